What follows belongs to an exercise in optimizing a design on an open flow for small area; a production flow would make more cautious choices. Where RTL was checked, it was by simulation tests only, not by an equivalence proof against the original. Order is by start time. A run may have started before the one above it ended, and the first run may already hold edits. Not every run is shown, and edits may drop behaviour that the tests do not exercise. No functional check of the RTL was part of run 11. Power figures rest on the tool's default switching activity, not on a simulated workload.

### design/flow/run.sh
#!/bin/bash
# synth_recipe.tcl (not shown) runs the flow's synth.tcl, then flattens the netlist and writes it again
# the make line also repeats each setting of config.mk as NAME=value (left out here)
make -C /OpenROAD-flow-scripts/flow DESIGN_CONFIG=/design/flow/config.mk WORK_HOME=/design/flow/orfs CLKGATE_MAP_FILE= SYNTH_SCRIPT=/design/flow/synth_recipe.tcl finish
### design/flow/config.mk
export PLATFORM = sky130hd
export DESIGN_NAME = transposed_filter
export DESIGN_NICKNAME = transposed_filter
export VERILOG_FILES = /design/flow/design.v
export SDC_FILE = /design/flow/constraint.sdc
export NUM_CORES = 4
export LEC_CHECK = 0
export CAP_MARGIN = 20
export CORE_MARGIN = 2
export CORE_UTILIZATION = 40
export SLEW_MARGIN = 20
### design/flow/constraint.sdc
create_clock -name core_clock -period 10.0 [get_ports {clk}]
set_input_delay 2.0000 -clock core_clock [delete_from_list [all_inputs] [get_ports {clk}]]
set_output_delay 2.0000 -clock core_clock [all_outputs]
set_load 0.01 [all_outputs]
### design/flow/design.v
module  transposed_filter(
  input signed [15:0] noisy_signal,
  input clk, rst,
  output reg signed [31:0] filtered_signal  
  );
 wire signed [15:0] coe0 = 16'b0000000000000000,
             coe1 = 16'b1111111111100101,
             coe2 = 16'b1111111110110111,
             coe3 = 16'b0000000010110100,
             coe4 = 16'b0000001000111010,
             coe5 = 16'b0000000000000000,
             coe6 = 16'b1111100110101011,
             coe7=  16'b1111100110101100,
             coe8 = 16'b0000101011010000,
             coe9 = 16'b0010010110111110,
             coe10 =16'b0011001100011111,
             coe11 =16'b0010010110111110,
             coe12= 16'b0000101011010000,
             coe13 =16'b1111100110101100,
             coe14 =16'b1111100110101011,
             coe15 =16'b0000000000000000,
             coe16 =16'b0000001000111010,
             coe17 =16'b0000000010110100,
             coe18 =16'b1111111110110111,
             coe19 =16'b1111111111100101,
             coe20 =16'b0000000000000000;
 wire signed [31:0] mul [1:21];
  assign mul[1] = coe20 * noisy_signal;
  assign mul[2] = coe19 * noisy_signal;
  assign mul[3] = coe18 * noisy_signal;
  assign mul[4] = coe17 * noisy_signal;
  assign mul[5] = coe16 * noisy_signal;
  assign mul[6] = coe15 * noisy_signal;
  assign mul[7] = coe14 * noisy_signal;
  assign mul[8] = coe13 * noisy_signal;
  assign mul[9] = coe12 * noisy_signal;
  assign mul[10] = coe11 * noisy_signal;
  assign mul[11] = coe10 * noisy_signal;
  assign mul[12] = coe9 * noisy_signal;
  assign mul[13] = coe8 * noisy_signal;
  assign mul[14] = coe7 * noisy_signal;
  assign mul[15] = coe6 * noisy_signal;
  assign mul[16] = coe5 * noisy_signal;
  assign mul[17] = coe4 * noisy_signal;
  assign mul[18] = coe3 * noisy_signal;
  assign mul[19] = coe2 * noisy_signal;
  assign mul[20] = coe1 * noisy_signal;
  assign mul[21] = coe0 * noisy_signal;
     reg signed [31:0] delayed [1:20];
     always@(posedge clk)
      begin 
      if(rst)
      begin
        delayed[1] <=0;
        delayed[2] <=0;
        delayed[3] <=0;
        delayed[4] <=0;
        delayed[5] <=0;
        delayed[6] <=0;
        delayed[7] <=0;
        delayed[8] <=0;
        delayed[9] <=0;
        delayed[10]<=0;
        delayed[11]<=0;
        delayed[12]<=0;
        delayed[13]<=0;
        delayed[14]<=0;
        delayed[15]<=0;
        delayed[16]<=0;
        delayed[17]<=0;
        delayed[18]<=0;
        delayed[19]<=0;
        delayed[20]<=0;
      end  
      else
      begin 
       delayed[1]  <= mul[1] ;  
       delayed[2]  <= delayed[1] + mul[2]; 
       delayed[3]  <= delayed[2] + mul[3]; 
       delayed[4]  <= delayed[3] + mul[4]; 
       delayed[5]  <= delayed[4] + mul[5]; 
       delayed[6]  <= delayed[5] + mul[6]; 
       delayed[7]  <= delayed[6] + mul[7]; 
       delayed[8]  <= delayed[7] + mul[8] ; 
       delayed[9]  <= delayed[8] + mul[9];
       delayed[10] <= delayed[9] + mul[10] ;
       delayed[11] <= delayed[10]+ mul[11];
       delayed[12] <= delayed[11]+ mul[12];
       delayed[13] <= delayed[12]+ mul[13];
       delayed[14] <= delayed[13]+ mul[14];
       delayed[15] <= delayed[14]+ mul[15];
       delayed[16] <= delayed[15]+ mul[16];
       delayed[17] <= delayed[16]+ mul[17];
       delayed[18] <= delayed[17]+ mul[18];
       delayed[19] <= delayed[18]+ mul[19];    
       delayed[20] <= delayed[19]+ mul[20];
       end
      end
always@(*)
 begin
 if(rst)
    filtered_signal = 16'd0; 
 else
   filtered_signal = delayed[20] + mul[21];  
 end
endmodule
==> results of run 1 <==
-- through the flow --
step | util [%] | instance area [um2] | TNS, ps | hold slack, ps | setup WS, ps
after floorplan | - | 61700 | 0 | 414 | 895
after global placement | 43.9 | 67500 | -57.1 | 418 | -57.1
after detailed placement | 43.9 | 67500 | -159 | 420 | -85.6
after CTS | 45.7 | 70200 | 0 | 426 | 638
after global routing | 45.7 | 70200 | 0 | 441 | 118
final | 45.7 | 70200 | 0 | 426 | 577
-- synthesized netlist by cell type (13+ instances only) --
cell type / instances / share of area [%]
or3_1: 48 / 0.49
o21bai_1: 77 / 0.94
or2_2: 22 / 0.22
and4_1: 14 / 0.20
buf_1: 13 / 0.079
a21boi_0: 16 / 0.19
nand2_1: 249 / 1.5
nor3_1: 151 / 1.2
nand4_1: 38 / 0.39
a41oi_1: 19 / 0.27
xnor2_1: 339 / 4.8
nor2_1: 637 / 3.9
o211ai_1: 40 / 0.49
a2111oi_0: 13 / 0.18
fa_1: 474 / 15
nor2b_1: 217 / 2.2
a31oi_1: 59 / 0.60
clkbuf_1: 75 / 0.46
nor4_1: 14 / 0.14
a211oi_1: 77 / 0.94
ha_1: 955 / 19
xor2_1: 230 / 3.3
and2_1: 46 / 0.47
a21oi_1: 465 / 3.8
a211o_1: 18 / 0.26
nand2b_1: 84 / 0.85
o21ai_0: 268 / 2.2
o31ai_1: 21 / 0.26
and3_1: 75 / 0.76
dfxtp_1: 598 / 19
o21ai_1: 20 / 0.16
o21a_1: 96 / 1.2
nand3_1: 104 / 0.84
inv_1: 950 / 5.8
a21o_1: 278 / 3.4
-- cell type report --
cell class	count	area, um2
clock inverter	35	518
sequential	598	12000
clock buffer	103	2200
fill	15028	83500
antenna	2	5.00
multi-input combinational	5384	45800
inverter	951	3570
timing repair buffer	440	3530
tap	2044	2560
-- worst max path at each step --
stage,depth (start not counted),to,startpoint
2_1_floorplan,28,delayed[11][31],noisy_signal[1]
3_3_place_gp,28,delayed[12][30],noisy_signal[9]
3_5_place_dp,31,delayed[11][31],noisy_signal[7]
4_1_cts,31,delayed[11][31],noisy_signal[7]
5_1_grt,29,delayed[10][31],noisy_signal[9]
6_report,28,delayed[12][30],noisy_signal[9]
-- cells by family after synthesis --
family	Yosys count	synth area share, %
AO/OA/AOI/OAI	1624	17.3
XOR/XNOR	574	8.26
adder cells (fa/ha/maj)	1429	34.7
buffers and inverters	1040	6.33
flip-flops	598	19.4
multiplexers	21	0.367
AND/OR/NAND/NOR	1736	13.6
-- per-layer routing --
layer  part of all wire (%)  up-vias
met4                    4.1        2
met1                     47    24604
met2                     44     1181
li1                       -    24815
met5                 0.0099        -
met3                    4.6      299
==> impl_metrics.ini, run 1 <==
[drt]
drc = 0
ant_nets = 0
vias = 50901
drt_iter0_drc = 3537
routed_via_density = 5.33
drt-total-wl_um = 203000
post_drt_wl_per_cell_um = 21.2
first_pass_iters = 6

[setup_path]
rr_endpoint = delayed[12][30]
cp_slowest_cell = clkdlybuf4s50_1
cp_max_fo = 17
rr_startpoint = delayed[11][4]
cp_common_cell = fa_1
r2r_cells = 12
arrival_ps = 10000
critPathMaxStageDelay_ps = 620
r2r_setup_slack_ps = 5800
crit_family = adder cells
crit_type = input port to flop
endpoint_kind = flop
crit_buf_inv = 8
worstPathRequired_ps = 10580
start_kind = input port

[floorplanning]
core-area_um2 = 154000
die_y_um = 397
initial_core_util_pct = 40.2
num_rows = 144
fp.dieW_um = 397
io_pins = 50
design.die.area_um2 = 157000

[placement]
io_buffers = 49
post-dp-hpwl_um = 169000
gp_congestion = 1.01
placed_cells = 9417

[cts]
post_cts_buffers = 0
clock_latency_ps = 720
clk_pin_slew_ps = 60
root_buffer = clkbuf_16
clock_path_buffers = 3
cts_htree_levels = 3
postCtsResizedCells = 0
cts_tree = yes
cts_buffers = 75
cts_sinks = 598
postCtsHoldBufs = 0

[finish]
largest-register = delayed
drive_above_1_share_pct = 7.95
largest_reg_flops = 598
fin_cells = 9557
nets = 8897
final_cell_mix = ha_1, inv_1, nor2_1
final_common_cell = ha_1
top_regs = delayed (598)
syn_to_final_growth_pct = 13.7

[min_path]
hold_path.class = flop to flop
holdPathEnd = delayed[16][16]
min_from = delayed[15][16]
min_path_cells = 1

[grt]
grt_pass1_wl_um = 310000
gr-max-usage-layer = met2
grt_overflow_total = 0
grtUsageTotal_pct = 25.8
grtUsageMet2_pct = 41.4
grt_pass1_vias = 52106
grt_use_met1_pct = 35.5
grt_max_degree = 81
grtUsageMet3_pct = 2.99
antenna_found_initial = 6

[synth]
ys.flop_type = dfxtp_1
synth_cells = 7022
synthesis.area_um2 = 61700
ys_seq_elements = 598
synth_edf_count = 0
syn_area_per_cell_um2 = 8.79
synth-seq-area-share_pct = 19.4
async_flop_share_pct = 0
yosys_warnings = 2
synth.distinct_cells = 93

[sta]
finClkSkew_ps = 34.1
grt_setup_unrepaired = no
finalMaxSlewViolations = 0
finalHoldViolCount = 0
fin_crit_ps = 9420
fin_crit_sh_pct = 94.2
max-slew-margin-rel_pct = 27.6
fmax_ghz = 0.106
tightest_slew_ps = 1080
setup_viol = 0

[outcome]
status = complete, no violations

[run]
maxCapViolCount = 0
Power of run 1 is left out: the tool's default activity adds up to more than one toggle a clock period on the data nets, which glitch-free logic cannot reach.
==> run 2, diff against run 1 <==
==> design/flow/design.v (replaced) <==
module transposed_filter(
  input signed [15:0] noisy_signal,
  input clk, rst,
  output signed [31:0] filtered_signal
  );
  reg [15:0] d1;
  reg [15:0] d2;
  reg [15:0] d3;
  reg [15:0] d4;
  reg [15:0] d5;
  reg [15:0] d6;
  reg [15:0] d7;
  reg [15:0] d8;
  reg [15:0] d9;
  reg [15:0] d10;
  reg [15:0] d11;
  reg [15:0] d12;
  reg [15:0] d13;
  reg [15:0] d14;
  reg [15:0] d15;
  reg [15:0] d16;
  reg [15:0] d17;
  reg [15:0] d18;
  reg [15:0] y;
  reg [31:16] ya, yb;
  reg r1;
  wire [15:0] sum;
  wire [31:16] suma, sumb, yo;
  always @(posedge clk) begin
    d1 <= rst ? 16'hffff : ~noisy_signal;
    d2 <= rst ? 16'h0000 : ~d1;
    d3 <= rst ? 16'hffff : ~d2;
    d4 <= rst ? 16'h0000 : ~d3;
    d5 <= rst ? 16'hffff : ~d4;
    d6 <= rst ? 16'h0000 : ~d5;
    d7 <= rst ? 16'hffff : ~d6;
    d8 <= rst ? 16'h0000 : ~d7;
    d9 <= rst ? 16'hffff : ~d8;
    d10 <= rst ? 16'h0000 : ~d9;
    d11 <= rst ? 16'hffff : ~d10;
    d12 <= rst ? 16'h0000 : ~d11;
    d13 <= rst ? 16'hffff : ~d12;
    d14 <= rst ? 16'h0000 : ~d13;
    d15 <= rst ? 16'hffff : ~d14;
    d16 <= rst ? 16'h0000 : ~d15;
    d17 <= rst ? 16'hffff : ~d16;
    d18 <= rst ? 16'h0000 : ~d17;
    r1 <= rst;
    y <= sum;
    ya <= suma;
    yb <= sumb;
  end
  assign filtered_signal = (rst | r1) ? 32'd0 : {yo, y};
  wire [32:16] oc;
  assign oc[16] = 1'b0;
  genvar gi;
  generate for (gi = 16; gi < 32; gi = gi + 1) begin : oadd
    fa u (.a(ya[gi]), .b(yb[gi]), .c(oc[gi]), .s(yo[gi]), .co(oc[gi+1]));
  end endgenerate
  wire s1, c2;
  ha us1 (.a(d18[0]), .b(noisy_signal[0]), .s(s1), .co(c2));
  wire s3, c4;
  fa us3 (.a(d18[1]), .b(noisy_signal[1]), .c(c2), .s(s3), .co(c4));
  wire s5, c6;
  fa us5 (.a(d18[2]), .b(noisy_signal[2]), .c(c4), .s(s5), .co(c6));
  wire s7, c8;
  fa us7 (.a(d18[3]), .b(noisy_signal[3]), .c(c6), .s(s7), .co(c8));
  wire s9, c10;
  fa us9 (.a(d18[4]), .b(noisy_signal[4]), .c(c8), .s(s9), .co(c10));
  wire s11, c12;
  fa us11 (.a(d18[5]), .b(noisy_signal[5]), .c(c10), .s(s11), .co(c12));
  wire s13, c14;
  fa us13 (.a(d18[6]), .b(noisy_signal[6]), .c(c12), .s(s13), .co(c14));
  wire s15, c16;
  fa us15 (.a(d18[7]), .b(noisy_signal[7]), .c(c14), .s(s15), .co(c16));
  wire s17, c18;
  ha us17 (.a(d18[8]), .b(noisy_signal[8]), .s(s17), .co(c18));
  wire s19, c20;
  fa us19 (.a(d18[9]), .b(noisy_signal[9]), .c(c18), .s(s19), .co(c20));
  wire s21, c22;
  fa us21 (.a(d18[10]), .b(noisy_signal[10]), .c(c20), .s(s21), .co(c22));
  wire s23, c24;
  fa us23 (.a(d18[11]), .b(noisy_signal[11]), .c(c22), .s(s23), .co(c24));
  wire s25, c26;
  fa us25 (.a(d18[12]), .b(noisy_signal[12]), .c(c24), .s(s25), .co(c26));
  wire s27, c28;
  fa us27 (.a(d18[13]), .b(noisy_signal[13]), .c(c26), .s(s27), .co(c28));
  wire s29, c30;
  fa us29 (.a(d18[14]), .b(noisy_signal[14]), .c(c28), .s(s29), .co(c30));
  wire s31, c32;
  fa us31 (.a(d18[15]), .b(noisy_signal[15]), .c(~c30), .s(s31), .co(c32));
  wire s33, c34;
  ha us33 (.a(~d1[0]), .b(~d17[0]), .s(s33), .co(c34));
  wire s35, c36;
  fa us35 (.a(d1[1]), .b(d17[1]), .c(~c34), .s(s35), .co(c36));
  wire s37, c38;
  fa us37 (.a(d1[2]), .b(d17[2]), .c(c36), .s(s37), .co(c38));
  wire s39, c40;
  fa us39 (.a(d1[3]), .b(d17[3]), .c(c38), .s(s39), .co(c40));
  wire s41, c42;
  fa us41 (.a(d1[4]), .b(d17[4]), .c(c40), .s(s41), .co(c42));
  wire s43, c44;
  fa us43 (.a(d1[5]), .b(d17[5]), .c(c42), .s(s43), .co(c44));
  wire s45, c46;
  fa us45 (.a(d1[6]), .b(d17[6]), .c(c44), .s(s45), .co(c46));
  wire s47, c48;
  fa us47 (.a(d1[7]), .b(d17[7]), .c(c46), .s(s47), .co(c48));
  wire s49, c50;
  ha us49 (.a(~d1[8]), .b(~d17[8]), .s(s49), .co(c50));
  wire s51, c52;
  fa us51 (.a(d1[9]), .b(d17[9]), .c(~c50), .s(s51), .co(c52));
  wire s53, c54;
  fa us53 (.a(d1[10]), .b(d17[10]), .c(c52), .s(s53), .co(c54));
  wire s55, c56;
  fa us55 (.a(d1[11]), .b(d17[11]), .c(c54), .s(s55), .co(c56));
  wire s57, c58;
  fa us57 (.a(d1[12]), .b(d17[12]), .c(c56), .s(s57), .co(c58));
  wire s59, c60;
  fa us59 (.a(d1[13]), .b(d17[13]), .c(c58), .s(s59), .co(c60));
  wire s61, c62;
  fa us61 (.a(d1[14]), .b(d17[14]), .c(c60), .s(s61), .co(c62));
  wire s63, c64;
  fa us63 (.a(d1[15]), .b(d17[15]), .c(~c62), .s(s63), .co(c64));
  wire s65, c66;
  ha us65 (.a(d2[0]), .b(d16[0]), .s(s65), .co(c66));
  wire s67, c68;
  fa us67 (.a(d2[1]), .b(d16[1]), .c(c66), .s(s67), .co(c68));
  wire s69, c70;
  fa us69 (.a(d2[2]), .b(d16[2]), .c(c68), .s(s69), .co(c70));
  wire s71, c72;
  fa us71 (.a(d2[3]), .b(d16[3]), .c(c70), .s(s71), .co(c72));
  wire s73, c74;
  fa us73 (.a(d2[4]), .b(d16[4]), .c(c72), .s(s73), .co(c74));
  wire s75, c76;
  fa us75 (.a(d2[5]), .b(d16[5]), .c(c74), .s(s75), .co(c76));
  wire s77, c78;
  fa us77 (.a(d2[6]), .b(d16[6]), .c(c76), .s(s77), .co(c78));
  wire s79, c80;
  fa us79 (.a(d2[7]), .b(d16[7]), .c(c78), .s(s79), .co(c80));
  wire s81, c82;
  ha us81 (.a(d2[8]), .b(d16[8]), .s(s81), .co(c82));
  wire s83, c84;
  fa us83 (.a(d2[9]), .b(d16[9]), .c(c82), .s(s83), .co(c84));
  wire s85, c86;
  fa us85 (.a(d2[10]), .b(d16[10]), .c(c84), .s(s85), .co(c86));
  wire s87, c88;
  fa us87 (.a(d2[11]), .b(d16[11]), .c(c86), .s(s87), .co(c88));
  wire s89, c90;
  fa us89 (.a(d2[12]), .b(d16[12]), .c(c88), .s(s89), .co(c90));
  wire s91, c92;
  fa us91 (.a(d2[13]), .b(d16[13]), .c(c90), .s(s91), .co(c92));
  wire s93, c94;
  fa us93 (.a(d2[14]), .b(d16[14]), .c(c92), .s(s93), .co(c94));
  wire s95, c96;
  fa us95 (.a(d2[15]), .b(d16[15]), .c(~c94), .s(s95), .co(c96));
  wire s97, c98;
  ha us97 (.a(~d3[0]), .b(~d15[0]), .s(s97), .co(c98));
  wire s99, c100;
  fa us99 (.a(d3[1]), .b(d15[1]), .c(~c98), .s(s99), .co(c100));
  wire s101, c102;
  fa us101 (.a(d3[2]), .b(d15[2]), .c(c100), .s(s101), .co(c102));
  wire s103, c104;
  fa us103 (.a(d3[3]), .b(d15[3]), .c(c102), .s(s103), .co(c104));
  wire s105, c106;
  fa us105 (.a(d3[4]), .b(d15[4]), .c(c104), .s(s105), .co(c106));
  wire s107, c108;
  fa us107 (.a(d3[5]), .b(d15[5]), .c(c106), .s(s107), .co(c108));
  wire s109, c110;
  fa us109 (.a(d3[6]), .b(d15[6]), .c(c108), .s(s109), .co(c110));
  wire s111, c112;
  fa us111 (.a(d3[7]), .b(d15[7]), .c(c110), .s(s111), .co(c112));
  wire s113, c114;
  ha us113 (.a(~d3[8]), .b(~d15[8]), .s(s113), .co(c114));
  wire s115, c116;
  fa us115 (.a(d3[9]), .b(d15[9]), .c(~c114), .s(s115), .co(c116));
  wire s117, c118;
  fa us117 (.a(d3[10]), .b(d15[10]), .c(c116), .s(s117), .co(c118));
  wire s119, c120;
  fa us119 (.a(d3[11]), .b(d15[11]), .c(c118), .s(s119), .co(c120));
  wire s121, c122;
  fa us121 (.a(d3[12]), .b(d15[12]), .c(c120), .s(s121), .co(c122));
  wire s123, c124;
  fa us123 (.a(d3[13]), .b(d15[13]), .c(c122), .s(s123), .co(c124));
  wire s125, c126;
  fa us125 (.a(d3[14]), .b(d15[14]), .c(c124), .s(s125), .co(c126));
  wire s127, c128;
  fa us127 (.a(d3[15]), .b(d15[15]), .c(~c126), .s(s127), .co(c128));
  wire s129, c130;
  ha us129 (.a(~d5[0]), .b(~d13[0]), .s(s129), .co(c130));
  wire s131, c132;
  fa us131 (.a(d5[1]), .b(d13[1]), .c(~c130), .s(s131), .co(c132));
  wire s133, c134;
  fa us133 (.a(d5[2]), .b(d13[2]), .c(c132), .s(s133), .co(c134));
  wire s135, c136;
  fa us135 (.a(d5[3]), .b(d13[3]), .c(c134), .s(s135), .co(c136));
  wire s137, c138;
  fa us137 (.a(d5[4]), .b(d13[4]), .c(c136), .s(s137), .co(c138));
  wire s139, c140;
  fa us139 (.a(d5[5]), .b(d13[5]), .c(c138), .s(s139), .co(c140));
  wire s141, c142;
  fa us141 (.a(d5[6]), .b(d13[6]), .c(c140), .s(s141), .co(c142));
  wire s143, c144;
  fa us143 (.a(d5[7]), .b(d13[7]), .c(c142), .s(s143), .co(c144));
  wire s145, c146;
  ha us145 (.a(~d5[8]), .b(~d13[8]), .s(s145), .co(c146));
  wire s147, c148;
  fa us147 (.a(d5[9]), .b(d13[9]), .c(~c146), .s(s147), .co(c148));
  wire s149, c150;
  fa us149 (.a(d5[10]), .b(d13[10]), .c(c148), .s(s149), .co(c150));
  wire s151, c152;
  fa us151 (.a(d5[11]), .b(d13[11]), .c(c150), .s(s151), .co(c152));
  wire s153, c154;
  fa us153 (.a(d5[12]), .b(d13[12]), .c(c152), .s(s153), .co(c154));
  wire s155, c156;
  fa us155 (.a(d5[13]), .b(d13[13]), .c(c154), .s(s155), .co(c156));
  wire s157, c158;
  fa us157 (.a(d5[14]), .b(d13[14]), .c(c156), .s(s157), .co(c158));
  wire s159, c160;
  fa us159 (.a(d5[15]), .b(d13[15]), .c(~c158), .s(s159), .co(c160));
  wire s161, c162;
  ha us161 (.a(d6[0]), .b(d12[0]), .s(s161), .co(c162));
  wire s163, c164;
  fa us163 (.a(d6[1]), .b(d12[1]), .c(c162), .s(s163), .co(c164));
  wire s165, c166;
  fa us165 (.a(d6[2]), .b(d12[2]), .c(c164), .s(s165), .co(c166));
  wire s167, c168;
  fa us167 (.a(d6[3]), .b(d12[3]), .c(c166), .s(s167), .co(c168));
  wire s169, c170;
  fa us169 (.a(d6[4]), .b(d12[4]), .c(c168), .s(s169), .co(c170));
  wire s171, c172;
  fa us171 (.a(d6[5]), .b(d12[5]), .c(c170), .s(s171), .co(c172));
  wire s173, c174;
  fa us173 (.a(d6[6]), .b(d12[6]), .c(c172), .s(s173), .co(c174));
  wire s175, c176;
  fa us175 (.a(d6[7]), .b(d12[7]), .c(c174), .s(s175), .co(c176));
  wire s177, c178;
  ha us177 (.a(d6[8]), .b(d12[8]), .s(s177), .co(c178));
  wire s179, c180;
  fa us179 (.a(d6[9]), .b(d12[9]), .c(c178), .s(s179), .co(c180));
  wire s181, c182;
  fa us181 (.a(d6[10]), .b(d12[10]), .c(c180), .s(s181), .co(c182));
  wire s183, c184;
  fa us183 (.a(d6[11]), .b(d12[11]), .c(c182), .s(s183), .co(c184));
  wire s185, c186;
  fa us185 (.a(d6[12]), .b(d12[12]), .c(c184), .s(s185), .co(c186));
  wire s187, c188;
  fa us187 (.a(d6[13]), .b(d12[13]), .c(c186), .s(s187), .co(c188));
  wire s189, c190;
  fa us189 (.a(d6[14]), .b(d12[14]), .c(c188), .s(s189), .co(c190));
  wire s191, c192;
  fa us191 (.a(d6[15]), .b(d12[15]), .c(~c190), .s(s191), .co(c192));
  wire s193, c194;
  ha us193 (.a(~d7[0]), .b(~d11[0]), .s(s193), .co(c194));
  wire s195, c196;
  fa us195 (.a(d7[1]), .b(d11[1]), .c(~c194), .s(s195), .co(c196));
  wire s197, c198;
  fa us197 (.a(d7[2]), .b(d11[2]), .c(c196), .s(s197), .co(c198));
  wire s199, c200;
  fa us199 (.a(d7[3]), .b(d11[3]), .c(c198), .s(s199), .co(c200));
  wire s201, c202;
  fa us201 (.a(d7[4]), .b(d11[4]), .c(c200), .s(s201), .co(c202));
  wire s203, c204;
  fa us203 (.a(d7[5]), .b(d11[5]), .c(c202), .s(s203), .co(c204));
  wire s205, c206;
  fa us205 (.a(d7[6]), .b(d11[6]), .c(c204), .s(s205), .co(c206));
  wire s207, c208;
  fa us207 (.a(d7[7]), .b(d11[7]), .c(c206), .s(s207), .co(c208));
  wire s209, c210;
  ha us209 (.a(~d7[8]), .b(~d11[8]), .s(s209), .co(c210));
  wire s211, c212;
  fa us211 (.a(d7[9]), .b(d11[9]), .c(~c210), .s(s211), .co(c212));
  wire s213, c214;
  fa us213 (.a(d7[10]), .b(d11[10]), .c(c212), .s(s213), .co(c214));
  wire s215, c216;
  fa us215 (.a(d7[11]), .b(d11[11]), .c(c214), .s(s215), .co(c216));
  wire s217, c218;
  fa us217 (.a(d7[12]), .b(d11[12]), .c(c216), .s(s217), .co(c218));
  wire s219, c220;
  fa us219 (.a(d7[13]), .b(d11[13]), .c(c218), .s(s219), .co(c220));
  wire s221, c222;
  fa us221 (.a(d7[14]), .b(d11[14]), .c(c220), .s(s221), .co(c222));
  wire s223, c224;
  fa us223 (.a(d7[15]), .b(d11[15]), .c(~c222), .s(s223), .co(c224));
  wire s225, c226;
  ha us225 (.a(d8[0]), .b(d10[0]), .s(s225), .co(c226));
  wire s227, c228;
  fa us227 (.a(d8[1]), .b(d10[1]), .c(c226), .s(s227), .co(c228));
  wire s229, c230;
  fa us229 (.a(d8[2]), .b(d10[2]), .c(c228), .s(s229), .co(c230));
  wire s231, c232;
  fa us231 (.a(d8[3]), .b(d10[3]), .c(c230), .s(s231), .co(c232));
  wire s233, c234;
  fa us233 (.a(d8[4]), .b(d10[4]), .c(c232), .s(s233), .co(c234));
  wire s235, c236;
  fa us235 (.a(d8[5]), .b(d10[5]), .c(c234), .s(s235), .co(c236));
  wire s237, c238;
  fa us237 (.a(d8[6]), .b(d10[6]), .c(c236), .s(s237), .co(c238));
  wire s239, c240;
  fa us239 (.a(d8[7]), .b(d10[7]), .c(c238), .s(s239), .co(c240));
  wire s241, c242;
  ha us241 (.a(d8[8]), .b(d10[8]), .s(s241), .co(c242));
  wire s243, c244;
  fa us243 (.a(d8[9]), .b(d10[9]), .c(c242), .s(s243), .co(c244));
  wire s245, c246;
  fa us245 (.a(d8[10]), .b(d10[10]), .c(c244), .s(s245), .co(c246));
  wire s247, c248;
  fa us247 (.a(d8[11]), .b(d10[11]), .c(c246), .s(s247), .co(c248));
  wire s249, c250;
  fa us249 (.a(d8[12]), .b(d10[12]), .c(c248), .s(s249), .co(c250));
  wire s251, c252;
  fa us251 (.a(d8[13]), .b(d10[13]), .c(c250), .s(s251), .co(c252));
  wire s253, c254;
  fa us253 (.a(d8[14]), .b(d10[14]), .c(c252), .s(s253), .co(c254));
  wire s255, c256;
  fa us255 (.a(d8[15]), .b(d10[15]), .c(~c254), .s(s255), .co(c256));
  wire s257, c258;
  ha us257 (.a(s129), .b(s161), .s(s257), .co(c258));
  wire s259, c260;
  fa us259 (.a(c258), .b(~s131), .c(s163), .s(s259), .co(c260));
  wire s261, c262;
  fa us261 (.a(~s133), .b(s165), .c(c260), .s(s261), .co(c262));
  wire s263, c264;
  fa us263 (.a(~s135), .b(s167), .c(c262), .s(s263), .co(c264));
  wire s265, c266;
  fa us265 (.a(~s137), .b(s169), .c(c264), .s(s265), .co(c266));
  wire s267, c268;
  fa us267 (.a(~s139), .b(s171), .c(c266), .s(s267), .co(c268));
  wire s269, c270;
  fa us269 (.a(~s141), .b(s173), .c(c268), .s(s269), .co(c270));
  wire s271, c272;
  fa us271 (.a(~s143), .b(s175), .c(c270), .s(s271), .co(c272));
  wire s273, c274;
  fa us273 (.a(s145), .b(s177), .c(c176), .s(s273), .co(c274));
  wire s275, c276;
  ha us275 (.a(~c144), .b(c272), .s(s275), .co(c276));
  wire s277, c278;
  fa us277 (.a(~s147), .b(s179), .c(c274), .s(s277), .co(c278));
  wire s279, c280;
  ha us279 (.a(c276), .b(s277), .s(s279), .co(c280));
  wire s281, c282;
  fa us281 (.a(~s149), .b(s181), .c(c278), .s(s281), .co(c282));
  wire s283, c284;
  ha us283 (.a(c280), .b(s281), .s(s283), .co(c284));
  wire s285, c286;
  fa us285 (.a(~s151), .b(s183), .c(c282), .s(s285), .co(c286));
  wire s287, c288;
  ha us287 (.a(c284), .b(s285), .s(s287), .co(c288));
  wire s289, c290;
  fa us289 (.a(~s153), .b(s185), .c(c286), .s(s289), .co(c290));
  wire s291, c292;
  ha us291 (.a(c288), .b(s289), .s(s291), .co(c292));
  wire s293, c294;
  fa us293 (.a(~s155), .b(s187), .c(c290), .s(s293), .co(c294));
  wire s295, c296;
  ha us295 (.a(c292), .b(s293), .s(s295), .co(c296));
  wire s297, c298;
  fa us297 (.a(~s157), .b(s189), .c(c294), .s(s297), .co(c298));
  wire s299, c300;
  ha us299 (.a(c296), .b(s297), .s(s299), .co(c300));
  wire s301, c302;
  fa us301 (.a(s159), .b(~s191), .c(c298), .s(s301), .co(c302));
  wire s303, c304;
  ha us303 (.a(c300), .b(s301), .s(s303), .co(c304));
  wire s305, c306;
  fa us305 (.a(c160), .b(~c192), .c(c302), .s(s305), .co(c306));
  wire s307, c308;
  fa us307 (.a(1'b1), .b(d9[0]), .c(~s129), .s(s307), .co(c308));
  wire s309, c310;
  fa us309 (.a(~s33), .b(s307), .c(s1), .s(s309), .co(c310));
  wire s311, c312;
  fa us311 (.a(d9[1]), .b(s97), .c(~s225), .s(s311), .co(c312));
  wire s313, c314;
  fa us313 (.a(c308), .b(s131), .c(s35), .s(s313), .co(c314));
  wire s315, c316;
  fa us315 (.a(s311), .b(s313), .c(c310), .s(s315), .co(c316));
  wire s317, c318;
  ha us317 (.a(s3), .b(s315), .s(s317), .co(c318));
  wire s319, c320;
  fa us319 (.a(d9[2]), .b(s65), .c(c312), .s(s319), .co(c320));
  wire s321, c322;
  fa us321 (.a(s257), .b(s99), .c(s227), .s(s321), .co(c322));
  wire s323, c324;
  fa us323 (.a(s133), .b(s37), .c(c314), .s(s323), .co(c324));
  wire s325, c326;
  fa us325 (.a(s319), .b(~s321), .c(s323), .s(s325), .co(c326));
  wire s327, c328;
  fa us327 (.a(s325), .b(s1), .c(c316), .s(s327), .co(c328));
  wire s329, c330;
  fa us329 (.a(s5), .b(c318), .c(s327), .s(s329), .co(c330));
  wire s331, c332;
  fa us331 (.a(1'b1), .b(d9[3]), .c(~s33), .s(s331), .co(c332));
  wire s333, c334;
  fa us333 (.a(~s97), .b(s67), .c(s331), .s(s333), .co(c334));
  wire s335, c336;
  fa us335 (.a(~c320), .b(s101), .c(s229), .s(s335), .co(c336));
  wire s337, c338;
  fa us337 (.a(c322), .b(s259), .c(~s333), .s(s337), .co(c338));
  wire s339, c340;
  fa us339 (.a(s135), .b(s39), .c(c324), .s(s339), .co(c340));
  wire s341, c342;
  fa us341 (.a(s335), .b(s337), .c(~c326), .s(s341), .co(c342));
  wire s343, c344;
  fa us343 (.a(s339), .b(~s341), .c(s3), .s(s343), .co(c344));
  wire s345, c346;
  fa us345 (.a(s343), .b(c328), .c(s7), .s(s345), .co(c346));
  wire s347, c348;
  ha us347 (.a(c330), .b(s345), .s(s347), .co(c348));
  wire s349, c350;
  fa us349 (.a(1'b1), .b(d9[4]), .c(s193), .s(s349), .co(c350));
  wire s351, c352;
  fa us351 (.a(s65), .b(s257), .c(~c332), .s(s351), .co(c352));
  wire s353, c354;
  fa us353 (.a(s35), .b(s99), .c(s349), .s(s353), .co(c354));
  wire s355, c356;
  fa us355 (.a(s69), .b(c334), .c(s353), .s(s355), .co(c356));
  wire s357, c358;
  fa us357 (.a(s351), .b(s103), .c(s231), .s(s357), .co(c358));
  wire s359, c360;
  fa us359 (.a(c336), .b(s261), .c(c338), .s(s359), .co(c360));
  wire s361, c362;
  fa us361 (.a(s355), .b(s137), .c(s41), .s(s361), .co(c362));
  wire s363, c364;
  fa us363 (.a(~c340), .b(s357), .c(s359), .s(s363), .co(c364));
  wire s365, c366;
  fa us365 (.a(c342), .b(~s361), .c(s363), .s(s365), .co(c366));
  wire s367, c368;
  fa us367 (.a(s5), .b(c344), .c(~s365), .s(s367), .co(c368));
  wire s369, c370;
  fa us369 (.a(s367), .b(s9), .c(c346), .s(s369), .co(c370));
  wire s371, c372;
  ha us371 (.a(c348), .b(s369), .s(s371), .co(c372));
  wire s373, c374;
  fa us373 (.a(d9[5]), .b(~d9[0]), .c(c350), .s(s373), .co(c374));
  wire s375, c376;
  fa us375 (.a(s67), .b(s195), .c(c352), .s(s375), .co(c376));
  wire s377, c378;
  fa us377 (.a(s37), .b(s101), .c(c354), .s(s377), .co(c378));
  wire s379, c380;
  fa us379 (.a(s373), .b(s71), .c(c356), .s(s379), .co(c380));
  wire s381, c382;
  fa us381 (.a(s259), .b(s375), .c(~s377), .s(s381), .co(c382));
  wire s383, c384;
  fa us383 (.a(s105), .b(s233), .c(c358), .s(s383), .co(c384));
  wire s385, c386;
  fa us385 (.a(s263), .b(c360), .c(s1), .s(s385), .co(c386));
  wire s387, c388;
  fa us387 (.a(s379), .b(s139), .c(s43), .s(s387), .co(c388));
  wire s389, c390;
  fa us389 (.a(s381), .b(s383), .c(c364), .s(s389), .co(c390));
  wire s391, c392;
  fa us391 (.a(c362), .b(~s385), .c(s387), .s(s391), .co(c392));
  wire s393, c394;
  fa us393 (.a(c366), .b(s389), .c(~s391), .s(s393), .co(c394));
  wire s395, c396;
  fa us395 (.a(s7), .b(c368), .c(~s393), .s(s395), .co(c396));
  wire s397, c398;
  fa us397 (.a(s11), .b(c370), .c(s395), .s(s397), .co(c398));
  wire s399, c400;
  ha us399 (.a(c372), .b(s397), .s(s399), .co(c400));
  wire s401, c402;
  fa us401 (.a(~d9[6]), .b(d9[1]), .c(s33), .s(s401), .co(c402));
  wire s403, c404;
  fa us403 (.a(s65), .b(s193), .c(s225), .s(s403), .co(c404));
  wire s405, c406;
  fa us405 (.a(~s97), .b(s257), .c(s401), .s(s405), .co(c406));
  wire s407, c408;
  fa us407 (.a(s403), .b(s69), .c(s197), .s(s407), .co(c408));
  wire s409, c410;
  fa us409 (.a(c374), .b(s39), .c(s103), .s(s409), .co(c410));
  wire s411, c412;
  fa us411 (.a(s405), .b(c376), .c(s261), .s(s411), .co(c412));
  wire s413, c414;
  fa us413 (.a(c378), .b(s73), .c(s409), .s(s413), .co(c414));
  wire s415, c416;
  fa us415 (.a(s407), .b(c382), .c(s411), .s(s415), .co(c416));
  wire s417, c418;
  fa us417 (.a(~c380), .b(s107), .c(s235), .s(s417), .co(c418));
  wire s419, c420;
  fa us419 (.a(c384), .b(s265), .c(c386), .s(s419), .co(c420));
  wire s421, c422;
  fa us421 (.a(s413), .b(s141), .c(s45), .s(s421), .co(c422));
  wire s423, c424;
  fa us423 (.a(s3), .b(s415), .c(s417), .s(s423), .co(c424));
  wire s425, c426;
  fa us425 (.a(c388), .b(c392), .c(s421), .s(s425), .co(c426));
  wire s427, c428;
  fa us427 (.a(c390), .b(s419), .c(s423), .s(s427), .co(c428));
  wire s429, c430;
  fa us429 (.a(~c394), .b(s425), .c(s9), .s(s429), .co(c430));
  wire s431, c432;
  fa us431 (.a(~s427), .b(c396), .c(s429), .s(s431), .co(c432));
  wire s433, c434;
  fa us433 (.a(s13), .b(c398), .c(s431), .s(s433), .co(c434));
  wire s435, c436;
  ha us435 (.a(c400), .b(s433), .s(s435), .co(c436));
  wire s437, c438;
  fa us437 (.a(1'b1), .b(d9[7]), .c(~d9[2]), .s(s437), .co(c438));
  wire s439, c440;
  fa us439 (.a(s437), .b(s35), .c(s195), .s(s439), .co(c440));
  wire s441, c442;
  fa us441 (.a(c402), .b(c404), .c(s67), .s(s441), .co(c442));
  wire s443, c444;
  fa us443 (.a(s99), .b(s227), .c(c406), .s(s443), .co(c444));
  wire s445, c446;
  fa us445 (.a(s259), .b(~s439), .c(s441), .s(s445), .co(c446));
  wire s447, c448;
  fa us447 (.a(s71), .b(s199), .c(c408), .s(s447), .co(c448));
  wire s449, c450;
  fa us449 (.a(s443), .b(s445), .c(s263), .s(s449), .co(c450));
  wire s451, c452;
  fa us451 (.a(s41), .b(s105), .c(c410), .s(s451), .co(c452));
  wire s453, c454;
  fa us453 (.a(c412), .b(s447), .c(c416), .s(s453), .co(c454));
  wire s455, c456;
  fa us455 (.a(s75), .b(c414), .c(s451), .s(s455), .co(c456));
  wire s457, c458;
  fa us457 (.a(s449), .b(s109), .c(s237), .s(s457), .co(c458));
  wire s459, c460;
  fa us459 (.a(c418), .b(s267), .c(c420), .s(s459), .co(c460));
  wire s461, c462;
  fa us461 (.a(s455), .b(s143), .c(s47), .s(s461), .co(c462));
  wire s463, c464;
  fa us463 (.a(s5), .b(s453), .c(c424), .s(s463), .co(c464));
  wire s465, c466;
  fa us465 (.a(c422), .b(c426), .c(s461), .s(s465), .co(c466));
  wire s467, c468;
  fa us467 (.a(s457), .b(s459), .c(c428), .s(s467), .co(c468));
  wire s469, c470;
  fa us469 (.a(~s463), .b(s465), .c(c430), .s(s469), .co(c470));
  wire s471, c472;
  fa us471 (.a(s11), .b(c432), .c(s469), .s(s471), .co(c472));
  wire s473, c474;
  fa us473 (.a(~s467), .b(s15), .c(c434), .s(s473), .co(c474));
  wire s475, c476;
  fa us475 (.a(s471), .b(c436), .c(s473), .s(s475), .co(c476));
  wire s477, c478;
  fa us477 (.a(1'b1), .b(d9[8]), .c(d9[0]), .s(s477), .co(c478));
  wire s479, c480;
  fa us479 (.a(d9[3]), .b(s145), .c(s49), .s(s479), .co(c480));
  wire s481, c482;
  fa us481 (.a(s65), .b(c438), .c(s477), .s(s481), .co(c482));
  wire s483, c484;
  fa us483 (.a(s193), .b(s479), .c(s69), .s(s483), .co(c484));
  wire s485, c486;
  fa us485 (.a(s481), .b(s37), .c(s197), .s(s485), .co(c486));
  wire s487, c488;
  fa us487 (.a(s101), .b(s229), .c(c442), .s(s487), .co(c488));
  wire s489, c490;
  fa us489 (.a(~c440), .b(s261), .c(c444), .s(s489), .co(c490));
  wire s491, c492;
  fa us491 (.a(c446), .b(s483), .c(s487), .s(s491), .co(c492));
  wire s493, c494;
  fa us493 (.a(~s485), .b(s73), .c(s201), .s(s493), .co(c494));
  wire s495, c496;
  fa us495 (.a(c448), .b(s489), .c(s491), .s(s495), .co(c496));
  wire s497, c498;
  fa us497 (.a(s17), .b(s43), .c(s107), .s(s497), .co(c498));
  wire s499, c500;
  fa us499 (.a(~c452), .b(s265), .c(c450), .s(s499), .co(c500));
  wire s501, c502;
  fa us501 (.a(s493), .b(s495), .c(c454), .s(s501), .co(c502));
  wire s503, c504;
  fa us503 (.a(s77), .b(c456), .c(s497), .s(s503), .co(c504));
  wire s505, c506;
  fa us505 (.a(s499), .b(s111), .c(s239), .s(s505), .co(c506));
  wire s507, c508;
  fa us507 (.a(c144), .b(c48), .c(s503), .s(s507), .co(c508));
  wire s509, c510;
  fa us509 (.a(c458), .b(s269), .c(c460), .s(s509), .co(c510));
  wire s511, c512;
  fa us511 (.a(s7), .b(s501), .c(c464), .s(s511), .co(c512));
  wire s513, c514;
  fa us513 (.a(c462), .b(~s505), .c(s507), .s(s513), .co(c514));
  wire s515, c516;
  fa us515 (.a(s509), .b(c468), .c(s511), .s(s515), .co(c516));
  wire s517, c518;
  fa us517 (.a(c466), .b(s513), .c(c470), .s(s517), .co(c518));
  wire s519, c520;
  fa us519 (.a(s13), .b(c16), .c(c472), .s(s519), .co(c520));
  wire s521, c522;
  fa us521 (.a(~s515), .b(s517), .c(c474), .s(s521), .co(c522));
  wire s523, c524;
  fa us523 (.a(s519), .b(c476), .c(s521), .s(s523), .co(c524));
  wire s525, c526;
  fa us525 (.a(d9[9]), .b(~d9[4]), .c(d9[1]), .s(s525), .co(c526));
  wire s527, c528;
  fa us527 (.a(s113), .b(s97), .c(c478), .s(s527), .co(c528));
  wire s529, c530;
  fa us529 (.a(s241), .b(s225), .c(c480), .s(s529), .co(c530));
  wire s531, c532;
  fa us531 (.a(s525), .b(s257), .c(s147), .s(s531), .co(c532));
  wire s533, c534;
  fa us533 (.a(s51), .b(s67), .c(s195), .s(s533), .co(c534));
  wire s535, c536;
  fa us535 (.a(c482), .b(s527), .c(s531), .s(s535), .co(c536));
  wire s537, c538;
  fa us537 (.a(s529), .b(s71), .c(s103), .s(s537), .co(c538));
  wire s539, c540;
  fa us539 (.a(s533), .b(s39), .c(s199), .s(s539), .co(c540));
  wire s541, c542;
  fa us541 (.a(s231), .b(c484), .c(c488), .s(s541), .co(c542));
  wire s543, c544;
  fa us543 (.a(c486), .b(s535), .c(s539), .s(s543), .co(c544));
  wire s545, c546;
  fa us545 (.a(s263), .b(c490), .c(c492), .s(s545), .co(c546));
  wire s547, c548;
  fa us547 (.a(s537), .b(s541), .c(s75), .s(s547), .co(c548));
  wire s549, c550;
  fa us549 (.a(s203), .b(c494), .c(c496), .s(s549), .co(c550));
  wire s551, c552;
  fa us551 (.a(s543), .b(s19), .c(s45), .s(s551), .co(c552));
  wire s553, c554;
  fa us553 (.a(s545), .b(s267), .c(c500), .s(s553), .co(c554));
  wire s555, c556;
  fa us555 (.a(s109), .b(c498), .c(~s547), .s(s555), .co(c556));
  wire s557, c558;
  fa us557 (.a(s549), .b(c112), .c(c240), .s(s557), .co(c558));
  wire s559, c560;
  fa us559 (.a(s79), .b(c504), .c(s551), .s(s559), .co(c560));
  wire s561, c562;
  fa us561 (.a(c502), .b(s553), .c(~s555), .s(s561), .co(c562));
  wire s563, c564;
  fa us563 (.a(c506), .b(s557), .c(s271), .s(s563), .co(c564));
  wire s565, c566;
  fa us565 (.a(c508), .b(s559), .c(~s9), .s(s565), .co(c566));
  wire s567, c568;
  fa us567 (.a(c510), .b(s561), .c(c512), .s(s567), .co(c568));
  wire s569, c570;
  fa us569 (.a(~s563), .b(c514), .c(s565), .s(s569), .co(c570));
  wire s571, c572;
  fa us571 (.a(c516), .b(s567), .c(~s569), .s(s571), .co(c572));
  wire s573, c574;
  fa us573 (.a(c518), .b(s15), .c(~s571), .s(s573), .co(c574));
  wire s575, c576;
  fa us575 (.a(c520), .b(s573), .c(c522), .s(s575), .co(c576));
  wire s577, c578;
  ha us577 (.a(c524), .b(s575), .s(s577), .co(c578));
  wire s579, c580;
  fa us579 (.a(d9[10]), .b(~d9[5]), .c(d9[2]), .s(s579), .co(c580));
  wire s581, c582;
  fa us581 (.a(d9[0]), .b(~s81), .c(s193), .s(s581), .co(c582));
  wire s583, c584;
  fa us583 (.a(c526), .b(s579), .c(c528), .s(s583), .co(c584));
  wire s585, c586;
  fa us585 (.a(s115), .b(s99), .c(s243), .s(s585), .co(c586));
  wire s587, c588;
  fa us587 (.a(s227), .b(s581), .c(c530), .s(s587), .co(c588));
  wire s589, c590;
  fa us589 (.a(s149), .b(s53), .c(s69), .s(s589), .co(c590));
  wire s591, c592;
  fa us591 (.a(s197), .b(c532), .c(c534), .s(s591), .co(c592));
  wire s593, c594;
  fa us593 (.a(s259), .b(~s585), .c(s583), .s(s593), .co(c594));
  wire s595, c596;
  fa us595 (.a(c536), .b(s589), .c(s591), .s(s595), .co(c596));
  wire s597, c598;
  fa us597 (.a(s587), .b(s73), .c(s105), .s(s597), .co(c598));
  wire s599, c600;
  fa us599 (.a(s593), .b(s41), .c(s201), .s(s599), .co(c600));
  wire s601, c602;
  fa us601 (.a(s233), .b(c538), .c(c542), .s(s601), .co(c602));
  wire s603, c604;
  fa us603 (.a(c540), .b(s595), .c(s17), .s(s603), .co(c604));
  wire s605, c606;
  fa us605 (.a(s265), .b(c546), .c(s597), .s(s605), .co(c606));
  wire s607, c608;
  fa us607 (.a(c544), .b(s599), .c(s603), .s(s607), .co(c608));
  wire s609, c610;
  fa us609 (.a(s601), .b(s77), .c(s205), .s(s609), .co(c610));
  wire s611, c612;
  fa us611 (.a(c548), .b(c550), .c(s605), .s(s611), .co(c612));
  wire s613, c614;
  fa us613 (.a(s21), .b(c80), .c(s607), .s(s613), .co(c614));
  wire s615, c616;
  fa us615 (.a(s47), .b(s111), .c(c552), .s(s615), .co(c616));
  wire s617, c618;
  fa us617 (.a(s269), .b(c554), .c(s609), .s(s617), .co(c618));
  wire s619, c620;
  fa us619 (.a(c556), .b(s613), .c(c560), .s(s619), .co(c620));
  wire s621, c622;
  fa us621 (.a(s611), .b(c558), .c(s273), .s(s621), .co(c622));
  wire s623, c624;
  fa us623 (.a(~s615), .b(c562), .c(s617), .s(s623), .co(c624));
  wire s625, c626;
  fa us625 (.a(s275), .b(c564), .c(s621), .s(s625), .co(c626));
  wire s627, c628;
  fa us627 (.a(s619), .b(c566), .c(~s11), .s(s627), .co(c628));
  wire s629, c630;
  fa us629 (.a(s623), .b(c568), .c(s625), .s(s629), .co(c630));
  wire s631, c632;
  fa us631 (.a(c570), .b(s627), .c(c16), .s(s631), .co(c632));
  wire s633, c634;
  fa us633 (.a(s629), .b(c572), .c(~s631), .s(s633), .co(c634));
  wire s635, c636;
  fa us635 (.a(c574), .b(~s633), .c(c576), .s(s635), .co(c636));
  wire s637, c638;
  ha us637 (.a(c578), .b(s635), .s(s637), .co(c638));
  wire s639, c640;
  fa us639 (.a(1'b1), .b(d9[11]), .c(d9[3]), .s(s639), .co(c640));
  wire s641, c642;
  fa us641 (.a(d9[6]), .b(d9[1]), .c(s49), .s(s641), .co(c642));
  wire s643, c644;
  fa us643 (.a(~s113), .b(s225), .c(c580), .s(s643), .co(c644));
  wire s645, c646;
  fa us645 (.a(s639), .b(s83), .c(s195), .s(s645), .co(c646));
  wire s647, c648;
  fa us647 (.a(s257), .b(c582), .c(s641), .s(s647), .co(c648));
  wire s649, c650;
  fa us649 (.a(s643), .b(s645), .c(c584), .s(s649), .co(c650));
  wire s651, c652;
  fa us651 (.a(s117), .b(s101), .c(s245), .s(s651), .co(c652));
  wire s653, c654;
  fa us653 (.a(s229), .b(c586), .c(s647), .s(s653), .co(c654));
  wire s655, c656;
  fa us655 (.a(c588), .b(s651), .c(s653), .s(s655), .co(c656));
  wire s657, c658;
  fa us657 (.a(s151), .b(s55), .c(s71), .s(s657), .co(c658));
  wire s659, c660;
  fa us659 (.a(s199), .b(c590), .c(c592), .s(s659), .co(c660));
  wire s661, c662;
  fa us661 (.a(s261), .b(c594), .c(s649), .s(s661), .co(c662));
  wire s663, c664;
  fa us663 (.a(c596), .b(s657), .c(s659), .s(s663), .co(c664));
  wire s665, c666;
  fa us665 (.a(s661), .b(s43), .c(s203), .s(s665), .co(c666));
  wire s667, c668;
  fa us667 (.a(s655), .b(s75), .c(s107), .s(s667), .co(c668));
  wire s669, c670;
  fa us669 (.a(s235), .b(c598), .c(c602), .s(s669), .co(c670));
  wire s671, c672;
  fa us671 (.a(c600), .b(s663), .c(c604), .s(s671), .co(c672));
  wire s673, c674;
  fa us673 (.a(s19), .b(s665), .c(c608), .s(s673), .co(c674));
  wire s675, c676;
  fa us675 (.a(s267), .b(c606), .c(s667), .s(s675), .co(c676));
  wire s677, c678;
  fa us677 (.a(s669), .b(s79), .c(s207), .s(s677), .co(c678));
  wire s679, c680;
  fa us679 (.a(s671), .b(c48), .c(c112), .s(s679), .co(c680));
  wire s681, c682;
  fa us681 (.a(c610), .b(c612), .c(s675), .s(s681), .co(c682));
  wire s683, c684;
  fa us683 (.a(s23), .b(c614), .c(s673), .s(s683), .co(c684));
  wire s685, c686;
  fa us685 (.a(c616), .b(s679), .c(~s271), .s(s685), .co(c686));
  wire s687, c688;
  fa us687 (.a(c618), .b(s677), .c(s681), .s(s687), .co(c688));
  wire s689, c690;
  fa us689 (.a(c622), .b(c624), .c(s279), .s(s689), .co(c690));
  wire s691, c692;
  fa us691 (.a(s683), .b(c620), .c(s685), .s(s691), .co(c692));
  wire s693, c694;
  fa us693 (.a(s687), .b(c626), .c(s13), .s(s693), .co(c694));
  wire s695, c696;
  fa us695 (.a(c628), .b(s691), .c(~s689), .s(s695), .co(c696));
  wire s697, c698;
  fa us697 (.a(c630), .b(s693), .c(~s695), .s(s697), .co(c698));
  wire s699, c700;
  fa us699 (.a(~c632), .b(s697), .c(c634), .s(s699), .co(c700));
  wire s701, c702;
  fa us701 (.a(~s699), .b(c636), .c(c638), .s(s701), .co(c702));
  wire s703, c704;
  fa us703 (.a(d9[12]), .b(d9[4]), .c(d9[0]), .s(s703), .co(c704));
  wire s705, c706;
  fa us705 (.a(d9[7]), .b(d9[2]), .c(s81), .s(s705), .co(c706));
  wire s707, c708;
  fa us707 (.a(s209), .b(s193), .c(c640), .s(s707), .co(c708));
  wire s709, c710;
  fa us709 (.a(s703), .b(s51), .c(s115), .s(s709), .co(c710));
  wire s711, c712;
  fa us711 (.a(c642), .b(~s227), .c(s705), .s(s711), .co(c712));
  wire s713, c714;
  fa us713 (.a(c644), .b(s707), .c(s85), .s(s713), .co(c714));
  wire s715, c716;
  fa us715 (.a(s197), .b(c646), .c(s709), .s(s715), .co(c716));
  wire s717, c718;
  fa us717 (.a(c648), .b(s259), .c(s711), .s(s717), .co(c718));
  wire s719, c720;
  fa us719 (.a(s119), .b(s103), .c(s247), .s(s719), .co(c720));
  wire s721, c722;
  fa us721 (.a(s231), .b(c652), .c(c654), .s(s721), .co(c722));
  wire s723, c724;
  fa us723 (.a(s713), .b(c650), .c(s715), .s(s723), .co(c724));
  wire s725, c726;
  fa us725 (.a(s717), .b(s719), .c(c656), .s(s725), .co(c726));
  wire s727, c728;
  fa us727 (.a(s153), .b(s57), .c(s73), .s(s727), .co(c728));
  wire s729, c730;
  fa us729 (.a(s201), .b(c658), .c(c660), .s(s729), .co(c730));
  wire s731, c732;
  fa us731 (.a(s263), .b(c662), .c(s723), .s(s731), .co(c732));
  wire s733, c734;
  fa us733 (.a(~s721), .b(c664), .c(s727), .s(s733), .co(c734));
  wire s735, c736;
  fa us735 (.a(s729), .b(s731), .c(s45), .s(s735), .co(c736));
  wire s737, c738;
  fa us737 (.a(s725), .b(s77), .c(s109), .s(s737), .co(c738));
  wire s739, c740;
  fa us739 (.a(s205), .b(c666), .c(s733), .s(s739), .co(c740));
  wire s741, c742;
  fa us741 (.a(s237), .b(c668), .c(c670), .s(s741), .co(c742));
  wire s743, c744;
  fa us743 (.a(c672), .b(s21), .c(s735), .s(s743), .co(c744));
  wire s745, c746;
  fa us745 (.a(c80), .b(c208), .c(s269), .s(s745), .co(c746));
  wire s747, c748;
  fa us747 (.a(c676), .b(s737), .c(s741), .s(s747), .co(c748));
  wire s749, c750;
  fa us749 (.a(s739), .b(c674), .c(c680), .s(s749), .co(c750));
  wire s751, c752;
  fa us751 (.a(s273), .b(c678), .c(c682), .s(s751), .co(c752));
  wire s753, c754;
  fa us753 (.a(s743), .b(s25), .c(c684), .s(s753), .co(c754));
  wire s755, c756;
  fa us755 (.a(s745), .b(s747), .c(s275), .s(s755), .co(c756));
  wire s757, c758;
  fa us757 (.a(s749), .b(c686), .c(s753), .s(s757), .co(c758));
  wire s759, c760;
  fa us759 (.a(c688), .b(s751), .c(s755), .s(s759), .co(c760));
  wire s761, c762;
  fa us761 (.a(~c692), .b(s283), .c(c690), .s(s761), .co(c762));
  wire s763, c764;
  fa us763 (.a(s759), .b(s15), .c(c694), .s(s763), .co(c764));
  wire s765, c766;
  fa us765 (.a(s757), .b(c696), .c(~s761), .s(s765), .co(c766));
  wire s767, c768;
  fa us767 (.a(s763), .b(c698), .c(~s765), .s(s767), .co(c768));
  wire s769, c770;
  fa us769 (.a(s767), .b(c700), .c(~c702), .s(s769), .co(c770));
  wire s771, c772;
  fa us771 (.a(d9[13]), .b(d9[5]), .c(d9[1]), .s(s771), .co(c772));
  wire s773, c774;
  fa us773 (.a(d9[8]), .b(d9[3]), .c(~s225), .s(s773), .co(c774));
  wire s775, c776;
  fa us775 (.a(c704), .b(s771), .c(c708), .s(s775), .co(c776));
  wire s777, c778;
  fa us777 (.a(c706), .b(s83), .c(s211), .s(s777), .co(c778));
  wire s779, c780;
  fa us779 (.a(s195), .b(s773), .c(c712), .s(s779), .co(c780));
  wire s781, c782;
  fa us781 (.a(s53), .b(s117), .c(s229), .s(s781), .co(c782));
  wire s783, c784;
  fa us783 (.a(c710), .b(s775), .c(s87), .s(s783), .co(c784));
  wire s785, c786;
  fa us785 (.a(s777), .b(s261), .c(c718), .s(s785), .co(c786));
  wire s787, c788;
  fa us787 (.a(s199), .b(c714), .c(c716), .s(s787), .co(c788));
  wire s789, c790;
  fa us789 (.a(s781), .b(s783), .c(c724), .s(s789), .co(c790));
  wire s791, c792;
  fa us791 (.a(s779), .b(s121), .c(s105), .s(s791), .co(c792));
  wire s793, c794;
  fa us793 (.a(s249), .b(s233), .c(c720), .s(s793), .co(c794));
  wire s795, c796;
  fa us795 (.a(c722), .b(s17), .c(s785), .s(s795), .co(c796));
  wire s797, c798;
  fa us797 (.a(s787), .b(s155), .c(s59), .s(s797), .co(c798));
  wire s799, c800;
  fa us799 (.a(s75), .b(s203), .c(c728), .s(s799), .co(c800));
  wire s801, c802;
  fa us801 (.a(c730), .b(s265), .c(c732), .s(s801), .co(c802));
  wire s803, c804;
  fa us803 (.a(s791), .b(s793), .c(c726), .s(s803), .co(c804));
  wire s805, c806;
  fa us805 (.a(s789), .b(c734), .c(s797), .s(s805), .co(c806));
  wire s807, c808;
  fa us807 (.a(s795), .b(s803), .c(s79), .s(s807), .co(c808));
  wire s809, c810;
  fa us809 (.a(s799), .b(s801), .c(s47), .s(s809), .co(c810));
  wire s811, c812;
  fa us811 (.a(s111), .b(s239), .c(c738), .s(s811), .co(c812));
  wire s813, c814;
  fa us813 (.a(s207), .b(c736), .c(c740), .s(s813), .co(c814));
  wire s815, c816;
  fa us815 (.a(~c742), .b(s805), .c(s23), .s(s815), .co(c816));
  wire s817, c818;
  fa us817 (.a(s271), .b(c746), .c(c748), .s(s817), .co(c818));
  wire s819, c820;
  fa us819 (.a(c744), .b(s809), .c(s813), .s(s819), .co(c820));
  wire s821, c822;
  fa us821 (.a(s807), .b(s811), .c(~s815), .s(s821), .co(c822));
  wire s823, c824;
  fa us823 (.a(c750), .b(s27), .c(s819), .s(s823), .co(c824));
  wire s825, c826;
  fa us825 (.a(c752), .b(s817), .c(s279), .s(s825), .co(c826));
  wire s827, c828;
  fa us827 (.a(c756), .b(~c754), .c(s821), .s(s827), .co(c828));
  wire s829, c830;
  fa us829 (.a(c760), .b(s825), .c(s827), .s(s829), .co(c830));
  wire s831, c832;
  fa us831 (.a(s823), .b(c758), .c(~c16), .s(s831), .co(c832));
  wire s833, c834;
  fa us833 (.a(s287), .b(c762), .c(s829), .s(s833), .co(c834));
  wire s835, c836;
  fa us835 (.a(~c764), .b(s831), .c(c766), .s(s835), .co(c836));
  wire s837, c838;
  fa us837 (.a(s833), .b(c768), .c(~s835), .s(s837), .co(c838));
  wire s839, c840;
  ha us839 (.a(~s837), .b(~c770), .s(s839), .co(c840));
  wire s841, c842;
  fa us841 (.a(d9[14]), .b(d9[6]), .c(d9[2]), .s(s841), .co(c842));
  wire s843, c844;
  fa us843 (.a(d9[9]), .b(d9[4]), .c(d9[0]), .s(s843), .co(c844));
  wire s845, c846;
  fa us845 (.a(s49), .b(s81), .c(s209), .s(s845), .co(c846));
  wire s847, c848;
  fa us847 (.a(s113), .b(c772), .c(s841), .s(s847), .co(c848));
  wire s849, c850;
  fa us849 (.a(s241), .b(s843), .c(c774), .s(s849), .co(c850));
  wire s851, c852;
  fa us851 (.a(s227), .b(~s845), .c(s847), .s(s851), .co(c852));
  wire s853, c854;
  fa us853 (.a(s85), .b(s213), .c(s197), .s(s853), .co(c854));
  wire s855, c856;
  fa us855 (.a(c778), .b(s849), .c(~c776), .s(s855), .co(c856));
  wire s857, c858;
  fa us857 (.a(s851), .b(s55), .c(s119), .s(s857), .co(c858));
  wire s859, c860;
  fa us859 (.a(s231), .b(c782), .c(~c780), .s(s859), .co(c860));
  wire s861, c862;
  fa us861 (.a(s853), .b(s855), .c(s263), .s(s861), .co(c862));
  wire s863, c864;
  fa us863 (.a(s89), .b(s201), .c(c784), .s(s863), .co(c864));
  wire s865, c866;
  fa us865 (.a(c788), .b(s857), .c(s859), .s(s865), .co(c866));
  wire s867, c868;
  fa us867 (.a(c786), .b(s123), .c(s107), .s(s867), .co(c868));
  wire s869, c870;
  fa us869 (.a(s251), .b(s235), .c(c792), .s(s869), .co(c870));
  wire s871, c872;
  fa us871 (.a(c794), .b(s861), .c(s19), .s(s871), .co(c872));
  wire s873, c874;
  fa us873 (.a(s863), .b(c790), .c(s865), .s(s873), .co(c874));
  wire s875, c876;
  fa us875 (.a(c796), .b(s867), .c(s869), .s(s875), .co(c876));
  wire s877, c878;
  fa us877 (.a(s157), .b(s61), .c(s77), .s(s877), .co(c878));
  wire s879, c880;
  fa us879 (.a(s205), .b(c798), .c(c800), .s(s879), .co(c880));
  wire s881, c882;
  fa us881 (.a(s267), .b(c802), .c(s873), .s(s881), .co(c882));
  wire s883, c884;
  fa us883 (.a(c804), .b(s871), .c(c80), .s(s883), .co(c884));
  wire s885, c886;
  fa us885 (.a(c48), .b(c208), .c(c806), .s(s885), .co(c886));
  wire s887, c888;
  fa us887 (.a(c112), .b(c240), .c(s875), .s(s887), .co(c888));
  wire s889, c890;
  fa us889 (.a(s877), .b(s879), .c(s881), .s(s889), .co(c890));
  wire s891, c892;
  fa us891 (.a(s273), .b(c808), .c(c812), .s(s891), .co(c892));
  wire s893, c894;
  fa us893 (.a(c810), .b(c814), .c(s885), .s(s893), .co(c894));
  wire s895, c896;
  fa us895 (.a(s883), .b(s887), .c(s275), .s(s895), .co(c896));
  wire s897, c898;
  fa us897 (.a(s25), .b(c816), .c(s889), .s(s897), .co(c898));
  wire s899, c900;
  fa us899 (.a(c818), .b(s891), .c(c822), .s(s899), .co(c900));
  wire s901, c902;
  fa us901 (.a(c820), .b(s893), .c(s897), .s(s901), .co(c902));
  wire s903, c904;
  fa us903 (.a(s895), .b(s283), .c(c826), .s(s903), .co(c904));
  wire s905, c906;
  fa us905 (.a(s29), .b(c824), .c(~c828), .s(s905), .co(c906));
  wire s907, c908;
  fa us907 (.a(s899), .b(s903), .c(c830), .s(s907), .co(c908));
  wire s909, c910;
  fa us909 (.a(s901), .b(s905), .c(c832), .s(s909), .co(c910));
  wire s911, c912;
  fa us911 (.a(s291), .b(c834), .c(s907), .s(s911), .co(c912));
  wire s913, c914;
  fa us913 (.a(s909), .b(c836), .c(~s911), .s(s913), .co(c914));
  wire s915, c916;
  fa us915 (.a(~c838), .b(s913), .c(c840), .s(s915), .co(c916));
  wire s917, c918;
  fa us917 (.a(d9[15]), .b(d9[10]), .c(d9[5]), .s(s917), .co(c918));
  wire s919, c920;
  fa us919 (.a(d9[7]), .b(d9[3]), .c(~d9[1]), .s(s919), .co(c920));
  wire s921, c922;
  fa us921 (.a(c842), .b(s919), .c(s51), .s(s921), .co(c922));
  wire s923, c924;
  fa us923 (.a(c844), .b(s917), .c(c846), .s(s923), .co(c924));
  wire s925, c926;
  fa us925 (.a(s83), .b(s115), .c(s243), .s(s925), .co(c926));
  wire s927, c928;
  fa us927 (.a(s211), .b(c848), .c(s229), .s(s927), .co(c928));
  wire s929, c930;
  fa us929 (.a(c850), .b(s923), .c(s925), .s(s929), .co(c930));
  wire s931, c932;
  fa us931 (.a(s921), .b(c852), .c(s927), .s(s931), .co(c932));
  wire s933, c934;
  fa us933 (.a(s87), .b(s215), .c(s199), .s(s933), .co(c934));
  wire s935, c936;
  fa us935 (.a(c854), .b(c856), .c(s929), .s(s935), .co(c936));
  wire s937, c938;
  fa us937 (.a(s57), .b(s121), .c(s233), .s(s937), .co(c938));
  wire s939, c940;
  fa us939 (.a(c858), .b(c860), .c(s931), .s(s939), .co(c940));
  wire s941, c942;
  fa us941 (.a(s933), .b(s935), .c(s265), .s(s941), .co(c942));
  wire s943, c944;
  fa us943 (.a(s91), .b(s203), .c(c864), .s(s943), .co(c944));
  wire s945, c946;
  fa us945 (.a(~c862), .b(s937), .c(c866), .s(s945), .co(c946));
  wire s947, c948;
  fa us947 (.a(s939), .b(s943), .c(c874), .s(s947), .co(c948));
  wire s949, c950;
  fa us949 (.a(s125), .b(s109), .c(s253), .s(s949), .co(c950));
  wire s951, c952;
  fa us951 (.a(s237), .b(c868), .c(c870), .s(s951), .co(c952));
  wire s953, c954;
  fa us953 (.a(s941), .b(s21), .c(c872), .s(s953), .co(c954));
  wire s955, c956;
  fa us955 (.a(s945), .b(s79), .c(s207), .s(s955), .co(c956));
  wire s957, c958;
  fa us957 (.a(s159), .b(s63), .c(c876), .s(s957), .co(c958));
  wire s959, c960;
  fa us959 (.a(c878), .b(c880), .c(s269), .s(s959), .co(c960));
  wire s961, c962;
  fa us961 (.a(s949), .b(s951), .c(s953), .s(s961), .co(c962));
  wire s963, c964;
  fa us963 (.a(c882), .b(s947), .c(c886), .s(s963), .co(c964));
  wire s965, c966;
  fa us965 (.a(c884), .b(c888), .c(s957), .s(s965), .co(c966));
  wire s967, c968;
  fa us967 (.a(s955), .b(s959), .c(c890), .s(s967), .co(c968));
  wire s969, c970;
  fa us969 (.a(s961), .b(c892), .c(s965), .s(s969), .co(c970));
  wire s971, c972;
  fa us971 (.a(c894), .b(s963), .c(s27), .s(s971), .co(c972));
  wire s973, c974;
  fa us973 (.a(s279), .b(c896), .c(c900), .s(s973), .co(c974));
  wire s975, c976;
  fa us975 (.a(c898), .b(s967), .c(s971), .s(s975), .co(c976));
  wire s977, c978;
  fa us977 (.a(s969), .b(s31), .c(s287), .s(s977), .co(c978));
  wire s979, c980;
  fa us979 (.a(c902), .b(c906), .c(s975), .s(s979), .co(c980));
  wire s981, c982;
  fa us981 (.a(c904), .b(s973), .c(s977), .s(s981), .co(c982));
  wire s983, c984;
  fa us983 (.a(~c908), .b(s979), .c(c910), .s(s983), .co(c984));
  wire s985, c986;
  fa us985 (.a(s295), .b(s981), .c(c912), .s(s985), .co(c986));
  wire s987, c988;
  fa us987 (.a(s983), .b(c914), .c(~s985), .s(s987), .co(c988));
  wire s989, c990;
  ha us989 (.a(s987), .b(c916), .s(s989), .co(c990));
  wire s991, c992;
  fa us991 (.a(d9[11]), .b(d9[6]), .c(d9[2]), .s(s991), .co(c992));
  wire s993, c994;
  fa us993 (.a(d9[8]), .b(d9[4]), .c(s81), .s(s993), .co(c994));
  wire s995, c996;
  fa us995 (.a(s209), .b(c918), .c(s991), .s(s995), .co(c996));
  wire s997, c998;
  fa us997 (.a(c920), .b(s993), .c(s53), .s(s997), .co(c998));
  wire s999, c1000;
  fa us999 (.a(s995), .b(c924), .c(s85), .s(s999), .co(c1000));
  wire s1001, c1002;
  fa us1001 (.a(s117), .b(s245), .c(c926), .s(s1001), .co(c1002));
  wire s1003, c1004;
  fa us1003 (.a(s213), .b(c922), .c(s231), .s(s1003), .co(c1004));
  wire s1005, c1006;
  fa us1005 (.a(c928), .b(~c930), .c(s997), .s(s1005), .co(c1006));
  wire s1007, c1008;
  fa us1007 (.a(s999), .b(s1001), .c(s89), .s(s1007), .co(c1008));
  wire s1009, c1010;
  fa us1009 (.a(s217), .b(s201), .c(c934), .s(s1009), .co(c1010));
  wire s1011, c1012;
  fa us1011 (.a(c932), .b(s1003), .c(s1005), .s(s1011), .co(c1012));
  wire s1013, c1014;
  fa us1013 (.a(c936), .b(s1007), .c(s1009), .s(s1013), .co(c1014));
  wire s1015, c1016;
  fa us1015 (.a(s59), .b(s123), .c(s235), .s(s1015), .co(c1016));
  wire s1017, c1018;
  fa us1017 (.a(c938), .b(c940), .c(s1011), .s(s1017), .co(c1018));
  wire s1019, c1020;
  fa us1019 (.a(s93), .b(s205), .c(c944), .s(s1019), .co(c1020));
  wire s1021, c1022;
  fa us1021 (.a(s267), .b(c942), .c(s1013), .s(s1021), .co(c1022));
  wire s1023, c1024;
  fa us1023 (.a(s1015), .b(c946), .c(s1017), .s(s1023), .co(c1024));
  wire s1025, c1026;
  fa us1025 (.a(c160), .b(c64), .c(s111), .s(s1025), .co(c1026));
  wire s1027, c1028;
  fa us1027 (.a(c80), .b(c208), .c(s127), .s(s1027), .co(c1028));
  wire s1029, c1030;
  fa us1029 (.a(s255), .b(s1019), .c(c948), .s(s1029), .co(c1030));
  wire s1031, c1032;
  fa us1031 (.a(s239), .b(c950), .c(c952), .s(s1031), .co(c1032));
  wire s1033, c1034;
  fa us1033 (.a(s23), .b(c954), .c(s1021), .s(s1033), .co(c1034));
  wire s1035, c1036;
  fa us1035 (.a(s1023), .b(c956), .c(s271), .s(s1035), .co(c1036));
  wire s1037, c1038;
  fa us1037 (.a(c958), .b(s1025), .c(s1031), .s(s1037), .co(c1038));
  wire s1039, c1040;
  fa us1039 (.a(c960), .b(s1027), .c(s1029), .s(s1039), .co(c1040));
  wire s1041, c1042;
  fa us1041 (.a(c962), .b(s1033), .c(c966), .s(s1041), .co(c1042));
  wire s1043, c1044;
  fa us1043 (.a(c964), .b(s1035), .c(c968), .s(s1043), .co(c1044));
  wire s1045, c1046;
  fa us1045 (.a(s1037), .b(c970), .c(s1041), .s(s1045), .co(c1046));
  wire s1047, c1048;
  fa us1047 (.a(s1039), .b(s29), .c(c972), .s(s1047), .co(c1048));
  wire s1049, c1050;
  fa us1049 (.a(s283), .b(c32), .c(c974), .s(s1049), .co(c1050));
  wire s1051, c1052;
  fa us1051 (.a(s1043), .b(c976), .c(s1047), .s(s1051), .co(c1052));
  wire s1053, c1054;
  fa us1053 (.a(s1045), .b(s291), .c(c978), .s(s1053), .co(c1054));
  wire s1055, c1056;
  fa us1055 (.a(~s1049), .b(c980), .c(s1051), .s(s1055), .co(c1056));
  wire s1057, c1058;
  fa us1057 (.a(c982), .b(s1053), .c(~s1055), .s(s1057), .co(c1058));
  wire s1059, c1060;
  fa us1059 (.a(~c984), .b(s299), .c(c986), .s(s1059), .co(c1060));
  wire s1061, c1062;
  fa us1061 (.a(s1057), .b(~c988), .c(s1059), .s(s1061), .co(c1062));
  wire s1063, c1064;
  fa us1063 (.a(d9[12]), .b(d9[7]), .c(d9[3]), .s(s1063), .co(c1064));
  wire s1065, c1066;
  fa us1065 (.a(d9[9]), .b(d9[5]), .c(s113), .s(s1065), .co(c1066));
  wire s1067, c1068;
  fa us1067 (.a(s241), .b(c992), .c(s1063), .s(s1067), .co(c1068));
  wire s1069, c1070;
  fa us1069 (.a(c994), .b(s83), .c(s211), .s(s1069), .co(c1070));
  wire s1071, c1072;
  fa us1071 (.a(~s1065), .b(c996), .c(s1067), .s(s1071), .co(c1072));
  wire s1073, c1074;
  fa us1073 (.a(s1069), .b(s55), .c(s215), .s(s1073), .co(c1074));
  wire s1075, c1076;
  fa us1075 (.a(s1071), .b(s87), .c(s119), .s(s1075), .co(c1076));
  wire s1077, c1078;
  fa us1077 (.a(s247), .b(c1000), .c(c1002), .s(s1077), .co(c1078));
  wire s1079, c1080;
  fa us1079 (.a(c998), .b(s233), .c(c1004), .s(s1079), .co(c1080));
  wire s1081, c1082;
  fa us1081 (.a(c1006), .b(s1073), .c(~s1075), .s(s1081), .co(c1082));
  wire s1083, c1084;
  fa us1083 (.a(s1077), .b(s91), .c(s219), .s(s1083), .co(c1084));
  wire s1085, c1086;
  fa us1085 (.a(s203), .b(c1008), .c(c1010), .s(s1085), .co(c1086));
  wire s1087, c1088;
  fa us1087 (.a(s1079), .b(c1012), .c(s1081), .s(s1087), .co(c1088));
  wire s1089, c1090;
  fa us1089 (.a(s61), .b(s125), .c(s237), .s(s1089), .co(c1090));
  wire s1091, c1092;
  fa us1091 (.a(c1016), .b(c1018), .c(s1087), .s(s1091), .co(c1092));
  wire s1093, c1094;
  fa us1093 (.a(c1014), .b(s1083), .c(s1085), .s(s1093), .co(c1094));
  wire s1095, c1096;
  fa us1095 (.a(c128), .b(c256), .c(s207), .s(s1095), .co(c1096));
  wire s1097, c1098;
  fa us1097 (.a(c112), .b(c240), .c(s95), .s(s1097), .co(c1098));
  wire s1099, c1100;
  fa us1099 (.a(c1020), .b(s1089), .c(c1024), .s(s1099), .co(c1100));
  wire s1101, c1102;
  fa us1101 (.a(s269), .b(c1022), .c(s1093), .s(s1101), .co(c1102));
  wire s1103, c1104;
  fa us1103 (.a(s1091), .b(s273), .c(c1028), .s(s1103), .co(c1104));
  wire s1105, c1106;
  fa us1105 (.a(c1026), .b(c1032), .c(s1097), .s(s1105), .co(c1106));
  wire s1107, c1108;
  fa us1107 (.a(s1095), .b(c1030), .c(s275), .s(s1107), .co(c1108));
  wire s1109, c1110;
  fa us1109 (.a(s25), .b(c1034), .c(s1101), .s(s1109), .co(c1110));
  wire s1111, c1112;
  fa us1111 (.a(s1099), .b(c1036), .c(s1103), .s(s1111), .co(c1112));
  wire s1113, c1114;
  fa us1113 (.a(c1038), .b(s1105), .c(s1109), .s(s1113), .co(c1114));
  wire s1115, c1116;
  fa us1115 (.a(c1040), .b(s1107), .c(s1111), .s(s1115), .co(c1116));
  wire s1117, c1118;
  fa us1117 (.a(c1042), .b(s1113), .c(s31), .s(s1117), .co(c1118));
  wire s1119, c1120;
  fa us1119 (.a(c1044), .b(c1048), .c(s1115), .s(s1119), .co(c1120));
  wire s1121, c1122;
  fa us1121 (.a(c1046), .b(s287), .c(c1050), .s(s1121), .co(c1122));
  wire s1123, c1124;
  fa us1123 (.a(c1052), .b(~s1117), .c(s1119), .s(s1123), .co(c1124));
  wire s1125, c1126;
  fa us1125 (.a(s295), .b(c1054), .c(s1121), .s(s1125), .co(c1126));
  wire s1127, c1128;
  fa us1127 (.a(c1056), .b(s1123), .c(~s1125), .s(s1127), .co(c1128));
  wire s1129, c1130;
  fa us1129 (.a(c1058), .b(s303), .c(c1060), .s(s1129), .co(c1130));
  wire s1131, c1132;
  ha us1131 (.a(s1127), .b(~c1062), .s(s1131), .co(c1132));
  wire s1133, c1134;
  fa us1133 (.a(1'b1), .b(d9[10]), .c(d9[6]), .s(s1133), .co(c1134));
  wire s1135, c1136;
  fa us1135 (.a(d9[13]), .b(d9[8]), .c(d9[4]), .s(s1135), .co(c1136));
  wire s1137, c1138;
  fa us1137 (.a(s209), .b(c1064), .c(s1135), .s(s1137), .co(c1138));
  wire s1139, c1140;
  fa us1139 (.a(s1133), .b(c1066), .c(~s115), .s(s1139), .co(c1140));
  wire s1141, c1142;
  fa us1141 (.a(s243), .b(c1068), .c(s1137), .s(s1141), .co(c1142));
  wire s1143, c1144;
  fa us1143 (.a(s85), .b(s213), .c(c1070), .s(s1143), .co(c1144));
  wire s1145, c1146;
  fa us1145 (.a(~s1139), .b(c1072), .c(s1141), .s(s1145), .co(c1146));
  wire s1147, c1148;
  fa us1147 (.a(s1143), .b(s57), .c(s217), .s(s1147), .co(c1148));
  wire s1149, c1150;
  fa us1149 (.a(s89), .b(s121), .c(s249), .s(s1149), .co(c1150));
  wire s1151, c1152;
  fa us1151 (.a(~c1074), .b(c1076), .c(c1078), .s(s1151), .co(c1152));
  wire s1153, c1154;
  fa us1153 (.a(s1145), .b(s1149), .c(s1151), .s(s1153), .co(c1154));
  wire s1155, c1156;
  fa us1155 (.a(s235), .b(c1080), .c(c1082), .s(s1155), .co(c1156));
  wire s1157, c1158;
  fa us1157 (.a(s1147), .b(c1088), .c(s1155), .s(s1157), .co(c1158));
  wire s1159, c1160;
  fa us1159 (.a(s93), .b(s221), .c(s205), .s(s1159), .co(c1160));
  wire s1161, c1162;
  fa us1161 (.a(c1084), .b(c1086), .c(s1153), .s(s1161), .co(c1162));
  wire s1163, c1164;
  fa us1163 (.a(c96), .b(s63), .c(s127), .s(s1163), .co(c1164));
  wire s1165, c1166;
  fa us1165 (.a(c208), .b(s239), .c(c1090), .s(s1165), .co(c1166));
  wire s1167, c1168;
  fa us1167 (.a(c1094), .b(s1159), .c(s1161), .s(s1167), .co(c1168));
  wire s1169, c1170;
  fa us1169 (.a(c1092), .b(s1157), .c(c1096), .s(s1169), .co(c1170));
  wire s1171, c1172;
  fa us1171 (.a(c1098), .b(s271), .c(s1163), .s(s1171), .co(c1172));
  wire s1173, c1174;
  fa us1173 (.a(s1165), .b(c1100), .c(c1104), .s(s1173), .co(c1174));
  wire s1175, c1176;
  fa us1175 (.a(c1102), .b(s1167), .c(c1106), .s(s1175), .co(c1176));
  wire s1177, c1178;
  fa us1177 (.a(s1169), .b(s279), .c(c1108), .s(s1177), .co(c1178));
  wire s1179, c1180;
  fa us1179 (.a(s1171), .b(s27), .c(c1110), .s(s1179), .co(c1180));
  wire s1181, c1182;
  fa us1181 (.a(c1112), .b(s1173), .c(s1177), .s(s1181), .co(c1182));
  wire s1183, c1184;
  fa us1183 (.a(s1175), .b(c1114), .c(s1179), .s(s1183), .co(c1184));
  wire s1185, c1186;
  fa us1185 (.a(c32), .b(s1183), .c(c1118), .s(s1185), .co(c1186));
  wire s1187, c1188;
  fa us1187 (.a(c1116), .b(s1181), .c(c1120), .s(s1187), .co(c1188));
  wire s1189, c1190;
  fa us1189 (.a(s291), .b(c1122), .c(s1185), .s(s1189), .co(c1190));
  wire s1191, c1192;
  fa us1191 (.a(c1124), .b(s1187), .c(~s299), .s(s1191), .co(c1192));
  wire s1193, c1194;
  fa us1193 (.a(c1126), .b(s1189), .c(c304), .s(s1193), .co(c1194));
  wire s1195, c1196;
  fa us1195 (.a(s1191), .b(~s305), .c(c1128), .s(s1195), .co(c1196));
  wire s1197, c1198;
  fa us1197 (.a(s1193), .b(c1130), .c(~s1195), .s(s1197), .co(c1198));
  wire s1199, c1200;
  fa us1199 (.a(d9[14]), .b(d9[9]), .c(d9[5]), .s(s1199), .co(c1200));
  wire s1201, c1202;
  fa us1201 (.a(d9[11]), .b(d9[7]), .c(s241), .s(s1201), .co(c1202));
  wire s1203, c1204;
  fa us1203 (.a(~c1134), .b(c1136), .c(s1199), .s(s1203), .co(c1204));
  wire s1205, c1206;
  fa us1205 (.a(s211), .b(s1201), .c(c1140), .s(s1205), .co(c1206));
  wire s1207, c1208;
  fa us1207 (.a(c1138), .b(s1203), .c(s117), .s(s1207), .co(c1208));
  wire s1209, c1210;
  fa us1209 (.a(s245), .b(c1142), .c(s1207), .s(s1209), .co(c1210));
  wire s1211, c1212;
  fa us1211 (.a(s87), .b(s215), .c(c1144), .s(s1211), .co(c1212));
  wire s1213, c1214;
  fa us1213 (.a(s1205), .b(~c1146), .c(s1211), .s(s1213), .co(c1214));
  wire s1215, c1216;
  fa us1215 (.a(s1209), .b(s91), .c(s123), .s(s1215), .co(c1216));
  wire s1217, c1218;
  fa us1217 (.a(s59), .b(s219), .c(c1148), .s(s1217), .co(c1218));
  wire s1219, c1220;
  fa us1219 (.a(s251), .b(c1150), .c(c1152), .s(s1219), .co(c1220));
  wire s1221, c1222;
  fa us1221 (.a(s1213), .b(s237), .c(c1156), .s(s1221), .co(c1222));
  wire s1223, c1224;
  fa us1223 (.a(c1154), .b(s1215), .c(s1219), .s(s1223), .co(c1224));
  wire s1225, c1226;
  fa us1225 (.a(s1217), .b(c240), .c(s95), .s(s1225), .co(c1226));
  wire s1227, c1228;
  fa us1227 (.a(c64), .b(c128), .c(s207), .s(s1227), .co(c1228));
  wire s1229, c1230;
  fa us1229 (.a(s223), .b(c1158), .c(s1221), .s(s1229), .co(c1230));
  wire s1231, c1232;
  fa us1231 (.a(c1160), .b(c1162), .c(s1223), .s(s1231), .co(c1232));
  wire s1233, c1234;
  fa us1233 (.a(s273), .b(c1164), .c(s1227), .s(s1233), .co(c1234));
  wire s1235, c1236;
  fa us1235 (.a(c1166), .b(s1225), .c(s1229), .s(s1235), .co(c1236));
  wire s1237, c1238;
  fa us1237 (.a(c1168), .b(s1231), .c(s275), .s(s1237), .co(c1238));
  wire s1239, c1240;
  fa us1239 (.a(~c1170), .b(c1172), .c(s1233), .s(s1239), .co(c1240));
  wire s1241, c1242;
  fa us1241 (.a(s1235), .b(~s1237), .c(c1174), .s(s1241), .co(c1242));
  wire s1243, c1244;
  fa us1243 (.a(c1176), .b(s29), .c(c1180), .s(s1243), .co(c1244));
  wire s1245, c1246;
  fa us1245 (.a(~s1239), .b(s283), .c(c1178), .s(s1245), .co(c1246));
  wire s1247, c1248;
  fa us1247 (.a(s1241), .b(c1182), .c(s1245), .s(s1247), .co(c1248));
  wire s1249, c1250;
  fa us1249 (.a(c1184), .b(s1243), .c(c1186), .s(s1249), .co(c1250));
  wire s1251, c1252;
  fa us1251 (.a(s1247), .b(c1188), .c(~s295), .s(s1251), .co(c1252));
  wire s1253, c1254;
  fa us1253 (.a(c1190), .b(s1249), .c(~s1251), .s(s1253), .co(c1254));
  wire s1255, c1256;
  fa us1255 (.a(s303), .b(c306), .c(s1253), .s(s1255), .co(c1256));
  wire s1257, c1258;
  fa us1257 (.a(c1192), .b(~c1194), .c(c1196), .s(s1257), .co(c1258));
  wire s1259, c1260;
  ha us1259 (.a(~s1255), .b(~c1198), .s(s1259), .co(c1260));
  wire s1261, c1262;
  fa us1261 (.a(d9[15]), .b(d9[12]), .c(d9[8]), .s(s1261), .co(c1262));
  wire s1263, c1264;
  fa us1263 (.a(d9[10]), .b(d9[6]), .c(c1200), .s(s1263), .co(c1264));
  wire s1265, c1266;
  fa us1265 (.a(s209), .b(s1261), .c(c1202), .s(s1265), .co(c1266));
  wire s1267, c1268;
  fa us1267 (.a(~s243), .b(c1204), .c(s1263), .s(s1267), .co(c1268));
  wire s1269, c1270;
  fa us1269 (.a(s213), .b(s1265), .c(c1206), .s(s1269), .co(c1270));
  wire s1271, c1272;
  fa us1271 (.a(s1267), .b(s119), .c(s247), .s(s1271), .co(c1272));
  wire s1273, c1274;
  fa us1273 (.a(c1208), .b(c1210), .c(s1271), .s(s1273), .co(c1274));
  wire s1275, c1276;
  fa us1275 (.a(s89), .b(s217), .c(c1212), .s(s1275), .co(c1276));
  wire s1277, c1278;
  fa us1277 (.a(s1269), .b(c1214), .c(s1275), .s(s1277), .co(c1278));
  wire s1279, c1280;
  fa us1279 (.a(s1273), .b(s93), .c(s125), .s(s1279), .co(c1280));
  wire s1281, c1282;
  fa us1281 (.a(s61), .b(s221), .c(c1218), .s(s1281), .co(c1282));
  wire s1283, c1284;
  fa us1283 (.a(s253), .b(c1216), .c(c1220), .s(s1283), .co(c1284));
  wire s1285, c1286;
  fa us1285 (.a(s1277), .b(c96), .c(c224), .s(s1285), .co(c1286));
  wire s1287, c1288;
  fa us1287 (.a(c208), .b(c1224), .c(s1279), .s(s1287), .co(c1288));
  wire s1289, c1290;
  fa us1289 (.a(s239), .b(c1222), .c(s1281), .s(s1289), .co(c1290));
  wire s1291, c1292;
  fa us1291 (.a(s1283), .b(c1228), .c(c1232), .s(s1291), .co(c1292));
  wire s1293, c1294;
  fa us1293 (.a(c1226), .b(s1285), .c(c1230), .s(s1293), .co(c1294));
  wire s1295, c1296;
  fa us1295 (.a(s1287), .b(c1234), .c(s1291), .s(s1295), .co(c1296));
  wire s1297, c1298;
  fa us1297 (.a(s1289), .b(c1236), .c(s1293), .s(s1297), .co(c1298));
  wire s1299, c1300;
  fa us1299 (.a(s279), .b(c1238), .c(c1240), .s(s1299), .co(c1300));
  wire s1301, c1302;
  fa us1301 (.a(s1295), .b(c1244), .c(s1299), .s(s1301), .co(c1302));
  wire s1303, c1304;
  fa us1303 (.a(s1297), .b(c1242), .c(s31), .s(s1303), .co(c1304));
  wire s1305, c1306;
  fa us1305 (.a(s287), .b(c1246), .c(s1303), .s(s1305), .co(c1306));
  wire s1307, c1308;
  fa us1307 (.a(~s1301), .b(c1248), .c(s1305), .s(s1307), .co(c1308));
  wire s1309, c1310;
  fa us1309 (.a(c1250), .b(s299), .c(~c1252), .s(s1309), .co(c1310));
  wire s1311, c1312;
  fa us1311 (.a(~s1307), .b(c304), .c(c1254), .s(s1311), .co(c1312));
  wire s1313, c1314;
  fa us1313 (.a(s1309), .b(s305), .c(c1256), .s(s1313), .co(c1314));
  wire s1315, c1316;
  fa us1315 (.a(s1311), .b(~c1258), .c(s1313), .s(s1315), .co(c1316));
  wire s1317, c1318;
  fa us1317 (.a(d9[13]), .b(~d9[11]), .c(d9[9]), .s(s1317), .co(c1318));
  wire s1319, c1320;
  fa us1319 (.a(~d9[7]), .b(s241), .c(c1262), .s(s1319), .co(c1320));
  wire s1321, c1322;
  fa us1321 (.a(~s1317), .b(s211), .c(c1264), .s(s1321), .co(c1322));
  wire s1323, c1324;
  fa us1323 (.a(s1319), .b(c1266), .c(s245), .s(s1323), .co(c1324));
  wire s1325, c1326;
  fa us1325 (.a(c1268), .b(s1321), .c(~s215), .s(s1325), .co(c1326));
  wire s1327, c1328;
  fa us1327 (.a(~s1323), .b(s121), .c(s249), .s(s1327), .co(c1328));
  wire s1329, c1330;
  fa us1329 (.a(~c1270), .b(c1272), .c(s1325), .s(s1329), .co(c1330));
  wire s1331, c1332;
  fa us1331 (.a(s91), .b(s219), .c(c1276), .s(s1331), .co(c1332));
  wire s1333, c1334;
  fa us1333 (.a(c1274), .b(s1327), .c(s1329), .s(s1333), .co(c1334));
  wire s1335, c1336;
  fa us1335 (.a(c1278), .b(s1331), .c(c240), .s(s1335), .co(c1336));
  wire s1337, c1338;
  fa us1337 (.a(s1333), .b(s63), .c(s223), .s(s1337), .co(c1338));
  wire s1339, c1340;
  fa us1339 (.a(s95), .b(s127), .c(s255), .s(s1339), .co(c1340));
  wire s1341, c1342;
  fa us1341 (.a(c1280), .b(~c1282), .c(c1284), .s(s1341), .co(c1342));
  wire s1343, c1344;
  fa us1343 (.a(c1286), .b(s1335), .c(c1290), .s(s1343), .co(c1344));
  wire s1345, c1346;
  fa us1345 (.a(c1288), .b(s1337), .c(s1341), .s(s1345), .co(c1346));
  wire s1347, c1348;
  fa us1347 (.a(s1339), .b(c1294), .c(s1343), .s(s1347), .co(c1348));
  wire s1349, c1350;
  fa us1349 (.a(c1292), .b(s1345), .c(c1296), .s(s1349), .co(c1350));
  wire s1351, c1352;
  fa us1351 (.a(c1298), .b(s1347), .c(~s283), .s(s1351), .co(c1352));
  wire s1353, c1354;
  fa us1353 (.a(~c32), .b(c1300), .c(s1349), .s(s1353), .co(c1354));
  wire s1355, c1356;
  fa us1355 (.a(s1351), .b(c1304), .c(s291), .s(s1355), .co(c1356));
  wire s1357, c1358;
  fa us1357 (.a(c1302), .b(s1353), .c(~c1306), .s(s1357), .co(c1358));
  wire s1359, c1360;
  fa us1359 (.a(s1355), .b(c1308), .c(~s1357), .s(s1359), .co(c1360));
  wire s1361, c1362;
  fa us1361 (.a(s303), .b(c1310), .c(c306), .s(s1361), .co(c1362));
  wire s1363, c1364;
  fa us1363 (.a(~s1359), .b(c1312), .c(s1361), .s(s1363), .co(c1364));
  wire s1365, c1366;
  ha us1365 (.a(~c1314), .b(~s1363), .s(s1365), .co(c1366));
  wire s1367, c1368;
  fa us1367 (.a(1'b1), .b(d9[14]), .c(d9[10]), .s(s1367), .co(c1368));
  wire s1369, c1370;
  fa us1369 (.a(d9[12]), .b(d9[8]), .c(~c1318), .s(s1369), .co(c1370));
  wire s1371, c1372;
  fa us1371 (.a(s1367), .b(s243), .c(c1320), .s(s1371), .co(c1372));
  wire s1373, c1374;
  fa us1373 (.a(s1369), .b(s213), .c(c1322), .s(s1373), .co(c1374));
  wire s1375, c1376;
  fa us1375 (.a(s1371), .b(s247), .c(c1324), .s(s1375), .co(c1376));
  wire s1377, c1378;
  fa us1377 (.a(s1373), .b(~s217), .c(c1326), .s(s1377), .co(c1378));
  wire s1379, c1380;
  fa us1379 (.a(~s1375), .b(s123), .c(s251), .s(s1379), .co(c1380));
  wire s1381, c1382;
  fa us1381 (.a(c1328), .b(c1330), .c(s1377), .s(s1381), .co(c1382));
  wire s1383, c1384;
  fa us1383 (.a(s93), .b(s221), .c(c1332), .s(s1383), .co(c1384));
  wire s1385, c1386;
  fa us1385 (.a(s1379), .b(c1334), .c(s1381), .s(s1385), .co(c1386));
  wire s1387, c1388;
  fa us1387 (.a(~c64), .b(c96), .c(c128), .s(s1387), .co(c1388));
  wire s1389, c1390;
  fa us1389 (.a(~c224), .b(c256), .c(s1383), .s(s1389), .co(c1390));
  wire s1391, c1392;
  fa us1391 (.a(s1385), .b(c1338), .c(c1342), .s(s1391), .co(c1392));
  wire s1393, c1394;
  fa us1393 (.a(c1336), .b(c1340), .c(s1387), .s(s1393), .co(c1394));
  wire s1395, c1396;
  fa us1395 (.a(s1389), .b(c1344), .c(s1393), .s(s1395), .co(c1396));
  wire s1397, c1398;
  fa us1397 (.a(c1346), .b(s1391), .c(~c1348), .s(s1397), .co(c1398));
  wire s1399, c1400;
  fa us1399 (.a(~s1395), .b(c1350), .c(s1397), .s(s1399), .co(c1400));
  wire s1401, c1402;
  fa us1401 (.a(s287), .b(c1354), .c(s1399), .s(s1401), .co(c1402));
  wire s1403, c1404;
  fa us1403 (.a(c1352), .b(s295), .c(c1356), .s(s1403), .co(c1404));
  wire s1405, c1406;
  fa us1405 (.a(s1401), .b(c1358), .c(~s1403), .s(s1405), .co(c1406));
  wire s1407, c1408;
  fa us1407 (.a(c304), .b(s305), .c(s1405), .s(s1407), .co(c1408));
  wire s1409, c1410;
  fa us1409 (.a(~c1360), .b(c1362), .c(s1407), .s(s1409), .co(c1410));
  wire s1411, c1412;
  ha us1411 (.a(~c1364), .b(~s1409), .s(s1411), .co(c1412));
  wire s1413, c1414;
  fa us1413 (.a(1'b0), .b(d9[15]), .c(d9[13]), .s(s1413), .co(c1414));
  wire s1415, c1416;
  fa us1415 (.a(d9[11]), .b(~d9[9]), .c(c1368), .s(s1415), .co(c1416));
  wire s1417, c1418;
  fa us1417 (.a(s1413), .b(c1370), .c(~s1415), .s(s1417), .co(c1418));
  wire s1419, c1420;
  fa us1419 (.a(s245), .b(c1372), .c(~s1417), .s(s1419), .co(c1420));
  wire s1421, c1422;
  fa us1421 (.a(s215), .b(c1374), .c(~s1419), .s(s1421), .co(c1422));
  wire s1423, c1424;
  fa us1423 (.a(s249), .b(c1376), .c(s219), .s(s1423), .co(c1424));
  wire s1425, c1426;
  fa us1425 (.a(c1378), .b(s1421), .c(s125), .s(s1425), .co(c1426));
  wire s1427, c1428;
  fa us1427 (.a(s253), .b(c1380), .c(c1382), .s(s1427), .co(c1428));
  wire s1429, c1430;
  fa us1429 (.a(~s1423), .b(s95), .c(s223), .s(s1429), .co(c1430));
  wire s1431, c1432;
  fa us1431 (.a(~c1384), .b(s1425), .c(c1386), .s(s1431), .co(c1432));
  wire s1433, c1434;
  fa us1433 (.a(s1427), .b(s1429), .c(s1431), .s(s1433), .co(c1434));
  wire s1435, c1436;
  fa us1435 (.a(c1388), .b(c1390), .c(c1394), .s(s1435), .co(c1436));
  wire s1437, c1438;
  fa us1437 (.a(c1392), .b(s1433), .c(~c1396), .s(s1437), .co(c1438));
  wire s1439, c1440;
  fa us1439 (.a(~s1435), .b(c1398), .c(s1437), .s(s1439), .co(c1440));
  wire s1441, c1442;
  fa us1441 (.a(c1400), .b(s1439), .c(s291), .s(s1441), .co(c1442));
  wire s1443, c1444;
  fa us1443 (.a(c1402), .b(s1441), .c(~s299), .s(s1443), .co(c1444));
  wire s1445, c1446;
  fa us1445 (.a(~c1404), .b(c306), .c(c1406), .s(s1445), .co(c1446));
  wire s1447, c1448;
  fa us1447 (.a(s1443), .b(c1408), .c(s1445), .s(s1447), .co(c1448));
  wire s1449, c1450;
  ha us1449 (.a(~c1410), .b(~s1447), .s(s1449), .co(c1450));
  wire s1451, c1452;
  fa us1451 (.a(d9[14]), .b(~d9[12]), .c(d9[10]), .s(s1451), .co(c1452));
  wire s1453, c1454;
  fa us1453 (.a(c1414), .b(s1451), .c(~c1416), .s(s1453), .co(c1454));
  wire s1455, c1456;
  fa us1455 (.a(c1418), .b(s1453), .c(~s247), .s(s1455), .co(c1456));
  wire s1457, c1458;
  fa us1457 (.a(~c1420), .b(s217), .c(s1455), .s(s1457), .co(c1458));
  wire s1459, c1460;
  fa us1459 (.a(c1422), .b(~s251), .c(s1457), .s(s1459), .co(c1460));
  wire s1461, c1462;
  fa us1461 (.a(s221), .b(c1424), .c(s127), .s(s1461), .co(c1462));
  wire s1463, c1464;
  fa us1463 (.a(s1459), .b(c96), .c(c224), .s(s1463), .co(c1464));
  wire s1465, c1466;
  fa us1465 (.a(~s255), .b(c1426), .c(c1428), .s(s1465), .co(c1466));
  wire s1467, c1468;
  fa us1467 (.a(c1430), .b(s1463), .c(c1432), .s(s1467), .co(c1468));
  wire s1469, c1470;
  fa us1469 (.a(~s1461), .b(s1465), .c(c1434), .s(s1469), .co(c1470));
  wire s1471, c1472;
  fa us1471 (.a(s1467), .b(s1469), .c(c1438), .s(s1471), .co(c1472));
  wire s1473, c1474;
  fa us1473 (.a(~c1436), .b(c1440), .c(s1471), .s(s1473), .co(c1474));
  wire s1475, c1476;
  fa us1475 (.a(s1473), .b(s295), .c(c1442), .s(s1475), .co(c1476));
  wire s1477, c1478;
  fa us1477 (.a(s1475), .b(~s303), .c(c1444), .s(s1477), .co(c1478));
  wire s1479, c1480;
  fa us1479 (.a(c1446), .b(s1477), .c(c1448), .s(s1479), .co(c1480));
  wire s1481, c1482;
  fa us1481 (.a(d9[15]), .b(d9[13]), .c(~d9[11]), .s(s1481), .co(c1482));
  wire s1483, c1484;
  fa us1483 (.a(c1452), .b(~s1481), .c(c1454), .s(s1483), .co(c1484));
  wire s1485, c1486;
  fa us1485 (.a(s1483), .b(~s249), .c(c1456), .s(s1485), .co(c1486));
  wire s1487, c1488;
  fa us1487 (.a(s219), .b(c1458), .c(s1485), .s(s1487), .co(c1488));
  wire s1489, c1490;
  fa us1489 (.a(s253), .b(c128), .c(c256), .s(s1489), .co(c1490));
  wire s1491, c1492;
  fa us1491 (.a(c1460), .b(s1487), .c(s223), .s(s1491), .co(c1492));
  wire s1493, c1494;
  fa us1493 (.a(c1464), .b(c1466), .c(s1491), .s(s1493), .co(c1494));
  wire s1495, c1496;
  fa us1495 (.a(c1462), .b(s1489), .c(~c1468), .s(s1495), .co(c1496));
  wire s1497, c1498;
  fa us1497 (.a(s1493), .b(c1470), .c(~s1495), .s(s1497), .co(c1498));
  wire s1499, c1500;
  fa us1499 (.a(s1497), .b(c1472), .c(c1474), .s(s1499), .co(c1500));
  wire s1501, c1502;
  fa us1501 (.a(s1499), .b(s299), .c(c1476), .s(s1501), .co(c1502));
  wire s1503, c1504;
  fa us1503 (.a(c304), .b(~s1501), .c(s305), .s(s1503), .co(c1504));
  wire s1505, c1506;
  ha us1505 (.a(~c1478), .b(s1503), .s(s1505), .co(c1506));
  wire s1507, c1508;
  fa us1507 (.a(1'b1), .b(d9[14]), .c(~d9[12]), .s(s1507), .co(c1508));
  wire s1509, c1510;
  fa us1509 (.a(c1482), .b(s1507), .c(~c1484), .s(s1509), .co(c1510));
  wire s1511, c1512;
  fa us1511 (.a(s1509), .b(s251), .c(~c1486), .s(s1511), .co(c1512));
  wire s1513, c1514;
  fa us1513 (.a(s221), .b(c1488), .c(~s1511), .s(s1513), .co(c1514));
  wire s1515, c1516;
  fa us1515 (.a(c224), .b(s255), .c(s1513), .s(s1515), .co(c1516));
  wire s1517, c1518;
  fa us1517 (.a(~c1490), .b(c1492), .c(s1515), .s(s1517), .co(c1518));
  wire s1519, c1520;
  fa us1519 (.a(c1494), .b(s1517), .c(~c1496), .s(s1519), .co(c1520));
  wire s1521, c1522;
  fa us1521 (.a(c1498), .b(s1519), .c(c1500), .s(s1521), .co(c1522));
  wire s1523, c1524;
  fa us1523 (.a(s1521), .b(s303), .c(c1502), .s(s1523), .co(c1524));
  wire s1525, c1526;
  fa us1525 (.a(c306), .b(~s1523), .c(c1504), .s(s1525), .co(c1526));
  wire s1527, c1528;
  fa us1527 (.a(d9[15]), .b(d9[13]), .c(~c1508), .s(s1527), .co(c1528));
  wire s1529, c1530;
  fa us1529 (.a(~s1527), .b(c1510), .c(s253), .s(s1529), .co(c1530));
  wire s1531, c1532;
  fa us1531 (.a(c1512), .b(s223), .c(s1529), .s(s1531), .co(c1532));
  wire s1533, c1534;
  fa us1533 (.a(c256), .b(c1514), .c(c1516), .s(s1533), .co(c1534));
  wire s1535, c1536;
  fa us1535 (.a(~s1531), .b(c1518), .c(s1533), .s(s1535), .co(c1536));
  wire s1537, c1538;
  fa us1537 (.a(s1535), .b(c1520), .c(c1522), .s(s1537), .co(c1538));
  wire s1539, c1540;
  fa us1539 (.a(c304), .b(s305), .c(s1537), .s(s1539), .co(c1540));
  wire s1541, c1542;
  ha us1541 (.a(~c1524), .b(~s1539), .s(s1541), .co(c1542));
  wire s1543, c1544;
  fa us1543 (.a(1'b0), .b(d9[14]), .c(c1528), .s(s1543), .co(c1544));
  wire s1545, c1546;
  fa us1545 (.a(s1543), .b(~c224), .c(s255), .s(s1545), .co(c1546));
  wire s1547, c1548;
  fa us1547 (.a(c1530), .b(c1532), .c(~s1545), .s(s1547), .co(c1548));
  wire s1549, c1550;
  fa us1549 (.a(c1534), .b(~s1547), .c(c1536), .s(s1549), .co(c1550));
  wire s1551, c1552;
  fa us1551 (.a(s1549), .b(c306), .c(c1538), .s(s1551), .co(c1552));
  wire s1553, c1554;
  ha us1553 (.a(~s1551), .b(~c1540), .s(s1553), .co(c1554));
  wire s1555, c1556;
  fa us1555 (.a(1'b1), .b(d9[15]), .c(~c1544), .s(s1555), .co(c1556));
  wire s1557, c1558;
  fa us1557 (.a(~s1555), .b(c256), .c(c1546), .s(s1557), .co(c1558));
  wire s1559, c1560;
  fa us1559 (.a(~c1548), .b(s1557), .c(c1550), .s(s1559), .co(c1560));
  wire s1561, c1562;
  ha us1561 (.a(~s1559), .b(~c1552), .s(s1561), .co(c1562));
  wire s1563, c1564;
  fa us1563 (.a(1'b1), .b(c1556), .c(~c1558), .s(s1563), .co(c1564));
  wire s1565, c1566;
  ha us1565 (.a(s1563), .b(~c1560), .s(s1565), .co(c1566));
  assign sum = {s989, s915, s839, ~s769, s701, s637, s577, s523, s475, s435, s399, s371, s347, s329, s317, s309};
  assign suma = {c1564, c1562, c1554, c1542, c1526, c1506, ~c1480, c1450, c1412, c1366, ~c1316, c1260, s1257, c1132, ~s1129, c990};
  assign sumb = {c1566, s1565, s1561, s1553, s1541, s1525, s1505, ~s1479, s1449, s1411, s1365, ~s1315, s1259, ~s1197, s1131, ~s1061};
endmodule
module fa(input a, b, c, output s, co);
  assign s = a ^ b ^ c;
  assign co = (a & b) | (a & c) | (b & c);
endmodule
module ha(input a, b, output s, co);
  assign s = a ^ b;
  assign co = a & b;
endmodule
--- a/design/flow/config.mk
+++ b/design/flow/config.mk
@@ -9,3 +9,4 @@
 export CORE_MARGIN = 2
 export CORE_UTILIZATION = 40
 export SLEW_MARGIN = 20
+export SYNTH_HIERARCHICAL = 1
==> impl_metrics.ini, run 2 <==
[drt]
drt_iter0_drc = 648
post_drt_wl_per_cell_um = 20.6
first_pass_iters = 4
drc = 0
ant_nets = 0
vias = 12347
routed_via_density = 4.59
drt-total-wl_um = 55300

[floorplanning]
initial_core_util_pct = 40.2
die_y_um = 255
design.die.area_um2 = 65100
num_rows = 92
fp.dieW_um = 255
io_pins = 50
core-area_um2 = 62700

[setup_path]
arrival_ps = 7620
cp_max_fo = 1
endpoint_kind = output port
crit_type = flop to output port
start_kind = flop
worstPathRequired_ps = 8000
r2r_setup_slack_ps = 710

[finish]
fin_util_pct = 44.8
n_antenna_cell = 0
final_common_cell = fa_1
final_cell_mix = fa_1, dfxtp_1, inv_1
nets = 2628
syn_to_final_growth_pct = 11.4
drive_above_1_share_pct = 4.56

[cts]
post_cts_buffers = 0
cts_buffers = 40
cts_htree_levels = 2
clock_path_buffers = 3
cts_sinks = 337
clock_latency_ps = 570
postCtsHoldBufs = 0
root_buffer = clkbuf_16
clk_pin_slew_ps = 60
cts_tree = yes

[placement]
gp_congestion = 0.902
post-dp-hpwl_um = 48200
io_buffers = 49
pre_cts_ws_ps = 480

[synth]
ys_seq_elements = 337
synth-seq-area-share_pct = 26.7
synthTopCellsByCount = fa_1, dfxtp_1, inv_1
yosysMostFrequentCell = fa_1
synth_top_area_share_pct = 59.9
yosys_warnings = 7
synth_area_leader_cell = fa_1
synth.distinct_cells = 11
async_flop_share_pct = 0
synthesis.area_um2 = 25200
ys.flop_type = dfxtp_1
ys_top_cells_by_area = fa_1, dfxtp_1, nand2b_1, inv_1, ha_1
synth_edf_count = 0
synth_cells = 1731
syn_area_per_cell_um2 = 14.6

[sta]
fmax_ghz = 0.104
finalMaxSlewViolations = 0
max-slew-margin-rel_pct = 49.2
tightest_slew_ps = 762
setup_viol = 0
grt_setup_unrepaired = no
final.setup.tns_ps = 0
fin_crit_ps = 9620
finalHoldViolCount = 0
fin_ws_ps = 379
fin_crit_sh_pct = 96.2
finClkSkew_ps = 31.9

[run]
maxCapViolCount = 0

[grt]
grt_max_degree = 93
grtUsageTotal_pct = 18.4
antenna_found_initial = 0
grt_overflow_total = 0
grt_pass1_vias = 15087
grt_pass1_wl_um = 86800

[outcome]
status = complete, no violations

[min_path]
hold_path.class = flop to flop
-- run 2: final timing paths --
kind | start | to | cells after the start
worst max-delay path | ya[16] | filtered_signal[30] | 17
worst min-delay path | d14[13] | d15[13] | 1
worst max register to register | d5[0] | y[15] | 29
worst min register to register | d14[13] | d15[13] | 1
-- run 2: metrics by stage --
| step | hold slack (ps) | instance area, um2 | std cells |
|---|---|---|---|
| 2_1_floorplan | 355 | 25300 | 1743 |
| 3_3_place_gp | 356 | 26700 | 2615 |
| 3_5_place_dp | 361 | 26700 | 2615 |
| 4_1_cts | 375 | 28100 | 2689 |
| 5_1_grt | 384 | 28100 | 2689 |
| 6_report | 373 | 28100 | 2689 |
-- run 2: modules after synthesis, one instance, submodules excluded --
module	cells	times used
transposed_filter	932	1
fa	1	755
ha	1	44
-- run 2: worst max-delay path, cell delays in order, from the launching register on --
cell	delay (ps)
dfxtp_1	310
fa_1	430
fa_1	380
fa_1	390
fa_1	390
fa_1	390
fa_1	400
fa_1	390
fa_1	390
fa_1	410
fa_1	390
fa_1	390
fa_1	380
fa_1	380
fa_1	390
fa_1	480
nor3b_1	180
clkdlybuf4s50_1	570
-- run 2: kinds of logic (layout without fill, tap and decap cells) --
group,Yosys count,count (layout),share of synthesized area (%)
buf+inv,273,373,4.49
fa+ha+maj,799,799,62.1
other cells,2,14,0.0298
flops,337,337,26.7
simple gates,320,320,6.66
-- run 2: routing by layer --
layer / wire, um / vias up / global-route usage, %
met5: 0 / - / 0
met4: 1110 / 0 / 4.56
met3: 2390 / 67 / 3.21
met2: 28900 / 219 / 32.2
met1: 23000 / 6873 / 23.8
li1: - / 5188 / -
-- run 2: area by class of cell --
cell class,instances,area [um2]
Clock buffer,58,1190
Tap cell,846,1060
Multi-Input combinational cell,1133,17400
Fill cell,5604,34600
Inverter,235,882
Sequential cell,337,6750
Clock inverter,16,226
Timing Repair Buffer,64,603
-- run 2: timing repair --
action / 4_1_cts / 5_1_grt
endpoints found under the hold margin: 0 / 0
pin swaps: 0 / 0
setup endpoints to repair: 1 / 1
gates resized for setup: 1 / 2
Power of run 2 is not shown: the default activity estimate is doubtful for this run.
==> run 3: too many edits to list; what changed since run 2 <==
design/flow/design.v: 1637 -> 1793 lines; modules unchanged: 2
  transposed_filter: edited, 1629 -> 1752 lines, shown in part
  hn: new, 4 lines
  fa1: new, 4 lines
  fa1n: new, 4 lines
  mx: new, 3 lines
  gxor: new, 3 lines
  gxnor: new, 3 lines
  gnor: new, 3 lines
  gorb: new, 3 lines
  gnand: new, 3 lines
  gor: new, 3 lines
==> module transposed_filter, changes in run 3, first 53 of 2371 lines <==
@@ -21,42 +21,109 @@
   reg [15:0] d16;
   reg [15:0] d17;
   reg [15:0] d18;
-  reg [15:0] y;
-  reg [31:16] ya, yb;
+  reg [11:0] y;
+  reg [31:12] ya, yb;
   reg r1;
-  wire [15:0] sum;
-  wire [31:16] suma, sumb, yo;
+  wire rstn = ~rst;
+  wire [15:0] d1n;
+  genvar gi;
+  generate for (gi = 0; gi < 15; gi = gi + 1) begin : g1
+    gnand u (.a(rstn), .b(noisy_signal[gi]), .y(d1n[gi]));
+  end endgenerate
+  assign d1n[15] = rstn & noisy_signal[15];
+  wire [15:0] d2n;
+  assign d2n[14:0] = ~({15{rst}} | d1[14:0]);
+  gnand un2 (.a(rstn), .b(d1[15]), .y(d2n[15]));
+  wire [15:0] d3n;
+  generate for (gi = 0; gi < 15; gi = gi + 1) begin : g3
+    gnand u (.a(rstn), .b(d2[gi]), .y(d3n[gi]));
+  end endgenerate
+  assign d3n[15] = ~(rst | d2[15]);
+  wire [15:0] d4n;
+  assign d4n[14:0] = ~({15{rst}} | d3[14:0]);
+  gnand un4 (.a(rstn), .b(d3[15]), .y(d4n[15]));
+  wire [15:0] d5n;
+  generate for (gi = 0; gi < 15; gi = gi + 1) begin : g5
+    gnand u (.a(rstn), .b(d4[gi]), .y(d5n[gi]));
+  end endgenerate
+  assign d5n[15] = ~(rst | d4[15]);
+  wire [15:0] d6n;
+  assign d6n[14:0] = ~({15{rst}} | d5[14:0]);
+  gnand un6 (.a(rstn), .b(d5[15]), .y(d6n[15]));
+  wire [15:0] d7n;
+  generate for (gi = 0; gi < 15; gi = gi + 1) begin : g7
+    gnand u (.a(rstn), .b(d6[gi]), .y(d7n[gi]));
+  end endgenerate
+  assign d7n[15] = ~(rst | d6[15]);
+  wire [15:0] d8n;
+  assign d8n[14:0] = ~({15{rst}} | d7[14:0]);
+  gnand un8 (.a(rstn), .b(d7[15]), .y(d8n[15]));
+  wire [15:0] d9n;
+  generate for (gi = 0; gi < 15; gi = gi + 1) begin : g9
+    gnand u (.a(rstn), .b(d8[gi]), .y(d9n[gi]));
+  end endgenerate
+  assign d9n[15] = ~(rst | d8[15]);
+  wire [15:0] d10n;
+  assign d10n[14:0] = ~({15{rst}} | d9[14:0]);
+  gnand un10 (.a(rstn), .b(d9[15]), .y(d10n[15]));
==> module hn as of run 3 <==
module hn(input a, b, output s, con);
  assign s = a ^ b;
  assign con = ~(a | b);
endmodule
==> module fa1 as of run 3 <==
module fa1(input a, b, output s, co);
  assign s = ~(a ^ b);
  assign co = a | b;
endmodule
==> module fa1n as of run 3 <==
module fa1n(input a, b, output s, co);
  assign s = ~(a ^ b);
  assign co = ~(a & b);
endmodule
==> module mx as of run 3 <==
module mx(input a, b, s, output y);
  assign y = s ? b : a;
endmodule
==> module gxor as of run 3 <==
module gxor(input a, b, output y);
  assign y = a ^ b;
endmodule
==> module gxnor as of run 3 <==
module gxnor(input a, b, output y);
  assign y = ~(a ^ b);
endmodule
==> module gnor as of run 3 <==
module gnor(input a, b, output y);
  assign y = ~(a | b);
endmodule
==> module gorb as of run 3 <==
module gorb(input an, b, output y);
  assign y = ~an | b;
endmodule
==> module gnand as of run 3 <==
module gnand(input a, b, output y);
  assign y = ~(a & b);
endmodule
==> module gor as of run 3 <==
module gor(input a, b, output y);
  assign y = a | b;
endmodule
==> impl_metrics.ini, run 3 <==
[power]
switching_share_pct = 39.0
power_switching_w = 0.00299
ir_worst_vdd_v = 0.000348
sequentialPowerShare_pct = 21.6
power_leakage_nw = 10.4
p_per_area_nw_per_um2 = 288
combPwrFrac_pct = 59.2
clockPowerShare_pct = 19.2
p_int_w = 0.00467

[setup_path]
start_kind = flop
arrival_ps = 9740
r2r_setup_slack_ps = 710
worstPathRequired_ps = 10450
endpoint_kind = flop
crit_type = flop to flop
cp_max_fo = 4

[drt]
vias = 11729
ant_nets = 0
first_pass_iters = 5
drt_iter0_drc = 627
drc = 0
routed_via_density = 4.72
post_drt_wl_per_cell_um = 23.1
drt-total-wl_um = 57500

[cts]
root_buffer = clkbuf_16
postCtsHoldBufs = 0
post_cts_buffers = 0
clk_pin_slew_ps = 60
cts_htree_levels = 2
postCtsResizedCells = 0
cts_tree = yes
clock_path_buffers = 3
cts_sinks = 339
clock_latency_ps = 570
cts_buffers = 38

[grt]
grt_overflow_total = 0
grtUsageTotal_pct = 20.3
antenna_found_initial = 0
grt_pass1_wl_um = 88500
grt_max_degree = 77
grt_pass1_vias = 14187

[synth]
synth_cells = 1601
synthesis.area_um2 = 23800
syn_area_per_cell_um2 = 14.9
yosys_warnings = 7
ys.flop_type = dfxtp_1
async_flop_share_pct = 0
ys_top_cells_by_area = fa_1, dfxtp_1, nor2_1, nand2_1, ha_1
synth_top_area_share_pct = 59.6
ys_seq_elements = 339
synth-seq-area-share_pct = 28.5
synthTopCellsByCount = fa_1, dfxtp_1, nor2_1
synth_edf_count = 0
yosysMostFrequentCell = fa_1
synth.distinct_cells = 14
synth_area_leader_cell = fa_1

[finish]
top_regs = ya (19), yb (19)
drive_above_1_share_pct = 5.20
fin_util_pct = 45.1
n_antenna_cell = 0
final_cell_mix = fa_1, dfxtp_1, nor2_1
final_common_cell = fa_1
syn_to_final_growth_pct = 11.5
nets = 2450

[floorplanning]
design.die.area_um2 = 61600
num_rows = 89
initial_core_util_pct = 40.4
fp.dieW_um = 248
io_pins = 50
die_y_um = 248
core-area_um2 = 59000

[sta]
tightest_slew_ps = 962
fin_ws_ps = 710
finalHoldViolCount = 0
fin_crit_sh_pct = 92.9
fin_crit_ps = 9290
fmax_ghz = 0.108
setup_viol = 0
finalMaxSlewViolations = 0
grt_setup_unrepaired = no
final.setup.tns_ps = 0
max-slew-margin-rel_pct = 35.6
finClkSkew_ps = 21.6

[min_path]
hold_path.class = flop to flop

[placement]
pre_cts_ws_ps = 623
post-dp-hpwl_um = 49700
io_buffers = 49
gp_congestion = 0.904

[run]
maxCapViolCount = 0

[outcome]
status = complete, no violations
-- run 3: cell count changes in the layout (fill, tap and decap cells not counted), moves of 8 or more --
cell / previous run / this run
or2_1: 0 / 9
inv_1: 235 / 94
nand2b_1: 144 / 5
xnor2_1: 0 / 13
nand2_1: 0 / 149
nor2_1: 144 / 164
conb_1: 14 / 0
mux2_4: 0 / 8
nor3b_1: 32 / 0
nor2b_1: 0 / 29
xor2_1: 0 / 22
fa_1: 755 / 710
-- run 3: critical path, stage by stage (launching register included) --
cell	delay (ps)
dfxtp_1	330
nor2_1	110
inv_1	60
fa_1	390
fa_1	400
fa_1	390
fa_1	400
fa_1	450
fa_1	560
inv_1	90
fa_1	450
fa_1	450
fa_1	420
fa_1	600
fa_1	460
ha_1	220
fa_1	430
fa_1	480
fa_1	520
fa_1	410
fa_1	510
inv_1	50
fa_1	390
fa_1	430
xor2_1	170
-- run 3: power by group through the flow --
stage	sequential [W]	combinational (W)	clock, W
floorplan	0.00168	0.00340	0
global placement	0.00169	0.00465	0
detailed placement	0.00169	0.00474	0
CTS	0.00166	0.00477	0.00150
global route	0.00167	0.00542	0.00156
finish	0.00166	0.00453	0.00147
-- run 3: kinds of logic after synthesis --
group	synth area share [%]
xor gates and xnor gates	1.29
buffers and inverters	2.05
muxes	0.504
adders and majority gates	61.6
DFF	28.5
and+or+nand+nor	6.05
-- run 3: area by class of cell --
cell class,count,area (um2)
Clock buffer,48,1070
Clock inverter,22,258
Fill cell,5312,32400
Inverter,95,359
Multi-Input combinational cell,1148,16600
Sequential cell,339,6790
Tap cell,773,967
Timing Repair Buffer,61,578
-- run 3: stage by stage --
step                      std cells  area (um2)  hold slack, ps  power (W)
final                          2486       26600             359    0.00766
after global routing           2486       26600             377    0.00865
after CTS                      2486       26600             364    0.00793
after global placement         2416       25300             345    0.00633
after floorplan                1601       23800             343    0.00508
after detailed placement       2416       25300             348    0.00643
-- run 3: final timing paths --
kind	startpoint	to	depth (start not counted)
min reg2reg	d14[12]	d15[12]	1
min	d14[12]	d15[12]	1
max	d13[0]	yb[7]	24
max reg2reg	d13[0]	yb[7]	24
-- run 3: per-module statistics from Yosys (local to each module, per instance) --
| module | flops+latches | area, um2 | cells inside | copies in the design |
|---|---|---|---|---|
| gnor | 0 | 3.75 | 1 | 17 |
| gnand | 0 | 3.75 | 1 | 149 |
| gxnor | 0 | 8.76 | 1 | 13 |
| gor | 0 | 6.26 | 1 | 9 |
| mx | 0 | 15.0 | 1 | 8 |
| gorb | 0 | 6.26 | 1 | 5 |
| fa | 0 | 20.0 | 1 | 710 |
| ha | 0 | 12.5 | 1 | 39 |
| gxor | 0 | 8.76 | 1 | 22 |
| transposed_filter | 339 | 8010 | 629 | 1 |
-- run 3: routing by layer --
metal  vias up  global-route usage [%]  share of wire (%)
met2       253                    33.1                 49
li1       4961                       -                  -
met5         -                       0                  0
met3        68                    4.32                5.5
met4         0                    5.30                2.2
met1      6447                    27.7                 43
==> run 4, diff against run 3 <==
==> design/flow/flow/run.sh (new file) <==
#!/bin/bash
# Own flow: the standard layout (standard.sh, unchanged synthesis, floorplan,
# power grid, placement and routing), with two settings passed to ORFS:
#  - port buffers use the smallest buffer cell instead of the one buffer_ports picks;
#  - clock tree synthesis without dummy loads, clkbuf_8 buffers and clusters of up to 20 sinks.
set -euo pipefail
export BUFFER_PORTS_ARGS="-buffer_cell sky130_fd_sc_hd__buf_1"
export CTS_ARGS="-sink_clustering_enable -repair_clock_nets -dont_use_dummy_load -buf_list sky130_fd_sc_hd__clkbuf_8 -sink_clustering_size 20 -sink_clustering_max_diameter 60"
bash standard.sh > standard.log 2>&1
==> design/flow/standard.sh (new file) <==
#!/bin/bash
# synth_recipe.tcl (not shown) runs the flow's synth.tcl, then flattens the netlist and writes it again
# the make line also repeats each setting of config.mk as NAME=value (left out here)
make -C /OpenROAD-flow-scripts/flow DESIGN_CONFIG=/design/flow/config.mk WORK_HOME=/design/flow/orfs CLKGATE_MAP_FILE= SYNTH_SCRIPT=/design/flow/synth_recipe.tcl "${@:-finish}"
removed: design/flow/run.sh
==> impl_metrics.ini, run 4 <==
[synth]
synth-seq-area-share_pct = 28.5
synthTopCellsByCount = fa_1, dfxtp_1, nor2_1
async_flop_share_pct = 0
yosys_warnings = 7
synth_cells = 1601
synth_area_leader_cell = fa_1
ys_top_cells_by_area = fa_1, dfxtp_1, nor2_1, nand2_1, ha_1
synth_edf_count = 0
ys_seq_elements = 339
yosysMostFrequentCell = fa_1
synth.distinct_cells = 14
syn_area_per_cell_um2 = 14.9
synthesis.area_um2 = 23800
ys.flop_type = dfxtp_1
synth_top_area_share_pct = 59.6

[sta]
final.setup.tns_ps = 0
fin_crit_ps = 9210
finalMaxSlewViolations = 0
grt_setup_unrepaired = no
fin_crit_sh_pct = 92.1
setup_viol = 0
fmax_ghz = 0.109
tightest_slew_ps = 951
finClkSkew_ps = 61.2
max-slew-margin-rel_pct = 36.6
fin_ws_ps = 791
finalHoldViolCount = 0

[drt]
post_drt_wl_per_cell_um = 23.2
vias = 11851
routed_via_density = 4.84
ant_nets = 0
first_pass_iters = 5
drt-total-wl_um = 56700
drc = 0
drt_iter0_drc = 709

[finish]
multi_input_area_um2 = 16600
top_regs = ya (19), yb (19)
final_common_cell = fa_1
drive_above_1_share_pct = 3.11
fillerInstances = 5414
fin_cells = 2447
regArea_um2 = 6790
final_cell_mix = fa_1, dfxtp_1, nor2_1
syn_to_final_growth_pct = 6.44
nets = 2442
design_area_um2 = 25400

[grt]
grt_overflow_total = 0
grt_pass1_vias = 14018
grt_use_met1_pct = 26.8
grtUsageMet3_pct = 4.49
grt_max_degree = 83
gr-max-usage-layer = met2
grt_pass1_wl_um = 86700
grtUsageMet2_pct = 31.9
antenna_found_initial = 1
grtUsageTotal_pct = 19.7

[cts]
cts_tree = yes
post_cts_buffers = 0
cts_htree_levels = 1
cts_sinks = 339
cts_buffers = 31
clk_pin_slew_ps = 110
postCtsHoldBufs = 0
clock_path_buffers = 3
postCtsResizedCells = 0
root_buffer = clkbuf_8
clock_latency_ps = 680

[power]
p_per_area_nw_per_um2 = 269
power_leakage_nw = 9.86
ir_worst_vdd_v = 0.000339
finalPower_w = 0.00683

[floorplanning]
num_rows = 89
design.die.area_um2 = 61600
initial_core_util_pct = 40.4
io_pins = 50
fp.dieW_um = 248
die_y_um = 248
core-area_um2 = 59000

[setup_path]
arrival_ps = 9730
worstPathRequired_ps = 10520
r2r_cells = 22
start_kind = flop
crit_path_start = d6[0]
crit_end = yb[7]
crit_type = flop to flop
endpoint_kind = flop
cp_max_fo = 3
r2r_setup_slack_ps = 790
rr_startpoint = d6[0]
rr_endpoint = yb[7]

[placement]
placed_cells = 2415
gp_congestion = 0.936
pre_cts_ws_ps = 766
post_dp_cell_area_um2 = 25000
io_buffers = 49
post-dp-hpwl_um = 49500

[outcome]
status = complete, no violations

[min_path]
hold_path.class = flop to flop

[run]
maxCapViolCount = 0
==> run 4: per-module statistics from Yosys, one instance, submodules excluded <==
module / area (um2) / cells / flip-flops and latches
gor: 6.26 / 1 / 0
gorb: 6.26 / 1 / 0
ha: 12.5 / 1 / 0
transposed_filter: 8010 / 629 / 339
gxor: 8.76 / 1 / 0
gxnor: 8.76 / 1 / 0
mx: 15.0 / 1 / 0
gnor: 3.75 / 1 / 0
gnand: 3.75 / 1 / 0
fa: 20.0 / 1 / 0
==> run 4: cell families after synthesis <==
group | after synthesis | share of synthesized area, %
xor gates and xnor gates | 35 | 1.29
adders and majority gates | 749 | 61.6
buffers and inverters | 114 | 2.05
DFF | 339 | 28.5
muxes | 8 | 0.504
and+or+nand+nor | 356 | 6.05
==> run 4: area by class of cell <==
class / count / area share, %
Antenna cell: 1 / 0.00986
Clock buffer: 31 / 1.68
Inverter: 95 / 1.41
Multi-Input combinational cell: 1148 / 65.3
Sequential cell: 339 / 26.7
Tap cell: 773 / 3.81
Timing Repair Buffer: 60 / 1.06
==> run 4: critical path: stages, from the launching register on <==
cell,delay (ps)
dfxtp_1,330
ha_1,210
fa_1,400
fa_1,400
fa_1,400
fa_1,400
fa_1,410
fa_1,400
fa_1,430
fa_1,430
fa_1,400
fa_1,450
fa_1,630
fa_1,470
fa_1,400
fa_1,570
fa_1,430
fa_1,420
fa_1,510
inv_1,50
fa_1,380
fa_1,430
xor2_1,170
==> run 4: how the worst min path moves through the flow <==
stage          cells past startpoint    start  endpoint
5_1_grt                            1  d14[12]   d15[12]
3_5_place_dp                       1   d14[5]    d15[5]
4_1_cts                            1  d14[12]   d15[12]
2_1_floorplan                      1   d14[0]    d15[0]
6_report                           1  d14[12]   d15[12]
3_3_place_gp                       1  d14[10]   d15[10]
==> run 4: per-layer routing <==
layer  part of all wire, %  routed length, um
met5                     0                  0
met4                   2.9               1660
met3                   7.2               4060
met2                    49              27600
met1                    41              23300
==> run 4: power breakdown <==
| part | total (W) | internal [W] | switching (W) |
|---|---|---|---|
| logic | 0.00447 | 0.00214 | 0.00233 |
| registers | 0.00166 | 0.00160 | 0.0000522 |
| clock network | 0.000709 | 0.000273 | 0.000436 |
| total | 0.00683 | 0.00402 | 0.00281 |
==> run 4: metrics by stage <==
stage / hold WS (ps) / util [%]
6_report: 329 / 43.0
5_1_grt: 347 / 43.0
4_1_cts: 337 / 43.0
3_5_place_dp: 347 / 42.3
3_3_place_gp: 344 / 42.3
2_1_floorplan: 343 / -
==> run 5, diff against run 4 <==
==> design/flow/flow/run.sh (replaced) <==
#!/bin/bash
# Own flow: the standard layout (standard.sh, unchanged synthesis, floorplan,
# power grid, placement and routing), with two settings passed to ORFS:
#  - port buffers use the smallest buffer cell instead of the one buffer_ports picks;
#  - clock tree synthesis without dummy loads.
set -euo pipefail
export BUFFER_PORTS_ARGS="-buffer_cell sky130_fd_sc_hd__buf_1"
export CTS_ARGS="-sink_clustering_enable -repair_clock_nets -dont_use_dummy_load "
bash standard.sh > standard.log 2>&1
==> impl_metrics.ini, run 5 <==
[grt]
grtUsageTotal_pct = 20.0
antenna_found_initial = 0
grt_overflow_total = 0
grt_max_degree = 83
grt_pass1_wl_um = 87600
grt_pass1_vias = 14166

[synth]
syn_area_per_cell_um2 = 14.9
synth_edf_count = 0
ys_seq_elements = 339
yosysMostFrequentCell = fa_1
synth_cells = 1601
synthesis.area_um2 = 23800
async_flop_share_pct = 0
yosys_warnings = 7
synth.distinct_cells = 14
synth_top_area_share_pct = 59.6
synth_area_leader_cell = fa_1
ys.flop_type = dfxtp_1
synthTopCellsByCount = fa_1, dfxtp_1, nor2_1
ys_top_cells_by_area = fa_1, dfxtp_1, nor2_1, nand2_1, ha_1
synth-seq-area-share_pct = 28.5

[outcome]
status = complete, no violations

[finish]
top_regs = ya (19), yb (19)
n_antenna_cell = 0
design_area_um2 = 26000
final_cell_mix = fa_1, dfxtp_1, nor2_1
final_common_cell = fa_1
fin_util_pct = 44.0
syn_to_final_growth_pct = 8.84
fin_cells = 2455
nets = 2451
drive_above_1_share_pct = 3.63

[cts]
postCtsResizedCells = 0
clock_latency_ps = 560
clk_pin_slew_ps = 50
cts_buffers = 40
postCtsHoldBufs = 0
cts_sinks = 339
root_buffer = clkbuf_16
cts_htree_levels = 2
clock_path_buffers = 3
post_cts_buffers = 0
cts_tree = yes

[sta]
fin_crit_sh_pct = 92.2
tightest_slew_ps = 954
max-slew-margin-rel_pct = 36.4
grt_setup_unrepaired = no
setup_viol = 0
finalHoldViolCount = 0
final.setup.tns_ps = 0
fin_crit_ps = 9220
fmax_ghz = 0.108
fin_hold_ws_ps = 353
finalMaxSlewViolations = 0
finClkSkew_ps = 44.1

[setup_path]
cp_common_cell = fa_1
r2r_cells = 22
worstPathRequired_ps = 10430
cp_max_fo = 3
rr_startpoint = d6[0]
crit_end = yb[7]
arrival_ps = 9650
r2r_setup_slack_ps = 780
cp_slowest_cell = fa_1
crit_type = flop to flop
crit_path_start = d6[0]
endpoint_kind = flop
cp_cell_sequence = ha_1, fa_1, fa_1, fa_1, fa_1, fa_1, fa_1, fa_1, fa_1, fa_1, fa_1, fa_1, fa_1, fa_1, fa_1, fa_1, fa_1, fa_1, inv_1, fa_1, fa_1, xor2_1
rr_endpoint = yb[7]
start_kind = flop
critPathMaxStageDelay_ps = 620

[power]
ir_worst_vdd_v = 0.000319
power_leakage_nw = 10.1
p_per_area_nw_per_um2 = 283

[floorplanning]
io_pins = 50
initial_core_util_pct = 40.4
design.die.area_um2 = 61600
die_y_um = 248
fp.dieW_um = 248
core-area_um2 = 59000
num_rows = 89

[placement]
io_buffers = 49
placed_cells = 2415
post_dp_cell_area_um2 = 25000
post-dp-hpwl_um = 49500
gp_congestion = 0.936

[drt]
routed_via_density = 4.87
post_drt_wl_per_cell_um = 23.3
first_pass_iters = 5
drt-total-wl_um = 57200
ant_nets = 0
drc = 0
drt_iter0_drc = 775
vias = 11957

[run]
maxCapViolCount = 0

[min_path]
hold_path.class = flop to flop
run 5: cell counts after synthesis:
Identical to the previous run, type by type.
run 5: cell families after synthesis:
logic type,Yosys count,synth area share [%]
simple gates,356,6.05
buf+inv,114,2.05
flops,339,28.5
fa+ha+maj,749,61.6
mux,8,0.504
xor+xnor,35,1.29
run 5: power breakdown:
part | internal, W | switching [W] | total (W) | leakage [nW]
Combinational | 0.00214 | 0.00233 | 0.00447 | 6.88
Clock | 0.000699 | 0.000518 | 0.00122 | 0.493
Sequential | 0.00161 | 0.0000523 | 0.00166 | 2.76
Total | 0.00445 | 0.00290 | 0.00735 | 10.1
run 5: Yosys stat by module (local to each module, per instance):
module | area [um2] | times used | flops+latches | cells
gnor | 3.75 | 17 | 0 | 1
mx | 15.0 | 8 | 0 | 1
gxnor | 8.76 | 13 | 0 | 1
gnand | 3.75 | 149 | 0 | 1
gorb | 6.26 | 5 | 0 | 1
fa | 20.0 | 710 | 0 | 1
transposed_filter | 8010 | 1 | 339 | 629
gxor | 8.76 | 22 | 0 | 1
ha | 12.5 | 39 | 0 | 1
gor | 6.26 | 9 | 0 | 1
run 5: final cells by class:
class	instances	area [um2]
inverter	95	359
timing repair buffer	60	270
multi-input combinational	1148	16600
clock buffer	40	1000
fill	5352	33100
tap	773	967
sequential	339	6790
run 5: routing by layer:
metal,track usage [%],share of wire [%],vias to the layer above
met5,0,0,-
met4,6.06,2.9,0
met3,4.84,7.2,92
met2,32.3,49,363
met1,27.0,41,6566
li1,-,-,4936
run 5: stage by stage:
| step | total power [W] | setup slack, ps |
|---|---|---|
| 2_1_floorplan | 0.00508 | 1270 |
| 3_3_place_gp | 0.00629 | 863 |
| 3_5_place_dp | 0.00635 | 766 |
| 4_1_cts | 0.00762 | 740 |
| 5_1_grt | 0.00839 | 448 |
| 6_report | 0.00735 | 778 |
run 5: critical path, delay by kind of cell, from the launching register on:
family	cells	cell delay [ps]
buf+inv	1	50
fa+ha+maj	20	8570
xor+xnor	1	170
flops	1	320
run 5: worst min-delay path by stage:
stage             from      end  slack, ps  cells after the start
2_1_floorplan   d14[0]   d15[0]        340                      1
5_1_grt         d14[6]   d15[6]        360                      1
4_1_cts         d14[6]   d15[6]        360                      1
6_report        d10[0]   d11[0]        350                      1
3_5_place_dp    d14[5]   d15[5]        350                      1
3_3_place_gp   d14[10]  d15[10]        340                      1
==> run 6, diff against run 5 <==
==> design/flow/flow/run.sh (replaced) <==
#!/bin/bash
# Own flow: the standard layout (standard.sh, unchanged synthesis, floorplan,
# power grid, placement and routing), with two settings passed to ORFS:
#  - port buffers use the smallest buffer cell instead of the one buffer_ports picks;
#  - clock tree synthesis without dummy loads, clkbuf_8 buffers and clusters of up to 14 sinks.
set -euo pipefail
export BUFFER_PORTS_ARGS="-buffer_cell sky130_fd_sc_hd__buf_1"
export CTS_ARGS="-sink_clustering_enable -repair_clock_nets -dont_use_dummy_load -buf_list sky130_fd_sc_hd__clkbuf_8 -sink_clustering_size 14 -sink_clustering_max_diameter 50"
bash standard.sh > standard.log 2>&1
==> impl_metrics.ini, run 6 <==
[synth]
synth_cells = 1601
ys_seq_elements = 339
synthesis.area_um2 = 23800
synthXorXnorAreaFrac_pct = 1.29
synth_top_family_by_area = adder cells
synth-seq-area-share_pct = 28.5
syn_area_per_cell_um2 = 14.9
yosys_warnings = 7
ys_top_cells_by_area = fa_1, dfxtp_1, nor2_1, nand2_1, ha_1
async_flop_share_pct = 0
yosysMostFrequentCell = fa_1
synth_compound_area_share_pct = 0
synth_fa_ha_area_share_pct = 61.6
synth.distinct_cells = 14
synth_area_leader_cell = fa_1
synth_edf_count = 0
synthMuxAreaShare_pct = 0.504
synthTopCellsByCount = fa_1, dfxtp_1, nor2_1
ys.flop_type = dfxtp_1
synthSimpleGateAreaFrac_pct = 6.05
synth_top_area_share_pct = 59.6

[power]
ir_worst_vdd_v = 0.000340
p_per_area_nw_per_um2 = 272
power_leakage_nw = 9.93

[floorplanning]
core-area_um2 = 59000
die_y_um = 248
fp.dieW_um = 248
design.die.area_um2 = 61600
io_pins = 50
initial_core_util_pct = 40.4
num_rows = 89

[cts]
clock_latency_ps = 660
cts_sinks = 339
clock_path_buffers = 3
postCtsHoldBufs = 0
postCtsResizedCells = 0
post_cts_buffers = 0
root_buffer = clkbuf_8
cts_buffers = 41
cts_tree = yes
cts_htree_levels = 2
clk_pin_slew_ps = 80

[sta]
finalHoldViolCount = 0
max-slew-margin-rel_pct = 35.8
tightest_slew_ps = 960
finClkSkew_ps = 100
grt_setup_unrepaired = no
fin_crit_sh_pct = 93.2
fin_crit_ps = 9320
final.setup.tns_ps = 0
fmax_ghz = 0.107
setup_viol = 0
finalMaxSlewViolations = 0
fin_ws_ps = 678

[placement]
pre_cts_ws_ps = 766
gp_congestion = 0.936
placed_cells = 2415
post-dp-hpwl_um = 49500
io_buffers = 49

[setup_path]
crit_type = flop to flop
r2r_cells = 22
worstPathRequired_ps = 10450
cp_cell_sequence = ha_1, fa_1, fa_1, fa_1, fa_1, fa_1, fa_1, fa_1, fa_1, fa_1, fa_1, fa_1, fa_1, fa_1, fa_1, fa_1, fa_1, fa_1, inv_1, fa_1, fa_1, xor2_1
critPathMaxStageDelay_ps = 620
cp_slowest_cell = fa_1
arrival_ps = 9770
endpoint_kind = flop
cp_common_cell = fa_1
cp_max_fo = 3
start_kind = flop

[finish]
final_cell_mix = fa_1, dfxtp_1, nor2_1
fillerInstances = 5392
drive_above_1_share_pct = 3.68
top_regs = ya (19), yb (19)
nets = 2452
final_common_cell = fa_1
fin_cells = 2457
syn_to_final_growth_pct = 7.02

[drt]
drc = 0
post_drt_wl_per_cell_um = 23.2
first_pass_iters = 4
drt_iter0_drc = 751
routed_via_density = 4.86
ant_nets = 0
vias = 11943
drt-total-wl_um = 57100

[outcome]
status = complete, no violations

[min_path]
min_path_cells = 1
hold_path.class = flop to flop

[grt]
grtUsageTotal_pct = 20.0
grt_overflow_total = 0
grt_max_degree = 83
antenna_found_initial = 1
grt_pass1_vias = 14149
grt_pass1_wl_um = 87100

[run]
maxCapViolCount = 0
## run 6: final timing paths
check                           slack, ps  endpoint  startpoint
worst max-delay path                  680     yb[7]       d6[0]
worst min register to register        290    d11[0]      d10[0]
worst min-delay path                  290    d11[0]      d10[0]
worst max register to register        680     yb[7]       d6[0]
## run 6: logic make-up after synthesis
kind of cell / after synthesis
xor gates and xnor gates: 35
adders and majority gates: 749
DFF: 339
buffers and inverters: 114
and+or+nand+nor: 356
muxes: 8
## run 6: power breakdown
part,internal [W],switching [W]
Sequential,0.00160,0.0000523
Combinational,0.00214,0.00232
Clock,0.000362,0.000468
## run 6: cell type report
cell class,instances,area (um2),area share (%)
Multi-Input combinational cell,1148,16600,64.9
Sequential cell,339,6790,26.6
Tap cell,773,967,3.79
Clock buffer,41,564,2.21
Inverter,95,359,1.41
Timing Repair Buffer,60,270,1.06
Antenna cell,1,2.50,0.00980
## run 6: modules after synthesis (local to each module, per instance)
module | flops+latches | cells
ha | 0 | 1
gxor | 0 | 1
gor | 0 | 1
gnor | 0 | 1
gnand | 0 | 1
gorb | 0 | 1
gxnor | 0 | 1
transposed_filter | 339 | 629
mx | 0 | 1
fa | 0 | 1
## run 6: worst max-delay path: cells and delay by family (launching register included)
| family | cells | cell delay (ps) |
|---|---|---|
| xor+xnor | 1 | 170 |
| fa+ha+maj | 20 | 8580 |
| buf+inv | 1 | 50 |
| flops | 1 | 330 |
## run 6: stage by stage
stage / utilization [%] / cell area [um2] / hold slack, ps / power [W]
finish: 43.2 / 25500 / 294 / 0.00695
global route: 43.2 / 25500 / 322 / 0.00800
CTS: 43.2 / 25500 / 319 / 0.00722
detailed placement: 42.3 / 25000 / 347 / 0.00635
global placement: 42.3 / 25000 / 344 / 0.00629
floorplan: - / 23800 / 343 / 0.00508
## run 6: routing by layer
metal / share of wire [%] / global-route usage, % / wire [um]
met1: 42 / 27.0 / 23800
met2: 49 / 32.0 / 27700
met3: 6.8 / 5.07 / 3900
met4: 2.9 / 5.95 / 1650
met5: 0 / 0 / 0
==> run 7, diff against run 6 <==
--- a/design/flow/design.v
+++ b/design/flow/design.v
@@ -1698,12 +1698,11 @@
   wire s1539, c1540;
   fa us1539 (.a(ya[23]), .b(yb[23]), .c(c1538), .s(s1539), .co(c1540));
   wire s1541, c1542;
-  gxor uxs1541 (.a(ya[24]), .b(yb[24]), .y(s1541));
-  gnor uns1541 (.a(ya[24]), .b(yb[24]), .y(c1542));
+  fa us1541 (.a(ya[24]), .b(yb[24]), .c(c1540), .s(s1541), .co(c1542));
   wire s1543, c1544;
-  fa us1543 (.a(~ya[25]), .b(yb[25]), .c(c1542), .s(s1543), .co(c1544));
+  fa us1543 (.a(ya[25]), .b(~yb[25]), .c(c1542), .s(s1543), .co(c1544));
   wire s1545, c1546;
-  fa us1545 (.a(ya[26]), .b(~yb[26]), .c(c1544), .s(s1545), .co(c1546));
+  ha us1545 (.a(ya[26]), .b(~yb[26]), .s(s1545), .co(c1546));
   wire s1547, c1548;
   fa us1547 (.a(~ya[27]), .b(yb[27]), .c(c1546), .s(s1547), .co(c1548));
   wire s1549, c1550;
@@ -1713,42 +1712,34 @@
   wire s1553, c1554;
   fa us1553 (.a(ya[30]), .b(yb[30]), .c(c1552), .s(s1553), .co(c1554));
   wire s1555, c1556;
-  gxnor uxs1555 (.a(ya[24]), .b(yb[24]), .y(s1555));
-  gnand uns1555 (.a(ya[24]), .b(yb[24]), .y(c1556));
+  gxor uxs1555 (.a(yb[26]), .b(ya[26]), .y(s1555));
+  gorb uns1555 (.an(yb[26]), .b(ya[26]), .y(c1556));
   wire s1557, c1558;
-  fa us1557 (.a(~ya[25]), .b(yb[25]), .c(c1556), .s(s1557), .co(c1558));
+  fa us1557 (.a(~ya[27]), .b(yb[27]), .c(c1556), .s(s1557), .co(c1558));
   wire s1559, c1560;
-  fa us1559 (.a(ya[26]), .b(~yb[26]), .c(c1558), .s(s1559), .co(c1560));
+  fa us1559 (.a(ya[28]), .b(~yb[28]), .c(c1558), .s(s1559), .co(c1560));
   wire s1561, c1562;
-  fa us1561 (.a(~ya[27]), .b(yb[27]), .c(c1560), .s(s1561), .co(c1562));
+  fa us1561 (.a(~ya[29]), .b(yb[29]), .c(c1560), .s(s1561), .co(c1562));
   wire s1563, c1564;
-  fa us1563 (.a(ya[28]), .b(~yb[28]), .c(c1562), .s(s1563), .co(c1564));
-  wire s1565, c1566;
-  fa us1565 (.a(~ya[29]), .b(yb[29]), .c(c1564), .s(s1565), .co(c1566));
-  wire s1567, c1568;
-  fa us1567 (.a(ya[30]), .b(yb[30]), .c(c1566), .s(s1567), .co(c1568));
+  fa us1563 (.a(ya[30]), .b(yb[30]), .c(c1562), .s(s1563), .co(c1564));
+  wire m1565;
+  mxi um1565 (.a(s1555), .b(s1545), .s(c1544), .y(m1565));
+  wire m1566;
+  mxi um1566 (.a(s1557), .b(s1547), .s(c1544), .y(m1566));
+  wire m1567;
+  mxi um1567 (.a(s1559), .b(s1549), .s(c1544), .y(m1567));
+  wire m1568;
+  mxi um1568 (.a(s1561), .b(s1551), .s(c1544), .y(m1568));
   wire m1569;
-  mx um1569 (.a(s1555), .b(s1541), .s(c1540), .y(m1569));
+  mxi um1569 (.a(s1563), .b(s1553), .s(c1544), .y(m1569));
   wire m1570;
-  mx um1570 (.a(s1557), .b(s1543), .s(c1540), .y(m1570));
-  wire m1571;
-  mx um1571 (.a(s1559), .b(s1545), .s(c1540), .y(m1571));
-  wire m1572;
-  mx um1572 (.a(s1561), .b(s1547), .s(c1540), .y(m1572));
-  wire m1573;
-  mx um1573 (.a(s1563), .b(s1549), .s(c1540), .y(m1573));
-  wire m1574;
-  mx um1574 (.a(s1565), .b(s1551), .s(c1540), .y(m1574));
-  wire m1575;
-  mx um1575 (.a(s1567), .b(s1553), .s(c1540), .y(m1575));
-  wire m1576;
-  mx um1576 (.a(c1568), .b(c1554), .s(c1540), .y(m1576));
+  mxi um1570 (.a(c1564), .b(c1554), .s(c1544), .y(m1570));
   assign sum = {s779, s725, s677, s633, s593, s557, s523, s497, s477, s459, s447, s439};
   assign suma = {1'b1, c1514, c1512, c1504, c1492, c1476, c1452, c1424, c1394, c1356, c1312, c1260, s1257, c1148, s1145, c1022, c956, c896, s893, c780};
   assign sumb = {1'b0, c1516, s1515, s1511, s1503, s1491, s1475, s1451, s1423, s1393, s1355, s1311, s1259, s1205, s1147, s1083, s1021, s959, s895, s837};
   wire clr;
   gor ucl (.a(rst), .b(r1), .y(clr));
-  assign filtered_signal = {~clr & ~m1576, ~clr & m1575, ~clr & m1574, ~clr & m1573, ~clr & m1572, ~clr & m1571, ~clr & m1570, ~clr & m1569, ~clr & ~s1539, ~clr & ~s1537, ~clr & s1535, ~clr & s1533, ~clr & s1531, ~clr & s1529, ~clr & s1527, ~clr & s1525, ~clr & s1523, ~clr & s1521, ~clr & s1519, ~clr & s1517, ~clr & ~y[11], ~clr & y[10], ~clr & y[9], ~clr & y[8], ~clr & y[7], ~clr & y[6], ~clr & y[5], ~clr & y[4], ~clr & y[3], ~clr & y[2], ~clr & y[1], ~clr & y[0]};
+  assign filtered_signal = {~clr & m1570, ~clr & ~m1569, ~clr & ~m1568, ~clr & ~m1567, ~clr & ~m1566, ~clr & ~m1565, ~clr & ~s1543, ~clr & ~s1541, ~clr & ~s1539, ~clr & ~s1537, ~clr & s1535, ~clr & s1533, ~clr & s1531, ~clr & s1529, ~clr & s1527, ~clr & s1525, ~clr & s1523, ~clr & s1521, ~clr & s1519, ~clr & s1517, ~clr & ~y[11], ~clr & y[10], ~clr & y[9], ~clr & y[8], ~clr & y[7], ~clr & y[6], ~clr & y[5], ~clr & y[4], ~clr & y[3], ~clr & y[2], ~clr & y[1], ~clr & y[0]};
 endmodule
 module fa(input a, b, c, output s, co);
   assign s = a ^ b ^ c;
@@ -1770,8 +1761,8 @@
   assign s = ~(a ^ b);
   assign co = ~(a & b);
 endmodule
-module mx(input a, b, s, output y);
-  assign y = s ? b : a;
+module mxi(input a, b, s, output y);
+  assign y = ~(s ? b : a);
 endmodule
 module gxor(input a, b, output y);
   assign y = a ^ b;
==> design/flow/flow/run.sh (replaced) <==
#!/bin/bash
# Own flow: the standard layout (standard.sh, unchanged synthesis, floorplan,
# power grid, placement and routing), with two settings passed to ORFS:
#  - port buffers use the smallest buffer cell instead of the one buffer_ports picks;
#  - clock tree synthesis without dummy loads, clkbuf_4 or clkbuf_8 buffers and clusters of up to 12 sinks.
set -euo pipefail
export BUFFER_PORTS_ARGS="-buffer_cell sky130_fd_sc_hd__buf_1"
export CTS_ARGS="-sink_clustering_enable -repair_clock_nets -dont_use_dummy_load -buf_list {sky130_fd_sc_hd__clkbuf_4 sky130_fd_sc_hd__clkbuf_8} -sink_clustering_size 12 -sink_clustering_max_diameter 40"
bash standard.sh > standard.log 2>&1
==> impl_metrics.ini, run 7 <==
[outcome]
status = complete, no violations

[drt]
drt_iter0_drc = 720
drt-total-wl_um = 56800
vias = 11885
drc = 0
ant_nets = 0
routed_via_density = 4.82
first_pass_iters = 5
post_drt_wl_per_cell_um = 23.1

[synth]
synthesis.area_um2 = 23700
syn_area_per_cell_um2 = 14.9
synth-seq-area-share_pct = 28.6
synth_area_leader_cell = fa_1
synth.distinct_cells = 14
synth_edf_count = 0
yosysMostFrequentCell = fa_1
ys_seq_elements = 339
yosys_warnings = 7
synth_cells = 1596
ys.flop_type = dfxtp_1
ys_top_cells_by_area = fa_1, dfxtp_1, nor2_1, nand2_1, ha_1
async_flop_share_pct = 0
synth_top_area_share_pct = 59.7
synthTopCellsByCount = fa_1, dfxtp_1, nor2_1

[setup_path]
crit_end = yb[7]
crit_buf_inv = 1
crit_family = adder cells
crit_type = flop to flop
worst-path-stages = 22
critPathMaxStageDelay_ps = 580
cp_max_fo = 3
arrival_ps = 9810
start_kind = flop
endpoint_kind = flop
cp_common_cell = fa_1
worstPathRequired_ps = 10490
crit_path_start = d6[0]
rr_endpoint = yb[7]
r2r_cells = 22
cp_cell_sequence = ha_1, fa_1, fa_1, fa_1, fa_1, fa_1, fa_1, fa_1, fa_1, fa_1, fa_1, fa_1, fa_1, fa_1, fa_1, fa_1, fa_1, fa_1, inv_1, fa_1, fa_1, xor2_1
cp_slowest_cell = fa_1
rr_startpoint = d6[0]
r2r_setup_slack_ps = 670

[grt]
grt_overflow_total = 0
antenna_found_initial = 1
grt_max_degree = 82
grtUsageTotal_pct = 20.0
grt_pass1_wl_um = 87300
grt_pass1_vias = 14334

[cts]
post_cts_buffers = 0
cts_htree_levels = 2
clk_pin_slew_ps = 80
cts_sinks = 339
clock_latency_ps = 640
postCtsResizedCells = 0
clock_path_buffers = 3
postCtsHoldBufs = 0
root_buffer = clkbuf_8
cts_buffers = 53
cts_tree = yes

[power]
p_per_area_nw_per_um2 = 275
power_leakage_nw = 9.98
sequentialPowerShare_pct = 23.6
combPwrFrac_pct = 62.9
p_int_w = 0.00415
finalPower_w = 0.00704
switching_share_pct = 41.0
ir_worst_vdd_v = 0.000319
clockPowerShare_pct = 13.5
power_switching_w = 0.00288

[sta]
finClkSkew_ps = 68.0
finalMaxSlewViolations = 0
fmax_ghz = 0.107
fin_crit_sh_pct = 93.3
fin_hold_ws_ps = 333
max-slew-margin-rel_pct = 36.0
fin_crit_ps = 9330
finalHoldViolCount = 0
fin_ws_ps = 671
setup_viol = 0
tightest_slew_ps = 960
final.setup.tns_ps = 0
grt_setup_unrepaired = no

[finish]
fin_util_pct = 43.5
top_regs = ya (19), yb (19)
drive_above_1_share_pct = 3.96
final_cell_mix = fa_1, dfxtp_1, nor2_1
final_common_cell = fa_1
nets = 2459
syn_to_final_growth_pct = 7.78

[floorplanning]
die_y_um = 248
fp.dieW_um = 248
initial_core_util_pct = 40.4
io_pins = 50
design.die.area_um2 = 61300
core-area_um2 = 58800
num_rows = 89

[placement]
gp_congestion = 0.901
post-dp-hpwl_um = 49600
io_buffers = 49
pre_cts_ws_ps = 723

[min_path]
hold_path.class = flop to flop

[run]
maxCapViolCount = 0
[run 7: cell count changes after synthesis]
cell	previous run	this run
nor2b_1	29	23
mux2i_1	0	6
mux2_4	8	0
xnor2_1	13	12
fa_1	710	708
ha_1	39	40
nand2_1	149	148
nand2b_1	5	6
nor2_1	164	169
[run 7: through the flow]
step           std cells  area [um2]
2_1_floorplan       1596       23700
3_3_place_gp        2411       24900
3_5_place_dp        2411       24900
4_1_cts             2464       25600
5_1_grt             2465       25600
6_report            2465       25600
[run 7: worst min-delay path by stage]
| stage | from | cells past startpoint | endpoint | slack (ps) |
|---|---|---|---|---|
| after global routing | d14[7] | 1 | d15[7] | 340 |
| after detailed placement | d14[9] | 1 | d15[9] | 350 |
| after floorplan | d14[0] | 1 | d15[0] | 340 |
| final | d14[7] | 1 | d15[7] | 330 |
| after global placement | d14[8] | 1 | d15[8] | 350 |
| after CTS | d14[8] | 1 | d15[8] | 330 |
[run 7: logic make-up (layout without fill, tap and decap cells)]
| group | after synthesis | in the layout | share of synthesized area [%] |
|---|---|---|---|
| fa+ha+maj | 748 | 748 | 61.8 |
| simple gates | 355 | 355 | 6.01 |
| other cells | 0 | 1 | 0 |
| flops | 339 | 339 | 28.6 |
| mux | 6 | 6 | 0.253 |
| xor+xnor | 34 | 34 | 1.25 |
| buf+inv | 114 | 209 | 2.06 |
[run 7: worst register-to-register path, cell delays in order (launching register included)]
cell,delay (ps)
dfxtp_1,320
ha_1,200
fa_1,380
fa_1,400
fa_1,390
fa_1,400
fa_1,400
fa_1,420
fa_1,440
fa_1,420
fa_1,410
fa_1,510
fa_1,460
fa_1,580
fa_1,460
fa_1,580
fa_1,430
fa_1,420
fa_1,510
inv_1,50
fa_1,380
fa_1,430
xor2_1,170
[run 7: modules after synthesis, one instance, submodules excluded]
module             flip-flops and latches  cells  copies in the design
fa                                      0      1                   708
gnand                                   0      1                   148
gnor                                    0      1                    16
gor                                     0      1                     9
gorb                                    0      1                     6
gxnor                                   0      1                    12
gxor                                    0      1                    22
ha                                      0      1                    40
mxi                                     0      1                     6
transposed_filter                     339    629                     1
[run 7: area by class of cell]
| cell class | count | area [um2] |
|---|---|---|
| fillers | 5394 | 33200 |
| multi-input cells | 1143 | 16500 |
| flip-flops and latches | 339 | 6790 |
| well taps | 773 | 967 |
| clock buffers | 53 | 729 |
| inverters | 95 | 359 |
| repair buffers | 61 | 278 |
| diodes | 1 | 2.50 |
[run 7: power by group through the flow]
stage / combinational [W] / sequential (W) / clock (W)
detailed placement: 0.00466 / 0.00169 / 0
global placement: 0.00460 / 0.00169 / 0
finish: 0.00443 / 0.00166 / 0.000952
global route: 0.00528 / 0.00167 / 0.00104
floorplan: 0.00330 / 0.00168 / 0
CTS: 0.00471 / 0.00166 / 0.000989
[run 7: per-layer routing]
metal / track usage (%) / part of all wire (%)
met1: 26.7 / 42
met2: 32.7 / 50
met3: 4.89 / 6.0
met4: 5.65 / 2.8
met5: 0 / 0
==> run 8, diff against run 7 <==
==> design/flow/flow/run.sh (replaced) <==
#!/bin/bash
# Own flow: the standard layout (standard.sh, unchanged synthesis, floorplan,
# power grid, placement and routing), with two settings passed to ORFS:
#  - port buffers use the smallest buffer cell instead of the one buffer_ports picks;
#  - clock tree synthesis without dummy loads, clkbuf_4 buffers and clusters of up to 10 sinks.
set -euo pipefail
export BUFFER_PORTS_ARGS="-buffer_cell sky130_fd_sc_hd__buf_1"
export CTS_ARGS="-sink_clustering_enable -repair_clock_nets -dont_use_dummy_load -buf_list sky130_fd_sc_hd__clkbuf_4 -sink_clustering_size 10 -sink_clustering_max_diameter 40"
bash standard.sh > standard.log 2>&1
==> impl_metrics.ini, run 8 <==
[outcome]
status = complete, no violations

[synth]
synthesis.area_um2 = 23700
ys.flop_type = dfxtp_1
ys_top_cells_by_area = fa_1, dfxtp_1, nor2_1, nand2_1, ha_1
synth_cells = 1596
synth_edf_count = 0
synthTopCellsByCount = fa_1, dfxtp_1, nor2_1
synth.distinct_cells = 14
synth_top_area_share_pct = 59.7
yosysMostFrequentCell = fa_1
synth-seq-area-share_pct = 28.6
yosys_warnings = 7
async_flop_share_pct = 0
synth_area_leader_cell = fa_1
syn_area_per_cell_um2 = 14.9
ys_seq_elements = 339

[sta]
finalMaxSlewViolations = 0
grt_setup_unrepaired = no
max-slew-margin-rel_pct = 34.6
fmax_ghz = 0.107
fin_ws_ps = 686
finClkSkew_ps = 155
setup_viol = 0
finalHoldViolCount = 0
final.setup.tns_ps = 0
tightest_slew_ps = 981
fin_crit_sh_pct = 93.1
fin_crit_ps = 9310

[finish]
nets = 2460
drive_above_1_share_pct = 4.02
fillerInstances = 5421
final_common_cell = fa_1
top_regs = ya (19), yb (19)
fin_util_pct = 43.0
regArea_um2 = 6790
multi_input_area_um2 = 16500
syn_to_final_growth_pct = 6.42
final_cell_mix = fa_1, dfxtp_1, nor2_1

[cts]
root_buffer = clkbuf_4
cts_htree_levels = 2
postCtsHoldBufs = 0
cts_sinks = 339
clock_latency_ps = 840
clk_pin_slew_ps = 110
cts_tree = yes
postCtsResizedCells = 0
post_cts_buffers = 0
cts_buffers = 54
clock_path_buffers = 3

[setup_path]
cp_max_fo = 3
crit_type = flop to flop
worstPathRequired_ps = 10660
crit_path_start = d6[0]
rr_endpoint = yb[7]
crit_end = yb[7]
cp_slowest_cell = fa_1
r2r_setup_slack_ps = 690
endpoint_kind = flop
arrival_ps = 9980
cp_cell_sequence = ha_1, fa_1, fa_1, fa_1, fa_1, fa_1, fa_1, fa_1, fa_1, fa_1, fa_1, fa_1, fa_1, fa_1, fa_1, fa_1, fa_1, fa_1, inv_1, fa_1, fa_1, xor2_1
r2r_cells = 22
rr_startpoint = d6[0]
critPathMaxStageDelay_ps = 590
start_kind = flop
cp_common_cell = fa_1

[drt]
drc = 0
vias = 11936
ant_nets = 0
post_drt_wl_per_cell_um = 23.0
routed_via_density = 4.84
first_pass_iters = 5
drt_iter0_drc = 719
drt-total-wl_um = 56800

[placement]
io_buffers = 49
pre_cts_ws_ps = 723
gp_congestion = 0.901
post-dp-hpwl_um = 49600

[floorplanning]
design.die.area_um2 = 61300
initial_core_util_pct = 40.4
core-area_um2 = 58800
io_pins = 50
num_rows = 89
die_y_um = 248
fp.dieW_um = 248

[grt]
grt_use_met1_pct = 26.7
grtUsageMet3_pct = 4.56
grt_pass1_wl_um = 87300
antenna_found_initial = 1
grt_overflow_total = 0
grt_max_degree = 82
gr-max-usage-layer = met2
grtUsageTotal_pct = 20.0
grt_pass1_vias = 14371
grtUsageMet2_pct = 32.7

[power]
p_per_area_nw_per_um2 = 269
ir_worst_vdd_v = 0.000319
finalPower_w = 0.00679
power_leakage_nw = 9.85

[min_path]
hold_path.class = flop to flop
min_from = d14[7]
min_path_cells = 1

[run]
maxCapViolCount = 0
==> run 8: modules after synthesis, one instance, submodules excluded, excerpt <==
module	cells	area (um2)	flip-flops and latches
gnand	1	3.75	0
gor	1	6.26	0
transposed_filter	629	7990	339
gxor	1	8.76	0
gnor	1	3.75	0
gorb	1	6.26	0
mxi	1	10.0	0
gxnor	1	8.76	0
ha	1	12.5	0
==> run 8: power breakdown <==
group	switching (W)	internal [W]	leakage (nW)	total [W]
registers	0.0000505	0.00160	2.76	0.00166
clock network	0.000457	0.000245	0.248	0.000702
logic	0.00235	0.00209	6.84	0.00443
==> run 8: worst max-delay path: cells and delay by family (launching register included) <==
kind	cells	cell delay (ps)
xor+xnor	1	170
fa+ha+maj	20	8620
flops	1	330
buf+inv	1	50
==> run 8: how the worst min path moves through the flow <==
| stage | to | slack [ps] |
|---|---|---|
| CTS | d15[8] | 310 |
| global route | d15[7] | 310 |
| floorplan | d15[0] | 340 |
| detailed placement | d15[9] | 350 |
| finish | d15[7] | 310 |
| global placement | d15[8] | 350 |
==> run 8: metrics by stage <==
step / area [um2] / hold slack (ps) / std cells
after floorplan: 23700 / 343 / 1596
after global placement: 24900 / 345 / 2411
after detailed placement: 24900 / 347 / 2411
after CTS: 25300 / 313 / 2465
after global routing: 25300 / 312 / 2466
final: 25300 / 306 / 2466
==> run 8: cell families (layout without fill, tap and decap cells) <==
logic type	count (synthesis)	after routing	synth area share, %
DFF	339	339	28.6
xor gates and xnor gates	34	34	1.25
buffers and inverters	114	210	2.06
and+or+nand+nor	355	355	6.01
other	0	1	0
adders and majority gates	748	748	61.8
muxes	6	6	0.253
==> run 8: layout make-up <==
cell class / instances / area share [%]
Antenna cell: 1 / 0.00991
Clock buffer: 54 / 1.60
Inverter: 95 / 1.42
Multi-Input combinational cell: 1143 / 65.2
Sequential cell: 339 / 26.9
Tap cell: 773 / 3.83
Timing Repair Buffer: 61 / 1.10
==> run 8: routing by layer <==
metal  vias up  wire length (um)
li1       4960                 -
met1      6589             23700
met2       305             28300
met3        82              3270
met4         0              1540
met5         -                 0
==> run 9, diff against run 8 <==
==> design/flow/flow/run.sh (replaced) <==
#!/bin/bash
# Own flow: the standard layout (standard.sh, unchanged synthesis, floorplan,
# power grid, placement and routing), with two settings passed to ORFS:
#  - port buffers use the smallest buffer cell instead of the one buffer_ports picks;
#  - clock tree synthesis without dummy loads, clkbuf_4 buffers and clusters of up to 12 sinks.
set -euo pipefail
export BUFFER_PORTS_ARGS="-buffer_cell sky130_fd_sc_hd__buf_1"
export CTS_ARGS="-sink_clustering_enable -repair_clock_nets -dont_use_dummy_load -buf_list sky130_fd_sc_hd__clkbuf_4 -sink_clustering_size 12 -sink_clustering_max_diameter 30"
bash standard.sh > standard.log 2>&1
==> impl_metrics.ini, run 9 <==
[outcome]
status = complete, no violations

[run]
maxCapViolCount = 0

[drt]
routed_via_density = 4.83
drt-total-wl_um = 56900
vias = 12026
drt_iter0_drc = 764
ant_nets = 0
drc = 0
first_pass_iters = 4
post_drt_wl_per_cell_um = 22.8

[synth]
ys_seq_elements = 339
yosys_warnings = 7
synth.distinct_cells = 14
yosysMostFrequentCell = fa_1
synth_cells = 1596
ys.flop_type = dfxtp_1
synth_area_leader_cell = fa_1
synth-seq-area-share_pct = 28.6
async_flop_share_pct = 0
synth_top_area_share_pct = 59.7
synth_edf_count = 0
ys_top_cells_by_area = fa_1, dfxtp_1, nor2_1, nand2_1, ha_1
syn_area_per_cell_um2 = 14.9
synthesis.area_um2 = 23700
synthTopCellsByCount = fa_1, dfxtp_1, nor2_1

[floorplanning]
io_pins = 50
core-area_um2 = 58800
fp.dieW_um = 248
design.die.area_um2 = 61300
initial_core_util_pct = 40.4
die_y_um = 248
num_rows = 89

[power]
clockPowerShare_pct = 12.0
combPwrFrac_pct = 64.0
switching_share_pct = 41.6
power_switching_w = 0.00287
sequentialPowerShare_pct = 24.0
p_per_area_nw_per_um2 = 271
power_leakage_nw = 9.96
finalPower_w = 0.00690
p_int_w = 0.00403
ir_worst_vdd_v = 0.000306

[sta]
finalMaxSlewViolations = 0
fmax_ghz = 0.107
max-slew-margin-rel_pct = 34.5
finalHoldViolCount = 0
fin_crit_ps = 9320
final.setup.tns_ps = 0
fin_crit_sh_pct = 93.2
grt_setup_unrepaired = no
finClkSkew_ps = 137
tightest_slew_ps = 982
setup_viol = 0

[setup_path]
rr_startpoint = d6[0]
endpoint_kind = flop
cp_common_cell = fa_1
cp_cell_sequence = ha_1, fa_1, fa_1, fa_1, fa_1, fa_1, fa_1, fa_1, fa_1, fa_1, fa_1, fa_1, fa_1, fa_1, fa_1, fa_1, fa_1, fa_1, inv_1, fa_1, fa_1, xor2_1
arrival_ps = 9950
r2r_cells = 22
start_kind = flop
critPathMaxStageDelay_ps = 590
worstPathRequired_ps = 10630
rr_endpoint = yb[7]
cp_max_fo = 3
crit_type = flop to flop
r2r_setup_slack_ps = 680
cp_slowest_cell = fa_1

[min_path]
min_path_cells = 1
min_from = d14[9]
hold_path.class = flop to flop
holdPathEnd = d15[9]

[grt]
antenna_found_initial = 1
grtUsageTotal_pct = 20.2
grtUsageMet3_pct = 4.97
grtUsageMet2_pct = 32.7
grt_pass1_vias = 14475
grt_use_met1_pct = 26.8
grt_max_degree = 82
gr-max-usage-layer = met2
grt_overflow_total = 0
grt_pass1_wl_um = 87700

[finish]
top_regs = ya (19), yb (19)
fillerInstances = 5412
nets = 2483
design_area_um2 = 25400
final_common_cell = fa_1
syn_to_final_growth_pct = 7.15
final_cell_mix = fa_1, dfxtp_1, nor2_1
drive_above_1_share_pct = 5.31

[cts]
post_cts_buffers = 0
cts_tree = yes
cts_htree_levels = 3
root_buffer = clkbuf_4
clk_pin_slew_ps = 80
clock_latency_ps = 830
postCtsResizedCells = 0
cts_buffers = 77
clock_path_buffers = 3
postCtsHoldBufs = 0
cts_sinks = 339

[placement]
post_dp_cell_area_um2 = 24900
post-dp-hpwl_um = 49600
io_buffers = 49
gp_congestion = 0.901
## run 9: changes by cell type in the layout (fill, tap and decap cells not counted), sizes merged
cell	before	now
diode	1	2
clkbuf	55	78
## run 9: cell families (layout without fill, tap and decap cells)
family	after synthesis	in the layout	synth area share, %
xor+xnor	34	34	1.25
mux	6	6	0.253
flops	339	339	28.6
fa+ha+maj	748	748	61.8
simple gates	355	355	6.01
other cells	0	2	0
buf+inv	114	233	2.06
## run 9: how the worst max path moves through the flow
stage | slack, ps | cells past startpoint | end | from
after global placement | 790 | 22 | yb[7] | d6[0]
after floorplan | 1270 | 24 | yb[7] | d13[0]
final | 680 | 22 | yb[7] | d6[0]
after CTS | 620 | 22 | yb[7] | d6[0]
after global routing | 310 | 24 | yb[7] | d13[0]
after detailed placement | 720 | 22 | yb[7] | d6[0]
## run 9: cell type report
type | instances | area, um2 | area share [%]
Sequential cell | 339 | 6790 | 26.7
Multi-Input combinational cell | 1143 | 16500 | 64.7
Tap cell | 773 | 967 | 3.80
Inverter | 95 | 359 | 1.41
Timing Repair Buffer | 61 | 278 | 1.09
Antenna cell | 2 | 5.00 | 0.0197
Clock buffer | 77 | 578 | 2.27
## run 9: routing by layer
metal / share of wire, % / wire, um
met5: 0 / 0
met3: 5.5 / 3150
met2: 50 / 28300
met1: 42 / 23900
met4: 2.7 / 1510
## run 9: Yosys stat by module, one instance, submodules excluded
module | flip-flops and latches | cells
transposed_filter | 339 | 629
fa | 0 | 1
ha | 0 | 1
mxi | 0 | 1
gxnor | 0 | 1
gxor | 0 | 1
gor | 0 | 1
gorb | 0 | 1
gnand | 0 | 1
gnor | 0 | 1
## run 9: through the flow
stage | hold slack, ps | worst slack (ps) | instances | utilization (%)
after floorplan | 343 | 1270 | 1596 | -
after global placement | 345 | 793 | 2411 | 42.3
after detailed placement | 347 | 723 | 2411 | 42.3
after CTS | 315 | 624 | 2488 | 43.2
after global routing | 322 | 312 | 2490 | 43.3
final | 308 | 677 | 2490 | 43.3
## run 9: power by group through the flow
stage	sequential, W	combinational [W]	clock (W)
global route	0.00167	0.00527	0.000933
floorplan	0.00168	0.00330	0
global placement	0.00169	0.00460	0
finish	0.00166	0.00442	0.000831
detailed placement	0.00169	0.00466	0
CTS	0.00166	0.00470	0.000877
## run 9: critical path: cells and delay by family, from the launching register on
kind	cells	cell delay, ps
buffers and inverters	1	50
flip-flops	1	320
XOR/XNOR	1	170
adder cells (fa/ha/maj)	20	8610
==> run 10: too many edits to list; what changed since run 9 <==
design/flow/design.v: 1784 -> 1672 lines; modules unchanged: 12
  transposed_filter: edited, 1743 -> 1631 lines, shown in part
==> module transposed_filter, changes in run 10, first 40 of 2129 lines <==
@@ -133,15 +133,15 @@
   wire s7, c8;
   fa us7 (.a(d18[3]), .b(noisy_signal[3]), .c(c6), .s(s7), .co(c8));
   wire s9, c10;
-  fa us9 (.a(d18[4]), .b(noisy_signal[4]), .c(c8), .s(s9), .co(c10));
+  ha us9 (.a(d18[4]), .b(noisy_signal[4]), .s(s9), .co(c10));
   wire s11, c12;
   fa us11 (.a(d18[5]), .b(noisy_signal[5]), .c(c10), .s(s11), .co(c12));
   wire s13, c14;
-  ha us13 (.a(d18[6]), .b(noisy_signal[6]), .s(s13), .co(c14));
+  fa us13 (.a(d18[6]), .b(noisy_signal[6]), .c(c12), .s(s13), .co(c14));
   wire s15, c16;
   fa us15 (.a(d18[7]), .b(noisy_signal[7]), .c(c14), .s(s15), .co(c16));
   wire s17, c18;
-  fa us17 (.a(d18[8]), .b(noisy_signal[8]), .c(c16), .s(s17), .co(c18));
+  ha us17 (.a(d18[8]), .b(noisy_signal[8]), .s(s17), .co(c18));
   wire s19, c20;
   fa us19 (.a(d18[9]), .b(noisy_signal[9]), .c(c18), .s(s19), .co(c20));
   wire s21, c22;
@@ -174,16 +174,16 @@
   wire s47, c48;
   fa us47 (.a(d1[7]), .b(d17[7]), .c(c46), .s(s47), .co(c48));
   wire s49, c50;
-  fa us49 (.a(d1[8]), .b(d17[8]), .c(c48), .s(s49), .co(c50));
+  gxor uxs49 (.a(d1[8]), .b(d17[8]), .y(s49));
+  gnor uns49 (.a(d1[8]), .b(d17[8]), .y(c50));
   wire s51, c52;
-  fa us51 (.a(d1[9]), .b(d17[9]), .c(c50), .s(s51), .co(c52));
+  fa us51 (.a(d1[9]), .b(d17[9]), .c(~c50), .s(s51), .co(c52));
   wire s53, c54;
   fa us53 (.a(d1[10]), .b(d17[10]), .c(c52), .s(s53), .co(c54));
   wire s55, c56;
-  gxor uxs55 (.a(d1[11]), .b(d17[11]), .y(s55));
-  gnor uns55 (.a(d1[11]), .b(d17[11]), .y(c56));
+  fa us55 (.a(d1[11]), .b(d17[11]), .c(c54), .s(s55), .co(c56));
   wire s57, c58;
-  fa us57 (.a(d1[12]), .b(d17[12]), .c(~c56), .s(s57), .co(c58));
+  fa us57 (.a(d1[12]), .b(d17[12]), .c(c56), .s(s57), .co(c58));
   wire s59, c60;
   fa us59 (.a(d1[13]), .b(d17[13]), .c(c58), .s(s59), .co(c60));
==> design/flow/flow/run.sh (replaced) <==
#!/bin/bash
# Own flow: the standard layout (standard.sh, unchanged synthesis, floorplan,
# power grid, placement and routing), with two settings passed to ORFS:
#  - port buffers use the smallest buffer cell instead of the one buffer_ports picks;
#  - clock tree synthesis without dummy loads, clkbuf_4 buffers and clusters of up to 10 sinks.
set -euo pipefail
export BUFFER_PORTS_ARGS="-buffer_cell sky130_fd_sc_hd__buf_1"
export CTS_ARGS="-sink_clustering_enable -repair_clock_nets -dont_use_dummy_load -buf_list sky130_fd_sc_hd__clkbuf_4 -sink_clustering_size 10 -sink_clustering_max_diameter 40"
bash standard.sh > standard.log 2>&1
==> impl_metrics.ini, run 10 <==
[sta]
max-slew-margin-rel_pct = 32.8
fmax_ghz = 0.108
fin_crit_sh_pct = 92.5
fin_crit_ps = 9250
fin_ws_ps = 751
finClkSkew_ps = 66.9
grt_setup_unrepaired = no
finalHoldViolCount = 0
setup_viol = 0
final.setup.tns_ps = 0
tightest_slew_ps = 1010
finalMaxSlewViolations = 0

[drt]
drc = 0
drt-total-wl_um = 50800
vias = 11392
ant_nets = 0
first_pass_iters = 4
drt_iter0_drc = 526
routed_via_density = 4.63
post_drt_wl_per_cell_um = 20.7

[synth]
ys_top_cells_by_area = fa_1, dfxtp_1, inv_1, nor2_1, nand2_1
synthTopCellsByCount = fa_1, dfxtp_1, inv_1
synth_cells = 1612
synth_top_area_share_pct = 57.3
synth.distinct_cells = 14
ys_seq_elements = 339
async_flop_share_pct = 0
syn_area_per_cell_um2 = 14.2
synth_area_leader_cell = fa_1
yosys_warnings = 7
synth_edf_count = 0
synth-seq-area-share_pct = 29.6
synthesis.area_um2 = 22900
ys.flop_type = dfxtp_1
yosysMostFrequentCell = fa_1

[setup_path]
endpoint_kind = flop
start_kind = flop
r2r_setup_slack_ps = 750
rr_endpoint = yb[9]
worstPathRequired_ps = 10660
r2r_cells = 27
rr_startpoint = d5[0]
cp_max_fo = 3
arrival_ps = 9910
crit_type = flop to flop
crit_path_start = d5[0]

[cts]
postCtsHoldBufs = 0
cts_htree_levels = 2
root_buffer = clkbuf_4
postCtsResizedCells = 0
clk_pin_slew_ps = 90
clock_path_buffers = 3
cts_buffers = 53
clock_latency_ps = 800
cts_tree = yes
cts_sinks = 339
post_cts_buffers = 0

[floorplanning]
core-area_um2 = 56600
num_rows = 87
initial_core_util_pct = 40.5
die_y_um = 244
io_pins = 50
design.die.area_um2 = 59300
fp.dieW_um = 244

[placement]
gp_congestion = 0.886
post-dp-hpwl_um = 44600
pre_cts_ws_ps = 712
io_buffers = 49
placed_cells = 2406

[grt]
grt_overflow_total = 0
gr-max-usage-layer = met2
grt_use_met1_pct = 24.1
antenna_found_initial = 1
grtUsageMet3_pct = 3.77
grtUsageMet2_pct = 30.5
grtUsageTotal_pct = 18.5
grt_max_degree = 86
grt_pass1_vias = 13619
grt_pass1_wl_um = 80100

[min_path]
min_path_cells = 1
min_from = d14[2]
holdPathEnd = d15[2]
hold_path.class = flop to flop

[finish]
drive_above_1_share_pct = 3.70
final_common_cell = fa_1
nets = 2418
final_cell_mix = fa_1, dfxtp_1, inv_1
fin_cells = 2460
multi_input_area_um2 = 15400
regArea_um2 = 6790
fillerInstances = 5248
syn_to_final_growth_pct = 6.38
top_regs = ya (19), yb (19)

[outcome]
status = complete, no violations

[run]
maxCapViolCount = 0

[power]
ir_worst_vdd_v = 0.000344
power_leakage_nw = 9.63
p_per_area_nw_per_um2 = 255
==> run 10: cell types whose count changed in the layout (fill, tap and decap cells not counted) <==
| cell | previous run | this run |
|---|---|---|
| diode_2 | 2 | 1 |
| buf_4 | 12 | 8 |
| nand2_1 | 148 | 147 |
| inv_1 | 94 | 167 |
| clkbuf_4 | 78 | 54 |
| nand2b_1 | 6 | 10 |
| or2_1 | 9 | 4 |
| ha_1 | 40 | 38 |
| xor2_1 | 22 | 26 |
| nor2b_1 | 23 | 28 |
| xnor2_1 | 12 | 6 |
| nor2_1 | 169 | 164 |
| fa_1 | 708 | 657 |
==> run 10: layout make-up <==
| cell class | instances | share of cell area, % |
|---|---|---|
| multi-input combinational | 1086 | 63.1 |
| sequential | 339 | 27.8 |
| tap | 756 | 3.87 |
| inverter | 168 | 2.59 |
| clock buffer | 53 | 1.63 |
| timing repair buffer | 57 | 1.01 |
| antenna | 1 | 0.0103 |
==> run 10: worst max-delay path by stage <==
stage / end / slack, ps
after CTS: yb[9] / 670
after detailed placement: yb[9] / 710
after floorplan: yb[9] / 1140
final: yb[9] / 750
after global placement: yb[9] / 750
after global routing: yb[9] / 400
==> run 10: modules after synthesis (local to each module, per instance) <==
module / cells inside / copies in the design / cell area [um2] / flops+latches
fa: 1 / 657 / 20.0 / 0
gnand: 1 / 147 / 3.75 / 0
gnor: 1 / 16 / 3.75 / 0
gor: 1 / 4 / 6.26 / 0
gorb: 1 / 10 / 6.26 / 0
gxnor: 1 / 6 / 8.76 / 0
gxor: 1 / 26 / 8.76 / 0
ha: 1 / 38 / 12.5 / 0
mxi: 1 / 6 / 10.0 / 0
transposed_filter: 702 / 1 / 8280 / 339
==> run 10: critical path, stage by stage (launching register included) <==
cell and delay (ps):
dfxtp_1 340, nor2_1 90, inv_1 60, fa_1 370
fa_1 550, inv_1 80, fa_1 430, fa_1 630
inv_1 90, fa_1 510, inv_1 60, fa_1 460
fa_1 440, fa_1 500, inv_1 70, fa_1 450
fa_1 390, inv_1 70, fa_1 410, inv_1 80
fa_1 500, fa_1 420, fa_1 390, fa_1 380
fa_1 480, inv_1 50, fa_1 370, fa_1 440
==> run 10: cell families (layout without fill, tap and decap cells) <==
logic type	count (synthesis)	in the layout	synth area share, %
XOR/XNOR	32	32	1.22
AND/OR/NAND/NOR	353	353	6.23
flip-flops	339	339	29.6
adder cells (fa/ha/maj)	695	695	59.4
multiplexers	6	6	0.262
other	0	1	0
buffers and inverters	187	278	3.33
==> run 10: stage by stage <==
| step | utilization (%) | instance area (um2) | power (W) | hold slack (ps) |
|---|---|---|---|---|
| 3_5_place_dp | 42.4 | 24000 | 0.00577 | 347 |
| 2_1_floorplan | - | 22900 | 0.00464 | 343 |
| 5_1_grt | 43.1 | 24400 | 0.00712 | 336 |
| 6_report | 43.1 | 24400 | 0.00622 | 333 |
| 3_3_place_gp | 42.4 | 24000 | 0.00563 | 346 |
| 4_1_cts | 43.1 | 24400 | 0.00651 | 338 |
==> run 10: layer usage <==
layer,vias up,wire length [um],share of wire [%]
li1,4914,-,-
met1,6137,20100,40
met2,250,25700,50
met3,91,2990,5.9
met4,0,2030,4.0
met5,-,0,0
==> run 10: power by group <==
group / switching (W) / internal, W
Sequential: 0.0000477 / 0.00161
Clock: 0.000453 / 0.000240
Combinational: 0.00205 / 0.00182
Total: 0.00255 / 0.00367
--- run 11: outline of the changes from run 10 ---
design/flow/design.v: 1672 -> 1650 lines; modules unchanged: 12
  transposed_filter: edited, 1631 -> 1609 lines, shown in part
==> module transposed_filter, changes in run 11, first 40 of 1890 lines <==
@@ -133,15 +133,15 @@
   wire s7, c8;
   fa us7 (.a(d18[3]), .b(noisy_signal[3]), .c(c6), .s(s7), .co(c8));
   wire s9, c10;
-  ha us9 (.a(d18[4]), .b(noisy_signal[4]), .s(s9), .co(c10));
+  fa us9 (.a(d18[4]), .b(noisy_signal[4]), .c(c8), .s(s9), .co(c10));
   wire s11, c12;
   fa us11 (.a(d18[5]), .b(noisy_signal[5]), .c(c10), .s(s11), .co(c12));
   wire s13, c14;
-  fa us13 (.a(d18[6]), .b(noisy_signal[6]), .c(c12), .s(s13), .co(c14));
+  ha us13 (.a(d18[6]), .b(noisy_signal[6]), .s(s13), .co(c14));
   wire s15, c16;
   fa us15 (.a(d18[7]), .b(noisy_signal[7]), .c(c14), .s(s15), .co(c16));
   wire s17, c18;
-  ha us17 (.a(d18[8]), .b(noisy_signal[8]), .s(s17), .co(c18));
+  fa us17 (.a(d18[8]), .b(noisy_signal[8]), .c(c16), .s(s17), .co(c18));
   wire s19, c20;
   fa us19 (.a(d18[9]), .b(noisy_signal[9]), .c(c18), .s(s19), .co(c20));
   wire s21, c22;
@@ -174,16 +174,16 @@
   wire s47, c48;
   fa us47 (.a(d1[7]), .b(d17[7]), .c(c46), .s(s47), .co(c48));
   wire s49, c50;
-  gxor uxs49 (.a(d1[8]), .b(d17[8]), .y(s49));
-  gnor uns49 (.a(d1[8]), .b(d17[8]), .y(c50));
+  fa us49 (.a(d1[8]), .b(d17[8]), .c(c48), .s(s49), .co(c50));
   wire s51, c52;
-  fa us51 (.a(d1[9]), .b(d17[9]), .c(~c50), .s(s51), .co(c52));
+  fa us51 (.a(d1[9]), .b(d17[9]), .c(c50), .s(s51), .co(c52));
   wire s53, c54;
   fa us53 (.a(d1[10]), .b(d17[10]), .c(c52), .s(s53), .co(c54));
   wire s55, c56;
-  fa us55 (.a(d1[11]), .b(d17[11]), .c(c54), .s(s55), .co(c56));
+  gxor uxs55 (.a(d1[11]), .b(d17[11]), .y(s55));
+  gnor uns55 (.a(d1[11]), .b(d17[11]), .y(c56));
   wire s57, c58;
-  fa us57 (.a(d1[12]), .b(d17[12]), .c(c56), .s(s57), .co(c58));
+  fa us57 (.a(d1[12]), .b(d17[12]), .c(~c56), .s(s57), .co(c58));
   wire s59, c60;
   fa us59 (.a(d1[13]), .b(d17[13]), .c(c58), .s(s59), .co(c60));
==> impl_metrics.ini, run 11 <==
[grt]
grt_overflow_total = 0
grt_pass1_vias = 13770
grt_max_degree = 90
grtUsageTotal_pct = 18.0
grt_pass1_wl_um = 79000
antenna_found_initial = 1

[finish]
final_common_cell = fa_1
nets = 2448
largest_reg_flops = 20
top_regs = yb (20), ya (19)
design_area_um2 = 24400
largest-register = yb
drive_above_1_share_pct = 4.19
fin_util_pct = 43.2
syn_to_final_growth_pct = 6.66
final_cell_mix = fa_1, dfxtp_1, inv_1

[setup_path]
r2r_setup_slack_ps = 300
cp_slowest_cell = fa_2
start_kind = flop
endpoint_kind = flop
cp_common_cell = fa_1
rr_endpoint = yb[23]
rr_startpoint = d13[0]
worstPathRequired_ps = 10650
critPathMaxStageDelay_ps = 590
r2r_cells = 26
arrival_ps = 10350
cp_max_fo = 3
crit_type = flop to flop

[synth]
ys.flop_type = dfxtp_1
ys_top_cells_by_area = fa_1, dfxtp_1, inv_1, nor2_1, nand2_1
yosysMostFrequentCell = fa_1
syn_area_per_cell_um2 = 13.9
synth_edf_count = 0
synthTopCellsByCount = fa_1, dfxtp_1, inv_1
synth_area_leader_cell = fa_1
yosys_warnings = 7
ys_seq_elements = 340
synth.distinct_cells = 14
async_flop_share_pct = 0
synth_top_area_share_pct = 56.2
synth_cells = 1646
synth-seq-area-share_pct = 29.8
synthesis.area_um2 = 22900

[sta]
finClkSkew_ps = 123
fin_hold_ws_ps = 297
finalMaxSlewViolations = 0
fin_crit_sh_pct = 97.0
finalHoldViolCount = 0
fmax_ghz = 0.103
setup_viol = 0
fin_crit_ps = 9700
tightest_slew_ps = 1020
max-slew-margin-rel_pct = 32.0
final.setup.tns_ps = 0
grt_setup_unrepaired = no

[power]
ir_worst_vdd_v = 0.000363
power_leakage_nw = 9.79
p_per_area_nw_per_um2 = 287

[cts]
cts_buffers = 54
clock_path_buffers = 3
cts_htree_levels = 2
root_buffer = clkbuf_4
cts_tree = yes
clk_pin_slew_ps = 100
postCtsHoldBufs = 0
clock_latency_ps = 840
cts_sinks = 340

[outcome]
status = complete, no violations

[placement]
post_dp_cell_area_um2 = 24000
gp_congestion = 0.869
io_buffers = 49
post-dp-hpwl_um = 43200

[drt]
drt-total-wl_um = 49600
routed_via_density = 4.63
post_drt_wl_per_cell_um = 19.8
ant_nets = 0
first_pass_iters = 5
vias = 11568
drt_iter0_drc = 558
drc = 0

[floorplanning]
design.die.area_um2 = 59100
num_rows = 87
core-area_um2 = 56500
initial_core_util_pct = 40.5
die_y_um = 243
fp.dieW_um = 243
io_pins = 50

[min_path]
hold_path.class = flop to flop
holdPathEnd = d15[12]
min_path_cells = 1
min_from = d14[12]

[run]
maxCapViolCount = 0
-- run 11: worst max path at each step --
stage                     startpoint      to  cells after the start
after floorplan               d13[0]  yb[23]                     26
after global placement        d13[0]  yb[21]                     27
after detailed placement      d13[0]  yb[23]                     26
after CTS                     d13[0]  yb[23]                     26
after global routing          d13[0]  yb[23]                     26
final                         d13[0]  yb[23]                     26
-- run 11: what timing repair did --
item                       in CTS  in global routing
gates resized for setup         0                  3
setup buffers                   0                  3
setup endpoints to repair       0                  6
-- run 11: routing by layer --
metal	global-route usage, %	routed length [um]
met2	30.2	25200
met1	24.5	21400
met5	0	0
met3	2.92	2020
met4	4.38	931
-- run 11: logic make-up after synthesis --
group / Yosys count / synth area share, %
adders and majority gates: 684 / 58.5
and+or+nand+nor: 351 / 6.19
DFF: 340 / 29.8
buffers and inverters: 233 / 4.09
xor gates and xnor gates: 32 / 1.23
muxes: 6 / 0.263
-- run 11: per-module statistics from Yosys, one instance, submodules excluded, excerpt --
module / cells inside / times used
gorb: 1 / 10
gnand: 1 / 146
gxor: 1 / 25
gor: 1 / 4
fa: 1 / 642
transposed_filter: 749 / 1
-- run 11: final cells by class --
cell class	instances	area [um2]
fillers	5288	32100
multi-input cells	1073	15100
flip-flops and latches	340	6810
well taps	756	946
inverters	214	806
clock buffers	54	405
repair buffers	63	293
diodes	1	2.50
-- run 11: metrics by stage --
stage	worst slack [ps]	std cells	power (W)
after CTS	188	2497	0.00725
after floorplan	814	1646	0.00488
after global routing	1.81	2501	0.00786
final	297	2501	0.00699
after detailed placement	265	2443	0.00653
after global placement	383	2443	0.00632
-- run 11: where the power goes --
part           leakage [nW]  total, W  switching [W]  internal, W
sequential             2.77   0.00169      0.0000560      0.00163
combinational          6.77   0.00461        0.00250      0.00211
clock                 0.248  0.000695       0.000450     0.000245
-- run 11: critical path: cells and delay by family (launching register included) --
kind | cells | cell delay, ps
adders and majority gates | 19 | 8660
buffers and inverters | 6 | 430
DFF | 1 | 330
and+or+nand+nor | 1 | 100
--- run 12: outline of the changes from run 11 ---
design/flow/design.v: 1650 -> 1667 lines; modules unchanged: 12
  transposed_filter: edited, 1609 -> 1626 lines, shown in part
==> module transposed_filter, changes in run 12, first 40 of 1996 lines <==
@@ -133,15 +133,15 @@
   wire s7, c8;
   fa us7 (.a(d18[3]), .b(noisy_signal[3]), .c(c6), .s(s7), .co(c8));
   wire s9, c10;
-  fa us9 (.a(d18[4]), .b(noisy_signal[4]), .c(c8), .s(s9), .co(c10));
+  ha us9 (.a(d18[4]), .b(noisy_signal[4]), .s(s9), .co(c10));
   wire s11, c12;
   fa us11 (.a(d18[5]), .b(noisy_signal[5]), .c(c10), .s(s11), .co(c12));
   wire s13, c14;
-  ha us13 (.a(d18[6]), .b(noisy_signal[6]), .s(s13), .co(c14));
+  fa us13 (.a(d18[6]), .b(noisy_signal[6]), .c(c12), .s(s13), .co(c14));
   wire s15, c16;
   fa us15 (.a(d18[7]), .b(noisy_signal[7]), .c(c14), .s(s15), .co(c16));
   wire s17, c18;
-  fa us17 (.a(d18[8]), .b(noisy_signal[8]), .c(c16), .s(s17), .co(c18));
+  ha us17 (.a(d18[8]), .b(noisy_signal[8]), .s(s17), .co(c18));
   wire s19, c20;
   fa us19 (.a(d18[9]), .b(noisy_signal[9]), .c(c18), .s(s19), .co(c20));
   wire s21, c22;
@@ -174,16 +174,16 @@
   wire s47, c48;
   fa us47 (.a(d1[7]), .b(d17[7]), .c(c46), .s(s47), .co(c48));
   wire s49, c50;
-  fa us49 (.a(d1[8]), .b(d17[8]), .c(c48), .s(s49), .co(c50));
+  gxor uxs49 (.a(d1[8]), .b(d17[8]), .y(s49));
+  gnor uns49 (.a(d1[8]), .b(d17[8]), .y(c50));
   wire s51, c52;
-  fa us51 (.a(d1[9]), .b(d17[9]), .c(c50), .s(s51), .co(c52));
+  fa us51 (.a(d1[9]), .b(d17[9]), .c(~c50), .s(s51), .co(c52));
   wire s53, c54;
   fa us53 (.a(d1[10]), .b(d17[10]), .c(c52), .s(s53), .co(c54));
   wire s55, c56;
-  gxor uxs55 (.a(d1[11]), .b(d17[11]), .y(s55));
-  gnor uns55 (.a(d1[11]), .b(d17[11]), .y(c56));
+  fa us55 (.a(d1[11]), .b(d17[11]), .c(c54), .s(s55), .co(c56));
   wire s57, c58;
-  fa us57 (.a(d1[12]), .b(d17[12]), .c(~c56), .s(s57), .co(c58));
+  fa us57 (.a(d1[12]), .b(d17[12]), .c(c56), .s(s57), .co(c58));
   wire s59, c60;
   fa us59 (.a(d1[13]), .b(d17[13]), .c(c58), .s(s59), .co(c60));
==> impl_metrics.ini, run 12 <==
[min_path]
min_from = d14[7]
min_path_cells = 1
hold_path.class = flop to flop
holdPathEnd = d15[7]

[setup_path]
cp_slowest_cell = fa_1
cp_max_fo = 6
crit_family = adder cells
r2r_cells = 25
r2r_setup_slack_ps = 1090
rr_endpoint = yb[9]
crit_type = flop to output port
rr_startpoint = d13[0]
start_kind = flop
arrival_ps = 6960
endpoint_kind = output port
crit_buf_inv = 2
critPathMaxStageDelay_ps = 540
worstPathRequired_ps = 8000
cp_common_cell = fa_1
cp_cell_sequence = inv_1, ha_1, fa_1, fa_1, fa_1, fa_1, fa_1, fa_1, fa_1, fa_1, fa_1, fa_1, fa_1, fa_1, fa_1, mux2i_1, nor2b_1, buf_1

[synth]
synth-seq-area-share_pct = 29.7
yosysMostFrequentCell = fa_1
synth_area_leader_cell = fa_1
synth.distinct_cells = 14
async_flop_share_pct = 0
synthesis.area_um2 = 22900
synth_top_area_share_pct = 57.5
synthTopCellsByCount = fa_1, dfxtp_1, nor2_1
synth_cells = 1599
ys.flop_type = dfxtp_1
synth_edf_count = 0
yosys_warnings = 7
ys_top_cells_by_area = fa_1, dfxtp_1, nor2_1, inv_1, nand2_1
ys_seq_elements = 339
syn_area_per_cell_um2 = 14.3

[cts]
root_buffer = clkbuf_4
post_cts_buffers = 0
postCtsResizedCells = 0
cts_sinks = 339
clock_path_buffers = 3
postCtsHoldBufs = 0
cts_htree_levels = 2
clock_latency_ps = 780
cts_buffers = 47
clk_pin_slew_ps = 100
cts_tree = yes

[floorplanning]
num_rows = 87
fp.dieW_um = 243
die_y_um = 243
initial_core_util_pct = 40.5
core-area_um2 = 56500
io_pins = 50
design.die.area_um2 = 59100

[drt]
first_pass_iters = 4
drc = 0
ant_nets = 0
vias = 11482
routed_via_density = 4.71
drt-total-wl_um = 52100
post_drt_wl_per_cell_um = 21.4
drt_iter0_drc = 625

[sta]
finalMaxSlewViolations = 0
final.setup.tns_ps = 0
finClkSkew_ps = 101
fin_crit_ps = 8960
finalHoldViolCount = 0
grt_setup_unrepaired = no
setup_viol = 0
fin_crit_sh_pct = 89.6
tightest_slew_ps = 956
max-slew-margin-rel_pct = 36.3
fmax_ghz = 0.112

[power]
clockPowerShare_pct = 11.4
p_per_area_nw_per_um2 = 237
ir_worst_vdd_v = 0.000308
power_switching_w = 0.00235
switching_share_pct = 40.7
power_leakage_nw = 9.61
sequentialPowerShare_pct = 28.3
p_int_w = 0.00341
combPwrFrac_pct = 60.3

[grt]
antenna_found_initial = 1
grt_max_degree = 79
grtUsageTotal_pct = 18.9
grt_overflow_total = 0
grt_pass1_vias = 13798
grt_pass1_wl_um = 82000

[finish]
fin_util_pct = 43.0
drive_above_1_share_pct = 3.27
syn_to_final_growth_pct = 6.14
final_cell_mix = fa_1, dfxtp_1, nor2_1
final_common_cell = fa_1
top_regs = ya (19), yb (19)
nets = 2396

[placement]
gp_congestion = 0.922
io_buffers = 49
post-dp-hpwl_um = 45800

[outcome]
status = complete, no violations

[run]
maxCapViolCount = 0
## run 12: cell count changes after synthesis
cell | before | now
fa_1 | 642 | 657
or2_1 | 4 | 3
ha_1 | 42 | 37
nor2_1 | 166 | 165
nand2b_1 | 10 | 9
nor2b_1 | 25 | 28
xnor2_1 | 7 | 5
dfxtp_1 | 340 | 339
xor2_1 | 25 | 26
inv_1 | 214 | 158
nand2_1 | 146 | 147
## run 12: logic make-up after synthesis
kind of cell | count (synthesis) | synth area share (%)
XOR/XNOR | 31 | 1.19
adder cells (fa/ha/maj) | 694 | 59.5
buffers and inverters | 177 | 3.17
flip-flops | 339 | 29.7
multiplexers | 6 | 0.262
AND/OR/NAND/NOR | 352 | 6.21
## run 12: worst max path at each step
stage	to	start	cells after the start	slack, ps
final	filtered_signal[31]	yb[0]	18	1040
after detailed placement	yb[9]	d13[0]	25	1090
after CTS	filtered_signal[31]	yb[0]	18	830
after floorplan	yb[9]	d13[0]	25	1550
after global placement	yb[9]	d13[0]	25	1160
after global routing	filtered_signal[31]	yb[0]	18	670
## run 12: final cells by class
type	count	area (um2)
inverter	158	596
fill	5181	32200
antenna	1	2.50
sequential	339	6790
multi-input combinational	1083	15400
clock buffer	47	353
tap	756	946
timing repair buffer	55	233
## run 12: power groups by stage
| stage | combinational, W | sequential [W] | clock, W |
|---|---|---|---|
| floorplan | 0.00262 | 0.00165 | 0 |
| global placement | 0.00350 | 0.00166 | 0 |
| detailed placement | 0.00362 | 0.00166 | 0 |
| CTS | 0.00365 | 0.00163 | 0.000689 |
| global route | 0.00414 | 0.00164 | 0.000741 |
| finish | 0.00348 | 0.00163 | 0.000656 |
## run 12: stage by stage
| stage | cells | power (W) | area (um2) | hold WS [ps] | worst slack (ps) |
|---|---|---|---|---|---|
| global placement | 2391 | 0.00516 | 23900 | 345 | 1160 |
| detailed placement | 2391 | 0.00528 | 23900 | 348 | 1090 |
| global route | 2439 | 0.00653 | 24300 | 345 | 673 |
| finish | 2439 | 0.00576 | 24300 | 339 | 1040 |
| CTS | 2438 | 0.00597 | 24300 | 335 | 829 |
| floorplan | 1599 | 0.00427 | 22900 | 343 | 1550 |
## run 12: metal layers
| layer | share of wire [%] | global-route usage (%) |
|---|---|---|
| met1 | 41 | 24.9 |
| met2 | 52 | 32.4 |
| met3 | 4.1 | 2.85 |
| met4 | 2.8 | 5.79 |
| met5 | 0 | 0 |
## run 12: worst register-to-register path, delay by kind of cell, from the launching register on
kind | cells | cell delay, ps
adders and majority gates | 17 | 7790
buffers and inverters | 6 | 410
DFF | 1 | 340
and+or+nand+nor | 2 | 250
## run 12: Yosys stat by module, one instance, submodules excluded
module / cells inside / area (um2) / flops+latches / copies in the design
transposed_filter: 692 / 8240 / 339 / 1
fa: 1 / 20.0 / 0 / 657
ha: 1 / 12.5 / 0 / 37
mxi: 1 / 10.0 / 0 / 6
gxnor: 1 / 8.76 / 0 / 5
gxor: 1 / 8.76 / 0 / 26
gor: 1 / 6.26 / 0 / 3
gorb: 1 / 6.26 / 0 / 9
gnand: 1 / 3.75 / 0 / 147
gnor: 1 / 3.75 / 0 / 17
## Run 13: large edit since run 12, in outline
design/flow/design.v: 1667 -> 1643 lines; modules unchanged: 12
  transposed_filter: edited, 1626 -> 1602 lines, shown in part
==> module transposed_filter, changes in run 13, first 49 of 2124 lines <==
@@ -25,6 +25,7 @@
   reg [31:12] ya, yb;
   reg r1;
   wire rstn = ~rst;
+  wire clr, clrn;
   wire [15:0] d1n;
   genvar gi;
   generate for (gi = 0; gi < 15; gi = gi + 1) begin : g1
@@ -40,53 +41,49 @@
   end endgenerate
   assign d3n[15] = ~(rst | d2[15]);
   wire [15:0] d4n;
-  assign d4n[14:0] = ~({15{rst}} | d3[14:0]);
-  gnand un4 (.a(rstn), .b(d3[15]), .y(d4n[15]));
+  assign d4n = d3;    
   wire [15:0] d5n;
-  generate for (gi = 0; gi < 15; gi = gi + 1) begin : g5
-    gnand u (.a(rstn), .b(d4[gi]), .y(d5n[gi]));
-  end endgenerate
-  assign d5n[15] = ~(rst | d4[15]);
+  assign d5n[14:0] = ~({15{clr}} | d4[14:0]);
+  gnand un5 (.a(clrn), .b(d4[15]), .y(d5n[15]));
   wire [15:0] d6n;
-  assign d6n[14:0] = ~({15{rst}} | d5[14:0]);
-  gnand un6 (.a(rstn), .b(d5[15]), .y(d6n[15]));
-  wire [15:0] d7n;
-  generate for (gi = 0; gi < 15; gi = gi + 1) begin : g7
-    gnand u (.a(rstn), .b(d6[gi]), .y(d7n[gi]));
+  generate for (gi = 0; gi < 15; gi = gi + 1) begin : g6
+    gnand u (.a(rstn), .b(d5[gi]), .y(d6n[gi]));
   end endgenerate
-  assign d7n[15] = ~(rst | d6[15]);
+  assign d6n[15] = ~(rst | d5[15]);
+  wire [15:0] d7n;
+  assign d7n[14:0] = ~({15{rst}} | d6[14:0]);
+  gnand un7 (.a(rstn), .b(d6[15]), .y(d7n[15]));
   wire [15:0] d8n;
-  assign d8n[14:0] = ~({15{rst}} | d7[14:0]);
-  gnand un8 (.a(rstn), .b(d7[15]), .y(d8n[15]));
-  wire [15:0] d9n;
-  generate for (gi = 0; gi < 15; gi = gi + 1) begin : g9
-    gnand u (.a(rstn), .b(d8[gi]), .y(d9n[gi]));
+  generate for (gi = 0; gi < 15; gi = gi + 1) begin : g8
+    gnand u (.a(rstn), .b(d7[gi]), .y(d8n[gi]));
   end endgenerate
-  assign d9n[15] = ~(rst | d8[15]);
+  assign d8n[15] = ~(rst | d7[15]);
+  wire [15:0] d9n;
+  assign d9n[14:0] = ~({15{rst}} | d8[14:0]);
==> impl_metrics.ini, run 13 <==
[outcome]
status = complete, no violations

[finish]
syn_to_final_growth_pct = 6.27
largest-register = yb
final_common_cell = fa_1
drive_above_1_share_pct = 3.55
largest_reg_flops = 20
final_cell_mix = fa_1, dfxtp_1, inv_1
top_regs = yb (20), ya (19)
nets = 2338
fillerInstances = 5166
fin_util_pct = 42.7

[cts]
postCtsResizedCells = 0
clk_pin_slew_ps = 110
clock_latency_ps = 850
root_buffer = clkbuf_4
cts_buffers = 49
post_cts_buffers = 0
cts_htree_levels = 2
cts_tree = yes
clock_path_buffers = 3
postCtsHoldBufs = 0
cts_sinks = 340

[floorplanning]
design.die.area_um2 = 58300
num_rows = 87
die_y_um = 241
fp.dieW_um = 241
initial_core_util_pct = 40.2
core-area_um2 = 56100
io_pins = 50

[synth]
synth_fa_ha_area_share_pct = 59.3
yosys_warnings = 7
syn_area_per_cell_um2 = 14.5
synthSimpleGateAreaFrac_pct = 5.86
synth_top_family_by_area = adder cells
yosysMostFrequentCell = fa_1
synth_area_leader_cell = fa_1
synthTopCellsByCount = fa_1, dfxtp_1, inv_1
ys_seq_elements = 340
async_flop_share_pct = 0
synth-seq-area-share_pct = 30.2
ys.flop_type = dfxtp_1
synth_edf_count = 0
synth_cells = 1551
synth_top_area_share_pct = 57.1
synthXorXnorAreaFrac_pct = 1.24
synthMuxAreaShare_pct = 0.266
synth.distinct_cells = 17
synth_compound_area_share_pct = 0
ys_top_cells_by_area = fa_1, dfxtp_1, inv_1, nor2_1, ha_1
synthesis.area_um2 = 22500

[grt]
grt_pass1_wl_um = 77500
antenna_found_initial = 2
grt_max_degree = 83
grtUsageTotal_pct = 18.5
grt_overflow_total = 0
grt_pass1_vias = 13227

[min_path]
hold_path.class = flop to flop

[placement]
io_buffers = 49
gp_congestion = 0.913
post-dp-hpwl_um = 42500

[sta]
finClkSkew_ps = 125
fmax_ghz = 0.108
tightest_slew_ps = 1040
fin_crit_sh_pct = 92.2
max-slew-margin-rel_pct = 30.5
grt_setup_unrepaired = no
final.setup.tns_ps = 0
finalHoldViolCount = 0
finalMaxSlewViolations = 0
setup_viol = 0
fin_crit_ps = 9220

[setup_path]
cp_common_cell = fa_1
worst-path-stages = 23
crit_end = ya[5]
crit_path_start = d5[0]
start_kind = flop
rr_endpoint = ya[5]
r2r_setup_slack_ps = 780
cp_cell_sequence = ha_1, fa_1, fa_1, fa_1, fa_1, fa_1, fa_1, inv_1, fa_1, inv_1, fa_1, fa_1, fa_1, fa_1, fa_1, fa_1, fa_1, fa_1, fa_1, fa_1, nor2_1, ha_1, fa_1
r2r_cells = 23
cp_max_fo = 3
worstPathRequired_ps = 10670
endpoint_kind = flop
critPathMaxStageDelay_ps = 560
cp_slowest_cell = fa_1
crit_buf_inv = 2
crit_family = adder cells
arrival_ps = 9890
rr_startpoint = d5[0]
crit_type = flop to flop

[power]
finalPower_w = 0.00608
power_leakage_nw = 9.89
ir_worst_vdd_v = 0.000373
p_per_area_nw_per_um2 = 254

[drt]
drt_iter0_drc = 530
drt-total-wl_um = 49500
routed_via_density = 4.60
post_drt_wl_per_cell_um = 20.6
ant_nets = 0
drc = 0
first_pass_iters = 5
vias = 11021

[run]
maxCapViolCount = 0
==> run 13: changes by cell type after synthesis, sizes merged, moves of 9 or more <==
cell / before / now
xnor2: 5 / 15
xor2: 26 / 17
nor2: 165 / 146
nand2: 147 / 130
fa: 657 / 643
or2: 3 / 12
nor2b: 28 / 19
==> run 13: worst min-delay path by stage <==
stage             from       to  slack (ps)  cells past startpoint
2_1_floorplan   d13[0]   d14[0]         330                      0
3_3_place_gp    d13[0]   d14[0]         340                      0
3_5_place_dp   d14[10]  d15[10]         350                      1
4_1_cts         d11[8]   d12[8]         310                      1
5_1_grt         d11[8]   d12[8]         350                      1
6_report        d11[8]   d12[8]         290                      1
==> run 13: where the power goes <==
| part | internal [W] | total (W) | switching [W] |
|---|---|---|---|
| sequential | 0.00161 | 0.00166 | 0.0000569 |
| combinational | 0.00172 | 0.00373 | 0.00201 |
| clock | 0.000223 | 0.000689 | 0.000466 |
==> run 13: logic make-up after synthesis <==
| group | after synthesis |
|---|---|
| XOR/XNOR | 32 |
| adder cells (fa/ha/maj) | 682 |
| buffers and inverters | 171 |
| flip-flops | 340 |
| multiplexers | 6 |
| AND/OR/NAND/NOR | 320 |
==> run 13: area by class of cell <==
| class | instances | area (um2) | share of cell area (%) |
|---|---|---|---|
| Multi-Input combinational cell | 1040 | 15000 | 62.7 |
| Tap cell | 756 | 946 | 3.95 |
| Clock buffer | 49 | 368 | 1.54 |
| Antenna cell | 5 | 12.5 | 0.0522 |
| Timing Repair Buffer | 54 | 225 | 0.940 |
| Inverter | 153 | 576 | 2.40 |
| Sequential cell | 340 | 6810 | 28.4 |
==> run 13: worst register-to-register path: cells and delay by family, from the launching register on <==
kind,cells,cell delay (ps)
AND/OR/NAND/NOR,1,120
flip-flops,1,350
buffers and inverters,2,100
adder cells (fa/ha/maj),20,8480
==> run 13: Yosys stat by module, one instance, submodules excluded, excerpt <==
module	cells	area (um2)	flip-flops and latches
ha	1	12.5	0
transposed_filter	671	8200	340
mxi	1	10.0	0
gor	1	6.26	0
gnor	1	3.75	0
gxor	1	8.76	0
gxnor	1	8.76	0
fa	1	20.0	0
==> run 13: through the flow <==
stage	instances	setup WS [ps]	cell area, um2	hold slack [ps]
floorplan	1551	1210	22500	334
global placement	2343	887	23600	340
detailed placement	2343	742	23600	347
CTS	2392	650	23900	314
global route	2397	371	24000	351
finish	2397	778	24000	286
==> run 13: routing by layer <==
| metal | GRT usage (%) | up-vias | wire length, um |
|---|---|---|---|
| met5 | 0 | - | 0 |
| met4 | 4.98 | 0 | 1360 |
| met3 | 4.24 | 70 | 2350 |
| met2 | 30.2 | 203 | 24500 |
| met1 | 25.1 | 6009 | 21300 |
| li1 | - | 4739 | - |
==> run 14, diff against run 13 <==
==> design/flow/design.v (replaced) <==
module transposed_filter(
  input signed [15:0] noisy_signal,
  input clk, rst,
  output signed [31:0] filtered_signal
  );
  reg [15:0] d1;
  reg [15:0] d2;
  reg [15:0] d3;
  reg [15:0] d4;
  reg [15:0] d5;
  reg [15:0] d6;
  reg [15:0] d7;
  reg [15:0] d8;
  reg [15:0] d9;
  reg [15:0] d10;
  reg [15:0] d11;
  reg [15:0] d12;
  reg [15:0] d13;
  reg [15:0] d14;
  reg [15:0] d15;
  reg [15:0] d16;
  reg [15:0] d17;
  reg [15:0] d18;
  reg [11:0] y;
  reg [31:12] ya, yb;
  reg r1;
  wire rstn = ~rst;
  wire clr, clrn;
  wire [15:0] d1n;
  genvar gi;
  generate for (gi = 0; gi < 15; gi = gi + 1) begin : g1
    gnand u (.a(rstn), .b(noisy_signal[gi]), .y(d1n[gi]));
  end endgenerate
  assign d1n[15] = rstn & noisy_signal[15];
  wire [15:0] d2n;
  assign d2n[14:0] = ~({15{rst}} | d1[14:0]);
  gnand un2 (.a(rstn), .b(d1[15]), .y(d2n[15]));
  wire [15:0] d3n;
  generate for (gi = 0; gi < 15; gi = gi + 1) begin : g3
    gnand u (.a(rstn), .b(d2[gi]), .y(d3n[gi]));
  end endgenerate
  assign d3n[15] = ~(rst | d2[15]);
  wire [15:0] d4n;
  assign d4n = d3;    
  wire [15:0] d5n;
  assign d5n[14:0] = ~({15{clr}} | d4[14:0]);
  gnand un5 (.a(clrn), .b(d4[15]), .y(d5n[15]));
  wire [15:0] d6n;
  generate for (gi = 0; gi < 15; gi = gi + 1) begin : g6
    gnand u (.a(rstn), .b(d5[gi]), .y(d6n[gi]));
  end endgenerate
  assign d6n[15] = ~(rst | d5[15]);
  wire [15:0] d7n;
  assign d7n[14:0] = ~({15{rst}} | d6[14:0]);
  gnand un7 (.a(rstn), .b(d6[15]), .y(d7n[15]));
  wire [15:0] d8n;
  generate for (gi = 0; gi < 15; gi = gi + 1) begin : g8
    gnand u (.a(rstn), .b(d7[gi]), .y(d8n[gi]));
  end endgenerate
  assign d8n[15] = ~(rst | d7[15]);
  wire [15:0] d9n;
  assign d9n[14:0] = ~({15{rst}} | d8[14:0]);
  gnand un9 (.a(rstn), .b(d8[15]), .y(d9n[15]));
  wire [15:0] d10n;
  generate for (gi = 0; gi < 15; gi = gi + 1) begin : g10
    gnand u (.a(rstn), .b(d9[gi]), .y(d10n[gi]));
  end endgenerate
  assign d10n[15] = ~(rst | d9[15]);
  wire [15:0] d11n;
  assign d11n[14:0] = ~({15{rst}} | d10[14:0]);
  gnand un11 (.a(rstn), .b(d10[15]), .y(d11n[15]));
  wire [15:0] d12n;
  generate for (gi = 0; gi < 15; gi = gi + 1) begin : g12
    gnand u (.a(rstn), .b(d11[gi]), .y(d12n[gi]));
  end endgenerate
  assign d12n[15] = ~(rst | d11[15]);
  wire [15:0] d13n;
  assign d13n[14:0] = ~({15{rst}} | d12[14:0]);
  gnand un13 (.a(rstn), .b(d12[15]), .y(d13n[15]));
  wire [15:0] d14n;
  assign d14n = d13;    
  wire [15:0] d15n;
  generate for (gi = 0; gi < 15; gi = gi + 1) begin : g15
    gnand u (.a(clrn), .b(d14[gi]), .y(d15n[gi]));
  end endgenerate
  assign d15n[15] = ~(clr | d14[15]);
  wire [15:0] d16n;
  assign d16n[14:0] = ~({15{rst}} | d15[14:0]);
  gnand un16 (.a(rstn), .b(d15[15]), .y(d16n[15]));
  wire [15:0] d17n;
  generate for (gi = 0; gi < 15; gi = gi + 1) begin : g17
    gnand u (.a(rstn), .b(d16[gi]), .y(d17n[gi]));
  end endgenerate
  assign d17n[15] = ~(rst | d16[15]);
  wire [15:0] d18n;
  assign d18n[14:0] = ~({15{rst}} | d17[14:0]);
  gnand un18 (.a(rstn), .b(d17[15]), .y(d18n[15]));
  wire [11:0] sum;
  wire [31:12] suma, sumb;
  always @(posedge clk) begin
    d1 <= d1n;
    d2 <= d2n;
    d3 <= d3n;
    d4 <= d4n;
    d5 <= d5n;
    d6 <= d6n;
    d7 <= d7n;
    d8 <= d8n;
    d9 <= d9n;
    d10 <= d10n;
    d11 <= d11n;
    d12 <= d12n;
    d13 <= d13n;
    d14 <= d14n;
    d15 <= d15n;
    d16 <= d16n;
    d17 <= d17n;
    d18 <= d18n;
    r1 <= rst;
    y <= sum;
    ya <= suma;
    yb <= sumb;
  end
  wire s1, c2;
  ha us1 (.a(d18[0]), .b(noisy_signal[0]), .s(s1), .co(c2));
  wire s3, c4;
  fa us3 (.a(d18[1]), .b(noisy_signal[1]), .c(c2), .s(s3), .co(c4));
  wire s5, c6;
  fa us5 (.a(d18[2]), .b(noisy_signal[2]), .c(c4), .s(s5), .co(c6));
  wire s7, c8;
  fa us7 (.a(d18[3]), .b(noisy_signal[3]), .c(c6), .s(s7), .co(c8));
  wire s9, c10;
  fa us9 (.a(d18[4]), .b(noisy_signal[4]), .c(c8), .s(s9), .co(c10));
  wire s11, c12;
  fa us11 (.a(d18[5]), .b(noisy_signal[5]), .c(c10), .s(s11), .co(c12));
  wire s13, c14;
  ha us13 (.a(d18[6]), .b(noisy_signal[6]), .s(s13), .co(c14));
  wire s15, c16;
  fa us15 (.a(d18[7]), .b(noisy_signal[7]), .c(c14), .s(s15), .co(c16));
  wire s17, c18;
  fa us17 (.a(d18[8]), .b(noisy_signal[8]), .c(c16), .s(s17), .co(c18));
  wire s19, c20;
  fa us19 (.a(d18[9]), .b(noisy_signal[9]), .c(c18), .s(s19), .co(c20));
  wire s21, c22;
  fa us21 (.a(d18[10]), .b(noisy_signal[10]), .c(c20), .s(s21), .co(c22));
  wire s23, c24;
  fa us23 (.a(d18[11]), .b(noisy_signal[11]), .c(c22), .s(s23), .co(c24));
  wire s25, c26;
  ha us25 (.a(d18[12]), .b(noisy_signal[12]), .s(s25), .co(c26));
  wire s27, c28;
  fa us27 (.a(d18[13]), .b(noisy_signal[13]), .c(c26), .s(s27), .co(c28));
  wire s29, c30;
  fa us29 (.a(d18[14]), .b(noisy_signal[14]), .c(c28), .s(s29), .co(c30));
  wire s31, c32;
  fa us31 (.a(d18[15]), .b(~noisy_signal[15]), .c(c30), .s(s31), .co(c32));
  wire s33, c34;
  gxor uxs33 (.a(d1[0]), .b(d17[0]), .y(s33));
  gnor uns33 (.a(d1[0]), .b(d17[0]), .y(c34));
  wire s35, c36;
  fa us35 (.a(d1[1]), .b(d17[1]), .c(~c34), .s(s35), .co(c36));
  wire s37, c38;
  fa us37 (.a(d1[2]), .b(d17[2]), .c(c36), .s(s37), .co(c38));
  wire s39, c40;
  fa us39 (.a(d1[3]), .b(d17[3]), .c(c38), .s(s39), .co(c40));
  wire s41, c42;
  fa us41 (.a(d1[4]), .b(d17[4]), .c(c40), .s(s41), .co(c42));
  wire s43, c44;
  fa us43 (.a(d1[5]), .b(d17[5]), .c(c42), .s(s43), .co(c44));
  wire s45, c46;
  fa us45 (.a(d1[6]), .b(d17[6]), .c(c44), .s(s45), .co(c46));
  wire s47, c48;
  fa us47 (.a(d1[7]), .b(d17[7]), .c(c46), .s(s47), .co(c48));
  wire s49, c50;
  fa us49 (.a(d1[8]), .b(d17[8]), .c(c48), .s(s49), .co(c50));
  wire s51, c52;
  fa us51 (.a(d1[9]), .b(d17[9]), .c(c50), .s(s51), .co(c52));
  wire s53, c54;
  gxor uxs53 (.a(d1[10]), .b(d17[10]), .y(s53));
  gnor uns53 (.a(d1[10]), .b(d17[10]), .y(c54));
  wire s55, c56;
  fa us55 (.a(d1[11]), .b(d17[11]), .c(~c54), .s(s55), .co(c56));
  wire s57, c58;
  fa us57 (.a(d1[12]), .b(d17[12]), .c(c56), .s(s57), .co(c58));
  wire s59, c60;
  fa us59 (.a(d1[13]), .b(d17[13]), .c(c58), .s(s59), .co(c60));
  wire s61, c62;
  fa us61 (.a(d1[14]), .b(d17[14]), .c(c60), .s(s61), .co(c62));
  wire s63, c64;
  fa us63 (.a(d1[15]), .b(d17[15]), .c(c62), .s(s63), .co(c64));
  wire s65, c66;
  ha us65 (.a(d2[0]), .b(d16[0]), .s(s65), .co(c66));
  wire s67, c68;
  fa us67 (.a(d2[1]), .b(d16[1]), .c(c66), .s(s67), .co(c68));
  wire s69, c70;
  fa us69 (.a(d2[2]), .b(d16[2]), .c(c68), .s(s69), .co(c70));
  wire s71, c72;
  fa us71 (.a(d2[3]), .b(d16[3]), .c(c70), .s(s71), .co(c72));
  wire s73, c74;
  fa us73 (.a(d2[4]), .b(d16[4]), .c(c72), .s(s73), .co(c74));
  wire s75, c76;
  fa us75 (.a(d2[5]), .b(d16[5]), .c(c74), .s(s75), .co(c76));
  wire s77, c78;
  fa us77 (.a(d2[6]), .b(d16[6]), .c(c76), .s(s77), .co(c78));
  wire s79, c80;
  fa us79 (.a(d2[7]), .b(d16[7]), .c(c78), .s(s79), .co(c80));
  wire s81, c82;
  fa us81 (.a(d2[8]), .b(d16[8]), .c(c80), .s(s81), .co(c82));
  wire s83, c84;
  fa us83 (.a(d2[9]), .b(d16[9]), .c(c82), .s(s83), .co(c84));
  wire s85, c86;
  ha us85 (.a(d2[10]), .b(d16[10]), .s(s85), .co(c86));
  wire s87, c88;
  fa us87 (.a(d2[11]), .b(d16[11]), .c(c86), .s(s87), .co(c88));
  wire s89, c90;
  fa us89 (.a(d2[12]), .b(d16[12]), .c(c88), .s(s89), .co(c90));
  wire s91, c92;
  fa us91 (.a(d2[13]), .b(d16[13]), .c(c90), .s(s91), .co(c92));
  wire s93, c94;
  fa us93 (.a(d2[14]), .b(d16[14]), .c(c92), .s(s93), .co(c94));
  wire s95, c96;
  fa us95 (.a(d2[15]), .b(d16[15]), .c(c94), .s(s95), .co(c96));
  wire s97, c98;
  gxnor uxs97 (.a(d3[0]), .b(d15[0]), .y(s97));
  gnand uns97 (.a(d3[0]), .b(d15[0]), .y(c98));
  wire s99, c100;
  fa us99 (.a(d3[1]), .b(d15[1]), .c(~c98), .s(s99), .co(c100));
  wire s101, c102;
  fa us101 (.a(d3[2]), .b(d15[2]), .c(c100), .s(s101), .co(c102));
  wire s103, c104;
  fa us103 (.a(d3[3]), .b(d15[3]), .c(c102), .s(s103), .co(c104));
  wire s105, c106;
  fa us105 (.a(d3[4]), .b(d15[4]), .c(c104), .s(s105), .co(c106));
  wire s107, c108;
  fa us107 (.a(d3[5]), .b(d15[5]), .c(c106), .s(s107), .co(c108));
  wire s109, c110;
  fa us109 (.a(d3[6]), .b(d15[6]), .c(c108), .s(s109), .co(c110));
  wire s111, c112;
  fa us111 (.a(d3[7]), .b(d15[7]), .c(c110), .s(s111), .co(c112));
  wire s113, c114;
  fa us113 (.a(d3[8]), .b(d15[8]), .c(c112), .s(s113), .co(c114));
  wire s115, c116;
  fa us115 (.a(d3[9]), .b(d15[9]), .c(c114), .s(s115), .co(c116));
  wire s117, c118;
  gxor uxs117 (.a(d3[10]), .b(d15[10]), .y(s117));
  gnor uns117 (.a(d3[10]), .b(d15[10]), .y(c118));
  wire s119, c120;
  fa us119 (.a(d3[11]), .b(d15[11]), .c(~c118), .s(s119), .co(c120));
  wire s121, c122;
  fa us121 (.a(d3[12]), .b(d15[12]), .c(c120), .s(s121), .co(c122));
  wire s123, c124;
  fa us123 (.a(d3[13]), .b(d15[13]), .c(c122), .s(s123), .co(c124));
  wire s125, c126;
  fa us125 (.a(d3[14]), .b(d15[14]), .c(c124), .s(s125), .co(c126));
  wire s127, c128;
  fa us127 (.a(d3[15]), .b(d15[15]), .c(c126), .s(s127), .co(c128));
  wire s129, c130;
  ha us129 (.a(d5[0]), .b(d13[0]), .s(s129), .co(c130));
  wire s131, c132;
  fa us131 (.a(d5[1]), .b(d13[1]), .c(c130), .s(s131), .co(c132));
  wire s133, c134;
  fa us133 (.a(d5[2]), .b(d13[2]), .c(c132), .s(s133), .co(c134));
  wire s135, c136;
  fa us135 (.a(d5[3]), .b(d13[3]), .c(c134), .s(s135), .co(c136));
  wire s137, c138;
  fa us137 (.a(d5[4]), .b(d13[4]), .c(c136), .s(s137), .co(c138));
  wire s139, c140;
  fa us139 (.a(d5[5]), .b(d13[5]), .c(c138), .s(s139), .co(c140));
  wire s141, c142;
  fa us141 (.a(d5[6]), .b(d13[6]), .c(c140), .s(s141), .co(c142));
  wire s143, c144;
  fa us143 (.a(d5[7]), .b(d13[7]), .c(c142), .s(s143), .co(c144));
  wire s145, c146;
  fa us145 (.a(d5[8]), .b(d13[8]), .c(c144), .s(s145), .co(c146));
  wire s147, c148;
  fa us147 (.a(d5[9]), .b(d13[9]), .c(c146), .s(s147), .co(c148));
  wire s149, c150;
  ha us149 (.a(d5[10]), .b(d13[10]), .s(s149), .co(c150));
  wire s151, c152;
  fa us151 (.a(d5[11]), .b(d13[11]), .c(c150), .s(s151), .co(c152));
  wire s153, c154;
  fa us153 (.a(d5[12]), .b(d13[12]), .c(c152), .s(s153), .co(c154));
  wire s155, c156;
  fa us155 (.a(d5[13]), .b(d13[13]), .c(c154), .s(s155), .co(c156));
  wire s157, c158;
  fa us157 (.a(d5[14]), .b(d13[14]), .c(c156), .s(s157), .co(c158));
  wire s159, c160;
  fa us159 (.a(d5[15]), .b(d13[15]), .c(c158), .s(s159), .co(c160));
  wire s161, c162;
  gxor uxs161 (.a(d6[0]), .b(d12[0]), .y(s161));
  gnor uns161 (.a(d6[0]), .b(d12[0]), .y(c162));
  wire s163, c164;
  fa us163 (.a(d6[1]), .b(d12[1]), .c(~c162), .s(s163), .co(c164));
  wire s165, c166;
  fa us165 (.a(d6[2]), .b(d12[2]), .c(c164), .s(s165), .co(c166));
  wire s167, c168;
  fa us167 (.a(d6[3]), .b(d12[3]), .c(c166), .s(s167), .co(c168));
  wire s169, c170;
  fa us169 (.a(d6[4]), .b(d12[4]), .c(c168), .s(s169), .co(c170));
  wire s171, c172;
  fa us171 (.a(d6[5]), .b(d12[5]), .c(c170), .s(s171), .co(c172));
  wire s173, c174;
  fa us173 (.a(d6[6]), .b(d12[6]), .c(c172), .s(s173), .co(c174));
  wire s175, c176;
  fa us175 (.a(d6[7]), .b(d12[7]), .c(c174), .s(s175), .co(c176));
  wire s177, c178;
  fa us177 (.a(d6[8]), .b(d12[8]), .c(c176), .s(s177), .co(c178));
  wire s179, c180;
  fa us179 (.a(d6[9]), .b(d12[9]), .c(c178), .s(s179), .co(c180));
  wire s181, c182;
  gxor uxs181 (.a(d6[10]), .b(d12[10]), .y(s181));
  gnor uns181 (.a(d6[10]), .b(d12[10]), .y(c182));
  wire s183, c184;
  fa us183 (.a(d6[11]), .b(d12[11]), .c(~c182), .s(s183), .co(c184));
  wire s185, c186;
  fa us185 (.a(d6[12]), .b(d12[12]), .c(c184), .s(s185), .co(c186));
  wire s187, c188;
  fa us187 (.a(d6[13]), .b(d12[13]), .c(c186), .s(s187), .co(c188));
  wire s189, c190;
  fa us189 (.a(d6[14]), .b(d12[14]), .c(c188), .s(s189), .co(c190));
  wire s191, c192;
  fa us191 (.a(d6[15]), .b(d12[15]), .c(c190), .s(s191), .co(c192));
  wire s193, c194;
  ha us193 (.a(d7[0]), .b(d11[0]), .s(s193), .co(c194));
  wire s195, c196;
  fa us195 (.a(d7[1]), .b(d11[1]), .c(c194), .s(s195), .co(c196));
  wire s197, c198;
  fa us197 (.a(d7[2]), .b(d11[2]), .c(c196), .s(s197), .co(c198));
  wire s199, c200;
  fa us199 (.a(d7[3]), .b(d11[3]), .c(c198), .s(s199), .co(c200));
  wire s201, c202;
  fa us201 (.a(d7[4]), .b(d11[4]), .c(c200), .s(s201), .co(c202));
  wire s203, c204;
  fa us203 (.a(d7[5]), .b(d11[5]), .c(c202), .s(s203), .co(c204));
  wire s205, c206;
  fa us205 (.a(d7[6]), .b(d11[6]), .c(c204), .s(s205), .co(c206));
  wire s207, c208;
  fa us207 (.a(d7[7]), .b(d11[7]), .c(c206), .s(s207), .co(c208));
  wire s209, c210;
  fa us209 (.a(d7[8]), .b(d11[8]), .c(c208), .s(s209), .co(c210));
  wire s211, c212;
  fa us211 (.a(d7[9]), .b(d11[9]), .c(c210), .s(s211), .co(c212));
  wire s213, c214;
  ha us213 (.a(d7[10]), .b(d11[10]), .s(s213), .co(c214));
  wire s215, c216;
  fa us215 (.a(d7[11]), .b(d11[11]), .c(c214), .s(s215), .co(c216));
  wire s217, c218;
  fa us217 (.a(d7[12]), .b(d11[12]), .c(c216), .s(s217), .co(c218));
  wire s219, c220;
  fa us219 (.a(d7[13]), .b(d11[13]), .c(c218), .s(s219), .co(c220));
  wire s221, c222;
  fa us221 (.a(d7[14]), .b(d11[14]), .c(c220), .s(s221), .co(c222));
  wire s223, c224;
  fa us223 (.a(d7[15]), .b(d11[15]), .c(c222), .s(s223), .co(c224));
  wire s225, c226;
  gxor uxs225 (.a(d8[0]), .b(d10[0]), .y(s225));
  gnor uns225 (.a(d8[0]), .b(d10[0]), .y(c226));
  wire s227, c228;
  fa us227 (.a(d8[1]), .b(d10[1]), .c(~c226), .s(s227), .co(c228));
  wire s229, c230;
  fa us229 (.a(d8[2]), .b(d10[2]), .c(c228), .s(s229), .co(c230));
  wire s231, c232;
  fa us231 (.a(d8[3]), .b(d10[3]), .c(c230), .s(s231), .co(c232));
  wire s233, c234;
  fa us233 (.a(d8[4]), .b(d10[4]), .c(c232), .s(s233), .co(c234));
  wire s235, c236;
  fa us235 (.a(d8[5]), .b(d10[5]), .c(c234), .s(s235), .co(c236));
  wire s237, c238;
  fa us237 (.a(d8[6]), .b(d10[6]), .c(c236), .s(s237), .co(c238));
  wire s239, c240;
  fa us239 (.a(d8[7]), .b(d10[7]), .c(c238), .s(s239), .co(c240));
  wire s241, c242;
  fa us241 (.a(d8[8]), .b(d10[8]), .c(c240), .s(s241), .co(c242));
  wire s243, c244;
  fa us243 (.a(d8[9]), .b(d10[9]), .c(c242), .s(s243), .co(c244));
  wire s245, c246;
  gxor uxs245 (.a(d8[10]), .b(d10[10]), .y(s245));
  gnor uns245 (.a(d8[10]), .b(d10[10]), .y(c246));
  wire s247, c248;
  fa us247 (.a(d8[11]), .b(d10[11]), .c(~c246), .s(s247), .co(c248));
  wire s249, c250;
  fa us249 (.a(d8[12]), .b(d10[12]), .c(c248), .s(s249), .co(c250));
  wire s251, c252;
  fa us251 (.a(d8[13]), .b(d10[13]), .c(c250), .s(s251), .co(c252));
  wire s253, c254;
  fa us253 (.a(d8[14]), .b(d10[14]), .c(c252), .s(s253), .co(c254));
  wire s255, c256;
  fa us255 (.a(d8[15]), .b(d10[15]), .c(c254), .s(s255), .co(c256));
  wire s257, c258;
  gxnor uxs257 (.a(s129), .b(s161), .y(s257));
  gor uns257 (.a(s129), .b(s161), .y(c258));
  wire s259, c260;
  fa us259 (.a(c258), .b(s131), .c(~s163), .s(s259), .co(c260));
  wire s261, c262;
  fa us261 (.a(s133), .b(~s165), .c(c260), .s(s261), .co(c262));
  wire s263, c264;
  fa us263 (.a(s135), .b(~s167), .c(c262), .s(s263), .co(c264));
  wire s265, c266;
  fa us265 (.a(s137), .b(~s169), .c(c264), .s(s265), .co(c266));
  wire s267, c268;
  fa us267 (.a(s139), .b(~s171), .c(c266), .s(s267), .co(c268));
  wire s269, c270;
  fa us269 (.a(s141), .b(~s173), .c(c268), .s(s269), .co(c270));
  wire s271, c272;
  fa us271 (.a(s143), .b(~s175), .c(c270), .s(s271), .co(c272));
  wire s273, c274;
  fa us273 (.a(s145), .b(~s177), .c(c272), .s(s273), .co(c274));
  wire s275, c276;
  ha us275 (.a(s147), .b(~s179), .s(s275), .co(c276));
  wire s277, c278;
  fa us277 (.a(s149), .b(s181), .c(c148), .s(s277), .co(c278));
  wire s279, c280;
  ha us279 (.a(~c180), .b(c276), .s(s279), .co(c280));
  wire s281, c282;
  fa us281 (.a(s151), .b(c278), .c(c280), .s(s281), .co(c282));
  wire s283, c284;
  ha us283 (.a(s153), .b(~s185), .s(s283), .co(c284));
  wire s285, c286;
  fa us285 (.a(c284), .b(s155), .c(~s187), .s(s285), .co(c286));
  wire s287, c288;
  fa us287 (.a(s157), .b(~s189), .c(c286), .s(s287), .co(c288));
  wire s289, c290;
  fa us289 (.a(s159), .b(~s191), .c(c288), .s(s289), .co(c290));
  wire s291, c292;
  fa us291 (.a(c160), .b(~c192), .c(c290), .s(s291), .co(c292));
  wire s293, c294;
  fa us293 (.a(~s65), .b(s225), .c(s257), .s(s293), .co(c294));
  wire s295, c296;
  ha us295 (.a(s99), .b(s293), .s(s295), .co(c296));
  wire s297, c298;
  fa us297 (.a(s97), .b(c294), .c(s101), .s(s297), .co(c298));
  wire s299, c300;
  fa us299 (.a(s67), .b(s227), .c(~s259), .s(s299), .co(c300));
  wire s301, c302;
  fa us301 (.a(c296), .b(s297), .c(~s299), .s(s301), .co(c302));
  wire s303, c304;
  fa us303 (.a(s65), .b(s257), .c(~s99), .s(s303), .co(c304));
  wire s305, c306;
  fa us305 (.a(s69), .b(s229), .c(c300), .s(s305), .co(c306));
  wire s307, c308;
  fa us307 (.a(s303), .b(s103), .c(c298), .s(s307), .co(c308));
  wire s309, c310;
  fa us309 (.a(s261), .b(s307), .c(c302), .s(s309), .co(c310));
  wire s311, c312;
  ha us311 (.a(~s305), .b(s309), .s(s311), .co(c312));
  wire s313, c314;
  fa us313 (.a(s97), .b(s67), .c(c304), .s(s313), .co(c314));
  wire s315, c316;
  fa us315 (.a(s101), .b(s71), .c(s231), .s(s315), .co(c316));
  wire s317, c318;
  fa us317 (.a(s259), .b(s313), .c(s105), .s(s317), .co(c318));
  wire s319, c320;
  fa us319 (.a(c308), .b(s263), .c(s317), .s(s319), .co(c320));
  wire s321, c322;
  fa us321 (.a(c306), .b(s315), .c(~c310), .s(s321), .co(c322));
  wire s323, c324;
  fa us323 (.a(c312), .b(s319), .c(~s321), .s(s323), .co(c324));
  wire s325, c326;
  fa us325 (.a(s99), .b(s103), .c(s73), .s(s325), .co(c326));
  wire s327, c328;
  fa us327 (.a(s69), .b(c314), .c(s261), .s(s327), .co(c328));
  wire s329, c330;
  fa us329 (.a(s233), .b(c316), .c(s325), .s(s329), .co(c330));
  wire s331, c332;
  fa us331 (.a(s327), .b(s107), .c(c318), .s(s331), .co(c332));
  wire s333, c334;
  fa us333 (.a(s265), .b(c320), .c(s331), .s(s333), .co(c334));
  wire s335, c336;
  fa us335 (.a(c322), .b(s329), .c(~s333), .s(s335), .co(c336));
  wire s337, c338;
  ha us337 (.a(c324), .b(~s335), .s(s337), .co(c338));
  wire s339, c340;
  fa us339 (.a(~s225), .b(s257), .c(s101), .s(s339), .co(c340));
  wire s341, c342;
  fa us341 (.a(s71), .b(s263), .c(c328), .s(s341), .co(c342));
  wire s343, c344;
  fa us343 (.a(s339), .b(s105), .c(s75), .s(s343), .co(c344));
  wire s345, c346;
  fa us345 (.a(s235), .b(c326), .c(c330), .s(s345), .co(c346));
  wire s347, c348;
  fa us347 (.a(s341), .b(s109), .c(c332), .s(s347), .co(c348));
  wire s349, c350;
  fa us349 (.a(s267), .b(c334), .c(s347), .s(s349), .co(c350));
  wire s351, c352;
  fa us351 (.a(s343), .b(s345), .c(c336), .s(s351), .co(c352));
  wire s353, c354;
  fa us353 (.a(s349), .b(c338), .c(~s351), .s(s353), .co(c354));
  wire s355, c356;
  fa us355 (.a(s227), .b(s259), .c(s103), .s(s355), .co(c356));
  wire s357, c358;
  fa us357 (.a(c340), .b(s355), .c(s107), .s(s357), .co(c358));
  wire s359, c360;
  fa us359 (.a(s73), .b(s265), .c(c342), .s(s359), .co(c360));
  wire s361, c362;
  fa us361 (.a(s77), .b(s237), .c(c344), .s(s361), .co(c362));
  wire s363, c364;
  fa us363 (.a(s357), .b(c346), .c(s361), .s(s363), .co(c364));
  wire s365, c366;
  fa us365 (.a(s359), .b(s111), .c(c348), .s(s365), .co(c366));
  wire s367, c368;
  fa us367 (.a(s269), .b(c350), .c(s365), .s(s367), .co(c368));
  wire s369, c370;
  fa us369 (.a(s363), .b(c352), .c(~s367), .s(s369), .co(c370));
  wire s371, c372;
  ha us371 (.a(c354), .b(~s369), .s(s371), .co(c372));
  wire s373, c374;
  fa us373 (.a(~s225), .b(s229), .c(s261), .s(s373), .co(c374));
  wire s375, c376;
  fa us375 (.a(s105), .b(c356), .c(s373), .s(s375), .co(c376));
  wire s377, c378;
  fa us377 (.a(s75), .b(s267), .c(c360), .s(s377), .co(c378));
  wire s379, c380;
  fa us379 (.a(s375), .b(s109), .c(c358), .s(s379), .co(c380));
  wire s381, c382;
  fa us381 (.a(s79), .b(s239), .c(c362), .s(s381), .co(c382));
  wire s383, c384;
  fa us383 (.a(s379), .b(c364), .c(s381), .s(s383), .co(c384));
  wire s385, c386;
  fa us385 (.a(s377), .b(s113), .c(c366), .s(s385), .co(c386));
  wire s387, c388;
  fa us387 (.a(s271), .b(c368), .c(s385), .s(s387), .co(c388));
  wire s389, c390;
  fa us389 (.a(s383), .b(c370), .c(~s387), .s(s389), .co(c390));
  wire s391, c392;
  ha us391 (.a(c372), .b(~s389), .s(s391), .co(c392));
  wire s393, c394;
  fa us393 (.a(s227), .b(s231), .c(s263), .s(s393), .co(c394));
  wire s395, c396;
  fa us395 (.a(c374), .b(s107), .c(c376), .s(s395), .co(c396));
  wire s397, c398;
  fa us397 (.a(s393), .b(s395), .c(s111), .s(s397), .co(c398));
  wire s399, c400;
  fa us399 (.a(s77), .b(s269), .c(c378), .s(s399), .co(c400));
  wire s401, c402;
  fa us401 (.a(c380), .b(s81), .c(s241), .s(s401), .co(c402));
  wire s403, c404;
  fa us403 (.a(c382), .b(s397), .c(c384), .s(s403), .co(c404));
  wire s405, c406;
  fa us405 (.a(s399), .b(s115), .c(c386), .s(s405), .co(c406));
  wire s407, c408;
  fa us407 (.a(s273), .b(c388), .c(s405), .s(s407), .co(c408));
  wire s409, c410;
  fa us409 (.a(s401), .b(s403), .c(c390), .s(s409), .co(c410));
  wire s411, c412;
  fa us411 (.a(s407), .b(c392), .c(~s409), .s(s411), .co(c412));
  wire s413, c414;
  fa us413 (.a(s117), .b(s229), .c(s233), .s(s413), .co(c414));
  wire s415, c416;
  fa us415 (.a(s265), .b(c394), .c(s413), .s(s415), .co(c416));
  wire s417, c418;
  fa us417 (.a(s109), .b(c396), .c(s415), .s(s417), .co(c418));
  wire s419, c420;
  fa us419 (.a(s79), .b(s271), .c(c400), .s(s419), .co(c420));
  wire s421, c422;
  fa us421 (.a(s417), .b(s113), .c(c398), .s(s421), .co(c422));
  wire s423, c424;
  fa us423 (.a(c116), .b(c274), .c(s419), .s(s423), .co(c424));
  wire s425, c426;
  fa us425 (.a(s83), .b(s243), .c(c402), .s(s425), .co(c426));
  wire s427, c428;
  fa us427 (.a(s421), .b(c404), .c(s425), .s(s427), .co(c428));
  wire s429, c430;
  fa us429 (.a(s275), .b(c406), .c(s423), .s(s429), .co(c430));
  wire s431, c432;
  fa us431 (.a(c408), .b(~s427), .c(s429), .s(s431), .co(c432));
  wire s433, c434;
  fa us433 (.a(~c410), .b(s431), .c(c412), .s(s433), .co(c434));
  wire s435, c436;
  fa us435 (.a(~s85), .b(s245), .c(s119), .s(s435), .co(c436));
  wire s437, c438;
  fa us437 (.a(~s435), .b(s231), .c(s235), .s(s437), .co(c438));
  wire s439, c440;
  fa us439 (.a(c414), .b(s267), .c(c416), .s(s439), .co(c440));
  wire s441, c442;
  fa us441 (.a(s437), .b(s111), .c(c418), .s(s441), .co(c442));
  wire s443, c444;
  fa us443 (.a(s439), .b(s441), .c(c84), .s(s443), .co(c444));
  wire s445, c446;
  fa us445 (.a(s81), .b(s273), .c(c420), .s(s445), .co(c446));
  wire s447, c448;
  fa us447 (.a(c244), .b(s115), .c(c422), .s(s447), .co(c448));
  wire s449, c450;
  fa us449 (.a(s277), .b(s279), .c(c424), .s(s449), .co(c450));
  wire s451, c452;
  fa us451 (.a(c426), .b(s443), .c(s447), .s(s451), .co(c452));
  wire s453, c454;
  fa us453 (.a(s445), .b(c430), .c(s449), .s(s453), .co(c454));
  wire s455, c456;
  fa us455 (.a(c428), .b(s451), .c(~c432), .s(s455), .co(c456));
  wire s457, c458;
  fa us457 (.a(s453), .b(~s455), .c(c434), .s(s457), .co(c458));
  wire s459, c460;
  fa us459 (.a(s117), .b(s121), .c(c436), .s(s459), .co(c460));
  wire s461, c462;
  fa us461 (.a(s87), .b(s183), .c(s247), .s(s461), .co(c462));
  wire s463, c464;
  fa us463 (.a(s461), .b(~s459), .c(s233), .s(s463), .co(c464));
  wire s465, c466;
  fa us465 (.a(s463), .b(s237), .c(c438), .s(s465), .co(c466));
  wire s467, c468;
  fa us467 (.a(s269), .b(c440), .c(s465), .s(s467), .co(c468));
  wire s469, c470;
  fa us469 (.a(s113), .b(c442), .c(s467), .s(s469), .co(c470));
  wire s471, c472;
  fa us471 (.a(c116), .b(s469), .c(c444), .s(s471), .co(c472));
  wire s473, c474;
  fa us473 (.a(s83), .b(c274), .c(s275), .s(s473), .co(c474));
  wire s475, c476;
  fa us475 (.a(c448), .b(s471), .c(c452), .s(s475), .co(c476));
  wire s477, c478;
  fa us477 (.a(c446), .b(s473), .c(s281), .s(s477), .co(c478));
  wire s479, c480;
  fa us479 (.a(c450), .b(s477), .c(c454), .s(s479), .co(c480));
  wire s481, c482;
  fa us481 (.a(s475), .b(c456), .c(~s479), .s(s481), .co(c482));
  wire s483, c484;
  ha us483 (.a(~s481), .b(c458), .s(s483), .co(c484));
  wire s485, c486;
  fa us485 (.a(s85), .b(s283), .c(s123), .s(s485), .co(c486));
  wire s487, c488;
  fa us487 (.a(s119), .b(s89), .c(s249), .s(s487), .co(c488));
  wire s489, c490;
  fa us489 (.a(c462), .b(~c460), .c(s487), .s(s489), .co(c490));
  wire s491, c492;
  fa us491 (.a(~s485), .b(s489), .c(s235), .s(s491), .co(c492));
  wire s493, c494;
  fa us493 (.a(c464), .b(s491), .c(s239), .s(s493), .co(c494));
  wire s495, c496;
  fa us495 (.a(c466), .b(s271), .c(c468), .s(s495), .co(c496));
  wire s497, c498;
  fa us497 (.a(s493), .b(s115), .c(c470), .s(s497), .co(c498));
  wire s499, c500;
  fa us499 (.a(c84), .b(s277), .c(s279), .s(s499), .co(c500));
  wire s501, c502;
  fa us501 (.a(s495), .b(s497), .c(c472), .s(s501), .co(c502));
  wire s503, c504;
  fa us503 (.a(c474), .b(c282), .c(s499), .s(s503), .co(c504));
  wire s505, c506;
  fa us505 (.a(s501), .b(c476), .c(~c478), .s(s505), .co(c506));
  wire s507, c508;
  fa us507 (.a(s503), .b(~s505), .c(c480), .s(s507), .co(c508));
  wire s509, c510;
  fa us509 (.a(~c482), .b(s507), .c(c484), .s(s509), .co(c510));
  wire s511, c512;
  fa us511 (.a(s117), .b(s87), .c(~s183), .s(s511), .co(c512));
  wire s513, c514;
  fa us513 (.a(s121), .b(s91), .c(s251), .s(s513), .co(c514));
  wire s515, c516;
  fa us515 (.a(s511), .b(s125), .c(c486), .s(s515), .co(c516));
  wire s517, c518;
  fa us517 (.a(c488), .b(c490), .c(s513), .s(s517), .co(c518));
  wire s519, c520;
  fa us519 (.a(s285), .b(s515), .c(~s517), .s(s519), .co(c520));
  wire s521, c522;
  fa us521 (.a(s237), .b(c492), .c(~s519), .s(s521), .co(c522));
  wire s523, c524;
  fa us523 (.a(s521), .b(s241), .c(c494), .s(s523), .co(c524));
  wire s525, c526;
  fa us525 (.a(c116), .b(s273), .c(c496), .s(s525), .co(c526));
  wire s527, c528;
  fa us527 (.a(s523), .b(c498), .c(s525), .s(s527), .co(c528));
  wire s529, c530;
  fa us529 (.a(s281), .b(c500), .c(c504), .s(s529), .co(c530));
  wire s531, c532;
  fa us531 (.a(s527), .b(c502), .c(c506), .s(s531), .co(c532));
  wire s533, c534;
  fa us533 (.a(s529), .b(~s531), .c(c508), .s(s533), .co(c534));
  wire s535, c536;
  ha us535 (.a(s533), .b(c510), .s(s535), .co(c536));
  wire s537, c538;
  fa us537 (.a(~s119), .b(s89), .c(c512), .s(s537), .co(c538));
  wire s539, c540;
  fa us539 (.a(s283), .b(~s123), .c(s537), .s(s539), .co(c540));
  wire s541, c542;
  fa us541 (.a(s93), .b(s253), .c(c514), .s(s541), .co(c542));
  wire s543, c544;
  fa us543 (.a(s539), .b(s127), .c(c516), .s(s543), .co(c544));
  wire s545, c546;
  fa us545 (.a(s287), .b(s543), .c(c520), .s(s545), .co(c546));
  wire s547, c548;
  fa us547 (.a(c518), .b(s541), .c(s239), .s(s547), .co(c548));
  wire s549, c550;
  fa us549 (.a(c522), .b(s547), .c(c274), .s(s549), .co(c550));
  wire s551, c552;
  fa us551 (.a(~s545), .b(s243), .c(c524), .s(s551), .co(c552));
  wire s553, c554;
  fa us553 (.a(s275), .b(c526), .c(s549), .s(s553), .co(c554));
  wire s555, c556;
  fa us555 (.a(s551), .b(c528), .c(s553), .s(s555), .co(c556));
  wire s557, c558;
  fa us557 (.a(c282), .b(~s555), .c(c530), .s(s557), .co(c558));
  wire s559, c560;
  fa us559 (.a(~c532), .b(s557), .c(c534), .s(s559), .co(c560));
  wire s561, c562;
  fa us561 (.a(s245), .b(s91), .c(c538), .s(s561), .co(c562));
  wire s563, c564;
  fa us563 (.a(s121), .b(s125), .c(s95), .s(s563), .co(c564));
  wire s565, c566;
  fa us565 (.a(s285), .b(c540), .c(s561), .s(s565), .co(c566));
  wire s567, c568;
  fa us567 (.a(c128), .b(s565), .c(c544), .s(s567), .co(c568));
  wire s569, c570;
  fa us569 (.a(s255), .b(c542), .c(s563), .s(s569), .co(c570));
  wire s571, c572;
  fa us571 (.a(s289), .b(s567), .c(c546), .s(s571), .co(c572));
  wire s573, c574;
  fa us573 (.a(s569), .b(s241), .c(c548), .s(s573), .co(c574));
  wire s575, c576;
  fa us575 (.a(~s571), .b(c244), .c(s573), .s(s575), .co(c576));
  wire s577, c578;
  fa us577 (.a(s277), .b(c550), .c(c552), .s(s577), .co(c578));
  wire s579, c580;
  fa us579 (.a(s279), .b(s575), .c(c554), .s(s579), .co(c580));
  wire s581, c582;
  fa us581 (.a(s577), .b(c556), .c(s579), .s(s581), .co(c582));
  wire s583, c584;
  fa us583 (.a(~s581), .b(c558), .c(c560), .s(s583), .co(c584));
  wire s585, c586;
  fa us585 (.a(s183), .b(s93), .c(c562), .s(s585), .co(c586));
  wire s587, c588;
  fa us587 (.a(s247), .b(s123), .c(c96), .s(s587), .co(c588));
  wire s589, c590;
  fa us589 (.a(c256), .b(s127), .c(c564), .s(s589), .co(c590));
  wire s591, c592;
  fa us591 (.a(s287), .b(c566), .c(s585), .s(s591), .co(c592));
  wire s593, c594;
  fa us593 (.a(s587), .b(c570), .c(s589), .s(s593), .co(c594));
  wire s595, c596;
  fa us595 (.a(s591), .b(c568), .c(s291), .s(s595), .co(c596));
  wire s597, c598;
  fa us597 (.a(c572), .b(~s593), .c(s595), .s(s597), .co(c598));
  wire s599, c600;
  fa us599 (.a(s243), .b(c574), .c(c576), .s(s599), .co(c600));
  wire s601, c602;
  fa us601 (.a(~s597), .b(c578), .c(s281), .s(s601), .co(c602));
  wire s603, c604;
  fa us603 (.a(s599), .b(c580), .c(s601), .s(s603), .co(c604));
  wire s605, c606;
  gxor uxs605 (.a(c582), .b(s603), .y(s605));
  gnor uns605 (.a(c582), .b(s603), .y(c606));
  wire s607, c608;
  fa us607 (.a(~s245), .b(s249), .c(s283), .s(s607), .co(c608));
  wire s609, c610;
  fa us609 (.a(s607), .b(s125), .c(c128), .s(s609), .co(c610));
  wire s611, c612;
  fa us611 (.a(s95), .b(c586), .c(s289), .s(s611), .co(c612));
  wire s613, c614;
  fa us613 (.a(c588), .b(s609), .c(c590), .s(s613), .co(c614));
  wire s615, c616;
  fa us615 (.a(c592), .b(c292), .c(s611), .s(s615), .co(c616));
  wire s617, c618;
  fa us617 (.a(c594), .b(s613), .c(c244), .s(s617), .co(c618));
  wire s619, c620;
  fa us619 (.a(c596), .b(s615), .c(c598), .s(s619), .co(c620));
  wire s621, c622;
  fa us621 (.a(s617), .b(c282), .c(c600), .s(s621), .co(c622));
  wire s623, c624;
  fa us623 (.a(~s619), .b(c602), .c(s621), .s(s623), .co(c624));
  wire s625, c626;
  fa us625 (.a(c604), .b(s623), .c(~c606), .s(s625), .co(c626));
  wire s627, c628;
  fa us627 (.a(s247), .b(s251), .c(c608), .s(s627), .co(c628));
  wire s629, c630;
  fa us629 (.a(s285), .b(s627), .c(s127), .s(s629), .co(c630));
  wire s631, c632;
  fa us631 (.a(c96), .b(s291), .c(c612), .s(s631), .co(c632));
  wire s633, c634;
  fa us633 (.a(c610), .b(s629), .c(c614), .s(s633), .co(c634));
  wire s635, c636;
  fa us635 (.a(c616), .b(s631), .c(c620), .s(s635), .co(c636));
  wire s637, c638;
  fa us637 (.a(s633), .b(c618), .c(c622), .s(s637), .co(c638));
  wire s639, c640;
  fa us639 (.a(~s635), .b(c624), .c(s637), .s(s639), .co(c640));
  wire s641, c642;
  gxor uxs641 (.a(s639), .b(c626), .y(s641));
  gnor uns641 (.a(s639), .b(c626), .y(c642));
  wire s643, c644;
  fa us643 (.a(s249), .b(s253), .c(c628), .s(s643), .co(c644));
  wire s645, c646;
  fa us645 (.a(c128), .b(s287), .c(s643), .s(s645), .co(c646));
  wire s647, c648;
  fa us647 (.a(c630), .b(~c292), .c(s645), .s(s647), .co(c648));
  wire s649, c650;
  fa us649 (.a(~c632), .b(s647), .c(c634), .s(s649), .co(c650));
  wire s651, c652;
  fa us651 (.a(s649), .b(c638), .c(c640), .s(s651), .co(c652));
  wire s653, c654;
  fa us653 (.a(c636), .b(~s651), .c(c642), .s(s653), .co(c654));
  wire s655, c656;
  fa us655 (.a(s251), .b(s255), .c(c644), .s(s655), .co(c656));
  wire s657, c658;
  fa us657 (.a(s289), .b(c646), .c(s655), .s(s657), .co(c658));
  wire s659, c660;
  fa us659 (.a(s657), .b(c648), .c(c650), .s(s659), .co(c660));
  wire s661, c662;
  fa us661 (.a(s659), .b(c652), .c(~c654), .s(s661), .co(c662));
  wire s663, c664;
  fa us663 (.a(s253), .b(c256), .c(c656), .s(s663), .co(c664));
  wire s665, c666;
  fa us665 (.a(s291), .b(s663), .c(c658), .s(s665), .co(c666));
  wire s667, c668;
  gxor uxs667 (.a(s665), .b(c660), .y(s667));
  gnor uns667 (.a(s665), .b(c660), .y(c668));
  wire s669, c670;
  fa us669 (.a(s255), .b(c292), .c(c664), .s(s669), .co(c670));
  wire s671, c672;
  fa us671 (.a(s669), .b(c666), .c(~c668), .s(s671), .co(c672));
  wire s673, c674;
  fa us673 (.a(c256), .b(c670), .c(c672), .s(s673), .co(c674));
  wire s675, c676;
  ha us675 (.a(s193), .b(s195), .s(s675), .co(c676));
  wire s677, c678;
  fa us677 (.a(s195), .b(c676), .c(s197), .s(s677), .co(c678));
  wire s679, c680;
  fa us679 (.a(s197), .b(s199), .c(c678), .s(s679), .co(c680));
  wire s681, c682;
  fa us681 (.a(s199), .b(s201), .c(c680), .s(s681), .co(c682));
  wire s683, c684;
  fa us683 (.a(s201), .b(s203), .c(c682), .s(s683), .co(c684));
  wire s685, c686;
  fa us685 (.a(s203), .b(s205), .c(c684), .s(s685), .co(c686));
  wire s687, c688;
  fa us687 (.a(s205), .b(s207), .c(c686), .s(s687), .co(c688));
  wire s689, c690;
  fa us689 (.a(s207), .b(s209), .c(c688), .s(s689), .co(c690));
  wire s691, c692;
  ha us691 (.a(s209), .b(s211), .s(s691), .co(c692));
  wire s693, c694;
  fa us693 (.a(s213), .b(c212), .c(s211), .s(s693), .co(c694));
  wire s695, c696;
  fa us695 (.a(s213), .b(s215), .c(c212), .s(s695), .co(c696));
  wire s697, c698;
  ha us697 (.a(s215), .b(s217), .s(s697), .co(c698));
  wire s699, c700;
  fa us699 (.a(s217), .b(c698), .c(s219), .s(s699), .co(c700));
  wire s701, c702;
  fa us701 (.a(s219), .b(s221), .c(c700), .s(s701), .co(c702));
  wire s703, c704;
  fa us703 (.a(s221), .b(s223), .c(c702), .s(s703), .co(c704));
  wire s705, c706;
  fa us705 (.a(c224), .b(s223), .c(c704), .s(s705), .co(c706));
  wire s707, c708;
  ha us707 (.a(c224), .b(c706), .s(s707), .co(c708));
  wire s709, c710;
  ha us709 (.a(d9[0]), .b(d9[1]), .s(s709), .co(c710));
  wire s711, c712;
  fa us711 (.a(d9[1]), .b(d9[2]), .c(c710), .s(s711), .co(c712));
  wire s713, c714;
  fa us713 (.a(d9[2]), .b(d9[3]), .c(c712), .s(s713), .co(c714));
  wire s715, c716;
  fa us715 (.a(d9[3]), .b(d9[4]), .c(c714), .s(s715), .co(c716));
  wire s717, c718;
  fa us717 (.a(d9[4]), .b(d9[5]), .c(c716), .s(s717), .co(c718));
  wire s719, c720;
  fa us719 (.a(d9[5]), .b(d9[6]), .c(c718), .s(s719), .co(c720));
  wire s721, c722;
  fa us721 (.a(d9[6]), .b(d9[7]), .c(c720), .s(s721), .co(c722));
  wire s723, c724;
  fa us723 (.a(d9[7]), .b(d9[8]), .c(c722), .s(s723), .co(c724));
  wire s725, c726;
  fa us725 (.a(d9[8]), .b(d9[9]), .c(c724), .s(s725), .co(c726));
  wire s727, c728;
  fa us727 (.a(d9[9]), .b(d9[10]), .c(c726), .s(s727), .co(c728));
  wire s729, c730;
  ha us729 (.a(d9[10]), .b(d9[11]), .s(s729), .co(c730));
  wire s731, c732;
  fa us731 (.a(d9[11]), .b(d9[12]), .c(c730), .s(s731), .co(c732));
  wire s733, c734;
  fa us733 (.a(d9[12]), .b(d9[13]), .c(c732), .s(s733), .co(c734));
  wire s735, c736;
  fa us735 (.a(d9[13]), .b(d9[14]), .c(c734), .s(s735), .co(c736));
  wire s737, c738;
  fa us737 (.a(d9[14]), .b(d9[15]), .c(c736), .s(s737), .co(c738));
  wire s739, c740;
  ha us739 (.a(d9[15]), .b(c738), .s(s739), .co(c740));
  wire s741, c742;
  gxnor uxs741 (.a(d9[0]), .b(s129), .y(s741));
  gnand uns741 (.a(d9[0]), .b(s129), .y(c742));
  wire s743, c744;
  fa us743 (.a(~s33), .b(s741), .c(s1), .s(s743), .co(c744));
  wire s745, c746;
  fa us745 (.a(~d9[1]), .b(s225), .c(s97), .s(s745), .co(c746));
  wire s747, c748;
  fa us747 (.a(c742), .b(s35), .c(s745), .s(s747), .co(c748));
  wire s749, c750;
  fa us749 (.a(~s131), .b(s747), .c(c744), .s(s749), .co(c750));
  wire s751, c752;
  ha us751 (.a(s3), .b(s749), .s(s751), .co(c752));
  wire s753, c754;
  fa us753 (.a(d9[2]), .b(s227), .c(s133), .s(s753), .co(c754));
  wire s755, c756;
  fa us755 (.a(c746), .b(s37), .c(c748), .s(s755), .co(c756));
  wire s757, c758;
  fa us757 (.a(s295), .b(s753), .c(~s755), .s(s757), .co(c758));
  wire s759, c760;
  fa us759 (.a(s1), .b(c750), .c(s5), .s(s759), .co(c760));
  wire s761, c762;
  fa us761 (.a(~s757), .b(c752), .c(s759), .s(s761), .co(c762));
  wire s763, c764;
  fa us763 (.a(d9[3]), .b(s33), .c(s229), .s(s763), .co(c764));
  wire s765, c766;
  fa us765 (.a(s135), .b(c754), .c(s763), .s(s765), .co(c766));
  wire s767, c768;
  fa us767 (.a(s39), .b(c756), .c(s3), .s(s767), .co(c768));
  wire s769, c770;
  fa us769 (.a(c758), .b(s765), .c(s301), .s(s769), .co(c770));
  wire s771, c772;
  fa us771 (.a(~s769), .b(s767), .c(s7), .s(s771), .co(c772));
  wire s773, c774;
  fa us773 (.a(c760), .b(s771), .c(c762), .s(s773), .co(c774));
  wire s775, c776;
  gxnor uxs775 (.a(d9[4]), .b(s193), .y(s775));
  gnand uns775 (.a(d9[4]), .b(s193), .y(c776));
  wire s777, c778;
  fa us777 (.a(s775), .b(s35), .c(s41), .s(s777), .co(c778));
  wire s779, c780;
  fa us779 (.a(s231), .b(c764), .c(s137), .s(s779), .co(c780));
  wire s781, c782;
  fa us781 (.a(c766), .b(s779), .c(c770), .s(s781), .co(c782));
  wire s783, c784;
  fa us783 (.a(s777), .b(s5), .c(c768), .s(s783), .co(c784));
  wire s785, c786;
  fa us785 (.a(s311), .b(s781), .c(~s783), .s(s785), .co(c786));
  wire s787, c788;
  fa us787 (.a(s9), .b(c772), .c(c774), .s(s787), .co(c788));
  wire s789, c790;
  ha us789 (.a(~s785), .b(s787), .s(s789), .co(c790));
  wire s791, c792;
  gxnor uxs791 (.a(d9[5]), .b(s97), .y(s791));
  gnand uns791 (.a(d9[5]), .b(s97), .y(c792));
  wire s793, c794;
  fa us793 (.a(d9[0]), .b(c776), .c(s791), .s(s793), .co(c794));
  wire s795, c796;
  fa us795 (.a(~s675), .b(s793), .c(s37), .s(s795), .co(c796));
  wire s797, c798;
  fa us797 (.a(s795), .b(s43), .c(c778), .s(s797), .co(c798));
  wire s799, c800;
  fa us799 (.a(s233), .b(s1), .c(s139), .s(s799), .co(c800));
  wire s801, c802;
  fa us801 (.a(c780), .b(s799), .c(c782), .s(s801), .co(c802));
  wire s803, c804;
  fa us803 (.a(s797), .b(s7), .c(c784), .s(s803), .co(c804));
  wire s805, c806;
  fa us805 (.a(s323), .b(s801), .c(c786), .s(s805), .co(c806));
  wire s807, c808;
  fa us807 (.a(s803), .b(s11), .c(c788), .s(s807), .co(c808));
  wire s809, c810;
  fa us809 (.a(~s805), .b(c790), .c(s807), .s(s809), .co(c810));
  wire s811, c812;
  gxnor uxs811 (.a(d9[6]), .b(s33), .y(s811));
  gnand uns811 (.a(d9[6]), .b(s33), .y(c812));
  wire s813, c814;
  fa us813 (.a(d9[1]), .b(c792), .c(s811), .s(s813), .co(c814));
  wire s815, c816;
  fa us815 (.a(c794), .b(s813), .c(s295), .s(s815), .co(c816));
  wire s817, c818;
  fa us817 (.a(s39), .b(c796), .c(s815), .s(s817), .co(c818));
  wire s819, c820;
  fa us819 (.a(s677), .b(s235), .c(s3), .s(s819), .co(c820));
  wire s821, c822;
  fa us821 (.a(s13), .b(s817), .c(s45), .s(s821), .co(c822));
  wire s823, c824;
  fa us823 (.a(s141), .b(c800), .c(s819), .s(s823), .co(c824));
  wire s825, c826;
  fa us825 (.a(c798), .b(s821), .c(s9), .s(s825), .co(c826));
  wire s827, c828;
  fa us827 (.a(c802), .b(s823), .c(s337), .s(s827), .co(c828));
  wire s829, c830;
  fa us829 (.a(c804), .b(c12), .c(s825), .s(s829), .co(c830));
  wire s831, c832;
  fa us831 (.a(c806), .b(s827), .c(~s829), .s(s831), .co(c832));
  wire s833, c834;
  fa us833 (.a(c808), .b(~s831), .c(c810), .s(s833), .co(c834));
  wire s835, c836;
  fa us835 (.a(~d9[7]), .b(d9[2]), .c(c812), .s(s835), .co(c836));
  wire s837, c838;
  fa us837 (.a(s35), .b(c814), .c(s835), .s(s837), .co(c838));
  wire s839, c840;
  fa us839 (.a(s837), .b(c816), .c(s41), .s(s839), .co(c840));
  wire s841, c842;
  fa us841 (.a(s679), .b(s237), .c(s5), .s(s841), .co(c842));
  wire s843, c844;
  fa us843 (.a(s301), .b(c818), .c(s839), .s(s843), .co(c844));
  wire s845, c846;
  fa us845 (.a(s15), .b(s843), .c(s47), .s(s845), .co(c846));
  wire s847, c848;
  fa us847 (.a(c820), .b(s143), .c(c824), .s(s847), .co(c848));
  wire s849, c850;
  fa us849 (.a(c822), .b(s845), .c(c826), .s(s849), .co(c850));
  wire s851, c852;
  fa us851 (.a(s841), .b(s847), .c(c828), .s(s851), .co(c852));
  wire s853, c854;
  fa us853 (.a(s11), .b(c830), .c(s849), .s(s853), .co(c854));
  wire s855, c856;
  fa us855 (.a(s353), .b(s851), .c(c832), .s(s855), .co(c856));
  wire s857, c858;
  fa us857 (.a(s853), .b(~s855), .c(c834), .s(s857), .co(c858));
  wire s859, c860;
  fa us859 (.a(d9[0]), .b(d9[3]), .c(s193), .s(s859), .co(c860));
  wire s861, c862;
  fa us861 (.a(~d9[8]), .b(s859), .c(c836), .s(s861), .co(c862));
  wire s863, c864;
  fa us863 (.a(s37), .b(c838), .c(s861), .s(s863), .co(c864));
  wire s865, c866;
  fa us865 (.a(s863), .b(s13), .c(s43), .s(s865), .co(c866));
  wire s867, c868;
  fa us867 (.a(c840), .b(c844), .c(s865), .s(s867), .co(c868));
  wire s869, c870;
  fa us869 (.a(s681), .b(s239), .c(s7), .s(s869), .co(c870));
  wire s871, c872;
  fa us871 (.a(s311), .b(s17), .c(s867), .s(s871), .co(c872));
  wire s873, c874;
  fa us873 (.a(c842), .b(s145), .c(s869), .s(s873), .co(c874));
  wire s875, c876;
  fa us875 (.a(s49), .b(c846), .c(s871), .s(s875), .co(c876));
  wire s877, c878;
  fa us877 (.a(c848), .b(s873), .c(s371), .s(s877), .co(c878));
  wire s879, c880;
  fa us879 (.a(c12), .b(s875), .c(c850), .s(s879), .co(c880));
  wire s881, c882;
  fa us881 (.a(c852), .b(s877), .c(c856), .s(s881), .co(c882));
  wire s883, c884;
  fa us883 (.a(c854), .b(s879), .c(c858), .s(s883), .co(c884));
  wire s885, c886;
  ha us885 (.a(~s881), .b(s883), .s(s885), .co(c886));
  wire s887, c888;
  fa us887 (.a(~d9[9]), .b(d9[4]), .c(s709), .s(s887), .co(c888));
  wire s889, c890;
  fa us889 (.a(c860), .b(s887), .c(s675), .s(s889), .co(c890));
  wire s891, c892;
  fa us891 (.a(c862), .b(s889), .c(s39), .s(s891), .co(c892));
  wire s893, c894;
  fa us893 (.a(c864), .b(s891), .c(s15), .s(s893), .co(c894));
  wire s895, c896;
  fa us895 (.a(s45), .b(c866), .c(s893), .s(s895), .co(c896));
  wire s897, c898;
  fa us897 (.a(s683), .b(s241), .c(s9), .s(s897), .co(c898));
  wire s899, c900;
  fa us899 (.a(c868), .b(s19), .c(s323), .s(s899), .co(c900));
  wire s901, c902;
  fa us901 (.a(s895), .b(c872), .c(s899), .s(s901), .co(c902));
  wire s903, c904;
  fa us903 (.a(c870), .b(s147), .c(c874), .s(s903), .co(c904));
  wire s905, c906;
  fa us905 (.a(s51), .b(c876), .c(s901), .s(s905), .co(c906));
  wire s907, c908;
  fa us907 (.a(s897), .b(s903), .c(s391), .s(s907), .co(c908));
  wire s909, c910;
  fa us909 (.a(s905), .b(c880), .c(~c878), .s(s909), .co(c910));
  wire s911, c912;
  fa us911 (.a(s907), .b(~s909), .c(c882), .s(s911), .co(c912));
  wire s913, c914;
  fa us913 (.a(~s911), .b(c884), .c(c886), .s(s913), .co(c914));
  wire s915, c916;
  gxnor uxs915 (.a(d9[10]), .b(s149), .y(s915));
  gnand uns915 (.a(d9[10]), .b(s149), .y(c916));
  wire s917, c918;
  fa us917 (.a(d9[5]), .b(s915), .c(c888), .s(s917), .co(c918));
  wire s919, c920;
  fa us919 (.a(~s53), .b(s711), .c(s917), .s(s919), .co(c920));
  wire s921, c922;
  fa us921 (.a(c890), .b(s677), .c(s919), .s(s921), .co(c922));
  wire s923, c924;
  fa us923 (.a(s41), .b(c892), .c(s921), .s(s923), .co(c924));
  wire s925, c926;
  fa us925 (.a(s923), .b(s17), .c(c894), .s(s925), .co(c926));
  wire s927, c928;
  fa us927 (.a(s47), .b(c896), .c(s925), .s(s927), .co(c928));
  wire s929, c930;
  fa us929 (.a(s685), .b(c148), .c(s243), .s(s929), .co(c930));
  wire s931, c932;
  fa us931 (.a(s21), .b(c900), .c(c52), .s(s931), .co(c932));
  wire s933, c934;
  fa us933 (.a(s927), .b(s337), .c(c902), .s(s933), .co(c934));
  wire s935, c936;
  fa us935 (.a(c898), .b(s11), .c(s929), .s(s935), .co(c936));
  wire s937, c938;
  fa us937 (.a(s931), .b(c906), .c(s933), .s(s937), .co(c938));
  wire s939, c940;
  fa us939 (.a(c904), .b(s935), .c(c908), .s(s939), .co(c940));
  wire s941, c942;
  fa us941 (.a(s937), .b(c910), .c(~s411), .s(s941), .co(c942));
  wire s943, c944;
  fa us943 (.a(s939), .b(c912), .c(~s941), .s(s943), .co(c944));
  wire s945, c946;
  ha us945 (.a(~s943), .b(c914), .s(s945), .co(c946));
  wire s947, c948;
  fa us947 (.a(~d9[11]), .b(d9[6]), .c(s245), .s(s947), .co(c948));
  wire s949, c950;
  fa us949 (.a(s193), .b(c916), .c(s55), .s(s949), .co(c950));
  wire s951, c952;
  fa us951 (.a(~s151), .b(s947), .c(c918), .s(s951), .co(c952));
  wire s953, c954;
  fa us953 (.a(s713), .b(s949), .c(c920), .s(s953), .co(c954));
  wire s955, c956;
  fa us955 (.a(s951), .b(s679), .c(c922), .s(s955), .co(c956));
  wire s957, c958;
  fa us957 (.a(s953), .b(s43), .c(c924), .s(s957), .co(c958));
  wire s959, c960;
  fa us959 (.a(s13), .b(s687), .c(c244), .s(s959), .co(c960));
  wire s961, c962;
  fa us961 (.a(s955), .b(s957), .c(s19), .s(s961), .co(c962));
  wire s963, c964;
  fa us963 (.a(c926), .b(s49), .c(s961), .s(s963), .co(c964));
  wire s965, c966;
  fa us965 (.a(c928), .b(s23), .c(c932), .s(s965), .co(c966));
  wire s967, c968;
  fa us967 (.a(c12), .b(c930), .c(s959), .s(s967), .co(c968));
  wire s969, c970;
  fa us969 (.a(s963), .b(s353), .c(c934), .s(s969), .co(c970));
  wire s971, c972;
  fa us971 (.a(s965), .b(c938), .c(s969), .s(s971), .co(c972));
  wire s973, c974;
  fa us973 (.a(c936), .b(s967), .c(c940), .s(s973), .co(c974));
  wire s975, c976;
  fa us975 (.a(s971), .b(~s433), .c(c942), .s(s975), .co(c976));
  wire s977, c978;
  fa us977 (.a(s973), .b(c944), .c(~s975), .s(s977), .co(c978));
  wire s979, c980;
  ha us979 (.a(~s977), .b(c946), .s(s979), .co(c980));
  wire s981, c982;
  gxnor uxs981 (.a(d9[0]), .b(d9[7]), .y(s981));
  gor uns981 (.a(d9[0]), .b(d9[7]), .y(c982));
  wire s983, c984;
  fa us983 (.a(d9[12]), .b(s247), .c(s153), .s(s983), .co(c984));
  wire s985, c986;
  fa us985 (.a(s981), .b(c948), .c(s195), .s(s985), .co(c986));
  wire s987, c988;
  fa us987 (.a(s57), .b(c950), .c(s985), .s(s987), .co(c988));
  wire s989, c990;
  fa us989 (.a(c952), .b(s715), .c(s987), .s(s989), .co(c990));
  wire s991, c992;
  fa us991 (.a(~s983), .b(c954), .c(s25), .s(s991), .co(c992));
  wire s993, c994;
  fa us993 (.a(s989), .b(s681), .c(c956), .s(s993), .co(c994));
  wire s995, c996;
  fa us995 (.a(~s15), .b(s991), .c(s45), .s(s995), .co(c996));
  wire s997, c998;
  fa us997 (.a(c958), .b(s993), .c(s995), .s(s997), .co(c998));
  wire s999, c1000;
  fa us999 (.a(s997), .b(s21), .c(c962), .s(s999), .co(c1000));
  wire s1001, c1002;
  fa us1001 (.a(s51), .b(c24), .c(c964), .s(s1001), .co(c1002));
  wire s1003, c1004;
  fa us1003 (.a(s689), .b(c960), .c(c968), .s(s1003), .co(c1004));
  wire s1005, c1006;
  fa us1005 (.a(s999), .b(c966), .c(s1001), .s(s1005), .co(c1006));
  wire s1007, c1008;
  fa us1007 (.a(s371), .b(c970), .c(s1005), .s(s1007), .co(c1008));
  wire s1009, c1010;
  fa us1009 (.a(~s1003), .b(c972), .c(s1007), .s(s1009), .co(c1010));
  wire s1011, c1012;
  fa us1011 (.a(~s1009), .b(c974), .c(s457), .s(s1011), .co(c1012));
  wire s1013, c1014;
  fa us1013 (.a(~c976), .b(c978), .c(s1011), .s(s1013), .co(c1014));
  wire s1015, c1016;
  fa us1015 (.a(d9[13]), .b(s53), .c(s249), .s(s1015), .co(c1016));
  wire s1017, c1018;
  fa us1017 (.a(d9[8]), .b(c982), .c(s709), .s(s1017), .co(c1018));
  wire s1019, c1020;
  fa us1019 (.a(s1017), .b(s197), .c(c986), .s(s1019), .co(c1020));
  wire s1021, c1022;
  fa us1021 (.a(s155), .b(c984), .c(s1015), .s(s1021), .co(c1022));
  wire s1023, c1024;
  fa us1023 (.a(s59), .b(c988), .c(s1019), .s(s1023), .co(c1024));
  wire s1025, c1026;
  fa us1025 (.a(s717), .b(c990), .c(s1023), .s(s1025), .co(c1026));
  wire s1027, c1028;
  fa us1027 (.a(~s1021), .b(c992), .c(s27), .s(s1027), .co(c1028));
  wire s1029, c1030;
  fa us1029 (.a(s1025), .b(s683), .c(c994), .s(s1029), .co(c1030));
  wire s1031, c1032;
  fa us1031 (.a(~s17), .b(s1027), .c(s47), .s(s1031), .co(c1032));
  wire s1033, c1034;
  fa us1033 (.a(c996), .b(s1029), .c(c998), .s(s1033), .co(c1034));
  wire s1035, c1036;
  fa us1035 (.a(s1031), .b(c52), .c(s1033), .s(s1035), .co(c1036));
  wire s1037, c1038;
  fa us1037 (.a(~c690), .b(s23), .c(c1000), .s(s1037), .co(c1038));
  wire s1039, c1040;
  fa us1039 (.a(~s691), .b(s1035), .c(c1002), .s(s1039), .co(c1040));
  wire s1041, c1042;
  fa us1041 (.a(s1037), .b(c1006), .c(s1039), .s(s1041), .co(c1042));
  wire s1043, c1044;
  fa us1043 (.a(~c1004), .b(s391), .c(c1008), .s(s1043), .co(c1044));
  wire s1045, c1046;
  fa us1045 (.a(s1041), .b(c1010), .c(s1043), .s(s1045), .co(c1046));
  wire s1047, c1048;
  fa us1047 (.a(~s1045), .b(s483), .c(c1012), .s(s1047), .co(c1048));
  wire s1049, c1050;
  fa us1049 (.a(d9[14]), .b(s251), .c(c1016), .s(s1049), .co(c1050));
  wire s1051, c1052;
  fa us1051 (.a(d9[9]), .b(c1018), .c(s55), .s(s1051), .co(c1052));
  wire s1053, c1054;
  fa us1053 (.a(s711), .b(s1051), .c(s199), .s(s1053), .co(c1054));
  wire s1055, c1056;
  fa us1055 (.a(c1020), .b(s61), .c(c1024), .s(s1055), .co(c1056));
  wire s1057, c1058;
  fa us1057 (.a(s157), .b(c1022), .c(s1049), .s(s1057), .co(c1058));
  wire s1059, c1060;
  fa us1059 (.a(s1053), .b(s25), .c(s719), .s(s1059), .co(c1060));
  wire s1061, c1062;
  fa us1061 (.a(c1026), .b(s1055), .c(s1059), .s(s1061), .co(c1062));
  wire s1063, c1064;
  fa us1063 (.a(~s1057), .b(s29), .c(c1028), .s(s1063), .co(c1064));
  wire s1065, c1066;
  fa us1065 (.a(s685), .b(c1030), .c(s1061), .s(s1065), .co(c1066));
  wire s1067, c1068;
  fa us1067 (.a(s19), .b(c692), .c(s693), .s(s1067), .co(c1068));
  wire s1069, c1070;
  fa us1069 (.a(s1063), .b(s49), .c(c1032), .s(s1069), .co(c1070));
  wire s1071, c1072;
  fa us1071 (.a(s1065), .b(c1034), .c(s1069), .s(s1071), .co(c1072));
  wire s1073, c1074;
  fa us1073 (.a(c24), .b(c1036), .c(s1071), .s(s1073), .co(c1074));
  wire s1075, c1076;
  fa us1075 (.a(c1038), .b(s1073), .c(c1040), .s(s1075), .co(c1076));
  wire s1077, c1078;
  fa us1077 (.a(~s1067), .b(c1042), .c(s1075), .s(s1077), .co(c1078));
  wire s1079, c1080;
  fa us1079 (.a(s411), .b(c1044), .c(s1077), .s(s1079), .co(c1080));
  wire s1081, c1082;
  fa us1081 (.a(c1046), .b(s1079), .c(~s509), .s(s1081), .co(c1082));
  wire s1083, c1084;
  fa us1083 (.a(d9[15]), .b(s253), .c(c1050), .s(s1083), .co(c1084));
  wire s1085, c1086;
  fa us1085 (.a(d9[10]), .b(s57), .c(s713), .s(s1085), .co(c1086));
  wire s1087, c1088;
  fa us1087 (.a(c1052), .b(s1085), .c(s201), .s(s1087), .co(c1088));
  wire s1089, c1090;
  fa us1089 (.a(c1054), .b(s63), .c(c1056), .s(s1089), .co(c1090));
  wire s1091, c1092;
  fa us1091 (.a(s159), .b(c1058), .c(s1083), .s(s1091), .co(c1092));
  wire s1093, c1094;
  fa us1093 (.a(s1087), .b(s27), .c(s721), .s(s1093), .co(c1094));
  wire s1095, c1096;
  fa us1095 (.a(c1060), .b(s1089), .c(c1062), .s(s1095), .co(c1096));
  wire s1097, c1098;
  fa us1097 (.a(~s1091), .b(s1093), .c(s31), .s(s1097), .co(c1098));
  wire s1099, c1100;
  fa us1099 (.a(c1064), .b(s687), .c(c1066), .s(s1099), .co(c1100));
  wire s1101, c1102;
  fa us1101 (.a(s1095), .b(s1097), .c(s51), .s(s1101), .co(c1102));
  wire s1103, c1104;
  fa us1103 (.a(s21), .b(c694), .c(s695), .s(s1103), .co(c1104));
  wire s1105, c1106;
  fa us1105 (.a(c1070), .b(s1099), .c(c1072), .s(s1105), .co(c1106));
  wire s1107, c1108;
  fa us1107 (.a(s1101), .b(c1074), .c(s1105), .s(s1107), .co(c1108));
  wire s1109, c1110;
  fa us1109 (.a(c1068), .b(s1103), .c(~s1107), .s(s1109), .co(c1110));
  wire s1111, c1112;
  fa us1111 (.a(c1076), .b(c1078), .c(s433), .s(s1111), .co(c1112));
  wire s1113, c1114;
  fa us1113 (.a(~s1109), .b(c1080), .c(s1111), .s(s1113), .co(c1114));
  wire s1115, c1116;
  ha us1115 (.a(s1113), .b(~s535), .s(s1115), .co(c1116));
  wire s1117, c1118;
  fa us1117 (.a(d9[11]), .b(s59), .c(s715), .s(s1117), .co(c1118));
  wire s1119, c1120;
  fa us1119 (.a(s53), .b(s697), .c(c160), .s(s1119), .co(c1120));
  wire s1121, c1122;
  fa us1121 (.a(c1086), .b(s1117), .c(c64), .s(s1121), .co(c1122));
  wire s1123, c1124;
  fa us1123 (.a(s255), .b(c1084), .c(s1119), .s(s1123), .co(c1124));
  wire s1125, c1126;
  fa us1125 (.a(s203), .b(c1088), .c(s1121), .s(s1125), .co(c1126));
  wire s1127, c1128;
  fa us1127 (.a(c1090), .b(s29), .c(s723), .s(s1127), .co(c1128));
  wire s1129, c1130;
  fa us1129 (.a(c1092), .b(s1123), .c(s23), .s(s1129), .co(c1130));
  wire s1131, c1132;
  fa us1131 (.a(c1094), .b(s1125), .c(c32), .s(s1131), .co(c1132));
  wire s1133, c1134;
  fa us1133 (.a(c1096), .b(s1127), .c(s1131), .s(s1133), .co(c1134));
  wire s1135, c1136;
  fa us1135 (.a(c1098), .b(c52), .c(s689), .s(s1135), .co(c1136));
  wire s1137, c1138;
  fa us1137 (.a(c1100), .b(s1133), .c(c1102), .s(s1137), .co(c1138));
  wire s1139, c1140;
  fa us1139 (.a(c696), .b(s1129), .c(c1104), .s(s1139), .co(c1140));
  wire s1141, c1142;
  fa us1141 (.a(s1135), .b(c1106), .c(s1137), .s(s1141), .co(c1142));
  wire s1143, c1144;
  fa us1143 (.a(~s1139), .b(c1108), .c(s1141), .s(s1143), .co(c1144));
  wire s1145, c1146;
  fa us1145 (.a(c1110), .b(s559), .c(c536), .s(s1145), .co(c1146));
  wire s1147, c1148;
  fa us1147 (.a(s1143), .b(s457), .c(c1112), .s(s1147), .co(c1148));
  wire s1149, c1150;
  fa us1149 (.a(c1114), .b(s1147), .c(c1116), .s(s1149), .co(c1150));
  wire s1151, c1152;
  fa us1151 (.a(d9[12]), .b(s55), .c(s61), .s(s1151), .co(c1152));
  wire s1153, c1154;
  fa us1153 (.a(s717), .b(c1118), .c(s1151), .s(s1153), .co(c1154));
  wire s1155, c1156;
  fa us1155 (.a(s699), .b(s25), .c(c256), .s(s1155), .co(c1156));
  wire s1157, c1158;
  fa us1157 (.a(c1120), .b(s1155), .c(c1124), .s(s1157), .co(c1158));
  wire s1159, c1160;
  fa us1159 (.a(c1122), .b(s205), .c(s1153), .s(s1159), .co(c1160));
  wire s1161, c1162;
  fa us1161 (.a(c1126), .b(s31), .c(s1159), .s(s1161), .co(c1162));
  wire s1163, c1164;
  fa us1163 (.a(s725), .b(c1128), .c(c1132), .s(s1163), .co(c1164));
  wire s1165, c1166;
  fa us1165 (.a(s1157), .b(c24), .c(c1130), .s(s1165), .co(c1166));
  wire s1167, c1168;
  fa us1167 (.a(s1161), .b(c690), .c(c1134), .s(s1167), .co(c1168));
  wire s1169, c1170;
  fa us1169 (.a(s1163), .b(s691), .c(c1136), .s(s1169), .co(c1170));
  wire s1171, c1172;
  fa us1171 (.a(s1167), .b(c1138), .c(s1169), .s(s1171), .co(c1172));
  wire s1173, c1174;
  fa us1173 (.a(s1165), .b(c1140), .c(~c1142), .s(s1173), .co(c1174));
  wire s1175, c1176;
  fa us1175 (.a(s1171), .b(c1144), .c(~s1173), .s(s1175), .co(c1176));
  wire s1177, c1178;
  fa us1177 (.a(s1175), .b(s483), .c(c1148), .s(s1177), .co(c1178));
  wire s1179, c1180;
  fa us1179 (.a(s583), .b(~s1177), .c(c1146), .s(s1179), .co(c1180));
  wire s1181, c1182;
  gxnor uxs1181 (.a(d9[13]), .b(s57), .y(s1181));
  gor uns1181 (.a(d9[13]), .b(s57), .y(c1182));
  wire s1183, c1184;
  fa us1183 (.a(s1181), .b(s63), .c(s719), .s(s1183), .co(c1184));
  wire s1185, c1186;
  fa us1185 (.a(c1152), .b(c1154), .c(s1183), .s(s1185), .co(c1186));
  wire s1187, c1188;
  fa us1187 (.a(s701), .b(s27), .c(c1156), .s(s1187), .co(c1188));
  wire s1189, c1190;
  fa us1189 (.a(s207), .b(c32), .c(c1160), .s(s1189), .co(c1190));
  wire s1191, c1192;
  fa us1191 (.a(s1187), .b(~s1185), .c(c1158), .s(s1191), .co(c1192));
  wire s1193, c1194;
  fa us1193 (.a(c1162), .b(s1189), .c(s727), .s(s1193), .co(c1194));
  wire s1195, c1196;
  fa us1195 (.a(~s1191), .b(c1164), .c(c692), .s(s1195), .co(c1196));
  wire s1197, c1198;
  fa us1197 (.a(s693), .b(s1193), .c(c1168), .s(s1197), .co(c1198));
  wire s1199, c1200;
  fa us1199 (.a(s1195), .b(c1170), .c(s1197), .s(s1199), .co(c1200));
  wire s1201, c1202;
  fa us1201 (.a(c1166), .b(c1174), .c(s605), .s(s1201), .co(c1202));
  wire s1203, c1204;
  fa us1203 (.a(c1172), .b(s1199), .c(c1176), .s(s1203), .co(c1204));
  wire s1205, c1206;
  fa us1205 (.a(s1201), .b(c584), .c(c1180), .s(s1205), .co(c1206));
  wire s1207, c1208;
  fa us1207 (.a(s1203), .b(s509), .c(c1178), .s(s1207), .co(c1208));
  wire s1209, c1210;
  gxnor uxs1209 (.a(d9[14]), .b(s729), .y(s1209));
  gor uns1209 (.a(d9[14]), .b(s729), .y(c1210));
  wire s1211, c1212;
  fa us1211 (.a(s1209), .b(c1182), .c(s59), .s(s1211), .co(c1212));
  wire s1213, c1214;
  fa us1213 (.a(s1211), .b(c64), .c(s721), .s(s1213), .co(c1214));
  wire s1215, c1216;
  fa us1215 (.a(c1184), .b(c1186), .c(s1213), .s(s1215), .co(c1216));
  wire s1217, c1218;
  fa us1217 (.a(s703), .b(s29), .c(c1188), .s(s1217), .co(c1218));
  wire s1219, c1220;
  fa us1219 (.a(s209), .b(c1190), .c(s1215), .s(s1219), .co(c1220));
  wire s1221, c1222;
  fa us1221 (.a(s1217), .b(~c728), .c(c1192), .s(s1221), .co(c1222));
  wire s1223, c1224;
  fa us1223 (.a(s1219), .b(c694), .c(s695), .s(s1223), .co(c1224));
  wire s1225, c1226;
  fa us1225 (.a(c1194), .b(c1196), .c(s1223), .s(s1225), .co(c1226));
  wire s1227, c1228;
  fa us1227 (.a(~s1221), .b(c1198), .c(s1225), .s(s1227), .co(c1228));
  wire s1229, c1230;
  fa us1229 (.a(c1200), .b(s1227), .c(s625), .s(s1229), .co(c1230));
  wire s1231, c1232;
  fa us1231 (.a(~c1202), .b(c1204), .c(s1229), .s(s1231), .co(c1232));
  wire s1233, c1234;
  fa us1233 (.a(s1231), .b(s535), .c(c1208), .s(s1233), .co(c1234));
  wire s1235, c1236;
  fa us1235 (.a(d9[15]), .b(c1210), .c(s731), .s(s1235), .co(c1236));
  wire s1237, c1238;
  fa us1237 (.a(s1235), .b(s697), .c(s61), .s(s1237), .co(c1238));
  wire s1239, c1240;
  fa us1239 (.a(c1212), .b(s1237), .c(s723), .s(s1239), .co(c1240));
  wire s1241, c1242;
  fa us1241 (.a(c1214), .b(c1216), .c(s1239), .s(s1241), .co(c1242));
  wire s1243, c1244;
  fa us1243 (.a(s705), .b(s31), .c(c1218), .s(s1243), .co(c1244));
  wire s1245, c1246;
  fa us1245 (.a(s211), .b(c1220), .c(s1241), .s(s1245), .co(c1246));
  wire s1247, c1248;
  fa us1247 (.a(s1243), .b(~c696), .c(c1222), .s(s1247), .co(c1248));
  wire s1249, c1250;
  fa us1249 (.a(s1245), .b(c1224), .c(c1226), .s(s1249), .co(c1250));
  wire s1251, c1252;
  fa us1251 (.a(~s1247), .b(c1228), .c(s1249), .s(s1251), .co(c1252));
  wire s1253, c1254;
  fa us1253 (.a(s1251), .b(c1230), .c(s559), .s(s1253), .co(c1254));
  wire s1255, c1256;
  fa us1255 (.a(~s641), .b(c1232), .c(c536), .s(s1255), .co(c1256));
  wire s1257, c1258;
  ha us1257 (.a(s1253), .b(s1255), .s(s1257), .co(c1258));
  wire s1259, c1260;
  fa us1259 (.a(s213), .b(s733), .c(c1236), .s(s1259), .co(c1260));
  wire s1261, c1262;
  fa us1261 (.a(s1259), .b(s699), .c(s63), .s(s1261), .co(c1262));
  wire s1263, c1264;
  fa us1263 (.a(c1238), .b(s1261), .c(s725), .s(s1263), .co(c1264));
  wire s1265, c1266;
  fa us1265 (.a(c32), .b(s707), .c(c1244), .s(s1265), .co(c1266));
  wire s1267, c1268;
  fa us1267 (.a(c1240), .b(c212), .c(c1242), .s(s1267), .co(c1268));
  wire s1269, c1270;
  fa us1269 (.a(s1263), .b(c1246), .c(s1267), .s(s1269), .co(c1270));
  wire s1271, c1272;
  fa us1271 (.a(s1265), .b(c1248), .c(~s1269), .s(s1271), .co(c1272));
  wire s1273, c1274;
  fa us1273 (.a(~s1271), .b(c1250), .c(c1252), .s(s1273), .co(c1274));
  wire s1275, c1276;
  fa us1275 (.a(s1273), .b(s583), .c(c1254), .s(s1275), .co(c1276));
  wire s1277, c1278;
  fa us1277 (.a(~s653), .b(c1256), .c(s1275), .s(s1277), .co(c1278));
  wire s1279, c1280;
  fa us1279 (.a(s215), .b(s735), .c(c1260), .s(s1279), .co(c1280));
  wire s1281, c1282;
  fa us1281 (.a(s1279), .b(c64), .c(s701), .s(s1281), .co(c1282));
  wire s1283, c1284;
  fa us1283 (.a(c1262), .b(s1281), .c(s727), .s(s1283), .co(c1284));
  wire s1285, c1286;
  fa us1285 (.a(c708), .b(~c1264), .c(c1266), .s(s1285), .co(c1286));
  wire s1287, c1288;
  fa us1287 (.a(c1268), .b(s1283), .c(c1270), .s(s1287), .co(c1288));
  wire s1289, c1290;
  fa us1289 (.a(s1285), .b(c1272), .c(~s1287), .s(s1289), .co(c1290));
  wire s1291, c1292;
  fa us1291 (.a(~s1289), .b(s605), .c(c1274), .s(s1291), .co(c1292));
  wire s1293, c1294;
  fa us1293 (.a(s1291), .b(c584), .c(s661), .s(s1293), .co(c1294));
  wire s1295, c1296;
  ha us1295 (.a(c1276), .b(s1293), .s(s1295), .co(c1296));
  wire s1297, c1298;
  gxnor uxs1297 (.a(s729), .b(s217), .y(s1297));
  gor uns1297 (.a(s729), .b(s217), .y(c1298));
  wire s1299, c1300;
  fa us1299 (.a(s1297), .b(s737), .c(c1280), .s(s1299), .co(c1300));
  wire s1301, c1302;
  fa us1301 (.a(s1299), .b(s703), .c(c1282), .s(s1301), .co(c1302));
  wire s1303, c1304;
  fa us1303 (.a(s1301), .b(c728), .c(c1284), .s(s1303), .co(c1304));
  wire s1305, c1306;
  fa us1305 (.a(c1286), .b(s667), .c(c1290), .s(s1305), .co(c1306));
  wire s1307, c1308;
  fa us1307 (.a(s1303), .b(c1288), .c(c1292), .s(s1307), .co(c1308));
  wire s1309, c1310;
  fa us1309 (.a(s1305), .b(s625), .c(~s1307), .s(s1309), .co(c1310));
  wire s1311, c1312;
  fa us1311 (.a(c662), .b(c1294), .c(c1296), .s(s1311), .co(c1312));
  wire s1313, c1314;
  fa us1313 (.a(s731), .b(c1298), .c(s219), .s(s1313), .co(c1314));
  wire s1315, c1316;
  fa us1315 (.a(s1313), .b(s739), .c(c1300), .s(s1315), .co(c1316));
  wire s1317, c1318;
  fa us1317 (.a(s1315), .b(s705), .c(c1302), .s(s1317), .co(c1318));
  wire s1319, c1320;
  fa us1319 (.a(s1317), .b(c1304), .c(s671), .s(s1319), .co(c1320));
  wire s1321, c1322;
  fa us1321 (.a(s1319), .b(s641), .c(c1308), .s(s1321), .co(c1322));
  wire s1323, c1324;
  fa us1323 (.a(c1306), .b(c1310), .c(~s1321), .s(s1323), .co(c1324));
  wire s1325, c1326;
  gxnor uxs1325 (.a(s733), .b(s221), .y(s1325));
  gor uns1325 (.a(s733), .b(s221), .y(c1326));
  wire s1327, c1328;
  fa us1327 (.a(c1314), .b(c740), .c(s1325), .s(s1327), .co(c1328));
  wire s1329, c1330;
  fa us1329 (.a(s1327), .b(c1316), .c(s707), .s(s1329), .co(c1330));
  wire s1331, c1332;
  fa us1331 (.a(c1318), .b(s1329), .c(s673), .s(s1331), .co(c1332));
  wire s1333, c1334;
  fa us1333 (.a(c1320), .b(s1331), .c(s653), .s(s1333), .co(c1334));
  wire s1335, c1336;
  ha us1335 (.a(s1333), .b(c1322), .s(s1335), .co(c1336));
  wire s1337, c1338;
  gxnor uxs1337 (.a(s735), .b(c1326), .y(s1337));
  gor uns1337 (.a(s735), .b(c1326), .y(c1338));
  wire s1339, c1340;
  fa us1339 (.a(s223), .b(s1337), .c(c1328), .s(s1339), .co(c1340));
  wire s1341, c1342;
  fa us1341 (.a(s1339), .b(c708), .c(c1330), .s(s1341), .co(c1342));
  wire s1343, c1344;
  fa us1343 (.a(s1341), .b(c674), .c(c1332), .s(s1343), .co(c1344));
  wire s1345, c1346;
  fa us1345 (.a(s1343), .b(c1334), .c(c1336), .s(s1345), .co(c1346));
  wire s1347, c1348;
  fa us1347 (.a(s737), .b(c224), .c(c1338), .s(s1347), .co(c1348));
  wire s1349, c1350;
  fa us1349 (.a(s1347), .b(c1340), .c(c1342), .s(s1349), .co(c1350));
  wire s1351, c1352;
  fa us1351 (.a(s1349), .b(s667), .c(c1344), .s(s1351), .co(c1352));
  wire s1353, c1354;
  ha us1353 (.a(s1351), .b(~c662), .s(s1353), .co(c1354));
  wire s1355, c1356;
  gxnor uxs1355 (.a(s739), .b(c1348), .y(s1355));
  gor uns1355 (.a(s739), .b(c1348), .y(c1356));
  wire s1357, c1358;
  fa us1357 (.a(s1355), .b(c1350), .c(~s671), .s(s1357), .co(c1358));
  wire s1359, c1360;
  ha us1359 (.a(s1357), .b(c1352), .s(s1359), .co(c1360));
  wire s1361, c1362;
  fa us1361 (.a(c740), .b(c1356), .c(c1358), .s(s1361), .co(c1362));
  wire s1363, c1364;
  ha us1363 (.a(~s673), .b(s1361), .s(s1363), .co(c1364));
  wire s1365, c1366;
  ha us1365 (.a(~c674), .b(c1362), .s(s1365), .co(c1366));
  wire s1367, c1368;
  ha us1367 (.a(ya[12]), .b(~yb[12]), .s(s1367), .co(c1368));
  wire s1369, c1370;
  fa us1369 (.a(ya[13]), .b(yb[13]), .c(~c1368), .s(s1369), .co(c1370));
  wire s1371, c1372;
  fa us1371 (.a(ya[14]), .b(~yb[14]), .c(c1370), .s(s1371), .co(c1372));
  wire s1373, c1374;
  fa us1373 (.a(ya[15]), .b(yb[15]), .c(~c1372), .s(s1373), .co(c1374));
  wire s1375, c1376;
  fa us1375 (.a(~ya[16]), .b(yb[16]), .c(c1374), .s(s1375), .co(c1376));
  wire s1377, c1378;
  fa us1377 (.a(ya[17]), .b(~yb[17]), .c(c1376), .s(s1377), .co(c1378));
  wire s1379, c1380;
  fa us1379 (.a(~ya[18]), .b(yb[18]), .c(c1378), .s(s1379), .co(c1380));
  wire s1381, c1382;
  fa us1381 (.a(~ya[19]), .b(yb[19]), .c(c1380), .s(s1381), .co(c1382));
  wire s1383, c1384;
  fa us1383 (.a(ya[20]), .b(yb[20]), .c(c1382), .s(s1383), .co(c1384));
  wire s1385, c1386;
  fa us1385 (.a(ya[21]), .b(yb[21]), .c(c1384), .s(s1385), .co(c1386));
  wire s1387, c1388;
  fa us1387 (.a(ya[22]), .b(yb[22]), .c(c1386), .s(s1387), .co(c1388));
  wire s1389, c1390;
  fa us1389 (.a(~ya[23]), .b(yb[23]), .c(c1388), .s(s1389), .co(c1390));
  wire s1391, c1392;
  fa us1391 (.a(ya[24]), .b(~yb[24]), .c(c1390), .s(s1391), .co(c1392));
  wire s1393, c1394;
  fa us1393 (.a(~ya[25]), .b(yb[25]), .c(c1392), .s(s1393), .co(c1394));
  wire s1395, c1396;
  ha us1395 (.a(~ya[26]), .b(yb[26]), .s(s1395), .co(c1396));
  wire s1397, c1398;
  fa us1397 (.a(ya[27]), .b(yb[27]), .c(c1396), .s(s1397), .co(c1398));
  wire s1399, c1400;
  fa us1399 (.a(ya[28]), .b(yb[28]), .c(c1398), .s(s1399), .co(c1400));
  wire s1401, c1402;
  fa us1401 (.a(ya[29]), .b(yb[29]), .c(c1400), .s(s1401), .co(c1402));
  wire s1403, c1404;
  fa us1403 (.a(ya[30]), .b(yb[30]), .c(c1402), .s(s1403), .co(c1404));
  wire s1405, c1406;
  gxnor uxs1405 (.a(yb[31]), .b(c1404), .y(s1405));
  gor uns1405 (.a(yb[31]), .b(c1404), .y(c1406));
  wire s1407, c1408;
  gxor uxs1407 (.a(ya[26]), .b(yb[26]), .y(s1407));
  gorb uns1407 (.an(ya[26]), .b(yb[26]), .y(c1408));
  wire s1409, c1410;
  fa us1409 (.a(ya[27]), .b(yb[27]), .c(c1408), .s(s1409), .co(c1410));
  wire s1411, c1412;
  fa us1411 (.a(ya[28]), .b(yb[28]), .c(c1410), .s(s1411), .co(c1412));
  wire s1413, c1414;
  fa us1413 (.a(ya[29]), .b(yb[29]), .c(c1412), .s(s1413), .co(c1414));
  wire s1415, c1416;
  fa us1415 (.a(ya[30]), .b(yb[30]), .c(c1414), .s(s1415), .co(c1416));
  wire s1417, c1418;
  gxnor uxs1417 (.a(yb[31]), .b(c1416), .y(s1417));
  gor uns1417 (.a(yb[31]), .b(c1416), .y(c1418));
  wire m1419;
  mxi um1419 (.a(s1395), .b(s1407), .s(c1394), .y(m1419));
  wire m1420;
  mxi um1420 (.a(s1397), .b(s1409), .s(c1394), .y(m1420));
  wire m1421;
  mxi um1421 (.a(s1399), .b(s1411), .s(c1394), .y(m1421));
  wire m1422;
  mxi um1422 (.a(s1401), .b(s1413), .s(c1394), .y(m1422));
  wire m1423;
  mxi um1423 (.a(s1403), .b(s1415), .s(c1394), .y(m1423));
  wire m1424;
  mxi um1424 (.a(s1405), .b(s1417), .s(c1394), .y(m1424));
  assign sum = {s979, s945, s913, s885, s857, s833, s809, s789, s773, s761, s751, s743};
  assign suma = {1'b1, c1364, c1360, c1354, c1346, s661, c1324, c1312, s1309, c1278, c1258, c1234, c1206, s1205, c1150, s1145, c1082, c1048, c1014, c980};
  assign sumb = {c1366, s1365, s1363, s1359, s1353, s1345, s1335, s1323, s1311, s1295, s1277, s1257, s1233, s1207, s1179, s1149, s1115, s1081, s1047, s1013};
  gor ucl (.a(rst), .b(r1), .y(clr));
  gnor ucln (.a(rst), .b(r1), .y(clrn));
  assign filtered_signal = {~clr & ~m1424, ~clr & ~m1423, ~clr & ~m1422, ~clr & ~m1421, ~clr & ~m1420, ~clr & ~m1419, ~clr & s1393, ~clr & s1391, ~clr & s1389, ~clr & s1387, ~clr & s1385, ~clr & s1383, ~clr & s1381, ~clr & s1379, ~clr & s1377, ~clr & s1375, ~clr & s1373, ~clr & ~s1371, ~clr & ~s1369, ~clr & s1367, ~clr & y[11], ~clr & y[10], ~clr & y[9], ~clr & y[8], ~clr & y[7], ~clr & y[6], ~clr & y[5], ~clr & y[4], ~clr & y[3], ~clr & y[2], ~clr & y[1], ~clr & y[0]};
endmodule
module fa(input a, b, c, output s, co);
  assign s = a ^ b ^ c;
  assign co = (a & b) | (a & c) | (b & c);
endmodule
module ha(input a, b, output s, co);
  assign s = a ^ b;
  assign co = a & b;
endmodule
module hn(input a, b, output s, con);
  assign s = a ^ b;
  assign con = ~(a | b);
endmodule
module fa1(input a, b, output s, co);
  assign s = ~(a ^ b);
  assign co = a | b;
endmodule
module fa1n(input a, b, output s, co);
  assign s = ~(a ^ b);
  assign co = ~(a & b);
endmodule
module mxi(input a, b, s, output y);
  assign y = ~(s ? b : a);
endmodule
module gxor(input a, b, output y);
  assign y = a ^ b;
endmodule
module gxnor(input a, b, output y);
  assign y = ~(a ^ b);
endmodule
module gnor(input a, b, output y);
  assign y = ~(a | b);
endmodule
module gorb(input an, b, output y);
  assign y = ~an | b;
endmodule
module gnand(input a, b, output y);
  assign y = ~(a & b);
endmodule
module gor(input a, b, output y);
  assign y = a | b;
endmodule
==> impl_metrics.ini, run 14 <==
[outcome]
status = complete, no violations

[sta]
fin_crit_sh_pct = 93.3
fmax_ghz = 0.107
setup_viol = 0
finalMaxSlewViolations = 0
fin_crit_ps = 9330
finalHoldViolCount = 0
final.setup.tns_ps = 0
grt_setup_unrepaired = no
tightest_slew_ps = 1130
finClkSkew_ps = 87.5
max-slew-margin-rel_pct = 24.9

[finish]
largest-register = yb
top_regs = yb (20), ya (19)
drive_above_1_share_pct = 3.79
final_common_cell = fa_1
final_cell_mix = fa_1, dfxtp_1, inv_1
syn_to_final_growth_pct = 6.34
nets = 2339
largest_reg_flops = 20

[synth]
synth.distinct_cells = 17
synthesis.area_um2 = 22500
syn_area_per_cell_um2 = 14.5
synth_area_leader_cell = fa_1
ys_top_cells_by_area = fa_1, dfxtp_1, inv_1, nor2_1, ha_1
synth_edf_count = 0
yosys_warnings = 7
synth_top_area_share_pct = 57.1
synth-seq-area-share_pct = 30.3
yosysMostFrequentCell = fa_1
synth_cells = 1548
ys.flop_type = dfxtp_1
async_flop_share_pct = 0
ys_seq_elements = 340
synthTopCellsByCount = fa_1, dfxtp_1, inv_1

[min_path]
hold_path.class = flop to flop

[cts]
root_buffer = clkbuf_4
postCtsHoldBufs = 0
cts_sinks = 340
post_cts_buffers = 0
postCtsResizedCells = 0
clock_latency_ps = 790
clock_path_buffers = 3
cts_buffers = 51
cts_tree = yes
clk_pin_slew_ps = 100
cts_htree_levels = 2

[power]
finalPower_w = 0.00708
p_per_area_nw_per_um2 = 296
power_leakage_nw = 9.74
ir_worst_vdd_v = 0.000539
clockPowerShare_pct = 9.7
p_int_w = 0.00402
power_switching_w = 0.00306
combPwrFrac_pct = 66.2
sequentialPowerShare_pct = 24.1
switching_share_pct = 43.2

[setup_path]
endpoint_kind = flop
worstPathRequired_ps = 10620
crit_end = ya[6]
crit_type = flop to flop
rr_startpoint = d5[0]
r2r_cells = 23
rr_endpoint = ya[6]
r2r_setup_slack_ps = 670
arrival_ps = 9950
cp_max_fo = 3
crit_path_start = d5[0]
start_kind = flop

[grt]
grt_max_degree = 82
grt_overflow_total = 0
grt_pass1_wl_um = 80100
grt_pass1_vias = 13363
grtUsageTotal_pct = 19.2
antenna_found_initial = 1

[floorplanning]
io_pins = 50
core-area_um2 = 55300
fp.dieW_um = 241
initial_core_util_pct = 40.6
design.die.area_um2 = 58100
num_rows = 86
die_y_um = 241

[drt]
post_drt_wl_per_cell_um = 21.5
first_pass_iters = 5
ant_nets = 0
drc = 0
routed_via_density = 4.67
drt_iter0_drc = 508
vias = 11153
drt-total-wl_um = 51300

[placement]
post-dp-hpwl_um = 44800
io_buffers = 49
gp_congestion = 0.909

[run]
maxCapViolCount = 0
==> run 14: changes by cell type in the layout (fill, tap and decap cells not counted), moves of 4 or more <==
cell,delta
nand2b_1,-4
xor2_1,-6
nand2_1,+4
and2b_1,-5
inv_1,+7
==> run 14: layer usage <==
| layer | vias up | global-route usage [%] | wire, um |
|---|---|---|---|
| li1 | 4731 | - | - |
| met1 | 6134 | 26.3 | 22000 |
| met2 | 232 | 31.8 | 25700 |
| met3 | 56 | 3.39 | 2530 |
| met4 | 0 | 4.83 | 1030 |
| met5 | - | 0 | 0 |
==> run 14: final cells by class <==
class / count / area (um2)
Antenna cell: 2 / 5.00
Inverter: 160 / 602
Sequential cell: 340 / 6810
Clock buffer: 51 / 383
Fill cell: 5151 / 31400
Tap cell: 748 / 936
Timing Repair Buffer: 56 / 240
Multi-Input combinational cell: 1030 / 14900
==> run 14: worst min-delay path by stage <==
| stage | startpoint | end | cells after the start |
|---|---|---|---|
| 2_1_floorplan | d13[0] | d14[0] | 0 |
| 3_5_place_dp | d13[0] | d14[0] | 0 |
| 6_report | d14[12] | d15[12] | 1 |
| 4_1_cts | d14[12] | d15[12] | 1 |
| 3_3_place_gp | d13[10] | d14[10] | 0 |
| 5_1_grt | d14[12] | d15[12] | 1 |
==> run 14: kinds of logic after synthesis <==
logic type,synth area share [%]
adders and majority gates,59.4
DFF,30.3
and+or+nand+nor,5.67
buffers and inverters,3.31
xor gates and xnor gates,1.05
muxes,0.267
==> run 14: critical path, cell delays in order (launching register included) <==
cell     delay, ps
dfxtp_1        340
ha_1           210
fa_1           380
fa_1           510
fa_1           710
fa_1           490
fa_1           510
fa_1           400
fa_1           450
fa_1           520
inv_1           50
fa_1           380
fa_1           440
fa_1           490
inv_1           50
fa_1           380
fa_1           420
fa_1           380
ha_1           200
fa_1           370
ha_1           250
fa_1           390
fa_1           380
fa_1           430
==> run 14: metrics by stage <==
step	worst slack (ps)	util (%)	hold WS [ps]	instances	cell area [um2]
floorplan	1170	-	334	1548	22500
finish	671	43.2	322	2387	23900
CTS	621	43.2	322	2385	23900
detailed placement	658	42.5	343	2334	23500
global placement	773	42.5	341	2334	23500
global route	419	43.2	328	2387	23900
==> run 14: power by group through the flow <==
stage	sequential, W	combinational, W	clock, W
2_1_floorplan	0.00173	0.00357	0
3_3_place_gp	0.00174	0.00481	0
3_5_place_dp	0.00174	0.00491	0
4_1_cts	0.00171	0.00495	0.000723
5_1_grt	0.00173	0.00573	0.000777
6_report	0.00171	0.00469	0.000684
==> run 14: per-module statistics from Yosys (local to each module, per instance) <==
| module | cell area [um2] | cells inside | copies in the design |
|---|---|---|---|
| gorb | 6.26 | 1 | 1 |
| gxor | 8.76 | 1 | 11 |
| gnor | 3.75 | 1 | 11 |
| transposed_filter | 8220 | 678 | 1 |
| mxi | 10.0 | 1 | 6 |
| gnand | 3.75 | 1 | 134 |
| gxnor | 8.76 | 1 | 16 |
| fa | 20.0 | 1 | 641 |
| gor | 6.26 | 1 | 9 |
| ha | 12.5 | 1 | 41 |
==> run 15, diff against run 14 <==
==> design/flow/flow/run.sh (replaced) <==
#!/bin/bash
# Own flow: the standard layout (standard.sh, unchanged synthesis, floorplan,
# power grid, placement and routing), with two settings passed to ORFS:
#  - port buffers use the smallest buffer cell instead of the one buffer_ports picks;
#  - clock tree synthesis without dummy loads, clkbuf_4 buffers and clusters of up to 11 sinks.
set -euo pipefail
export BUFFER_PORTS_ARGS="-buffer_cell sky130_fd_sc_hd__buf_1"
export CTS_ARGS="-sink_clustering_enable -repair_clock_nets -dont_use_dummy_load -buf_list sky130_fd_sc_hd__clkbuf_4 -sink_clustering_size 11 -sink_clustering_max_diameter 40"
bash standard.sh > standard.log 2>&1
==> impl_metrics.ini, run 15 <==
[grt]
grtUsageMet3_pct = 3.58
grtUsageTotal_pct = 19.2
grt_max_degree = 82
gr-max-usage-layer = met2
grt_use_met1_pct = 26.1
grt_overflow_total = 0
grtUsageMet2_pct = 31.7
grt_pass1_wl_um = 80100
grt_pass1_vias = 13336
antenna_found_initial = 1

[sta]
tightest_slew_ps = 1110
setup_viol = 0
finClkSkew_ps = 98.8
fmax_ghz = 0.107
fin_crit_ps = 9320
grt_setup_unrepaired = no
max-slew-margin-rel_pct = 26.2
final.setup.tns_ps = 0
fin_crit_sh_pct = 93.2
finalHoldViolCount = 0
finalMaxSlewViolations = 0

[synth]
synth-seq-area-share_pct = 30.3
async_flop_share_pct = 0
synthMuxAreaShare_pct = 0.267
yosys_warnings = 7
ys.flop_type = dfxtp_1
ys_seq_elements = 340
synth.distinct_cells = 17
synthesis.area_um2 = 22500
synth_top_family_by_area = adder cells
ys_top_cells_by_area = fa_1, dfxtp_1, inv_1, nor2_1, ha_1
synthXorXnorAreaFrac_pct = 1.05
synth_area_leader_cell = fa_1
synth_compound_area_share_pct = 0
synth_fa_ha_area_share_pct = 59.4
synthSimpleGateAreaFrac_pct = 5.67
synth_edf_count = 0
synthTopCellsByCount = fa_1, dfxtp_1, inv_1
syn_area_per_cell_um2 = 14.5
yosysMostFrequentCell = fa_1
synth_top_area_share_pct = 57.1
synth_cells = 1548

[floorplanning]
die_y_um = 241
core-area_um2 = 55300
design.die.area_um2 = 58100
io_pins = 50
initial_core_util_pct = 40.6
fp.dieW_um = 241
num_rows = 86

[finish]
multi_input_area_um2 = 14900
nets = 2338
top_regs = yb (20), ya (19)
final_common_cell = fa_1
largest-register = yb
largest_reg_flops = 20
final_cell_mix = fa_1, dfxtp_1, inv_1
drive_above_1_share_pct = 3.73
syn_to_final_growth_pct = 6.30
fillerInstances = 5151
fin_cells = 2386
fin_util_pct = 43.2
regArea_um2 = 6810

[setup_path]
crit_path_start = d5[0]
crit_family = adder cells
rr_startpoint = d5[0]
rr_endpoint = ya[6]
worst-path-stages = 23
crit_buf_inv = 2
endpoint_kind = flop
r2r_setup_slack_ps = 680
r2r_cells = 23
cp_cell_sequence = ha_1, fa_1, fa_1, fa_1, fa_1, fa_1, fa_1, fa_1, fa_1, fa_1, inv_1, fa_1, fa_1, inv_1, fa_1, fa_1, fa_1, ha_1, fa_1, ha_1, fa_1, fa_1, fa_1
cp_common_cell = fa_1
worstPathRequired_ps = 10620
cp_max_fo = 3
crit_type = flop to flop
cp_slowest_cell = fa_1
arrival_ps = 9950
crit_end = ya[6]
start_kind = flop
critPathMaxStageDelay_ps = 710

[drt]
first_pass_iters = 4
vias = 11117
routed_via_density = 4.66
ant_nets = 0
drc = 0
drt-total-wl_um = 51300
post_drt_wl_per_cell_um = 21.5
drt_iter0_drc = 470

[cts]
cts_htree_levels = 2
cts_buffers = 50
postCtsHoldBufs = 0
cts_tree = yes
root_buffer = clkbuf_4
clk_pin_slew_ps = 110
clock_path_buffers = 3
postCtsResizedCells = 0
cts_sinks = 340
post_cts_buffers = 0
clock_latency_ps = 790

[placement]
placed_cells = 2334
post-dp-hpwl_um = 44800
gp_congestion = 0.909
io_buffers = 49

[power]
p_per_area_nw_per_um2 = 297
ir_worst_vdd_v = 0.000539
power_leakage_nw = 9.73
clockPowerShare_pct = 9.6
sequentialPowerShare_pct = 24.1
finalPower_w = 0.00709
p_int_w = 0.00402
combPwrFrac_pct = 66.3
power_switching_w = 0.00307
switching_share_pct = 43.3

[run]
maxCapViolCount = 0

[min_path]
hold_path.class = flop to flop
min_from = d16[12]

[outcome]
status = complete, no violations
run 15: layout make-up:
type,count,area share [%]
tap,748,3.92
inverter,160,2.52
sequential,340,28.5
timing repair buffer,56,1.01
clock buffer,50,1.57
antenna,2,0.0210
multi-input combinational,1030,62.5
run 15: cell families after synthesis:
| family | Yosys count |
|---|---|
| buf+inv | 178 |
| simple gates | 315 |
| xor+xnor | 27 |
| fa+ha+maj | 682 |
| mux | 6 |
| flops | 340 |
run 15: worst min path at each step:
stage	depth (start not counted)	slack (ps)	to
2_1_floorplan	0	330	d14[0]
3_5_place_dp	0	340	d14[0]
5_1_grt	1	340	d15[12]
6_report	1	330	d17[12]
3_3_place_gp	0	340	d14[10]
4_1_cts	1	330	d15[12]
run 15: per-layer routing:
layer | share of wire [%] | vias up
li1 | - | 4723
met1 | 43 | 6105
met2 | 50 | 224
met3 | 4.9 | 65
met4 | 2.1 | 0
met5 | 0 | -
run 15: Yosys stat by module (local to each module, per instance):
module	flip-flops and latches	copies in the design	cells inside
fa	0	641	1
gnand	0	134	1
gnor	0	11	1
gor	0	9	1
gorb	0	1	1
gxnor	0	16	1
gxor	0	11	1
ha	0	41	1
mxi	0	6	1
transposed_filter	340	1	678
run 15: power groups by stage:
stage / Clock [W] / Combinational [W] / Sequential (W)
floorplan: 0 / 0.00357 / 0.00173
global placement: 0 / 0.00481 / 0.00174
detailed placement: 0 / 0.00491 / 0.00174
CTS: 0.000715 / 0.00495 / 0.00171
global route: 0.000772 / 0.00573 / 0.00173
finish: 0.000683 / 0.00470 / 0.00171
run 15: through the flow:
step,hold slack (ps),cell area (um2),setup WS [ps]
3_3_place_gp,341,23500,773
6_report,328,23900,679
5_1_grt,338,23900,435
3_5_place_dp,343,23500,658
2_1_floorplan,334,22500,1170
4_1_cts,330,23900,619
==> run 16, diff against run 15 <==
--- a/design/flow/design.v
+++ b/design/flow/design.v
@@ -1540,11 +1540,11 @@
   wire s1393, c1394;
   fa us1393 (.a(~ya[25]), .b(yb[25]), .c(c1392), .s(s1393), .co(c1394));
   wire s1395, c1396;
-  ha us1395 (.a(~ya[26]), .b(yb[26]), .s(s1395), .co(c1396));
+  fa us1395 (.a(~ya[26]), .b(yb[26]), .c(c1394), .s(s1395), .co(c1396));
   wire s1397, c1398;
   fa us1397 (.a(ya[27]), .b(yb[27]), .c(c1396), .s(s1397), .co(c1398));
   wire s1399, c1400;
-  fa us1399 (.a(ya[28]), .b(yb[28]), .c(c1398), .s(s1399), .co(c1400));
+  ha us1399 (.a(ya[28]), .b(yb[28]), .s(s1399), .co(c1400));
   wire s1401, c1402;
   fa us1401 (.a(ya[29]), .b(yb[29]), .c(c1400), .s(s1401), .co(c1402));
   wire s1403, c1404;
@@ -1553,37 +1553,29 @@
   gxnor uxs1405 (.a(yb[31]), .b(c1404), .y(s1405));
   gor uns1405 (.a(yb[31]), .b(c1404), .y(c1406));
   wire s1407, c1408;
-  gxor uxs1407 (.a(ya[26]), .b(yb[26]), .y(s1407));
-  gorb uns1407 (.an(ya[26]), .b(yb[26]), .y(c1408));
+  gxnor uxs1407 (.a(ya[28]), .b(yb[28]), .y(s1407));
+  gor uns1407 (.a(ya[28]), .b(yb[28]), .y(c1408));
   wire s1409, c1410;
-  fa us1409 (.a(ya[27]), .b(yb[27]), .c(c1408), .s(s1409), .co(c1410));
+  fa us1409 (.a(ya[29]), .b(yb[29]), .c(c1408), .s(s1409), .co(c1410));
   wire s1411, c1412;
-  fa us1411 (.a(ya[28]), .b(yb[28]), .c(c1410), .s(s1411), .co(c1412));
+  fa us1411 (.a(ya[30]), .b(yb[30]), .c(c1410), .s(s1411), .co(c1412));
   wire s1413, c1414;
-  fa us1413 (.a(ya[29]), .b(yb[29]), .c(c1412), .s(s1413), .co(c1414));
-  wire s1415, c1416;
-  fa us1415 (.a(ya[30]), .b(yb[30]), .c(c1414), .s(s1415), .co(c1416));
-  wire s1417, c1418;
-  gxnor uxs1417 (.a(yb[31]), .b(c1416), .y(s1417));
-  gor uns1417 (.a(yb[31]), .b(c1416), .y(c1418));
-  wire m1419;
-  mxi um1419 (.a(s1395), .b(s1407), .s(c1394), .y(m1419));
-  wire m1420;
-  mxi um1420 (.a(s1397), .b(s1409), .s(c1394), .y(m1420));
-  wire m1421;
-  mxi um1421 (.a(s1399), .b(s1411), .s(c1394), .y(m1421));
-  wire m1422;
-  mxi um1422 (.a(s1401), .b(s1413), .s(c1394), .y(m1422));
-  wire m1423;
-  mxi um1423 (.a(s1403), .b(s1415), .s(c1394), .y(m1423));
-  wire m1424;
-  mxi um1424 (.a(s1405), .b(s1417), .s(c1394), .y(m1424));
+  gxnor uxs1413 (.a(yb[31]), .b(c1412), .y(s1413));
+  gor uns1413 (.a(yb[31]), .b(c1412), .y(c1414));
+  wire m1415;
+  mxi um1415 (.a(s1399), .b(s1407), .s(c1398), .y(m1415));
+  wire m1416;
+  mxi um1416 (.a(s1401), .b(s1409), .s(c1398), .y(m1416));
+  wire m1417;
+  mxi um1417 (.a(s1403), .b(s1411), .s(c1398), .y(m1417));
+  wire m1418;
+  mxi um1418 (.a(s1405), .b(s1413), .s(c1398), .y(m1418));
   assign sum = {s979, s945, s913, s885, s857, s833, s809, s789, s773, s761, s751, s743};
   assign suma = {1'b1, c1364, c1360, c1354, c1346, s661, c1324, c1312, s1309, c1278, c1258, c1234, c1206, s1205, c1150, s1145, c1082, c1048, c1014, c980};
   assign sumb = {c1366, s1365, s1363, s1359, s1353, s1345, s1335, s1323, s1311, s1295, s1277, s1257, s1233, s1207, s1179, s1149, s1115, s1081, s1047, s1013};
   gor ucl (.a(rst), .b(r1), .y(clr));
   gnor ucln (.a(rst), .b(r1), .y(clrn));
-  assign filtered_signal = {~clr & ~m1424, ~clr & ~m1423, ~clr & ~m1422, ~clr & ~m1421, ~clr & ~m1420, ~clr & ~m1419, ~clr & s1393, ~clr & s1391, ~clr & s1389, ~clr & s1387, ~clr & s1385, ~clr & s1383, ~clr & s1381, ~clr & s1379, ~clr & s1377, ~clr & s1375, ~clr & s1373, ~clr & ~s1371, ~clr & ~s1369, ~clr & s1367, ~clr & y[11], ~clr & y[10], ~clr & y[9], ~clr & y[8], ~clr & y[7], ~clr & y[6], ~clr & y[5], ~clr & y[4], ~clr & y[3], ~clr & y[2], ~clr & y[1], ~clr & y[0]};
+  assign filtered_signal = {~clr & ~m1418, ~clr & ~m1417, ~clr & ~m1416, ~clr & ~m1415, ~clr & s1397, ~clr & s1395, ~clr & s1393, ~clr & s1391, ~clr & s1389, ~clr & s1387, ~clr & s1385, ~clr & s1383, ~clr & s1381, ~clr & s1379, ~clr & s1377, ~clr & s1375, ~clr & s1373, ~clr & ~s1371, ~clr & ~s1369, ~clr & s1367, ~clr & y[11], ~clr & y[10], ~clr & y[9], ~clr & y[8], ~clr & y[7], ~clr & y[6], ~clr & y[5], ~clr & y[4], ~clr & y[3], ~clr & y[2], ~clr & y[1], ~clr & y[0]};
 endmodule
 module fa(input a, b, c, output s, co);
   assign s = a ^ b ^ c;
==> design/flow/flow/run.sh (replaced) <==
#!/bin/bash
# Own flow: the standard layout (standard.sh, unchanged synthesis, floorplan,
# power grid, placement and routing), with two settings passed to ORFS:
#  - port buffers use the smallest buffer cell instead of the one buffer_ports picks;
#  - clock tree synthesis without dummy loads, clkbuf_4 buffers and clusters of up to 10 sinks.
set -euo pipefail
export BUFFER_PORTS_ARGS="-buffer_cell sky130_fd_sc_hd__buf_1"
export CTS_ARGS="-sink_clustering_enable -repair_clock_nets -dont_use_dummy_load -buf_list sky130_fd_sc_hd__clkbuf_4 -sink_clustering_size 10 -sink_clustering_max_diameter 40"
bash standard.sh > standard.log 2>&1
==> impl_metrics.ini, run 16 <==
[synth]
synth_top_area_share_pct = 57.1
ys_top_cells_by_area = fa_1, dfxtp_1, inv_1, nor2_1, ha_1
synthesis.area_um2 = 22400
async_flop_share_pct = 0
yosys_warnings = 7
synth-seq-area-share_pct = 30.4
syn_area_per_cell_um2 = 14.5
synth.distinct_cells = 16
ys_seq_elements = 340
yosysMostFrequentCell = fa_1
synth_edf_count = 0
synth_cells = 1544
ys.flop_type = dfxtp_1
synthTopCellsByCount = fa_1, dfxtp_1, inv_1
synth_area_leader_cell = fa_1

[finish]
largest-register = yb
top_regs = yb (20), ya (19)
drive_above_1_share_pct = 3.97
largest_reg_flops = 20
final_common_cell = fa_1
syn_to_final_growth_pct = 6.45
nets = 2336
fillerInstances = 5101
final_cell_mix = fa_1, dfxtp_1, inv_1

[sta]
final.setup.tns_ps = 0
finalHoldViolCount = 0
setup_viol = 0
finClkSkew_ps = 104
fin_ws_ps = 639
grt_setup_unrepaired = no
fin_crit_ps = 9360
fin_crit_sh_pct = 93.6
max-slew-margin-rel_pct = 27.3
tightest_slew_ps = 1090
fmax_ghz = 0.107
finalMaxSlewViolations = 0

[floorplanning]
io_pins = 50
core-area_um2 = 55200
initial_core_util_pct = 40.6
design.die.area_um2 = 58000
fp.dieW_um = 241
die_y_um = 241
num_rows = 86

[setup_path]
crit_type = flop to flop
critPathMaxStageDelay_ps = 650
cp_slowest_cell = fa_1
worstPathRequired_ps = 10650
crit_family = adder cells
crit_buf_inv = 0
cp_max_fo = 3
arrival_ps = 10010
start_kind = flop
cp_cell_sequence = ha_1, fa_1, fa_1, fa_1, fa_1, fa_1, fa_1, fa_1, fa_1, fa_1, fa_1, fa_1, fa_1, fa_1, fa_1, fa_1, fa_1, fa_1, fa_1, ha_1, fa_1
endpoint_kind = flop
cp_common_cell = fa_1

[placement]
post-dp-hpwl_um = 43900
gp_congestion = 0.893
io_buffers = 49
pre_cts_ws_ps = 562

[cts]
postCtsResizedCells = 0
clk_pin_slew_ps = 100
cts_htree_levels = 2
post_cts_buffers = 0
cts_tree = yes
clock_path_buffers = 3
cts_sinks = 340
postCtsHoldBufs = 0
root_buffer = clkbuf_4
cts_buffers = 52
clock_latency_ps = 820

[grt]
grt_pass1_vias = 13191
antenna_found_initial = 1
grt_pass1_wl_um = 78500
grt_overflow_total = 0
grt_max_degree = 73
grtUsageTotal_pct = 18.9

[drt]
routed_via_density = 4.60
first_pass_iters = 4
post_drt_wl_per_cell_um = 21.1
ant_nets = 0
vias = 10977
drc = 0
drt_iter0_drc = 519
drt-total-wl_um = 50200

[outcome]
status = complete, no violations

[power]
power_leakage_nw = 9.75
p_per_area_nw_per_um2 = 295
ir_worst_vdd_v = 0.000525

[min_path]
hold_path.class = flop to flop

[run]
maxCapViolCount = 0
## run 16: changes by cell type in the layout (fill, tap and decap cells not counted), sizes merged, moves of 2 or more
cell / before / now
and2b: 3 / 8
nor2b: 22 / 19
buf: 55 / 57
clkbuf: 51 / 53
fa: 641 / 639
mux2i: 6 / 4
nor2: 146 / 144
## run 16: per-stage QoR
stage | instances | utilization (%) | power, W | hold WS [ps] | instance area [um2]
floorplan | 1544 | - | 0.00526 | 334 | 22400
global placement | 2332 | 42.5 | 0.00645 | 342 | 23500
detailed placement | 2332 | 42.5 | 0.00662 | 346 | 23500
CTS | 2384 | 43.2 | 0.00733 | 333 | 23900
global route | 2385 | 43.2 | 0.00815 | 343 | 23900
finish | 2385 | 43.2 | 0.00703 | 329 | 23900
## run 16: final timing paths
| path | from | end | slack, ps | cells after the start |
|---|---|---|---|---|
| worst max register to register | d5[0] | yb[23] | 640 | 21 |
| worst max-delay path | d5[0] | yb[23] | 640 | 21 |
| worst min register to register | d13[11] | d14[11] | 330 | 0 |
| worst min-delay path | d13[11] | d14[11] | 330 | 0 |
## run 16: cell families (layout without fill, tap and decap cells)
logic type                 count (synthesis)  in the layout  share of synthesized area, %
adders and majority gates                680            680                          59.4
DFF                                      340            340                          30.4
and+or+nand+nor                          315            315                          5.73
buffers and inverters                    178            270                          3.32
xor gates and xnor gates                  27             27                          1.05
muxes                                      4              4                         0.179
other                                      0              1                             0
## run 16: modules after synthesis, one instance, submodules excluded
module | copies in the design | flip-flops and latches | area (um2)
fa | 639 | 0 | 20.0
gxor | 10 | 0 | 8.76
gxnor | 17 | 0 | 8.76
gnor | 11 | 0 | 3.75
mxi | 4 | 0 | 10.0
gnand | 134 | 0 | 3.75
gor | 10 | 0 | 6.26
ha | 41 | 0 | 12.5
transposed_filter | 1 | 340 | 8230
## run 16: layout make-up
cell class              count  area, um2  share of cell area [%]
well taps                 748        936                    3.92
repair buffers             58        255                    1.07
flip-flops and latches    340       6810                    28.5
diodes                      1       2.50                  0.0105
inverters                 160        602                    2.52
clock buffers              52        390                    1.64
multi-input cells        1026      14900                    62.3
## run 16: metal layers
| layer | part of all wire (%) | routed length [um] | GRT usage [%] |
|---|---|---|---|
| met1 | 42 | 21100 | 25.0 |
| met2 | 50 | 25100 | 31.2 |
| met3 | 5.5 | 2750 | 4.36 |
| met4 | 2.5 | 1260 | 5.48 |
| met5 | 0 | 0 | 0 |
## run 16: power breakdown
part           internal (W)  total, W  switching, W
Combinational       0.00211   0.00464       0.00253
Sequential          0.00165   0.00170     0.0000536
Clock              0.000236  0.000688      0.000452
Total               0.00399   0.00703       0.00304
==> run 17, diff against run 16 <==
==> design/flow/flow/run.sh (replaced) <==
#!/bin/bash
# Own flow: the standard layout (standard.sh, unchanged synthesis, floorplan,
# power grid, placement and routing), with two settings passed to ORFS:
#  - port buffers use the smallest buffer cell instead of the one buffer_ports picks;
#  - clock tree synthesis without dummy loads, clkbuf_4 buffers and clusters of up to 12 sinks.
set -euo pipefail
export BUFFER_PORTS_ARGS="-buffer_cell sky130_fd_sc_hd__buf_1"
export CTS_ARGS="-sink_clustering_enable -repair_clock_nets -dont_use_dummy_load -buf_list sky130_fd_sc_hd__clkbuf_4 -sink_clustering_size 12 -sink_clustering_max_diameter 40"
bash standard.sh > standard.log 2>&1
--- a/design/flow/config.mk
+++ b/design/flow/config.mk
@@ -7,6 +7,6 @@
 export LEC_CHECK = 0
 export CAP_MARGIN = 20
 export CORE_MARGIN = 2
-export CORE_UTILIZATION = 40
+export CORE_UTILIZATION = 65
 export SLEW_MARGIN = 20
 export SYNTH_HIERARCHICAL = 1
==> impl_metrics.ini, run 17 <==
[cts]
root_buffer = clkbuf_4
cts_sinks = 340
postCtsHoldBufs = 0
clk_pin_slew_ps = 120
cts_buffers = 46
clock_latency_ps = 780
postCtsResizedCells = 0
cts_htree_levels = 2
cts_tree = yes
clock_path_buffers = 3
post_cts_buffers = 0

[power]
power_leakage_nw = 9.72
ir_worst_vdd_v = 0.000573
p_per_area_nw_per_um2 = 304

[setup_path]
crit_type = flop to output port
endpoint_kind = output port
cp_max_fo = 4
r2r_cells = 25
worstPathRequired_ps = 8000
start_kind = flop
arrival_ps = 7340

[finish]
syn_to_final_growth_pct = 4.63
final_common_cell = fa_1
drive_above_1_share_pct = 3.62
multi_input_area_um2 = 14900
top_regs = yb (20), ya (19)
nets = 2330
fillerInstances = 2531
largest-register = yb
regArea_um2 = 6810
largest_reg_flops = 20
fin_util_pct = 68.4
final_cell_mix = fa_1, dfxtp_1, inv_1

[floorplanning]
fp.dieW_um = 190
die_y_um = 190
io_pins = 50
initial_core_util_pct = 65.4
num_rows = 68
design.die.area_um2 = 36000
core-area_um2 = 34300

[drt]
first_pass_iters = 4
vias = 11108
post_drt_wl_per_cell_um = 23.7
ant_nets = 0
drc = 0
routed_via_density = 5.32
drt-total-wl_um = 49500
drt_iter0_drc = 525

[grt]
grt_pass1_vias = 13052
grt_pass1_wl_um = 76900
grt_max_degree = 87
grt_overflow_total = 0
grtUsageTotal_pct = 30.5
antenna_found_initial = 1

[sta]
finClkSkew_ps = 79.9
setup_viol = 0
tightest_slew_ps = 1090
grt_setup_unrepaired = no
finalHoldViolCount = 0
fin_crit_ps = 9340
final.setup.tns_ps = 0
max-slew-margin-rel_pct = 27.2
fmax_ghz = 0.107
fin_hold_ws_ps = 282
fin_crit_sh_pct = 93.4
finalMaxSlewViolations = 0

[run]
maxCapViolCount = 0

[synth]
synth_edf_count = 0
synth_cells = 1544
ys.flop_type = dfxtp_1
syn_area_per_cell_um2 = 14.5
synthesis.area_um2 = 22400
yosys_warnings = 7
async_flop_share_pct = 0
synth_area_leader_cell = fa_1
synth-seq-area-share_pct = 30.4
yosysMostFrequentCell = fa_1
synth_top_area_share_pct = 57.1
ys_seq_elements = 340
synth.distinct_cells = 16
synthTopCellsByCount = fa_1, dfxtp_1, inv_1
ys_top_cells_by_area = fa_1, dfxtp_1, inv_1, nor2_1, ha_1

[outcome]
status = complete, no violations

[placement]
gp_congestion = 0.944
io_buffers = 49
post-dp-hpwl_um = 43400

[min_path]
min_path_cells = 1
hold_path.class = flop to flop
[run 17: report_power, final]
part	internal [W]	switching, W
Combinational	0.00216	0.00262
Sequential	0.00165	0.0000517
Clock	0.000210	0.000437
Total	0.00402	0.00311
[run 17: critical path, stage by stage (launching register included)]
cell and delay (ps):
dfxtp_1 310, inv_1 40, ha_1 160, inv_1 60
fa_1 180, fa_1 170, inv_1 50, fa_1 380
fa_1 410, fa_1 420, fa_1 390, fa_1 380
fa_1 390, fa_1 390, fa_1 390, fa_1 390
fa_1 380, fa_1 380, fa_1 390, fa_1 490
mux2i_1 160, nor2_1 110, buf_1 170
[run 17: final timing paths]
kind / start / endpoint / slack, ps
max: yb[12] / filtered_signal[30] / 660
min: d14[9] / d15[9] / 280
max reg2reg: d10[10] / yb[23] / 670
min reg2reg: d14[9] / d15[9] / 280
[run 17: stage by stage]
stage	cell area, um2	setup WS (ps)	power [W]	instances
5_1_grt	23500	290	0.00820	2087
4_1_cts	23400	489	0.00738	2085
3_5_place_dp	23100	633	0.00670	2039
3_3_place_gp	23100	763	0.00654	2039
2_1_floorplan	22400	1170	0.00526	1544
6_report	23500	662	0.00713	2088
[run 17: cells by family (layout without fill, tap and decap cells)]
logic type	after synthesis	in the layout	share of synthesized area, %
mux	4	4	0.179
flops	340	340	30.4
buf+inv	178	264	3.32
fa+ha+maj	680	680	59.4
simple gates	315	315	5.73
xor+xnor	27	27	1.05
other cells	0	3	0
[run 17: layer usage]
layer | global-route usage [%] | wire [um] | vias up
li1 | - | - | 4717
met5 | 0 | 0 | -
met1 | 38.4 | 18600 | 5976
met4 | 17.1 | 3390 | 0
met2 | 50.8 | 25300 | 288
met3 | 5.46 | 2180 | 127
[run 17: layout make-up]
class                      instances  share of cell area [%]
multi-input combinational       1026                    63.4
inverter                         160                    2.57
sequential                       340                    29.0
tap                              455                    2.43
clock buffer                      46                    1.47
antenna                            3                  0.0320
timing repair buffer              58                    1.09
[run 17: per-module statistics from Yosys (local to each module, per instance), excerpt]
module,cells inside,area [um2],flip-flops and latches
fa,1,20.0,0
gnand,1,3.75,0
gnor,1,3.75,0
gor,1,6.26,0
gxor,1,8.76,0
ha,1,12.5,0
mxi,1,10.0,0
transposed_filter,678,8230,340
==> run 18, diff against run 17 <==
==> design/flow/flow/run.sh (replaced) <==
#!/bin/bash
# Own flow: the standard layout (standard.sh, unchanged synthesis, floorplan,
# power grid, placement and routing), with two settings passed to ORFS:
#  - port buffers use the smallest buffer cell instead of the one buffer_ports picks;
#  - clock tree synthesis without dummy loads, clkbuf_4 buffers and clusters of up to 10 sinks.
set -euo pipefail
export BUFFER_PORTS_ARGS="-buffer_cell sky130_fd_sc_hd__buf_1"
export CTS_ARGS="-sink_clustering_enable -repair_clock_nets -dont_use_dummy_load -buf_list sky130_fd_sc_hd__clkbuf_4 -sink_clustering_size 10 -sink_clustering_max_diameter 40"
bash standard.sh > standard.log 2>&1
==> impl_metrics.ini, run 18 <==
[outcome]
status = complete, no violations

[finish]
largest_reg_flops = 20
fillerInstances = 2536
syn_to_final_growth_pct = 4.71
final_common_cell = fa_1
top_regs = yb (20), ya (19)
fin_cells = 2089
drive_above_1_share_pct = 3.80
nets = 2333
largest-register = yb
final_cell_mix = fa_1, dfxtp_1, inv_1

[setup_path]
critPathMaxStageDelay_ps = 490
cp_cell_sequence = inv_1, ha_1, inv_1, fa_1, fa_1, inv_1, fa_1, fa_1, fa_1, fa_1, fa_1, fa_1, fa_1, fa_1, fa_1, fa_1, fa_1, fa_1, fa_1, mux2i_1, nor2_1, buf_1
cp_slowest_cell = fa_1
crit_type = flop to output port
endpoint_kind = output port
r2r_cells = 25
arrival_ps = 7350
cp_max_fo = 4
start_kind = flop
cp_common_cell = fa_1
worstPathRequired_ps = 8000

[cts]
cts_sinks = 340
postCtsHoldBufs = 0
clk_pin_slew_ps = 110
post_cts_buffers = 0
clock_latency_ps = 790
cts_buffers = 49
postCtsResizedCells = 0
cts_tree = yes
cts_htree_levels = 2
clock_path_buffers = 3
root_buffer = clkbuf_4

[floorplanning]
design.die.area_um2 = 36000
core-area_um2 = 34300
die_y_um = 190
io_pins = 50
fp.dieW_um = 190
num_rows = 68
initial_core_util_pct = 65.4

[drt]
routed_via_density = 5.33
first_pass_iters = 4
vias = 11137
drt_iter0_drc = 525
drc = 0
ant_nets = 0
drt-total-wl_um = 49600
post_drt_wl_per_cell_um = 23.7

[sta]
fmax_ghz = 0.107
finClkSkew_ps = 82.6
grt_setup_unrepaired = no
setup_viol = 0
tightest_slew_ps = 1100
fin_ws_ps = 651
fin_hold_ws_ps = 294
finalHoldViolCount = 0
max-slew-margin-rel_pct = 26.5
fin_crit_ps = 9350
finalMaxSlewViolations = 0
fin_crit_sh_pct = 93.5
final.setup.tns_ps = 0

[grt]
grt_pass1_wl_um = 76900
grtUsageTotal_pct = 30.5
grt_max_degree = 87
grt_overflow_total = 0
grt_pass1_vias = 13061
antenna_found_initial = 1

[run]
maxCapViolCount = 0

[synth]
synthesis.area_um2 = 22400
synth_area_leader_cell = fa_1
synth.distinct_cells = 16
async_flop_share_pct = 0
ys_seq_elements = 340
ys.flop_type = dfxtp_1
synth-seq-area-share_pct = 30.4
synth_top_area_share_pct = 57.1
yosysMostFrequentCell = fa_1
ys_top_cells_by_area = fa_1, dfxtp_1, inv_1, nor2_1, ha_1
synthTopCellsByCount = fa_1, dfxtp_1, inv_1
synth_edf_count = 0
yosys_warnings = 7
syn_area_per_cell_um2 = 14.5
synth_cells = 1544

[min_path]
min_path_cells = 1
hold_path.class = flop to flop

[power]
power_leakage_nw = 9.73
ir_worst_vdd_v = 0.000573
p_per_area_nw_per_um2 = 305

[placement]
pre_cts_ws_ps = 633
placed_cells = 2039
post-dp-hpwl_um = 43400
gp_congestion = 0.944
io_buffers = 49
[run 18: cell count changes in the layout (fill, tap and decap cells not counted)]
cell,previous run,this run
clkbuf_4,47,50
diode_2,3,1
[run 18: power breakdown]
part           internal, W  switching, W  leakage (nW)
clock             0.000223      0.000449         0.225
combinational      0.00216       0.00262          6.74
sequential         0.00165     0.0000517          2.77
[run 18: worst paths after layout]
kind,startpoint,end,slack [ps]
hold reg to reg,d14[9],d15[9],290
setup / recovery,yb[12],filtered_signal[30],650
setup reg to reg,d10[10],yb[23],660
hold / removal,d14[9],d15[9],290
[run 18: stage by stage]
stage	cell area (um2)	util (%)	power (W)
6_report	23500	68.5	0.00715
2_1_floorplan	22400	-	0.00526
4_1_cts	23500	68.4	0.00739
3_5_place_dp	23100	67.4	0.00670
3_3_place_gp	23100	67.4	0.00654
5_1_grt	23500	68.5	0.00821
[run 18: cells by family after synthesis]
| kind of cell | after synthesis | share of synthesized area (%) |
|---|---|---|
| adder cells (fa/ha/maj) | 680 | 59.4 |
| flip-flops | 340 | 30.4 |
| AND/OR/NAND/NOR | 315 | 5.73 |
| buffers and inverters | 178 | 3.32 |
| XOR/XNOR | 27 | 1.05 |
| multiplexers | 4 | 0.179 |
[run 18: Yosys stat by module (local to each module, per instance)]
module             cell area (um2)  flops+latches  cells inside  times used
transposed_filter             8230            340           678           1
gxor                          8.76              0             1          10
fa                            20.0              0             1         639
gxnor                         8.76              0             1          17
ha                            12.5              0             1          41
gnand                         3.75              0             1         134
gnor                          3.75              0             1          11
mxi                           10.0              0             1           4
gor                           6.26              0             1          10
[run 18: layout make-up]
type	count	area (um2)	area share [%]
flip-flops and latches	340	6810	29.0
repair buffers	58	255	1.09
diodes	1	2.50	0.0107
clock buffers	49	368	1.57
multi-input cells	1026	14900	63.3
well taps	455	569	2.43
inverters	160	602	2.56
[run 18: worst max-delay path: cells and delay by family, from the launching register on]
family	cells	cell delay, ps
fa+ha+maj	16	5690
mux	1	160
flops	1	310
buf+inv	4	320
simple gates	1	110
[run 18: layer usage]
layer	global-route usage (%)	routed length, um	vias up
li1	-	-	4720
met1	38.2	18400	6008
met2	51.0	25600	290
met3	5.72	2380	119
met4	16.5	3190	0
met5	0	0	-
==> run 19, diff against run 18 <==
--- a/design/flow/design.v
+++ b/design/flow/design.v
@@ -1254,7 +1254,7 @@
   wire s1113, c1114;
   fa us1113 (.a(~s1109), .b(c1080), .c(s1111), .s(s1113), .co(c1114));
   wire s1115, c1116;
-  ha us1115 (.a(s1113), .b(~s535), .s(s1115), .co(c1116));
+  fa us1115 (.a(s1113), .b(~s535), .c(c1082), .s(s1115), .co(c1116));
   wire s1117, c1118;
   fa us1117 (.a(d9[11]), .b(s59), .c(s715), .s(s1117), .co(c1118));
   wire s1119, c1120;
@@ -1478,7 +1478,7 @@
   wire s1333, c1334;
   fa us1333 (.a(c1320), .b(s1331), .c(s653), .s(s1333), .co(c1334));
   wire s1335, c1336;
-  ha us1335 (.a(s1333), .b(c1322), .s(s1335), .co(c1336));
+  fa us1335 (.a(s1333), .b(c1322), .c(~c1324), .s(s1335), .co(c1336));
   wire s1337, c1338;
   gxnor uxs1337 (.a(s735), .b(c1326), .y(s1337));
   gor uns1337 (.a(s735), .b(c1326), .y(c1338));
@@ -1489,7 +1489,7 @@
   wire s1343, c1344;
   fa us1343 (.a(s1341), .b(c674), .c(c1332), .s(s1343), .co(c1344));
   wire s1345, c1346;
-  fa us1345 (.a(s1343), .b(c1334), .c(c1336), .s(s1345), .co(c1346));
+  fa us1345 (.a(s1343), .b(~s661), .c(c1334), .s(s1345), .co(c1346));
   wire s1347, c1348;
   fa us1347 (.a(s737), .b(c224), .c(c1338), .s(s1347), .co(c1348));
   wire s1349, c1350;
@@ -1497,7 +1497,7 @@
   wire s1351, c1352;
   fa us1351 (.a(s1349), .b(s667), .c(c1344), .s(s1351), .co(c1352));
   wire s1353, c1354;
-  ha us1353 (.a(s1351), .b(~c662), .s(s1353), .co(c1354));
+  fa us1353 (.a(s1351), .b(~c662), .c(c1346), .s(s1353), .co(c1354));
   wire s1355, c1356;
   gxnor uxs1355 (.a(s739), .b(c1348), .y(s1355));
   gor uns1355 (.a(s739), .b(c1348), .y(c1356));
@@ -1508,9 +1508,9 @@
   wire s1361, c1362;
   fa us1361 (.a(c740), .b(c1356), .c(c1358), .s(s1361), .co(c1362));
   wire s1363, c1364;
-  ha us1363 (.a(~s673), .b(s1361), .s(s1363), .co(c1364));
+  fa us1363 (.a(~s673), .b(s1361), .c(c1360), .s(s1363), .co(c1364));
   wire s1365, c1366;
-  ha us1365 (.a(~c674), .b(c1362), .s(s1365), .co(c1366));
+  fa us1365 (.a(~c674), .b(c1362), .c(c1364), .s(s1365), .co(c1366));
   wire s1367, c1368;
   ha us1367 (.a(ya[12]), .b(~yb[12]), .s(s1367), .co(c1368));
   wire s1369, c1370;
@@ -1518,7 +1518,7 @@
   wire s1371, c1372;
   fa us1371 (.a(ya[14]), .b(~yb[14]), .c(c1370), .s(s1371), .co(c1372));
   wire s1373, c1374;
-  fa us1373 (.a(ya[15]), .b(yb[15]), .c(~c1372), .s(s1373), .co(c1374));
+  ha us1373 (.a(ya[15]), .b(~c1372), .s(s1373), .co(c1374));
   wire s1375, c1376;
   fa us1375 (.a(~ya[16]), .b(yb[16]), .c(c1374), .s(s1375), .co(c1376));
   wire s1377, c1378;
@@ -1538,44 +1538,28 @@
   wire s1391, c1392;
   fa us1391 (.a(ya[24]), .b(~yb[24]), .c(c1390), .s(s1391), .co(c1392));
   wire s1393, c1394;
-  fa us1393 (.a(~ya[25]), .b(yb[25]), .c(c1392), .s(s1393), .co(c1394));
+  ha us1393 (.a(ya[25]), .b(c1392), .s(s1393), .co(c1394));
   wire s1395, c1396;
-  fa us1395 (.a(~ya[26]), .b(yb[26]), .c(c1394), .s(s1395), .co(c1396));
+  fa us1395 (.a(ya[26]), .b(yb[26]), .c(c1394), .s(s1395), .co(c1396));
   wire s1397, c1398;
-  fa us1397 (.a(ya[27]), .b(yb[27]), .c(c1396), .s(s1397), .co(c1398));
+  ha us1397 (.a(ya[27]), .b(c1396), .s(s1397), .co(c1398));
   wire s1399, c1400;
-  ha us1399 (.a(ya[28]), .b(yb[28]), .s(s1399), .co(c1400));
+  fa us1399 (.a(ya[28]), .b(yb[28]), .c(c1398), .s(s1399), .co(c1400));
   wire s1401, c1402;
-  fa us1401 (.a(ya[29]), .b(yb[29]), .c(c1400), .s(s1401), .co(c1402));
+  ha us1401 (.a(ya[29]), .b(c1400), .s(s1401), .co(c1402));
   wire s1403, c1404;
-  fa us1403 (.a(ya[30]), .b(yb[30]), .c(c1402), .s(s1403), .co(c1404));
-  wire s1405, c1406;
-  gxnor uxs1405 (.a(yb[31]), .b(c1404), .y(s1405));
-  gor uns1405 (.a(yb[31]), .b(c1404), .y(c1406));
-  wire s1407, c1408;
-  gxnor uxs1407 (.a(ya[28]), .b(yb[28]), .y(s1407));
-  gor uns1407 (.a(ya[28]), .b(yb[28]), .y(c1408));
-  wire s1409, c1410;
-  fa us1409 (.a(ya[29]), .b(yb[29]), .c(c1408), .s(s1409), .co(c1410));
-  wire s1411, c1412;
-  fa us1411 (.a(ya[30]), .b(yb[30]), .c(c1410), .s(s1411), .co(c1412));
-  wire s1413, c1414;
-  gxnor uxs1413 (.a(yb[31]), .b(c1412), .y(s1413));
-  gor uns1413 (.a(yb[31]), .b(c1412), .y(c1414));
-  wire m1415;
-  mxi um1415 (.a(s1399), .b(s1407), .s(c1398), .y(m1415));
-  wire m1416;
-  mxi um1416 (.a(s1401), .b(s1409), .s(c1398), .y(m1416));
-  wire m1417;
-  mxi um1417 (.a(s1403), .b(s1411), .s(c1398), .y(m1417));
-  wire m1418;
-  mxi um1418 (.a(s1405), .b(s1413), .s(c1398), .y(m1418));
+  gxnor uxs1403 (.a(yb[31]), .b(ya[30]), .y(s1403));
+  gor uns1403 (.a(yb[31]), .b(ya[30]), .y(c1404));
+  wire m1405;
+  mxi um1405 (.a(ya[30]), .b(~ya[30]), .s(c1402), .y(m1405));
+  wire m1406;
+  mxi um1406 (.a(yb[31]), .b(~s1403), .s(c1402), .y(m1406));
   assign sum = {s979, s945, s913, s885, s857, s833, s809, s789, s773, s761, s751, s743};
-  assign suma = {1'b1, c1364, c1360, c1354, c1346, s661, c1324, c1312, s1309, c1278, c1258, c1234, c1206, s1205, c1150, s1145, c1082, c1048, c1014, c980};
-  assign sumb = {c1366, s1365, s1363, s1359, s1353, s1345, s1335, s1323, s1311, s1295, s1277, s1257, s1233, s1207, s1179, s1149, s1115, s1081, s1047, s1013};
+  assign suma = {1'b1, s1365, s1363, c1354, s1353, c1336, s1335, c1312, s1309, c1278, c1258, c1234, c1206, s1205, c1150, s1145, s1115, c1048, c1014, c980};
+  assign sumb = {c1366, 1'b0, 1'b0, s1359, 1'b0, s1345, 1'b0, s1323, s1311, s1295, s1277, s1257, s1233, s1207, s1179, s1149, 1'b0, s1081, s1047, s1013};
   gor ucl (.a(rst), .b(r1), .y(clr));
   gnor ucln (.a(rst), .b(r1), .y(clrn));
-  assign filtered_signal = {~clr & ~m1418, ~clr & ~m1417, ~clr & ~m1416, ~clr & ~m1415, ~clr & s1397, ~clr & s1395, ~clr & s1393, ~clr & s1391, ~clr & s1389, ~clr & s1387, ~clr & s1385, ~clr & s1383, ~clr & s1381, ~clr & s1379, ~clr & s1377, ~clr & s1375, ~clr & s1373, ~clr & ~s1371, ~clr & ~s1369, ~clr & s1367, ~clr & y[11], ~clr & y[10], ~clr & y[9], ~clr & y[8], ~clr & y[7], ~clr & y[6], ~clr & y[5], ~clr & y[4], ~clr & y[3], ~clr & y[2], ~clr & y[1], ~clr & y[0]};
+  assign filtered_signal = {~clr & m1406, ~clr & ~m1405, ~clr & s1401, ~clr & s1399, ~clr & s1397, ~clr & s1395, ~clr & s1393, ~clr & s1391, ~clr & s1389, ~clr & s1387, ~clr & s1385, ~clr & s1383, ~clr & s1381, ~clr & s1379, ~clr & s1377, ~clr & s1375, ~clr & s1373, ~clr & ~s1371, ~clr & ~s1369, ~clr & s1367, ~clr & y[11], ~clr & y[10], ~clr & y[9], ~clr & y[8], ~clr & y[7], ~clr & y[6], ~clr & y[5], ~clr & y[4], ~clr & y[3], ~clr & y[2], ~clr & y[1], ~clr & y[0]};
 endmodule
 module fa(input a, b, c, output s, co);
   assign s = a ^ b ^ c;
==> impl_metrics.ini, run 19 <==
[synth]
synth.distinct_cells = 16
yosys_warnings = 7
synthMuxAreaShare_pct = 0.0900
ys_seq_elements = 335
synth_fa_ha_area_share_pct = 59.6
synth_top_area_share_pct = 57.4
synthTopCellsByCount = fa_1, dfxtp_1, inv_1
synth_cells = 1533
synthXorXnorAreaFrac_pct = 0.984
async_flop_share_pct = 0
syn_area_per_cell_um2 = 14.5
synth_top_family_by_area = adder cells
synth_area_leader_cell = fa_1
synthSimpleGateAreaFrac_pct = 5.78
synth_edf_count = 0
synthesis.area_um2 = 22200
ys.flop_type = dfxtp_1
synth-seq-area-share_pct = 30.2
ys_top_cells_by_area = fa_1, dfxtp_1, inv_1, nor2_1, nand2_1
synth_compound_area_share_pct = 0
yosysMostFrequentCell = fa_1

[sta]
finalMaxSlewViolations = 0
fin_crit_sh_pct = 94.4
fin_hold_ws_ps = 345
fmax_ghz = 0.106
max-slew-margin-rel_pct = 28.5
finClkSkew_ps = 96.5
fin_ws_ps = 562
fin_crit_ps = 9440
final.setup.tns_ps = 0
setup_viol = 0
tightest_slew_ps = 1070
finalHoldViolCount = 0
grt_setup_unrepaired = no

[cts]
postCtsResizedCells = 0
cts_tree = yes
cts_sinks = 335
post_cts_buffers = 0
root_buffer = clkbuf_4
postCtsHoldBufs = 0
cts_buffers = 50
clock_latency_ps = 800
cts_htree_levels = 2
clock_path_buffers = 3
clk_pin_slew_ps = 110

[finish]
fillerInstances = 2433
largest_reg_flops = 19
nets = 2318
drive_above_1_share_pct = 3.76
largest-register = ya
fin_cells = 2072
syn_to_final_growth_pct = 4.70
design_area_um2 = 23300
final_common_cell = fa_1
final_cell_mix = fa_1, dfxtp_1, inv_1

[floorplanning]
num_rows = 67
fp.dieW_um = 189
core-area_um2 = 33600
io_pins = 50
initial_core_util_pct = 66.2
design.die.area_um2 = 35700
die_y_um = 189

[placement]
pre_cts_ws_ps = 592
post_dp_cell_area_um2 = 22900
gp_congestion = 0.949
io_buffers = 49
post-dp-hpwl_um = 42900
placed_cells = 2019

[power]
clockPowerShare_pct = 9.4
sequentialPowerShare_pct = 23.4
power_leakage_nw = 9.66
power_switching_w = 0.00313
combPwrFrac_pct = 67.2
switching_share_pct = 43.7
p_int_w = 0.00403
ir_worst_vdd_v = 0.000606
p_per_area_nw_per_um2 = 308

[setup_path]
rr_endpoint = ya[13]
crit_end = ya[13]
start_kind = flop
r2r_cells = 22
arrival_ps = 10070
crit_path_start = d9[0]
worstPathRequired_ps = 10630
r2r_setup_slack_ps = 560
crit_type = flop to flop
cp_max_fo = 8
endpoint_kind = flop
rr_startpoint = d9[0]

[drt]
vias = 11146
drt-total-wl_um = 49100
drt_iter0_drc = 640
routed_via_density = 5.38
first_pass_iters = 5
post_drt_wl_per_cell_um = 23.7
ant_nets = 0
drc = 0

[grt]
antenna_found_initial = 2
grt_pass1_vias = 13228
grtUsageTotal_pct = 30.4
grt_overflow_total = 0
grt_max_degree = 78
grt_pass1_wl_um = 77400

[min_path]
min_from = d14[2]
hold_path.class = flop to flop

[run]
maxCapViolCount = 0

[outcome]
status = complete, no violations
==> run 19: logic make-up (layout without fill, tap and decap cells) <==
| family | after synthesis | after routing |
|---|---|---|
| xor gates and xnor gates | 25 | 25 |
| adders and majority gates | 677 | 677 |
| buffers and inverters | 180 | 268 |
| DFF | 335 | 335 |
| muxes | 2 | 2 |
| other | 0 | 3 |
| and+or+nand+nor | 314 | 314 |
==> run 19: routing by layer <==
| layer | track usage (%) | vias up | share of wire [%] |
|---|---|---|---|
| li1 | - | 4676 | - |
| met1 | 39.4 | 6067 | 38 |
| met2 | 52.5 | 304 | 53 |
| met3 | 4.45 | 99 | 4.3 |
| met4 | 12.1 | 0 | 4.6 |
| met5 | 0 | - | 0 |
==> run 19: modules after synthesis, one instance, submodules excluded <==
module / cell area [um2] / times used / flops+latches / cells
fa: 20.0 / 638 / 0 / 1
gnand: 3.75 / 134 / 0 / 1
gnor: 3.75 / 11 / 0 / 1
gor: 6.26 / 9 / 0 / 1
gxnor: 8.76 / 15 / 0 / 1
gxor: 8.76 / 10 / 0 / 1
ha: 12.5 / 39 / 0 / 1
mxi: 10.0 / 2 / 0 / 1
transposed_filter: 8140 / 1 / 335 / 675
==> run 19: critical path: stages, from the launching register on <==
cell,delay (ps)
dfxtp_1,530
ha_1,330
fa_1,390
fa_1,400
fa_1,390
fa_1,390
fa_1,590
fa_1,450
fa_1,400
fa_1,540
fa_1,450
fa_1,570
fa_1,420
fa_1,400
fa_1,410
fa_1,400
fa_1,400
fa_1,500
inv_1,50
fa_1,390
fa_1,410
inv_1,80
fa_1,400
==> run 19: worst min-delay path by stage <==
stage	end	slack (ps)	depth (start not counted)
CTS	d15[2]	340	1
finish	d15[2]	350	1
floorplan	d14[0]	330	0
global route	d15[2]	340	1
global placement	d14[0]	340	0
detailed placement	d14[0]	350	0
==> run 19: area by class of cell <==
type	instances	area, um2	share of cell area, %
antenna	3	7.51	0.0322
sequential	335	6710	28.8
multi-input combinational	1018	14800	63.5
timing repair buffer	56	240	1.03
clock buffer	50	375	1.61
tap	448	561	2.41
inverter	162	609	2.62
==> run 19: per-stage QoR <==
stage	util (%)	power, W
global placement	68.1	0.00656
floorplan	-	0.00531
CTS	69.3	0.00740
finish	69.3	0.00716
global route	69.3	0.00824
detailed placement	68.1	0.00667
==> run 19: power by group through the flow <==
stage / combinational (W) / sequential, W / clock [W]
2_1_floorplan: 0.00361 / 0.00170 / 0
3_3_place_gp: 0.00486 / 0.00171 / 0
3_5_place_dp: 0.00496 / 0.00171 / 0
4_1_cts: 0.00502 / 0.00168 / 0.000695
5_1_grt: 0.00580 / 0.00169 / 0.000745
6_report: 0.00482 / 0.00168 / 0.000670

afterwards: timing with drivers on the ports:
In the flow no input, the clock included, has a driving cell. The finished layouts below were timed again as built, in two steps. Step 1 sets driving cells, clkbuf_16 on the clock port and buf_2 on the other inputs (assumed; they add their load-dependent delay and slew). Step 2 adds t to the input delays and takes it off the output delays; t is the mean of the earliest and latest rising clock arrival at the registers after step 1. Input paths then give back, and output paths get back, about the clock's delay inside the block. Slacks: ideal ports / drivers / drivers and shift; pairs: ideal ports / drivers.
run | shift t [ns] | setup slack, ns | slew at the worst register clock pin (ns)
run 1 | 0.780 | 0.577 / 0.623 / -0.158 | 0.07 / 0.07
run 2 | 0.620 | 0.379 / 0.316 / 0.626 | 0.06 / 0.06
run 3 | 0.621 | 0.710 / 0.710 / 0.651 | 0.07 / 0.07
run 4 | 0.696 | 0.791 / 0.791 / 0.791 | 0.12 / 0.12
run 5 | 0.599 | 0.778 / 0.778 / 0.778 | 0.06 / 0.06
run 6 | 0.664 | 0.678 / 0.678 / 0.678 | 0.09 / 0.09
run 7 | 0.665 | 0.671 / 0.671 / 0.671 | 0.08 / 0.08
run 8 | 0.817 | 0.686 / 0.686 / 0.686 | 0.11 / 0.11
run 9 | 0.816 | 0.677 / 0.677 / 0.677 | 0.10 / 0.10
run 10 | 0.823 | 0.751 / 0.751 / 0.751 | 0.11 / 0.11
run 11 | 0.819 | 0.297 / 0.297 / 0.297 | 0.11 / 0.11
run 12 | 0.783 | 1.036 / 0.986 / 1.095 | 0.11 / 0.11
run 13 | 0.825 | 0.778 / 0.778 / 0.778 | 0.12 / 0.12
run 14 | 0.809 | 0.671 / 0.671 / 0.671 | 0.11 / 0.11
run 15 | 0.809 | 0.679 / 0.679 / 0.679 | 0.12 / 0.12
run 16 | 0.818 | 0.639 / 0.620 / 0.639 | 0.11 / 0.11
run 17 | 0.790 | 0.662 / 0.611 / 0.674 | 0.12 / 0.12
run 18 | 0.803 | 0.651 / 0.600 / 0.661 | 0.11 / 0.11
run 19 | 0.817 | 0.562 / 0.562 / 0.562 | 0.11 / 0.11
With both steps, setup timing fails in run 1, where it was met with ideal ports. For run 1, which loses most, drivers alone change the setup slack by +0.046 ns; drivers and shift together by -0.735 ns.
